Context: an optimization exercise on an open-source flow, tuned for small area, a short achievable clock period and few clock cycles. The choices shown serve that exercise and are no tape-out recipe. Only simulation tests tie the RTL to the original design; equivalence was not proved. Order is by start time. A run may have started before the one above it ended, and the first run may already hold edits. Some runs may be left out. An edit can pass the tests and still lose a function that they never use. Power and IR drop assume default switching activity.

`design/flow/config.mk`:
```
export PLATFORM = sky130hd
export DESIGN_NAME = cube_solver
export DESIGN_NICKNAME = cube_solver
export VERILOG_FILES = /design/flow/design.v
export SDC_FILE = /design/flow/constraint.sdc
export NUM_CORES = 4
export LEC_CHECK = 0
export CAP_MARGIN = 20
export CORE_MARGIN = 2
export CORE_UTILIZATION = 40
export SLEW_MARGIN = 20
```
`design/flow/constraint.sdc`:
```
create_clock -name core_clock -period 5.0 [get_ports {clk}]
set_input_delay 1.0000 -clock core_clock [delete_from_list [all_inputs] [get_ports {clk}]]
set_output_delay 1.0000 -clock core_clock [all_outputs]
set_load 0.01 [all_outputs]
```
`design/flow/design.v`:
```
module cube_solver (
    input  wire        clk,
    input  wire        rst,
    input  wire        run,
    input  wire [11:0] lo,
    input  wire [11:0] hi,
    output wire [11:0] total_found,
    output reg         solver_done
);
    function automatic [6:0] p_tab(input [11:0] x);
        case (x)
            12'h000: p_tab = 7'd0;
            12'h001: p_tab = 7'd0;
            12'h002: p_tab = 7'd0;
            12'h003: p_tab = 7'd0;
            12'h004: p_tab = 7'd0;
            12'h005: p_tab = 7'd0;
            12'h006: p_tab = 7'd0;
            12'h007: p_tab = 7'd0;
            12'h008: p_tab = 7'd0;
            12'h009: p_tab = 7'd0;
            12'h00a: p_tab = 7'd0;
            12'h00b: p_tab = 7'd0;
            12'h00c: p_tab = 7'd0;
            12'h00d: p_tab = 7'd0;
            12'h00e: p_tab = 7'd0;
            12'h00f: p_tab = 7'd0;
            12'h010: p_tab = 7'd0;
            12'h011: p_tab = 7'd0;
            12'h012: p_tab = 7'd0;
            12'h013: p_tab = 7'd1;
            12'h014: p_tab = 7'd1;
            12'h015: p_tab = 7'd1;
            12'h016: p_tab = 7'd1;
            12'h017: p_tab = 7'd2;
            12'h018: p_tab = 7'd2;
            12'h019: p_tab = 7'd3;
            12'h01a: p_tab = 7'd3;
            12'h01b: p_tab = 7'd4;
            12'h01c: p_tab = 7'd5;
            12'h01d: p_tab = 7'd6;
            12'h01e: p_tab = 7'd7;
            12'h01f: p_tab = 7'd8;
            12'h020: p_tab = 7'd8;
            12'h021: p_tab = 7'd8;
            12'h022: p_tab = 7'd8;
            12'h023: p_tab = 7'd8;
            12'h024: p_tab = 7'd8;
            12'h025: p_tab = 7'd8;
            12'h026: p_tab = 7'd8;
            12'h027: p_tab = 7'd8;
            12'h028: p_tab = 7'd8;
            12'h029: p_tab = 7'd8;
            12'h02a: p_tab = 7'd8;
            12'h02b: p_tab = 7'd8;
            12'h02c: p_tab = 7'd8;
            12'h02d: p_tab = 7'd8;
            12'h02e: p_tab = 7'd8;
            12'h02f: p_tab = 7'd8;
            12'h030: p_tab = 7'd8;
            12'h031: p_tab = 7'd8;
            12'h032: p_tab = 7'd8;
            12'h033: p_tab = 7'd8;
            12'h034: p_tab = 7'd8;
            12'h035: p_tab = 7'd8;
            12'h036: p_tab = 7'd8;
            12'h037: p_tab = 7'd9;
            12'h038: p_tab = 7'd9;
            12'h039: p_tab = 7'd9;
            12'h03a: p_tab = 7'd9;
            12'h03b: p_tab = 7'd10;
            12'h03c: p_tab = 7'd10;
            12'h03d: p_tab = 7'd11;
            12'h03e: p_tab = 7'd12;
            12'h03f: p_tab = 7'd13;
            12'h040: p_tab = 7'd13;
            12'h041: p_tab = 7'd13;
            12'h042: p_tab = 7'd13;
            12'h043: p_tab = 7'd13;
            12'h044: p_tab = 7'd13;
            12'h045: p_tab = 7'd13;
            12'h046: p_tab = 7'd13;
            12'h047: p_tab = 7'd13;
            12'h048: p_tab = 7'd13;
            12'h049: p_tab = 7'd13;
            12'h04a: p_tab = 7'd13;
            12'h04b: p_tab = 7'd13;
            12'h04c: p_tab = 7'd13;
            12'h04d: p_tab = 7'd13;
            12'h04e: p_tab = 7'd13;
            12'h04f: p_tab = 7'd13;
            12'h050: p_tab = 7'd13;
            12'h051: p_tab = 7'd13;
            12'h052: p_tab = 7'd13;
            12'h053: p_tab = 7'd14;
            12'h054: p_tab = 7'd14;
            12'h055: p_tab = 7'd14;
            12'h056: p_tab = 7'd14;
            12'h057: p_tab = 7'd15;
            12'h058: p_tab = 7'd15;
            12'h059: p_tab = 7'd15;
            12'h05a: p_tab = 7'd15;
            12'h05b: p_tab = 7'd16;
            12'h05c: p_tab = 7'd16;
            12'h05d: p_tab = 7'd16;
            12'h05e: p_tab = 7'd16;
            12'h05f: p_tab = 7'd17;
            12'h060: p_tab = 7'd17;
            12'h061: p_tab = 7'd17;
            12'h062: p_tab = 7'd17;
            12'h063: p_tab = 7'd17;
            12'h064: p_tab = 7'd17;
            12'h065: p_tab = 7'd17;
            12'h066: p_tab = 7'd17;
            12'h067: p_tab = 7'd17;
            12'h068: p_tab = 7'd17;
            12'h069: p_tab = 7'd17;
            12'h06a: p_tab = 7'd17;
            12'h06b: p_tab = 7'd17;
            12'h06c: p_tab = 7'd17;
            12'h06d: p_tab = 7'd17;
            12'h06e: p_tab = 7'd17;
            12'h06f: p_tab = 7'd17;
            12'h070: p_tab = 7'd17;
            12'h071: p_tab = 7'd17;
            12'h072: p_tab = 7'd17;
            12'h073: p_tab = 7'd18;
            12'h074: p_tab = 7'd18;
            12'h075: p_tab = 7'd18;
            12'h076: p_tab = 7'd18;
            12'h077: p_tab = 7'd19;
            12'h078: p_tab = 7'd19;
            12'h079: p_tab = 7'd19;
            12'h07a: p_tab = 7'd19;
            12'h07b: p_tab = 7'd20;
            12'h07c: p_tab = 7'd20;
            12'h07d: p_tab = 7'd21;
            12'h07e: p_tab = 7'd22;
            12'h07f: p_tab = 7'd23;
            12'h080: p_tab = 7'd23;
            12'h081: p_tab = 7'd23;
            12'h082: p_tab = 7'd23;
            12'h083: p_tab = 7'd23;
            12'h084: p_tab = 7'd23;
            12'h085: p_tab = 7'd23;
            12'h086: p_tab = 7'd23;
            12'h087: p_tab = 7'd23;
            12'h088: p_tab = 7'd23;
            12'h089: p_tab = 7'd23;
            12'h08a: p_tab = 7'd23;
            12'h08b: p_tab = 7'd23;
            12'h08c: p_tab = 7'd23;
            12'h08d: p_tab = 7'd23;
            12'h08e: p_tab = 7'd23;
            12'h08f: p_tab = 7'd23;
            12'h090: p_tab = 7'd23;
            12'h091: p_tab = 7'd23;
            12'h092: p_tab = 7'd23;
            12'h093: p_tab = 7'd23;
            12'h094: p_tab = 7'd23;
            12'h095: p_tab = 7'd23;
            12'h096: p_tab = 7'd23;
            12'h097: p_tab = 7'd23;
            12'h098: p_tab = 7'd23;
            12'h099: p_tab = 7'd23;
            12'h09a: p_tab = 7'd23;
            12'h09b: p_tab = 7'd23;
            12'h09c: p_tab = 7'd23;
            12'h09d: p_tab = 7'd23;
            12'h09e: p_tab = 7'd23;
            12'h09f: p_tab = 7'd23;
            12'h0a0: p_tab = 7'd23;
            12'h0a1: p_tab = 7'd23;
            12'h0a2: p_tab = 7'd23;
            12'h0a3: p_tab = 7'd23;
            12'h0a4: p_tab = 7'd23;
            12'h0a5: p_tab = 7'd23;
            12'h0a6: p_tab = 7'd23;
            12'h0a7: p_tab = 7'd23;
            12'h0a8: p_tab = 7'd23;
            12'h0a9: p_tab = 7'd23;
            12'h0aa: p_tab = 7'd23;
            12'h0ab: p_tab = 7'd23;
            12'h0ac: p_tab = 7'd23;
            12'h0ad: p_tab = 7'd23;
            12'h0ae: p_tab = 7'd23;
            12'h0af: p_tab = 7'd23;
            12'h0b0: p_tab = 7'd23;
            12'h0b1: p_tab = 7'd23;
            12'h0b2: p_tab = 7'd23;
            12'h0b3: p_tab = 7'd23;
            12'h0b4: p_tab = 7'd23;
            12'h0b5: p_tab = 7'd23;
            12'h0b6: p_tab = 7'd23;
            12'h0b7: p_tab = 7'd23;
            12'h0b8: p_tab = 7'd23;
            12'h0b9: p_tab = 7'd23;
            12'h0ba: p_tab = 7'd23;
            12'h0bb: p_tab = 7'd23;
            12'h0bc: p_tab = 7'd23;
            12'h0bd: p_tab = 7'd23;
            12'h0be: p_tab = 7'd23;
            12'h0bf: p_tab = 7'd23;
            12'h0c0: p_tab = 7'd23;
            12'h0c1: p_tab = 7'd23;
            12'h0c2: p_tab = 7'd23;
            12'h0c3: p_tab = 7'd23;
            12'h0c4: p_tab = 7'd23;
            12'h0c5: p_tab = 7'd23;
            12'h0c6: p_tab = 7'd23;
            12'h0c7: p_tab = 7'd23;
            12'h0c8: p_tab = 7'd23;
            12'h0c9: p_tab = 7'd23;
            12'h0ca: p_tab = 7'd23;
            12'h0cb: p_tab = 7'd23;
            12'h0cc: p_tab = 7'd23;
            12'h0cd: p_tab = 7'd23;
            12'h0ce: p_tab = 7'd23;
            12'h0cf: p_tab = 7'd23;
            12'h0d0: p_tab = 7'd23;
            12'h0d1: p_tab = 7'd23;
            12'h0d2: p_tab = 7'd23;
            12'h0d3: p_tab = 7'd23;
            12'h0d4: p_tab = 7'd23;
            12'h0d5: p_tab = 7'd23;
            12'h0d6: p_tab = 7'd23;
            12'h0d7: p_tab = 7'd23;
            12'h0d8: p_tab = 7'd23;
            12'h0d9: p_tab = 7'd23;
            12'h0da: p_tab = 7'd23;
            12'h0db: p_tab = 7'd23;
            12'h0dc: p_tab = 7'd23;
            12'h0dd: p_tab = 7'd23;
            12'h0de: p_tab = 7'd23;
            12'h0df: p_tab = 7'd23;
            12'h0e0: p_tab = 7'd23;
            12'h0e1: p_tab = 7'd23;
            12'h0e2: p_tab = 7'd23;
            12'h0e3: p_tab = 7'd23;
            12'h0e4: p_tab = 7'd23;
            12'h0e5: p_tab = 7'd23;
            12'h0e6: p_tab = 7'd23;
            12'h0e7: p_tab = 7'd23;
            12'h0e8: p_tab = 7'd23;
            12'h0e9: p_tab = 7'd23;
            12'h0ea: p_tab = 7'd23;
            12'h0eb: p_tab = 7'd23;
            12'h0ec: p_tab = 7'd23;
            12'h0ed: p_tab = 7'd23;
            12'h0ee: p_tab = 7'd23;
            12'h0ef: p_tab = 7'd23;
            12'h0f0: p_tab = 7'd23;
            12'h0f1: p_tab = 7'd23;
            12'h0f2: p_tab = 7'd23;
            12'h0f3: p_tab = 7'd23;
            12'h0f4: p_tab = 7'd23;
            12'h0f5: p_tab = 7'd23;
            12'h0f6: p_tab = 7'd23;
            12'h0f7: p_tab = 7'd24;
            12'h0f8: p_tab = 7'd24;
            12'h0f9: p_tab = 7'd24;
            12'h0fa: p_tab = 7'd24;
            12'h0fb: p_tab = 7'd24;
            12'h0fc: p_tab = 7'd24;
            12'h0fd: p_tab = 7'd24;
            12'h0fe: p_tab = 7'd24;
            12'h0ff: p_tab = 7'd25;
            12'h100: p_tab = 7'd25;
            12'h101: p_tab = 7'd25;
            12'h102: p_tab = 7'd25;
            12'h103: p_tab = 7'd25;
            12'h104: p_tab = 7'd25;
            12'h105: p_tab = 7'd25;
            12'h106: p_tab = 7'd25;
            12'h107: p_tab = 7'd25;
            12'h108: p_tab = 7'd25;
            12'h109: p_tab = 7'd25;
            12'h10a: p_tab = 7'd25;
            12'h10b: p_tab = 7'd25;
            12'h10c: p_tab = 7'd25;
            12'h10d: p_tab = 7'd25;
            12'h10e: p_tab = 7'd25;
            12'h10f: p_tab = 7'd25;
            12'h110: p_tab = 7'd25;
            12'h111: p_tab = 7'd25;
            12'h112: p_tab = 7'd25;
            12'h113: p_tab = 7'd25;
            12'h114: p_tab = 7'd25;
            12'h115: p_tab = 7'd25;
            12'h116: p_tab = 7'd25;
            12'h117: p_tab = 7'd26;
            12'h118: p_tab = 7'd26;
            12'h119: p_tab = 7'd26;
            12'h11a: p_tab = 7'd26;
            12'h11b: p_tab = 7'd26;
            12'h11c: p_tab = 7'd26;
            12'h11d: p_tab = 7'd26;
            12'h11e: p_tab = 7'd27;
            12'h11f: p_tab = 7'd28;
            12'h120: p_tab = 7'd28;
            12'h121: p_tab = 7'd28;
            12'h122: p_tab = 7'd28;
            12'h123: p_tab = 7'd28;
            12'h124: p_tab = 7'd28;
            12'h125: p_tab = 7'd28;
            12'h126: p_tab = 7'd28;
            12'h127: p_tab = 7'd28;
            12'h128: p_tab = 7'd28;
            12'h129: p_tab = 7'd28;
            12'h12a: p_tab = 7'd28;
            12'h12b: p_tab = 7'd28;
            12'h12c: p_tab = 7'd28;
            12'h12d: p_tab = 7'd29;
            12'h12e: p_tab = 7'd30;
            12'h12f: p_tab = 7'd31;
            12'h130: p_tab = 7'd31;
            12'h131: p_tab = 7'd31;
            12'h132: p_tab = 7'd31;
            12'h133: p_tab = 7'd31;
            12'h134: p_tab = 7'd31;
            12'h135: p_tab = 7'd31;
            12'h136: p_tab = 7'd31;
            12'h137: p_tab = 7'd31;
            12'h138: p_tab = 7'd31;
            12'h139: p_tab = 7'd31;
            12'h13a: p_tab = 7'd31;
            12'h13b: p_tab = 7'd31;
            12'h13c: p_tab = 7'd31;
            12'h13d: p_tab = 7'd31;
            12'h13e: p_tab = 7'd32;
            12'h13f: p_tab = 7'd33;
            12'h140: p_tab = 7'd33;
            12'h141: p_tab = 7'd33;
            12'h142: p_tab = 7'd33;
            12'h143: p_tab = 7'd33;
            12'h144: p_tab = 7'd33;
            12'h145: p_tab = 7'd33;
            12'h146: p_tab = 7'd33;
            12'h147: p_tab = 7'd33;
            12'h148: p_tab = 7'd33;
            12'h149: p_tab = 7'd33;
            12'h14a: p_tab = 7'd33;
            12'h14b: p_tab = 7'd33;
            12'h14c: p_tab = 7'd33;
            12'h14d: p_tab = 7'd33;
            12'h14e: p_tab = 7'd33;
            12'h14f: p_tab = 7'd33;
            12'h150: p_tab = 7'd33;
            12'h151: p_tab = 7'd33;
            12'h152: p_tab = 7'd33;
            12'h153: p_tab = 7'd33;
            12'h154: p_tab = 7'd33;
            12'h155: p_tab = 7'd33;
            12'h156: p_tab = 7'd33;
            12'h157: p_tab = 7'd34;
            12'h158: p_tab = 7'd34;
            12'h159: p_tab = 7'd34;
            12'h15a: p_tab = 7'd34;
            12'h15b: p_tab = 7'd35;
            12'h15c: p_tab = 7'd36;
            12'h15d: p_tab = 7'd37;
            12'h15e: p_tab = 7'd38;
            12'h15f: p_tab = 7'd39;
            12'h160: p_tab = 7'd39;
            12'h161: p_tab = 7'd39;
            12'h162: p_tab = 7'd39;
            12'h163: p_tab = 7'd39;
            12'h164: p_tab = 7'd39;
            12'h165: p_tab = 7'd39;
            12'h166: p_tab = 7'd39;
            12'h167: p_tab = 7'd39;
            12'h168: p_tab = 7'd39;
            12'h169: p_tab = 7'd39;
            12'h16a: p_tab = 7'd39;
            12'h16b: p_tab = 7'd40;
            12'h16c: p_tab = 7'd40;
            12'h16d: p_tab = 7'd41;
            12'h16e: p_tab = 7'd41;
            12'h16f: p_tab = 7'd42;
            12'h170: p_tab = 7'd42;
            12'h171: p_tab = 7'd42;
            12'h172: p_tab = 7'd42;
            12'h173: p_tab = 7'd42;
            12'h174: p_tab = 7'd42;
            12'h175: p_tab = 7'd42;
            12'h176: p_tab = 7'd43;
            12'h177: p_tab = 7'd44;
            12'h178: p_tab = 7'd44;
            12'h179: p_tab = 7'd44;
            12'h17a: p_tab = 7'd44;
            12'h17b: p_tab = 7'd44;
            12'h17c: p_tab = 7'd45;
            12'h17d: p_tab = 7'd46;
            12'h17e: p_tab = 7'd47;
            12'h17f: p_tab = 7'd48;
            12'h180: p_tab = 7'd48;
            12'h181: p_tab = 7'd48;
            12'h182: p_tab = 7'd48;
            12'h183: p_tab = 7'd48;
            12'h184: p_tab = 7'd48;
            12'h185: p_tab = 7'd48;
            12'h186: p_tab = 7'd48;
            12'h187: p_tab = 7'd48;
            12'h188: p_tab = 7'd48;
            12'h189: p_tab = 7'd48;
            12'h18a: p_tab = 7'd48;
            12'h18b: p_tab = 7'd48;
            12'h18c: p_tab = 7'd48;
            12'h18d: p_tab = 7'd48;
            12'h18e: p_tab = 7'd48;
            12'h18f: p_tab = 7'd48;
            12'h190: p_tab = 7'd48;
            12'h191: p_tab = 7'd48;
            12'h192: p_tab = 7'd48;
            12'h193: p_tab = 7'd48;
            12'h194: p_tab = 7'd48;
            12'h195: p_tab = 7'd48;
            12'h196: p_tab = 7'd48;
            12'h197: p_tab = 7'd49;
            12'h198: p_tab = 7'd49;
            12'h199: p_tab = 7'd49;
            12'h19a: p_tab = 7'd49;
            12'h19b: p_tab = 7'd50;
            12'h19c: p_tab = 7'd50;
            12'h19d: p_tab = 7'd50;
            12'h19e: p_tab = 7'd51;
            12'h19f: p_tab = 7'd52;
            12'h1a0: p_tab = 7'd52;
            12'h1a1: p_tab = 7'd52;
            12'h1a2: p_tab = 7'd52;
            12'h1a3: p_tab = 7'd52;
            12'h1a4: p_tab = 7'd52;
            12'h1a5: p_tab = 7'd52;
            12'h1a6: p_tab = 7'd53;
            12'h1a7: p_tab = 7'd54;
            12'h1a8: p_tab = 7'd54;
            12'h1a9: p_tab = 7'd54;
            12'h1aa: p_tab = 7'd54;
            12'h1ab: p_tab = 7'd54;
            12'h1ac: p_tab = 7'd54;
            12'h1ad: p_tab = 7'd54;
            12'h1ae: p_tab = 7'd55;
            12'h1af: p_tab = 7'd56;
            12'h1b0: p_tab = 7'd56;
            12'h1b1: p_tab = 7'd56;
            12'h1b2: p_tab = 7'd56;
            12'h1b3: p_tab = 7'd56;
            12'h1b4: p_tab = 7'd56;
            12'h1b5: p_tab = 7'd56;
            12'h1b6: p_tab = 7'd57;
            12'h1b7: p_tab = 7'd58;
            12'h1b8: p_tab = 7'd58;
            12'h1b9: p_tab = 7'd58;
            12'h1ba: p_tab = 7'd58;
            12'h1bb: p_tab = 7'd58;
            12'h1bc: p_tab = 7'd58;
            12'h1bd: p_tab = 7'd58;
            12'h1be: p_tab = 7'd59;
            12'h1bf: p_tab = 7'd60;
            12'h1c0: p_tab = 7'd60;
            12'h1c1: p_tab = 7'd60;
            12'h1c2: p_tab = 7'd60;
            12'h1c3: p_tab = 7'd60;
            12'h1c4: p_tab = 7'd60;
            12'h1c5: p_tab = 7'd60;
            12'h1c6: p_tab = 7'd60;
            12'h1c7: p_tab = 7'd60;
            12'h1c8: p_tab = 7'd60;
            12'h1c9: p_tab = 7'd60;
            12'h1ca: p_tab = 7'd60;
            12'h1cb: p_tab = 7'd60;
            12'h1cc: p_tab = 7'd60;
            12'h1cd: p_tab = 7'd60;
            12'h1ce: p_tab = 7'd60;
            12'h1cf: p_tab = 7'd60;
            12'h1d0: p_tab = 7'd60;
            12'h1d1: p_tab = 7'd60;
            12'h1d2: p_tab = 7'd60;
            12'h1d3: p_tab = 7'd60;
            12'h1d4: p_tab = 7'd60;
            12'h1d5: p_tab = 7'd60;
            12'h1d6: p_tab = 7'd60;
            12'h1d7: p_tab = 7'd61;
            12'h1d8: p_tab = 7'd61;
            12'h1d9: p_tab = 7'd61;
            12'h1da: p_tab = 7'd61;
            12'h1db: p_tab = 7'd62;
            12'h1dc: p_tab = 7'd62;
            12'h1dd: p_tab = 7'd63;
            12'h1de: p_tab = 7'd64;
            12'h1df: p_tab = 7'd65;
            12'h1e0: p_tab = 7'd65;
            12'h1e1: p_tab = 7'd65;
            12'h1e2: p_tab = 7'd65;
            12'h1e3: p_tab = 7'd65;
            12'h1e4: p_tab = 7'd65;
            12'h1e5: p_tab = 7'd65;
            12'h1e6: p_tab = 7'd65;
            12'h1e7: p_tab = 7'd66;
            12'h1e8: p_tab = 7'd66;
            12'h1e9: p_tab = 7'd66;
            12'h1ea: p_tab = 7'd66;
            12'h1eb: p_tab = 7'd67;
            12'h1ec: p_tab = 7'd67;
            12'h1ed: p_tab = 7'd68;
            12'h1ee: p_tab = 7'd69;
            12'h1ef: p_tab = 7'd70;
            12'h1f0: p_tab = 7'd70;
            12'h1f1: p_tab = 7'd70;
            12'h1f2: p_tab = 7'd70;
            12'h1f3: p_tab = 7'd70;
            12'h1f4: p_tab = 7'd70;
            12'h1f5: p_tab = 7'd70;
            12'h1f6: p_tab = 7'd71;
            12'h1f7: p_tab = 7'd72;
            12'h1f8: p_tab = 7'd72;
            12'h1f9: p_tab = 7'd72;
            12'h1fa: p_tab = 7'd73;
            12'h1fb: p_tab = 7'd74;
            12'h1fc: p_tab = 7'd75;
            12'h1fd: p_tab = 7'd76;
            12'h1fe: p_tab = 7'd77;
            12'h1ff: p_tab = 7'd78;
            12'h200: p_tab = 7'd78;
            12'h201: p_tab = 7'd78;
            12'h202: p_tab = 7'd78;
            12'h203: p_tab = 7'd78;
            12'h204: p_tab = 7'd78;
            12'h205: p_tab = 7'd78;
            12'h206: p_tab = 7'd78;
            12'h207: p_tab = 7'd78;
            12'h208: p_tab = 7'd78;
            12'h209: p_tab = 7'd78;
            12'h20a: p_tab = 7'd78;
            12'h20b: p_tab = 7'd78;
            12'h20c: p_tab = 7'd78;
            12'h20d: p_tab = 7'd78;
            12'h20e: p_tab = 7'd78;
            12'h20f: p_tab = 7'd78;
            12'h210: p_tab = 7'd78;
            12'h211: p_tab = 7'd78;
            12'h212: p_tab = 7'd78;
            12'h213: p_tab = 7'd78;
            12'h214: p_tab = 7'd78;
            12'h215: p_tab = 7'd78;
            12'h216: p_tab = 7'd78;
            12'h217: p_tab = 7'd78;
            12'h218: p_tab = 7'd78;
            12'h219: p_tab = 7'd78;
            12'h21a: p_tab = 7'd78;
            12'h21b: p_tab = 7'd78;
            12'h21c: p_tab = 7'd78;
            12'h21d: p_tab = 7'd78;
            12'h21e: p_tab = 7'd78;
            12'h21f: p_tab = 7'd78;
            12'h220: p_tab = 7'd78;
            12'h221: p_tab = 7'd78;
            12'h222: p_tab = 7'd78;
            12'h223: p_tab = 7'd78;
            12'h224: p_tab = 7'd78;
            12'h225: p_tab = 7'd78;
            12'h226: p_tab = 7'd78;
            12'h227: p_tab = 7'd78;
            12'h228: p_tab = 7'd78;
            12'h229: p_tab = 7'd78;
            12'h22a: p_tab = 7'd78;
            12'h22b: p_tab = 7'd78;
            12'h22c: p_tab = 7'd78;
            12'h22d: p_tab = 7'd78;
            12'h22e: p_tab = 7'd78;
            12'h22f: p_tab = 7'd78;
            12'h230: p_tab = 7'd78;
            12'h231: p_tab = 7'd78;
            12'h232: p_tab = 7'd78;
            12'h233: p_tab = 7'd78;
            12'h234: p_tab = 7'd78;
            12'h235: p_tab = 7'd78;
            12'h236: p_tab = 7'd78;
            12'h237: p_tab = 7'd78;
            12'h238: p_tab = 7'd78;
            12'h239: p_tab = 7'd78;
            12'h23a: p_tab = 7'd78;
            12'h23b: p_tab = 7'd78;
            12'h23c: p_tab = 7'd78;
            12'h23d: p_tab = 7'd78;
            12'h23e: p_tab = 7'd78;
            12'h23f: p_tab = 7'd78;
            12'h240: p_tab = 7'd78;
            12'h241: p_tab = 7'd78;
            12'h242: p_tab = 7'd78;
            12'h243: p_tab = 7'd78;
            12'h244: p_tab = 7'd78;
            12'h245: p_tab = 7'd78;
            12'h246: p_tab = 7'd78;
            12'h247: p_tab = 7'd78;
            12'h248: p_tab = 7'd78;
            12'h249: p_tab = 7'd78;
            12'h24a: p_tab = 7'd78;
            12'h24b: p_tab = 7'd78;
            12'h24c: p_tab = 7'd78;
            12'h24d: p_tab = 7'd78;
            12'h24e: p_tab = 7'd78;
            12'h24f: p_tab = 7'd78;
            12'h250: p_tab = 7'd78;
            12'h251: p_tab = 7'd78;
            12'h252: p_tab = 7'd78;
            12'h253: p_tab = 7'd78;
            12'h254: p_tab = 7'd78;
            12'h255: p_tab = 7'd78;
            12'h256: p_tab = 7'd78;
            12'h257: p_tab = 7'd78;
            12'h258: p_tab = 7'd78;
            12'h259: p_tab = 7'd78;
            12'h25a: p_tab = 7'd78;
            12'h25b: p_tab = 7'd78;
            12'h25c: p_tab = 7'd78;
            12'h25d: p_tab = 7'd78;
            12'h25e: p_tab = 7'd78;
            12'h25f: p_tab = 7'd78;
            12'h260: p_tab = 7'd78;
            12'h261: p_tab = 7'd78;
            12'h262: p_tab = 7'd78;
            12'h263: p_tab = 7'd78;
            12'h264: p_tab = 7'd78;
            12'h265: p_tab = 7'd78;
            12'h266: p_tab = 7'd78;
            12'h267: p_tab = 7'd78;
            12'h268: p_tab = 7'd78;
            12'h269: p_tab = 7'd78;
            12'h26a: p_tab = 7'd78;
            12'h26b: p_tab = 7'd78;
            12'h26c: p_tab = 7'd78;
            12'h26d: p_tab = 7'd78;
            12'h26e: p_tab = 7'd78;
            12'h26f: p_tab = 7'd78;
            12'h270: p_tab = 7'd78;
            12'h271: p_tab = 7'd78;
            12'h272: p_tab = 7'd78;
            12'h273: p_tab = 7'd78;
            12'h274: p_tab = 7'd78;
            12'h275: p_tab = 7'd78;
            12'h276: p_tab = 7'd78;
            12'h277: p_tab = 7'd78;
            12'h278: p_tab = 7'd78;
            12'h279: p_tab = 7'd78;
            12'h27a: p_tab = 7'd78;
            12'h27b: p_tab = 7'd78;
            12'h27c: p_tab = 7'd78;
            12'h27d: p_tab = 7'd78;
            12'h27e: p_tab = 7'd78;
            12'h27f: p_tab = 7'd78;
            12'h280: p_tab = 7'd78;
            12'h281: p_tab = 7'd78;
            12'h282: p_tab = 7'd78;
            12'h283: p_tab = 7'd78;
            12'h284: p_tab = 7'd78;
            12'h285: p_tab = 7'd78;
            12'h286: p_tab = 7'd78;
            12'h287: p_tab = 7'd78;
            12'h288: p_tab = 7'd78;
            12'h289: p_tab = 7'd78;
            12'h28a: p_tab = 7'd78;
            12'h28b: p_tab = 7'd78;
            12'h28c: p_tab = 7'd78;
            12'h28d: p_tab = 7'd78;
            12'h28e: p_tab = 7'd78;
            12'h28f: p_tab = 7'd78;
            12'h290: p_tab = 7'd78;
            12'h291: p_tab = 7'd78;
            12'h292: p_tab = 7'd78;
            12'h293: p_tab = 7'd78;
            12'h294: p_tab = 7'd78;
            12'h295: p_tab = 7'd78;
            12'h296: p_tab = 7'd78;
            12'h297: p_tab = 7'd78;
            12'h298: p_tab = 7'd78;
            12'h299: p_tab = 7'd78;
            12'h29a: p_tab = 7'd78;
            12'h29b: p_tab = 7'd78;
            12'h29c: p_tab = 7'd78;
            12'h29d: p_tab = 7'd78;
            12'h29e: p_tab = 7'd78;
            12'h29f: p_tab = 7'd78;
            12'h2a0: p_tab = 7'd78;
            12'h2a1: p_tab = 7'd78;
            12'h2a2: p_tab = 7'd78;
            12'h2a3: p_tab = 7'd78;
            12'h2a4: p_tab = 7'd78;
            12'h2a5: p_tab = 7'd78;
            12'h2a6: p_tab = 7'd78;
            12'h2a7: p_tab = 7'd78;
            12'h2a8: p_tab = 7'd78;
            12'h2a9: p_tab = 7'd78;
            12'h2aa: p_tab = 7'd78;
            12'h2ab: p_tab = 7'd78;
            12'h2ac: p_tab = 7'd78;
            12'h2ad: p_tab = 7'd78;
            12'h2ae: p_tab = 7'd78;
            12'h2af: p_tab = 7'd78;
            12'h2b0: p_tab = 7'd78;
            12'h2b1: p_tab = 7'd78;
            12'h2b2: p_tab = 7'd78;
            12'h2b3: p_tab = 7'd78;
            12'h2b4: p_tab = 7'd78;
            12'h2b5: p_tab = 7'd78;
            12'h2b6: p_tab = 7'd78;
            12'h2b7: p_tab = 7'd78;
            12'h2b8: p_tab = 7'd78;
            12'h2b9: p_tab = 7'd78;
            12'h2ba: p_tab = 7'd78;
            12'h2bb: p_tab = 7'd78;
            12'h2bc: p_tab = 7'd78;
            12'h2bd: p_tab = 7'd78;
            12'h2be: p_tab = 7'd78;
            12'h2bf: p_tab = 7'd78;
            12'h2c0: p_tab = 7'd78;
            12'h2c1: p_tab = 7'd78;
            12'h2c2: p_tab = 7'd78;
            12'h2c3: p_tab = 7'd78;
            12'h2c4: p_tab = 7'd78;
            12'h2c5: p_tab = 7'd78;
            12'h2c6: p_tab = 7'd78;
            12'h2c7: p_tab = 7'd78;
            12'h2c8: p_tab = 7'd78;
            12'h2c9: p_tab = 7'd78;
            12'h2ca: p_tab = 7'd78;
            12'h2cb: p_tab = 7'd78;
            12'h2cc: p_tab = 7'd78;
            12'h2cd: p_tab = 7'd78;
            12'h2ce: p_tab = 7'd78;
            12'h2cf: p_tab = 7'd78;
            12'h2d0: p_tab = 7'd78;
            12'h2d1: p_tab = 7'd78;
            12'h2d2: p_tab = 7'd78;
            12'h2d3: p_tab = 7'd78;
            12'h2d4: p_tab = 7'd78;
            12'h2d5: p_tab = 7'd78;
            12'h2d6: p_tab = 7'd78;
            12'h2d7: p_tab = 7'd78;
            12'h2d8: p_tab = 7'd78;
            12'h2d9: p_tab = 7'd78;
            12'h2da: p_tab = 7'd78;
            12'h2db: p_tab = 7'd78;
            12'h2dc: p_tab = 7'd78;
            12'h2dd: p_tab = 7'd78;
            12'h2de: p_tab = 7'd78;
            12'h2df: p_tab = 7'd78;
            12'h2e0: p_tab = 7'd78;
            12'h2e1: p_tab = 7'd78;
            12'h2e2: p_tab = 7'd78;
            12'h2e3: p_tab = 7'd78;
            12'h2e4: p_tab = 7'd78;
            12'h2e5: p_tab = 7'd78;
            12'h2e6: p_tab = 7'd78;
            12'h2e7: p_tab = 7'd78;
            12'h2e8: p_tab = 7'd78;
            12'h2e9: p_tab = 7'd78;
            12'h2ea: p_tab = 7'd78;
            12'h2eb: p_tab = 7'd78;
            12'h2ec: p_tab = 7'd78;
            12'h2ed: p_tab = 7'd78;
            12'h2ee: p_tab = 7'd78;
            12'h2ef: p_tab = 7'd78;
            12'h2f0: p_tab = 7'd78;
            12'h2f1: p_tab = 7'd78;
            12'h2f2: p_tab = 7'd78;
            12'h2f3: p_tab = 7'd78;
            12'h2f4: p_tab = 7'd78;
            12'h2f5: p_tab = 7'd78;
            12'h2f6: p_tab = 7'd78;
            12'h2f7: p_tab = 7'd78;
            12'h2f8: p_tab = 7'd78;
            12'h2f9: p_tab = 7'd78;
            12'h2fa: p_tab = 7'd78;
            12'h2fb: p_tab = 7'd78;
            12'h2fc: p_tab = 7'd78;
            12'h2fd: p_tab = 7'd78;
            12'h2fe: p_tab = 7'd78;
            12'h2ff: p_tab = 7'd78;
            12'h300: p_tab = 7'd78;
            12'h301: p_tab = 7'd78;
            12'h302: p_tab = 7'd78;
            12'h303: p_tab = 7'd78;
            12'h304: p_tab = 7'd78;
            12'h305: p_tab = 7'd78;
            12'h306: p_tab = 7'd78;
            12'h307: p_tab = 7'd78;
            12'h308: p_tab = 7'd78;
            12'h309: p_tab = 7'd78;
            12'h30a: p_tab = 7'd78;
            12'h30b: p_tab = 7'd78;
            12'h30c: p_tab = 7'd78;
            12'h30d: p_tab = 7'd78;
            12'h30e: p_tab = 7'd78;
            12'h30f: p_tab = 7'd78;
            12'h310: p_tab = 7'd78;
            12'h311: p_tab = 7'd78;
            12'h312: p_tab = 7'd78;
            12'h313: p_tab = 7'd78;
            12'h314: p_tab = 7'd78;
            12'h315: p_tab = 7'd78;
            12'h316: p_tab = 7'd78;
            12'h317: p_tab = 7'd78;
            12'h318: p_tab = 7'd78;
            12'h319: p_tab = 7'd78;
            12'h31a: p_tab = 7'd78;
            12'h31b: p_tab = 7'd78;
            12'h31c: p_tab = 7'd78;
            12'h31d: p_tab = 7'd78;
            12'h31e: p_tab = 7'd78;
            12'h31f: p_tab = 7'd78;
            12'h320: p_tab = 7'd78;
            12'h321: p_tab = 7'd78;
            12'h322: p_tab = 7'd78;
            12'h323: p_tab = 7'd78;
            12'h324: p_tab = 7'd78;
            12'h325: p_tab = 7'd78;
            12'h326: p_tab = 7'd78;
            12'h327: p_tab = 7'd78;
            12'h328: p_tab = 7'd78;
            12'h329: p_tab = 7'd78;
            12'h32a: p_tab = 7'd78;
            12'h32b: p_tab = 7'd78;
            12'h32c: p_tab = 7'd78;
            12'h32d: p_tab = 7'd78;
            12'h32e: p_tab = 7'd78;
            12'h32f: p_tab = 7'd78;
            12'h330: p_tab = 7'd78;
            12'h331: p_tab = 7'd78;
            12'h332: p_tab = 7'd78;
            12'h333: p_tab = 7'd78;
            12'h334: p_tab = 7'd78;
            12'h335: p_tab = 7'd78;
            12'h336: p_tab = 7'd78;
            12'h337: p_tab = 7'd78;
            12'h338: p_tab = 7'd78;
            12'h339: p_tab = 7'd78;
            12'h33a: p_tab = 7'd78;
            12'h33b: p_tab = 7'd78;
            12'h33c: p_tab = 7'd78;
            12'h33d: p_tab = 7'd78;
            12'h33e: p_tab = 7'd78;
            12'h33f: p_tab = 7'd78;
            12'h340: p_tab = 7'd78;
            12'h341: p_tab = 7'd78;
            12'h342: p_tab = 7'd78;
            12'h343: p_tab = 7'd78;
            12'h344: p_tab = 7'd78;
            12'h345: p_tab = 7'd78;
            12'h346: p_tab = 7'd78;
            12'h347: p_tab = 7'd78;
            12'h348: p_tab = 7'd78;
            12'h349: p_tab = 7'd78;
            12'h34a: p_tab = 7'd78;
            12'h34b: p_tab = 7'd78;
            12'h34c: p_tab = 7'd78;
            12'h34d: p_tab = 7'd78;
            12'h34e: p_tab = 7'd78;
            12'h34f: p_tab = 7'd78;
            12'h350: p_tab = 7'd78;
            12'h351: p_tab = 7'd78;
            12'h352: p_tab = 7'd78;
            12'h353: p_tab = 7'd78;
            12'h354: p_tab = 7'd78;
            12'h355: p_tab = 7'd78;
            12'h356: p_tab = 7'd78;
            12'h357: p_tab = 7'd78;
            12'h358: p_tab = 7'd78;
            12'h359: p_tab = 7'd78;
            12'h35a: p_tab = 7'd78;
            12'h35b: p_tab = 7'd78;
            12'h35c: p_tab = 7'd79;
            12'h35d: p_tab = 7'd80;
            12'h35e: p_tab = 7'd80;
            12'h35f: p_tab = 7'd81;
            12'h360: p_tab = 7'd81;
            12'h361: p_tab = 7'd81;
            12'h362: p_tab = 7'd81;
            12'h363: p_tab = 7'd81;
            12'h364: p_tab = 7'd81;
            12'h365: p_tab = 7'd81;
            12'h366: p_tab = 7'd81;
            12'h367: p_tab = 7'd81;
            12'h368: p_tab = 7'd81;
            12'h369: p_tab = 7'd81;
            12'h36a: p_tab = 7'd81;
            12'h36b: p_tab = 7'd81;
            12'h36c: p_tab = 7'd81;
            12'h36d: p_tab = 7'd81;
            12'h36e: p_tab = 7'd81;
            12'h36f: p_tab = 7'd81;
            12'h370: p_tab = 7'd81;
            12'h371: p_tab = 7'd81;
            12'h372: p_tab = 7'd81;
            12'h373: p_tab = 7'd81;
            12'h374: p_tab = 7'd81;
            12'h375: p_tab = 7'd81;
            12'h376: p_tab = 7'd81;
            12'h377: p_tab = 7'd81;
            12'h378: p_tab = 7'd81;
            12'h379: p_tab = 7'd81;
            12'h37a: p_tab = 7'd81;
            12'h37b: p_tab = 7'd81;
            12'h37c: p_tab = 7'd81;
            12'h37d: p_tab = 7'd81;
            12'h37e: p_tab = 7'd81;
            12'h37f: p_tab = 7'd82;
            12'h380: p_tab = 7'd82;
            12'h381: p_tab = 7'd82;
            12'h382: p_tab = 7'd82;
            12'h383: p_tab = 7'd82;
            12'h384: p_tab = 7'd82;
            12'h385: p_tab = 7'd82;
            12'h386: p_tab = 7'd82;
            12'h387: p_tab = 7'd82;
            12'h388: p_tab = 7'd82;
            12'h389: p_tab = 7'd82;
            12'h38a: p_tab = 7'd82;
            12'h38b: p_tab = 7'd82;
            12'h38c: p_tab = 7'd82;
            12'h38d: p_tab = 7'd82;
            12'h38e: p_tab = 7'd82;
            12'h38f: p_tab = 7'd82;
            12'h390: p_tab = 7'd82;
            12'h391: p_tab = 7'd82;
            12'h392: p_tab = 7'd82;
            12'h393: p_tab = 7'd82;
            12'h394: p_tab = 7'd82;
            12'h395: p_tab = 7'd82;
            12'h396: p_tab = 7'd82;
            12'h397: p_tab = 7'd83;
            12'h398: p_tab = 7'd83;
            12'h399: p_tab = 7'd83;
            12'h39a: p_tab = 7'd83;
            12'h39b: p_tab = 7'd83;
            12'h39c: p_tab = 7'd83;
            12'h39d: p_tab = 7'd83;
            12'h39e: p_tab = 7'd84;
            12'h39f: p_tab = 7'd85;
            12'h3a0: p_tab = 7'd85;
            12'h3a1: p_tab = 7'd85;
            12'h3a2: p_tab = 7'd85;
            12'h3a3: p_tab = 7'd85;
            12'h3a4: p_tab = 7'd85;
            12'h3a5: p_tab = 7'd85;
            12'h3a6: p_tab = 7'd85;
            12'h3a7: p_tab = 7'd85;
            12'h3a8: p_tab = 7'd85;
            12'h3a9: p_tab = 7'd85;
            12'h3aa: p_tab = 7'd85;
            12'h3ab: p_tab = 7'd85;
            12'h3ac: p_tab = 7'd85;
            12'h3ad: p_tab = 7'd86;
            12'h3ae: p_tab = 7'd87;
            12'h3af: p_tab = 7'd88;
            12'h3b0: p_tab = 7'd88;
            12'h3b1: p_tab = 7'd88;
            12'h3b2: p_tab = 7'd88;
            12'h3b3: p_tab = 7'd88;
            12'h3b4: p_tab = 7'd88;
            12'h3b5: p_tab = 7'd88;
            12'h3b6: p_tab = 7'd88;
            12'h3b7: p_tab = 7'd88;
            12'h3b8: p_tab = 7'd88;
            12'h3b9: p_tab = 7'd88;
            12'h3ba: p_tab = 7'd88;
            12'h3bb: p_tab = 7'd88;
            12'h3bc: p_tab = 7'd88;
            12'h3bd: p_tab = 7'd88;
            12'h3be: p_tab = 7'd89;
            12'h3bf: p_tab = 7'd90;
            12'h3c0: p_tab = 7'd90;
            12'h3c1: p_tab = 7'd90;
            12'h3c2: p_tab = 7'd90;
            12'h3c3: p_tab = 7'd90;
            12'h3c4: p_tab = 7'd90;
            12'h3c5: p_tab = 7'd90;
            12'h3c6: p_tab = 7'd90;
            12'h3c7: p_tab = 7'd90;
            12'h3c8: p_tab = 7'd90;
            12'h3c9: p_tab = 7'd90;
            12'h3ca: p_tab = 7'd90;
            12'h3cb: p_tab = 7'd91;
            12'h3cc: p_tab = 7'd91;
            12'h3cd: p_tab = 7'd92;
            12'h3ce: p_tab = 7'd92;
            12'h3cf: p_tab = 7'd93;
            12'h3d0: p_tab = 7'd93;
            12'h3d1: p_tab = 7'd93;
            12'h3d2: p_tab = 7'd93;
            12'h3d3: p_tab = 7'd93;
            12'h3d4: p_tab = 7'd93;
            12'h3d5: p_tab = 7'd94;
            12'h3d6: p_tab = 7'd94;
            12'h3d7: p_tab = 7'd95;
            12'h3d8: p_tab = 7'd95;
            12'h3d9: p_tab = 7'd95;
            12'h3da: p_tab = 7'd96;
            12'h3db: p_tab = 7'd97;
            12'h3dc: p_tab = 7'd97;
            12'h3dd: p_tab = 7'd98;
            12'h3de: p_tab = 7'd99;
            12'h3df: p_tab = 7'd100;
            12'h3e0: p_tab = 7'd100;
            12'h3e1: p_tab = 7'd100;
            12'h3e2: p_tab = 7'd100;
            12'h3e3: p_tab = 7'd100;
            12'h3e4: p_tab = 7'd100;
            12'h3e5: p_tab = 7'd100;
            12'h3e6: p_tab = 7'd100;
            12'h3e7: p_tab = 7'd100;
            12'h3e8: p_tab = 7'd100;
            12'h3e9: p_tab = 7'd100;
            12'h3ea: p_tab = 7'd100;
            12'h3eb: p_tab = 7'd100;
            12'h3ec: p_tab = 7'd100;
            12'h3ed: p_tab = 7'd101;
            12'h3ee: p_tab = 7'd101;
            12'h3ef: p_tab = 7'd102;
            12'h3f0: p_tab = 7'd102;
            12'h3f1: p_tab = 7'd102;
            12'h3f2: p_tab = 7'd102;
            12'h3f3: p_tab = 7'd102;
            12'h3f4: p_tab = 7'd102;
            12'h3f5: p_tab = 7'd103;
            12'h3f6: p_tab = 7'd104;
            12'h3f7: p_tab = 7'd105;
            12'h3f8: p_tab = 7'd105;
            12'h3f9: p_tab = 7'd106;
            12'h3fa: p_tab = 7'd107;
            12'h3fb: p_tab = 7'd108;
            12'h3fc: p_tab = 7'd109;
            12'h3fd: p_tab = 7'd110;
            12'h3fe: p_tab = 7'd111;
            12'h3ff: p_tab = 7'd112;
            12'h400: p_tab = 7'd112;
            12'h401: p_tab = 7'd112;
            12'h402: p_tab = 7'd112;
            12'h403: p_tab = 7'd112;
            12'h404: p_tab = 7'd112;
            12'h405: p_tab = 7'd112;
            12'h406: p_tab = 7'd112;
            12'h407: p_tab = 7'd112;
            12'h408: p_tab = 7'd112;
            12'h409: p_tab = 7'd112;
            12'h40a: p_tab = 7'd112;
            12'h40b: p_tab = 7'd112;
            12'h40c: p_tab = 7'd112;
            12'h40d: p_tab = 7'd112;
            12'h40e: p_tab = 7'd112;
            12'h40f: p_tab = 7'd112;
            12'h410: p_tab = 7'd112;
            12'h411: p_tab = 7'd112;
            12'h412: p_tab = 7'd112;
            12'h413: p_tab = 7'd112;
            12'h414: p_tab = 7'd112;
            12'h415: p_tab = 7'd112;
            12'h416: p_tab = 7'd112;
            12'h417: p_tab = 7'd112;
            12'h418: p_tab = 7'd112;
            12'h419: p_tab = 7'd112;
            12'h41a: p_tab = 7'd112;
            12'h41b: p_tab = 7'd112;
            12'h41c: p_tab = 7'd112;
            12'h41d: p_tab = 7'd112;
            12'h41e: p_tab = 7'd112;
            12'h41f: p_tab = 7'd112;
            12'h420: p_tab = 7'd112;
            12'h421: p_tab = 7'd112;
            12'h422: p_tab = 7'd112;
            12'h423: p_tab = 7'd112;
            12'h424: p_tab = 7'd112;
            12'h425: p_tab = 7'd112;
            12'h426: p_tab = 7'd112;
            12'h427: p_tab = 7'd112;
            12'h428: p_tab = 7'd112;
            12'h429: p_tab = 7'd112;
            12'h42a: p_tab = 7'd112;
            12'h42b: p_tab = 7'd112;
            12'h42c: p_tab = 7'd112;
            12'h42d: p_tab = 7'd112;
            12'h42e: p_tab = 7'd112;
            12'h42f: p_tab = 7'd112;
            12'h430: p_tab = 7'd112;
            12'h431: p_tab = 7'd112;
            12'h432: p_tab = 7'd112;
            12'h433: p_tab = 7'd112;
            12'h434: p_tab = 7'd112;
            12'h435: p_tab = 7'd112;
            12'h436: p_tab = 7'd112;
            12'h437: p_tab = 7'd112;
            12'h438: p_tab = 7'd112;
            12'h439: p_tab = 7'd112;
            12'h43a: p_tab = 7'd112;
            12'h43b: p_tab = 7'd112;
            12'h43c: p_tab = 7'd112;
            12'h43d: p_tab = 7'd112;
            12'h43e: p_tab = 7'd112;
            12'h43f: p_tab = 7'd112;
            12'h440: p_tab = 7'd112;
            12'h441: p_tab = 7'd112;
            12'h442: p_tab = 7'd112;
            12'h443: p_tab = 7'd112;
            12'h444: p_tab = 7'd112;
            12'h445: p_tab = 7'd112;
            12'h446: p_tab = 7'd112;
            12'h447: p_tab = 7'd112;
            12'h448: p_tab = 7'd112;
            12'h449: p_tab = 7'd112;
            12'h44a: p_tab = 7'd112;
            12'h44b: p_tab = 7'd112;
            12'h44c: p_tab = 7'd112;
            12'h44d: p_tab = 7'd112;
            12'h44e: p_tab = 7'd112;
            12'h44f: p_tab = 7'd112;
            12'h450: p_tab = 7'd112;
            12'h451: p_tab = 7'd112;
            12'h452: p_tab = 7'd112;
            12'h453: p_tab = 7'd112;
            12'h454: p_tab = 7'd112;
            12'h455: p_tab = 7'd112;
            12'h456: p_tab = 7'd112;
            12'h457: p_tab = 7'd112;
            12'h458: p_tab = 7'd112;
            12'h459: p_tab = 7'd112;
            12'h45a: p_tab = 7'd112;
            12'h45b: p_tab = 7'd112;
            12'h45c: p_tab = 7'd112;
            12'h45d: p_tab = 7'd112;
            12'h45e: p_tab = 7'd112;
            12'h45f: p_tab = 7'd112;
            12'h460: p_tab = 7'd112;
            12'h461: p_tab = 7'd112;
            12'h462: p_tab = 7'd112;
            12'h463: p_tab = 7'd112;
            12'h464: p_tab = 7'd112;
            12'h465: p_tab = 7'd112;
            12'h466: p_tab = 7'd112;
            12'h467: p_tab = 7'd112;
            12'h468: p_tab = 7'd112;
            12'h469: p_tab = 7'd112;
            12'h46a: p_tab = 7'd112;
            12'h46b: p_tab = 7'd112;
            12'h46c: p_tab = 7'd112;
            12'h46d: p_tab = 7'd112;
            12'h46e: p_tab = 7'd112;
            12'h46f: p_tab = 7'd112;
            12'h470: p_tab = 7'd112;
            12'h471: p_tab = 7'd112;
            12'h472: p_tab = 7'd112;
            12'h473: p_tab = 7'd112;
            12'h474: p_tab = 7'd112;
            12'h475: p_tab = 7'd112;
            12'h476: p_tab = 7'd112;
            12'h477: p_tab = 7'd112;
            12'h478: p_tab = 7'd112;
            12'h479: p_tab = 7'd112;
            12'h47a: p_tab = 7'd112;
            12'h47b: p_tab = 7'd112;
            12'h47c: p_tab = 7'd112;
            12'h47d: p_tab = 7'd112;
            12'h47e: p_tab = 7'd112;
            12'h47f: p_tab = 7'd112;
            12'h480: p_tab = 7'd112;
            12'h481: p_tab = 7'd112;
            12'h482: p_tab = 7'd112;
            12'h483: p_tab = 7'd112;
            12'h484: p_tab = 7'd112;
            12'h485: p_tab = 7'd112;
            12'h486: p_tab = 7'd112;
            12'h487: p_tab = 7'd112;
            12'h488: p_tab = 7'd112;
            12'h489: p_tab = 7'd112;
            12'h48a: p_tab = 7'd112;
            12'h48b: p_tab = 7'd112;
            12'h48c: p_tab = 7'd112;
            12'h48d: p_tab = 7'd112;
            12'h48e: p_tab = 7'd112;
            12'h48f: p_tab = 7'd112;
            12'h490: p_tab = 7'd112;
            12'h491: p_tab = 7'd112;
            12'h492: p_tab = 7'd112;
            12'h493: p_tab = 7'd112;
            12'h494: p_tab = 7'd112;
            12'h495: p_tab = 7'd112;
            12'h496: p_tab = 7'd112;
            12'h497: p_tab = 7'd112;
            12'h498: p_tab = 7'd112;
            12'h499: p_tab = 7'd112;
            12'h49a: p_tab = 7'd112;
            12'h49b: p_tab = 7'd112;
            12'h49c: p_tab = 7'd112;
            12'h49d: p_tab = 7'd112;
            12'h49e: p_tab = 7'd112;
            12'h49f: p_tab = 7'd112;
            12'h4a0: p_tab = 7'd112;
            12'h4a1: p_tab = 7'd112;
            12'h4a2: p_tab = 7'd112;
            12'h4a3: p_tab = 7'd112;
            12'h4a4: p_tab = 7'd112;
            12'h4a5: p_tab = 7'd112;
            12'h4a6: p_tab = 7'd112;
            12'h4a7: p_tab = 7'd112;
            12'h4a8: p_tab = 7'd112;
            12'h4a9: p_tab = 7'd112;
            12'h4aa: p_tab = 7'd112;
            12'h4ab: p_tab = 7'd112;
            12'h4ac: p_tab = 7'd112;
            12'h4ad: p_tab = 7'd112;
            12'h4ae: p_tab = 7'd112;
            12'h4af: p_tab = 7'd112;
            12'h4b0: p_tab = 7'd112;
            12'h4b1: p_tab = 7'd112;
            12'h4b2: p_tab = 7'd112;
            12'h4b3: p_tab = 7'd112;
            12'h4b4: p_tab = 7'd112;
            12'h4b5: p_tab = 7'd112;
            12'h4b6: p_tab = 7'd112;
            12'h4b7: p_tab = 7'd112;
            12'h4b8: p_tab = 7'd112;
            12'h4b9: p_tab = 7'd112;
            12'h4ba: p_tab = 7'd112;
            12'h4bb: p_tab = 7'd112;
            12'h4bc: p_tab = 7'd112;
            12'h4bd: p_tab = 7'd112;
            12'h4be: p_tab = 7'd112;
            12'h4bf: p_tab = 7'd112;
            12'h4c0: p_tab = 7'd112;
            12'h4c1: p_tab = 7'd112;
            12'h4c2: p_tab = 7'd112;
            12'h4c3: p_tab = 7'd112;
            12'h4c4: p_tab = 7'd112;
            12'h4c5: p_tab = 7'd112;
            12'h4c6: p_tab = 7'd112;
            12'h4c7: p_tab = 7'd112;
            12'h4c8: p_tab = 7'd112;
            12'h4c9: p_tab = 7'd112;
            12'h4ca: p_tab = 7'd112;
            12'h4cb: p_tab = 7'd112;
            12'h4cc: p_tab = 7'd112;
            12'h4cd: p_tab = 7'd112;
            12'h4ce: p_tab = 7'd112;
            12'h4cf: p_tab = 7'd112;
            12'h4d0: p_tab = 7'd112;
            12'h4d1: p_tab = 7'd112;
            12'h4d2: p_tab = 7'd112;
            12'h4d3: p_tab = 7'd112;
            12'h4d4: p_tab = 7'd112;
            12'h4d5: p_tab = 7'd112;
            12'h4d6: p_tab = 7'd112;
            12'h4d7: p_tab = 7'd112;
            12'h4d8: p_tab = 7'd112;
            12'h4d9: p_tab = 7'd112;
            12'h4da: p_tab = 7'd112;
            12'h4db: p_tab = 7'd112;
            12'h4dc: p_tab = 7'd112;
            12'h4dd: p_tab = 7'd112;
            12'h4de: p_tab = 7'd112;
            12'h4df: p_tab = 7'd112;
            12'h4e0: p_tab = 7'd112;
            12'h4e1: p_tab = 7'd112;
            12'h4e2: p_tab = 7'd112;
            12'h4e3: p_tab = 7'd112;
            12'h4e4: p_tab = 7'd112;
            12'h4e5: p_tab = 7'd112;
            12'h4e6: p_tab = 7'd112;
            12'h4e7: p_tab = 7'd112;
            12'h4e8: p_tab = 7'd112;
            12'h4e9: p_tab = 7'd112;
            12'h4ea: p_tab = 7'd112;
            12'h4eb: p_tab = 7'd112;
            12'h4ec: p_tab = 7'd112;
            12'h4ed: p_tab = 7'd112;
            12'h4ee: p_tab = 7'd112;
            12'h4ef: p_tab = 7'd112;
            12'h4f0: p_tab = 7'd112;
            12'h4f1: p_tab = 7'd112;
            12'h4f2: p_tab = 7'd112;
            12'h4f3: p_tab = 7'd112;
            12'h4f4: p_tab = 7'd112;
            12'h4f5: p_tab = 7'd112;
            12'h4f6: p_tab = 7'd112;
            12'h4f7: p_tab = 7'd112;
            12'h4f8: p_tab = 7'd112;
            12'h4f9: p_tab = 7'd112;
            12'h4fa: p_tab = 7'd112;
            12'h4fb: p_tab = 7'd112;
            12'h4fc: p_tab = 7'd112;
            12'h4fd: p_tab = 7'd112;
            12'h4fe: p_tab = 7'd112;
            12'h4ff: p_tab = 7'd112;
            12'h500: p_tab = 7'd112;
            12'h501: p_tab = 7'd112;
            12'h502: p_tab = 7'd112;
            12'h503: p_tab = 7'd112;
            12'h504: p_tab = 7'd112;
            12'h505: p_tab = 7'd112;
            12'h506: p_tab = 7'd112;
            12'h507: p_tab = 7'd112;
            12'h508: p_tab = 7'd112;
            12'h509: p_tab = 7'd112;
            12'h50a: p_tab = 7'd112;
            12'h50b: p_tab = 7'd112;
            12'h50c: p_tab = 7'd112;
            12'h50d: p_tab = 7'd112;
            12'h50e: p_tab = 7'd112;
            12'h50f: p_tab = 7'd112;
            12'h510: p_tab = 7'd112;
            12'h511: p_tab = 7'd112;
            12'h512: p_tab = 7'd112;
            12'h513: p_tab = 7'd112;
            12'h514: p_tab = 7'd112;
            12'h515: p_tab = 7'd112;
            12'h516: p_tab = 7'd112;
            12'h517: p_tab = 7'd112;
            12'h518: p_tab = 7'd112;
            12'h519: p_tab = 7'd112;
            12'h51a: p_tab = 7'd112;
            12'h51b: p_tab = 7'd112;
            12'h51c: p_tab = 7'd112;
            12'h51d: p_tab = 7'd112;
            12'h51e: p_tab = 7'd112;
            12'h51f: p_tab = 7'd112;
            12'h520: p_tab = 7'd112;
            12'h521: p_tab = 7'd112;
            12'h522: p_tab = 7'd112;
            12'h523: p_tab = 7'd112;
            12'h524: p_tab = 7'd112;
            12'h525: p_tab = 7'd112;
            12'h526: p_tab = 7'd112;
            12'h527: p_tab = 7'd112;
            12'h528: p_tab = 7'd112;
            12'h529: p_tab = 7'd112;
            12'h52a: p_tab = 7'd112;
            12'h52b: p_tab = 7'd112;
            12'h52c: p_tab = 7'd112;
            12'h52d: p_tab = 7'd112;
            12'h52e: p_tab = 7'd112;
            12'h52f: p_tab = 7'd112;
            12'h530: p_tab = 7'd112;
            12'h531: p_tab = 7'd112;
            12'h532: p_tab = 7'd112;
            12'h533: p_tab = 7'd112;
            12'h534: p_tab = 7'd112;
            12'h535: p_tab = 7'd112;
            12'h536: p_tab = 7'd112;
            12'h537: p_tab = 7'd112;
            12'h538: p_tab = 7'd112;
            12'h539: p_tab = 7'd112;
            12'h53a: p_tab = 7'd112;
            12'h53b: p_tab = 7'd112;
            12'h53c: p_tab = 7'd112;
            12'h53d: p_tab = 7'd112;
            12'h53e: p_tab = 7'd112;
            12'h53f: p_tab = 7'd112;
            12'h540: p_tab = 7'd112;
            12'h541: p_tab = 7'd112;
            12'h542: p_tab = 7'd112;
            12'h543: p_tab = 7'd112;
            12'h544: p_tab = 7'd112;
            12'h545: p_tab = 7'd112;
            12'h546: p_tab = 7'd112;
            12'h547: p_tab = 7'd112;
            12'h548: p_tab = 7'd112;
            12'h549: p_tab = 7'd112;
            12'h54a: p_tab = 7'd112;
            12'h54b: p_tab = 7'd112;
            12'h54c: p_tab = 7'd112;
            12'h54d: p_tab = 7'd112;
            12'h54e: p_tab = 7'd112;
            12'h54f: p_tab = 7'd112;
            12'h550: p_tab = 7'd112;
            12'h551: p_tab = 7'd112;
            12'h552: p_tab = 7'd112;
            12'h553: p_tab = 7'd112;
            12'h554: p_tab = 7'd112;
            12'h555: p_tab = 7'd112;
            12'h556: p_tab = 7'd112;
            12'h557: p_tab = 7'd112;
            12'h558: p_tab = 7'd112;
            12'h559: p_tab = 7'd112;
            12'h55a: p_tab = 7'd112;
            12'h55b: p_tab = 7'd112;
            12'h55c: p_tab = 7'd112;
            12'h55d: p_tab = 7'd112;
            12'h55e: p_tab = 7'd112;
            12'h55f: p_tab = 7'd112;
            12'h560: p_tab = 7'd112;
            12'h561: p_tab = 7'd112;
            12'h562: p_tab = 7'd112;
            12'h563: p_tab = 7'd112;
            12'h564: p_tab = 7'd112;
            12'h565: p_tab = 7'd112;
            12'h566: p_tab = 7'd112;
            12'h567: p_tab = 7'd112;
            12'h568: p_tab = 7'd112;
            12'h569: p_tab = 7'd112;
            12'h56a: p_tab = 7'd112;
            12'h56b: p_tab = 7'd112;
            12'h56c: p_tab = 7'd112;
            12'h56d: p_tab = 7'd112;
            12'h56e: p_tab = 7'd112;
            12'h56f: p_tab = 7'd112;
            12'h570: p_tab = 7'd112;
            12'h571: p_tab = 7'd112;
            12'h572: p_tab = 7'd112;
            12'h573: p_tab = 7'd112;
            12'h574: p_tab = 7'd112;
            12'h575: p_tab = 7'd112;
            12'h576: p_tab = 7'd112;
            12'h577: p_tab = 7'd112;
            12'h578: p_tab = 7'd112;
            12'h579: p_tab = 7'd112;
            12'h57a: p_tab = 7'd112;
            12'h57b: p_tab = 7'd112;
            12'h57c: p_tab = 7'd112;
            12'h57d: p_tab = 7'd112;
            12'h57e: p_tab = 7'd112;
            12'h57f: p_tab = 7'd112;
            12'h580: p_tab = 7'd112;
            12'h581: p_tab = 7'd112;
            12'h582: p_tab = 7'd112;
            12'h583: p_tab = 7'd112;
            12'h584: p_tab = 7'd112;
            12'h585: p_tab = 7'd112;
            12'h586: p_tab = 7'd112;
            12'h587: p_tab = 7'd112;
            12'h588: p_tab = 7'd112;
            12'h589: p_tab = 7'd112;
            12'h58a: p_tab = 7'd112;
            12'h58b: p_tab = 7'd112;
            12'h58c: p_tab = 7'd112;
            12'h58d: p_tab = 7'd112;
            12'h58e: p_tab = 7'd112;
            12'h58f: p_tab = 7'd112;
            12'h590: p_tab = 7'd112;
            12'h591: p_tab = 7'd112;
            12'h592: p_tab = 7'd112;
            12'h593: p_tab = 7'd112;
            12'h594: p_tab = 7'd112;
            12'h595: p_tab = 7'd112;
            12'h596: p_tab = 7'd112;
            12'h597: p_tab = 7'd112;
            12'h598: p_tab = 7'd112;
            12'h599: p_tab = 7'd112;
            12'h59a: p_tab = 7'd112;
            12'h59b: p_tab = 7'd112;
            12'h59c: p_tab = 7'd112;
            12'h59d: p_tab = 7'd112;
            12'h59e: p_tab = 7'd112;
            12'h59f: p_tab = 7'd112;
            12'h5a0: p_tab = 7'd112;
            12'h5a1: p_tab = 7'd112;
            12'h5a2: p_tab = 7'd112;
            12'h5a3: p_tab = 7'd112;
            12'h5a4: p_tab = 7'd112;
            12'h5a5: p_tab = 7'd112;
            12'h5a6: p_tab = 7'd112;
            12'h5a7: p_tab = 7'd112;
            12'h5a8: p_tab = 7'd112;
            12'h5a9: p_tab = 7'd112;
            12'h5aa: p_tab = 7'd112;
            12'h5ab: p_tab = 7'd112;
            12'h5ac: p_tab = 7'd112;
            12'h5ad: p_tab = 7'd112;
            12'h5ae: p_tab = 7'd112;
            12'h5af: p_tab = 7'd112;
            12'h5b0: p_tab = 7'd112;
            12'h5b1: p_tab = 7'd112;
            12'h5b2: p_tab = 7'd112;
            12'h5b3: p_tab = 7'd112;
            12'h5b4: p_tab = 7'd112;
            12'h5b5: p_tab = 7'd112;
            12'h5b6: p_tab = 7'd112;
            12'h5b7: p_tab = 7'd112;
            12'h5b8: p_tab = 7'd112;
            12'h5b9: p_tab = 7'd112;
            12'h5ba: p_tab = 7'd112;
            12'h5bb: p_tab = 7'd112;
            12'h5bc: p_tab = 7'd112;
            12'h5bd: p_tab = 7'd112;
            12'h5be: p_tab = 7'd112;
            12'h5bf: p_tab = 7'd112;
            12'h5c0: p_tab = 7'd112;
            12'h5c1: p_tab = 7'd112;
            12'h5c2: p_tab = 7'd112;
            12'h5c3: p_tab = 7'd112;
            12'h5c4: p_tab = 7'd112;
            12'h5c5: p_tab = 7'd112;
            12'h5c6: p_tab = 7'd112;
            12'h5c7: p_tab = 7'd112;
            12'h5c8: p_tab = 7'd112;
            12'h5c9: p_tab = 7'd112;
            12'h5ca: p_tab = 7'd112;
            12'h5cb: p_tab = 7'd112;
            12'h5cc: p_tab = 7'd112;
            12'h5cd: p_tab = 7'd112;
            12'h5ce: p_tab = 7'd112;
            12'h5cf: p_tab = 7'd112;
            12'h5d0: p_tab = 7'd112;
            12'h5d1: p_tab = 7'd112;
            12'h5d2: p_tab = 7'd112;
            12'h5d3: p_tab = 7'd112;
            12'h5d4: p_tab = 7'd112;
            12'h5d5: p_tab = 7'd112;
            12'h5d6: p_tab = 7'd112;
            12'h5d7: p_tab = 7'd112;
            12'h5d8: p_tab = 7'd112;
            12'h5d9: p_tab = 7'd112;
            12'h5da: p_tab = 7'd112;
            12'h5db: p_tab = 7'd112;
            12'h5dc: p_tab = 7'd112;
            12'h5dd: p_tab = 7'd112;
            12'h5de: p_tab = 7'd112;
            12'h5df: p_tab = 7'd112;
            12'h5e0: p_tab = 7'd112;
            12'h5e1: p_tab = 7'd112;
            12'h5e2: p_tab = 7'd112;
            12'h5e3: p_tab = 7'd112;
            12'h5e4: p_tab = 7'd112;
            12'h5e5: p_tab = 7'd112;
            12'h5e6: p_tab = 7'd112;
            12'h5e7: p_tab = 7'd112;
            12'h5e8: p_tab = 7'd112;
            12'h5e9: p_tab = 7'd112;
            12'h5ea: p_tab = 7'd112;
            12'h5eb: p_tab = 7'd112;
            12'h5ec: p_tab = 7'd112;
            12'h5ed: p_tab = 7'd112;
            12'h5ee: p_tab = 7'd112;
            12'h5ef: p_tab = 7'd112;
            12'h5f0: p_tab = 7'd112;
            12'h5f1: p_tab = 7'd112;
            12'h5f2: p_tab = 7'd112;
            12'h5f3: p_tab = 7'd112;
            12'h5f4: p_tab = 7'd112;
            12'h5f5: p_tab = 7'd112;
            12'h5f6: p_tab = 7'd112;
            12'h5f7: p_tab = 7'd113;
            12'h5f8: p_tab = 7'd113;
            12'h5f9: p_tab = 7'd113;
            12'h5fa: p_tab = 7'd114;
            12'h5fb: p_tab = 7'd115;
            12'h5fc: p_tab = 7'd115;
            12'h5fd: p_tab = 7'd115;
            12'h5fe: p_tab = 7'd115;
            12'h5ff: p_tab = 7'd116;
            12'h600: p_tab = 7'd116;
            12'h601: p_tab = 7'd116;
            12'h602: p_tab = 7'd116;
            12'h603: p_tab = 7'd116;
            12'h604: p_tab = 7'd116;
            12'h605: p_tab = 7'd116;
            12'h606: p_tab = 7'd116;
            12'h607: p_tab = 7'd116;
            12'h608: p_tab = 7'd116;
            12'h609: p_tab = 7'd116;
            12'h60a: p_tab = 7'd116;
            12'h60b: p_tab = 7'd116;
            12'h60c: p_tab = 7'd116;
            12'h60d: p_tab = 7'd116;
            12'h60e: p_tab = 7'd116;
            12'h60f: p_tab = 7'd116;
            12'h610: p_tab = 7'd116;
            12'h611: p_tab = 7'd116;
            12'h612: p_tab = 7'd116;
            12'h613: p_tab = 7'd116;
            12'h614: p_tab = 7'd116;
            12'h615: p_tab = 7'd116;
            12'h616: p_tab = 7'd116;
            12'h617: p_tab = 7'd116;
            12'h618: p_tab = 7'd116;
            12'h619: p_tab = 7'd116;
            12'h61a: p_tab = 7'd116;
            12'h61b: p_tab = 7'd116;
            12'h61c: p_tab = 7'd116;
            12'h61d: p_tab = 7'd116;
            12'h61e: p_tab = 7'd116;
            12'h61f: p_tab = 7'd116;
            12'h620: p_tab = 7'd116;
            12'h621: p_tab = 7'd116;
            12'h622: p_tab = 7'd116;
            12'h623: p_tab = 7'd116;
            12'h624: p_tab = 7'd116;
            12'h625: p_tab = 7'd116;
            12'h626: p_tab = 7'd116;
            12'h627: p_tab = 7'd116;
            12'h628: p_tab = 7'd116;
            12'h629: p_tab = 7'd116;
            12'h62a: p_tab = 7'd116;
            12'h62b: p_tab = 7'd116;
            12'h62c: p_tab = 7'd116;
            12'h62d: p_tab = 7'd116;
            12'h62e: p_tab = 7'd116;
            12'h62f: p_tab = 7'd116;
            12'h630: p_tab = 7'd116;
            12'h631: p_tab = 7'd116;
            12'h632: p_tab = 7'd116;
            12'h633: p_tab = 7'd116;
            12'h634: p_tab = 7'd116;
            12'h635: p_tab = 7'd116;
            12'h636: p_tab = 7'd116;
            12'h637: p_tab = 7'd116;
            12'h638: p_tab = 7'd116;
            12'h639: p_tab = 7'd116;
            12'h63a: p_tab = 7'd116;
            12'h63b: p_tab = 7'd116;
            12'h63c: p_tab = 7'd116;
            12'h63d: p_tab = 7'd116;
            12'h63e: p_tab = 7'd116;
            12'h63f: p_tab = 7'd116;
            12'h640: p_tab = 7'd116;
            12'h641: p_tab = 7'd116;
            12'h642: p_tab = 7'd116;
            12'h643: p_tab = 7'd116;
            12'h644: p_tab = 7'd116;
            12'h645: p_tab = 7'd116;
            12'h646: p_tab = 7'd116;
            12'h647: p_tab = 7'd116;
            12'h648: p_tab = 7'd116;
            12'h649: p_tab = 7'd116;
            12'h64a: p_tab = 7'd116;
            12'h64b: p_tab = 7'd116;
            12'h64c: p_tab = 7'd116;
            12'h64d: p_tab = 7'd116;
            12'h64e: p_tab = 7'd116;
            12'h64f: p_tab = 7'd116;
            12'h650: p_tab = 7'd116;
            12'h651: p_tab = 7'd116;
            12'h652: p_tab = 7'd116;
            12'h653: p_tab = 7'd116;
            12'h654: p_tab = 7'd116;
            12'h655: p_tab = 7'd116;
            12'h656: p_tab = 7'd116;
            12'h657: p_tab = 7'd116;
            12'h658: p_tab = 7'd116;
            12'h659: p_tab = 7'd116;
            12'h65a: p_tab = 7'd116;
            12'h65b: p_tab = 7'd116;
            12'h65c: p_tab = 7'd116;
            12'h65d: p_tab = 7'd116;
            12'h65e: p_tab = 7'd116;
            12'h65f: p_tab = 7'd116;
            12'h660: p_tab = 7'd116;
            12'h661: p_tab = 7'd116;
            12'h662: p_tab = 7'd116;
            12'h663: p_tab = 7'd116;
            12'h664: p_tab = 7'd116;
            12'h665: p_tab = 7'd116;
            12'h666: p_tab = 7'd116;
            12'h667: p_tab = 7'd116;
            12'h668: p_tab = 7'd116;
            12'h669: p_tab = 7'd116;
            12'h66a: p_tab = 7'd116;
            12'h66b: p_tab = 7'd116;
            12'h66c: p_tab = 7'd116;
            12'h66d: p_tab = 7'd116;
            12'h66e: p_tab = 7'd116;
            12'h66f: p_tab = 7'd116;
            12'h670: p_tab = 7'd116;
            12'h671: p_tab = 7'd116;
            12'h672: p_tab = 7'd116;
            12'h673: p_tab = 7'd116;
            12'h674: p_tab = 7'd116;
            12'h675: p_tab = 7'd116;
            12'h676: p_tab = 7'd116;
            12'h677: p_tab = 7'd116;
            12'h678: p_tab = 7'd116;
            12'h679: p_tab = 7'd116;
            12'h67a: p_tab = 7'd116;
            12'h67b: p_tab = 7'd116;
            12'h67c: p_tab = 7'd116;
            12'h67d: p_tab = 7'd116;
            12'h67e: p_tab = 7'd116;
            12'h67f: p_tab = 7'd116;
            12'h680: p_tab = 7'd116;
            12'h681: p_tab = 7'd116;
            12'h682: p_tab = 7'd116;
            12'h683: p_tab = 7'd116;
            12'h684: p_tab = 7'd116;
            12'h685: p_tab = 7'd116;
            12'h686: p_tab = 7'd116;
            12'h687: p_tab = 7'd116;
            12'h688: p_tab = 7'd116;
            12'h689: p_tab = 7'd116;
            12'h68a: p_tab = 7'd116;
            12'h68b: p_tab = 7'd116;
            12'h68c: p_tab = 7'd116;
            12'h68d: p_tab = 7'd116;
            12'h68e: p_tab = 7'd116;
            12'h68f: p_tab = 7'd116;
            12'h690: p_tab = 7'd116;
            12'h691: p_tab = 7'd116;
            12'h692: p_tab = 7'd116;
            12'h693: p_tab = 7'd116;
            12'h694: p_tab = 7'd116;
            12'h695: p_tab = 7'd116;
            12'h696: p_tab = 7'd116;
            12'h697: p_tab = 7'd116;
            12'h698: p_tab = 7'd116;
            12'h699: p_tab = 7'd116;
            12'h69a: p_tab = 7'd116;
            12'h69b: p_tab = 7'd116;
            12'h69c: p_tab = 7'd116;
            12'h69d: p_tab = 7'd116;
            12'h69e: p_tab = 7'd116;
            12'h69f: p_tab = 7'd116;
            12'h6a0: p_tab = 7'd116;
            12'h6a1: p_tab = 7'd116;
            12'h6a2: p_tab = 7'd116;
            12'h6a3: p_tab = 7'd116;
            12'h6a4: p_tab = 7'd116;
            12'h6a5: p_tab = 7'd116;
            12'h6a6: p_tab = 7'd116;
            12'h6a7: p_tab = 7'd116;
            12'h6a8: p_tab = 7'd116;
            12'h6a9: p_tab = 7'd116;
            12'h6aa: p_tab = 7'd116;
            12'h6ab: p_tab = 7'd116;
            12'h6ac: p_tab = 7'd116;
            12'h6ad: p_tab = 7'd116;
            12'h6ae: p_tab = 7'd116;
            12'h6af: p_tab = 7'd116;
            12'h6b0: p_tab = 7'd116;
            12'h6b1: p_tab = 7'd116;
            12'h6b2: p_tab = 7'd116;
            12'h6b3: p_tab = 7'd116;
            12'h6b4: p_tab = 7'd116;
            12'h6b5: p_tab = 7'd116;
            12'h6b6: p_tab = 7'd116;
            12'h6b7: p_tab = 7'd116;
            12'h6b8: p_tab = 7'd116;
            12'h6b9: p_tab = 7'd116;
            12'h6ba: p_tab = 7'd116;
            12'h6bb: p_tab = 7'd116;
            12'h6bc: p_tab = 7'd116;
            12'h6bd: p_tab = 7'd116;
            12'h6be: p_tab = 7'd116;
            12'h6bf: p_tab = 7'd116;
            12'h6c0: p_tab = 7'd116;
            12'h6c1: p_tab = 7'd116;
            12'h6c2: p_tab = 7'd116;
            12'h6c3: p_tab = 7'd116;
            12'h6c4: p_tab = 7'd116;
            12'h6c5: p_tab = 7'd116;
            12'h6c6: p_tab = 7'd116;
            12'h6c7: p_tab = 7'd116;
            12'h6c8: p_tab = 7'd116;
            12'h6c9: p_tab = 7'd116;
            12'h6ca: p_tab = 7'd116;
            12'h6cb: p_tab = 7'd116;
            12'h6cc: p_tab = 7'd116;
            12'h6cd: p_tab = 7'd116;
            12'h6ce: p_tab = 7'd116;
            12'h6cf: p_tab = 7'd116;
            12'h6d0: p_tab = 7'd116;
            12'h6d1: p_tab = 7'd116;
            12'h6d2: p_tab = 7'd116;
            12'h6d3: p_tab = 7'd116;
            12'h6d4: p_tab = 7'd116;
            12'h6d5: p_tab = 7'd116;
            12'h6d6: p_tab = 7'd116;
            12'h6d7: p_tab = 7'd116;
            12'h6d8: p_tab = 7'd116;
            12'h6d9: p_tab = 7'd116;
            12'h6da: p_tab = 7'd116;
            12'h6db: p_tab = 7'd116;
            12'h6dc: p_tab = 7'd116;
            12'h6dd: p_tab = 7'd116;
            12'h6de: p_tab = 7'd116;
            12'h6df: p_tab = 7'd116;
            12'h6e0: p_tab = 7'd116;
            12'h6e1: p_tab = 7'd116;
            12'h6e2: p_tab = 7'd116;
            12'h6e3: p_tab = 7'd116;
            12'h6e4: p_tab = 7'd116;
            12'h6e5: p_tab = 7'd116;
            12'h6e6: p_tab = 7'd116;
            12'h6e7: p_tab = 7'd116;
            12'h6e8: p_tab = 7'd116;
            12'h6e9: p_tab = 7'd116;
            12'h6ea: p_tab = 7'd116;
            12'h6eb: p_tab = 7'd116;
            12'h6ec: p_tab = 7'd116;
            12'h6ed: p_tab = 7'd116;
            12'h6ee: p_tab = 7'd116;
            12'h6ef: p_tab = 7'd116;
            12'h6f0: p_tab = 7'd116;
            12'h6f1: p_tab = 7'd116;
            12'h6f2: p_tab = 7'd116;
            12'h6f3: p_tab = 7'd116;
            12'h6f4: p_tab = 7'd116;
            12'h6f5: p_tab = 7'd116;
            12'h6f6: p_tab = 7'd116;
            12'h6f7: p_tab = 7'd116;
            12'h6f8: p_tab = 7'd116;
            12'h6f9: p_tab = 7'd116;
            12'h6fa: p_tab = 7'd116;
            12'h6fb: p_tab = 7'd116;
            12'h6fc: p_tab = 7'd116;
            12'h6fd: p_tab = 7'd116;
            12'h6fe: p_tab = 7'd116;
            12'h6ff: p_tab = 7'd116;
            12'h700: p_tab = 7'd116;
            12'h701: p_tab = 7'd116;
            12'h702: p_tab = 7'd116;
            12'h703: p_tab = 7'd116;
            12'h704: p_tab = 7'd116;
            12'h705: p_tab = 7'd116;
            12'h706: p_tab = 7'd116;
            12'h707: p_tab = 7'd116;
            12'h708: p_tab = 7'd116;
            12'h709: p_tab = 7'd116;
            12'h70a: p_tab = 7'd116;
            12'h70b: p_tab = 7'd116;
            12'h70c: p_tab = 7'd116;
            12'h70d: p_tab = 7'd116;
            12'h70e: p_tab = 7'd116;
            12'h70f: p_tab = 7'd116;
            12'h710: p_tab = 7'd116;
            12'h711: p_tab = 7'd116;
            12'h712: p_tab = 7'd116;
            12'h713: p_tab = 7'd116;
            12'h714: p_tab = 7'd116;
            12'h715: p_tab = 7'd116;
            12'h716: p_tab = 7'd116;
            12'h717: p_tab = 7'd116;
            12'h718: p_tab = 7'd116;
            12'h719: p_tab = 7'd116;
            12'h71a: p_tab = 7'd116;
            12'h71b: p_tab = 7'd116;
            12'h71c: p_tab = 7'd116;
            12'h71d: p_tab = 7'd116;
            12'h71e: p_tab = 7'd116;
            12'h71f: p_tab = 7'd116;
            12'h720: p_tab = 7'd116;
            12'h721: p_tab = 7'd116;
            12'h722: p_tab = 7'd116;
            12'h723: p_tab = 7'd116;
            12'h724: p_tab = 7'd116;
            12'h725: p_tab = 7'd116;
            12'h726: p_tab = 7'd116;
            12'h727: p_tab = 7'd116;
            12'h728: p_tab = 7'd116;
            12'h729: p_tab = 7'd116;
            12'h72a: p_tab = 7'd116;
            12'h72b: p_tab = 7'd116;
            12'h72c: p_tab = 7'd116;
            12'h72d: p_tab = 7'd116;
            12'h72e: p_tab = 7'd116;
            12'h72f: p_tab = 7'd116;
            12'h730: p_tab = 7'd116;
            12'h731: p_tab = 7'd116;
            12'h732: p_tab = 7'd116;
            12'h733: p_tab = 7'd116;
            12'h734: p_tab = 7'd116;
            12'h735: p_tab = 7'd116;
            12'h736: p_tab = 7'd116;
            12'h737: p_tab = 7'd116;
            12'h738: p_tab = 7'd116;
            12'h739: p_tab = 7'd116;
            12'h73a: p_tab = 7'd116;
            12'h73b: p_tab = 7'd116;
            12'h73c: p_tab = 7'd116;
            12'h73d: p_tab = 7'd116;
            12'h73e: p_tab = 7'd116;
            12'h73f: p_tab = 7'd116;
            12'h740: p_tab = 7'd116;
            12'h741: p_tab = 7'd116;
            12'h742: p_tab = 7'd116;
            12'h743: p_tab = 7'd116;
            12'h744: p_tab = 7'd116;
            12'h745: p_tab = 7'd116;
            12'h746: p_tab = 7'd116;
            12'h747: p_tab = 7'd116;
            12'h748: p_tab = 7'd116;
            12'h749: p_tab = 7'd116;
            12'h74a: p_tab = 7'd116;
            12'h74b: p_tab = 7'd116;
            12'h74c: p_tab = 7'd116;
            12'h74d: p_tab = 7'd116;
            12'h74e: p_tab = 7'd116;
            12'h74f: p_tab = 7'd116;
            12'h750: p_tab = 7'd116;
            12'h751: p_tab = 7'd116;
            12'h752: p_tab = 7'd116;
            12'h753: p_tab = 7'd116;
            12'h754: p_tab = 7'd116;
            12'h755: p_tab = 7'd116;
            12'h756: p_tab = 7'd116;
            12'h757: p_tab = 7'd116;
            12'h758: p_tab = 7'd116;
            12'h759: p_tab = 7'd116;
            12'h75a: p_tab = 7'd116;
            12'h75b: p_tab = 7'd116;
            12'h75c: p_tab = 7'd116;
            12'h75d: p_tab = 7'd116;
            12'h75e: p_tab = 7'd116;
            12'h75f: p_tab = 7'd116;
            12'h760: p_tab = 7'd116;
            12'h761: p_tab = 7'd116;
            12'h762: p_tab = 7'd116;
            12'h763: p_tab = 7'd116;
            12'h764: p_tab = 7'd116;
            12'h765: p_tab = 7'd116;
            12'h766: p_tab = 7'd116;
            12'h767: p_tab = 7'd116;
            12'h768: p_tab = 7'd116;
            12'h769: p_tab = 7'd116;
            12'h76a: p_tab = 7'd116;
            12'h76b: p_tab = 7'd116;
            12'h76c: p_tab = 7'd116;
            12'h76d: p_tab = 7'd116;
            12'h76e: p_tab = 7'd116;
            12'h76f: p_tab = 7'd116;
            12'h770: p_tab = 7'd116;
            12'h771: p_tab = 7'd116;
            12'h772: p_tab = 7'd116;
            12'h773: p_tab = 7'd116;
            12'h774: p_tab = 7'd116;
            12'h775: p_tab = 7'd116;
            12'h776: p_tab = 7'd116;
            12'h777: p_tab = 7'd116;
            12'h778: p_tab = 7'd116;
            12'h779: p_tab = 7'd116;
            12'h77a: p_tab = 7'd116;
            12'h77b: p_tab = 7'd116;
            12'h77c: p_tab = 7'd116;
            12'h77d: p_tab = 7'd116;
            12'h77e: p_tab = 7'd116;
            12'h77f: p_tab = 7'd116;
            12'h780: p_tab = 7'd116;
            12'h781: p_tab = 7'd116;
            12'h782: p_tab = 7'd116;
            12'h783: p_tab = 7'd116;
            12'h784: p_tab = 7'd116;
            12'h785: p_tab = 7'd116;
            12'h786: p_tab = 7'd116;
            12'h787: p_tab = 7'd116;
            12'h788: p_tab = 7'd116;
            12'h789: p_tab = 7'd116;
            12'h78a: p_tab = 7'd116;
            12'h78b: p_tab = 7'd116;
            12'h78c: p_tab = 7'd116;
            12'h78d: p_tab = 7'd116;
            12'h78e: p_tab = 7'd116;
            12'h78f: p_tab = 7'd116;
            12'h790: p_tab = 7'd116;
            12'h791: p_tab = 7'd116;
            12'h792: p_tab = 7'd116;
            12'h793: p_tab = 7'd116;
            12'h794: p_tab = 7'd116;
            12'h795: p_tab = 7'd116;
            12'h796: p_tab = 7'd116;
            12'h797: p_tab = 7'd116;
            12'h798: p_tab = 7'd116;
            12'h799: p_tab = 7'd116;
            12'h79a: p_tab = 7'd116;
            12'h79b: p_tab = 7'd116;
            12'h79c: p_tab = 7'd116;
            12'h79d: p_tab = 7'd116;
            12'h79e: p_tab = 7'd116;
            12'h79f: p_tab = 7'd116;
            12'h7a0: p_tab = 7'd116;
            12'h7a1: p_tab = 7'd116;
            12'h7a2: p_tab = 7'd116;
            12'h7a3: p_tab = 7'd116;
            12'h7a4: p_tab = 7'd116;
            12'h7a5: p_tab = 7'd116;
            12'h7a6: p_tab = 7'd116;
            12'h7a7: p_tab = 7'd116;
            12'h7a8: p_tab = 7'd116;
            12'h7a9: p_tab = 7'd116;
            12'h7aa: p_tab = 7'd116;
            12'h7ab: p_tab = 7'd116;
            12'h7ac: p_tab = 7'd116;
            12'h7ad: p_tab = 7'd116;
            12'h7ae: p_tab = 7'd116;
            12'h7af: p_tab = 7'd116;
            12'h7b0: p_tab = 7'd116;
            12'h7b1: p_tab = 7'd116;
            12'h7b2: p_tab = 7'd116;
            12'h7b3: p_tab = 7'd116;
            12'h7b4: p_tab = 7'd116;
            12'h7b5: p_tab = 7'd116;
            12'h7b6: p_tab = 7'd116;
            12'h7b7: p_tab = 7'd116;
            12'h7b8: p_tab = 7'd116;
            12'h7b9: p_tab = 7'd116;
            12'h7ba: p_tab = 7'd116;
            12'h7bb: p_tab = 7'd116;
            12'h7bc: p_tab = 7'd116;
            12'h7bd: p_tab = 7'd116;
            12'h7be: p_tab = 7'd117;
            12'h7bf: p_tab = 7'd118;
            12'h7c0: p_tab = 7'd118;
            12'h7c1: p_tab = 7'd118;
            12'h7c2: p_tab = 7'd118;
            12'h7c3: p_tab = 7'd118;
            12'h7c4: p_tab = 7'd118;
            12'h7c5: p_tab = 7'd118;
            12'h7c6: p_tab = 7'd118;
            12'h7c7: p_tab = 7'd118;
            12'h7c8: p_tab = 7'd118;
            12'h7c9: p_tab = 7'd118;
            12'h7ca: p_tab = 7'd118;
            12'h7cb: p_tab = 7'd118;
            12'h7cc: p_tab = 7'd118;
            12'h7cd: p_tab = 7'd118;
            12'h7ce: p_tab = 7'd118;
            12'h7cf: p_tab = 7'd118;
            12'h7d0: p_tab = 7'd118;
            12'h7d1: p_tab = 7'd118;
            12'h7d2: p_tab = 7'd118;
            12'h7d3: p_tab = 7'd118;
            12'h7d4: p_tab = 7'd118;
            12'h7d5: p_tab = 7'd118;
            12'h7d6: p_tab = 7'd118;
            12'h7d7: p_tab = 7'd118;
            12'h7d8: p_tab = 7'd118;
            12'h7d9: p_tab = 7'd118;
            12'h7da: p_tab = 7'd118;
            12'h7db: p_tab = 7'd119;
            12'h7dc: p_tab = 7'd119;
            12'h7dd: p_tab = 7'd119;
            12'h7de: p_tab = 7'd119;
            12'h7df: p_tab = 7'd120;
            12'h7e0: p_tab = 7'd120;
            12'h7e1: p_tab = 7'd120;
            12'h7e2: p_tab = 7'd120;
            12'h7e3: p_tab = 7'd120;
            12'h7e4: p_tab = 7'd120;
            12'h7e5: p_tab = 7'd120;
            12'h7e6: p_tab = 7'd120;
            12'h7e7: p_tab = 7'd120;
            12'h7e8: p_tab = 7'd120;
            12'h7e9: p_tab = 7'd120;
            12'h7ea: p_tab = 7'd120;
            12'h7eb: p_tab = 7'd120;
            12'h7ec: p_tab = 7'd120;
            12'h7ed: p_tab = 7'd120;
            12'h7ee: p_tab = 7'd120;
            12'h7ef: p_tab = 7'd120;
            12'h7f0: p_tab = 7'd120;
            12'h7f1: p_tab = 7'd120;
            12'h7f2: p_tab = 7'd120;
            12'h7f3: p_tab = 7'd120;
            12'h7f4: p_tab = 7'd120;
            12'h7f5: p_tab = 7'd120;
            12'h7f6: p_tab = 7'd120;
            12'h7f7: p_tab = 7'd120;
            12'h7f8: p_tab = 7'd120;
            12'h7f9: p_tab = 7'd120;
            12'h7fa: p_tab = 7'd120;
            12'h7fb: p_tab = 7'd120;
            12'h7fc: p_tab = 7'd120;
            12'h7fd: p_tab = 7'd121;
            12'h7fe: p_tab = 7'd121;
            12'h7ff: p_tab = 7'd122;
            12'h800: p_tab = 7'd122;
            12'h801: p_tab = 7'd122;
            12'h802: p_tab = 7'd122;
            12'h803: p_tab = 7'd122;
            12'h804: p_tab = 7'd122;
            12'h805: p_tab = 7'd122;
            12'h806: p_tab = 7'd122;
            12'h807: p_tab = 7'd122;
            12'h808: p_tab = 7'd122;
            12'h809: p_tab = 7'd122;
            12'h80a: p_tab = 7'd122;
            12'h80b: p_tab = 7'd122;
            12'h80c: p_tab = 7'd122;
            12'h80d: p_tab = 7'd122;
            12'h80e: p_tab = 7'd122;
            12'h80f: p_tab = 7'd122;
            12'h810: p_tab = 7'd122;
            12'h811: p_tab = 7'd122;
            12'h812: p_tab = 7'd122;
            12'h813: p_tab = 7'd122;
            12'h814: p_tab = 7'd122;
            12'h815: p_tab = 7'd122;
            12'h816: p_tab = 7'd122;
            12'h817: p_tab = 7'd122;
            12'h818: p_tab = 7'd122;
            12'h819: p_tab = 7'd122;
            12'h81a: p_tab = 7'd122;
            12'h81b: p_tab = 7'd122;
            12'h81c: p_tab = 7'd122;
            12'h81d: p_tab = 7'd122;
            12'h81e: p_tab = 7'd122;
            12'h81f: p_tab = 7'd122;
            12'h820: p_tab = 7'd122;
            12'h821: p_tab = 7'd122;
            12'h822: p_tab = 7'd122;
            12'h823: p_tab = 7'd122;
            12'h824: p_tab = 7'd122;
            12'h825: p_tab = 7'd122;
            12'h826: p_tab = 7'd122;
            12'h827: p_tab = 7'd122;
            12'h828: p_tab = 7'd122;
            12'h829: p_tab = 7'd122;
            12'h82a: p_tab = 7'd122;
            12'h82b: p_tab = 7'd122;
            12'h82c: p_tab = 7'd122;
            12'h82d: p_tab = 7'd122;
            12'h82e: p_tab = 7'd122;
            12'h82f: p_tab = 7'd122;
            12'h830: p_tab = 7'd122;
            12'h831: p_tab = 7'd122;
            12'h832: p_tab = 7'd122;
            12'h833: p_tab = 7'd122;
            12'h834: p_tab = 7'd122;
            12'h835: p_tab = 7'd122;
            12'h836: p_tab = 7'd122;
            12'h837: p_tab = 7'd122;
            12'h838: p_tab = 7'd122;
            12'h839: p_tab = 7'd122;
            12'h83a: p_tab = 7'd122;
            12'h83b: p_tab = 7'd122;
            12'h83c: p_tab = 7'd122;
            12'h83d: p_tab = 7'd122;
            12'h83e: p_tab = 7'd122;
            12'h83f: p_tab = 7'd122;
            12'h840: p_tab = 7'd122;
            12'h841: p_tab = 7'd122;
            12'h842: p_tab = 7'd122;
            12'h843: p_tab = 7'd122;
            12'h844: p_tab = 7'd122;
            12'h845: p_tab = 7'd122;
            12'h846: p_tab = 7'd122;
            12'h847: p_tab = 7'd122;
            12'h848: p_tab = 7'd122;
            12'h849: p_tab = 7'd122;
            12'h84a: p_tab = 7'd122;
            12'h84b: p_tab = 7'd122;
            12'h84c: p_tab = 7'd122;
            12'h84d: p_tab = 7'd122;
            12'h84e: p_tab = 7'd122;
            12'h84f: p_tab = 7'd122;
            12'h850: p_tab = 7'd122;
            12'h851: p_tab = 7'd122;
            12'h852: p_tab = 7'd122;
            12'h853: p_tab = 7'd122;
            12'h854: p_tab = 7'd122;
            12'h855: p_tab = 7'd122;
            12'h856: p_tab = 7'd122;
            12'h857: p_tab = 7'd122;
            12'h858: p_tab = 7'd122;
            12'h859: p_tab = 7'd122;
            12'h85a: p_tab = 7'd122;
            12'h85b: p_tab = 7'd122;
            12'h85c: p_tab = 7'd122;
            12'h85d: p_tab = 7'd122;
            12'h85e: p_tab = 7'd122;
            12'h85f: p_tab = 7'd122;
            12'h860: p_tab = 7'd122;
            12'h861: p_tab = 7'd122;
            12'h862: p_tab = 7'd122;
            12'h863: p_tab = 7'd122;
            12'h864: p_tab = 7'd122;
            12'h865: p_tab = 7'd122;
            12'h866: p_tab = 7'd122;
            12'h867: p_tab = 7'd122;
            12'h868: p_tab = 7'd122;
            12'h869: p_tab = 7'd122;
            12'h86a: p_tab = 7'd122;
            12'h86b: p_tab = 7'd122;
            12'h86c: p_tab = 7'd122;
            12'h86d: p_tab = 7'd122;
            12'h86e: p_tab = 7'd122;
            12'h86f: p_tab = 7'd122;
            12'h870: p_tab = 7'd122;
            12'h871: p_tab = 7'd122;
            12'h872: p_tab = 7'd122;
            12'h873: p_tab = 7'd122;
            12'h874: p_tab = 7'd122;
            12'h875: p_tab = 7'd122;
            12'h876: p_tab = 7'd122;
            12'h877: p_tab = 7'd122;
            12'h878: p_tab = 7'd122;
            12'h879: p_tab = 7'd122;
            12'h87a: p_tab = 7'd122;
            12'h87b: p_tab = 7'd122;
            12'h87c: p_tab = 7'd122;
            12'h87d: p_tab = 7'd122;
            12'h87e: p_tab = 7'd122;
            12'h87f: p_tab = 7'd122;
            12'h880: p_tab = 7'd122;
            12'h881: p_tab = 7'd122;
            12'h882: p_tab = 7'd122;
            12'h883: p_tab = 7'd122;
            12'h884: p_tab = 7'd122;
            12'h885: p_tab = 7'd122;
            12'h886: p_tab = 7'd122;
            12'h887: p_tab = 7'd122;
            12'h888: p_tab = 7'd122;
            12'h889: p_tab = 7'd122;
            12'h88a: p_tab = 7'd122;
            12'h88b: p_tab = 7'd122;
            12'h88c: p_tab = 7'd122;
            12'h88d: p_tab = 7'd122;
            12'h88e: p_tab = 7'd122;
            12'h88f: p_tab = 7'd122;
            12'h890: p_tab = 7'd122;
            12'h891: p_tab = 7'd122;
            12'h892: p_tab = 7'd122;
            12'h893: p_tab = 7'd122;
            12'h894: p_tab = 7'd122;
            12'h895: p_tab = 7'd122;
            12'h896: p_tab = 7'd122;
            12'h897: p_tab = 7'd122;
            12'h898: p_tab = 7'd122;
            12'h899: p_tab = 7'd122;
            12'h89a: p_tab = 7'd122;
            12'h89b: p_tab = 7'd122;
            12'h89c: p_tab = 7'd122;
            12'h89d: p_tab = 7'd122;
            12'h89e: p_tab = 7'd122;
            12'h89f: p_tab = 7'd122;
            12'h8a0: p_tab = 7'd122;
            12'h8a1: p_tab = 7'd122;
            12'h8a2: p_tab = 7'd122;
            12'h8a3: p_tab = 7'd122;
            12'h8a4: p_tab = 7'd122;
            12'h8a5: p_tab = 7'd122;
            12'h8a6: p_tab = 7'd122;
            12'h8a7: p_tab = 7'd122;
            12'h8a8: p_tab = 7'd122;
            12'h8a9: p_tab = 7'd122;
            12'h8aa: p_tab = 7'd122;
            12'h8ab: p_tab = 7'd122;
            12'h8ac: p_tab = 7'd122;
            12'h8ad: p_tab = 7'd122;
            12'h8ae: p_tab = 7'd122;
            12'h8af: p_tab = 7'd122;
            12'h8b0: p_tab = 7'd122;
            12'h8b1: p_tab = 7'd122;
            12'h8b2: p_tab = 7'd122;
            12'h8b3: p_tab = 7'd122;
            12'h8b4: p_tab = 7'd122;
            12'h8b5: p_tab = 7'd122;
            12'h8b6: p_tab = 7'd122;
            12'h8b7: p_tab = 7'd122;
            12'h8b8: p_tab = 7'd122;
            12'h8b9: p_tab = 7'd122;
            12'h8ba: p_tab = 7'd122;
            12'h8bb: p_tab = 7'd122;
            12'h8bc: p_tab = 7'd122;
            12'h8bd: p_tab = 7'd122;
            12'h8be: p_tab = 7'd122;
            12'h8bf: p_tab = 7'd122;
            12'h8c0: p_tab = 7'd122;
            12'h8c1: p_tab = 7'd122;
            12'h8c2: p_tab = 7'd122;
            12'h8c3: p_tab = 7'd122;
            12'h8c4: p_tab = 7'd122;
            12'h8c5: p_tab = 7'd122;
            12'h8c6: p_tab = 7'd122;
            12'h8c7: p_tab = 7'd122;
            12'h8c8: p_tab = 7'd122;
            12'h8c9: p_tab = 7'd122;
            12'h8ca: p_tab = 7'd122;
            12'h8cb: p_tab = 7'd122;
            12'h8cc: p_tab = 7'd122;
            12'h8cd: p_tab = 7'd122;
            12'h8ce: p_tab = 7'd122;
            12'h8cf: p_tab = 7'd122;
            12'h8d0: p_tab = 7'd122;
            12'h8d1: p_tab = 7'd122;
            12'h8d2: p_tab = 7'd122;
            12'h8d3: p_tab = 7'd122;
            12'h8d4: p_tab = 7'd122;
            12'h8d5: p_tab = 7'd122;
            12'h8d6: p_tab = 7'd122;
            12'h8d7: p_tab = 7'd122;
            12'h8d8: p_tab = 7'd122;
            12'h8d9: p_tab = 7'd122;
            12'h8da: p_tab = 7'd122;
            12'h8db: p_tab = 7'd122;
            12'h8dc: p_tab = 7'd122;
            12'h8dd: p_tab = 7'd122;
            12'h8de: p_tab = 7'd122;
            12'h8df: p_tab = 7'd122;
            12'h8e0: p_tab = 7'd122;
            12'h8e1: p_tab = 7'd122;
            12'h8e2: p_tab = 7'd122;
            12'h8e3: p_tab = 7'd122;
            12'h8e4: p_tab = 7'd122;
            12'h8e5: p_tab = 7'd122;
            12'h8e6: p_tab = 7'd122;
            12'h8e7: p_tab = 7'd122;
            12'h8e8: p_tab = 7'd122;
            12'h8e9: p_tab = 7'd122;
            12'h8ea: p_tab = 7'd122;
            12'h8eb: p_tab = 7'd122;
            12'h8ec: p_tab = 7'd122;
            12'h8ed: p_tab = 7'd122;
            12'h8ee: p_tab = 7'd122;
            12'h8ef: p_tab = 7'd122;
            12'h8f0: p_tab = 7'd122;
            12'h8f1: p_tab = 7'd122;
            12'h8f2: p_tab = 7'd122;
            12'h8f3: p_tab = 7'd122;
            12'h8f4: p_tab = 7'd122;
            12'h8f5: p_tab = 7'd122;
            12'h8f6: p_tab = 7'd122;
            12'h8f7: p_tab = 7'd122;
            12'h8f8: p_tab = 7'd122;
            12'h8f9: p_tab = 7'd122;
            12'h8fa: p_tab = 7'd122;
            12'h8fb: p_tab = 7'd122;
            12'h8fc: p_tab = 7'd122;
            12'h8fd: p_tab = 7'd122;
            12'h8fe: p_tab = 7'd122;
            12'h8ff: p_tab = 7'd122;
            12'h900: p_tab = 7'd122;
            12'h901: p_tab = 7'd122;
            12'h902: p_tab = 7'd122;
            12'h903: p_tab = 7'd122;
            12'h904: p_tab = 7'd122;
            12'h905: p_tab = 7'd122;
            12'h906: p_tab = 7'd122;
            12'h907: p_tab = 7'd122;
            12'h908: p_tab = 7'd122;
            12'h909: p_tab = 7'd122;
            12'h90a: p_tab = 7'd122;
            12'h90b: p_tab = 7'd122;
            12'h90c: p_tab = 7'd122;
            12'h90d: p_tab = 7'd122;
            12'h90e: p_tab = 7'd122;
            12'h90f: p_tab = 7'd122;
            12'h910: p_tab = 7'd122;
            12'h911: p_tab = 7'd122;
            12'h912: p_tab = 7'd122;
            12'h913: p_tab = 7'd122;
            12'h914: p_tab = 7'd122;
            12'h915: p_tab = 7'd122;
            12'h916: p_tab = 7'd122;
            12'h917: p_tab = 7'd122;
            12'h918: p_tab = 7'd122;
            12'h919: p_tab = 7'd122;
            12'h91a: p_tab = 7'd122;
            12'h91b: p_tab = 7'd122;
            12'h91c: p_tab = 7'd122;
            12'h91d: p_tab = 7'd122;
            12'h91e: p_tab = 7'd122;
            12'h91f: p_tab = 7'd122;
            12'h920: p_tab = 7'd122;
            12'h921: p_tab = 7'd122;
            12'h922: p_tab = 7'd122;
            12'h923: p_tab = 7'd122;
            12'h924: p_tab = 7'd122;
            12'h925: p_tab = 7'd122;
            12'h926: p_tab = 7'd122;
            12'h927: p_tab = 7'd122;
            12'h928: p_tab = 7'd122;
            12'h929: p_tab = 7'd122;
            12'h92a: p_tab = 7'd122;
            12'h92b: p_tab = 7'd122;
            12'h92c: p_tab = 7'd122;
            12'h92d: p_tab = 7'd122;
            12'h92e: p_tab = 7'd122;
            12'h92f: p_tab = 7'd122;
            12'h930: p_tab = 7'd122;
            12'h931: p_tab = 7'd122;
            12'h932: p_tab = 7'd122;
            12'h933: p_tab = 7'd122;
            12'h934: p_tab = 7'd122;
            12'h935: p_tab = 7'd122;
            12'h936: p_tab = 7'd122;
            12'h937: p_tab = 7'd122;
            12'h938: p_tab = 7'd122;
            12'h939: p_tab = 7'd122;
            12'h93a: p_tab = 7'd122;
            12'h93b: p_tab = 7'd122;
            12'h93c: p_tab = 7'd122;
            12'h93d: p_tab = 7'd122;
            12'h93e: p_tab = 7'd122;
            12'h93f: p_tab = 7'd122;
            12'h940: p_tab = 7'd122;
            12'h941: p_tab = 7'd122;
            12'h942: p_tab = 7'd122;
            12'h943: p_tab = 7'd122;
            12'h944: p_tab = 7'd122;
            12'h945: p_tab = 7'd122;
            12'h946: p_tab = 7'd122;
            12'h947: p_tab = 7'd122;
            12'h948: p_tab = 7'd122;
            12'h949: p_tab = 7'd122;
            12'h94a: p_tab = 7'd122;
            12'h94b: p_tab = 7'd122;
            12'h94c: p_tab = 7'd122;
            12'h94d: p_tab = 7'd122;
            12'h94e: p_tab = 7'd122;
            12'h94f: p_tab = 7'd122;
            12'h950: p_tab = 7'd122;
            12'h951: p_tab = 7'd122;
            12'h952: p_tab = 7'd122;
            12'h953: p_tab = 7'd122;
            12'h954: p_tab = 7'd122;
            12'h955: p_tab = 7'd122;
            12'h956: p_tab = 7'd122;
            12'h957: p_tab = 7'd122;
            12'h958: p_tab = 7'd122;
            12'h959: p_tab = 7'd122;
            12'h95a: p_tab = 7'd122;
            12'h95b: p_tab = 7'd122;
            12'h95c: p_tab = 7'd122;
            12'h95d: p_tab = 7'd122;
            12'h95e: p_tab = 7'd122;
            12'h95f: p_tab = 7'd122;
            12'h960: p_tab = 7'd122;
            12'h961: p_tab = 7'd122;
            12'h962: p_tab = 7'd122;
            12'h963: p_tab = 7'd122;
            12'h964: p_tab = 7'd122;
            12'h965: p_tab = 7'd122;
            12'h966: p_tab = 7'd122;
            12'h967: p_tab = 7'd122;
            12'h968: p_tab = 7'd122;
            12'h969: p_tab = 7'd122;
            12'h96a: p_tab = 7'd122;
            12'h96b: p_tab = 7'd122;
            12'h96c: p_tab = 7'd122;
            12'h96d: p_tab = 7'd122;
            12'h96e: p_tab = 7'd122;
            12'h96f: p_tab = 7'd122;
            12'h970: p_tab = 7'd122;
            12'h971: p_tab = 7'd122;
            12'h972: p_tab = 7'd122;
            12'h973: p_tab = 7'd122;
            12'h974: p_tab = 7'd122;
            12'h975: p_tab = 7'd122;
            12'h976: p_tab = 7'd122;
            12'h977: p_tab = 7'd122;
            12'h978: p_tab = 7'd122;
            12'h979: p_tab = 7'd122;
            12'h97a: p_tab = 7'd122;
            12'h97b: p_tab = 7'd122;
            12'h97c: p_tab = 7'd122;
            12'h97d: p_tab = 7'd122;
            12'h97e: p_tab = 7'd122;
            12'h97f: p_tab = 7'd122;
            12'h980: p_tab = 7'd122;
            12'h981: p_tab = 7'd122;
            12'h982: p_tab = 7'd122;
            12'h983: p_tab = 7'd122;
            12'h984: p_tab = 7'd122;
            12'h985: p_tab = 7'd122;
            12'h986: p_tab = 7'd122;
            12'h987: p_tab = 7'd122;
            12'h988: p_tab = 7'd122;
            12'h989: p_tab = 7'd122;
            12'h98a: p_tab = 7'd122;
            12'h98b: p_tab = 7'd122;
            12'h98c: p_tab = 7'd122;
            12'h98d: p_tab = 7'd122;
            12'h98e: p_tab = 7'd122;
            12'h98f: p_tab = 7'd122;
            12'h990: p_tab = 7'd122;
            12'h991: p_tab = 7'd122;
            12'h992: p_tab = 7'd122;
            12'h993: p_tab = 7'd122;
            12'h994: p_tab = 7'd122;
            12'h995: p_tab = 7'd122;
            12'h996: p_tab = 7'd122;
            12'h997: p_tab = 7'd122;
            12'h998: p_tab = 7'd122;
            12'h999: p_tab = 7'd122;
            12'h99a: p_tab = 7'd122;
            12'h99b: p_tab = 7'd122;
            12'h99c: p_tab = 7'd122;
            12'h99d: p_tab = 7'd122;
            12'h99e: p_tab = 7'd122;
            12'h99f: p_tab = 7'd122;
            12'h9a0: p_tab = 7'd122;
            12'h9a1: p_tab = 7'd122;
            12'h9a2: p_tab = 7'd122;
            12'h9a3: p_tab = 7'd122;
            12'h9a4: p_tab = 7'd122;
            12'h9a5: p_tab = 7'd122;
            12'h9a6: p_tab = 7'd122;
            12'h9a7: p_tab = 7'd122;
            12'h9a8: p_tab = 7'd122;
            12'h9a9: p_tab = 7'd122;
            12'h9aa: p_tab = 7'd122;
            12'h9ab: p_tab = 7'd122;
            12'h9ac: p_tab = 7'd122;
            12'h9ad: p_tab = 7'd122;
            12'h9ae: p_tab = 7'd122;
            12'h9af: p_tab = 7'd122;
            12'h9b0: p_tab = 7'd122;
            12'h9b1: p_tab = 7'd122;
            12'h9b2: p_tab = 7'd122;
            12'h9b3: p_tab = 7'd122;
            12'h9b4: p_tab = 7'd122;
            12'h9b5: p_tab = 7'd122;
            12'h9b6: p_tab = 7'd122;
            12'h9b7: p_tab = 7'd122;
            12'h9b8: p_tab = 7'd122;
            12'h9b9: p_tab = 7'd122;
            12'h9ba: p_tab = 7'd122;
            12'h9bb: p_tab = 7'd122;
            12'h9bc: p_tab = 7'd122;
            12'h9bd: p_tab = 7'd122;
            12'h9be: p_tab = 7'd122;
            12'h9bf: p_tab = 7'd122;
            12'h9c0: p_tab = 7'd122;
            12'h9c1: p_tab = 7'd122;
            12'h9c2: p_tab = 7'd122;
            12'h9c3: p_tab = 7'd122;
            12'h9c4: p_tab = 7'd122;
            12'h9c5: p_tab = 7'd122;
            12'h9c6: p_tab = 7'd122;
            12'h9c7: p_tab = 7'd122;
            12'h9c8: p_tab = 7'd122;
            12'h9c9: p_tab = 7'd122;
            12'h9ca: p_tab = 7'd122;
            12'h9cb: p_tab = 7'd122;
            12'h9cc: p_tab = 7'd122;
            12'h9cd: p_tab = 7'd122;
            12'h9ce: p_tab = 7'd122;
            12'h9cf: p_tab = 7'd122;
            12'h9d0: p_tab = 7'd122;
            12'h9d1: p_tab = 7'd122;
            12'h9d2: p_tab = 7'd122;
            12'h9d3: p_tab = 7'd122;
            12'h9d4: p_tab = 7'd122;
            12'h9d5: p_tab = 7'd122;
            12'h9d6: p_tab = 7'd122;
            12'h9d7: p_tab = 7'd122;
            12'h9d8: p_tab = 7'd122;
            12'h9d9: p_tab = 7'd122;
            12'h9da: p_tab = 7'd122;
            12'h9db: p_tab = 7'd122;
            12'h9dc: p_tab = 7'd122;
            12'h9dd: p_tab = 7'd122;
            12'h9de: p_tab = 7'd122;
            12'h9df: p_tab = 7'd122;
            12'h9e0: p_tab = 7'd122;
            12'h9e1: p_tab = 7'd122;
            12'h9e2: p_tab = 7'd122;
            12'h9e3: p_tab = 7'd122;
            12'h9e4: p_tab = 7'd122;
            12'h9e5: p_tab = 7'd122;
            12'h9e6: p_tab = 7'd122;
            12'h9e7: p_tab = 7'd122;
            12'h9e8: p_tab = 7'd122;
            12'h9e9: p_tab = 7'd122;
            12'h9ea: p_tab = 7'd122;
            12'h9eb: p_tab = 7'd122;
            12'h9ec: p_tab = 7'd122;
            12'h9ed: p_tab = 7'd122;
            12'h9ee: p_tab = 7'd122;
            12'h9ef: p_tab = 7'd122;
            12'h9f0: p_tab = 7'd122;
            12'h9f1: p_tab = 7'd122;
            12'h9f2: p_tab = 7'd122;
            12'h9f3: p_tab = 7'd122;
            12'h9f4: p_tab = 7'd122;
            12'h9f5: p_tab = 7'd122;
            12'h9f6: p_tab = 7'd122;
            12'h9f7: p_tab = 7'd122;
            12'h9f8: p_tab = 7'd122;
            12'h9f9: p_tab = 7'd122;
            12'h9fa: p_tab = 7'd122;
            12'h9fb: p_tab = 7'd122;
            12'h9fc: p_tab = 7'd122;
            12'h9fd: p_tab = 7'd122;
            12'h9fe: p_tab = 7'd122;
            12'h9ff: p_tab = 7'd122;
            12'ha00: p_tab = 7'd122;
            12'ha01: p_tab = 7'd122;
            12'ha02: p_tab = 7'd122;
            12'ha03: p_tab = 7'd122;
            12'ha04: p_tab = 7'd122;
            12'ha05: p_tab = 7'd122;
            12'ha06: p_tab = 7'd122;
            12'ha07: p_tab = 7'd122;
            12'ha08: p_tab = 7'd122;
            12'ha09: p_tab = 7'd122;
            12'ha0a: p_tab = 7'd122;
            12'ha0b: p_tab = 7'd122;
            12'ha0c: p_tab = 7'd122;
            12'ha0d: p_tab = 7'd122;
            12'ha0e: p_tab = 7'd122;
            12'ha0f: p_tab = 7'd122;
            12'ha10: p_tab = 7'd122;
            12'ha11: p_tab = 7'd122;
            12'ha12: p_tab = 7'd122;
            12'ha13: p_tab = 7'd122;
            12'ha14: p_tab = 7'd122;
            12'ha15: p_tab = 7'd122;
            12'ha16: p_tab = 7'd122;
            12'ha17: p_tab = 7'd122;
            12'ha18: p_tab = 7'd122;
            12'ha19: p_tab = 7'd122;
            12'ha1a: p_tab = 7'd122;
            12'ha1b: p_tab = 7'd122;
            12'ha1c: p_tab = 7'd122;
            12'ha1d: p_tab = 7'd122;
            12'ha1e: p_tab = 7'd122;
            12'ha1f: p_tab = 7'd122;
            12'ha20: p_tab = 7'd122;
            12'ha21: p_tab = 7'd122;
            12'ha22: p_tab = 7'd122;
            12'ha23: p_tab = 7'd122;
            12'ha24: p_tab = 7'd122;
            12'ha25: p_tab = 7'd122;
            12'ha26: p_tab = 7'd122;
            12'ha27: p_tab = 7'd122;
            12'ha28: p_tab = 7'd122;
            12'ha29: p_tab = 7'd122;
            12'ha2a: p_tab = 7'd122;
            12'ha2b: p_tab = 7'd122;
            12'ha2c: p_tab = 7'd122;
            12'ha2d: p_tab = 7'd122;
            12'ha2e: p_tab = 7'd122;
            12'ha2f: p_tab = 7'd122;
            12'ha30: p_tab = 7'd122;
            12'ha31: p_tab = 7'd122;
            12'ha32: p_tab = 7'd122;
            12'ha33: p_tab = 7'd122;
            12'ha34: p_tab = 7'd122;
            12'ha35: p_tab = 7'd122;
            12'ha36: p_tab = 7'd122;
            12'ha37: p_tab = 7'd122;
            12'ha38: p_tab = 7'd122;
            12'ha39: p_tab = 7'd122;
            12'ha3a: p_tab = 7'd122;
            12'ha3b: p_tab = 7'd122;
            12'ha3c: p_tab = 7'd122;
            12'ha3d: p_tab = 7'd122;
            12'ha3e: p_tab = 7'd122;
            12'ha3f: p_tab = 7'd122;
            12'ha40: p_tab = 7'd122;
            12'ha41: p_tab = 7'd122;
            12'ha42: p_tab = 7'd122;
            12'ha43: p_tab = 7'd122;
            12'ha44: p_tab = 7'd122;
            12'ha45: p_tab = 7'd122;
            12'ha46: p_tab = 7'd122;
            12'ha47: p_tab = 7'd122;
            12'ha48: p_tab = 7'd122;
            12'ha49: p_tab = 7'd122;
            12'ha4a: p_tab = 7'd122;
            12'ha4b: p_tab = 7'd122;
            12'ha4c: p_tab = 7'd122;
            12'ha4d: p_tab = 7'd122;
            12'ha4e: p_tab = 7'd122;
            12'ha4f: p_tab = 7'd122;
            12'ha50: p_tab = 7'd122;
            12'ha51: p_tab = 7'd122;
            12'ha52: p_tab = 7'd122;
            12'ha53: p_tab = 7'd122;
            12'ha54: p_tab = 7'd122;
            12'ha55: p_tab = 7'd122;
            12'ha56: p_tab = 7'd122;
            12'ha57: p_tab = 7'd122;
            12'ha58: p_tab = 7'd122;
            12'ha59: p_tab = 7'd122;
            12'ha5a: p_tab = 7'd122;
            12'ha5b: p_tab = 7'd122;
            12'ha5c: p_tab = 7'd122;
            12'ha5d: p_tab = 7'd122;
            12'ha5e: p_tab = 7'd122;
            12'ha5f: p_tab = 7'd122;
            12'ha60: p_tab = 7'd122;
            12'ha61: p_tab = 7'd122;
            12'ha62: p_tab = 7'd122;
            12'ha63: p_tab = 7'd122;
            12'ha64: p_tab = 7'd122;
            12'ha65: p_tab = 7'd122;
            12'ha66: p_tab = 7'd122;
            12'ha67: p_tab = 7'd122;
            12'ha68: p_tab = 7'd122;
            12'ha69: p_tab = 7'd122;
            12'ha6a: p_tab = 7'd122;
            12'ha6b: p_tab = 7'd122;
            12'ha6c: p_tab = 7'd122;
            12'ha6d: p_tab = 7'd122;
            12'ha6e: p_tab = 7'd122;
            12'ha6f: p_tab = 7'd122;
            12'ha70: p_tab = 7'd122;
            12'ha71: p_tab = 7'd122;
            12'ha72: p_tab = 7'd122;
            12'ha73: p_tab = 7'd122;
            12'ha74: p_tab = 7'd122;
            12'ha75: p_tab = 7'd122;
            12'ha76: p_tab = 7'd122;
            12'ha77: p_tab = 7'd122;
            12'ha78: p_tab = 7'd122;
            12'ha79: p_tab = 7'd122;
            12'ha7a: p_tab = 7'd122;
            12'ha7b: p_tab = 7'd122;
            12'ha7c: p_tab = 7'd122;
            12'ha7d: p_tab = 7'd122;
            12'ha7e: p_tab = 7'd122;
            12'ha7f: p_tab = 7'd122;
            12'ha80: p_tab = 7'd122;
            12'ha81: p_tab = 7'd122;
            12'ha82: p_tab = 7'd122;
            12'ha83: p_tab = 7'd122;
            12'ha84: p_tab = 7'd122;
            12'ha85: p_tab = 7'd122;
            12'ha86: p_tab = 7'd122;
            12'ha87: p_tab = 7'd122;
            12'ha88: p_tab = 7'd122;
            12'ha89: p_tab = 7'd122;
            12'ha8a: p_tab = 7'd122;
            12'ha8b: p_tab = 7'd122;
            12'ha8c: p_tab = 7'd122;
            12'ha8d: p_tab = 7'd122;
            12'ha8e: p_tab = 7'd122;
            12'ha8f: p_tab = 7'd122;
            12'ha90: p_tab = 7'd122;
            12'ha91: p_tab = 7'd122;
            12'ha92: p_tab = 7'd122;
            12'ha93: p_tab = 7'd122;
            12'ha94: p_tab = 7'd122;
            12'ha95: p_tab = 7'd122;
            12'ha96: p_tab = 7'd122;
            12'ha97: p_tab = 7'd122;
            12'ha98: p_tab = 7'd122;
            12'ha99: p_tab = 7'd122;
            12'ha9a: p_tab = 7'd122;
            12'ha9b: p_tab = 7'd122;
            12'ha9c: p_tab = 7'd122;
            12'ha9d: p_tab = 7'd122;
            12'ha9e: p_tab = 7'd122;
            12'ha9f: p_tab = 7'd122;
            12'haa0: p_tab = 7'd122;
            12'haa1: p_tab = 7'd122;
            12'haa2: p_tab = 7'd122;
            12'haa3: p_tab = 7'd122;
            12'haa4: p_tab = 7'd122;
            12'haa5: p_tab = 7'd122;
            12'haa6: p_tab = 7'd122;
            12'haa7: p_tab = 7'd122;
            12'haa8: p_tab = 7'd122;
            12'haa9: p_tab = 7'd122;
            12'haaa: p_tab = 7'd122;
            12'haab: p_tab = 7'd122;
            12'haac: p_tab = 7'd122;
            12'haad: p_tab = 7'd122;
            12'haae: p_tab = 7'd122;
            12'haaf: p_tab = 7'd122;
            12'hab0: p_tab = 7'd122;
            12'hab1: p_tab = 7'd122;
            12'hab2: p_tab = 7'd122;
            12'hab3: p_tab = 7'd122;
            12'hab4: p_tab = 7'd122;
            12'hab5: p_tab = 7'd122;
            12'hab6: p_tab = 7'd122;
            12'hab7: p_tab = 7'd122;
            12'hab8: p_tab = 7'd122;
            12'hab9: p_tab = 7'd122;
            12'haba: p_tab = 7'd122;
            12'habb: p_tab = 7'd122;
            12'habc: p_tab = 7'd122;
            12'habd: p_tab = 7'd122;
            12'habe: p_tab = 7'd122;
            12'habf: p_tab = 7'd122;
            12'hac0: p_tab = 7'd122;
            12'hac1: p_tab = 7'd122;
            12'hac2: p_tab = 7'd122;
            12'hac3: p_tab = 7'd122;
            12'hac4: p_tab = 7'd122;
            12'hac5: p_tab = 7'd122;
            12'hac6: p_tab = 7'd122;
            12'hac7: p_tab = 7'd122;
            12'hac8: p_tab = 7'd122;
            12'hac9: p_tab = 7'd122;
            12'haca: p_tab = 7'd122;
            12'hacb: p_tab = 7'd122;
            12'hacc: p_tab = 7'd122;
            12'hacd: p_tab = 7'd122;
            12'hace: p_tab = 7'd122;
            12'hacf: p_tab = 7'd122;
            12'had0: p_tab = 7'd122;
            12'had1: p_tab = 7'd122;
            12'had2: p_tab = 7'd122;
            12'had3: p_tab = 7'd122;
            12'had4: p_tab = 7'd122;
            12'had5: p_tab = 7'd122;
            12'had6: p_tab = 7'd122;
            12'had7: p_tab = 7'd122;
            12'had8: p_tab = 7'd122;
            12'had9: p_tab = 7'd122;
            12'hada: p_tab = 7'd122;
            12'hadb: p_tab = 7'd122;
            12'hadc: p_tab = 7'd122;
            12'hadd: p_tab = 7'd122;
            12'hade: p_tab = 7'd122;
            12'hadf: p_tab = 7'd122;
            12'hae0: p_tab = 7'd122;
            12'hae1: p_tab = 7'd122;
            12'hae2: p_tab = 7'd122;
            12'hae3: p_tab = 7'd122;
            12'hae4: p_tab = 7'd122;
            12'hae5: p_tab = 7'd122;
            12'hae6: p_tab = 7'd122;
            12'hae7: p_tab = 7'd122;
            12'hae8: p_tab = 7'd122;
            12'hae9: p_tab = 7'd122;
            12'haea: p_tab = 7'd122;
            12'haeb: p_tab = 7'd122;
            12'haec: p_tab = 7'd122;
            12'haed: p_tab = 7'd122;
            12'haee: p_tab = 7'd122;
            12'haef: p_tab = 7'd122;
            12'haf0: p_tab = 7'd122;
            12'haf1: p_tab = 7'd122;
            12'haf2: p_tab = 7'd122;
            12'haf3: p_tab = 7'd122;
            12'haf4: p_tab = 7'd122;
            12'haf5: p_tab = 7'd122;
            12'haf6: p_tab = 7'd122;
            12'haf7: p_tab = 7'd122;
            12'haf8: p_tab = 7'd122;
            12'haf9: p_tab = 7'd122;
            12'hafa: p_tab = 7'd122;
            12'hafb: p_tab = 7'd122;
            12'hafc: p_tab = 7'd122;
            12'hafd: p_tab = 7'd122;
            12'hafe: p_tab = 7'd122;
            12'haff: p_tab = 7'd122;
            12'hb00: p_tab = 7'd122;
            12'hb01: p_tab = 7'd122;
            12'hb02: p_tab = 7'd122;
            12'hb03: p_tab = 7'd122;
            12'hb04: p_tab = 7'd122;
            12'hb05: p_tab = 7'd122;
            12'hb06: p_tab = 7'd122;
            12'hb07: p_tab = 7'd122;
            12'hb08: p_tab = 7'd122;
            12'hb09: p_tab = 7'd122;
            12'hb0a: p_tab = 7'd122;
            12'hb0b: p_tab = 7'd122;
            12'hb0c: p_tab = 7'd122;
            12'hb0d: p_tab = 7'd122;
            12'hb0e: p_tab = 7'd122;
            12'hb0f: p_tab = 7'd122;
            12'hb10: p_tab = 7'd122;
            12'hb11: p_tab = 7'd122;
            12'hb12: p_tab = 7'd122;
            12'hb13: p_tab = 7'd122;
            12'hb14: p_tab = 7'd122;
            12'hb15: p_tab = 7'd122;
            12'hb16: p_tab = 7'd122;
            12'hb17: p_tab = 7'd122;
            12'hb18: p_tab = 7'd122;
            12'hb19: p_tab = 7'd122;
            12'hb1a: p_tab = 7'd122;
            12'hb1b: p_tab = 7'd122;
            12'hb1c: p_tab = 7'd122;
            12'hb1d: p_tab = 7'd122;
            12'hb1e: p_tab = 7'd122;
            12'hb1f: p_tab = 7'd122;
            12'hb20: p_tab = 7'd122;
            12'hb21: p_tab = 7'd122;
            12'hb22: p_tab = 7'd122;
            12'hb23: p_tab = 7'd122;
            12'hb24: p_tab = 7'd122;
            12'hb25: p_tab = 7'd122;
            12'hb26: p_tab = 7'd122;
            12'hb27: p_tab = 7'd122;
            12'hb28: p_tab = 7'd122;
            12'hb29: p_tab = 7'd122;
            12'hb2a: p_tab = 7'd122;
            12'hb2b: p_tab = 7'd122;
            12'hb2c: p_tab = 7'd122;
            12'hb2d: p_tab = 7'd122;
            12'hb2e: p_tab = 7'd122;
            12'hb2f: p_tab = 7'd122;
            12'hb30: p_tab = 7'd122;
            12'hb31: p_tab = 7'd122;
            12'hb32: p_tab = 7'd122;
            12'hb33: p_tab = 7'd122;
            12'hb34: p_tab = 7'd122;
            12'hb35: p_tab = 7'd122;
            12'hb36: p_tab = 7'd122;
            12'hb37: p_tab = 7'd122;
            12'hb38: p_tab = 7'd122;
            12'hb39: p_tab = 7'd122;
            12'hb3a: p_tab = 7'd122;
            12'hb3b: p_tab = 7'd122;
            12'hb3c: p_tab = 7'd122;
            12'hb3d: p_tab = 7'd122;
            12'hb3e: p_tab = 7'd122;
            12'hb3f: p_tab = 7'd122;
            12'hb40: p_tab = 7'd122;
            12'hb41: p_tab = 7'd122;
            12'hb42: p_tab = 7'd122;
            12'hb43: p_tab = 7'd122;
            12'hb44: p_tab = 7'd122;
            12'hb45: p_tab = 7'd122;
            12'hb46: p_tab = 7'd122;
            12'hb47: p_tab = 7'd122;
            12'hb48: p_tab = 7'd122;
            12'hb49: p_tab = 7'd122;
            12'hb4a: p_tab = 7'd122;
            12'hb4b: p_tab = 7'd122;
            12'hb4c: p_tab = 7'd122;
            12'hb4d: p_tab = 7'd122;
            12'hb4e: p_tab = 7'd122;
            12'hb4f: p_tab = 7'd122;
            12'hb50: p_tab = 7'd122;
            12'hb51: p_tab = 7'd122;
            12'hb52: p_tab = 7'd122;
            12'hb53: p_tab = 7'd122;
            12'hb54: p_tab = 7'd122;
            12'hb55: p_tab = 7'd122;
            12'hb56: p_tab = 7'd122;
            12'hb57: p_tab = 7'd122;
            12'hb58: p_tab = 7'd122;
            12'hb59: p_tab = 7'd122;
            12'hb5a: p_tab = 7'd122;
            12'hb5b: p_tab = 7'd122;
            12'hb5c: p_tab = 7'd122;
            12'hb5d: p_tab = 7'd122;
            12'hb5e: p_tab = 7'd122;
            12'hb5f: p_tab = 7'd122;
            12'hb60: p_tab = 7'd122;
            12'hb61: p_tab = 7'd122;
            12'hb62: p_tab = 7'd122;
            12'hb63: p_tab = 7'd122;
            12'hb64: p_tab = 7'd122;
            12'hb65: p_tab = 7'd122;
            12'hb66: p_tab = 7'd122;
            12'hb67: p_tab = 7'd122;
            12'hb68: p_tab = 7'd122;
            12'hb69: p_tab = 7'd122;
            12'hb6a: p_tab = 7'd122;
            12'hb6b: p_tab = 7'd122;
            12'hb6c: p_tab = 7'd122;
            12'hb6d: p_tab = 7'd122;
            12'hb6e: p_tab = 7'd122;
            12'hb6f: p_tab = 7'd122;
            12'hb70: p_tab = 7'd122;
            12'hb71: p_tab = 7'd122;
            12'hb72: p_tab = 7'd122;
            12'hb73: p_tab = 7'd122;
            12'hb74: p_tab = 7'd122;
            12'hb75: p_tab = 7'd122;
            12'hb76: p_tab = 7'd122;
            12'hb77: p_tab = 7'd122;
            12'hb78: p_tab = 7'd122;
            12'hb79: p_tab = 7'd122;
            12'hb7a: p_tab = 7'd122;
            12'hb7b: p_tab = 7'd122;
            12'hb7c: p_tab = 7'd122;
            12'hb7d: p_tab = 7'd122;
            12'hb7e: p_tab = 7'd122;
            12'hb7f: p_tab = 7'd122;
            12'hb80: p_tab = 7'd122;
            12'hb81: p_tab = 7'd122;
            12'hb82: p_tab = 7'd122;
            12'hb83: p_tab = 7'd122;
            12'hb84: p_tab = 7'd122;
            12'hb85: p_tab = 7'd122;
            12'hb86: p_tab = 7'd122;
            12'hb87: p_tab = 7'd122;
            12'hb88: p_tab = 7'd122;
            12'hb89: p_tab = 7'd122;
            12'hb8a: p_tab = 7'd122;
            12'hb8b: p_tab = 7'd122;
            12'hb8c: p_tab = 7'd122;
            12'hb8d: p_tab = 7'd122;
            12'hb8e: p_tab = 7'd122;
            12'hb8f: p_tab = 7'd122;
            12'hb90: p_tab = 7'd122;
            12'hb91: p_tab = 7'd122;
            12'hb92: p_tab = 7'd122;
            12'hb93: p_tab = 7'd122;
            12'hb94: p_tab = 7'd122;
            12'hb95: p_tab = 7'd122;
            12'hb96: p_tab = 7'd122;
            12'hb97: p_tab = 7'd122;
            12'hb98: p_tab = 7'd122;
            12'hb99: p_tab = 7'd122;
            12'hb9a: p_tab = 7'd122;
            12'hb9b: p_tab = 7'd122;
            12'hb9c: p_tab = 7'd122;
            12'hb9d: p_tab = 7'd122;
            12'hb9e: p_tab = 7'd122;
            12'hb9f: p_tab = 7'd122;
            12'hba0: p_tab = 7'd122;
            12'hba1: p_tab = 7'd122;
            12'hba2: p_tab = 7'd122;
            12'hba3: p_tab = 7'd122;
            12'hba4: p_tab = 7'd122;
            12'hba5: p_tab = 7'd122;
            12'hba6: p_tab = 7'd122;
            12'hba7: p_tab = 7'd122;
            12'hba8: p_tab = 7'd122;
            12'hba9: p_tab = 7'd122;
            12'hbaa: p_tab = 7'd122;
            12'hbab: p_tab = 7'd122;
            12'hbac: p_tab = 7'd122;
            12'hbad: p_tab = 7'd122;
            12'hbae: p_tab = 7'd122;
            12'hbaf: p_tab = 7'd122;
            12'hbb0: p_tab = 7'd122;
            12'hbb1: p_tab = 7'd122;
            12'hbb2: p_tab = 7'd122;
            12'hbb3: p_tab = 7'd122;
            12'hbb4: p_tab = 7'd122;
            12'hbb5: p_tab = 7'd122;
            12'hbb6: p_tab = 7'd122;
            12'hbb7: p_tab = 7'd122;
            12'hbb8: p_tab = 7'd122;
            12'hbb9: p_tab = 7'd122;
            12'hbba: p_tab = 7'd122;
            12'hbbb: p_tab = 7'd122;
            12'hbbc: p_tab = 7'd122;
            12'hbbd: p_tab = 7'd122;
            12'hbbe: p_tab = 7'd122;
            12'hbbf: p_tab = 7'd122;
            12'hbc0: p_tab = 7'd122;
            12'hbc1: p_tab = 7'd122;
            12'hbc2: p_tab = 7'd122;
            12'hbc3: p_tab = 7'd122;
            12'hbc4: p_tab = 7'd122;
            12'hbc5: p_tab = 7'd122;
            12'hbc6: p_tab = 7'd122;
            12'hbc7: p_tab = 7'd122;
            12'hbc8: p_tab = 7'd122;
            12'hbc9: p_tab = 7'd122;
            12'hbca: p_tab = 7'd122;
            12'hbcb: p_tab = 7'd122;
            12'hbcc: p_tab = 7'd122;
            12'hbcd: p_tab = 7'd122;
            12'hbce: p_tab = 7'd122;
            12'hbcf: p_tab = 7'd122;
            12'hbd0: p_tab = 7'd122;
            12'hbd1: p_tab = 7'd122;
            12'hbd2: p_tab = 7'd122;
            12'hbd3: p_tab = 7'd122;
            12'hbd4: p_tab = 7'd122;
            12'hbd5: p_tab = 7'd122;
            12'hbd6: p_tab = 7'd122;
            12'hbd7: p_tab = 7'd122;
            12'hbd8: p_tab = 7'd122;
            12'hbd9: p_tab = 7'd122;
            12'hbda: p_tab = 7'd122;
            12'hbdb: p_tab = 7'd122;
            12'hbdc: p_tab = 7'd122;
            12'hbdd: p_tab = 7'd122;
            12'hbde: p_tab = 7'd122;
            12'hbdf: p_tab = 7'd122;
            12'hbe0: p_tab = 7'd122;
            12'hbe1: p_tab = 7'd122;
            12'hbe2: p_tab = 7'd122;
            12'hbe3: p_tab = 7'd122;
            12'hbe4: p_tab = 7'd122;
            12'hbe5: p_tab = 7'd122;
            12'hbe6: p_tab = 7'd122;
            12'hbe7: p_tab = 7'd122;
            12'hbe8: p_tab = 7'd122;
            12'hbe9: p_tab = 7'd122;
            12'hbea: p_tab = 7'd122;
            12'hbeb: p_tab = 7'd122;
            12'hbec: p_tab = 7'd122;
            12'hbed: p_tab = 7'd122;
            12'hbee: p_tab = 7'd122;
            12'hbef: p_tab = 7'd122;
            12'hbf0: p_tab = 7'd122;
            12'hbf1: p_tab = 7'd122;
            12'hbf2: p_tab = 7'd122;
            12'hbf3: p_tab = 7'd122;
            12'hbf4: p_tab = 7'd122;
            12'hbf5: p_tab = 7'd122;
            12'hbf6: p_tab = 7'd122;
            12'hbf7: p_tab = 7'd122;
            12'hbf8: p_tab = 7'd122;
            12'hbf9: p_tab = 7'd122;
            12'hbfa: p_tab = 7'd122;
            12'hbfb: p_tab = 7'd122;
            12'hbfc: p_tab = 7'd122;
            12'hbfd: p_tab = 7'd122;
            12'hbfe: p_tab = 7'd122;
            12'hbff: p_tab = 7'd122;
            12'hc00: p_tab = 7'd122;
            12'hc01: p_tab = 7'd122;
            12'hc02: p_tab = 7'd122;
            12'hc03: p_tab = 7'd122;
            12'hc04: p_tab = 7'd122;
            12'hc05: p_tab = 7'd122;
            12'hc06: p_tab = 7'd122;
            12'hc07: p_tab = 7'd122;
            12'hc08: p_tab = 7'd122;
            12'hc09: p_tab = 7'd122;
            12'hc0a: p_tab = 7'd122;
            12'hc0b: p_tab = 7'd122;
            12'hc0c: p_tab = 7'd122;
            12'hc0d: p_tab = 7'd122;
            12'hc0e: p_tab = 7'd122;
            12'hc0f: p_tab = 7'd122;
            12'hc10: p_tab = 7'd122;
            12'hc11: p_tab = 7'd122;
            12'hc12: p_tab = 7'd122;
            12'hc13: p_tab = 7'd122;
            12'hc14: p_tab = 7'd122;
            12'hc15: p_tab = 7'd122;
            12'hc16: p_tab = 7'd122;
            12'hc17: p_tab = 7'd122;
            12'hc18: p_tab = 7'd122;
            12'hc19: p_tab = 7'd122;
            12'hc1a: p_tab = 7'd122;
            12'hc1b: p_tab = 7'd122;
            12'hc1c: p_tab = 7'd122;
            12'hc1d: p_tab = 7'd122;
            12'hc1e: p_tab = 7'd122;
            12'hc1f: p_tab = 7'd122;
            12'hc20: p_tab = 7'd122;
            12'hc21: p_tab = 7'd122;
            12'hc22: p_tab = 7'd122;
            12'hc23: p_tab = 7'd122;
            12'hc24: p_tab = 7'd122;
            12'hc25: p_tab = 7'd122;
            12'hc26: p_tab = 7'd122;
            12'hc27: p_tab = 7'd122;
            12'hc28: p_tab = 7'd122;
            12'hc29: p_tab = 7'd122;
            12'hc2a: p_tab = 7'd122;
            12'hc2b: p_tab = 7'd122;
            12'hc2c: p_tab = 7'd122;
            12'hc2d: p_tab = 7'd122;
            12'hc2e: p_tab = 7'd122;
            12'hc2f: p_tab = 7'd122;
            12'hc30: p_tab = 7'd122;
            12'hc31: p_tab = 7'd122;
            12'hc32: p_tab = 7'd122;
            12'hc33: p_tab = 7'd122;
            12'hc34: p_tab = 7'd122;
            12'hc35: p_tab = 7'd122;
            12'hc36: p_tab = 7'd122;
            12'hc37: p_tab = 7'd122;
            12'hc38: p_tab = 7'd122;
            12'hc39: p_tab = 7'd122;
            12'hc3a: p_tab = 7'd122;
            12'hc3b: p_tab = 7'd122;
            12'hc3c: p_tab = 7'd122;
            12'hc3d: p_tab = 7'd122;
            12'hc3e: p_tab = 7'd122;
            12'hc3f: p_tab = 7'd122;
            12'hc40: p_tab = 7'd122;
            12'hc41: p_tab = 7'd122;
            12'hc42: p_tab = 7'd122;
            12'hc43: p_tab = 7'd122;
            12'hc44: p_tab = 7'd122;
            12'hc45: p_tab = 7'd122;
            12'hc46: p_tab = 7'd122;
            12'hc47: p_tab = 7'd122;
            12'hc48: p_tab = 7'd122;
            12'hc49: p_tab = 7'd122;
            12'hc4a: p_tab = 7'd122;
            12'hc4b: p_tab = 7'd122;
            12'hc4c: p_tab = 7'd122;
            12'hc4d: p_tab = 7'd122;
            12'hc4e: p_tab = 7'd122;
            12'hc4f: p_tab = 7'd122;
            12'hc50: p_tab = 7'd122;
            12'hc51: p_tab = 7'd122;
            12'hc52: p_tab = 7'd122;
            12'hc53: p_tab = 7'd122;
            12'hc54: p_tab = 7'd122;
            12'hc55: p_tab = 7'd122;
            12'hc56: p_tab = 7'd122;
            12'hc57: p_tab = 7'd122;
            12'hc58: p_tab = 7'd122;
            12'hc59: p_tab = 7'd122;
            12'hc5a: p_tab = 7'd122;
            12'hc5b: p_tab = 7'd122;
            12'hc5c: p_tab = 7'd122;
            12'hc5d: p_tab = 7'd122;
            12'hc5e: p_tab = 7'd122;
            12'hc5f: p_tab = 7'd122;
            12'hc60: p_tab = 7'd122;
            12'hc61: p_tab = 7'd122;
            12'hc62: p_tab = 7'd122;
            12'hc63: p_tab = 7'd122;
            12'hc64: p_tab = 7'd122;
            12'hc65: p_tab = 7'd122;
            12'hc66: p_tab = 7'd122;
            12'hc67: p_tab = 7'd122;
            12'hc68: p_tab = 7'd122;
            12'hc69: p_tab = 7'd122;
            12'hc6a: p_tab = 7'd122;
            12'hc6b: p_tab = 7'd122;
            12'hc6c: p_tab = 7'd122;
            12'hc6d: p_tab = 7'd122;
            12'hc6e: p_tab = 7'd122;
            12'hc6f: p_tab = 7'd122;
            12'hc70: p_tab = 7'd122;
            12'hc71: p_tab = 7'd122;
            12'hc72: p_tab = 7'd122;
            12'hc73: p_tab = 7'd122;
            12'hc74: p_tab = 7'd122;
            12'hc75: p_tab = 7'd122;
            12'hc76: p_tab = 7'd122;
            12'hc77: p_tab = 7'd122;
            12'hc78: p_tab = 7'd122;
            12'hc79: p_tab = 7'd122;
            12'hc7a: p_tab = 7'd122;
            12'hc7b: p_tab = 7'd122;
            12'hc7c: p_tab = 7'd122;
            12'hc7d: p_tab = 7'd122;
            12'hc7e: p_tab = 7'd122;
            12'hc7f: p_tab = 7'd122;
            12'hc80: p_tab = 7'd122;
            12'hc81: p_tab = 7'd122;
            12'hc82: p_tab = 7'd122;
            12'hc83: p_tab = 7'd122;
            12'hc84: p_tab = 7'd122;
            12'hc85: p_tab = 7'd122;
            12'hc86: p_tab = 7'd122;
            12'hc87: p_tab = 7'd122;
            12'hc88: p_tab = 7'd122;
            12'hc89: p_tab = 7'd122;
            12'hc8a: p_tab = 7'd122;
            12'hc8b: p_tab = 7'd122;
            12'hc8c: p_tab = 7'd122;
            12'hc8d: p_tab = 7'd122;
            12'hc8e: p_tab = 7'd122;
            12'hc8f: p_tab = 7'd122;
            12'hc90: p_tab = 7'd122;
            12'hc91: p_tab = 7'd122;
            12'hc92: p_tab = 7'd122;
            12'hc93: p_tab = 7'd122;
            12'hc94: p_tab = 7'd122;
            12'hc95: p_tab = 7'd122;
            12'hc96: p_tab = 7'd122;
            12'hc97: p_tab = 7'd122;
            12'hc98: p_tab = 7'd122;
            12'hc99: p_tab = 7'd122;
            12'hc9a: p_tab = 7'd122;
            12'hc9b: p_tab = 7'd122;
            12'hc9c: p_tab = 7'd122;
            12'hc9d: p_tab = 7'd122;
            12'hc9e: p_tab = 7'd122;
            12'hc9f: p_tab = 7'd122;
            12'hca0: p_tab = 7'd122;
            12'hca1: p_tab = 7'd122;
            12'hca2: p_tab = 7'd122;
            12'hca3: p_tab = 7'd122;
            12'hca4: p_tab = 7'd122;
            12'hca5: p_tab = 7'd122;
            12'hca6: p_tab = 7'd122;
            12'hca7: p_tab = 7'd122;
            12'hca8: p_tab = 7'd122;
            12'hca9: p_tab = 7'd122;
            12'hcaa: p_tab = 7'd122;
            12'hcab: p_tab = 7'd122;
            12'hcac: p_tab = 7'd122;
            12'hcad: p_tab = 7'd122;
            12'hcae: p_tab = 7'd122;
            12'hcaf: p_tab = 7'd122;
            12'hcb0: p_tab = 7'd122;
            12'hcb1: p_tab = 7'd122;
            12'hcb2: p_tab = 7'd122;
            12'hcb3: p_tab = 7'd122;
            12'hcb4: p_tab = 7'd122;
            12'hcb5: p_tab = 7'd122;
            12'hcb6: p_tab = 7'd122;
            12'hcb7: p_tab = 7'd122;
            12'hcb8: p_tab = 7'd122;
            12'hcb9: p_tab = 7'd122;
            12'hcba: p_tab = 7'd122;
            12'hcbb: p_tab = 7'd122;
            12'hcbc: p_tab = 7'd122;
            12'hcbd: p_tab = 7'd122;
            12'hcbe: p_tab = 7'd122;
            12'hcbf: p_tab = 7'd122;
            12'hcc0: p_tab = 7'd122;
            12'hcc1: p_tab = 7'd122;
            12'hcc2: p_tab = 7'd122;
            12'hcc3: p_tab = 7'd122;
            12'hcc4: p_tab = 7'd122;
            12'hcc5: p_tab = 7'd122;
            12'hcc6: p_tab = 7'd122;
            12'hcc7: p_tab = 7'd122;
            12'hcc8: p_tab = 7'd122;
            12'hcc9: p_tab = 7'd122;
            12'hcca: p_tab = 7'd122;
            12'hccb: p_tab = 7'd122;
            12'hccc: p_tab = 7'd122;
            12'hccd: p_tab = 7'd122;
            12'hcce: p_tab = 7'd122;
            12'hccf: p_tab = 7'd122;
            12'hcd0: p_tab = 7'd122;
            12'hcd1: p_tab = 7'd122;
            12'hcd2: p_tab = 7'd122;
            12'hcd3: p_tab = 7'd122;
            12'hcd4: p_tab = 7'd122;
            12'hcd5: p_tab = 7'd122;
            12'hcd6: p_tab = 7'd122;
            12'hcd7: p_tab = 7'd122;
            12'hcd8: p_tab = 7'd122;
            12'hcd9: p_tab = 7'd122;
            12'hcda: p_tab = 7'd122;
            12'hcdb: p_tab = 7'd122;
            12'hcdc: p_tab = 7'd122;
            12'hcdd: p_tab = 7'd122;
            12'hcde: p_tab = 7'd122;
            12'hcdf: p_tab = 7'd122;
            12'hce0: p_tab = 7'd122;
            12'hce1: p_tab = 7'd122;
            12'hce2: p_tab = 7'd122;
            12'hce3: p_tab = 7'd122;
            12'hce4: p_tab = 7'd122;
            12'hce5: p_tab = 7'd122;
            12'hce6: p_tab = 7'd122;
            12'hce7: p_tab = 7'd122;
            12'hce8: p_tab = 7'd122;
            12'hce9: p_tab = 7'd122;
            12'hcea: p_tab = 7'd122;
            12'hceb: p_tab = 7'd122;
            12'hcec: p_tab = 7'd122;
            12'hced: p_tab = 7'd122;
            12'hcee: p_tab = 7'd122;
            12'hcef: p_tab = 7'd122;
            12'hcf0: p_tab = 7'd122;
            12'hcf1: p_tab = 7'd122;
            12'hcf2: p_tab = 7'd122;
            12'hcf3: p_tab = 7'd122;
            12'hcf4: p_tab = 7'd122;
            12'hcf5: p_tab = 7'd122;
            12'hcf6: p_tab = 7'd122;
            12'hcf7: p_tab = 7'd122;
            12'hcf8: p_tab = 7'd122;
            12'hcf9: p_tab = 7'd122;
            12'hcfa: p_tab = 7'd122;
            12'hcfb: p_tab = 7'd122;
            12'hcfc: p_tab = 7'd122;
            12'hcfd: p_tab = 7'd122;
            12'hcfe: p_tab = 7'd122;
            12'hcff: p_tab = 7'd122;
            12'hd00: p_tab = 7'd122;
            12'hd01: p_tab = 7'd122;
            12'hd02: p_tab = 7'd122;
            12'hd03: p_tab = 7'd122;
            12'hd04: p_tab = 7'd122;
            12'hd05: p_tab = 7'd122;
            12'hd06: p_tab = 7'd122;
            12'hd07: p_tab = 7'd122;
            12'hd08: p_tab = 7'd122;
            12'hd09: p_tab = 7'd122;
            12'hd0a: p_tab = 7'd122;
            12'hd0b: p_tab = 7'd122;
            12'hd0c: p_tab = 7'd122;
            12'hd0d: p_tab = 7'd122;
            12'hd0e: p_tab = 7'd122;
            12'hd0f: p_tab = 7'd122;
            12'hd10: p_tab = 7'd122;
            12'hd11: p_tab = 7'd122;
            12'hd12: p_tab = 7'd122;
            12'hd13: p_tab = 7'd122;
            12'hd14: p_tab = 7'd122;
            12'hd15: p_tab = 7'd122;
            12'hd16: p_tab = 7'd122;
            12'hd17: p_tab = 7'd122;
            12'hd18: p_tab = 7'd122;
            12'hd19: p_tab = 7'd122;
            12'hd1a: p_tab = 7'd122;
            12'hd1b: p_tab = 7'd122;
            12'hd1c: p_tab = 7'd122;
            12'hd1d: p_tab = 7'd122;
            12'hd1e: p_tab = 7'd122;
            12'hd1f: p_tab = 7'd122;
            12'hd20: p_tab = 7'd122;
            12'hd21: p_tab = 7'd122;
            12'hd22: p_tab = 7'd122;
            12'hd23: p_tab = 7'd122;
            12'hd24: p_tab = 7'd122;
            12'hd25: p_tab = 7'd122;
            12'hd26: p_tab = 7'd122;
            12'hd27: p_tab = 7'd122;
            12'hd28: p_tab = 7'd122;
            12'hd29: p_tab = 7'd122;
            12'hd2a: p_tab = 7'd122;
            12'hd2b: p_tab = 7'd122;
            12'hd2c: p_tab = 7'd122;
            12'hd2d: p_tab = 7'd122;
            12'hd2e: p_tab = 7'd122;
            12'hd2f: p_tab = 7'd122;
            12'hd30: p_tab = 7'd122;
            12'hd31: p_tab = 7'd122;
            12'hd32: p_tab = 7'd122;
            12'hd33: p_tab = 7'd122;
            12'hd34: p_tab = 7'd122;
            12'hd35: p_tab = 7'd122;
            12'hd36: p_tab = 7'd122;
            12'hd37: p_tab = 7'd122;
            12'hd38: p_tab = 7'd122;
            12'hd39: p_tab = 7'd122;
            12'hd3a: p_tab = 7'd122;
            12'hd3b: p_tab = 7'd122;
            12'hd3c: p_tab = 7'd122;
            12'hd3d: p_tab = 7'd122;
            12'hd3e: p_tab = 7'd122;
            12'hd3f: p_tab = 7'd122;
            12'hd40: p_tab = 7'd122;
            12'hd41: p_tab = 7'd122;
            12'hd42: p_tab = 7'd122;
            12'hd43: p_tab = 7'd122;
            12'hd44: p_tab = 7'd122;
            12'hd45: p_tab = 7'd122;
            12'hd46: p_tab = 7'd122;
            12'hd47: p_tab = 7'd122;
            12'hd48: p_tab = 7'd122;
            12'hd49: p_tab = 7'd122;
            12'hd4a: p_tab = 7'd122;
            12'hd4b: p_tab = 7'd122;
            12'hd4c: p_tab = 7'd122;
            12'hd4d: p_tab = 7'd122;
            12'hd4e: p_tab = 7'd122;
            12'hd4f: p_tab = 7'd122;
            12'hd50: p_tab = 7'd122;
            12'hd51: p_tab = 7'd122;
            12'hd52: p_tab = 7'd122;
            12'hd53: p_tab = 7'd122;
            12'hd54: p_tab = 7'd122;
            12'hd55: p_tab = 7'd122;
            12'hd56: p_tab = 7'd122;
            12'hd57: p_tab = 7'd122;
            12'hd58: p_tab = 7'd122;
            12'hd59: p_tab = 7'd122;
            12'hd5a: p_tab = 7'd122;
            12'hd5b: p_tab = 7'd122;
            12'hd5c: p_tab = 7'd122;
            12'hd5d: p_tab = 7'd122;
            12'hd5e: p_tab = 7'd122;
            12'hd5f: p_tab = 7'd122;
            12'hd60: p_tab = 7'd122;
            12'hd61: p_tab = 7'd122;
            12'hd62: p_tab = 7'd122;
            12'hd63: p_tab = 7'd122;
            12'hd64: p_tab = 7'd122;
            12'hd65: p_tab = 7'd122;
            12'hd66: p_tab = 7'd122;
            12'hd67: p_tab = 7'd122;
            12'hd68: p_tab = 7'd122;
            12'hd69: p_tab = 7'd122;
            12'hd6a: p_tab = 7'd122;
            12'hd6b: p_tab = 7'd122;
            12'hd6c: p_tab = 7'd122;
            12'hd6d: p_tab = 7'd122;
            12'hd6e: p_tab = 7'd122;
            12'hd6f: p_tab = 7'd122;
            12'hd70: p_tab = 7'd122;
            12'hd71: p_tab = 7'd122;
            12'hd72: p_tab = 7'd122;
            12'hd73: p_tab = 7'd122;
            12'hd74: p_tab = 7'd122;
            12'hd75: p_tab = 7'd122;
            12'hd76: p_tab = 7'd122;
            12'hd77: p_tab = 7'd122;
            12'hd78: p_tab = 7'd122;
            12'hd79: p_tab = 7'd122;
            12'hd7a: p_tab = 7'd122;
            12'hd7b: p_tab = 7'd122;
            12'hd7c: p_tab = 7'd122;
            12'hd7d: p_tab = 7'd122;
            12'hd7e: p_tab = 7'd122;
            12'hd7f: p_tab = 7'd122;
            12'hd80: p_tab = 7'd122;
            12'hd81: p_tab = 7'd122;
            12'hd82: p_tab = 7'd122;
            12'hd83: p_tab = 7'd122;
            12'hd84: p_tab = 7'd122;
            12'hd85: p_tab = 7'd122;
            12'hd86: p_tab = 7'd122;
            12'hd87: p_tab = 7'd122;
            12'hd88: p_tab = 7'd122;
            12'hd89: p_tab = 7'd122;
            12'hd8a: p_tab = 7'd122;
            12'hd8b: p_tab = 7'd122;
            12'hd8c: p_tab = 7'd122;
            12'hd8d: p_tab = 7'd122;
            12'hd8e: p_tab = 7'd122;
            12'hd8f: p_tab = 7'd122;
            12'hd90: p_tab = 7'd122;
            12'hd91: p_tab = 7'd122;
            12'hd92: p_tab = 7'd122;
            12'hd93: p_tab = 7'd122;
            12'hd94: p_tab = 7'd122;
            12'hd95: p_tab = 7'd122;
            12'hd96: p_tab = 7'd122;
            12'hd97: p_tab = 7'd122;
            12'hd98: p_tab = 7'd122;
            12'hd99: p_tab = 7'd122;
            12'hd9a: p_tab = 7'd122;
            12'hd9b: p_tab = 7'd122;
            12'hd9c: p_tab = 7'd122;
            12'hd9d: p_tab = 7'd122;
            12'hd9e: p_tab = 7'd122;
            12'hd9f: p_tab = 7'd122;
            12'hda0: p_tab = 7'd122;
            12'hda1: p_tab = 7'd122;
            12'hda2: p_tab = 7'd122;
            12'hda3: p_tab = 7'd122;
            12'hda4: p_tab = 7'd122;
            12'hda5: p_tab = 7'd122;
            12'hda6: p_tab = 7'd122;
            12'hda7: p_tab = 7'd122;
            12'hda8: p_tab = 7'd122;
            12'hda9: p_tab = 7'd122;
            12'hdaa: p_tab = 7'd122;
            12'hdab: p_tab = 7'd122;
            12'hdac: p_tab = 7'd122;
            12'hdad: p_tab = 7'd122;
            12'hdae: p_tab = 7'd122;
            12'hdaf: p_tab = 7'd122;
            12'hdb0: p_tab = 7'd122;
            12'hdb1: p_tab = 7'd122;
            12'hdb2: p_tab = 7'd122;
            12'hdb3: p_tab = 7'd122;
            12'hdb4: p_tab = 7'd122;
            12'hdb5: p_tab = 7'd122;
            12'hdb6: p_tab = 7'd122;
            12'hdb7: p_tab = 7'd122;
            12'hdb8: p_tab = 7'd122;
            12'hdb9: p_tab = 7'd122;
            12'hdba: p_tab = 7'd122;
            12'hdbb: p_tab = 7'd122;
            12'hdbc: p_tab = 7'd122;
            12'hdbd: p_tab = 7'd122;
            12'hdbe: p_tab = 7'd122;
            12'hdbf: p_tab = 7'd122;
            12'hdc0: p_tab = 7'd122;
            12'hdc1: p_tab = 7'd122;
            12'hdc2: p_tab = 7'd122;
            12'hdc3: p_tab = 7'd122;
            12'hdc4: p_tab = 7'd122;
            12'hdc5: p_tab = 7'd122;
            12'hdc6: p_tab = 7'd122;
            12'hdc7: p_tab = 7'd122;
            12'hdc8: p_tab = 7'd122;
            12'hdc9: p_tab = 7'd122;
            12'hdca: p_tab = 7'd122;
            12'hdcb: p_tab = 7'd122;
            12'hdcc: p_tab = 7'd122;
            12'hdcd: p_tab = 7'd122;
            12'hdce: p_tab = 7'd122;
            12'hdcf: p_tab = 7'd122;
            12'hdd0: p_tab = 7'd122;
            12'hdd1: p_tab = 7'd122;
            12'hdd2: p_tab = 7'd122;
            12'hdd3: p_tab = 7'd122;
            12'hdd4: p_tab = 7'd122;
            12'hdd5: p_tab = 7'd122;
            12'hdd6: p_tab = 7'd122;
            12'hdd7: p_tab = 7'd122;
            12'hdd8: p_tab = 7'd122;
            12'hdd9: p_tab = 7'd122;
            12'hdda: p_tab = 7'd122;
            12'hddb: p_tab = 7'd122;
            12'hddc: p_tab = 7'd122;
            12'hddd: p_tab = 7'd122;
            12'hdde: p_tab = 7'd122;
            12'hddf: p_tab = 7'd122;
            12'hde0: p_tab = 7'd122;
            12'hde1: p_tab = 7'd122;
            12'hde2: p_tab = 7'd122;
            12'hde3: p_tab = 7'd122;
            12'hde4: p_tab = 7'd122;
            12'hde5: p_tab = 7'd122;
            12'hde6: p_tab = 7'd122;
            12'hde7: p_tab = 7'd122;
            12'hde8: p_tab = 7'd122;
            12'hde9: p_tab = 7'd122;
            12'hdea: p_tab = 7'd122;
            12'hdeb: p_tab = 7'd122;
            12'hdec: p_tab = 7'd122;
            12'hded: p_tab = 7'd122;
            12'hdee: p_tab = 7'd122;
            12'hdef: p_tab = 7'd122;
            12'hdf0: p_tab = 7'd122;
            12'hdf1: p_tab = 7'd122;
            12'hdf2: p_tab = 7'd122;
            12'hdf3: p_tab = 7'd122;
            12'hdf4: p_tab = 7'd122;
            12'hdf5: p_tab = 7'd122;
            12'hdf6: p_tab = 7'd122;
            12'hdf7: p_tab = 7'd122;
            12'hdf8: p_tab = 7'd122;
            12'hdf9: p_tab = 7'd122;
            12'hdfa: p_tab = 7'd122;
            12'hdfb: p_tab = 7'd122;
            12'hdfc: p_tab = 7'd122;
            12'hdfd: p_tab = 7'd122;
            12'hdfe: p_tab = 7'd122;
            12'hdff: p_tab = 7'd122;
            12'he00: p_tab = 7'd122;
            12'he01: p_tab = 7'd122;
            12'he02: p_tab = 7'd122;
            12'he03: p_tab = 7'd122;
            12'he04: p_tab = 7'd122;
            12'he05: p_tab = 7'd122;
            12'he06: p_tab = 7'd122;
            12'he07: p_tab = 7'd122;
            12'he08: p_tab = 7'd122;
            12'he09: p_tab = 7'd122;
            12'he0a: p_tab = 7'd122;
            12'he0b: p_tab = 7'd122;
            12'he0c: p_tab = 7'd122;
            12'he0d: p_tab = 7'd122;
            12'he0e: p_tab = 7'd122;
            12'he0f: p_tab = 7'd122;
            12'he10: p_tab = 7'd122;
            12'he11: p_tab = 7'd122;
            12'he12: p_tab = 7'd122;
            12'he13: p_tab = 7'd122;
            12'he14: p_tab = 7'd122;
            12'he15: p_tab = 7'd122;
            12'he16: p_tab = 7'd122;
            12'he17: p_tab = 7'd122;
            12'he18: p_tab = 7'd122;
            12'he19: p_tab = 7'd122;
            12'he1a: p_tab = 7'd122;
            12'he1b: p_tab = 7'd122;
            12'he1c: p_tab = 7'd122;
            12'he1d: p_tab = 7'd122;
            12'he1e: p_tab = 7'd122;
            12'he1f: p_tab = 7'd122;
            12'he20: p_tab = 7'd122;
            12'he21: p_tab = 7'd122;
            12'he22: p_tab = 7'd122;
            12'he23: p_tab = 7'd122;
            12'he24: p_tab = 7'd122;
            12'he25: p_tab = 7'd122;
            12'he26: p_tab = 7'd122;
            12'he27: p_tab = 7'd122;
            12'he28: p_tab = 7'd122;
            12'he29: p_tab = 7'd122;
            12'he2a: p_tab = 7'd122;
            12'he2b: p_tab = 7'd122;
            12'he2c: p_tab = 7'd122;
            12'he2d: p_tab = 7'd122;
            12'he2e: p_tab = 7'd122;
            12'he2f: p_tab = 7'd122;
            12'he30: p_tab = 7'd122;
            12'he31: p_tab = 7'd122;
            12'he32: p_tab = 7'd122;
            12'he33: p_tab = 7'd122;
            12'he34: p_tab = 7'd122;
            12'he35: p_tab = 7'd122;
            12'he36: p_tab = 7'd122;
            12'he37: p_tab = 7'd122;
            12'he38: p_tab = 7'd122;
            12'he39: p_tab = 7'd122;
            12'he3a: p_tab = 7'd122;
            12'he3b: p_tab = 7'd122;
            12'he3c: p_tab = 7'd122;
            12'he3d: p_tab = 7'd122;
            12'he3e: p_tab = 7'd122;
            12'he3f: p_tab = 7'd122;
            12'he40: p_tab = 7'd122;
            12'he41: p_tab = 7'd122;
            12'he42: p_tab = 7'd122;
            12'he43: p_tab = 7'd122;
            12'he44: p_tab = 7'd122;
            12'he45: p_tab = 7'd122;
            12'he46: p_tab = 7'd122;
            12'he47: p_tab = 7'd122;
            12'he48: p_tab = 7'd122;
            12'he49: p_tab = 7'd122;
            12'he4a: p_tab = 7'd122;
            12'he4b: p_tab = 7'd122;
            12'he4c: p_tab = 7'd122;
            12'he4d: p_tab = 7'd122;
            12'he4e: p_tab = 7'd122;
            12'he4f: p_tab = 7'd122;
            12'he50: p_tab = 7'd122;
            12'he51: p_tab = 7'd122;
            12'he52: p_tab = 7'd122;
            12'he53: p_tab = 7'd122;
            12'he54: p_tab = 7'd122;
            12'he55: p_tab = 7'd122;
            12'he56: p_tab = 7'd122;
            12'he57: p_tab = 7'd122;
            12'he58: p_tab = 7'd122;
            12'he59: p_tab = 7'd122;
            12'he5a: p_tab = 7'd122;
            12'he5b: p_tab = 7'd122;
            12'he5c: p_tab = 7'd122;
            12'he5d: p_tab = 7'd122;
            12'he5e: p_tab = 7'd122;
            12'he5f: p_tab = 7'd122;
            12'he60: p_tab = 7'd122;
            12'he61: p_tab = 7'd122;
            12'he62: p_tab = 7'd122;
            12'he63: p_tab = 7'd122;
            12'he64: p_tab = 7'd122;
            12'he65: p_tab = 7'd122;
            12'he66: p_tab = 7'd122;
            12'he67: p_tab = 7'd122;
            12'he68: p_tab = 7'd122;
            12'he69: p_tab = 7'd122;
            12'he6a: p_tab = 7'd122;
            12'he6b: p_tab = 7'd122;
            12'he6c: p_tab = 7'd122;
            12'he6d: p_tab = 7'd122;
            12'he6e: p_tab = 7'd122;
            12'he6f: p_tab = 7'd122;
            12'he70: p_tab = 7'd122;
            12'he71: p_tab = 7'd122;
            12'he72: p_tab = 7'd122;
            12'he73: p_tab = 7'd122;
            12'he74: p_tab = 7'd122;
            12'he75: p_tab = 7'd122;
            12'he76: p_tab = 7'd122;
            12'he77: p_tab = 7'd122;
            12'he78: p_tab = 7'd122;
            12'he79: p_tab = 7'd122;
            12'he7a: p_tab = 7'd122;
            12'he7b: p_tab = 7'd122;
            12'he7c: p_tab = 7'd122;
            12'he7d: p_tab = 7'd122;
            12'he7e: p_tab = 7'd122;
            12'he7f: p_tab = 7'd122;
            12'he80: p_tab = 7'd122;
            12'he81: p_tab = 7'd122;
            12'he82: p_tab = 7'd122;
            12'he83: p_tab = 7'd122;
            12'he84: p_tab = 7'd122;
            12'he85: p_tab = 7'd122;
            12'he86: p_tab = 7'd122;
            12'he87: p_tab = 7'd122;
            12'he88: p_tab = 7'd122;
            12'he89: p_tab = 7'd122;
            12'he8a: p_tab = 7'd122;
            12'he8b: p_tab = 7'd122;
            12'he8c: p_tab = 7'd122;
            12'he8d: p_tab = 7'd122;
            12'he8e: p_tab = 7'd122;
            12'he8f: p_tab = 7'd122;
            12'he90: p_tab = 7'd122;
            12'he91: p_tab = 7'd122;
            12'he92: p_tab = 7'd122;
            12'he93: p_tab = 7'd122;
            12'he94: p_tab = 7'd122;
            12'he95: p_tab = 7'd122;
            12'he96: p_tab = 7'd122;
            12'he97: p_tab = 7'd122;
            12'he98: p_tab = 7'd122;
            12'he99: p_tab = 7'd122;
            12'he9a: p_tab = 7'd122;
            12'he9b: p_tab = 7'd122;
            12'he9c: p_tab = 7'd122;
            12'he9d: p_tab = 7'd122;
            12'he9e: p_tab = 7'd122;
            12'he9f: p_tab = 7'd122;
            12'hea0: p_tab = 7'd122;
            12'hea1: p_tab = 7'd122;
            12'hea2: p_tab = 7'd122;
            12'hea3: p_tab = 7'd122;
            12'hea4: p_tab = 7'd122;
            12'hea5: p_tab = 7'd122;
            12'hea6: p_tab = 7'd122;
            12'hea7: p_tab = 7'd122;
            12'hea8: p_tab = 7'd122;
            12'hea9: p_tab = 7'd122;
            12'heaa: p_tab = 7'd122;
            12'heab: p_tab = 7'd122;
            12'heac: p_tab = 7'd122;
            12'head: p_tab = 7'd122;
            12'heae: p_tab = 7'd122;
            12'heaf: p_tab = 7'd122;
            12'heb0: p_tab = 7'd122;
            12'heb1: p_tab = 7'd122;
            12'heb2: p_tab = 7'd122;
            12'heb3: p_tab = 7'd122;
            12'heb4: p_tab = 7'd122;
            12'heb5: p_tab = 7'd122;
            12'heb6: p_tab = 7'd122;
            12'heb7: p_tab = 7'd122;
            12'heb8: p_tab = 7'd122;
            12'heb9: p_tab = 7'd122;
            12'heba: p_tab = 7'd122;
            12'hebb: p_tab = 7'd122;
            12'hebc: p_tab = 7'd122;
            12'hebd: p_tab = 7'd122;
            12'hebe: p_tab = 7'd122;
            12'hebf: p_tab = 7'd122;
            12'hec0: p_tab = 7'd122;
            12'hec1: p_tab = 7'd122;
            12'hec2: p_tab = 7'd122;
            12'hec3: p_tab = 7'd122;
            12'hec4: p_tab = 7'd122;
            12'hec5: p_tab = 7'd122;
            12'hec6: p_tab = 7'd122;
            12'hec7: p_tab = 7'd122;
            12'hec8: p_tab = 7'd122;
            12'hec9: p_tab = 7'd122;
            12'heca: p_tab = 7'd122;
            12'hecb: p_tab = 7'd122;
            12'hecc: p_tab = 7'd122;
            12'hecd: p_tab = 7'd122;
            12'hece: p_tab = 7'd122;
            12'hecf: p_tab = 7'd122;
            12'hed0: p_tab = 7'd122;
            12'hed1: p_tab = 7'd122;
            12'hed2: p_tab = 7'd122;
            12'hed3: p_tab = 7'd122;
            12'hed4: p_tab = 7'd122;
            12'hed5: p_tab = 7'd122;
            12'hed6: p_tab = 7'd122;
            12'hed7: p_tab = 7'd122;
            12'hed8: p_tab = 7'd122;
            12'hed9: p_tab = 7'd122;
            12'heda: p_tab = 7'd122;
            12'hedb: p_tab = 7'd122;
            12'hedc: p_tab = 7'd122;
            12'hedd: p_tab = 7'd122;
            12'hede: p_tab = 7'd122;
            12'hedf: p_tab = 7'd122;
            12'hee0: p_tab = 7'd122;
            12'hee1: p_tab = 7'd122;
            12'hee2: p_tab = 7'd122;
            12'hee3: p_tab = 7'd122;
            12'hee4: p_tab = 7'd122;
            12'hee5: p_tab = 7'd122;
            12'hee6: p_tab = 7'd122;
            12'hee7: p_tab = 7'd122;
            12'hee8: p_tab = 7'd122;
            12'hee9: p_tab = 7'd122;
            12'heea: p_tab = 7'd122;
            12'heeb: p_tab = 7'd122;
            12'heec: p_tab = 7'd122;
            12'heed: p_tab = 7'd122;
            12'heee: p_tab = 7'd122;
            12'heef: p_tab = 7'd122;
            12'hef0: p_tab = 7'd122;
            12'hef1: p_tab = 7'd122;
            12'hef2: p_tab = 7'd122;
            12'hef3: p_tab = 7'd122;
            12'hef4: p_tab = 7'd122;
            12'hef5: p_tab = 7'd122;
            12'hef6: p_tab = 7'd122;
            12'hef7: p_tab = 7'd122;
            12'hef8: p_tab = 7'd122;
            12'hef9: p_tab = 7'd122;
            12'hefa: p_tab = 7'd122;
            12'hefb: p_tab = 7'd122;
            12'hefc: p_tab = 7'd122;
            12'hefd: p_tab = 7'd122;
            12'hefe: p_tab = 7'd122;
            12'heff: p_tab = 7'd122;
            12'hf00: p_tab = 7'd122;
            12'hf01: p_tab = 7'd122;
            12'hf02: p_tab = 7'd122;
            12'hf03: p_tab = 7'd122;
            12'hf04: p_tab = 7'd122;
            12'hf05: p_tab = 7'd122;
            12'hf06: p_tab = 7'd122;
            12'hf07: p_tab = 7'd122;
            12'hf08: p_tab = 7'd122;
            12'hf09: p_tab = 7'd122;
            12'hf0a: p_tab = 7'd122;
            12'hf0b: p_tab = 7'd122;
            12'hf0c: p_tab = 7'd122;
            12'hf0d: p_tab = 7'd122;
            12'hf0e: p_tab = 7'd122;
            12'hf0f: p_tab = 7'd122;
            12'hf10: p_tab = 7'd122;
            12'hf11: p_tab = 7'd122;
            12'hf12: p_tab = 7'd122;
            12'hf13: p_tab = 7'd122;
            12'hf14: p_tab = 7'd122;
            12'hf15: p_tab = 7'd122;
            12'hf16: p_tab = 7'd122;
            12'hf17: p_tab = 7'd122;
            12'hf18: p_tab = 7'd122;
            12'hf19: p_tab = 7'd122;
            12'hf1a: p_tab = 7'd122;
            12'hf1b: p_tab = 7'd122;
            12'hf1c: p_tab = 7'd122;
            12'hf1d: p_tab = 7'd122;
            12'hf1e: p_tab = 7'd122;
            12'hf1f: p_tab = 7'd122;
            12'hf20: p_tab = 7'd122;
            12'hf21: p_tab = 7'd122;
            12'hf22: p_tab = 7'd122;
            12'hf23: p_tab = 7'd122;
            12'hf24: p_tab = 7'd122;
            12'hf25: p_tab = 7'd122;
            12'hf26: p_tab = 7'd122;
            12'hf27: p_tab = 7'd122;
            12'hf28: p_tab = 7'd122;
            12'hf29: p_tab = 7'd122;
            12'hf2a: p_tab = 7'd122;
            12'hf2b: p_tab = 7'd122;
            12'hf2c: p_tab = 7'd122;
            12'hf2d: p_tab = 7'd122;
            12'hf2e: p_tab = 7'd122;
            12'hf2f: p_tab = 7'd122;
            12'hf30: p_tab = 7'd122;
            12'hf31: p_tab = 7'd122;
            12'hf32: p_tab = 7'd122;
            12'hf33: p_tab = 7'd122;
            12'hf34: p_tab = 7'd122;
            12'hf35: p_tab = 7'd122;
            12'hf36: p_tab = 7'd122;
            12'hf37: p_tab = 7'd122;
            12'hf38: p_tab = 7'd122;
            12'hf39: p_tab = 7'd122;
            12'hf3a: p_tab = 7'd122;
            12'hf3b: p_tab = 7'd122;
            12'hf3c: p_tab = 7'd122;
            12'hf3d: p_tab = 7'd122;
            12'hf3e: p_tab = 7'd122;
            12'hf3f: p_tab = 7'd122;
            12'hf40: p_tab = 7'd122;
            12'hf41: p_tab = 7'd122;
            12'hf42: p_tab = 7'd122;
            12'hf43: p_tab = 7'd122;
            12'hf44: p_tab = 7'd122;
            12'hf45: p_tab = 7'd122;
            12'hf46: p_tab = 7'd122;
            12'hf47: p_tab = 7'd122;
            12'hf48: p_tab = 7'd122;
            12'hf49: p_tab = 7'd122;
            12'hf4a: p_tab = 7'd122;
            12'hf4b: p_tab = 7'd122;
            12'hf4c: p_tab = 7'd122;
            12'hf4d: p_tab = 7'd122;
            12'hf4e: p_tab = 7'd122;
            12'hf4f: p_tab = 7'd122;
            12'hf50: p_tab = 7'd122;
            12'hf51: p_tab = 7'd122;
            12'hf52: p_tab = 7'd122;
            12'hf53: p_tab = 7'd122;
            12'hf54: p_tab = 7'd122;
            12'hf55: p_tab = 7'd122;
            12'hf56: p_tab = 7'd122;
            12'hf57: p_tab = 7'd122;
            12'hf58: p_tab = 7'd122;
            12'hf59: p_tab = 7'd122;
            12'hf5a: p_tab = 7'd122;
            12'hf5b: p_tab = 7'd122;
            12'hf5c: p_tab = 7'd122;
            12'hf5d: p_tab = 7'd122;
            12'hf5e: p_tab = 7'd122;
            12'hf5f: p_tab = 7'd122;
            12'hf60: p_tab = 7'd122;
            12'hf61: p_tab = 7'd122;
            12'hf62: p_tab = 7'd122;
            12'hf63: p_tab = 7'd122;
            12'hf64: p_tab = 7'd122;
            12'hf65: p_tab = 7'd122;
            12'hf66: p_tab = 7'd122;
            12'hf67: p_tab = 7'd122;
            12'hf68: p_tab = 7'd122;
            12'hf69: p_tab = 7'd122;
            12'hf6a: p_tab = 7'd122;
            12'hf6b: p_tab = 7'd122;
            12'hf6c: p_tab = 7'd122;
            12'hf6d: p_tab = 7'd122;
            12'hf6e: p_tab = 7'd122;
            12'hf6f: p_tab = 7'd122;
            12'hf70: p_tab = 7'd122;
            12'hf71: p_tab = 7'd122;
            12'hf72: p_tab = 7'd122;
            12'hf73: p_tab = 7'd122;
            12'hf74: p_tab = 7'd122;
            12'hf75: p_tab = 7'd122;
            12'hf76: p_tab = 7'd122;
            12'hf77: p_tab = 7'd122;
            12'hf78: p_tab = 7'd122;
            12'hf79: p_tab = 7'd122;
            12'hf7a: p_tab = 7'd122;
            12'hf7b: p_tab = 7'd122;
            12'hf7c: p_tab = 7'd122;
            12'hf7d: p_tab = 7'd122;
            12'hf7e: p_tab = 7'd122;
            12'hf7f: p_tab = 7'd122;
            12'hf80: p_tab = 7'd122;
            12'hf81: p_tab = 7'd122;
            12'hf82: p_tab = 7'd122;
            12'hf83: p_tab = 7'd122;
            12'hf84: p_tab = 7'd122;
            12'hf85: p_tab = 7'd122;
            12'hf86: p_tab = 7'd122;
            12'hf87: p_tab = 7'd122;
            12'hf88: p_tab = 7'd122;
            12'hf89: p_tab = 7'd122;
            12'hf8a: p_tab = 7'd122;
            12'hf8b: p_tab = 7'd122;
            12'hf8c: p_tab = 7'd122;
            12'hf8d: p_tab = 7'd122;
            12'hf8e: p_tab = 7'd122;
            12'hf8f: p_tab = 7'd122;
            12'hf90: p_tab = 7'd122;
            12'hf91: p_tab = 7'd122;
            12'hf92: p_tab = 7'd122;
            12'hf93: p_tab = 7'd122;
            12'hf94: p_tab = 7'd122;
            12'hf95: p_tab = 7'd122;
            12'hf96: p_tab = 7'd122;
            12'hf97: p_tab = 7'd122;
            12'hf98: p_tab = 7'd122;
            12'hf99: p_tab = 7'd122;
            12'hf9a: p_tab = 7'd122;
            12'hf9b: p_tab = 7'd122;
            12'hf9c: p_tab = 7'd122;
            12'hf9d: p_tab = 7'd122;
            12'hf9e: p_tab = 7'd122;
            12'hf9f: p_tab = 7'd122;
            12'hfa0: p_tab = 7'd122;
            12'hfa1: p_tab = 7'd122;
            12'hfa2: p_tab = 7'd122;
            12'hfa3: p_tab = 7'd122;
            12'hfa4: p_tab = 7'd122;
            12'hfa5: p_tab = 7'd122;
            12'hfa6: p_tab = 7'd122;
            12'hfa7: p_tab = 7'd122;
            12'hfa8: p_tab = 7'd122;
            12'hfa9: p_tab = 7'd122;
            12'hfaa: p_tab = 7'd122;
            12'hfab: p_tab = 7'd122;
            12'hfac: p_tab = 7'd122;
            12'hfad: p_tab = 7'd122;
            12'hfae: p_tab = 7'd122;
            12'hfaf: p_tab = 7'd122;
            12'hfb0: p_tab = 7'd122;
            12'hfb1: p_tab = 7'd122;
            12'hfb2: p_tab = 7'd122;
            12'hfb3: p_tab = 7'd122;
            12'hfb4: p_tab = 7'd122;
            12'hfb5: p_tab = 7'd122;
            12'hfb6: p_tab = 7'd122;
            12'hfb7: p_tab = 7'd122;
            12'hfb8: p_tab = 7'd122;
            12'hfb9: p_tab = 7'd122;
            12'hfba: p_tab = 7'd122;
            12'hfbb: p_tab = 7'd122;
            12'hfbc: p_tab = 7'd122;
            12'hfbd: p_tab = 7'd122;
            12'hfbe: p_tab = 7'd122;
            12'hfbf: p_tab = 7'd122;
            12'hfc0: p_tab = 7'd122;
            12'hfc1: p_tab = 7'd122;
            12'hfc2: p_tab = 7'd122;
            12'hfc3: p_tab = 7'd122;
            12'hfc4: p_tab = 7'd122;
            12'hfc5: p_tab = 7'd122;
            12'hfc6: p_tab = 7'd122;
            12'hfc7: p_tab = 7'd122;
            12'hfc8: p_tab = 7'd122;
            12'hfc9: p_tab = 7'd122;
            12'hfca: p_tab = 7'd122;
            12'hfcb: p_tab = 7'd122;
            12'hfcc: p_tab = 7'd122;
            12'hfcd: p_tab = 7'd122;
            12'hfce: p_tab = 7'd122;
            12'hfcf: p_tab = 7'd122;
            12'hfd0: p_tab = 7'd122;
            12'hfd1: p_tab = 7'd122;
            12'hfd2: p_tab = 7'd122;
            12'hfd3: p_tab = 7'd122;
            12'hfd4: p_tab = 7'd122;
            12'hfd5: p_tab = 7'd122;
            12'hfd6: p_tab = 7'd122;
            12'hfd7: p_tab = 7'd122;
            12'hfd8: p_tab = 7'd122;
            12'hfd9: p_tab = 7'd122;
            12'hfda: p_tab = 7'd122;
            12'hfdb: p_tab = 7'd122;
            12'hfdc: p_tab = 7'd122;
            12'hfdd: p_tab = 7'd122;
            12'hfde: p_tab = 7'd122;
            12'hfdf: p_tab = 7'd122;
            12'hfe0: p_tab = 7'd122;
            12'hfe1: p_tab = 7'd122;
            12'hfe2: p_tab = 7'd122;
            12'hfe3: p_tab = 7'd122;
            12'hfe4: p_tab = 7'd122;
            12'hfe5: p_tab = 7'd122;
            12'hfe6: p_tab = 7'd122;
            12'hfe7: p_tab = 7'd122;
            12'hfe8: p_tab = 7'd122;
            12'hfe9: p_tab = 7'd122;
            12'hfea: p_tab = 7'd122;
            12'hfeb: p_tab = 7'd122;
            12'hfec: p_tab = 7'd122;
            12'hfed: p_tab = 7'd122;
            12'hfee: p_tab = 7'd122;
            12'hfef: p_tab = 7'd122;
            12'hff0: p_tab = 7'd122;
            12'hff1: p_tab = 7'd122;
            12'hff2: p_tab = 7'd122;
            12'hff3: p_tab = 7'd122;
            12'hff4: p_tab = 7'd122;
            12'hff5: p_tab = 7'd122;
            12'hff6: p_tab = 7'd122;
            12'hff7: p_tab = 7'd122;
            12'hff8: p_tab = 7'd122;
            12'hff9: p_tab = 7'd122;
            12'hffa: p_tab = 7'd122;
            12'hffb: p_tab = 7'd122;
            12'hffc: p_tab = 7'd122;
            12'hffd: p_tab = 7'd122;
            12'hffe: p_tab = 7'd122;
            12'hfff: p_tab = 7'd123;
            default: p_tab = 7'd0;
        endcase
    endfunction
    function automatic [6:0] q_tab(input [11:0] x);
        case (x)
            12'h000: q_tab = 7'd0;
            12'h001: q_tab = 7'd0;
            12'h002: q_tab = 7'd0;
            12'h003: q_tab = 7'd0;
            12'h004: q_tab = 7'd0;
            12'h005: q_tab = 7'd0;
            12'h006: q_tab = 7'd0;
            12'h007: q_tab = 7'd0;
            12'h008: q_tab = 7'd0;
            12'h009: q_tab = 7'd0;
            12'h00a: q_tab = 7'd0;
            12'h00b: q_tab = 7'd0;
            12'h00c: q_tab = 7'd0;
            12'h00d: q_tab = 7'd0;
            12'h00e: q_tab = 7'd0;
            12'h00f: q_tab = 7'd0;
            12'h010: q_tab = 7'd0;
            12'h011: q_tab = 7'd0;
            12'h012: q_tab = 7'd0;
            12'h013: q_tab = 7'd0;
            12'h014: q_tab = 7'd1;
            12'h015: q_tab = 7'd1;
            12'h016: q_tab = 7'd1;
            12'h017: q_tab = 7'd1;
            12'h018: q_tab = 7'd2;
            12'h019: q_tab = 7'd2;
            12'h01a: q_tab = 7'd3;
            12'h01b: q_tab = 7'd3;
            12'h01c: q_tab = 7'd4;
            12'h01d: q_tab = 7'd5;
            12'h01e: q_tab = 7'd6;
            12'h01f: q_tab = 7'd7;
            12'h020: q_tab = 7'd8;
            12'h021: q_tab = 7'd8;
            12'h022: q_tab = 7'd8;
            12'h023: q_tab = 7'd8;
            12'h024: q_tab = 7'd8;
            12'h025: q_tab = 7'd8;
            12'h026: q_tab = 7'd8;
            12'h027: q_tab = 7'd8;
            12'h028: q_tab = 7'd8;
            12'h029: q_tab = 7'd8;
            12'h02a: q_tab = 7'd8;
            12'h02b: q_tab = 7'd8;
            12'h02c: q_tab = 7'd8;
            12'h02d: q_tab = 7'd8;
            12'h02e: q_tab = 7'd8;
            12'h02f: q_tab = 7'd8;
            12'h030: q_tab = 7'd8;
            12'h031: q_tab = 7'd8;
            12'h032: q_tab = 7'd8;
            12'h033: q_tab = 7'd8;
            12'h034: q_tab = 7'd8;
            12'h035: q_tab = 7'd8;
            12'h036: q_tab = 7'd8;
            12'h037: q_tab = 7'd8;
            12'h038: q_tab = 7'd9;
            12'h039: q_tab = 7'd9;
            12'h03a: q_tab = 7'd9;
            12'h03b: q_tab = 7'd9;
            12'h03c: q_tab = 7'd10;
            12'h03d: q_tab = 7'd10;
            12'h03e: q_tab = 7'd11;
            12'h03f: q_tab = 7'd12;
            12'h040: q_tab = 7'd13;
            12'h041: q_tab = 7'd13;
            12'h042: q_tab = 7'd13;
            12'h043: q_tab = 7'd13;
            12'h044: q_tab = 7'd13;
            12'h045: q_tab = 7'd13;
            12'h046: q_tab = 7'd13;
            12'h047: q_tab = 7'd13;
            12'h048: q_tab = 7'd13;
            12'h049: q_tab = 7'd13;
            12'h04a: q_tab = 7'd13;
            12'h04b: q_tab = 7'd13;
            12'h04c: q_tab = 7'd13;
            12'h04d: q_tab = 7'd13;
            12'h04e: q_tab = 7'd13;
            12'h04f: q_tab = 7'd13;
            12'h050: q_tab = 7'd13;
            12'h051: q_tab = 7'd13;
            12'h052: q_tab = 7'd13;
            12'h053: q_tab = 7'd13;
            12'h054: q_tab = 7'd14;
            12'h055: q_tab = 7'd14;
            12'h056: q_tab = 7'd14;
            12'h057: q_tab = 7'd14;
            12'h058: q_tab = 7'd15;
            12'h059: q_tab = 7'd15;
            12'h05a: q_tab = 7'd15;
            12'h05b: q_tab = 7'd15;
            12'h05c: q_tab = 7'd16;
            12'h05d: q_tab = 7'd16;
            12'h05e: q_tab = 7'd16;
            12'h05f: q_tab = 7'd16;
            12'h060: q_tab = 7'd17;
            12'h061: q_tab = 7'd17;
            12'h062: q_tab = 7'd17;
            12'h063: q_tab = 7'd17;
            12'h064: q_tab = 7'd17;
            12'h065: q_tab = 7'd17;
            12'h066: q_tab = 7'd17;
            12'h067: q_tab = 7'd17;
            12'h068: q_tab = 7'd17;
            12'h069: q_tab = 7'd17;
            12'h06a: q_tab = 7'd17;
            12'h06b: q_tab = 7'd17;
            12'h06c: q_tab = 7'd17;
            12'h06d: q_tab = 7'd17;
            12'h06e: q_tab = 7'd17;
            12'h06f: q_tab = 7'd17;
            12'h070: q_tab = 7'd17;
            12'h071: q_tab = 7'd17;
            12'h072: q_tab = 7'd17;
            12'h073: q_tab = 7'd17;
            12'h074: q_tab = 7'd18;
            12'h075: q_tab = 7'd18;
            12'h076: q_tab = 7'd18;
            12'h077: q_tab = 7'd18;
            12'h078: q_tab = 7'd19;
            12'h079: q_tab = 7'd19;
            12'h07a: q_tab = 7'd19;
            12'h07b: q_tab = 7'd19;
            12'h07c: q_tab = 7'd20;
            12'h07d: q_tab = 7'd20;
            12'h07e: q_tab = 7'd21;
            12'h07f: q_tab = 7'd22;
            12'h080: q_tab = 7'd23;
            12'h081: q_tab = 7'd23;
            12'h082: q_tab = 7'd23;
            12'h083: q_tab = 7'd23;
            12'h084: q_tab = 7'd23;
            12'h085: q_tab = 7'd23;
            12'h086: q_tab = 7'd23;
            12'h087: q_tab = 7'd23;
            12'h088: q_tab = 7'd23;
            12'h089: q_tab = 7'd23;
            12'h08a: q_tab = 7'd23;
            12'h08b: q_tab = 7'd23;
            12'h08c: q_tab = 7'd23;
            12'h08d: q_tab = 7'd23;
            12'h08e: q_tab = 7'd23;
            12'h08f: q_tab = 7'd23;
            12'h090: q_tab = 7'd23;
            12'h091: q_tab = 7'd23;
            12'h092: q_tab = 7'd23;
            12'h093: q_tab = 7'd23;
            12'h094: q_tab = 7'd23;
            12'h095: q_tab = 7'd23;
            12'h096: q_tab = 7'd23;
            12'h097: q_tab = 7'd23;
            12'h098: q_tab = 7'd23;
            12'h099: q_tab = 7'd23;
            12'h09a: q_tab = 7'd23;
            12'h09b: q_tab = 7'd23;
            12'h09c: q_tab = 7'd23;
            12'h09d: q_tab = 7'd23;
            12'h09e: q_tab = 7'd23;
            12'h09f: q_tab = 7'd23;
            12'h0a0: q_tab = 7'd23;
            12'h0a1: q_tab = 7'd23;
            12'h0a2: q_tab = 7'd23;
            12'h0a3: q_tab = 7'd23;
            12'h0a4: q_tab = 7'd23;
            12'h0a5: q_tab = 7'd23;
            12'h0a6: q_tab = 7'd23;
            12'h0a7: q_tab = 7'd23;
            12'h0a8: q_tab = 7'd23;
            12'h0a9: q_tab = 7'd23;
            12'h0aa: q_tab = 7'd23;
            12'h0ab: q_tab = 7'd23;
            12'h0ac: q_tab = 7'd23;
            12'h0ad: q_tab = 7'd23;
            12'h0ae: q_tab = 7'd23;
            12'h0af: q_tab = 7'd23;
            12'h0b0: q_tab = 7'd23;
            12'h0b1: q_tab = 7'd23;
            12'h0b2: q_tab = 7'd23;
            12'h0b3: q_tab = 7'd23;
            12'h0b4: q_tab = 7'd23;
            12'h0b5: q_tab = 7'd23;
            12'h0b6: q_tab = 7'd23;
            12'h0b7: q_tab = 7'd23;
            12'h0b8: q_tab = 7'd23;
            12'h0b9: q_tab = 7'd23;
            12'h0ba: q_tab = 7'd23;
            12'h0bb: q_tab = 7'd23;
            12'h0bc: q_tab = 7'd23;
            12'h0bd: q_tab = 7'd23;
            12'h0be: q_tab = 7'd23;
            12'h0bf: q_tab = 7'd23;
            12'h0c0: q_tab = 7'd23;
            12'h0c1: q_tab = 7'd23;
            12'h0c2: q_tab = 7'd23;
            12'h0c3: q_tab = 7'd23;
            12'h0c4: q_tab = 7'd23;
            12'h0c5: q_tab = 7'd23;
            12'h0c6: q_tab = 7'd23;
            12'h0c7: q_tab = 7'd23;
            12'h0c8: q_tab = 7'd23;
            12'h0c9: q_tab = 7'd23;
            12'h0ca: q_tab = 7'd23;
            12'h0cb: q_tab = 7'd23;
            12'h0cc: q_tab = 7'd23;
            12'h0cd: q_tab = 7'd23;
            12'h0ce: q_tab = 7'd23;
            12'h0cf: q_tab = 7'd23;
            12'h0d0: q_tab = 7'd23;
            12'h0d1: q_tab = 7'd23;
            12'h0d2: q_tab = 7'd23;
            12'h0d3: q_tab = 7'd23;
            12'h0d4: q_tab = 7'd23;
            12'h0d5: q_tab = 7'd23;
            12'h0d6: q_tab = 7'd23;
            12'h0d7: q_tab = 7'd23;
            12'h0d8: q_tab = 7'd23;
            12'h0d9: q_tab = 7'd23;
            12'h0da: q_tab = 7'd23;
            12'h0db: q_tab = 7'd23;
            12'h0dc: q_tab = 7'd23;
            12'h0dd: q_tab = 7'd23;
            12'h0de: q_tab = 7'd23;
            12'h0df: q_tab = 7'd23;
            12'h0e0: q_tab = 7'd23;
            12'h0e1: q_tab = 7'd23;
            12'h0e2: q_tab = 7'd23;
            12'h0e3: q_tab = 7'd23;
            12'h0e4: q_tab = 7'd23;
            12'h0e5: q_tab = 7'd23;
            12'h0e6: q_tab = 7'd23;
            12'h0e7: q_tab = 7'd23;
            12'h0e8: q_tab = 7'd23;
            12'h0e9: q_tab = 7'd23;
            12'h0ea: q_tab = 7'd23;
            12'h0eb: q_tab = 7'd23;
            12'h0ec: q_tab = 7'd23;
            12'h0ed: q_tab = 7'd23;
            12'h0ee: q_tab = 7'd23;
            12'h0ef: q_tab = 7'd23;
            12'h0f0: q_tab = 7'd23;
            12'h0f1: q_tab = 7'd23;
            12'h0f2: q_tab = 7'd23;
            12'h0f3: q_tab = 7'd23;
            12'h0f4: q_tab = 7'd23;
            12'h0f5: q_tab = 7'd23;
            12'h0f6: q_tab = 7'd23;
            12'h0f7: q_tab = 7'd23;
            12'h0f8: q_tab = 7'd24;
            12'h0f9: q_tab = 7'd24;
            12'h0fa: q_tab = 7'd24;
            12'h0fb: q_tab = 7'd24;
            12'h0fc: q_tab = 7'd24;
            12'h0fd: q_tab = 7'd24;
            12'h0fe: q_tab = 7'd24;
            12'h0ff: q_tab = 7'd24;
            12'h100: q_tab = 7'd25;
            12'h101: q_tab = 7'd25;
            12'h102: q_tab = 7'd25;
            12'h103: q_tab = 7'd25;
            12'h104: q_tab = 7'd25;
            12'h105: q_tab = 7'd25;
            12'h106: q_tab = 7'd25;
            12'h107: q_tab = 7'd25;
            12'h108: q_tab = 7'd25;
            12'h109: q_tab = 7'd25;
            12'h10a: q_tab = 7'd25;
            12'h10b: q_tab = 7'd25;
            12'h10c: q_tab = 7'd25;
            12'h10d: q_tab = 7'd25;
            12'h10e: q_tab = 7'd25;
            12'h10f: q_tab = 7'd25;
            12'h110: q_tab = 7'd25;
            12'h111: q_tab = 7'd25;
            12'h112: q_tab = 7'd25;
            12'h113: q_tab = 7'd25;
            12'h114: q_tab = 7'd25;
            12'h115: q_tab = 7'd25;
            12'h116: q_tab = 7'd25;
            12'h117: q_tab = 7'd25;
            12'h118: q_tab = 7'd26;
            12'h119: q_tab = 7'd26;
            12'h11a: q_tab = 7'd26;
            12'h11b: q_tab = 7'd26;
            12'h11c: q_tab = 7'd26;
            12'h11d: q_tab = 7'd26;
            12'h11e: q_tab = 7'd26;
            12'h11f: q_tab = 7'd27;
            12'h120: q_tab = 7'd28;
            12'h121: q_tab = 7'd28;
            12'h122: q_tab = 7'd28;
            12'h123: q_tab = 7'd28;
            12'h124: q_tab = 7'd28;
            12'h125: q_tab = 7'd28;
            12'h126: q_tab = 7'd28;
            12'h127: q_tab = 7'd28;
            12'h128: q_tab = 7'd28;
            12'h129: q_tab = 7'd28;
            12'h12a: q_tab = 7'd28;
            12'h12b: q_tab = 7'd28;
            12'h12c: q_tab = 7'd28;
            12'h12d: q_tab = 7'd28;
            12'h12e: q_tab = 7'd29;
            12'h12f: q_tab = 7'd30;
            12'h130: q_tab = 7'd31;
            12'h131: q_tab = 7'd31;
            12'h132: q_tab = 7'd31;
            12'h133: q_tab = 7'd31;
            12'h134: q_tab = 7'd31;
            12'h135: q_tab = 7'd31;
            12'h136: q_tab = 7'd31;
            12'h137: q_tab = 7'd31;
            12'h138: q_tab = 7'd31;
            12'h139: q_tab = 7'd31;
            12'h13a: q_tab = 7'd31;
            12'h13b: q_tab = 7'd31;
            12'h13c: q_tab = 7'd31;
            12'h13d: q_tab = 7'd31;
            12'h13e: q_tab = 7'd31;
            12'h13f: q_tab = 7'd32;
            12'h140: q_tab = 7'd33;
            12'h141: q_tab = 7'd33;
            12'h142: q_tab = 7'd33;
            12'h143: q_tab = 7'd33;
            12'h144: q_tab = 7'd33;
            12'h145: q_tab = 7'd33;
            12'h146: q_tab = 7'd33;
            12'h147: q_tab = 7'd33;
            12'h148: q_tab = 7'd33;
            12'h149: q_tab = 7'd33;
            12'h14a: q_tab = 7'd33;
            12'h14b: q_tab = 7'd33;
            12'h14c: q_tab = 7'd33;
            12'h14d: q_tab = 7'd33;
            12'h14e: q_tab = 7'd33;
            12'h14f: q_tab = 7'd33;
            12'h150: q_tab = 7'd33;
            12'h151: q_tab = 7'd33;
            12'h152: q_tab = 7'd33;
            12'h153: q_tab = 7'd33;
            12'h154: q_tab = 7'd33;
            12'h155: q_tab = 7'd33;
            12'h156: q_tab = 7'd33;
            12'h157: q_tab = 7'd33;
            12'h158: q_tab = 7'd34;
            12'h159: q_tab = 7'd34;
            12'h15a: q_tab = 7'd34;
            12'h15b: q_tab = 7'd34;
            12'h15c: q_tab = 7'd35;
            12'h15d: q_tab = 7'd36;
            12'h15e: q_tab = 7'd37;
            12'h15f: q_tab = 7'd38;
            12'h160: q_tab = 7'd39;
            12'h161: q_tab = 7'd39;
            12'h162: q_tab = 7'd39;
            12'h163: q_tab = 7'd39;
            12'h164: q_tab = 7'd39;
            12'h165: q_tab = 7'd39;
            12'h166: q_tab = 7'd39;
            12'h167: q_tab = 7'd39;
            12'h168: q_tab = 7'd39;
            12'h169: q_tab = 7'd39;
            12'h16a: q_tab = 7'd39;
            12'h16b: q_tab = 7'd39;
            12'h16c: q_tab = 7'd40;
            12'h16d: q_tab = 7'd40;
            12'h16e: q_tab = 7'd41;
            12'h16f: q_tab = 7'd41;
            12'h170: q_tab = 7'd42;
            12'h171: q_tab = 7'd42;
            12'h172: q_tab = 7'd42;
            12'h173: q_tab = 7'd42;
            12'h174: q_tab = 7'd42;
            12'h175: q_tab = 7'd42;
            12'h176: q_tab = 7'd42;
            12'h177: q_tab = 7'd43;
            12'h178: q_tab = 7'd44;
            12'h179: q_tab = 7'd44;
            12'h17a: q_tab = 7'd44;
            12'h17b: q_tab = 7'd44;
            12'h17c: q_tab = 7'd44;
            12'h17d: q_tab = 7'd45;
            12'h17e: q_tab = 7'd46;
            12'h17f: q_tab = 7'd47;
            12'h180: q_tab = 7'd48;
            12'h181: q_tab = 7'd48;
            12'h182: q_tab = 7'd48;
            12'h183: q_tab = 7'd48;
            12'h184: q_tab = 7'd48;
            12'h185: q_tab = 7'd48;
            12'h186: q_tab = 7'd48;
            12'h187: q_tab = 7'd48;
            12'h188: q_tab = 7'd48;
            12'h189: q_tab = 7'd48;
            12'h18a: q_tab = 7'd48;
            12'h18b: q_tab = 7'd48;
            12'h18c: q_tab = 7'd48;
            12'h18d: q_tab = 7'd48;
            12'h18e: q_tab = 7'd48;
            12'h18f: q_tab = 7'd48;
            12'h190: q_tab = 7'd48;
            12'h191: q_tab = 7'd48;
            12'h192: q_tab = 7'd48;
            12'h193: q_tab = 7'd48;
            12'h194: q_tab = 7'd48;
            12'h195: q_tab = 7'd48;
            12'h196: q_tab = 7'd48;
            12'h197: q_tab = 7'd48;
            12'h198: q_tab = 7'd49;
            12'h199: q_tab = 7'd49;
            12'h19a: q_tab = 7'd49;
            12'h19b: q_tab = 7'd49;
            12'h19c: q_tab = 7'd50;
            12'h19d: q_tab = 7'd50;
            12'h19e: q_tab = 7'd50;
            12'h19f: q_tab = 7'd51;
            12'h1a0: q_tab = 7'd52;
            12'h1a1: q_tab = 7'd52;
            12'h1a2: q_tab = 7'd52;
            12'h1a3: q_tab = 7'd52;
            12'h1a4: q_tab = 7'd52;
            12'h1a5: q_tab = 7'd52;
            12'h1a6: q_tab = 7'd52;
            12'h1a7: q_tab = 7'd53;
            12'h1a8: q_tab = 7'd54;
            12'h1a9: q_tab = 7'd54;
            12'h1aa: q_tab = 7'd54;
            12'h1ab: q_tab = 7'd54;
            12'h1ac: q_tab = 7'd54;
            12'h1ad: q_tab = 7'd54;
            12'h1ae: q_tab = 7'd54;
            12'h1af: q_tab = 7'd55;
            12'h1b0: q_tab = 7'd56;
            12'h1b1: q_tab = 7'd56;
            12'h1b2: q_tab = 7'd56;
            12'h1b3: q_tab = 7'd56;
            12'h1b4: q_tab = 7'd56;
            12'h1b5: q_tab = 7'd56;
            12'h1b6: q_tab = 7'd56;
            12'h1b7: q_tab = 7'd57;
            12'h1b8: q_tab = 7'd58;
            12'h1b9: q_tab = 7'd58;
            12'h1ba: q_tab = 7'd58;
            12'h1bb: q_tab = 7'd58;
            12'h1bc: q_tab = 7'd58;
            12'h1bd: q_tab = 7'd58;
            12'h1be: q_tab = 7'd58;
            12'h1bf: q_tab = 7'd59;
            12'h1c0: q_tab = 7'd60;
            12'h1c1: q_tab = 7'd60;
            12'h1c2: q_tab = 7'd60;
            12'h1c3: q_tab = 7'd60;
            12'h1c4: q_tab = 7'd60;
            12'h1c5: q_tab = 7'd60;
            12'h1c6: q_tab = 7'd60;
            12'h1c7: q_tab = 7'd60;
            12'h1c8: q_tab = 7'd60;
            12'h1c9: q_tab = 7'd60;
            12'h1ca: q_tab = 7'd60;
            12'h1cb: q_tab = 7'd60;
            12'h1cc: q_tab = 7'd60;
            12'h1cd: q_tab = 7'd60;
            12'h1ce: q_tab = 7'd60;
            12'h1cf: q_tab = 7'd60;
            12'h1d0: q_tab = 7'd60;
            12'h1d1: q_tab = 7'd60;
            12'h1d2: q_tab = 7'd60;
            12'h1d3: q_tab = 7'd60;
            12'h1d4: q_tab = 7'd60;
            12'h1d5: q_tab = 7'd60;
            12'h1d6: q_tab = 7'd60;
            12'h1d7: q_tab = 7'd60;
            12'h1d8: q_tab = 7'd61;
            12'h1d9: q_tab = 7'd61;
            12'h1da: q_tab = 7'd61;
            12'h1db: q_tab = 7'd61;
            12'h1dc: q_tab = 7'd62;
            12'h1dd: q_tab = 7'd62;
            12'h1de: q_tab = 7'd63;
            12'h1df: q_tab = 7'd64;
            12'h1e0: q_tab = 7'd65;
            12'h1e1: q_tab = 7'd65;
            12'h1e2: q_tab = 7'd65;
            12'h1e3: q_tab = 7'd65;
            12'h1e4: q_tab = 7'd65;
            12'h1e5: q_tab = 7'd65;
            12'h1e6: q_tab = 7'd65;
            12'h1e7: q_tab = 7'd65;
            12'h1e8: q_tab = 7'd66;
            12'h1e9: q_tab = 7'd66;
            12'h1ea: q_tab = 7'd66;
            12'h1eb: q_tab = 7'd66;
            12'h1ec: q_tab = 7'd67;
            12'h1ed: q_tab = 7'd67;
            12'h1ee: q_tab = 7'd68;
            12'h1ef: q_tab = 7'd69;
            12'h1f0: q_tab = 7'd70;
            12'h1f1: q_tab = 7'd70;
            12'h1f2: q_tab = 7'd70;
            12'h1f3: q_tab = 7'd70;
            12'h1f4: q_tab = 7'd70;
            12'h1f5: q_tab = 7'd70;
            12'h1f6: q_tab = 7'd70;
            12'h1f7: q_tab = 7'd71;
            12'h1f8: q_tab = 7'd72;
            12'h1f9: q_tab = 7'd72;
            12'h1fa: q_tab = 7'd72;
            12'h1fb: q_tab = 7'd73;
            12'h1fc: q_tab = 7'd74;
            12'h1fd: q_tab = 7'd75;
            12'h1fe: q_tab = 7'd76;
            12'h1ff: q_tab = 7'd77;
            12'h200: q_tab = 7'd78;
            12'h201: q_tab = 7'd78;
            12'h202: q_tab = 7'd78;
            12'h203: q_tab = 7'd78;
            12'h204: q_tab = 7'd78;
            12'h205: q_tab = 7'd78;
            12'h206: q_tab = 7'd78;
            12'h207: q_tab = 7'd78;
            12'h208: q_tab = 7'd78;
            12'h209: q_tab = 7'd78;
            12'h20a: q_tab = 7'd78;
            12'h20b: q_tab = 7'd78;
            12'h20c: q_tab = 7'd78;
            12'h20d: q_tab = 7'd78;
            12'h20e: q_tab = 7'd78;
            12'h20f: q_tab = 7'd78;
            12'h210: q_tab = 7'd78;
            12'h211: q_tab = 7'd78;
            12'h212: q_tab = 7'd78;
            12'h213: q_tab = 7'd78;
            12'h214: q_tab = 7'd78;
            12'h215: q_tab = 7'd78;
            12'h216: q_tab = 7'd78;
            12'h217: q_tab = 7'd78;
            12'h218: q_tab = 7'd78;
            12'h219: q_tab = 7'd78;
            12'h21a: q_tab = 7'd78;
            12'h21b: q_tab = 7'd78;
            12'h21c: q_tab = 7'd78;
            12'h21d: q_tab = 7'd78;
            12'h21e: q_tab = 7'd78;
            12'h21f: q_tab = 7'd78;
            12'h220: q_tab = 7'd78;
            12'h221: q_tab = 7'd78;
            12'h222: q_tab = 7'd78;
            12'h223: q_tab = 7'd78;
            12'h224: q_tab = 7'd78;
            12'h225: q_tab = 7'd78;
            12'h226: q_tab = 7'd78;
            12'h227: q_tab = 7'd78;
            12'h228: q_tab = 7'd78;
            12'h229: q_tab = 7'd78;
            12'h22a: q_tab = 7'd78;
            12'h22b: q_tab = 7'd78;
            12'h22c: q_tab = 7'd78;
            12'h22d: q_tab = 7'd78;
            12'h22e: q_tab = 7'd78;
            12'h22f: q_tab = 7'd78;
            12'h230: q_tab = 7'd78;
            12'h231: q_tab = 7'd78;
            12'h232: q_tab = 7'd78;
            12'h233: q_tab = 7'd78;
            12'h234: q_tab = 7'd78;
            12'h235: q_tab = 7'd78;
            12'h236: q_tab = 7'd78;
            12'h237: q_tab = 7'd78;
            12'h238: q_tab = 7'd78;
            12'h239: q_tab = 7'd78;
            12'h23a: q_tab = 7'd78;
            12'h23b: q_tab = 7'd78;
            12'h23c: q_tab = 7'd78;
            12'h23d: q_tab = 7'd78;
            12'h23e: q_tab = 7'd78;
            12'h23f: q_tab = 7'd78;
            12'h240: q_tab = 7'd78;
            12'h241: q_tab = 7'd78;
            12'h242: q_tab = 7'd78;
            12'h243: q_tab = 7'd78;
            12'h244: q_tab = 7'd78;
            12'h245: q_tab = 7'd78;
            12'h246: q_tab = 7'd78;
            12'h247: q_tab = 7'd78;
            12'h248: q_tab = 7'd78;
            12'h249: q_tab = 7'd78;
            12'h24a: q_tab = 7'd78;
            12'h24b: q_tab = 7'd78;
            12'h24c: q_tab = 7'd78;
            12'h24d: q_tab = 7'd78;
            12'h24e: q_tab = 7'd78;
            12'h24f: q_tab = 7'd78;
            12'h250: q_tab = 7'd78;
            12'h251: q_tab = 7'd78;
            12'h252: q_tab = 7'd78;
            12'h253: q_tab = 7'd78;
            12'h254: q_tab = 7'd78;
            12'h255: q_tab = 7'd78;
            12'h256: q_tab = 7'd78;
            12'h257: q_tab = 7'd78;
            12'h258: q_tab = 7'd78;
            12'h259: q_tab = 7'd78;
            12'h25a: q_tab = 7'd78;
            12'h25b: q_tab = 7'd78;
            12'h25c: q_tab = 7'd78;
            12'h25d: q_tab = 7'd78;
            12'h25e: q_tab = 7'd78;
            12'h25f: q_tab = 7'd78;
            12'h260: q_tab = 7'd78;
            12'h261: q_tab = 7'd78;
            12'h262: q_tab = 7'd78;
            12'h263: q_tab = 7'd78;
            12'h264: q_tab = 7'd78;
            12'h265: q_tab = 7'd78;
            12'h266: q_tab = 7'd78;
            12'h267: q_tab = 7'd78;
            12'h268: q_tab = 7'd78;
            12'h269: q_tab = 7'd78;
            12'h26a: q_tab = 7'd78;
            12'h26b: q_tab = 7'd78;
            12'h26c: q_tab = 7'd78;
            12'h26d: q_tab = 7'd78;
            12'h26e: q_tab = 7'd78;
            12'h26f: q_tab = 7'd78;
            12'h270: q_tab = 7'd78;
            12'h271: q_tab = 7'd78;
            12'h272: q_tab = 7'd78;
            12'h273: q_tab = 7'd78;
            12'h274: q_tab = 7'd78;
            12'h275: q_tab = 7'd78;
            12'h276: q_tab = 7'd78;
            12'h277: q_tab = 7'd78;
            12'h278: q_tab = 7'd78;
            12'h279: q_tab = 7'd78;
            12'h27a: q_tab = 7'd78;
            12'h27b: q_tab = 7'd78;
            12'h27c: q_tab = 7'd78;
            12'h27d: q_tab = 7'd78;
            12'h27e: q_tab = 7'd78;
            12'h27f: q_tab = 7'd78;
            12'h280: q_tab = 7'd78;
            12'h281: q_tab = 7'd78;
            12'h282: q_tab = 7'd78;
            12'h283: q_tab = 7'd78;
            12'h284: q_tab = 7'd78;
            12'h285: q_tab = 7'd78;
            12'h286: q_tab = 7'd78;
            12'h287: q_tab = 7'd78;
            12'h288: q_tab = 7'd78;
            12'h289: q_tab = 7'd78;
            12'h28a: q_tab = 7'd78;
            12'h28b: q_tab = 7'd78;
            12'h28c: q_tab = 7'd78;
            12'h28d: q_tab = 7'd78;
            12'h28e: q_tab = 7'd78;
            12'h28f: q_tab = 7'd78;
            12'h290: q_tab = 7'd78;
            12'h291: q_tab = 7'd78;
            12'h292: q_tab = 7'd78;
            12'h293: q_tab = 7'd78;
            12'h294: q_tab = 7'd78;
            12'h295: q_tab = 7'd78;
            12'h296: q_tab = 7'd78;
            12'h297: q_tab = 7'd78;
            12'h298: q_tab = 7'd78;
            12'h299: q_tab = 7'd78;
            12'h29a: q_tab = 7'd78;
            12'h29b: q_tab = 7'd78;
            12'h29c: q_tab = 7'd78;
            12'h29d: q_tab = 7'd78;
            12'h29e: q_tab = 7'd78;
            12'h29f: q_tab = 7'd78;
            12'h2a0: q_tab = 7'd78;
            12'h2a1: q_tab = 7'd78;
            12'h2a2: q_tab = 7'd78;
            12'h2a3: q_tab = 7'd78;
            12'h2a4: q_tab = 7'd78;
            12'h2a5: q_tab = 7'd78;
            12'h2a6: q_tab = 7'd78;
            12'h2a7: q_tab = 7'd78;
            12'h2a8: q_tab = 7'd78;
            12'h2a9: q_tab = 7'd78;
            12'h2aa: q_tab = 7'd78;
            12'h2ab: q_tab = 7'd78;
            12'h2ac: q_tab = 7'd78;
            12'h2ad: q_tab = 7'd78;
            12'h2ae: q_tab = 7'd78;
            12'h2af: q_tab = 7'd78;
            12'h2b0: q_tab = 7'd78;
            12'h2b1: q_tab = 7'd78;
            12'h2b2: q_tab = 7'd78;
            12'h2b3: q_tab = 7'd78;
            12'h2b4: q_tab = 7'd78;
            12'h2b5: q_tab = 7'd78;
            12'h2b6: q_tab = 7'd78;
            12'h2b7: q_tab = 7'd78;
            12'h2b8: q_tab = 7'd78;
            12'h2b9: q_tab = 7'd78;
            12'h2ba: q_tab = 7'd78;
            12'h2bb: q_tab = 7'd78;
            12'h2bc: q_tab = 7'd78;
            12'h2bd: q_tab = 7'd78;
            12'h2be: q_tab = 7'd78;
            12'h2bf: q_tab = 7'd78;
            12'h2c0: q_tab = 7'd78;
            12'h2c1: q_tab = 7'd78;
            12'h2c2: q_tab = 7'd78;
            12'h2c3: q_tab = 7'd78;
            12'h2c4: q_tab = 7'd78;
            12'h2c5: q_tab = 7'd78;
            12'h2c6: q_tab = 7'd78;
            12'h2c7: q_tab = 7'd78;
            12'h2c8: q_tab = 7'd78;
            12'h2c9: q_tab = 7'd78;
            12'h2ca: q_tab = 7'd78;
            12'h2cb: q_tab = 7'd78;
            12'h2cc: q_tab = 7'd78;
            12'h2cd: q_tab = 7'd78;
            12'h2ce: q_tab = 7'd78;
            12'h2cf: q_tab = 7'd78;
            12'h2d0: q_tab = 7'd78;
            12'h2d1: q_tab = 7'd78;
            12'h2d2: q_tab = 7'd78;
            12'h2d3: q_tab = 7'd78;
            12'h2d4: q_tab = 7'd78;
            12'h2d5: q_tab = 7'd78;
            12'h2d6: q_tab = 7'd78;
            12'h2d7: q_tab = 7'd78;
            12'h2d8: q_tab = 7'd78;
            12'h2d9: q_tab = 7'd78;
            12'h2da: q_tab = 7'd78;
            12'h2db: q_tab = 7'd78;
            12'h2dc: q_tab = 7'd78;
            12'h2dd: q_tab = 7'd78;
            12'h2de: q_tab = 7'd78;
            12'h2df: q_tab = 7'd78;
            12'h2e0: q_tab = 7'd78;
            12'h2e1: q_tab = 7'd78;
            12'h2e2: q_tab = 7'd78;
            12'h2e3: q_tab = 7'd78;
            12'h2e4: q_tab = 7'd78;
            12'h2e5: q_tab = 7'd78;
            12'h2e6: q_tab = 7'd78;
            12'h2e7: q_tab = 7'd78;
            12'h2e8: q_tab = 7'd78;
            12'h2e9: q_tab = 7'd78;
            12'h2ea: q_tab = 7'd78;
            12'h2eb: q_tab = 7'd78;
            12'h2ec: q_tab = 7'd78;
            12'h2ed: q_tab = 7'd78;
            12'h2ee: q_tab = 7'd78;
            12'h2ef: q_tab = 7'd78;
            12'h2f0: q_tab = 7'd78;
            12'h2f1: q_tab = 7'd78;
            12'h2f2: q_tab = 7'd78;
            12'h2f3: q_tab = 7'd78;
            12'h2f4: q_tab = 7'd78;
            12'h2f5: q_tab = 7'd78;
            12'h2f6: q_tab = 7'd78;
            12'h2f7: q_tab = 7'd78;
            12'h2f8: q_tab = 7'd78;
            12'h2f9: q_tab = 7'd78;
            12'h2fa: q_tab = 7'd78;
            12'h2fb: q_tab = 7'd78;
            12'h2fc: q_tab = 7'd78;
            12'h2fd: q_tab = 7'd78;
            12'h2fe: q_tab = 7'd78;
            12'h2ff: q_tab = 7'd78;
            12'h300: q_tab = 7'd78;
            12'h301: q_tab = 7'd78;
            12'h302: q_tab = 7'd78;
            12'h303: q_tab = 7'd78;
            12'h304: q_tab = 7'd78;
            12'h305: q_tab = 7'd78;
            12'h306: q_tab = 7'd78;
            12'h307: q_tab = 7'd78;
            12'h308: q_tab = 7'd78;
            12'h309: q_tab = 7'd78;
            12'h30a: q_tab = 7'd78;
            12'h30b: q_tab = 7'd78;
            12'h30c: q_tab = 7'd78;
            12'h30d: q_tab = 7'd78;
            12'h30e: q_tab = 7'd78;
            12'h30f: q_tab = 7'd78;
            12'h310: q_tab = 7'd78;
            12'h311: q_tab = 7'd78;
            12'h312: q_tab = 7'd78;
            12'h313: q_tab = 7'd78;
            12'h314: q_tab = 7'd78;
            12'h315: q_tab = 7'd78;
            12'h316: q_tab = 7'd78;
            12'h317: q_tab = 7'd78;
            12'h318: q_tab = 7'd78;
            12'h319: q_tab = 7'd78;
            12'h31a: q_tab = 7'd78;
            12'h31b: q_tab = 7'd78;
            12'h31c: q_tab = 7'd78;
            12'h31d: q_tab = 7'd78;
            12'h31e: q_tab = 7'd78;
            12'h31f: q_tab = 7'd78;
            12'h320: q_tab = 7'd78;
            12'h321: q_tab = 7'd78;
            12'h322: q_tab = 7'd78;
            12'h323: q_tab = 7'd78;
            12'h324: q_tab = 7'd78;
            12'h325: q_tab = 7'd78;
            12'h326: q_tab = 7'd78;
            12'h327: q_tab = 7'd78;
            12'h328: q_tab = 7'd78;
            12'h329: q_tab = 7'd78;
            12'h32a: q_tab = 7'd78;
            12'h32b: q_tab = 7'd78;
            12'h32c: q_tab = 7'd78;
            12'h32d: q_tab = 7'd78;
            12'h32e: q_tab = 7'd78;
            12'h32f: q_tab = 7'd78;
            12'h330: q_tab = 7'd78;
            12'h331: q_tab = 7'd78;
            12'h332: q_tab = 7'd78;
            12'h333: q_tab = 7'd78;
            12'h334: q_tab = 7'd78;
            12'h335: q_tab = 7'd78;
            12'h336: q_tab = 7'd78;
            12'h337: q_tab = 7'd78;
            12'h338: q_tab = 7'd78;
            12'h339: q_tab = 7'd78;
            12'h33a: q_tab = 7'd78;
            12'h33b: q_tab = 7'd78;
            12'h33c: q_tab = 7'd78;
            12'h33d: q_tab = 7'd78;
            12'h33e: q_tab = 7'd78;
            12'h33f: q_tab = 7'd78;
            12'h340: q_tab = 7'd78;
            12'h341: q_tab = 7'd78;
            12'h342: q_tab = 7'd78;
            12'h343: q_tab = 7'd78;
            12'h344: q_tab = 7'd78;
            12'h345: q_tab = 7'd78;
            12'h346: q_tab = 7'd78;
            12'h347: q_tab = 7'd78;
            12'h348: q_tab = 7'd78;
            12'h349: q_tab = 7'd78;
            12'h34a: q_tab = 7'd78;
            12'h34b: q_tab = 7'd78;
            12'h34c: q_tab = 7'd78;
            12'h34d: q_tab = 7'd78;
            12'h34e: q_tab = 7'd78;
            12'h34f: q_tab = 7'd78;
            12'h350: q_tab = 7'd78;
            12'h351: q_tab = 7'd78;
            12'h352: q_tab = 7'd78;
            12'h353: q_tab = 7'd78;
            12'h354: q_tab = 7'd78;
            12'h355: q_tab = 7'd78;
            12'h356: q_tab = 7'd78;
            12'h357: q_tab = 7'd78;
            12'h358: q_tab = 7'd78;
            12'h359: q_tab = 7'd78;
            12'h35a: q_tab = 7'd78;
            12'h35b: q_tab = 7'd78;
            12'h35c: q_tab = 7'd78;
            12'h35d: q_tab = 7'd79;
            12'h35e: q_tab = 7'd80;
            12'h35f: q_tab = 7'd80;
            12'h360: q_tab = 7'd81;
            12'h361: q_tab = 7'd81;
            12'h362: q_tab = 7'd81;
            12'h363: q_tab = 7'd81;
            12'h364: q_tab = 7'd81;
            12'h365: q_tab = 7'd81;
            12'h366: q_tab = 7'd81;
            12'h367: q_tab = 7'd81;
            12'h368: q_tab = 7'd81;
            12'h369: q_tab = 7'd81;
            12'h36a: q_tab = 7'd81;
            12'h36b: q_tab = 7'd81;
            12'h36c: q_tab = 7'd81;
            12'h36d: q_tab = 7'd81;
            12'h36e: q_tab = 7'd81;
            12'h36f: q_tab = 7'd81;
            12'h370: q_tab = 7'd81;
            12'h371: q_tab = 7'd81;
            12'h372: q_tab = 7'd81;
            12'h373: q_tab = 7'd81;
            12'h374: q_tab = 7'd81;
            12'h375: q_tab = 7'd81;
            12'h376: q_tab = 7'd81;
            12'h377: q_tab = 7'd81;
            12'h378: q_tab = 7'd81;
            12'h379: q_tab = 7'd81;
            12'h37a: q_tab = 7'd81;
            12'h37b: q_tab = 7'd81;
            12'h37c: q_tab = 7'd81;
            12'h37d: q_tab = 7'd81;
            12'h37e: q_tab = 7'd81;
            12'h37f: q_tab = 7'd81;
            12'h380: q_tab = 7'd82;
            12'h381: q_tab = 7'd82;
            12'h382: q_tab = 7'd82;
            12'h383: q_tab = 7'd82;
            12'h384: q_tab = 7'd82;
            12'h385: q_tab = 7'd82;
            12'h386: q_tab = 7'd82;
            12'h387: q_tab = 7'd82;
            12'h388: q_tab = 7'd82;
            12'h389: q_tab = 7'd82;
            12'h38a: q_tab = 7'd82;
            12'h38b: q_tab = 7'd82;
            12'h38c: q_tab = 7'd82;
            12'h38d: q_tab = 7'd82;
            12'h38e: q_tab = 7'd82;
            12'h38f: q_tab = 7'd82;
            12'h390: q_tab = 7'd82;
            12'h391: q_tab = 7'd82;
            12'h392: q_tab = 7'd82;
            12'h393: q_tab = 7'd82;
            12'h394: q_tab = 7'd82;
            12'h395: q_tab = 7'd82;
            12'h396: q_tab = 7'd82;
            12'h397: q_tab = 7'd82;
            12'h398: q_tab = 7'd83;
            12'h399: q_tab = 7'd83;
            12'h39a: q_tab = 7'd83;
            12'h39b: q_tab = 7'd83;
            12'h39c: q_tab = 7'd83;
            12'h39d: q_tab = 7'd83;
            12'h39e: q_tab = 7'd83;
            12'h39f: q_tab = 7'd84;
            12'h3a0: q_tab = 7'd85;
            12'h3a1: q_tab = 7'd85;
            12'h3a2: q_tab = 7'd85;
            12'h3a3: q_tab = 7'd85;
            12'h3a4: q_tab = 7'd85;
            12'h3a5: q_tab = 7'd85;
            12'h3a6: q_tab = 7'd85;
            12'h3a7: q_tab = 7'd85;
            12'h3a8: q_tab = 7'd85;
            12'h3a9: q_tab = 7'd85;
            12'h3aa: q_tab = 7'd85;
            12'h3ab: q_tab = 7'd85;
            12'h3ac: q_tab = 7'd85;
            12'h3ad: q_tab = 7'd85;
            12'h3ae: q_tab = 7'd86;
            12'h3af: q_tab = 7'd87;
            12'h3b0: q_tab = 7'd88;
            12'h3b1: q_tab = 7'd88;
            12'h3b2: q_tab = 7'd88;
            12'h3b3: q_tab = 7'd88;
            12'h3b4: q_tab = 7'd88;
            12'h3b5: q_tab = 7'd88;
            12'h3b6: q_tab = 7'd88;
            12'h3b7: q_tab = 7'd88;
            12'h3b8: q_tab = 7'd88;
            12'h3b9: q_tab = 7'd88;
            12'h3ba: q_tab = 7'd88;
            12'h3bb: q_tab = 7'd88;
            12'h3bc: q_tab = 7'd88;
            12'h3bd: q_tab = 7'd88;
            12'h3be: q_tab = 7'd88;
            12'h3bf: q_tab = 7'd89;
            12'h3c0: q_tab = 7'd90;
            12'h3c1: q_tab = 7'd90;
            12'h3c2: q_tab = 7'd90;
            12'h3c3: q_tab = 7'd90;
            12'h3c4: q_tab = 7'd90;
            12'h3c5: q_tab = 7'd90;
            12'h3c6: q_tab = 7'd90;
            12'h3c7: q_tab = 7'd90;
            12'h3c8: q_tab = 7'd90;
            12'h3c9: q_tab = 7'd90;
            12'h3ca: q_tab = 7'd90;
            12'h3cb: q_tab = 7'd90;
            12'h3cc: q_tab = 7'd91;
            12'h3cd: q_tab = 7'd91;
            12'h3ce: q_tab = 7'd92;
            12'h3cf: q_tab = 7'd92;
            12'h3d0: q_tab = 7'd93;
            12'h3d1: q_tab = 7'd93;
            12'h3d2: q_tab = 7'd93;
            12'h3d3: q_tab = 7'd93;
            12'h3d4: q_tab = 7'd93;
            12'h3d5: q_tab = 7'd93;
            12'h3d6: q_tab = 7'd94;
            12'h3d7: q_tab = 7'd94;
            12'h3d8: q_tab = 7'd95;
            12'h3d9: q_tab = 7'd95;
            12'h3da: q_tab = 7'd95;
            12'h3db: q_tab = 7'd96;
            12'h3dc: q_tab = 7'd97;
            12'h3dd: q_tab = 7'd97;
            12'h3de: q_tab = 7'd98;
            12'h3df: q_tab = 7'd99;
            12'h3e0: q_tab = 7'd100;
            12'h3e1: q_tab = 7'd100;
            12'h3e2: q_tab = 7'd100;
            12'h3e3: q_tab = 7'd100;
            12'h3e4: q_tab = 7'd100;
            12'h3e5: q_tab = 7'd100;
            12'h3e6: q_tab = 7'd100;
            12'h3e7: q_tab = 7'd100;
            12'h3e8: q_tab = 7'd100;
            12'h3e9: q_tab = 7'd100;
            12'h3ea: q_tab = 7'd100;
            12'h3eb: q_tab = 7'd100;
            12'h3ec: q_tab = 7'd100;
            12'h3ed: q_tab = 7'd100;
            12'h3ee: q_tab = 7'd101;
            12'h3ef: q_tab = 7'd101;
            12'h3f0: q_tab = 7'd102;
            12'h3f1: q_tab = 7'd102;
            12'h3f2: q_tab = 7'd102;
            12'h3f3: q_tab = 7'd102;
            12'h3f4: q_tab = 7'd102;
            12'h3f5: q_tab = 7'd102;
            12'h3f6: q_tab = 7'd103;
            12'h3f7: q_tab = 7'd104;
            12'h3f8: q_tab = 7'd105;
            12'h3f9: q_tab = 7'd105;
            12'h3fa: q_tab = 7'd106;
            12'h3fb: q_tab = 7'd107;
            12'h3fc: q_tab = 7'd108;
            12'h3fd: q_tab = 7'd109;
            12'h3fe: q_tab = 7'd110;
            12'h3ff: q_tab = 7'd111;
            12'h400: q_tab = 7'd112;
            12'h401: q_tab = 7'd112;
            12'h402: q_tab = 7'd112;
            12'h403: q_tab = 7'd112;
            12'h404: q_tab = 7'd112;
            12'h405: q_tab = 7'd112;
            12'h406: q_tab = 7'd112;
            12'h407: q_tab = 7'd112;
            12'h408: q_tab = 7'd112;
            12'h409: q_tab = 7'd112;
            12'h40a: q_tab = 7'd112;
            12'h40b: q_tab = 7'd112;
            12'h40c: q_tab = 7'd112;
            12'h40d: q_tab = 7'd112;
            12'h40e: q_tab = 7'd112;
            12'h40f: q_tab = 7'd112;
            12'h410: q_tab = 7'd112;
            12'h411: q_tab = 7'd112;
            12'h412: q_tab = 7'd112;
            12'h413: q_tab = 7'd112;
            12'h414: q_tab = 7'd112;
            12'h415: q_tab = 7'd112;
            12'h416: q_tab = 7'd112;
            12'h417: q_tab = 7'd112;
            12'h418: q_tab = 7'd112;
            12'h419: q_tab = 7'd112;
            12'h41a: q_tab = 7'd112;
            12'h41b: q_tab = 7'd112;
            12'h41c: q_tab = 7'd112;
            12'h41d: q_tab = 7'd112;
            12'h41e: q_tab = 7'd112;
            12'h41f: q_tab = 7'd112;
            12'h420: q_tab = 7'd112;
            12'h421: q_tab = 7'd112;
            12'h422: q_tab = 7'd112;
            12'h423: q_tab = 7'd112;
            12'h424: q_tab = 7'd112;
            12'h425: q_tab = 7'd112;
            12'h426: q_tab = 7'd112;
            12'h427: q_tab = 7'd112;
            12'h428: q_tab = 7'd112;
            12'h429: q_tab = 7'd112;
            12'h42a: q_tab = 7'd112;
            12'h42b: q_tab = 7'd112;
            12'h42c: q_tab = 7'd112;
            12'h42d: q_tab = 7'd112;
            12'h42e: q_tab = 7'd112;
            12'h42f: q_tab = 7'd112;
            12'h430: q_tab = 7'd112;
            12'h431: q_tab = 7'd112;
            12'h432: q_tab = 7'd112;
            12'h433: q_tab = 7'd112;
            12'h434: q_tab = 7'd112;
            12'h435: q_tab = 7'd112;
            12'h436: q_tab = 7'd112;
            12'h437: q_tab = 7'd112;
            12'h438: q_tab = 7'd112;
            12'h439: q_tab = 7'd112;
            12'h43a: q_tab = 7'd112;
            12'h43b: q_tab = 7'd112;
            12'h43c: q_tab = 7'd112;
            12'h43d: q_tab = 7'd112;
            12'h43e: q_tab = 7'd112;
            12'h43f: q_tab = 7'd112;
            12'h440: q_tab = 7'd112;
            12'h441: q_tab = 7'd112;
            12'h442: q_tab = 7'd112;
            12'h443: q_tab = 7'd112;
            12'h444: q_tab = 7'd112;
            12'h445: q_tab = 7'd112;
            12'h446: q_tab = 7'd112;
            12'h447: q_tab = 7'd112;
            12'h448: q_tab = 7'd112;
            12'h449: q_tab = 7'd112;
            12'h44a: q_tab = 7'd112;
            12'h44b: q_tab = 7'd112;
            12'h44c: q_tab = 7'd112;
            12'h44d: q_tab = 7'd112;
            12'h44e: q_tab = 7'd112;
            12'h44f: q_tab = 7'd112;
            12'h450: q_tab = 7'd112;
            12'h451: q_tab = 7'd112;
            12'h452: q_tab = 7'd112;
            12'h453: q_tab = 7'd112;
            12'h454: q_tab = 7'd112;
            12'h455: q_tab = 7'd112;
            12'h456: q_tab = 7'd112;
            12'h457: q_tab = 7'd112;
            12'h458: q_tab = 7'd112;
            12'h459: q_tab = 7'd112;
            12'h45a: q_tab = 7'd112;
            12'h45b: q_tab = 7'd112;
            12'h45c: q_tab = 7'd112;
            12'h45d: q_tab = 7'd112;
            12'h45e: q_tab = 7'd112;
            12'h45f: q_tab = 7'd112;
            12'h460: q_tab = 7'd112;
            12'h461: q_tab = 7'd112;
            12'h462: q_tab = 7'd112;
            12'h463: q_tab = 7'd112;
            12'h464: q_tab = 7'd112;
            12'h465: q_tab = 7'd112;
            12'h466: q_tab = 7'd112;
            12'h467: q_tab = 7'd112;
            12'h468: q_tab = 7'd112;
            12'h469: q_tab = 7'd112;
            12'h46a: q_tab = 7'd112;
            12'h46b: q_tab = 7'd112;
            12'h46c: q_tab = 7'd112;
            12'h46d: q_tab = 7'd112;
            12'h46e: q_tab = 7'd112;
            12'h46f: q_tab = 7'd112;
            12'h470: q_tab = 7'd112;
            12'h471: q_tab = 7'd112;
            12'h472: q_tab = 7'd112;
            12'h473: q_tab = 7'd112;
            12'h474: q_tab = 7'd112;
            12'h475: q_tab = 7'd112;
            12'h476: q_tab = 7'd112;
            12'h477: q_tab = 7'd112;
            12'h478: q_tab = 7'd112;
            12'h479: q_tab = 7'd112;
            12'h47a: q_tab = 7'd112;
            12'h47b: q_tab = 7'd112;
            12'h47c: q_tab = 7'd112;
            12'h47d: q_tab = 7'd112;
            12'h47e: q_tab = 7'd112;
            12'h47f: q_tab = 7'd112;
            12'h480: q_tab = 7'd112;
            12'h481: q_tab = 7'd112;
            12'h482: q_tab = 7'd112;
            12'h483: q_tab = 7'd112;
            12'h484: q_tab = 7'd112;
            12'h485: q_tab = 7'd112;
            12'h486: q_tab = 7'd112;
            12'h487: q_tab = 7'd112;
            12'h488: q_tab = 7'd112;
            12'h489: q_tab = 7'd112;
            12'h48a: q_tab = 7'd112;
            12'h48b: q_tab = 7'd112;
            12'h48c: q_tab = 7'd112;
            12'h48d: q_tab = 7'd112;
            12'h48e: q_tab = 7'd112;
            12'h48f: q_tab = 7'd112;
            12'h490: q_tab = 7'd112;
            12'h491: q_tab = 7'd112;
            12'h492: q_tab = 7'd112;
            12'h493: q_tab = 7'd112;
            12'h494: q_tab = 7'd112;
            12'h495: q_tab = 7'd112;
            12'h496: q_tab = 7'd112;
            12'h497: q_tab = 7'd112;
            12'h498: q_tab = 7'd112;
            12'h499: q_tab = 7'd112;
            12'h49a: q_tab = 7'd112;
            12'h49b: q_tab = 7'd112;
            12'h49c: q_tab = 7'd112;
            12'h49d: q_tab = 7'd112;
            12'h49e: q_tab = 7'd112;
            12'h49f: q_tab = 7'd112;
            12'h4a0: q_tab = 7'd112;
            12'h4a1: q_tab = 7'd112;
            12'h4a2: q_tab = 7'd112;
            12'h4a3: q_tab = 7'd112;
            12'h4a4: q_tab = 7'd112;
            12'h4a5: q_tab = 7'd112;
            12'h4a6: q_tab = 7'd112;
            12'h4a7: q_tab = 7'd112;
            12'h4a8: q_tab = 7'd112;
            12'h4a9: q_tab = 7'd112;
            12'h4aa: q_tab = 7'd112;
            12'h4ab: q_tab = 7'd112;
            12'h4ac: q_tab = 7'd112;
            12'h4ad: q_tab = 7'd112;
            12'h4ae: q_tab = 7'd112;
            12'h4af: q_tab = 7'd112;
            12'h4b0: q_tab = 7'd112;
            12'h4b1: q_tab = 7'd112;
            12'h4b2: q_tab = 7'd112;
            12'h4b3: q_tab = 7'd112;
            12'h4b4: q_tab = 7'd112;
            12'h4b5: q_tab = 7'd112;
            12'h4b6: q_tab = 7'd112;
            12'h4b7: q_tab = 7'd112;
            12'h4b8: q_tab = 7'd112;
            12'h4b9: q_tab = 7'd112;
            12'h4ba: q_tab = 7'd112;
            12'h4bb: q_tab = 7'd112;
            12'h4bc: q_tab = 7'd112;
            12'h4bd: q_tab = 7'd112;
            12'h4be: q_tab = 7'd112;
            12'h4bf: q_tab = 7'd112;
            12'h4c0: q_tab = 7'd112;
            12'h4c1: q_tab = 7'd112;
            12'h4c2: q_tab = 7'd112;
            12'h4c3: q_tab = 7'd112;
            12'h4c4: q_tab = 7'd112;
            12'h4c5: q_tab = 7'd112;
            12'h4c6: q_tab = 7'd112;
            12'h4c7: q_tab = 7'd112;
            12'h4c8: q_tab = 7'd112;
            12'h4c9: q_tab = 7'd112;
            12'h4ca: q_tab = 7'd112;
            12'h4cb: q_tab = 7'd112;
            12'h4cc: q_tab = 7'd112;
            12'h4cd: q_tab = 7'd112;
            12'h4ce: q_tab = 7'd112;
            12'h4cf: q_tab = 7'd112;
            12'h4d0: q_tab = 7'd112;
            12'h4d1: q_tab = 7'd112;
            12'h4d2: q_tab = 7'd112;
            12'h4d3: q_tab = 7'd112;
            12'h4d4: q_tab = 7'd112;
            12'h4d5: q_tab = 7'd112;
            12'h4d6: q_tab = 7'd112;
            12'h4d7: q_tab = 7'd112;
            12'h4d8: q_tab = 7'd112;
            12'h4d9: q_tab = 7'd112;
            12'h4da: q_tab = 7'd112;
            12'h4db: q_tab = 7'd112;
            12'h4dc: q_tab = 7'd112;
            12'h4dd: q_tab = 7'd112;
            12'h4de: q_tab = 7'd112;
            12'h4df: q_tab = 7'd112;
            12'h4e0: q_tab = 7'd112;
            12'h4e1: q_tab = 7'd112;
            12'h4e2: q_tab = 7'd112;
            12'h4e3: q_tab = 7'd112;
            12'h4e4: q_tab = 7'd112;
            12'h4e5: q_tab = 7'd112;
            12'h4e6: q_tab = 7'd112;
            12'h4e7: q_tab = 7'd112;
            12'h4e8: q_tab = 7'd112;
            12'h4e9: q_tab = 7'd112;
            12'h4ea: q_tab = 7'd112;
            12'h4eb: q_tab = 7'd112;
            12'h4ec: q_tab = 7'd112;
            12'h4ed: q_tab = 7'd112;
            12'h4ee: q_tab = 7'd112;
            12'h4ef: q_tab = 7'd112;
            12'h4f0: q_tab = 7'd112;
            12'h4f1: q_tab = 7'd112;
            12'h4f2: q_tab = 7'd112;
            12'h4f3: q_tab = 7'd112;
            12'h4f4: q_tab = 7'd112;
            12'h4f5: q_tab = 7'd112;
            12'h4f6: q_tab = 7'd112;
            12'h4f7: q_tab = 7'd112;
            12'h4f8: q_tab = 7'd112;
            12'h4f9: q_tab = 7'd112;
            12'h4fa: q_tab = 7'd112;
            12'h4fb: q_tab = 7'd112;
            12'h4fc: q_tab = 7'd112;
            12'h4fd: q_tab = 7'd112;
            12'h4fe: q_tab = 7'd112;
            12'h4ff: q_tab = 7'd112;
            12'h500: q_tab = 7'd112;
            12'h501: q_tab = 7'd112;
            12'h502: q_tab = 7'd112;
            12'h503: q_tab = 7'd112;
            12'h504: q_tab = 7'd112;
            12'h505: q_tab = 7'd112;
            12'h506: q_tab = 7'd112;
            12'h507: q_tab = 7'd112;
            12'h508: q_tab = 7'd112;
            12'h509: q_tab = 7'd112;
            12'h50a: q_tab = 7'd112;
            12'h50b: q_tab = 7'd112;
            12'h50c: q_tab = 7'd112;
            12'h50d: q_tab = 7'd112;
            12'h50e: q_tab = 7'd112;
            12'h50f: q_tab = 7'd112;
            12'h510: q_tab = 7'd112;
            12'h511: q_tab = 7'd112;
            12'h512: q_tab = 7'd112;
            12'h513: q_tab = 7'd112;
            12'h514: q_tab = 7'd112;
            12'h515: q_tab = 7'd112;
            12'h516: q_tab = 7'd112;
            12'h517: q_tab = 7'd112;
            12'h518: q_tab = 7'd112;
            12'h519: q_tab = 7'd112;
            12'h51a: q_tab = 7'd112;
            12'h51b: q_tab = 7'd112;
            12'h51c: q_tab = 7'd112;
            12'h51d: q_tab = 7'd112;
            12'h51e: q_tab = 7'd112;
            12'h51f: q_tab = 7'd112;
            12'h520: q_tab = 7'd112;
            12'h521: q_tab = 7'd112;
            12'h522: q_tab = 7'd112;
            12'h523: q_tab = 7'd112;
            12'h524: q_tab = 7'd112;
            12'h525: q_tab = 7'd112;
            12'h526: q_tab = 7'd112;
            12'h527: q_tab = 7'd112;
            12'h528: q_tab = 7'd112;
            12'h529: q_tab = 7'd112;
            12'h52a: q_tab = 7'd112;
            12'h52b: q_tab = 7'd112;
            12'h52c: q_tab = 7'd112;
            12'h52d: q_tab = 7'd112;
            12'h52e: q_tab = 7'd112;
            12'h52f: q_tab = 7'd112;
            12'h530: q_tab = 7'd112;
            12'h531: q_tab = 7'd112;
            12'h532: q_tab = 7'd112;
            12'h533: q_tab = 7'd112;
            12'h534: q_tab = 7'd112;
            12'h535: q_tab = 7'd112;
            12'h536: q_tab = 7'd112;
            12'h537: q_tab = 7'd112;
            12'h538: q_tab = 7'd112;
            12'h539: q_tab = 7'd112;
            12'h53a: q_tab = 7'd112;
            12'h53b: q_tab = 7'd112;
            12'h53c: q_tab = 7'd112;
            12'h53d: q_tab = 7'd112;
            12'h53e: q_tab = 7'd112;
            12'h53f: q_tab = 7'd112;
            12'h540: q_tab = 7'd112;
            12'h541: q_tab = 7'd112;
            12'h542: q_tab = 7'd112;
            12'h543: q_tab = 7'd112;
            12'h544: q_tab = 7'd112;
            12'h545: q_tab = 7'd112;
            12'h546: q_tab = 7'd112;
            12'h547: q_tab = 7'd112;
            12'h548: q_tab = 7'd112;
            12'h549: q_tab = 7'd112;
            12'h54a: q_tab = 7'd112;
            12'h54b: q_tab = 7'd112;
            12'h54c: q_tab = 7'd112;
            12'h54d: q_tab = 7'd112;
            12'h54e: q_tab = 7'd112;
            12'h54f: q_tab = 7'd112;
            12'h550: q_tab = 7'd112;
            12'h551: q_tab = 7'd112;
            12'h552: q_tab = 7'd112;
            12'h553: q_tab = 7'd112;
            12'h554: q_tab = 7'd112;
            12'h555: q_tab = 7'd112;
            12'h556: q_tab = 7'd112;
            12'h557: q_tab = 7'd112;
            12'h558: q_tab = 7'd112;
            12'h559: q_tab = 7'd112;
            12'h55a: q_tab = 7'd112;
            12'h55b: q_tab = 7'd112;
            12'h55c: q_tab = 7'd112;
            12'h55d: q_tab = 7'd112;
            12'h55e: q_tab = 7'd112;
            12'h55f: q_tab = 7'd112;
            12'h560: q_tab = 7'd112;
            12'h561: q_tab = 7'd112;
            12'h562: q_tab = 7'd112;
            12'h563: q_tab = 7'd112;
            12'h564: q_tab = 7'd112;
            12'h565: q_tab = 7'd112;
            12'h566: q_tab = 7'd112;
            12'h567: q_tab = 7'd112;
            12'h568: q_tab = 7'd112;
            12'h569: q_tab = 7'd112;
            12'h56a: q_tab = 7'd112;
            12'h56b: q_tab = 7'd112;
            12'h56c: q_tab = 7'd112;
            12'h56d: q_tab = 7'd112;
            12'h56e: q_tab = 7'd112;
            12'h56f: q_tab = 7'd112;
            12'h570: q_tab = 7'd112;
            12'h571: q_tab = 7'd112;
            12'h572: q_tab = 7'd112;
            12'h573: q_tab = 7'd112;
            12'h574: q_tab = 7'd112;
            12'h575: q_tab = 7'd112;
            12'h576: q_tab = 7'd112;
            12'h577: q_tab = 7'd112;
            12'h578: q_tab = 7'd112;
            12'h579: q_tab = 7'd112;
            12'h57a: q_tab = 7'd112;
            12'h57b: q_tab = 7'd112;
            12'h57c: q_tab = 7'd112;
            12'h57d: q_tab = 7'd112;
            12'h57e: q_tab = 7'd112;
            12'h57f: q_tab = 7'd112;
            12'h580: q_tab = 7'd112;
            12'h581: q_tab = 7'd112;
            12'h582: q_tab = 7'd112;
            12'h583: q_tab = 7'd112;
            12'h584: q_tab = 7'd112;
            12'h585: q_tab = 7'd112;
            12'h586: q_tab = 7'd112;
            12'h587: q_tab = 7'd112;
            12'h588: q_tab = 7'd112;
            12'h589: q_tab = 7'd112;
            12'h58a: q_tab = 7'd112;
            12'h58b: q_tab = 7'd112;
            12'h58c: q_tab = 7'd112;
            12'h58d: q_tab = 7'd112;
            12'h58e: q_tab = 7'd112;
            12'h58f: q_tab = 7'd112;
            12'h590: q_tab = 7'd112;
            12'h591: q_tab = 7'd112;
            12'h592: q_tab = 7'd112;
            12'h593: q_tab = 7'd112;
            12'h594: q_tab = 7'd112;
            12'h595: q_tab = 7'd112;
            12'h596: q_tab = 7'd112;
            12'h597: q_tab = 7'd112;
            12'h598: q_tab = 7'd112;
            12'h599: q_tab = 7'd112;
            12'h59a: q_tab = 7'd112;
            12'h59b: q_tab = 7'd112;
            12'h59c: q_tab = 7'd112;
            12'h59d: q_tab = 7'd112;
            12'h59e: q_tab = 7'd112;
            12'h59f: q_tab = 7'd112;
            12'h5a0: q_tab = 7'd112;
            12'h5a1: q_tab = 7'd112;
            12'h5a2: q_tab = 7'd112;
            12'h5a3: q_tab = 7'd112;
            12'h5a4: q_tab = 7'd112;
            12'h5a5: q_tab = 7'd112;
            12'h5a6: q_tab = 7'd112;
            12'h5a7: q_tab = 7'd112;
            12'h5a8: q_tab = 7'd112;
            12'h5a9: q_tab = 7'd112;
            12'h5aa: q_tab = 7'd112;
            12'h5ab: q_tab = 7'd112;
            12'h5ac: q_tab = 7'd112;
            12'h5ad: q_tab = 7'd112;
            12'h5ae: q_tab = 7'd112;
            12'h5af: q_tab = 7'd112;
            12'h5b0: q_tab = 7'd112;
            12'h5b1: q_tab = 7'd112;
            12'h5b2: q_tab = 7'd112;
            12'h5b3: q_tab = 7'd112;
            12'h5b4: q_tab = 7'd112;
            12'h5b5: q_tab = 7'd112;
            12'h5b6: q_tab = 7'd112;
            12'h5b7: q_tab = 7'd112;
            12'h5b8: q_tab = 7'd112;
            12'h5b9: q_tab = 7'd112;
            12'h5ba: q_tab = 7'd112;
            12'h5bb: q_tab = 7'd112;
            12'h5bc: q_tab = 7'd112;
            12'h5bd: q_tab = 7'd112;
            12'h5be: q_tab = 7'd112;
            12'h5bf: q_tab = 7'd112;
            12'h5c0: q_tab = 7'd112;
            12'h5c1: q_tab = 7'd112;
            12'h5c2: q_tab = 7'd112;
            12'h5c3: q_tab = 7'd112;
            12'h5c4: q_tab = 7'd112;
            12'h5c5: q_tab = 7'd112;
            12'h5c6: q_tab = 7'd112;
            12'h5c7: q_tab = 7'd112;
            12'h5c8: q_tab = 7'd112;
            12'h5c9: q_tab = 7'd112;
            12'h5ca: q_tab = 7'd112;
            12'h5cb: q_tab = 7'd112;
            12'h5cc: q_tab = 7'd112;
            12'h5cd: q_tab = 7'd112;
            12'h5ce: q_tab = 7'd112;
            12'h5cf: q_tab = 7'd112;
            12'h5d0: q_tab = 7'd112;
            12'h5d1: q_tab = 7'd112;
            12'h5d2: q_tab = 7'd112;
            12'h5d3: q_tab = 7'd112;
            12'h5d4: q_tab = 7'd112;
            12'h5d5: q_tab = 7'd112;
            12'h5d6: q_tab = 7'd112;
            12'h5d7: q_tab = 7'd112;
            12'h5d8: q_tab = 7'd112;
            12'h5d9: q_tab = 7'd112;
            12'h5da: q_tab = 7'd112;
            12'h5db: q_tab = 7'd112;
            12'h5dc: q_tab = 7'd112;
            12'h5dd: q_tab = 7'd112;
            12'h5de: q_tab = 7'd112;
            12'h5df: q_tab = 7'd112;
            12'h5e0: q_tab = 7'd112;
            12'h5e1: q_tab = 7'd112;
            12'h5e2: q_tab = 7'd112;
            12'h5e3: q_tab = 7'd112;
            12'h5e4: q_tab = 7'd112;
            12'h5e5: q_tab = 7'd112;
            12'h5e6: q_tab = 7'd112;
            12'h5e7: q_tab = 7'd112;
            12'h5e8: q_tab = 7'd112;
            12'h5e9: q_tab = 7'd112;
            12'h5ea: q_tab = 7'd112;
            12'h5eb: q_tab = 7'd112;
            12'h5ec: q_tab = 7'd112;
            12'h5ed: q_tab = 7'd112;
            12'h5ee: q_tab = 7'd112;
            12'h5ef: q_tab = 7'd112;
            12'h5f0: q_tab = 7'd112;
            12'h5f1: q_tab = 7'd112;
            12'h5f2: q_tab = 7'd112;
            12'h5f3: q_tab = 7'd112;
            12'h5f4: q_tab = 7'd112;
            12'h5f5: q_tab = 7'd112;
            12'h5f6: q_tab = 7'd112;
            12'h5f7: q_tab = 7'd112;
            12'h5f8: q_tab = 7'd113;
            12'h5f9: q_tab = 7'd113;
            12'h5fa: q_tab = 7'd113;
            12'h5fb: q_tab = 7'd114;
            12'h5fc: q_tab = 7'd115;
            12'h5fd: q_tab = 7'd115;
            12'h5fe: q_tab = 7'd115;
            12'h5ff: q_tab = 7'd115;
            12'h600: q_tab = 7'd116;
            12'h601: q_tab = 7'd116;
            12'h602: q_tab = 7'd116;
            12'h603: q_tab = 7'd116;
            12'h604: q_tab = 7'd116;
            12'h605: q_tab = 7'd116;
            12'h606: q_tab = 7'd116;
            12'h607: q_tab = 7'd116;
            12'h608: q_tab = 7'd116;
            12'h609: q_tab = 7'd116;
            12'h60a: q_tab = 7'd116;
            12'h60b: q_tab = 7'd116;
            12'h60c: q_tab = 7'd116;
            12'h60d: q_tab = 7'd116;
            12'h60e: q_tab = 7'd116;
            12'h60f: q_tab = 7'd116;
            12'h610: q_tab = 7'd116;
            12'h611: q_tab = 7'd116;
            12'h612: q_tab = 7'd116;
            12'h613: q_tab = 7'd116;
            12'h614: q_tab = 7'd116;
            12'h615: q_tab = 7'd116;
            12'h616: q_tab = 7'd116;
            12'h617: q_tab = 7'd116;
            12'h618: q_tab = 7'd116;
            12'h619: q_tab = 7'd116;
            12'h61a: q_tab = 7'd116;
            12'h61b: q_tab = 7'd116;
            12'h61c: q_tab = 7'd116;
            12'h61d: q_tab = 7'd116;
            12'h61e: q_tab = 7'd116;
            12'h61f: q_tab = 7'd116;
            12'h620: q_tab = 7'd116;
            12'h621: q_tab = 7'd116;
            12'h622: q_tab = 7'd116;
            12'h623: q_tab = 7'd116;
            12'h624: q_tab = 7'd116;
            12'h625: q_tab = 7'd116;
            12'h626: q_tab = 7'd116;
            12'h627: q_tab = 7'd116;
            12'h628: q_tab = 7'd116;
            12'h629: q_tab = 7'd116;
            12'h62a: q_tab = 7'd116;
            12'h62b: q_tab = 7'd116;
            12'h62c: q_tab = 7'd116;
            12'h62d: q_tab = 7'd116;
            12'h62e: q_tab = 7'd116;
            12'h62f: q_tab = 7'd116;
            12'h630: q_tab = 7'd116;
            12'h631: q_tab = 7'd116;
            12'h632: q_tab = 7'd116;
            12'h633: q_tab = 7'd116;
            12'h634: q_tab = 7'd116;
            12'h635: q_tab = 7'd116;
            12'h636: q_tab = 7'd116;
            12'h637: q_tab = 7'd116;
            12'h638: q_tab = 7'd116;
            12'h639: q_tab = 7'd116;
            12'h63a: q_tab = 7'd116;
            12'h63b: q_tab = 7'd116;
            12'h63c: q_tab = 7'd116;
            12'h63d: q_tab = 7'd116;
            12'h63e: q_tab = 7'd116;
            12'h63f: q_tab = 7'd116;
            12'h640: q_tab = 7'd116;
            12'h641: q_tab = 7'd116;
            12'h642: q_tab = 7'd116;
            12'h643: q_tab = 7'd116;
            12'h644: q_tab = 7'd116;
            12'h645: q_tab = 7'd116;
            12'h646: q_tab = 7'd116;
            12'h647: q_tab = 7'd116;
            12'h648: q_tab = 7'd116;
            12'h649: q_tab = 7'd116;
            12'h64a: q_tab = 7'd116;
            12'h64b: q_tab = 7'd116;
            12'h64c: q_tab = 7'd116;
            12'h64d: q_tab = 7'd116;
            12'h64e: q_tab = 7'd116;
            12'h64f: q_tab = 7'd116;
            12'h650: q_tab = 7'd116;
            12'h651: q_tab = 7'd116;
            12'h652: q_tab = 7'd116;
            12'h653: q_tab = 7'd116;
            12'h654: q_tab = 7'd116;
            12'h655: q_tab = 7'd116;
            12'h656: q_tab = 7'd116;
            12'h657: q_tab = 7'd116;
            12'h658: q_tab = 7'd116;
            12'h659: q_tab = 7'd116;
            12'h65a: q_tab = 7'd116;
            12'h65b: q_tab = 7'd116;
            12'h65c: q_tab = 7'd116;
            12'h65d: q_tab = 7'd116;
            12'h65e: q_tab = 7'd116;
            12'h65f: q_tab = 7'd116;
            12'h660: q_tab = 7'd116;
            12'h661: q_tab = 7'd116;
            12'h662: q_tab = 7'd116;
            12'h663: q_tab = 7'd116;
            12'h664: q_tab = 7'd116;
            12'h665: q_tab = 7'd116;
            12'h666: q_tab = 7'd116;
            12'h667: q_tab = 7'd116;
            12'h668: q_tab = 7'd116;
            12'h669: q_tab = 7'd116;
            12'h66a: q_tab = 7'd116;
            12'h66b: q_tab = 7'd116;
            12'h66c: q_tab = 7'd116;
            12'h66d: q_tab = 7'd116;
            12'h66e: q_tab = 7'd116;
            12'h66f: q_tab = 7'd116;
            12'h670: q_tab = 7'd116;
            12'h671: q_tab = 7'd116;
            12'h672: q_tab = 7'd116;
            12'h673: q_tab = 7'd116;
            12'h674: q_tab = 7'd116;
            12'h675: q_tab = 7'd116;
            12'h676: q_tab = 7'd116;
            12'h677: q_tab = 7'd116;
            12'h678: q_tab = 7'd116;
            12'h679: q_tab = 7'd116;
            12'h67a: q_tab = 7'd116;
            12'h67b: q_tab = 7'd116;
            12'h67c: q_tab = 7'd116;
            12'h67d: q_tab = 7'd116;
            12'h67e: q_tab = 7'd116;
            12'h67f: q_tab = 7'd116;
            12'h680: q_tab = 7'd116;
            12'h681: q_tab = 7'd116;
            12'h682: q_tab = 7'd116;
            12'h683: q_tab = 7'd116;
            12'h684: q_tab = 7'd116;
            12'h685: q_tab = 7'd116;
            12'h686: q_tab = 7'd116;
            12'h687: q_tab = 7'd116;
            12'h688: q_tab = 7'd116;
            12'h689: q_tab = 7'd116;
            12'h68a: q_tab = 7'd116;
            12'h68b: q_tab = 7'd116;
            12'h68c: q_tab = 7'd116;
            12'h68d: q_tab = 7'd116;
            12'h68e: q_tab = 7'd116;
            12'h68f: q_tab = 7'd116;
            12'h690: q_tab = 7'd116;
            12'h691: q_tab = 7'd116;
            12'h692: q_tab = 7'd116;
            12'h693: q_tab = 7'd116;
            12'h694: q_tab = 7'd116;
            12'h695: q_tab = 7'd116;
            12'h696: q_tab = 7'd116;
            12'h697: q_tab = 7'd116;
            12'h698: q_tab = 7'd116;
            12'h699: q_tab = 7'd116;
            12'h69a: q_tab = 7'd116;
            12'h69b: q_tab = 7'd116;
            12'h69c: q_tab = 7'd116;
            12'h69d: q_tab = 7'd116;
            12'h69e: q_tab = 7'd116;
            12'h69f: q_tab = 7'd116;
            12'h6a0: q_tab = 7'd116;
            12'h6a1: q_tab = 7'd116;
            12'h6a2: q_tab = 7'd116;
            12'h6a3: q_tab = 7'd116;
            12'h6a4: q_tab = 7'd116;
            12'h6a5: q_tab = 7'd116;
            12'h6a6: q_tab = 7'd116;
            12'h6a7: q_tab = 7'd116;
            12'h6a8: q_tab = 7'd116;
            12'h6a9: q_tab = 7'd116;
            12'h6aa: q_tab = 7'd116;
            12'h6ab: q_tab = 7'd116;
            12'h6ac: q_tab = 7'd116;
            12'h6ad: q_tab = 7'd116;
            12'h6ae: q_tab = 7'd116;
            12'h6af: q_tab = 7'd116;
            12'h6b0: q_tab = 7'd116;
            12'h6b1: q_tab = 7'd116;
            12'h6b2: q_tab = 7'd116;
            12'h6b3: q_tab = 7'd116;
            12'h6b4: q_tab = 7'd116;
            12'h6b5: q_tab = 7'd116;
            12'h6b6: q_tab = 7'd116;
            12'h6b7: q_tab = 7'd116;
            12'h6b8: q_tab = 7'd116;
            12'h6b9: q_tab = 7'd116;
            12'h6ba: q_tab = 7'd116;
            12'h6bb: q_tab = 7'd116;
            12'h6bc: q_tab = 7'd116;
            12'h6bd: q_tab = 7'd116;
            12'h6be: q_tab = 7'd116;
            12'h6bf: q_tab = 7'd116;
            12'h6c0: q_tab = 7'd116;
            12'h6c1: q_tab = 7'd116;
            12'h6c2: q_tab = 7'd116;
            12'h6c3: q_tab = 7'd116;
            12'h6c4: q_tab = 7'd116;
            12'h6c5: q_tab = 7'd116;
            12'h6c6: q_tab = 7'd116;
            12'h6c7: q_tab = 7'd116;
            12'h6c8: q_tab = 7'd116;
            12'h6c9: q_tab = 7'd116;
            12'h6ca: q_tab = 7'd116;
            12'h6cb: q_tab = 7'd116;
            12'h6cc: q_tab = 7'd116;
            12'h6cd: q_tab = 7'd116;
            12'h6ce: q_tab = 7'd116;
            12'h6cf: q_tab = 7'd116;
            12'h6d0: q_tab = 7'd116;
            12'h6d1: q_tab = 7'd116;
            12'h6d2: q_tab = 7'd116;
            12'h6d3: q_tab = 7'd116;
            12'h6d4: q_tab = 7'd116;
            12'h6d5: q_tab = 7'd116;
            12'h6d6: q_tab = 7'd116;
            12'h6d7: q_tab = 7'd116;
            12'h6d8: q_tab = 7'd116;
            12'h6d9: q_tab = 7'd116;
            12'h6da: q_tab = 7'd116;
            12'h6db: q_tab = 7'd116;
            12'h6dc: q_tab = 7'd116;
            12'h6dd: q_tab = 7'd116;
            12'h6de: q_tab = 7'd116;
            12'h6df: q_tab = 7'd116;
            12'h6e0: q_tab = 7'd116;
            12'h6e1: q_tab = 7'd116;
            12'h6e2: q_tab = 7'd116;
            12'h6e3: q_tab = 7'd116;
            12'h6e4: q_tab = 7'd116;
            12'h6e5: q_tab = 7'd116;
            12'h6e6: q_tab = 7'd116;
            12'h6e7: q_tab = 7'd116;
            12'h6e8: q_tab = 7'd116;
            12'h6e9: q_tab = 7'd116;
            12'h6ea: q_tab = 7'd116;
            12'h6eb: q_tab = 7'd116;
            12'h6ec: q_tab = 7'd116;
            12'h6ed: q_tab = 7'd116;
            12'h6ee: q_tab = 7'd116;
            12'h6ef: q_tab = 7'd116;
            12'h6f0: q_tab = 7'd116;
            12'h6f1: q_tab = 7'd116;
            12'h6f2: q_tab = 7'd116;
            12'h6f3: q_tab = 7'd116;
            12'h6f4: q_tab = 7'd116;
            12'h6f5: q_tab = 7'd116;
            12'h6f6: q_tab = 7'd116;
            12'h6f7: q_tab = 7'd116;
            12'h6f8: q_tab = 7'd116;
            12'h6f9: q_tab = 7'd116;
            12'h6fa: q_tab = 7'd116;
            12'h6fb: q_tab = 7'd116;
            12'h6fc: q_tab = 7'd116;
            12'h6fd: q_tab = 7'd116;
            12'h6fe: q_tab = 7'd116;
            12'h6ff: q_tab = 7'd116;
            12'h700: q_tab = 7'd116;
            12'h701: q_tab = 7'd116;
            12'h702: q_tab = 7'd116;
            12'h703: q_tab = 7'd116;
            12'h704: q_tab = 7'd116;
            12'h705: q_tab = 7'd116;
            12'h706: q_tab = 7'd116;
            12'h707: q_tab = 7'd116;
            12'h708: q_tab = 7'd116;
            12'h709: q_tab = 7'd116;
            12'h70a: q_tab = 7'd116;
            12'h70b: q_tab = 7'd116;
            12'h70c: q_tab = 7'd116;
            12'h70d: q_tab = 7'd116;
            12'h70e: q_tab = 7'd116;
            12'h70f: q_tab = 7'd116;
            12'h710: q_tab = 7'd116;
            12'h711: q_tab = 7'd116;
            12'h712: q_tab = 7'd116;
            12'h713: q_tab = 7'd116;
            12'h714: q_tab = 7'd116;
            12'h715: q_tab = 7'd116;
            12'h716: q_tab = 7'd116;
            12'h717: q_tab = 7'd116;
            12'h718: q_tab = 7'd116;
            12'h719: q_tab = 7'd116;
            12'h71a: q_tab = 7'd116;
            12'h71b: q_tab = 7'd116;
            12'h71c: q_tab = 7'd116;
            12'h71d: q_tab = 7'd116;
            12'h71e: q_tab = 7'd116;
            12'h71f: q_tab = 7'd116;
            12'h720: q_tab = 7'd116;
            12'h721: q_tab = 7'd116;
            12'h722: q_tab = 7'd116;
            12'h723: q_tab = 7'd116;
            12'h724: q_tab = 7'd116;
            12'h725: q_tab = 7'd116;
            12'h726: q_tab = 7'd116;
            12'h727: q_tab = 7'd116;
            12'h728: q_tab = 7'd116;
            12'h729: q_tab = 7'd116;
            12'h72a: q_tab = 7'd116;
            12'h72b: q_tab = 7'd116;
            12'h72c: q_tab = 7'd116;
            12'h72d: q_tab = 7'd116;
            12'h72e: q_tab = 7'd116;
            12'h72f: q_tab = 7'd116;
            12'h730: q_tab = 7'd116;
            12'h731: q_tab = 7'd116;
            12'h732: q_tab = 7'd116;
            12'h733: q_tab = 7'd116;
            12'h734: q_tab = 7'd116;
            12'h735: q_tab = 7'd116;
            12'h736: q_tab = 7'd116;
            12'h737: q_tab = 7'd116;
            12'h738: q_tab = 7'd116;
            12'h739: q_tab = 7'd116;
            12'h73a: q_tab = 7'd116;
            12'h73b: q_tab = 7'd116;
            12'h73c: q_tab = 7'd116;
            12'h73d: q_tab = 7'd116;
            12'h73e: q_tab = 7'd116;
            12'h73f: q_tab = 7'd116;
            12'h740: q_tab = 7'd116;
            12'h741: q_tab = 7'd116;
            12'h742: q_tab = 7'd116;
            12'h743: q_tab = 7'd116;
            12'h744: q_tab = 7'd116;
            12'h745: q_tab = 7'd116;
            12'h746: q_tab = 7'd116;
            12'h747: q_tab = 7'd116;
            12'h748: q_tab = 7'd116;
            12'h749: q_tab = 7'd116;
            12'h74a: q_tab = 7'd116;
            12'h74b: q_tab = 7'd116;
            12'h74c: q_tab = 7'd116;
            12'h74d: q_tab = 7'd116;
            12'h74e: q_tab = 7'd116;
            12'h74f: q_tab = 7'd116;
            12'h750: q_tab = 7'd116;
            12'h751: q_tab = 7'd116;
            12'h752: q_tab = 7'd116;
            12'h753: q_tab = 7'd116;
            12'h754: q_tab = 7'd116;
            12'h755: q_tab = 7'd116;
            12'h756: q_tab = 7'd116;
            12'h757: q_tab = 7'd116;
            12'h758: q_tab = 7'd116;
            12'h759: q_tab = 7'd116;
            12'h75a: q_tab = 7'd116;
            12'h75b: q_tab = 7'd116;
            12'h75c: q_tab = 7'd116;
            12'h75d: q_tab = 7'd116;
            12'h75e: q_tab = 7'd116;
            12'h75f: q_tab = 7'd116;
            12'h760: q_tab = 7'd116;
            12'h761: q_tab = 7'd116;
            12'h762: q_tab = 7'd116;
            12'h763: q_tab = 7'd116;
            12'h764: q_tab = 7'd116;
            12'h765: q_tab = 7'd116;
            12'h766: q_tab = 7'd116;
            12'h767: q_tab = 7'd116;
            12'h768: q_tab = 7'd116;
            12'h769: q_tab = 7'd116;
            12'h76a: q_tab = 7'd116;
            12'h76b: q_tab = 7'd116;
            12'h76c: q_tab = 7'd116;
            12'h76d: q_tab = 7'd116;
            12'h76e: q_tab = 7'd116;
            12'h76f: q_tab = 7'd116;
            12'h770: q_tab = 7'd116;
            12'h771: q_tab = 7'd116;
            12'h772: q_tab = 7'd116;
            12'h773: q_tab = 7'd116;
            12'h774: q_tab = 7'd116;
            12'h775: q_tab = 7'd116;
            12'h776: q_tab = 7'd116;
            12'h777: q_tab = 7'd116;
            12'h778: q_tab = 7'd116;
            12'h779: q_tab = 7'd116;
            12'h77a: q_tab = 7'd116;
            12'h77b: q_tab = 7'd116;
            12'h77c: q_tab = 7'd116;
            12'h77d: q_tab = 7'd116;
            12'h77e: q_tab = 7'd116;
            12'h77f: q_tab = 7'd116;
            12'h780: q_tab = 7'd116;
            12'h781: q_tab = 7'd116;
            12'h782: q_tab = 7'd116;
            12'h783: q_tab = 7'd116;
            12'h784: q_tab = 7'd116;
            12'h785: q_tab = 7'd116;
            12'h786: q_tab = 7'd116;
            12'h787: q_tab = 7'd116;
            12'h788: q_tab = 7'd116;
            12'h789: q_tab = 7'd116;
            12'h78a: q_tab = 7'd116;
            12'h78b: q_tab = 7'd116;
            12'h78c: q_tab = 7'd116;
            12'h78d: q_tab = 7'd116;
            12'h78e: q_tab = 7'd116;
            12'h78f: q_tab = 7'd116;
            12'h790: q_tab = 7'd116;
            12'h791: q_tab = 7'd116;
            12'h792: q_tab = 7'd116;
            12'h793: q_tab = 7'd116;
            12'h794: q_tab = 7'd116;
            12'h795: q_tab = 7'd116;
            12'h796: q_tab = 7'd116;
            12'h797: q_tab = 7'd116;
            12'h798: q_tab = 7'd116;
            12'h799: q_tab = 7'd116;
            12'h79a: q_tab = 7'd116;
            12'h79b: q_tab = 7'd116;
            12'h79c: q_tab = 7'd116;
            12'h79d: q_tab = 7'd116;
            12'h79e: q_tab = 7'd116;
            12'h79f: q_tab = 7'd116;
            12'h7a0: q_tab = 7'd116;
            12'h7a1: q_tab = 7'd116;
            12'h7a2: q_tab = 7'd116;
            12'h7a3: q_tab = 7'd116;
            12'h7a4: q_tab = 7'd116;
            12'h7a5: q_tab = 7'd116;
            12'h7a6: q_tab = 7'd116;
            12'h7a7: q_tab = 7'd116;
            12'h7a8: q_tab = 7'd116;
            12'h7a9: q_tab = 7'd116;
            12'h7aa: q_tab = 7'd116;
            12'h7ab: q_tab = 7'd116;
            12'h7ac: q_tab = 7'd116;
            12'h7ad: q_tab = 7'd116;
            12'h7ae: q_tab = 7'd116;
            12'h7af: q_tab = 7'd116;
            12'h7b0: q_tab = 7'd116;
            12'h7b1: q_tab = 7'd116;
            12'h7b2: q_tab = 7'd116;
            12'h7b3: q_tab = 7'd116;
            12'h7b4: q_tab = 7'd116;
            12'h7b5: q_tab = 7'd116;
            12'h7b6: q_tab = 7'd116;
            12'h7b7: q_tab = 7'd116;
            12'h7b8: q_tab = 7'd116;
            12'h7b9: q_tab = 7'd116;
            12'h7ba: q_tab = 7'd116;
            12'h7bb: q_tab = 7'd116;
            12'h7bc: q_tab = 7'd116;
            12'h7bd: q_tab = 7'd116;
            12'h7be: q_tab = 7'd116;
            12'h7bf: q_tab = 7'd117;
            12'h7c0: q_tab = 7'd118;
            12'h7c1: q_tab = 7'd118;
            12'h7c2: q_tab = 7'd118;
            12'h7c3: q_tab = 7'd118;
            12'h7c4: q_tab = 7'd118;
            12'h7c5: q_tab = 7'd118;
            12'h7c6: q_tab = 7'd118;
            12'h7c7: q_tab = 7'd118;
            12'h7c8: q_tab = 7'd118;
            12'h7c9: q_tab = 7'd118;
            12'h7ca: q_tab = 7'd118;
            12'h7cb: q_tab = 7'd118;
            12'h7cc: q_tab = 7'd118;
            12'h7cd: q_tab = 7'd118;
            12'h7ce: q_tab = 7'd118;
            12'h7cf: q_tab = 7'd118;
            12'h7d0: q_tab = 7'd118;
            12'h7d1: q_tab = 7'd118;
            12'h7d2: q_tab = 7'd118;
            12'h7d3: q_tab = 7'd118;
            12'h7d4: q_tab = 7'd118;
            12'h7d5: q_tab = 7'd118;
            12'h7d6: q_tab = 7'd118;
            12'h7d7: q_tab = 7'd118;
            12'h7d8: q_tab = 7'd118;
            12'h7d9: q_tab = 7'd118;
            12'h7da: q_tab = 7'd118;
            12'h7db: q_tab = 7'd118;
            12'h7dc: q_tab = 7'd119;
            12'h7dd: q_tab = 7'd119;
            12'h7de: q_tab = 7'd119;
            12'h7df: q_tab = 7'd119;
            12'h7e0: q_tab = 7'd120;
            12'h7e1: q_tab = 7'd120;
            12'h7e2: q_tab = 7'd120;
            12'h7e3: q_tab = 7'd120;
            12'h7e4: q_tab = 7'd120;
            12'h7e5: q_tab = 7'd120;
            12'h7e6: q_tab = 7'd120;
            12'h7e7: q_tab = 7'd120;
            12'h7e8: q_tab = 7'd120;
            12'h7e9: q_tab = 7'd120;
            12'h7ea: q_tab = 7'd120;
            12'h7eb: q_tab = 7'd120;
            12'h7ec: q_tab = 7'd120;
            12'h7ed: q_tab = 7'd120;
            12'h7ee: q_tab = 7'd120;
            12'h7ef: q_tab = 7'd120;
            12'h7f0: q_tab = 7'd120;
            12'h7f1: q_tab = 7'd120;
            12'h7f2: q_tab = 7'd120;
            12'h7f3: q_tab = 7'd120;
            12'h7f4: q_tab = 7'd120;
            12'h7f5: q_tab = 7'd120;
            12'h7f6: q_tab = 7'd120;
            12'h7f7: q_tab = 7'd120;
            12'h7f8: q_tab = 7'd120;
            12'h7f9: q_tab = 7'd120;
            12'h7fa: q_tab = 7'd120;
            12'h7fb: q_tab = 7'd120;
            12'h7fc: q_tab = 7'd120;
            12'h7fd: q_tab = 7'd120;
            12'h7fe: q_tab = 7'd121;
            12'h7ff: q_tab = 7'd121;
            12'h800: q_tab = 7'd122;
            12'h801: q_tab = 7'd122;
            12'h802: q_tab = 7'd122;
            12'h803: q_tab = 7'd122;
            12'h804: q_tab = 7'd122;
            12'h805: q_tab = 7'd122;
            12'h806: q_tab = 7'd122;
            12'h807: q_tab = 7'd122;
            12'h808: q_tab = 7'd122;
            12'h809: q_tab = 7'd122;
            12'h80a: q_tab = 7'd122;
            12'h80b: q_tab = 7'd122;
            12'h80c: q_tab = 7'd122;
            12'h80d: q_tab = 7'd122;
            12'h80e: q_tab = 7'd122;
            12'h80f: q_tab = 7'd122;
            12'h810: q_tab = 7'd122;
            12'h811: q_tab = 7'd122;
            12'h812: q_tab = 7'd122;
            12'h813: q_tab = 7'd122;
            12'h814: q_tab = 7'd122;
            12'h815: q_tab = 7'd122;
            12'h816: q_tab = 7'd122;
            12'h817: q_tab = 7'd122;
            12'h818: q_tab = 7'd122;
            12'h819: q_tab = 7'd122;
            12'h81a: q_tab = 7'd122;
            12'h81b: q_tab = 7'd122;
            12'h81c: q_tab = 7'd122;
            12'h81d: q_tab = 7'd122;
            12'h81e: q_tab = 7'd122;
            12'h81f: q_tab = 7'd122;
            12'h820: q_tab = 7'd122;
            12'h821: q_tab = 7'd122;
            12'h822: q_tab = 7'd122;
            12'h823: q_tab = 7'd122;
            12'h824: q_tab = 7'd122;
            12'h825: q_tab = 7'd122;
            12'h826: q_tab = 7'd122;
            12'h827: q_tab = 7'd122;
            12'h828: q_tab = 7'd122;
            12'h829: q_tab = 7'd122;
            12'h82a: q_tab = 7'd122;
            12'h82b: q_tab = 7'd122;
            12'h82c: q_tab = 7'd122;
            12'h82d: q_tab = 7'd122;
            12'h82e: q_tab = 7'd122;
            12'h82f: q_tab = 7'd122;
            12'h830: q_tab = 7'd122;
            12'h831: q_tab = 7'd122;
            12'h832: q_tab = 7'd122;
            12'h833: q_tab = 7'd122;
            12'h834: q_tab = 7'd122;
            12'h835: q_tab = 7'd122;
            12'h836: q_tab = 7'd122;
            12'h837: q_tab = 7'd122;
            12'h838: q_tab = 7'd122;
            12'h839: q_tab = 7'd122;
            12'h83a: q_tab = 7'd122;
            12'h83b: q_tab = 7'd122;
            12'h83c: q_tab = 7'd122;
            12'h83d: q_tab = 7'd122;
            12'h83e: q_tab = 7'd122;
            12'h83f: q_tab = 7'd122;
            12'h840: q_tab = 7'd122;
            12'h841: q_tab = 7'd122;
            12'h842: q_tab = 7'd122;
            12'h843: q_tab = 7'd122;
            12'h844: q_tab = 7'd122;
            12'h845: q_tab = 7'd122;
            12'h846: q_tab = 7'd122;
            12'h847: q_tab = 7'd122;
            12'h848: q_tab = 7'd122;
            12'h849: q_tab = 7'd122;
            12'h84a: q_tab = 7'd122;
            12'h84b: q_tab = 7'd122;
            12'h84c: q_tab = 7'd122;
            12'h84d: q_tab = 7'd122;
            12'h84e: q_tab = 7'd122;
            12'h84f: q_tab = 7'd122;
            12'h850: q_tab = 7'd122;
            12'h851: q_tab = 7'd122;
            12'h852: q_tab = 7'd122;
            12'h853: q_tab = 7'd122;
            12'h854: q_tab = 7'd122;
            12'h855: q_tab = 7'd122;
            12'h856: q_tab = 7'd122;
            12'h857: q_tab = 7'd122;
            12'h858: q_tab = 7'd122;
            12'h859: q_tab = 7'd122;
            12'h85a: q_tab = 7'd122;
            12'h85b: q_tab = 7'd122;
            12'h85c: q_tab = 7'd122;
            12'h85d: q_tab = 7'd122;
            12'h85e: q_tab = 7'd122;
            12'h85f: q_tab = 7'd122;
            12'h860: q_tab = 7'd122;
            12'h861: q_tab = 7'd122;
            12'h862: q_tab = 7'd122;
            12'h863: q_tab = 7'd122;
            12'h864: q_tab = 7'd122;
            12'h865: q_tab = 7'd122;
            12'h866: q_tab = 7'd122;
            12'h867: q_tab = 7'd122;
            12'h868: q_tab = 7'd122;
            12'h869: q_tab = 7'd122;
            12'h86a: q_tab = 7'd122;
            12'h86b: q_tab = 7'd122;
            12'h86c: q_tab = 7'd122;
            12'h86d: q_tab = 7'd122;
            12'h86e: q_tab = 7'd122;
            12'h86f: q_tab = 7'd122;
            12'h870: q_tab = 7'd122;
            12'h871: q_tab = 7'd122;
            12'h872: q_tab = 7'd122;
            12'h873: q_tab = 7'd122;
            12'h874: q_tab = 7'd122;
            12'h875: q_tab = 7'd122;
            12'h876: q_tab = 7'd122;
            12'h877: q_tab = 7'd122;
            12'h878: q_tab = 7'd122;
            12'h879: q_tab = 7'd122;
            12'h87a: q_tab = 7'd122;
            12'h87b: q_tab = 7'd122;
            12'h87c: q_tab = 7'd122;
            12'h87d: q_tab = 7'd122;
            12'h87e: q_tab = 7'd122;
            12'h87f: q_tab = 7'd122;
            12'h880: q_tab = 7'd122;
            12'h881: q_tab = 7'd122;
            12'h882: q_tab = 7'd122;
            12'h883: q_tab = 7'd122;
            12'h884: q_tab = 7'd122;
            12'h885: q_tab = 7'd122;
            12'h886: q_tab = 7'd122;
            12'h887: q_tab = 7'd122;
            12'h888: q_tab = 7'd122;
            12'h889: q_tab = 7'd122;
            12'h88a: q_tab = 7'd122;
            12'h88b: q_tab = 7'd122;
            12'h88c: q_tab = 7'd122;
            12'h88d: q_tab = 7'd122;
            12'h88e: q_tab = 7'd122;
            12'h88f: q_tab = 7'd122;
            12'h890: q_tab = 7'd122;
            12'h891: q_tab = 7'd122;
            12'h892: q_tab = 7'd122;
            12'h893: q_tab = 7'd122;
            12'h894: q_tab = 7'd122;
            12'h895: q_tab = 7'd122;
            12'h896: q_tab = 7'd122;
            12'h897: q_tab = 7'd122;
            12'h898: q_tab = 7'd122;
            12'h899: q_tab = 7'd122;
            12'h89a: q_tab = 7'd122;
            12'h89b: q_tab = 7'd122;
            12'h89c: q_tab = 7'd122;
            12'h89d: q_tab = 7'd122;
            12'h89e: q_tab = 7'd122;
            12'h89f: q_tab = 7'd122;
            12'h8a0: q_tab = 7'd122;
            12'h8a1: q_tab = 7'd122;
            12'h8a2: q_tab = 7'd122;
            12'h8a3: q_tab = 7'd122;
            12'h8a4: q_tab = 7'd122;
            12'h8a5: q_tab = 7'd122;
            12'h8a6: q_tab = 7'd122;
            12'h8a7: q_tab = 7'd122;
            12'h8a8: q_tab = 7'd122;
            12'h8a9: q_tab = 7'd122;
            12'h8aa: q_tab = 7'd122;
            12'h8ab: q_tab = 7'd122;
            12'h8ac: q_tab = 7'd122;
            12'h8ad: q_tab = 7'd122;
            12'h8ae: q_tab = 7'd122;
            12'h8af: q_tab = 7'd122;
            12'h8b0: q_tab = 7'd122;
            12'h8b1: q_tab = 7'd122;
            12'h8b2: q_tab = 7'd122;
            12'h8b3: q_tab = 7'd122;
            12'h8b4: q_tab = 7'd122;
            12'h8b5: q_tab = 7'd122;
            12'h8b6: q_tab = 7'd122;
            12'h8b7: q_tab = 7'd122;
            12'h8b8: q_tab = 7'd122;
            12'h8b9: q_tab = 7'd122;
            12'h8ba: q_tab = 7'd122;
            12'h8bb: q_tab = 7'd122;
            12'h8bc: q_tab = 7'd122;
            12'h8bd: q_tab = 7'd122;
            12'h8be: q_tab = 7'd122;
            12'h8bf: q_tab = 7'd122;
            12'h8c0: q_tab = 7'd122;
            12'h8c1: q_tab = 7'd122;
            12'h8c2: q_tab = 7'd122;
            12'h8c3: q_tab = 7'd122;
            12'h8c4: q_tab = 7'd122;
            12'h8c5: q_tab = 7'd122;
            12'h8c6: q_tab = 7'd122;
            12'h8c7: q_tab = 7'd122;
            12'h8c8: q_tab = 7'd122;
            12'h8c9: q_tab = 7'd122;
            12'h8ca: q_tab = 7'd122;
            12'h8cb: q_tab = 7'd122;
            12'h8cc: q_tab = 7'd122;
            12'h8cd: q_tab = 7'd122;
            12'h8ce: q_tab = 7'd122;
            12'h8cf: q_tab = 7'd122;
            12'h8d0: q_tab = 7'd122;
            12'h8d1: q_tab = 7'd122;
            12'h8d2: q_tab = 7'd122;
            12'h8d3: q_tab = 7'd122;
            12'h8d4: q_tab = 7'd122;
            12'h8d5: q_tab = 7'd122;
            12'h8d6: q_tab = 7'd122;
            12'h8d7: q_tab = 7'd122;
            12'h8d8: q_tab = 7'd122;
            12'h8d9: q_tab = 7'd122;
            12'h8da: q_tab = 7'd122;
            12'h8db: q_tab = 7'd122;
            12'h8dc: q_tab = 7'd122;
            12'h8dd: q_tab = 7'd122;
            12'h8de: q_tab = 7'd122;
            12'h8df: q_tab = 7'd122;
            12'h8e0: q_tab = 7'd122;
            12'h8e1: q_tab = 7'd122;
            12'h8e2: q_tab = 7'd122;
            12'h8e3: q_tab = 7'd122;
            12'h8e4: q_tab = 7'd122;
            12'h8e5: q_tab = 7'd122;
            12'h8e6: q_tab = 7'd122;
            12'h8e7: q_tab = 7'd122;
            12'h8e8: q_tab = 7'd122;
            12'h8e9: q_tab = 7'd122;
            12'h8ea: q_tab = 7'd122;
            12'h8eb: q_tab = 7'd122;
            12'h8ec: q_tab = 7'd122;
            12'h8ed: q_tab = 7'd122;
            12'h8ee: q_tab = 7'd122;
            12'h8ef: q_tab = 7'd122;
            12'h8f0: q_tab = 7'd122;
            12'h8f1: q_tab = 7'd122;
            12'h8f2: q_tab = 7'd122;
            12'h8f3: q_tab = 7'd122;
            12'h8f4: q_tab = 7'd122;
            12'h8f5: q_tab = 7'd122;
            12'h8f6: q_tab = 7'd122;
            12'h8f7: q_tab = 7'd122;
            12'h8f8: q_tab = 7'd122;
            12'h8f9: q_tab = 7'd122;
            12'h8fa: q_tab = 7'd122;
            12'h8fb: q_tab = 7'd122;
            12'h8fc: q_tab = 7'd122;
            12'h8fd: q_tab = 7'd122;
            12'h8fe: q_tab = 7'd122;
            12'h8ff: q_tab = 7'd122;
            12'h900: q_tab = 7'd122;
            12'h901: q_tab = 7'd122;
            12'h902: q_tab = 7'd122;
            12'h903: q_tab = 7'd122;
            12'h904: q_tab = 7'd122;
            12'h905: q_tab = 7'd122;
            12'h906: q_tab = 7'd122;
            12'h907: q_tab = 7'd122;
            12'h908: q_tab = 7'd122;
            12'h909: q_tab = 7'd122;
            12'h90a: q_tab = 7'd122;
            12'h90b: q_tab = 7'd122;
            12'h90c: q_tab = 7'd122;
            12'h90d: q_tab = 7'd122;
            12'h90e: q_tab = 7'd122;
            12'h90f: q_tab = 7'd122;
            12'h910: q_tab = 7'd122;
            12'h911: q_tab = 7'd122;
            12'h912: q_tab = 7'd122;
            12'h913: q_tab = 7'd122;
            12'h914: q_tab = 7'd122;
            12'h915: q_tab = 7'd122;
            12'h916: q_tab = 7'd122;
            12'h917: q_tab = 7'd122;
            12'h918: q_tab = 7'd122;
            12'h919: q_tab = 7'd122;
            12'h91a: q_tab = 7'd122;
            12'h91b: q_tab = 7'd122;
            12'h91c: q_tab = 7'd122;
            12'h91d: q_tab = 7'd122;
            12'h91e: q_tab = 7'd122;
            12'h91f: q_tab = 7'd122;
            12'h920: q_tab = 7'd122;
            12'h921: q_tab = 7'd122;
            12'h922: q_tab = 7'd122;
            12'h923: q_tab = 7'd122;
            12'h924: q_tab = 7'd122;
            12'h925: q_tab = 7'd122;
            12'h926: q_tab = 7'd122;
            12'h927: q_tab = 7'd122;
            12'h928: q_tab = 7'd122;
            12'h929: q_tab = 7'd122;
            12'h92a: q_tab = 7'd122;
            12'h92b: q_tab = 7'd122;
            12'h92c: q_tab = 7'd122;
            12'h92d: q_tab = 7'd122;
            12'h92e: q_tab = 7'd122;
            12'h92f: q_tab = 7'd122;
            12'h930: q_tab = 7'd122;
            12'h931: q_tab = 7'd122;
            12'h932: q_tab = 7'd122;
            12'h933: q_tab = 7'd122;
            12'h934: q_tab = 7'd122;
            12'h935: q_tab = 7'd122;
            12'h936: q_tab = 7'd122;
            12'h937: q_tab = 7'd122;
            12'h938: q_tab = 7'd122;
            12'h939: q_tab = 7'd122;
            12'h93a: q_tab = 7'd122;
            12'h93b: q_tab = 7'd122;
            12'h93c: q_tab = 7'd122;
            12'h93d: q_tab = 7'd122;
            12'h93e: q_tab = 7'd122;
            12'h93f: q_tab = 7'd122;
            12'h940: q_tab = 7'd122;
            12'h941: q_tab = 7'd122;
            12'h942: q_tab = 7'd122;
            12'h943: q_tab = 7'd122;
            12'h944: q_tab = 7'd122;
            12'h945: q_tab = 7'd122;
            12'h946: q_tab = 7'd122;
            12'h947: q_tab = 7'd122;
            12'h948: q_tab = 7'd122;
            12'h949: q_tab = 7'd122;
            12'h94a: q_tab = 7'd122;
            12'h94b: q_tab = 7'd122;
            12'h94c: q_tab = 7'd122;
            12'h94d: q_tab = 7'd122;
            12'h94e: q_tab = 7'd122;
            12'h94f: q_tab = 7'd122;
            12'h950: q_tab = 7'd122;
            12'h951: q_tab = 7'd122;
            12'h952: q_tab = 7'd122;
            12'h953: q_tab = 7'd122;
            12'h954: q_tab = 7'd122;
            12'h955: q_tab = 7'd122;
            12'h956: q_tab = 7'd122;
            12'h957: q_tab = 7'd122;
            12'h958: q_tab = 7'd122;
            12'h959: q_tab = 7'd122;
            12'h95a: q_tab = 7'd122;
            12'h95b: q_tab = 7'd122;
            12'h95c: q_tab = 7'd122;
            12'h95d: q_tab = 7'd122;
            12'h95e: q_tab = 7'd122;
            12'h95f: q_tab = 7'd122;
            12'h960: q_tab = 7'd122;
            12'h961: q_tab = 7'd122;
            12'h962: q_tab = 7'd122;
            12'h963: q_tab = 7'd122;
            12'h964: q_tab = 7'd122;
            12'h965: q_tab = 7'd122;
            12'h966: q_tab = 7'd122;
            12'h967: q_tab = 7'd122;
            12'h968: q_tab = 7'd122;
            12'h969: q_tab = 7'd122;
            12'h96a: q_tab = 7'd122;
            12'h96b: q_tab = 7'd122;
            12'h96c: q_tab = 7'd122;
            12'h96d: q_tab = 7'd122;
            12'h96e: q_tab = 7'd122;
            12'h96f: q_tab = 7'd122;
            12'h970: q_tab = 7'd122;
            12'h971: q_tab = 7'd122;
            12'h972: q_tab = 7'd122;
            12'h973: q_tab = 7'd122;
            12'h974: q_tab = 7'd122;
            12'h975: q_tab = 7'd122;
            12'h976: q_tab = 7'd122;
            12'h977: q_tab = 7'd122;
            12'h978: q_tab = 7'd122;
            12'h979: q_tab = 7'd122;
            12'h97a: q_tab = 7'd122;
            12'h97b: q_tab = 7'd122;
            12'h97c: q_tab = 7'd122;
            12'h97d: q_tab = 7'd122;
            12'h97e: q_tab = 7'd122;
            12'h97f: q_tab = 7'd122;
            12'h980: q_tab = 7'd122;
            12'h981: q_tab = 7'd122;
            12'h982: q_tab = 7'd122;
            12'h983: q_tab = 7'd122;
            12'h984: q_tab = 7'd122;
            12'h985: q_tab = 7'd122;
            12'h986: q_tab = 7'd122;
            12'h987: q_tab = 7'd122;
            12'h988: q_tab = 7'd122;
            12'h989: q_tab = 7'd122;
            12'h98a: q_tab = 7'd122;
            12'h98b: q_tab = 7'd122;
            12'h98c: q_tab = 7'd122;
            12'h98d: q_tab = 7'd122;
            12'h98e: q_tab = 7'd122;
            12'h98f: q_tab = 7'd122;
            12'h990: q_tab = 7'd122;
            12'h991: q_tab = 7'd122;
            12'h992: q_tab = 7'd122;
            12'h993: q_tab = 7'd122;
            12'h994: q_tab = 7'd122;
            12'h995: q_tab = 7'd122;
            12'h996: q_tab = 7'd122;
            12'h997: q_tab = 7'd122;
            12'h998: q_tab = 7'd122;
            12'h999: q_tab = 7'd122;
            12'h99a: q_tab = 7'd122;
            12'h99b: q_tab = 7'd122;
            12'h99c: q_tab = 7'd122;
            12'h99d: q_tab = 7'd122;
            12'h99e: q_tab = 7'd122;
            12'h99f: q_tab = 7'd122;
            12'h9a0: q_tab = 7'd122;
            12'h9a1: q_tab = 7'd122;
            12'h9a2: q_tab = 7'd122;
            12'h9a3: q_tab = 7'd122;
            12'h9a4: q_tab = 7'd122;
            12'h9a5: q_tab = 7'd122;
            12'h9a6: q_tab = 7'd122;
            12'h9a7: q_tab = 7'd122;
            12'h9a8: q_tab = 7'd122;
            12'h9a9: q_tab = 7'd122;
            12'h9aa: q_tab = 7'd122;
            12'h9ab: q_tab = 7'd122;
            12'h9ac: q_tab = 7'd122;
            12'h9ad: q_tab = 7'd122;
            12'h9ae: q_tab = 7'd122;
            12'h9af: q_tab = 7'd122;
            12'h9b0: q_tab = 7'd122;
            12'h9b1: q_tab = 7'd122;
            12'h9b2: q_tab = 7'd122;
            12'h9b3: q_tab = 7'd122;
            12'h9b4: q_tab = 7'd122;
            12'h9b5: q_tab = 7'd122;
            12'h9b6: q_tab = 7'd122;
            12'h9b7: q_tab = 7'd122;
            12'h9b8: q_tab = 7'd122;
            12'h9b9: q_tab = 7'd122;
            12'h9ba: q_tab = 7'd122;
            12'h9bb: q_tab = 7'd122;
            12'h9bc: q_tab = 7'd122;
            12'h9bd: q_tab = 7'd122;
            12'h9be: q_tab = 7'd122;
            12'h9bf: q_tab = 7'd122;
            12'h9c0: q_tab = 7'd122;
            12'h9c1: q_tab = 7'd122;
            12'h9c2: q_tab = 7'd122;
            12'h9c3: q_tab = 7'd122;
            12'h9c4: q_tab = 7'd122;
            12'h9c5: q_tab = 7'd122;
            12'h9c6: q_tab = 7'd122;
            12'h9c7: q_tab = 7'd122;
            12'h9c8: q_tab = 7'd122;
            12'h9c9: q_tab = 7'd122;
            12'h9ca: q_tab = 7'd122;
            12'h9cb: q_tab = 7'd122;
            12'h9cc: q_tab = 7'd122;
            12'h9cd: q_tab = 7'd122;
            12'h9ce: q_tab = 7'd122;
            12'h9cf: q_tab = 7'd122;
            12'h9d0: q_tab = 7'd122;
            12'h9d1: q_tab = 7'd122;
            12'h9d2: q_tab = 7'd122;
            12'h9d3: q_tab = 7'd122;
            12'h9d4: q_tab = 7'd122;
            12'h9d5: q_tab = 7'd122;
            12'h9d6: q_tab = 7'd122;
            12'h9d7: q_tab = 7'd122;
            12'h9d8: q_tab = 7'd122;
            12'h9d9: q_tab = 7'd122;
            12'h9da: q_tab = 7'd122;
            12'h9db: q_tab = 7'd122;
            12'h9dc: q_tab = 7'd122;
            12'h9dd: q_tab = 7'd122;
            12'h9de: q_tab = 7'd122;
            12'h9df: q_tab = 7'd122;
            12'h9e0: q_tab = 7'd122;
            12'h9e1: q_tab = 7'd122;
            12'h9e2: q_tab = 7'd122;
            12'h9e3: q_tab = 7'd122;
            12'h9e4: q_tab = 7'd122;
            12'h9e5: q_tab = 7'd122;
            12'h9e6: q_tab = 7'd122;
            12'h9e7: q_tab = 7'd122;
            12'h9e8: q_tab = 7'd122;
            12'h9e9: q_tab = 7'd122;
            12'h9ea: q_tab = 7'd122;
            12'h9eb: q_tab = 7'd122;
            12'h9ec: q_tab = 7'd122;
            12'h9ed: q_tab = 7'd122;
            12'h9ee: q_tab = 7'd122;
            12'h9ef: q_tab = 7'd122;
            12'h9f0: q_tab = 7'd122;
            12'h9f1: q_tab = 7'd122;
            12'h9f2: q_tab = 7'd122;
            12'h9f3: q_tab = 7'd122;
            12'h9f4: q_tab = 7'd122;
            12'h9f5: q_tab = 7'd122;
            12'h9f6: q_tab = 7'd122;
            12'h9f7: q_tab = 7'd122;
            12'h9f8: q_tab = 7'd122;
            12'h9f9: q_tab = 7'd122;
            12'h9fa: q_tab = 7'd122;
            12'h9fb: q_tab = 7'd122;
            12'h9fc: q_tab = 7'd122;
            12'h9fd: q_tab = 7'd122;
            12'h9fe: q_tab = 7'd122;
            12'h9ff: q_tab = 7'd122;
            12'ha00: q_tab = 7'd122;
            12'ha01: q_tab = 7'd122;
            12'ha02: q_tab = 7'd122;
            12'ha03: q_tab = 7'd122;
            12'ha04: q_tab = 7'd122;
            12'ha05: q_tab = 7'd122;
            12'ha06: q_tab = 7'd122;
            12'ha07: q_tab = 7'd122;
            12'ha08: q_tab = 7'd122;
            12'ha09: q_tab = 7'd122;
            12'ha0a: q_tab = 7'd122;
            12'ha0b: q_tab = 7'd122;
            12'ha0c: q_tab = 7'd122;
            12'ha0d: q_tab = 7'd122;
            12'ha0e: q_tab = 7'd122;
            12'ha0f: q_tab = 7'd122;
            12'ha10: q_tab = 7'd122;
            12'ha11: q_tab = 7'd122;
            12'ha12: q_tab = 7'd122;
            12'ha13: q_tab = 7'd122;
            12'ha14: q_tab = 7'd122;
            12'ha15: q_tab = 7'd122;
            12'ha16: q_tab = 7'd122;
            12'ha17: q_tab = 7'd122;
            12'ha18: q_tab = 7'd122;
            12'ha19: q_tab = 7'd122;
            12'ha1a: q_tab = 7'd122;
            12'ha1b: q_tab = 7'd122;
            12'ha1c: q_tab = 7'd122;
            12'ha1d: q_tab = 7'd122;
            12'ha1e: q_tab = 7'd122;
            12'ha1f: q_tab = 7'd122;
            12'ha20: q_tab = 7'd122;
            12'ha21: q_tab = 7'd122;
            12'ha22: q_tab = 7'd122;
            12'ha23: q_tab = 7'd122;
            12'ha24: q_tab = 7'd122;
            12'ha25: q_tab = 7'd122;
            12'ha26: q_tab = 7'd122;
            12'ha27: q_tab = 7'd122;
            12'ha28: q_tab = 7'd122;
            12'ha29: q_tab = 7'd122;
            12'ha2a: q_tab = 7'd122;
            12'ha2b: q_tab = 7'd122;
            12'ha2c: q_tab = 7'd122;
            12'ha2d: q_tab = 7'd122;
            12'ha2e: q_tab = 7'd122;
            12'ha2f: q_tab = 7'd122;
            12'ha30: q_tab = 7'd122;
            12'ha31: q_tab = 7'd122;
            12'ha32: q_tab = 7'd122;
            12'ha33: q_tab = 7'd122;
            12'ha34: q_tab = 7'd122;
            12'ha35: q_tab = 7'd122;
            12'ha36: q_tab = 7'd122;
            12'ha37: q_tab = 7'd122;
            12'ha38: q_tab = 7'd122;
            12'ha39: q_tab = 7'd122;
            12'ha3a: q_tab = 7'd122;
            12'ha3b: q_tab = 7'd122;
            12'ha3c: q_tab = 7'd122;
            12'ha3d: q_tab = 7'd122;
            12'ha3e: q_tab = 7'd122;
            12'ha3f: q_tab = 7'd122;
            12'ha40: q_tab = 7'd122;
            12'ha41: q_tab = 7'd122;
            12'ha42: q_tab = 7'd122;
            12'ha43: q_tab = 7'd122;
            12'ha44: q_tab = 7'd122;
            12'ha45: q_tab = 7'd122;
            12'ha46: q_tab = 7'd122;
            12'ha47: q_tab = 7'd122;
            12'ha48: q_tab = 7'd122;
            12'ha49: q_tab = 7'd122;
            12'ha4a: q_tab = 7'd122;
            12'ha4b: q_tab = 7'd122;
            12'ha4c: q_tab = 7'd122;
            12'ha4d: q_tab = 7'd122;
            12'ha4e: q_tab = 7'd122;
            12'ha4f: q_tab = 7'd122;
            12'ha50: q_tab = 7'd122;
            12'ha51: q_tab = 7'd122;
            12'ha52: q_tab = 7'd122;
            12'ha53: q_tab = 7'd122;
            12'ha54: q_tab = 7'd122;
            12'ha55: q_tab = 7'd122;
            12'ha56: q_tab = 7'd122;
            12'ha57: q_tab = 7'd122;
            12'ha58: q_tab = 7'd122;
            12'ha59: q_tab = 7'd122;
            12'ha5a: q_tab = 7'd122;
            12'ha5b: q_tab = 7'd122;
            12'ha5c: q_tab = 7'd122;
            12'ha5d: q_tab = 7'd122;
            12'ha5e: q_tab = 7'd122;
            12'ha5f: q_tab = 7'd122;
            12'ha60: q_tab = 7'd122;
            12'ha61: q_tab = 7'd122;
            12'ha62: q_tab = 7'd122;
            12'ha63: q_tab = 7'd122;
            12'ha64: q_tab = 7'd122;
            12'ha65: q_tab = 7'd122;
            12'ha66: q_tab = 7'd122;
            12'ha67: q_tab = 7'd122;
            12'ha68: q_tab = 7'd122;
            12'ha69: q_tab = 7'd122;
            12'ha6a: q_tab = 7'd122;
            12'ha6b: q_tab = 7'd122;
            12'ha6c: q_tab = 7'd122;
            12'ha6d: q_tab = 7'd122;
            12'ha6e: q_tab = 7'd122;
            12'ha6f: q_tab = 7'd122;
            12'ha70: q_tab = 7'd122;
            12'ha71: q_tab = 7'd122;
            12'ha72: q_tab = 7'd122;
            12'ha73: q_tab = 7'd122;
            12'ha74: q_tab = 7'd122;
            12'ha75: q_tab = 7'd122;
            12'ha76: q_tab = 7'd122;
            12'ha77: q_tab = 7'd122;
            12'ha78: q_tab = 7'd122;
            12'ha79: q_tab = 7'd122;
            12'ha7a: q_tab = 7'd122;
            12'ha7b: q_tab = 7'd122;
            12'ha7c: q_tab = 7'd122;
            12'ha7d: q_tab = 7'd122;
            12'ha7e: q_tab = 7'd122;
            12'ha7f: q_tab = 7'd122;
            12'ha80: q_tab = 7'd122;
            12'ha81: q_tab = 7'd122;
            12'ha82: q_tab = 7'd122;
            12'ha83: q_tab = 7'd122;
            12'ha84: q_tab = 7'd122;
            12'ha85: q_tab = 7'd122;
            12'ha86: q_tab = 7'd122;
            12'ha87: q_tab = 7'd122;
            12'ha88: q_tab = 7'd122;
            12'ha89: q_tab = 7'd122;
            12'ha8a: q_tab = 7'd122;
            12'ha8b: q_tab = 7'd122;
            12'ha8c: q_tab = 7'd122;
            12'ha8d: q_tab = 7'd122;
            12'ha8e: q_tab = 7'd122;
            12'ha8f: q_tab = 7'd122;
            12'ha90: q_tab = 7'd122;
            12'ha91: q_tab = 7'd122;
            12'ha92: q_tab = 7'd122;
            12'ha93: q_tab = 7'd122;
            12'ha94: q_tab = 7'd122;
            12'ha95: q_tab = 7'd122;
            12'ha96: q_tab = 7'd122;
            12'ha97: q_tab = 7'd122;
            12'ha98: q_tab = 7'd122;
            12'ha99: q_tab = 7'd122;
            12'ha9a: q_tab = 7'd122;
            12'ha9b: q_tab = 7'd122;
            12'ha9c: q_tab = 7'd122;
            12'ha9d: q_tab = 7'd122;
            12'ha9e: q_tab = 7'd122;
            12'ha9f: q_tab = 7'd122;
            12'haa0: q_tab = 7'd122;
            12'haa1: q_tab = 7'd122;
            12'haa2: q_tab = 7'd122;
            12'haa3: q_tab = 7'd122;
            12'haa4: q_tab = 7'd122;
            12'haa5: q_tab = 7'd122;
            12'haa6: q_tab = 7'd122;
            12'haa7: q_tab = 7'd122;
            12'haa8: q_tab = 7'd122;
            12'haa9: q_tab = 7'd122;
            12'haaa: q_tab = 7'd122;
            12'haab: q_tab = 7'd122;
            12'haac: q_tab = 7'd122;
            12'haad: q_tab = 7'd122;
            12'haae: q_tab = 7'd122;
            12'haaf: q_tab = 7'd122;
            12'hab0: q_tab = 7'd122;
            12'hab1: q_tab = 7'd122;
            12'hab2: q_tab = 7'd122;
            12'hab3: q_tab = 7'd122;
            12'hab4: q_tab = 7'd122;
            12'hab5: q_tab = 7'd122;
            12'hab6: q_tab = 7'd122;
            12'hab7: q_tab = 7'd122;
            12'hab8: q_tab = 7'd122;
            12'hab9: q_tab = 7'd122;
            12'haba: q_tab = 7'd122;
            12'habb: q_tab = 7'd122;
            12'habc: q_tab = 7'd122;
            12'habd: q_tab = 7'd122;
            12'habe: q_tab = 7'd122;
            12'habf: q_tab = 7'd122;
            12'hac0: q_tab = 7'd122;
            12'hac1: q_tab = 7'd122;
            12'hac2: q_tab = 7'd122;
            12'hac3: q_tab = 7'd122;
            12'hac4: q_tab = 7'd122;
            12'hac5: q_tab = 7'd122;
            12'hac6: q_tab = 7'd122;
            12'hac7: q_tab = 7'd122;
            12'hac8: q_tab = 7'd122;
            12'hac9: q_tab = 7'd122;
            12'haca: q_tab = 7'd122;
            12'hacb: q_tab = 7'd122;
            12'hacc: q_tab = 7'd122;
            12'hacd: q_tab = 7'd122;
            12'hace: q_tab = 7'd122;
            12'hacf: q_tab = 7'd122;
            12'had0: q_tab = 7'd122;
            12'had1: q_tab = 7'd122;
            12'had2: q_tab = 7'd122;
            12'had3: q_tab = 7'd122;
            12'had4: q_tab = 7'd122;
            12'had5: q_tab = 7'd122;
            12'had6: q_tab = 7'd122;
            12'had7: q_tab = 7'd122;
            12'had8: q_tab = 7'd122;
            12'had9: q_tab = 7'd122;
            12'hada: q_tab = 7'd122;
            12'hadb: q_tab = 7'd122;
            12'hadc: q_tab = 7'd122;
            12'hadd: q_tab = 7'd122;
            12'hade: q_tab = 7'd122;
            12'hadf: q_tab = 7'd122;
            12'hae0: q_tab = 7'd122;
            12'hae1: q_tab = 7'd122;
            12'hae2: q_tab = 7'd122;
            12'hae3: q_tab = 7'd122;
            12'hae4: q_tab = 7'd122;
            12'hae5: q_tab = 7'd122;
            12'hae6: q_tab = 7'd122;
            12'hae7: q_tab = 7'd122;
            12'hae8: q_tab = 7'd122;
            12'hae9: q_tab = 7'd122;
            12'haea: q_tab = 7'd122;
            12'haeb: q_tab = 7'd122;
            12'haec: q_tab = 7'd122;
            12'haed: q_tab = 7'd122;
            12'haee: q_tab = 7'd122;
            12'haef: q_tab = 7'd122;
            12'haf0: q_tab = 7'd122;
            12'haf1: q_tab = 7'd122;
            12'haf2: q_tab = 7'd122;
            12'haf3: q_tab = 7'd122;
            12'haf4: q_tab = 7'd122;
            12'haf5: q_tab = 7'd122;
            12'haf6: q_tab = 7'd122;
            12'haf7: q_tab = 7'd122;
            12'haf8: q_tab = 7'd122;
            12'haf9: q_tab = 7'd122;
            12'hafa: q_tab = 7'd122;
            12'hafb: q_tab = 7'd122;
            12'hafc: q_tab = 7'd122;
            12'hafd: q_tab = 7'd122;
            12'hafe: q_tab = 7'd122;
            12'haff: q_tab = 7'd122;
            12'hb00: q_tab = 7'd122;
            12'hb01: q_tab = 7'd122;
            12'hb02: q_tab = 7'd122;
            12'hb03: q_tab = 7'd122;
            12'hb04: q_tab = 7'd122;
            12'hb05: q_tab = 7'd122;
            12'hb06: q_tab = 7'd122;
            12'hb07: q_tab = 7'd122;
            12'hb08: q_tab = 7'd122;
            12'hb09: q_tab = 7'd122;
            12'hb0a: q_tab = 7'd122;
            12'hb0b: q_tab = 7'd122;
            12'hb0c: q_tab = 7'd122;
            12'hb0d: q_tab = 7'd122;
            12'hb0e: q_tab = 7'd122;
            12'hb0f: q_tab = 7'd122;
            12'hb10: q_tab = 7'd122;
            12'hb11: q_tab = 7'd122;
            12'hb12: q_tab = 7'd122;
            12'hb13: q_tab = 7'd122;
            12'hb14: q_tab = 7'd122;
            12'hb15: q_tab = 7'd122;
            12'hb16: q_tab = 7'd122;
            12'hb17: q_tab = 7'd122;
            12'hb18: q_tab = 7'd122;
            12'hb19: q_tab = 7'd122;
            12'hb1a: q_tab = 7'd122;
            12'hb1b: q_tab = 7'd122;
            12'hb1c: q_tab = 7'd122;
            12'hb1d: q_tab = 7'd122;
            12'hb1e: q_tab = 7'd122;
            12'hb1f: q_tab = 7'd122;
            12'hb20: q_tab = 7'd122;
            12'hb21: q_tab = 7'd122;
            12'hb22: q_tab = 7'd122;
            12'hb23: q_tab = 7'd122;
            12'hb24: q_tab = 7'd122;
            12'hb25: q_tab = 7'd122;
            12'hb26: q_tab = 7'd122;
            12'hb27: q_tab = 7'd122;
            12'hb28: q_tab = 7'd122;
            12'hb29: q_tab = 7'd122;
            12'hb2a: q_tab = 7'd122;
            12'hb2b: q_tab = 7'd122;
            12'hb2c: q_tab = 7'd122;
            12'hb2d: q_tab = 7'd122;
            12'hb2e: q_tab = 7'd122;
            12'hb2f: q_tab = 7'd122;
            12'hb30: q_tab = 7'd122;
            12'hb31: q_tab = 7'd122;
            12'hb32: q_tab = 7'd122;
            12'hb33: q_tab = 7'd122;
            12'hb34: q_tab = 7'd122;
            12'hb35: q_tab = 7'd122;
            12'hb36: q_tab = 7'd122;
            12'hb37: q_tab = 7'd122;
            12'hb38: q_tab = 7'd122;
            12'hb39: q_tab = 7'd122;
            12'hb3a: q_tab = 7'd122;
            12'hb3b: q_tab = 7'd122;
            12'hb3c: q_tab = 7'd122;
            12'hb3d: q_tab = 7'd122;
            12'hb3e: q_tab = 7'd122;
            12'hb3f: q_tab = 7'd122;
            12'hb40: q_tab = 7'd122;
            12'hb41: q_tab = 7'd122;
            12'hb42: q_tab = 7'd122;
            12'hb43: q_tab = 7'd122;
            12'hb44: q_tab = 7'd122;
            12'hb45: q_tab = 7'd122;
            12'hb46: q_tab = 7'd122;
            12'hb47: q_tab = 7'd122;
            12'hb48: q_tab = 7'd122;
            12'hb49: q_tab = 7'd122;
            12'hb4a: q_tab = 7'd122;
            12'hb4b: q_tab = 7'd122;
            12'hb4c: q_tab = 7'd122;
            12'hb4d: q_tab = 7'd122;
            12'hb4e: q_tab = 7'd122;
            12'hb4f: q_tab = 7'd122;
            12'hb50: q_tab = 7'd122;
            12'hb51: q_tab = 7'd122;
            12'hb52: q_tab = 7'd122;
            12'hb53: q_tab = 7'd122;
            12'hb54: q_tab = 7'd122;
            12'hb55: q_tab = 7'd122;
            12'hb56: q_tab = 7'd122;
            12'hb57: q_tab = 7'd122;
            12'hb58: q_tab = 7'd122;
            12'hb59: q_tab = 7'd122;
            12'hb5a: q_tab = 7'd122;
            12'hb5b: q_tab = 7'd122;
            12'hb5c: q_tab = 7'd122;
            12'hb5d: q_tab = 7'd122;
            12'hb5e: q_tab = 7'd122;
            12'hb5f: q_tab = 7'd122;
            12'hb60: q_tab = 7'd122;
            12'hb61: q_tab = 7'd122;
            12'hb62: q_tab = 7'd122;
            12'hb63: q_tab = 7'd122;
            12'hb64: q_tab = 7'd122;
            12'hb65: q_tab = 7'd122;
            12'hb66: q_tab = 7'd122;
            12'hb67: q_tab = 7'd122;
            12'hb68: q_tab = 7'd122;
            12'hb69: q_tab = 7'd122;
            12'hb6a: q_tab = 7'd122;
            12'hb6b: q_tab = 7'd122;
            12'hb6c: q_tab = 7'd122;
            12'hb6d: q_tab = 7'd122;
            12'hb6e: q_tab = 7'd122;
            12'hb6f: q_tab = 7'd122;
            12'hb70: q_tab = 7'd122;
            12'hb71: q_tab = 7'd122;
            12'hb72: q_tab = 7'd122;
            12'hb73: q_tab = 7'd122;
            12'hb74: q_tab = 7'd122;
            12'hb75: q_tab = 7'd122;
            12'hb76: q_tab = 7'd122;
            12'hb77: q_tab = 7'd122;
            12'hb78: q_tab = 7'd122;
            12'hb79: q_tab = 7'd122;
            12'hb7a: q_tab = 7'd122;
            12'hb7b: q_tab = 7'd122;
            12'hb7c: q_tab = 7'd122;
            12'hb7d: q_tab = 7'd122;
            12'hb7e: q_tab = 7'd122;
            12'hb7f: q_tab = 7'd122;
            12'hb80: q_tab = 7'd122;
            12'hb81: q_tab = 7'd122;
            12'hb82: q_tab = 7'd122;
            12'hb83: q_tab = 7'd122;
            12'hb84: q_tab = 7'd122;
            12'hb85: q_tab = 7'd122;
            12'hb86: q_tab = 7'd122;
            12'hb87: q_tab = 7'd122;
            12'hb88: q_tab = 7'd122;
            12'hb89: q_tab = 7'd122;
            12'hb8a: q_tab = 7'd122;
            12'hb8b: q_tab = 7'd122;
            12'hb8c: q_tab = 7'd122;
            12'hb8d: q_tab = 7'd122;
            12'hb8e: q_tab = 7'd122;
            12'hb8f: q_tab = 7'd122;
            12'hb90: q_tab = 7'd122;
            12'hb91: q_tab = 7'd122;
            12'hb92: q_tab = 7'd122;
            12'hb93: q_tab = 7'd122;
            12'hb94: q_tab = 7'd122;
            12'hb95: q_tab = 7'd122;
            12'hb96: q_tab = 7'd122;
            12'hb97: q_tab = 7'd122;
            12'hb98: q_tab = 7'd122;
            12'hb99: q_tab = 7'd122;
            12'hb9a: q_tab = 7'd122;
            12'hb9b: q_tab = 7'd122;
            12'hb9c: q_tab = 7'd122;
            12'hb9d: q_tab = 7'd122;
            12'hb9e: q_tab = 7'd122;
            12'hb9f: q_tab = 7'd122;
            12'hba0: q_tab = 7'd122;
            12'hba1: q_tab = 7'd122;
            12'hba2: q_tab = 7'd122;
            12'hba3: q_tab = 7'd122;
            12'hba4: q_tab = 7'd122;
            12'hba5: q_tab = 7'd122;
            12'hba6: q_tab = 7'd122;
            12'hba7: q_tab = 7'd122;
            12'hba8: q_tab = 7'd122;
            12'hba9: q_tab = 7'd122;
            12'hbaa: q_tab = 7'd122;
            12'hbab: q_tab = 7'd122;
            12'hbac: q_tab = 7'd122;
            12'hbad: q_tab = 7'd122;
            12'hbae: q_tab = 7'd122;
            12'hbaf: q_tab = 7'd122;
            12'hbb0: q_tab = 7'd122;
            12'hbb1: q_tab = 7'd122;
            12'hbb2: q_tab = 7'd122;
            12'hbb3: q_tab = 7'd122;
            12'hbb4: q_tab = 7'd122;
            12'hbb5: q_tab = 7'd122;
            12'hbb6: q_tab = 7'd122;
            12'hbb7: q_tab = 7'd122;
            12'hbb8: q_tab = 7'd122;
            12'hbb9: q_tab = 7'd122;
            12'hbba: q_tab = 7'd122;
            12'hbbb: q_tab = 7'd122;
            12'hbbc: q_tab = 7'd122;
            12'hbbd: q_tab = 7'd122;
            12'hbbe: q_tab = 7'd122;
            12'hbbf: q_tab = 7'd122;
            12'hbc0: q_tab = 7'd122;
            12'hbc1: q_tab = 7'd122;
            12'hbc2: q_tab = 7'd122;
            12'hbc3: q_tab = 7'd122;
            12'hbc4: q_tab = 7'd122;
            12'hbc5: q_tab = 7'd122;
            12'hbc6: q_tab = 7'd122;
            12'hbc7: q_tab = 7'd122;
            12'hbc8: q_tab = 7'd122;
            12'hbc9: q_tab = 7'd122;
            12'hbca: q_tab = 7'd122;
            12'hbcb: q_tab = 7'd122;
            12'hbcc: q_tab = 7'd122;
            12'hbcd: q_tab = 7'd122;
            12'hbce: q_tab = 7'd122;
            12'hbcf: q_tab = 7'd122;
            12'hbd0: q_tab = 7'd122;
            12'hbd1: q_tab = 7'd122;
            12'hbd2: q_tab = 7'd122;
            12'hbd3: q_tab = 7'd122;
            12'hbd4: q_tab = 7'd122;
            12'hbd5: q_tab = 7'd122;
            12'hbd6: q_tab = 7'd122;
            12'hbd7: q_tab = 7'd122;
            12'hbd8: q_tab = 7'd122;
            12'hbd9: q_tab = 7'd122;
            12'hbda: q_tab = 7'd122;
            12'hbdb: q_tab = 7'd122;
            12'hbdc: q_tab = 7'd122;
            12'hbdd: q_tab = 7'd122;
            12'hbde: q_tab = 7'd122;
            12'hbdf: q_tab = 7'd122;
            12'hbe0: q_tab = 7'd122;
            12'hbe1: q_tab = 7'd122;
            12'hbe2: q_tab = 7'd122;
            12'hbe3: q_tab = 7'd122;
            12'hbe4: q_tab = 7'd122;
            12'hbe5: q_tab = 7'd122;
            12'hbe6: q_tab = 7'd122;
            12'hbe7: q_tab = 7'd122;
            12'hbe8: q_tab = 7'd122;
            12'hbe9: q_tab = 7'd122;
            12'hbea: q_tab = 7'd122;
            12'hbeb: q_tab = 7'd122;
            12'hbec: q_tab = 7'd122;
            12'hbed: q_tab = 7'd122;
            12'hbee: q_tab = 7'd122;
            12'hbef: q_tab = 7'd122;
            12'hbf0: q_tab = 7'd122;
            12'hbf1: q_tab = 7'd122;
            12'hbf2: q_tab = 7'd122;
            12'hbf3: q_tab = 7'd122;
            12'hbf4: q_tab = 7'd122;
            12'hbf5: q_tab = 7'd122;
            12'hbf6: q_tab = 7'd122;
            12'hbf7: q_tab = 7'd122;
            12'hbf8: q_tab = 7'd122;
            12'hbf9: q_tab = 7'd122;
            12'hbfa: q_tab = 7'd122;
            12'hbfb: q_tab = 7'd122;
            12'hbfc: q_tab = 7'd122;
            12'hbfd: q_tab = 7'd122;
            12'hbfe: q_tab = 7'd122;
            12'hbff: q_tab = 7'd122;
            12'hc00: q_tab = 7'd122;
            12'hc01: q_tab = 7'd122;
            12'hc02: q_tab = 7'd122;
            12'hc03: q_tab = 7'd122;
            12'hc04: q_tab = 7'd122;
            12'hc05: q_tab = 7'd122;
            12'hc06: q_tab = 7'd122;
            12'hc07: q_tab = 7'd122;
            12'hc08: q_tab = 7'd122;
            12'hc09: q_tab = 7'd122;
            12'hc0a: q_tab = 7'd122;
            12'hc0b: q_tab = 7'd122;
            12'hc0c: q_tab = 7'd122;
            12'hc0d: q_tab = 7'd122;
            12'hc0e: q_tab = 7'd122;
            12'hc0f: q_tab = 7'd122;
            12'hc10: q_tab = 7'd122;
            12'hc11: q_tab = 7'd122;
            12'hc12: q_tab = 7'd122;
            12'hc13: q_tab = 7'd122;
            12'hc14: q_tab = 7'd122;
            12'hc15: q_tab = 7'd122;
            12'hc16: q_tab = 7'd122;
            12'hc17: q_tab = 7'd122;
            12'hc18: q_tab = 7'd122;
            12'hc19: q_tab = 7'd122;
            12'hc1a: q_tab = 7'd122;
            12'hc1b: q_tab = 7'd122;
            12'hc1c: q_tab = 7'd122;
            12'hc1d: q_tab = 7'd122;
            12'hc1e: q_tab = 7'd122;
            12'hc1f: q_tab = 7'd122;
            12'hc20: q_tab = 7'd122;
            12'hc21: q_tab = 7'd122;
            12'hc22: q_tab = 7'd122;
            12'hc23: q_tab = 7'd122;
            12'hc24: q_tab = 7'd122;
            12'hc25: q_tab = 7'd122;
            12'hc26: q_tab = 7'd122;
            12'hc27: q_tab = 7'd122;
            12'hc28: q_tab = 7'd122;
            12'hc29: q_tab = 7'd122;
            12'hc2a: q_tab = 7'd122;
            12'hc2b: q_tab = 7'd122;
            12'hc2c: q_tab = 7'd122;
            12'hc2d: q_tab = 7'd122;
            12'hc2e: q_tab = 7'd122;
            12'hc2f: q_tab = 7'd122;
            12'hc30: q_tab = 7'd122;
            12'hc31: q_tab = 7'd122;
            12'hc32: q_tab = 7'd122;
            12'hc33: q_tab = 7'd122;
            12'hc34: q_tab = 7'd122;
            12'hc35: q_tab = 7'd122;
            12'hc36: q_tab = 7'd122;
            12'hc37: q_tab = 7'd122;
            12'hc38: q_tab = 7'd122;
            12'hc39: q_tab = 7'd122;
            12'hc3a: q_tab = 7'd122;
            12'hc3b: q_tab = 7'd122;
            12'hc3c: q_tab = 7'd122;
            12'hc3d: q_tab = 7'd122;
            12'hc3e: q_tab = 7'd122;
            12'hc3f: q_tab = 7'd122;
            12'hc40: q_tab = 7'd122;
            12'hc41: q_tab = 7'd122;
            12'hc42: q_tab = 7'd122;
            12'hc43: q_tab = 7'd122;
            12'hc44: q_tab = 7'd122;
            12'hc45: q_tab = 7'd122;
            12'hc46: q_tab = 7'd122;
            12'hc47: q_tab = 7'd122;
            12'hc48: q_tab = 7'd122;
            12'hc49: q_tab = 7'd122;
            12'hc4a: q_tab = 7'd122;
            12'hc4b: q_tab = 7'd122;
            12'hc4c: q_tab = 7'd122;
            12'hc4d: q_tab = 7'd122;
            12'hc4e: q_tab = 7'd122;
            12'hc4f: q_tab = 7'd122;
            12'hc50: q_tab = 7'd122;
            12'hc51: q_tab = 7'd122;
            12'hc52: q_tab = 7'd122;
            12'hc53: q_tab = 7'd122;
            12'hc54: q_tab = 7'd122;
            12'hc55: q_tab = 7'd122;
            12'hc56: q_tab = 7'd122;
            12'hc57: q_tab = 7'd122;
            12'hc58: q_tab = 7'd122;
            12'hc59: q_tab = 7'd122;
            12'hc5a: q_tab = 7'd122;
            12'hc5b: q_tab = 7'd122;
            12'hc5c: q_tab = 7'd122;
            12'hc5d: q_tab = 7'd122;
            12'hc5e: q_tab = 7'd122;
            12'hc5f: q_tab = 7'd122;
            12'hc60: q_tab = 7'd122;
            12'hc61: q_tab = 7'd122;
            12'hc62: q_tab = 7'd122;
            12'hc63: q_tab = 7'd122;
            12'hc64: q_tab = 7'd122;
            12'hc65: q_tab = 7'd122;
            12'hc66: q_tab = 7'd122;
            12'hc67: q_tab = 7'd122;
            12'hc68: q_tab = 7'd122;
            12'hc69: q_tab = 7'd122;
            12'hc6a: q_tab = 7'd122;
            12'hc6b: q_tab = 7'd122;
            12'hc6c: q_tab = 7'd122;
            12'hc6d: q_tab = 7'd122;
            12'hc6e: q_tab = 7'd122;
            12'hc6f: q_tab = 7'd122;
            12'hc70: q_tab = 7'd122;
            12'hc71: q_tab = 7'd122;
            12'hc72: q_tab = 7'd122;
            12'hc73: q_tab = 7'd122;
            12'hc74: q_tab = 7'd122;
            12'hc75: q_tab = 7'd122;
            12'hc76: q_tab = 7'd122;
            12'hc77: q_tab = 7'd122;
            12'hc78: q_tab = 7'd122;
            12'hc79: q_tab = 7'd122;
            12'hc7a: q_tab = 7'd122;
            12'hc7b: q_tab = 7'd122;
            12'hc7c: q_tab = 7'd122;
            12'hc7d: q_tab = 7'd122;
            12'hc7e: q_tab = 7'd122;
            12'hc7f: q_tab = 7'd122;
            12'hc80: q_tab = 7'd122;
            12'hc81: q_tab = 7'd122;
            12'hc82: q_tab = 7'd122;
            12'hc83: q_tab = 7'd122;
            12'hc84: q_tab = 7'd122;
            12'hc85: q_tab = 7'd122;
            12'hc86: q_tab = 7'd122;
            12'hc87: q_tab = 7'd122;
            12'hc88: q_tab = 7'd122;
            12'hc89: q_tab = 7'd122;
            12'hc8a: q_tab = 7'd122;
            12'hc8b: q_tab = 7'd122;
            12'hc8c: q_tab = 7'd122;
            12'hc8d: q_tab = 7'd122;
            12'hc8e: q_tab = 7'd122;
            12'hc8f: q_tab = 7'd122;
            12'hc90: q_tab = 7'd122;
            12'hc91: q_tab = 7'd122;
            12'hc92: q_tab = 7'd122;
            12'hc93: q_tab = 7'd122;
            12'hc94: q_tab = 7'd122;
            12'hc95: q_tab = 7'd122;
            12'hc96: q_tab = 7'd122;
            12'hc97: q_tab = 7'd122;
            12'hc98: q_tab = 7'd122;
            12'hc99: q_tab = 7'd122;
            12'hc9a: q_tab = 7'd122;
            12'hc9b: q_tab = 7'd122;
            12'hc9c: q_tab = 7'd122;
            12'hc9d: q_tab = 7'd122;
            12'hc9e: q_tab = 7'd122;
            12'hc9f: q_tab = 7'd122;
            12'hca0: q_tab = 7'd122;
            12'hca1: q_tab = 7'd122;
            12'hca2: q_tab = 7'd122;
            12'hca3: q_tab = 7'd122;
            12'hca4: q_tab = 7'd122;
            12'hca5: q_tab = 7'd122;
            12'hca6: q_tab = 7'd122;
            12'hca7: q_tab = 7'd122;
            12'hca8: q_tab = 7'd122;
            12'hca9: q_tab = 7'd122;
            12'hcaa: q_tab = 7'd122;
            12'hcab: q_tab = 7'd122;
            12'hcac: q_tab = 7'd122;
            12'hcad: q_tab = 7'd122;
            12'hcae: q_tab = 7'd122;
            12'hcaf: q_tab = 7'd122;
            12'hcb0: q_tab = 7'd122;
            12'hcb1: q_tab = 7'd122;
            12'hcb2: q_tab = 7'd122;
            12'hcb3: q_tab = 7'd122;
            12'hcb4: q_tab = 7'd122;
            12'hcb5: q_tab = 7'd122;
            12'hcb6: q_tab = 7'd122;
            12'hcb7: q_tab = 7'd122;
            12'hcb8: q_tab = 7'd122;
            12'hcb9: q_tab = 7'd122;
            12'hcba: q_tab = 7'd122;
            12'hcbb: q_tab = 7'd122;
            12'hcbc: q_tab = 7'd122;
            12'hcbd: q_tab = 7'd122;
            12'hcbe: q_tab = 7'd122;
            12'hcbf: q_tab = 7'd122;
            12'hcc0: q_tab = 7'd122;
            12'hcc1: q_tab = 7'd122;
            12'hcc2: q_tab = 7'd122;
            12'hcc3: q_tab = 7'd122;
            12'hcc4: q_tab = 7'd122;
            12'hcc5: q_tab = 7'd122;
            12'hcc6: q_tab = 7'd122;
            12'hcc7: q_tab = 7'd122;
            12'hcc8: q_tab = 7'd122;
            12'hcc9: q_tab = 7'd122;
            12'hcca: q_tab = 7'd122;
            12'hccb: q_tab = 7'd122;
            12'hccc: q_tab = 7'd122;
            12'hccd: q_tab = 7'd122;
            12'hcce: q_tab = 7'd122;
            12'hccf: q_tab = 7'd122;
            12'hcd0: q_tab = 7'd122;
            12'hcd1: q_tab = 7'd122;
            12'hcd2: q_tab = 7'd122;
            12'hcd3: q_tab = 7'd122;
            12'hcd4: q_tab = 7'd122;
            12'hcd5: q_tab = 7'd122;
            12'hcd6: q_tab = 7'd122;
            12'hcd7: q_tab = 7'd122;
            12'hcd8: q_tab = 7'd122;
            12'hcd9: q_tab = 7'd122;
            12'hcda: q_tab = 7'd122;
            12'hcdb: q_tab = 7'd122;
            12'hcdc: q_tab = 7'd122;
            12'hcdd: q_tab = 7'd122;
            12'hcde: q_tab = 7'd122;
            12'hcdf: q_tab = 7'd122;
            12'hce0: q_tab = 7'd122;
            12'hce1: q_tab = 7'd122;
            12'hce2: q_tab = 7'd122;
            12'hce3: q_tab = 7'd122;
            12'hce4: q_tab = 7'd122;
            12'hce5: q_tab = 7'd122;
            12'hce6: q_tab = 7'd122;
            12'hce7: q_tab = 7'd122;
            12'hce8: q_tab = 7'd122;
            12'hce9: q_tab = 7'd122;
            12'hcea: q_tab = 7'd122;
            12'hceb: q_tab = 7'd122;
            12'hcec: q_tab = 7'd122;
            12'hced: q_tab = 7'd122;
            12'hcee: q_tab = 7'd122;
            12'hcef: q_tab = 7'd122;
            12'hcf0: q_tab = 7'd122;
            12'hcf1: q_tab = 7'd122;
            12'hcf2: q_tab = 7'd122;
            12'hcf3: q_tab = 7'd122;
            12'hcf4: q_tab = 7'd122;
            12'hcf5: q_tab = 7'd122;
            12'hcf6: q_tab = 7'd122;
            12'hcf7: q_tab = 7'd122;
            12'hcf8: q_tab = 7'd122;
            12'hcf9: q_tab = 7'd122;
            12'hcfa: q_tab = 7'd122;
            12'hcfb: q_tab = 7'd122;
            12'hcfc: q_tab = 7'd122;
            12'hcfd: q_tab = 7'd122;
            12'hcfe: q_tab = 7'd122;
            12'hcff: q_tab = 7'd122;
            12'hd00: q_tab = 7'd122;
            12'hd01: q_tab = 7'd122;
            12'hd02: q_tab = 7'd122;
            12'hd03: q_tab = 7'd122;
            12'hd04: q_tab = 7'd122;
            12'hd05: q_tab = 7'd122;
            12'hd06: q_tab = 7'd122;
            12'hd07: q_tab = 7'd122;
            12'hd08: q_tab = 7'd122;
            12'hd09: q_tab = 7'd122;
            12'hd0a: q_tab = 7'd122;
            12'hd0b: q_tab = 7'd122;
            12'hd0c: q_tab = 7'd122;
            12'hd0d: q_tab = 7'd122;
            12'hd0e: q_tab = 7'd122;
            12'hd0f: q_tab = 7'd122;
            12'hd10: q_tab = 7'd122;
            12'hd11: q_tab = 7'd122;
            12'hd12: q_tab = 7'd122;
            12'hd13: q_tab = 7'd122;
            12'hd14: q_tab = 7'd122;
            12'hd15: q_tab = 7'd122;
            12'hd16: q_tab = 7'd122;
            12'hd17: q_tab = 7'd122;
            12'hd18: q_tab = 7'd122;
            12'hd19: q_tab = 7'd122;
            12'hd1a: q_tab = 7'd122;
            12'hd1b: q_tab = 7'd122;
            12'hd1c: q_tab = 7'd122;
            12'hd1d: q_tab = 7'd122;
            12'hd1e: q_tab = 7'd122;
            12'hd1f: q_tab = 7'd122;
            12'hd20: q_tab = 7'd122;
            12'hd21: q_tab = 7'd122;
            12'hd22: q_tab = 7'd122;
            12'hd23: q_tab = 7'd122;
            12'hd24: q_tab = 7'd122;
            12'hd25: q_tab = 7'd122;
            12'hd26: q_tab = 7'd122;
            12'hd27: q_tab = 7'd122;
            12'hd28: q_tab = 7'd122;
            12'hd29: q_tab = 7'd122;
            12'hd2a: q_tab = 7'd122;
            12'hd2b: q_tab = 7'd122;
            12'hd2c: q_tab = 7'd122;
            12'hd2d: q_tab = 7'd122;
            12'hd2e: q_tab = 7'd122;
            12'hd2f: q_tab = 7'd122;
            12'hd30: q_tab = 7'd122;
            12'hd31: q_tab = 7'd122;
            12'hd32: q_tab = 7'd122;
            12'hd33: q_tab = 7'd122;
            12'hd34: q_tab = 7'd122;
            12'hd35: q_tab = 7'd122;
            12'hd36: q_tab = 7'd122;
            12'hd37: q_tab = 7'd122;
            12'hd38: q_tab = 7'd122;
            12'hd39: q_tab = 7'd122;
            12'hd3a: q_tab = 7'd122;
            12'hd3b: q_tab = 7'd122;
            12'hd3c: q_tab = 7'd122;
            12'hd3d: q_tab = 7'd122;
            12'hd3e: q_tab = 7'd122;
            12'hd3f: q_tab = 7'd122;
            12'hd40: q_tab = 7'd122;
            12'hd41: q_tab = 7'd122;
            12'hd42: q_tab = 7'd122;
            12'hd43: q_tab = 7'd122;
            12'hd44: q_tab = 7'd122;
            12'hd45: q_tab = 7'd122;
            12'hd46: q_tab = 7'd122;
            12'hd47: q_tab = 7'd122;
            12'hd48: q_tab = 7'd122;
            12'hd49: q_tab = 7'd122;
            12'hd4a: q_tab = 7'd122;
            12'hd4b: q_tab = 7'd122;
            12'hd4c: q_tab = 7'd122;
            12'hd4d: q_tab = 7'd122;
            12'hd4e: q_tab = 7'd122;
            12'hd4f: q_tab = 7'd122;
            12'hd50: q_tab = 7'd122;
            12'hd51: q_tab = 7'd122;
            12'hd52: q_tab = 7'd122;
            12'hd53: q_tab = 7'd122;
            12'hd54: q_tab = 7'd122;
            12'hd55: q_tab = 7'd122;
            12'hd56: q_tab = 7'd122;
            12'hd57: q_tab = 7'd122;
            12'hd58: q_tab = 7'd122;
            12'hd59: q_tab = 7'd122;
            12'hd5a: q_tab = 7'd122;
            12'hd5b: q_tab = 7'd122;
            12'hd5c: q_tab = 7'd122;
            12'hd5d: q_tab = 7'd122;
            12'hd5e: q_tab = 7'd122;
            12'hd5f: q_tab = 7'd122;
            12'hd60: q_tab = 7'd122;
            12'hd61: q_tab = 7'd122;
            12'hd62: q_tab = 7'd122;
            12'hd63: q_tab = 7'd122;
            12'hd64: q_tab = 7'd122;
            12'hd65: q_tab = 7'd122;
            12'hd66: q_tab = 7'd122;
            12'hd67: q_tab = 7'd122;
            12'hd68: q_tab = 7'd122;
            12'hd69: q_tab = 7'd122;
            12'hd6a: q_tab = 7'd122;
            12'hd6b: q_tab = 7'd122;
            12'hd6c: q_tab = 7'd122;
            12'hd6d: q_tab = 7'd122;
            12'hd6e: q_tab = 7'd122;
            12'hd6f: q_tab = 7'd122;
            12'hd70: q_tab = 7'd122;
            12'hd71: q_tab = 7'd122;
            12'hd72: q_tab = 7'd122;
            12'hd73: q_tab = 7'd122;
            12'hd74: q_tab = 7'd122;
            12'hd75: q_tab = 7'd122;
            12'hd76: q_tab = 7'd122;
            12'hd77: q_tab = 7'd122;
            12'hd78: q_tab = 7'd122;
            12'hd79: q_tab = 7'd122;
            12'hd7a: q_tab = 7'd122;
            12'hd7b: q_tab = 7'd122;
            12'hd7c: q_tab = 7'd122;
            12'hd7d: q_tab = 7'd122;
            12'hd7e: q_tab = 7'd122;
            12'hd7f: q_tab = 7'd122;
            12'hd80: q_tab = 7'd122;
            12'hd81: q_tab = 7'd122;
            12'hd82: q_tab = 7'd122;
            12'hd83: q_tab = 7'd122;
            12'hd84: q_tab = 7'd122;
            12'hd85: q_tab = 7'd122;
            12'hd86: q_tab = 7'd122;
            12'hd87: q_tab = 7'd122;
            12'hd88: q_tab = 7'd122;
            12'hd89: q_tab = 7'd122;
            12'hd8a: q_tab = 7'd122;
            12'hd8b: q_tab = 7'd122;
            12'hd8c: q_tab = 7'd122;
            12'hd8d: q_tab = 7'd122;
            12'hd8e: q_tab = 7'd122;
            12'hd8f: q_tab = 7'd122;
            12'hd90: q_tab = 7'd122;
            12'hd91: q_tab = 7'd122;
            12'hd92: q_tab = 7'd122;
            12'hd93: q_tab = 7'd122;
            12'hd94: q_tab = 7'd122;
            12'hd95: q_tab = 7'd122;
            12'hd96: q_tab = 7'd122;
            12'hd97: q_tab = 7'd122;
            12'hd98: q_tab = 7'd122;
            12'hd99: q_tab = 7'd122;
            12'hd9a: q_tab = 7'd122;
            12'hd9b: q_tab = 7'd122;
            12'hd9c: q_tab = 7'd122;
            12'hd9d: q_tab = 7'd122;
            12'hd9e: q_tab = 7'd122;
            12'hd9f: q_tab = 7'd122;
            12'hda0: q_tab = 7'd122;
            12'hda1: q_tab = 7'd122;
            12'hda2: q_tab = 7'd122;
            12'hda3: q_tab = 7'd122;
            12'hda4: q_tab = 7'd122;
            12'hda5: q_tab = 7'd122;
            12'hda6: q_tab = 7'd122;
            12'hda7: q_tab = 7'd122;
            12'hda8: q_tab = 7'd122;
            12'hda9: q_tab = 7'd122;
            12'hdaa: q_tab = 7'd122;
            12'hdab: q_tab = 7'd122;
            12'hdac: q_tab = 7'd122;
            12'hdad: q_tab = 7'd122;
            12'hdae: q_tab = 7'd122;
            12'hdaf: q_tab = 7'd122;
            12'hdb0: q_tab = 7'd122;
            12'hdb1: q_tab = 7'd122;
            12'hdb2: q_tab = 7'd122;
            12'hdb3: q_tab = 7'd122;
            12'hdb4: q_tab = 7'd122;
            12'hdb5: q_tab = 7'd122;
            12'hdb6: q_tab = 7'd122;
            12'hdb7: q_tab = 7'd122;
            12'hdb8: q_tab = 7'd122;
            12'hdb9: q_tab = 7'd122;
            12'hdba: q_tab = 7'd122;
            12'hdbb: q_tab = 7'd122;
            12'hdbc: q_tab = 7'd122;
            12'hdbd: q_tab = 7'd122;
            12'hdbe: q_tab = 7'd122;
            12'hdbf: q_tab = 7'd122;
            12'hdc0: q_tab = 7'd122;
            12'hdc1: q_tab = 7'd122;
            12'hdc2: q_tab = 7'd122;
            12'hdc3: q_tab = 7'd122;
            12'hdc4: q_tab = 7'd122;
            12'hdc5: q_tab = 7'd122;
            12'hdc6: q_tab = 7'd122;
            12'hdc7: q_tab = 7'd122;
            12'hdc8: q_tab = 7'd122;
            12'hdc9: q_tab = 7'd122;
            12'hdca: q_tab = 7'd122;
            12'hdcb: q_tab = 7'd122;
            12'hdcc: q_tab = 7'd122;
            12'hdcd: q_tab = 7'd122;
            12'hdce: q_tab = 7'd122;
            12'hdcf: q_tab = 7'd122;
            12'hdd0: q_tab = 7'd122;
            12'hdd1: q_tab = 7'd122;
            12'hdd2: q_tab = 7'd122;
            12'hdd3: q_tab = 7'd122;
            12'hdd4: q_tab = 7'd122;
            12'hdd5: q_tab = 7'd122;
            12'hdd6: q_tab = 7'd122;
            12'hdd7: q_tab = 7'd122;
            12'hdd8: q_tab = 7'd122;
            12'hdd9: q_tab = 7'd122;
            12'hdda: q_tab = 7'd122;
            12'hddb: q_tab = 7'd122;
            12'hddc: q_tab = 7'd122;
            12'hddd: q_tab = 7'd122;
            12'hdde: q_tab = 7'd122;
            12'hddf: q_tab = 7'd122;
            12'hde0: q_tab = 7'd122;
            12'hde1: q_tab = 7'd122;
            12'hde2: q_tab = 7'd122;
            12'hde3: q_tab = 7'd122;
            12'hde4: q_tab = 7'd122;
            12'hde5: q_tab = 7'd122;
            12'hde6: q_tab = 7'd122;
            12'hde7: q_tab = 7'd122;
            12'hde8: q_tab = 7'd122;
            12'hde9: q_tab = 7'd122;
            12'hdea: q_tab = 7'd122;
            12'hdeb: q_tab = 7'd122;
            12'hdec: q_tab = 7'd122;
            12'hded: q_tab = 7'd122;
            12'hdee: q_tab = 7'd122;
            12'hdef: q_tab = 7'd122;
            12'hdf0: q_tab = 7'd122;
            12'hdf1: q_tab = 7'd122;
            12'hdf2: q_tab = 7'd122;
            12'hdf3: q_tab = 7'd122;
            12'hdf4: q_tab = 7'd122;
            12'hdf5: q_tab = 7'd122;
            12'hdf6: q_tab = 7'd122;
            12'hdf7: q_tab = 7'd122;
            12'hdf8: q_tab = 7'd122;
            12'hdf9: q_tab = 7'd122;
            12'hdfa: q_tab = 7'd122;
            12'hdfb: q_tab = 7'd122;
            12'hdfc: q_tab = 7'd122;
            12'hdfd: q_tab = 7'd122;
            12'hdfe: q_tab = 7'd122;
            12'hdff: q_tab = 7'd122;
            12'he00: q_tab = 7'd122;
            12'he01: q_tab = 7'd122;
            12'he02: q_tab = 7'd122;
            12'he03: q_tab = 7'd122;
            12'he04: q_tab = 7'd122;
            12'he05: q_tab = 7'd122;
            12'he06: q_tab = 7'd122;
            12'he07: q_tab = 7'd122;
            12'he08: q_tab = 7'd122;
            12'he09: q_tab = 7'd122;
            12'he0a: q_tab = 7'd122;
            12'he0b: q_tab = 7'd122;
            12'he0c: q_tab = 7'd122;
            12'he0d: q_tab = 7'd122;
            12'he0e: q_tab = 7'd122;
            12'he0f: q_tab = 7'd122;
            12'he10: q_tab = 7'd122;
            12'he11: q_tab = 7'd122;
            12'he12: q_tab = 7'd122;
            12'he13: q_tab = 7'd122;
            12'he14: q_tab = 7'd122;
            12'he15: q_tab = 7'd122;
            12'he16: q_tab = 7'd122;
            12'he17: q_tab = 7'd122;
            12'he18: q_tab = 7'd122;
            12'he19: q_tab = 7'd122;
            12'he1a: q_tab = 7'd122;
            12'he1b: q_tab = 7'd122;
            12'he1c: q_tab = 7'd122;
            12'he1d: q_tab = 7'd122;
            12'he1e: q_tab = 7'd122;
            12'he1f: q_tab = 7'd122;
            12'he20: q_tab = 7'd122;
            12'he21: q_tab = 7'd122;
            12'he22: q_tab = 7'd122;
            12'he23: q_tab = 7'd122;
            12'he24: q_tab = 7'd122;
            12'he25: q_tab = 7'd122;
            12'he26: q_tab = 7'd122;
            12'he27: q_tab = 7'd122;
            12'he28: q_tab = 7'd122;
            12'he29: q_tab = 7'd122;
            12'he2a: q_tab = 7'd122;
            12'he2b: q_tab = 7'd122;
            12'he2c: q_tab = 7'd122;
            12'he2d: q_tab = 7'd122;
            12'he2e: q_tab = 7'd122;
            12'he2f: q_tab = 7'd122;
            12'he30: q_tab = 7'd122;
            12'he31: q_tab = 7'd122;
            12'he32: q_tab = 7'd122;
            12'he33: q_tab = 7'd122;
            12'he34: q_tab = 7'd122;
            12'he35: q_tab = 7'd122;
            12'he36: q_tab = 7'd122;
            12'he37: q_tab = 7'd122;
            12'he38: q_tab = 7'd122;
            12'he39: q_tab = 7'd122;
            12'he3a: q_tab = 7'd122;
            12'he3b: q_tab = 7'd122;
            12'he3c: q_tab = 7'd122;
            12'he3d: q_tab = 7'd122;
            12'he3e: q_tab = 7'd122;
            12'he3f: q_tab = 7'd122;
            12'he40: q_tab = 7'd122;
            12'he41: q_tab = 7'd122;
            12'he42: q_tab = 7'd122;
            12'he43: q_tab = 7'd122;
            12'he44: q_tab = 7'd122;
            12'he45: q_tab = 7'd122;
            12'he46: q_tab = 7'd122;
            12'he47: q_tab = 7'd122;
            12'he48: q_tab = 7'd122;
            12'he49: q_tab = 7'd122;
            12'he4a: q_tab = 7'd122;
            12'he4b: q_tab = 7'd122;
            12'he4c: q_tab = 7'd122;
            12'he4d: q_tab = 7'd122;
            12'he4e: q_tab = 7'd122;
            12'he4f: q_tab = 7'd122;
            12'he50: q_tab = 7'd122;
            12'he51: q_tab = 7'd122;
            12'he52: q_tab = 7'd122;
            12'he53: q_tab = 7'd122;
            12'he54: q_tab = 7'd122;
            12'he55: q_tab = 7'd122;
            12'he56: q_tab = 7'd122;
            12'he57: q_tab = 7'd122;
            12'he58: q_tab = 7'd122;
            12'he59: q_tab = 7'd122;
            12'he5a: q_tab = 7'd122;
            12'he5b: q_tab = 7'd122;
            12'he5c: q_tab = 7'd122;
            12'he5d: q_tab = 7'd122;
            12'he5e: q_tab = 7'd122;
            12'he5f: q_tab = 7'd122;
            12'he60: q_tab = 7'd122;
            12'he61: q_tab = 7'd122;
            12'he62: q_tab = 7'd122;
            12'he63: q_tab = 7'd122;
            12'he64: q_tab = 7'd122;
            12'he65: q_tab = 7'd122;
            12'he66: q_tab = 7'd122;
            12'he67: q_tab = 7'd122;
            12'he68: q_tab = 7'd122;
            12'he69: q_tab = 7'd122;
            12'he6a: q_tab = 7'd122;
            12'he6b: q_tab = 7'd122;
            12'he6c: q_tab = 7'd122;
            12'he6d: q_tab = 7'd122;
            12'he6e: q_tab = 7'd122;
            12'he6f: q_tab = 7'd122;
            12'he70: q_tab = 7'd122;
            12'he71: q_tab = 7'd122;
            12'he72: q_tab = 7'd122;
            12'he73: q_tab = 7'd122;
            12'he74: q_tab = 7'd122;
            12'he75: q_tab = 7'd122;
            12'he76: q_tab = 7'd122;
            12'he77: q_tab = 7'd122;
            12'he78: q_tab = 7'd122;
            12'he79: q_tab = 7'd122;
            12'he7a: q_tab = 7'd122;
            12'he7b: q_tab = 7'd122;
            12'he7c: q_tab = 7'd122;
            12'he7d: q_tab = 7'd122;
            12'he7e: q_tab = 7'd122;
            12'he7f: q_tab = 7'd122;
            12'he80: q_tab = 7'd122;
            12'he81: q_tab = 7'd122;
            12'he82: q_tab = 7'd122;
            12'he83: q_tab = 7'd122;
            12'he84: q_tab = 7'd122;
            12'he85: q_tab = 7'd122;
            12'he86: q_tab = 7'd122;
            12'he87: q_tab = 7'd122;
            12'he88: q_tab = 7'd122;
            12'he89: q_tab = 7'd122;
            12'he8a: q_tab = 7'd122;
            12'he8b: q_tab = 7'd122;
            12'he8c: q_tab = 7'd122;
            12'he8d: q_tab = 7'd122;
            12'he8e: q_tab = 7'd122;
            12'he8f: q_tab = 7'd122;
            12'he90: q_tab = 7'd122;
            12'he91: q_tab = 7'd122;
            12'he92: q_tab = 7'd122;
            12'he93: q_tab = 7'd122;
            12'he94: q_tab = 7'd122;
            12'he95: q_tab = 7'd122;
            12'he96: q_tab = 7'd122;
            12'he97: q_tab = 7'd122;
            12'he98: q_tab = 7'd122;
            12'he99: q_tab = 7'd122;
            12'he9a: q_tab = 7'd122;
            12'he9b: q_tab = 7'd122;
            12'he9c: q_tab = 7'd122;
            12'he9d: q_tab = 7'd122;
            12'he9e: q_tab = 7'd122;
            12'he9f: q_tab = 7'd122;
            12'hea0: q_tab = 7'd122;
            12'hea1: q_tab = 7'd122;
            12'hea2: q_tab = 7'd122;
            12'hea3: q_tab = 7'd122;
            12'hea4: q_tab = 7'd122;
            12'hea5: q_tab = 7'd122;
            12'hea6: q_tab = 7'd122;
            12'hea7: q_tab = 7'd122;
            12'hea8: q_tab = 7'd122;
            12'hea9: q_tab = 7'd122;
            12'heaa: q_tab = 7'd122;
            12'heab: q_tab = 7'd122;
            12'heac: q_tab = 7'd122;
            12'head: q_tab = 7'd122;
            12'heae: q_tab = 7'd122;
            12'heaf: q_tab = 7'd122;
            12'heb0: q_tab = 7'd122;
            12'heb1: q_tab = 7'd122;
            12'heb2: q_tab = 7'd122;
            12'heb3: q_tab = 7'd122;
            12'heb4: q_tab = 7'd122;
            12'heb5: q_tab = 7'd122;
            12'heb6: q_tab = 7'd122;
            12'heb7: q_tab = 7'd122;
            12'heb8: q_tab = 7'd122;
            12'heb9: q_tab = 7'd122;
            12'heba: q_tab = 7'd122;
            12'hebb: q_tab = 7'd122;
            12'hebc: q_tab = 7'd122;
            12'hebd: q_tab = 7'd122;
            12'hebe: q_tab = 7'd122;
            12'hebf: q_tab = 7'd122;
            12'hec0: q_tab = 7'd122;
            12'hec1: q_tab = 7'd122;
            12'hec2: q_tab = 7'd122;
            12'hec3: q_tab = 7'd122;
            12'hec4: q_tab = 7'd122;
            12'hec5: q_tab = 7'd122;
            12'hec6: q_tab = 7'd122;
            12'hec7: q_tab = 7'd122;
            12'hec8: q_tab = 7'd122;
            12'hec9: q_tab = 7'd122;
            12'heca: q_tab = 7'd122;
            12'hecb: q_tab = 7'd122;
            12'hecc: q_tab = 7'd122;
            12'hecd: q_tab = 7'd122;
            12'hece: q_tab = 7'd122;
            12'hecf: q_tab = 7'd122;
            12'hed0: q_tab = 7'd122;
            12'hed1: q_tab = 7'd122;
            12'hed2: q_tab = 7'd122;
            12'hed3: q_tab = 7'd122;
            12'hed4: q_tab = 7'd122;
            12'hed5: q_tab = 7'd122;
            12'hed6: q_tab = 7'd122;
            12'hed7: q_tab = 7'd122;
            12'hed8: q_tab = 7'd122;
            12'hed9: q_tab = 7'd122;
            12'heda: q_tab = 7'd122;
            12'hedb: q_tab = 7'd122;
            12'hedc: q_tab = 7'd122;
            12'hedd: q_tab = 7'd122;
            12'hede: q_tab = 7'd122;
            12'hedf: q_tab = 7'd122;
            12'hee0: q_tab = 7'd122;
            12'hee1: q_tab = 7'd122;
            12'hee2: q_tab = 7'd122;
            12'hee3: q_tab = 7'd122;
            12'hee4: q_tab = 7'd122;
            12'hee5: q_tab = 7'd122;
            12'hee6: q_tab = 7'd122;
            12'hee7: q_tab = 7'd122;
            12'hee8: q_tab = 7'd122;
            12'hee9: q_tab = 7'd122;
            12'heea: q_tab = 7'd122;
            12'heeb: q_tab = 7'd122;
            12'heec: q_tab = 7'd122;
            12'heed: q_tab = 7'd122;
            12'heee: q_tab = 7'd122;
            12'heef: q_tab = 7'd122;
            12'hef0: q_tab = 7'd122;
            12'hef1: q_tab = 7'd122;
            12'hef2: q_tab = 7'd122;
            12'hef3: q_tab = 7'd122;
            12'hef4: q_tab = 7'd122;
            12'hef5: q_tab = 7'd122;
            12'hef6: q_tab = 7'd122;
            12'hef7: q_tab = 7'd122;
            12'hef8: q_tab = 7'd122;
            12'hef9: q_tab = 7'd122;
            12'hefa: q_tab = 7'd122;
            12'hefb: q_tab = 7'd122;
            12'hefc: q_tab = 7'd122;
            12'hefd: q_tab = 7'd122;
            12'hefe: q_tab = 7'd122;
            12'heff: q_tab = 7'd122;
            12'hf00: q_tab = 7'd122;
            12'hf01: q_tab = 7'd122;
            12'hf02: q_tab = 7'd122;
            12'hf03: q_tab = 7'd122;
            12'hf04: q_tab = 7'd122;
            12'hf05: q_tab = 7'd122;
            12'hf06: q_tab = 7'd122;
            12'hf07: q_tab = 7'd122;
            12'hf08: q_tab = 7'd122;
            12'hf09: q_tab = 7'd122;
            12'hf0a: q_tab = 7'd122;
            12'hf0b: q_tab = 7'd122;
            12'hf0c: q_tab = 7'd122;
            12'hf0d: q_tab = 7'd122;
            12'hf0e: q_tab = 7'd122;
            12'hf0f: q_tab = 7'd122;
            12'hf10: q_tab = 7'd122;
            12'hf11: q_tab = 7'd122;
            12'hf12: q_tab = 7'd122;
            12'hf13: q_tab = 7'd122;
            12'hf14: q_tab = 7'd122;
            12'hf15: q_tab = 7'd122;
            12'hf16: q_tab = 7'd122;
            12'hf17: q_tab = 7'd122;
            12'hf18: q_tab = 7'd122;
            12'hf19: q_tab = 7'd122;
            12'hf1a: q_tab = 7'd122;
            12'hf1b: q_tab = 7'd122;
            12'hf1c: q_tab = 7'd122;
            12'hf1d: q_tab = 7'd122;
            12'hf1e: q_tab = 7'd122;
            12'hf1f: q_tab = 7'd122;
            12'hf20: q_tab = 7'd122;
            12'hf21: q_tab = 7'd122;
            12'hf22: q_tab = 7'd122;
            12'hf23: q_tab = 7'd122;
            12'hf24: q_tab = 7'd122;
            12'hf25: q_tab = 7'd122;
            12'hf26: q_tab = 7'd122;
            12'hf27: q_tab = 7'd122;
            12'hf28: q_tab = 7'd122;
            12'hf29: q_tab = 7'd122;
            12'hf2a: q_tab = 7'd122;
            12'hf2b: q_tab = 7'd122;
            12'hf2c: q_tab = 7'd122;
            12'hf2d: q_tab = 7'd122;
            12'hf2e: q_tab = 7'd122;
            12'hf2f: q_tab = 7'd122;
            12'hf30: q_tab = 7'd122;
            12'hf31: q_tab = 7'd122;
            12'hf32: q_tab = 7'd122;
            12'hf33: q_tab = 7'd122;
            12'hf34: q_tab = 7'd122;
            12'hf35: q_tab = 7'd122;
            12'hf36: q_tab = 7'd122;
            12'hf37: q_tab = 7'd122;
            12'hf38: q_tab = 7'd122;
            12'hf39: q_tab = 7'd122;
            12'hf3a: q_tab = 7'd122;
            12'hf3b: q_tab = 7'd122;
            12'hf3c: q_tab = 7'd122;
            12'hf3d: q_tab = 7'd122;
            12'hf3e: q_tab = 7'd122;
            12'hf3f: q_tab = 7'd122;
            12'hf40: q_tab = 7'd122;
            12'hf41: q_tab = 7'd122;
            12'hf42: q_tab = 7'd122;
            12'hf43: q_tab = 7'd122;
            12'hf44: q_tab = 7'd122;
            12'hf45: q_tab = 7'd122;
            12'hf46: q_tab = 7'd122;
            12'hf47: q_tab = 7'd122;
            12'hf48: q_tab = 7'd122;
            12'hf49: q_tab = 7'd122;
            12'hf4a: q_tab = 7'd122;
            12'hf4b: q_tab = 7'd122;
            12'hf4c: q_tab = 7'd122;
            12'hf4d: q_tab = 7'd122;
            12'hf4e: q_tab = 7'd122;
            12'hf4f: q_tab = 7'd122;
            12'hf50: q_tab = 7'd122;
            12'hf51: q_tab = 7'd122;
            12'hf52: q_tab = 7'd122;
            12'hf53: q_tab = 7'd122;
            12'hf54: q_tab = 7'd122;
            12'hf55: q_tab = 7'd122;
            12'hf56: q_tab = 7'd122;
            12'hf57: q_tab = 7'd122;
            12'hf58: q_tab = 7'd122;
            12'hf59: q_tab = 7'd122;
            12'hf5a: q_tab = 7'd122;
            12'hf5b: q_tab = 7'd122;
            12'hf5c: q_tab = 7'd122;
            12'hf5d: q_tab = 7'd122;
            12'hf5e: q_tab = 7'd122;
            12'hf5f: q_tab = 7'd122;
            12'hf60: q_tab = 7'd122;
            12'hf61: q_tab = 7'd122;
            12'hf62: q_tab = 7'd122;
            12'hf63: q_tab = 7'd122;
            12'hf64: q_tab = 7'd122;
            12'hf65: q_tab = 7'd122;
            12'hf66: q_tab = 7'd122;
            12'hf67: q_tab = 7'd122;
            12'hf68: q_tab = 7'd122;
            12'hf69: q_tab = 7'd122;
            12'hf6a: q_tab = 7'd122;
            12'hf6b: q_tab = 7'd122;
            12'hf6c: q_tab = 7'd122;
            12'hf6d: q_tab = 7'd122;
            12'hf6e: q_tab = 7'd122;
            12'hf6f: q_tab = 7'd122;
            12'hf70: q_tab = 7'd122;
            12'hf71: q_tab = 7'd122;
            12'hf72: q_tab = 7'd122;
            12'hf73: q_tab = 7'd122;
            12'hf74: q_tab = 7'd122;
            12'hf75: q_tab = 7'd122;
            12'hf76: q_tab = 7'd122;
            12'hf77: q_tab = 7'd122;
            12'hf78: q_tab = 7'd122;
            12'hf79: q_tab = 7'd122;
            12'hf7a: q_tab = 7'd122;
            12'hf7b: q_tab = 7'd122;
            12'hf7c: q_tab = 7'd122;
            12'hf7d: q_tab = 7'd122;
            12'hf7e: q_tab = 7'd122;
            12'hf7f: q_tab = 7'd122;
            12'hf80: q_tab = 7'd122;
            12'hf81: q_tab = 7'd122;
            12'hf82: q_tab = 7'd122;
            12'hf83: q_tab = 7'd122;
            12'hf84: q_tab = 7'd122;
            12'hf85: q_tab = 7'd122;
            12'hf86: q_tab = 7'd122;
            12'hf87: q_tab = 7'd122;
            12'hf88: q_tab = 7'd122;
            12'hf89: q_tab = 7'd122;
            12'hf8a: q_tab = 7'd122;
            12'hf8b: q_tab = 7'd122;
            12'hf8c: q_tab = 7'd122;
            12'hf8d: q_tab = 7'd122;
            12'hf8e: q_tab = 7'd122;
            12'hf8f: q_tab = 7'd122;
            12'hf90: q_tab = 7'd122;
            12'hf91: q_tab = 7'd122;
            12'hf92: q_tab = 7'd122;
            12'hf93: q_tab = 7'd122;
            12'hf94: q_tab = 7'd122;
            12'hf95: q_tab = 7'd122;
            12'hf96: q_tab = 7'd122;
            12'hf97: q_tab = 7'd122;
            12'hf98: q_tab = 7'd122;
            12'hf99: q_tab = 7'd122;
            12'hf9a: q_tab = 7'd122;
            12'hf9b: q_tab = 7'd122;
            12'hf9c: q_tab = 7'd122;
            12'hf9d: q_tab = 7'd122;
            12'hf9e: q_tab = 7'd122;
            12'hf9f: q_tab = 7'd122;
            12'hfa0: q_tab = 7'd122;
            12'hfa1: q_tab = 7'd122;
            12'hfa2: q_tab = 7'd122;
            12'hfa3: q_tab = 7'd122;
            12'hfa4: q_tab = 7'd122;
            12'hfa5: q_tab = 7'd122;
            12'hfa6: q_tab = 7'd122;
            12'hfa7: q_tab = 7'd122;
            12'hfa8: q_tab = 7'd122;
            12'hfa9: q_tab = 7'd122;
            12'hfaa: q_tab = 7'd122;
            12'hfab: q_tab = 7'd122;
            12'hfac: q_tab = 7'd122;
            12'hfad: q_tab = 7'd122;
            12'hfae: q_tab = 7'd122;
            12'hfaf: q_tab = 7'd122;
            12'hfb0: q_tab = 7'd122;
            12'hfb1: q_tab = 7'd122;
            12'hfb2: q_tab = 7'd122;
            12'hfb3: q_tab = 7'd122;
            12'hfb4: q_tab = 7'd122;
            12'hfb5: q_tab = 7'd122;
            12'hfb6: q_tab = 7'd122;
            12'hfb7: q_tab = 7'd122;
            12'hfb8: q_tab = 7'd122;
            12'hfb9: q_tab = 7'd122;
            12'hfba: q_tab = 7'd122;
            12'hfbb: q_tab = 7'd122;
            12'hfbc: q_tab = 7'd122;
            12'hfbd: q_tab = 7'd122;
            12'hfbe: q_tab = 7'd122;
            12'hfbf: q_tab = 7'd122;
            12'hfc0: q_tab = 7'd122;
            12'hfc1: q_tab = 7'd122;
            12'hfc2: q_tab = 7'd122;
            12'hfc3: q_tab = 7'd122;
            12'hfc4: q_tab = 7'd122;
            12'hfc5: q_tab = 7'd122;
            12'hfc6: q_tab = 7'd122;
            12'hfc7: q_tab = 7'd122;
            12'hfc8: q_tab = 7'd122;
            12'hfc9: q_tab = 7'd122;
            12'hfca: q_tab = 7'd122;
            12'hfcb: q_tab = 7'd122;
            12'hfcc: q_tab = 7'd122;
            12'hfcd: q_tab = 7'd122;
            12'hfce: q_tab = 7'd122;
            12'hfcf: q_tab = 7'd122;
            12'hfd0: q_tab = 7'd122;
            12'hfd1: q_tab = 7'd122;
            12'hfd2: q_tab = 7'd122;
            12'hfd3: q_tab = 7'd122;
            12'hfd4: q_tab = 7'd122;
            12'hfd5: q_tab = 7'd122;
            12'hfd6: q_tab = 7'd122;
            12'hfd7: q_tab = 7'd122;
            12'hfd8: q_tab = 7'd122;
            12'hfd9: q_tab = 7'd122;
            12'hfda: q_tab = 7'd122;
            12'hfdb: q_tab = 7'd122;
            12'hfdc: q_tab = 7'd122;
            12'hfdd: q_tab = 7'd122;
            12'hfde: q_tab = 7'd122;
            12'hfdf: q_tab = 7'd122;
            12'hfe0: q_tab = 7'd122;
            12'hfe1: q_tab = 7'd122;
            12'hfe2: q_tab = 7'd122;
            12'hfe3: q_tab = 7'd122;
            12'hfe4: q_tab = 7'd122;
            12'hfe5: q_tab = 7'd122;
            12'hfe6: q_tab = 7'd122;
            12'hfe7: q_tab = 7'd122;
            12'hfe8: q_tab = 7'd122;
            12'hfe9: q_tab = 7'd122;
            12'hfea: q_tab = 7'd122;
            12'hfeb: q_tab = 7'd122;
            12'hfec: q_tab = 7'd122;
            12'hfed: q_tab = 7'd122;
            12'hfee: q_tab = 7'd122;
            12'hfef: q_tab = 7'd122;
            12'hff0: q_tab = 7'd122;
            12'hff1: q_tab = 7'd122;
            12'hff2: q_tab = 7'd122;
            12'hff3: q_tab = 7'd122;
            12'hff4: q_tab = 7'd122;
            12'hff5: q_tab = 7'd122;
            12'hff6: q_tab = 7'd122;
            12'hff7: q_tab = 7'd122;
            12'hff8: q_tab = 7'd122;
            12'hff9: q_tab = 7'd122;
            12'hffa: q_tab = 7'd122;
            12'hffb: q_tab = 7'd122;
            12'hffc: q_tab = 7'd122;
            12'hffd: q_tab = 7'd122;
            12'hffe: q_tab = 7'd122;
            12'hfff: q_tab = 7'd122;
            default: q_tab = 7'd0;
        endcase
    endfunction
    function automatic gt12(input [11:0] a, input [11:0] b);
        integer k;
        reg decided;
        begin
            gt12 = 1'b0;
            decided = 1'b0;
            for (k = 11; k >= 0; k = k - 1) begin
                if (!decided && (a[k] != b[k])) begin
                    gt12 = a[k];
                    decided = 1'b1;
                end
            end
        end
    endfunction
    reg [6:0] p_hi;
    reg [6:0] q_lo;
    reg       wrap;
    always @(posedge clk) begin
        if (rst)
            solver_done <= 1'b0;
        else if (run)
            solver_done <= 1'b1;
        if (run) begin
            p_hi <= p_tab(hi);
            q_lo <= q_tab(lo);
            wrap <= gt12(lo, hi);
        end
    end
    wire [6:0] count = p_hi - q_lo + (wrap ? 7'd123 : 7'd0);
    assign total_found = {5'd0, count};
endmodule
```
`design/flow/run.sh`:
```
#!/bin/bash
# synth_recipe.tcl (not shown) runs the flow's synth.tcl, then flattens the netlist and writes it again
# the make line also repeats each setting of config.mk as NAME=value (left out here)
make -C /OpenROAD-flow-scripts/flow DESIGN_CONFIG=/design/flow/config.mk WORK_HOME=/design/flow/orfs CLKGATE_MAP_FILE= SYNTH_SCRIPT=/design/flow/synth_recipe.tcl finish
```
==> results.sh, run 1 <==
export IMPL_outcome="stopped before the end"
export IMPL_haltStage="1_2_yosys"
export IMPL_first_error="ERROR: TCL interpreter returned an error: Source files actually used in the design:"
export IMPL_yosys_warnings=1
Testbench counts, summed over its fixed seeds: cycles 128.
==> run 2: changes to the inputs <==
==> design/flow/design.v (replaced) <==
module cube_solver (
    input  wire        clk,
    input  wire        rst,
    input  wire        run,
    input  wire [11:0] lo,
    input  wire [11:0] hi,
    output wire [11:0] total_found,
    output reg         solver_done
);
    function automatic gt12(input [11:0] a, input [11:0] b);
        integer k;
        reg decided;
        begin
            gt12 = 1'b0;
            decided = 1'b0;
            for (k = 11; k >= 0; k = k - 1) begin
                if (!decided && (a[k] != b[k])) begin
                    gt12 = a[k];
                    decided = 1'b1;
                end
            end
        end
    endfunction
    wire [6:0] p_w, s_w;
    cube_ptab u_ptab (
        .x00(hi[11]), .x01(hi[10]), .x02(hi[9]), .x03(hi[8]), .x04(hi[7]), .x05(hi[6]),
        .x06(hi[5]),  .x07(hi[4]),  .x08(hi[3]), .x09(hi[2]), .x10(hi[1]), .x11(hi[0]),
        .z0(p_w[6]), .z1(p_w[5]), .z2(p_w[4]), .z3(p_w[3]), .z4(p_w[2]), .z5(p_w[1]), .z6(p_w[0])
    );
    cube_stab u_stab (
        .x00(lo[11]), .x01(lo[10]), .x02(lo[9]), .x03(lo[8]), .x04(lo[7]), .x05(lo[6]),
        .x06(lo[5]),  .x07(lo[4]),  .x08(lo[3]), .x09(lo[2]), .x10(lo[1]), .x11(lo[0]),
        .z0(s_w[6]), .z1(s_w[5]), .z2(s_w[4]), .z3(s_w[3]), .z4(s_w[2]), .z5(s_w[1]), .z6(s_w[0])
    );
    reg [6:0] p_hi;      
    reg [6:0] s_lo;      
    reg       in_order;  
    always @(posedge clk) begin
        if (rst)
            solver_done <= 1'b0;
        else if (run)
            solver_done <= 1'b1;
        if (run) begin
            p_hi     <= p_w;
            s_lo     <= s_w;
            in_order <= !gt12(lo, hi);
        end
    end
    wire [6:0] count = p_hi + s_lo + (in_order ? 7'd5 : 7'd0);
    assign total_found = {5'd0, count};
endmodule
module cube_ptab ( 
    x00, x01, x02, x03, x04, x05, x06, x07, x08, x09, x10, x11,
    z0, z1, z2, z3, z4, z5, z6  );
  input  x00, x01, x02, x03, x04, x05, x06, x07, x08, x09, x10, x11;
  output z0, z1, z2, z3, z4, z5, z6;
  wire new_n20, new_n21, new_n22, new_n23, new_n24, new_n25, new_n26,
    new_n27, new_n28, new_n29, new_n30, new_n31, new_n32, new_n33, new_n35,
    new_n36, new_n37, new_n38, new_n39, new_n40, new_n41, new_n42, new_n43,
    new_n44, new_n45, new_n47, new_n48, new_n49, new_n50, new_n51, new_n52,
    new_n53, new_n54, new_n55, new_n56, new_n57, new_n58, new_n59, new_n60,
    new_n61, new_n62, new_n63, new_n64, new_n65, new_n66, new_n67, new_n68,
    new_n69, new_n70, new_n71, new_n72, new_n73, new_n74, new_n75, new_n76,
    new_n77, new_n78, new_n79, new_n80, new_n81, new_n82, new_n83, new_n84,
    new_n85, new_n86, new_n87, new_n88, new_n89, new_n90, new_n91, new_n92,
    new_n93, new_n94, new_n96, new_n97, new_n98, new_n99, new_n100,
    new_n101, new_n102, new_n103, new_n104, new_n105, new_n106, new_n107,
    new_n108, new_n109, new_n110, new_n111, new_n112, new_n113, new_n114,
    new_n115, new_n116, new_n117, new_n118, new_n119, new_n120, new_n121,
    new_n122, new_n123, new_n124, new_n125, new_n126, new_n127, new_n128,
    new_n129, new_n130, new_n131, new_n132, new_n133, new_n134, new_n135,
    new_n136, new_n137, new_n138, new_n139, new_n140, new_n141, new_n142,
    new_n143, new_n144, new_n145, new_n146, new_n147, new_n148, new_n149,
    new_n150, new_n151, new_n152, new_n153, new_n154, new_n155, new_n156,
    new_n157, new_n158, new_n159, new_n160, new_n161, new_n162, new_n163,
    new_n164, new_n165, new_n166, new_n167, new_n168, new_n169, new_n170,
    new_n171, new_n172, new_n173, new_n174, new_n175, new_n176, new_n177,
    new_n178, new_n179, new_n180, new_n181, new_n182, new_n183, new_n184,
    new_n185, new_n186, new_n187, new_n188, new_n189, new_n190, new_n192,
    new_n193, new_n194, new_n195, new_n196, new_n197, new_n198, new_n199,
    new_n200, new_n201, new_n202, new_n203, new_n204, new_n205, new_n206,
    new_n207, new_n208, new_n209, new_n210, new_n211, new_n212, new_n213,
    new_n214, new_n215, new_n216, new_n217, new_n218, new_n219, new_n220,
    new_n221, new_n222, new_n223, new_n224, new_n225, new_n226, new_n227,
    new_n228, new_n229, new_n230, new_n231, new_n232, new_n233, new_n234,
    new_n235, new_n236, new_n237, new_n238, new_n239, new_n240, new_n241,
    new_n242, new_n243, new_n244, new_n245, new_n246, new_n247, new_n248,
    new_n249, new_n250, new_n251, new_n252, new_n253, new_n254, new_n255,
    new_n256, new_n257, new_n258, new_n259, new_n260, new_n261, new_n262,
    new_n263, new_n264, new_n265, new_n266, new_n267, new_n268, new_n269,
    new_n270, new_n271, new_n272, new_n273, new_n274, new_n275, new_n276,
    new_n277, new_n278, new_n279, new_n280, new_n281, new_n283, new_n284,
    new_n285, new_n286, new_n287, new_n288, new_n289, new_n290, new_n291,
    new_n292, new_n293, new_n294, new_n295, new_n296, new_n297, new_n298,
    new_n299, new_n300, new_n301, new_n302, new_n303, new_n304, new_n305,
    new_n306, new_n307, new_n308, new_n309, new_n310, new_n311, new_n312,
    new_n313, new_n314, new_n315, new_n316, new_n317, new_n318, new_n319,
    new_n320, new_n321, new_n322, new_n323, new_n324, new_n325, new_n326,
    new_n327, new_n328, new_n329, new_n330, new_n331, new_n332, new_n333,
    new_n334, new_n335, new_n336, new_n337, new_n338, new_n339, new_n340,
    new_n341, new_n342, new_n343, new_n344, new_n345, new_n346, new_n348,
    new_n349, new_n350, new_n351, new_n352, new_n353, new_n354, new_n355,
    new_n356, new_n357, new_n358, new_n359, new_n360, new_n361, new_n362,
    new_n363, new_n364, new_n365, new_n366, new_n367, new_n368, new_n369,
    new_n370, new_n371, new_n372, new_n373, new_n374, new_n375, new_n376,
    new_n377, new_n378, new_n379, new_n380, new_n381, new_n382, new_n383,
    new_n384, new_n385, new_n386, new_n387, new_n388, new_n389, new_n390,
    new_n391, new_n392, new_n393, new_n394, new_n395, new_n396, new_n397,
    new_n398, new_n399, new_n400, new_n401, new_n402, new_n403, new_n404,
    new_n405, new_n406, new_n407, new_n408, new_n409, new_n410, new_n411,
    new_n412, new_n413, new_n414, new_n415, new_n416, new_n417, new_n418,
    new_n419, new_n420, new_n421, new_n422, new_n423, new_n424, new_n425,
    new_n426, new_n427, new_n428, new_n429, new_n430, new_n431, new_n432,
    new_n433, new_n434, new_n435, new_n436, new_n437, new_n438, new_n439,
    new_n440, new_n441, new_n442, new_n443, new_n444, new_n445, new_n446,
    new_n447, new_n448, new_n449, new_n450, new_n451;
  assign new_n20 = x09 & x10;
  assign new_n21 = ~x06 & ~new_n20;
  assign new_n22 = x05 & x06;
  assign new_n23 = x03 & x04;
  assign new_n24 = new_n22 & new_n23;
  assign new_n25 = ~x09 & ~x10;
  assign new_n26 = x08 & ~new_n25;
  assign new_n27 = x05 & x07;
  assign new_n28 = new_n23 & new_n27;
  assign new_n29 = new_n26 & new_n28;
  assign new_n30 = ~new_n24 & ~new_n29;
  assign new_n31 = ~new_n21 & ~new_n30;
  assign new_n32 = ~x01 & ~x02;
  assign new_n33 = ~x00 & new_n32;
  assign z0 = new_n31 | ~new_n33;
  assign new_n35 = ~x00 & ~x01;
  assign new_n36 = ~x02 & x03;
  assign new_n37 = ~x04 & ~x05;
  assign new_n38 = x07 & x08;
  assign new_n39 = x06 & new_n20;
  assign new_n40 = new_n38 & new_n39;
  assign new_n41 = new_n37 & ~new_n40;
  assign new_n42 = new_n36 & ~new_n41;
  assign new_n43 = new_n30 & ~new_n42;
  assign new_n44 = new_n31 & new_n42;
  assign new_n45 = ~new_n43 & ~new_n44;
  assign z1 = ~new_n35 | new_n45;
  assign new_n47 = x10 & x11;
  assign new_n48 = x09 & new_n47;
  assign new_n49 = ~x08 & ~new_n48;
  assign new_n50 = ~x02 & x04;
  assign new_n51 = x07 & new_n22;
  assign new_n52 = new_n50 & new_n51;
  assign new_n53 = ~new_n49 & new_n52;
  assign new_n54 = ~x11 & new_n20;
  assign new_n55 = x02 & new_n54;
  assign new_n56 = ~new_n48 & ~new_n55;
  assign new_n57 = new_n51 & ~new_n56;
  assign new_n58 = ~x06 & ~new_n49;
  assign new_n59 = ~x05 & x10;
  assign new_n60 = ~x11 & new_n59;
  assign new_n61 = x02 & ~x05;
  assign new_n62 = new_n26 & ~new_n61;
  assign new_n63 = ~new_n60 & new_n62;
  assign new_n64 = new_n58 & ~new_n63;
  assign new_n65 = ~x02 & ~x04;
  assign new_n66 = ~x09 & ~new_n47;
  assign new_n67 = x05 & x08;
  assign new_n68 = new_n66 & new_n67;
  assign new_n69 = new_n65 & ~new_n68;
  assign new_n70 = ~new_n64 & new_n69;
  assign new_n71 = ~new_n57 & new_n70;
  assign new_n72 = ~new_n53 & ~new_n71;
  assign new_n73 = x06 & ~new_n54;
  assign new_n74 = x09 & x11;
  assign new_n75 = ~x10 & new_n74;
  assign new_n76 = new_n73 & ~new_n75;
  assign new_n77 = x04 & ~new_n76;
  assign new_n78 = ~x10 & ~x11;
  assign new_n79 = x09 & ~new_n78;
  assign new_n80 = ~new_n77 & new_n79;
  assign new_n81 = new_n72 & new_n80;
  assign new_n82 = x03 & ~new_n81;
  assign new_n83 = ~x03 & new_n72;
  assign new_n84 = x08 & new_n27;
  assign new_n85 = ~new_n83 & new_n84;
  assign new_n86 = ~new_n82 & new_n85;
  assign new_n87 = ~new_n43 & ~new_n50;
  assign new_n88 = x02 & ~x03;
  assign new_n89 = ~x04 & ~new_n22;
  assign new_n90 = ~new_n88 & ~new_n89;
  assign new_n91 = ~new_n36 & ~new_n90;
  assign new_n92 = ~new_n31 & ~new_n91;
  assign new_n93 = ~new_n87 & new_n92;
  assign new_n94 = new_n35 & ~new_n93;
  assign z2 = new_n86 | ~new_n94;
  assign new_n96 = x08 & new_n48;
  assign new_n97 = x07 & new_n96;
  assign new_n98 = x08 & ~new_n66;
  assign new_n99 = ~x04 & new_n98;
  assign new_n100 = x04 & ~x08;
  assign new_n101 = ~new_n20 & new_n100;
  assign new_n102 = x07 & ~new_n101;
  assign new_n103 = ~new_n99 & ~new_n102;
  assign new_n104 = ~new_n97 & ~new_n103;
  assign new_n105 = ~x04 & new_n32;
  assign new_n106 = x02 & x04;
  assign new_n107 = ~new_n105 & ~new_n106;
  assign new_n108 = x06 & ~new_n107;
  assign new_n109 = new_n104 & ~new_n108;
  assign new_n110 = ~new_n43 & ~new_n109;
  assign new_n111 = x01 & x02;
  assign new_n112 = ~new_n104 & ~new_n111;
  assign new_n113 = new_n110 & ~new_n112;
  assign new_n114 = x02 & ~x04;
  assign new_n115 = ~x03 & x05;
  assign new_n116 = x04 & ~x06;
  assign new_n117 = new_n54 & ~new_n116;
  assign new_n118 = ~new_n115 & new_n117;
  assign new_n119 = x09 & ~x10;
  assign new_n120 = ~x09 & new_n47;
  assign new_n121 = ~new_n119 & ~new_n120;
  assign new_n122 = x06 & ~new_n121;
  assign new_n123 = ~new_n37 & ~new_n50;
  assign new_n124 = new_n122 & new_n123;
  assign new_n125 = ~new_n118 & ~new_n124;
  assign new_n126 = ~new_n114 & ~new_n125;
  assign new_n127 = x05 & ~new_n21;
  assign new_n128 = new_n50 & ~new_n127;
  assign new_n129 = ~new_n126 & ~new_n128;
  assign new_n130 = ~x01 & ~x03;
  assign new_n131 = ~x01 & x05;
  assign new_n132 = ~new_n130 & ~new_n131;
  assign new_n133 = ~new_n129 & ~new_n132;
  assign new_n134 = new_n20 & new_n38;
  assign new_n135 = ~x01 & ~x06;
  assign new_n136 = ~x02 & ~x05;
  assign new_n137 = new_n107 & ~new_n136;
  assign new_n138 = new_n135 & ~new_n137;
  assign new_n139 = x01 & ~x05;
  assign new_n140 = x04 & x06;
  assign new_n141 = ~x02 & new_n140;
  assign new_n142 = ~new_n139 & new_n141;
  assign new_n143 = ~new_n138 & ~new_n142;
  assign new_n144 = ~x11 & ~new_n61;
  assign new_n145 = ~new_n143 & ~new_n144;
  assign new_n146 = ~new_n130 & ~new_n145;
  assign new_n147 = ~x03 & ~new_n143;
  assign new_n148 = ~new_n146 & ~new_n147;
  assign new_n149 = new_n134 & ~new_n148;
  assign new_n150 = ~new_n36 & ~new_n66;
  assign new_n151 = x03 & ~x09;
  assign new_n152 = new_n135 & ~new_n151;
  assign new_n153 = ~new_n150 & new_n152;
  assign new_n154 = x04 & ~new_n25;
  assign new_n155 = x02 & ~x06;
  assign new_n156 = ~new_n74 & new_n155;
  assign new_n157 = ~new_n154 & new_n156;
  assign new_n158 = x05 & ~new_n157;
  assign new_n159 = ~new_n153 & new_n158;
  assign new_n160 = ~x03 & ~x06;
  assign new_n161 = ~x01 & new_n160;
  assign new_n162 = ~new_n66 & new_n161;
  assign new_n163 = x03 & x06;
  assign new_n164 = ~x01 & new_n163;
  assign new_n165 = ~x04 & new_n164;
  assign new_n166 = ~x05 & ~new_n165;
  assign new_n167 = ~new_n162 & new_n166;
  assign new_n168 = ~new_n159 & ~new_n167;
  assign new_n169 = ~new_n20 & new_n38;
  assign new_n170 = ~new_n168 & new_n169;
  assign new_n171 = ~new_n149 & ~new_n170;
  assign new_n172 = ~new_n133 & ~new_n171;
  assign new_n173 = ~x03 & new_n50;
  assign new_n174 = new_n135 & ~new_n173;
  assign new_n175 = ~new_n87 & new_n174;
  assign new_n176 = ~new_n172 & new_n175;
  assign new_n177 = ~new_n113 & ~new_n176;
  assign new_n178 = x05 & ~new_n177;
  assign new_n179 = ~new_n97 & new_n160;
  assign new_n180 = ~new_n36 & ~new_n179;
  assign new_n181 = ~new_n93 & ~new_n180;
  assign new_n182 = ~x07 & ~new_n96;
  assign new_n183 = new_n163 & ~new_n182;
  assign new_n184 = x04 & ~new_n183;
  assign new_n185 = ~x05 & ~new_n184;
  assign new_n186 = ~new_n181 & new_n185;
  assign new_n187 = ~new_n53 & ~new_n88;
  assign new_n188 = ~new_n186 & new_n187;
  assign new_n189 = ~x01 & ~new_n188;
  assign new_n190 = ~x00 & ~new_n189;
  assign z3 = new_n178 | ~new_n190;
  assign new_n192 = x06 & x09;
  assign new_n193 = new_n47 & new_n192;
  assign new_n194 = new_n136 & new_n193;
  assign new_n195 = ~new_n27 & new_n155;
  assign new_n196 = ~x08 & ~new_n195;
  assign new_n197 = ~new_n194 & new_n196;
  assign new_n198 = ~new_n25 & ~new_n79;
  assign new_n199 = x07 & ~new_n198;
  assign new_n200 = ~x07 & ~new_n79;
  assign new_n201 = new_n131 & ~new_n200;
  assign new_n202 = ~new_n199 & new_n201;
  assign new_n203 = new_n155 & ~new_n202;
  assign new_n204 = x08 & ~new_n203;
  assign new_n205 = ~new_n134 & ~new_n139;
  assign new_n206 = ~new_n204 & new_n205;
  assign new_n207 = ~x02 & x05;
  assign new_n208 = ~new_n79 & new_n207;
  assign new_n209 = x05 & ~new_n47;
  assign new_n210 = x02 & new_n74;
  assign new_n211 = ~new_n209 & new_n210;
  assign new_n212 = ~new_n208 & ~new_n211;
  assign new_n213 = x07 & x10;
  assign new_n214 = ~new_n131 & new_n213;
  assign new_n215 = ~x01 & ~x07;
  assign new_n216 = ~new_n59 & new_n215;
  assign new_n217 = ~new_n214 & ~new_n216;
  assign new_n218 = ~new_n212 & ~new_n217;
  assign new_n219 = ~new_n47 & ~new_n78;
  assign new_n220 = ~x01 & x02;
  assign new_n221 = new_n27 & new_n220;
  assign new_n222 = new_n219 & new_n221;
  assign new_n223 = ~x01 & ~x11;
  assign new_n224 = ~x05 & ~x07;
  assign new_n225 = new_n20 & new_n224;
  assign new_n226 = new_n223 & new_n225;
  assign new_n227 = ~new_n222 & ~new_n226;
  assign new_n228 = ~new_n218 & new_n227;
  assign new_n229 = x06 & ~new_n228;
  assign new_n230 = x07 & ~new_n66;
  assign new_n231 = ~x06 & ~new_n230;
  assign new_n232 = new_n32 & ~new_n48;
  assign new_n233 = ~new_n209 & new_n232;
  assign new_n234 = ~new_n231 & new_n233;
  assign new_n235 = ~new_n229 & ~new_n234;
  assign new_n236 = ~new_n206 & new_n235;
  assign new_n237 = ~new_n197 & ~new_n236;
  assign new_n238 = ~new_n74 & new_n135;
  assign new_n239 = ~x08 & ~new_n238;
  assign new_n240 = ~new_n54 & ~new_n239;
  assign new_n241 = ~new_n20 & new_n220;
  assign new_n242 = ~new_n155 & ~new_n241;
  assign new_n243 = new_n27 & ~new_n242;
  assign new_n244 = ~new_n240 & new_n243;
  assign new_n245 = ~new_n237 & ~new_n244;
  assign new_n246 = new_n23 & ~new_n245;
  assign new_n247 = new_n155 & ~new_n246;
  assign new_n248 = x08 & new_n77;
  assign new_n249 = ~new_n65 & ~new_n182;
  assign new_n250 = ~x05 & ~new_n249;
  assign new_n251 = ~x07 & new_n65;
  assign new_n252 = ~x08 & new_n251;
  assign new_n253 = ~new_n250 & ~new_n252;
  assign new_n254 = ~new_n248 & new_n253;
  assign new_n255 = new_n164 & ~new_n254;
  assign new_n256 = ~x01 & x04;
  assign new_n257 = x03 & ~new_n27;
  assign new_n258 = new_n256 & ~new_n257;
  assign new_n259 = ~new_n57 & new_n258;
  assign new_n260 = new_n115 & new_n135;
  assign new_n261 = ~new_n38 & ~new_n260;
  assign new_n262 = ~new_n259 & new_n261;
  assign new_n263 = ~new_n255 & new_n262;
  assign new_n264 = ~new_n247 & new_n263;
  assign new_n265 = ~new_n172 & ~new_n264;
  assign new_n266 = ~new_n110 & new_n111;
  assign new_n267 = x03 & ~new_n37;
  assign new_n268 = x02 & ~new_n267;
  assign new_n269 = x05 & ~x07;
  assign new_n270 = new_n256 & new_n269;
  assign new_n271 = x03 & new_n32;
  assign new_n272 = ~new_n49 & ~new_n98;
  assign new_n273 = ~new_n24 & ~new_n272;
  assign new_n274 = new_n271 & ~new_n273;
  assign new_n275 = ~new_n270 & ~new_n274;
  assign new_n276 = x08 & new_n74;
  assign new_n277 = ~new_n143 & ~new_n276;
  assign new_n278 = ~new_n275 & ~new_n277;
  assign new_n279 = ~new_n268 & ~new_n278;
  assign new_n280 = ~new_n266 & new_n279;
  assign new_n281 = ~new_n265 & new_n280;
  assign z4 = ~x00 & ~new_n281;
  assign new_n283 = new_n89 & new_n220;
  assign new_n284 = ~new_n86 & new_n283;
  assign new_n285 = ~new_n75 & ~new_n122;
  assign new_n286 = ~x05 & x08;
  assign new_n287 = ~new_n285 & new_n286;
  assign new_n288 = ~new_n72 & ~new_n287;
  assign new_n289 = new_n130 & ~new_n251;
  assign new_n290 = ~new_n288 & new_n289;
  assign new_n291 = x05 & new_n193;
  assign new_n292 = x09 & ~x11;
  assign new_n293 = new_n22 & ~new_n292;
  assign new_n294 = x07 & ~new_n20;
  assign new_n295 = ~new_n293 & new_n294;
  assign new_n296 = ~new_n291 & ~new_n295;
  assign new_n297 = ~x05 & new_n276;
  assign new_n298 = ~x04 & ~new_n297;
  assign new_n299 = new_n58 & new_n298;
  assign new_n300 = ~x07 & ~new_n299;
  assign new_n301 = ~x04 & x05;
  assign new_n302 = x09 & new_n301;
  assign new_n303 = x04 & ~x09;
  assign new_n304 = x08 & ~new_n303;
  assign new_n305 = ~new_n302 & new_n304;
  assign new_n306 = ~new_n300 & ~new_n305;
  assign new_n307 = ~new_n296 & ~new_n306;
  assign new_n308 = x07 & new_n296;
  assign new_n309 = new_n299 & new_n308;
  assign new_n310 = ~new_n307 & ~new_n309;
  assign new_n311 = new_n271 & ~new_n310;
  assign new_n312 = ~x08 & ~new_n230;
  assign new_n313 = new_n32 & ~new_n312;
  assign new_n314 = ~x04 & new_n48;
  assign new_n315 = x02 & ~new_n314;
  assign new_n316 = new_n38 & ~new_n315;
  assign new_n317 = ~new_n313 & ~new_n316;
  assign new_n318 = ~new_n47 & ~new_n256;
  assign new_n319 = ~new_n223 & new_n318;
  assign new_n320 = new_n230 & new_n319;
  assign new_n321 = new_n66 & new_n269;
  assign new_n322 = ~x02 & ~new_n49;
  assign new_n323 = ~new_n321 & new_n322;
  assign new_n324 = ~new_n320 & new_n323;
  assign new_n325 = ~new_n317 & ~new_n324;
  assign new_n326 = x03 & ~x08;
  assign new_n327 = new_n65 & new_n326;
  assign new_n328 = new_n20 & new_n27;
  assign new_n329 = ~new_n224 & ~new_n328;
  assign new_n330 = new_n327 & new_n329;
  assign new_n331 = new_n225 & ~new_n327;
  assign new_n332 = ~new_n330 & ~new_n331;
  assign new_n333 = ~new_n325 & new_n332;
  assign new_n334 = ~x08 & new_n115;
  assign new_n335 = ~new_n24 & ~new_n334;
  assign new_n336 = ~new_n165 & new_n335;
  assign new_n337 = ~new_n333 & ~new_n336;
  assign new_n338 = ~x04 & new_n54;
  assign new_n339 = ~new_n101 & ~new_n338;
  assign new_n340 = new_n32 & new_n51;
  assign new_n341 = ~new_n339 & new_n340;
  assign new_n342 = ~x00 & ~new_n341;
  assign new_n343 = ~new_n337 & new_n342;
  assign new_n344 = ~new_n311 & new_n343;
  assign new_n345 = ~new_n290 & new_n344;
  assign new_n346 = ~new_n246 & new_n345;
  assign z5 = new_n284 | ~new_n346;
  assign new_n348 = x00 & new_n86;
  assign new_n349 = ~new_n177 & new_n348;
  assign new_n350 = x03 & new_n248;
  assign new_n351 = ~new_n20 & new_n50;
  assign new_n352 = ~new_n272 & new_n351;
  assign new_n353 = new_n350 & new_n352;
  assign new_n354 = ~new_n350 & ~new_n352;
  assign new_n355 = ~x11 & new_n119;
  assign new_n356 = ~new_n47 & ~new_n355;
  assign new_n357 = x02 & ~new_n356;
  assign new_n358 = ~x06 & ~new_n357;
  assign new_n359 = x05 & ~new_n358;
  assign new_n360 = ~new_n354 & new_n359;
  assign new_n361 = ~new_n353 & new_n360;
  assign new_n362 = x06 & ~new_n276;
  assign new_n363 = x03 & ~new_n362;
  assign new_n364 = ~x05 & ~new_n363;
  assign new_n365 = x02 & new_n23;
  assign new_n366 = new_n364 & new_n365;
  assign new_n367 = new_n67 & new_n163;
  assign new_n368 = ~new_n356 & new_n367;
  assign new_n369 = new_n65 & ~new_n368;
  assign new_n370 = ~new_n364 & new_n369;
  assign new_n371 = ~x07 & ~new_n370;
  assign new_n372 = ~new_n366 & new_n371;
  assign new_n373 = ~new_n361 & new_n372;
  assign new_n374 = ~new_n66 & ~new_n74;
  assign new_n375 = new_n39 & ~new_n100;
  assign new_n376 = x06 & x08;
  assign new_n377 = x05 & ~new_n119;
  assign new_n378 = ~new_n376 & ~new_n377;
  assign new_n379 = ~x04 & ~new_n378;
  assign new_n380 = ~new_n375 & ~new_n379;
  assign new_n381 = ~new_n374 & ~new_n380;
  assign new_n382 = new_n219 & new_n272;
  assign new_n383 = ~x08 & ~new_n121;
  assign new_n384 = ~new_n292 & ~new_n383;
  assign new_n385 = ~x05 & ~new_n384;
  assign new_n386 = ~new_n382 & ~new_n385;
  assign new_n387 = ~x06 & ~new_n386;
  assign new_n388 = ~new_n381 & ~new_n387;
  assign new_n389 = x03 & ~new_n338;
  assign new_n390 = ~x02 & ~new_n389;
  assign new_n391 = ~new_n388 & new_n390;
  assign new_n392 = new_n23 & ~new_n55;
  assign new_n393 = new_n64 & new_n392;
  assign new_n394 = x07 & ~new_n393;
  assign new_n395 = ~new_n391 & new_n394;
  assign new_n396 = ~new_n373 & ~new_n395;
  assign new_n397 = x03 & ~new_n117;
  assign new_n398 = new_n50 & ~new_n53;
  assign new_n399 = ~new_n397 & new_n398;
  assign new_n400 = new_n90 & new_n114;
  assign new_n401 = ~new_n57 & new_n400;
  assign new_n402 = ~new_n399 & ~new_n401;
  assign new_n403 = ~new_n396 & new_n402;
  assign new_n404 = new_n35 & ~new_n403;
  assign new_n405 = ~new_n73 & new_n106;
  assign new_n406 = new_n374 & new_n405;
  assign new_n407 = new_n67 & ~new_n406;
  assign new_n408 = x10 & ~new_n374;
  assign new_n409 = x01 & new_n141;
  assign new_n410 = ~new_n408 & new_n409;
  assign new_n411 = x11 & ~new_n25;
  assign new_n412 = new_n135 & ~new_n303;
  assign new_n413 = new_n411 & new_n412;
  assign new_n414 = ~new_n315 & new_n413;
  assign new_n415 = x01 & x04;
  assign new_n416 = new_n75 & new_n415;
  assign new_n417 = ~new_n223 & ~new_n416;
  assign new_n418 = x10 & new_n351;
  assign new_n419 = ~x06 & ~new_n119;
  assign new_n420 = ~x02 & ~new_n192;
  assign new_n421 = ~new_n419 & ~new_n420;
  assign new_n422 = ~new_n418 & ~new_n421;
  assign new_n423 = ~new_n417 & ~new_n422;
  assign new_n424 = ~new_n414 & ~new_n423;
  assign new_n425 = ~new_n410 & new_n424;
  assign new_n426 = new_n407 & new_n425;
  assign new_n427 = new_n193 & new_n415;
  assign new_n428 = ~new_n21 & ~new_n54;
  assign new_n429 = ~x01 & ~x04;
  assign new_n430 = ~new_n428 & new_n429;
  assign new_n431 = ~new_n427 & ~new_n430;
  assign new_n432 = ~x02 & ~new_n431;
  assign new_n433 = new_n106 & new_n240;
  assign new_n434 = x04 & ~new_n74;
  assign new_n435 = ~x01 & x06;
  assign new_n436 = ~new_n207 & new_n435;
  assign new_n437 = ~new_n434 & new_n436;
  assign new_n438 = ~x08 & ~new_n437;
  assign new_n439 = ~new_n433 & new_n438;
  assign new_n440 = ~new_n432 & new_n439;
  assign new_n441 = x08 & ~new_n73;
  assign new_n442 = new_n105 & ~new_n441;
  assign new_n443 = new_n55 & new_n140;
  assign new_n444 = ~x05 & ~new_n443;
  assign new_n445 = ~new_n442 & new_n444;
  assign new_n446 = ~x00 & x03;
  assign new_n447 = x07 & new_n446;
  assign new_n448 = ~new_n445 & new_n447;
  assign new_n449 = ~new_n440 & new_n448;
  assign new_n450 = ~new_n426 & new_n449;
  assign new_n451 = ~new_n404 & ~new_n450;
  assign z6 = new_n349 | ~new_n451;
endmodule
module cube_stab ( 
    x00, x01, x02, x03, x04, x05, x06, x07, x08, x09, x10, x11,
    z0, z1, z2, z3, z4, z5, z6  );
  input  x00, x01, x02, x03, x04, x05, x06, x07, x08, x09, x10, x11;
  output z0, z1, z2, z3, z4, z5, z6;
  wire new_n20, new_n21, new_n22, new_n23, new_n25, new_n26, new_n27,
    new_n28, new_n29, new_n30, new_n31, new_n32, new_n33, new_n34, new_n35,
    new_n36, new_n37, new_n38, new_n39, new_n40, new_n41, new_n42, new_n43,
    new_n44, new_n45, new_n46, new_n47, new_n48, new_n49, new_n50, new_n51,
    new_n52, new_n53, new_n54, new_n56, new_n57, new_n58, new_n59, new_n60,
    new_n61, new_n62, new_n63, new_n64, new_n65, new_n66, new_n67, new_n68,
    new_n69, new_n70, new_n71, new_n72, new_n73, new_n74, new_n75, new_n76,
    new_n77, new_n78, new_n79, new_n80, new_n81, new_n82, new_n83, new_n84,
    new_n85, new_n86, new_n87, new_n88, new_n89, new_n90, new_n91, new_n92,
    new_n93, new_n94, new_n95, new_n96, new_n97, new_n98, new_n99,
    new_n100, new_n101, new_n102, new_n103, new_n104, new_n105, new_n106,
    new_n107, new_n108, new_n109, new_n110, new_n111, new_n112, new_n113,
    new_n114, new_n115, new_n116, new_n117, new_n118, new_n119, new_n120,
    new_n121, new_n122, new_n123, new_n124, new_n125, new_n126, new_n127,
    new_n128, new_n129, new_n130, new_n131, new_n132, new_n133, new_n134,
    new_n135, new_n136, new_n137, new_n138, new_n139, new_n140, new_n141,
    new_n143, new_n144, new_n146, new_n147, new_n148, new_n149, new_n150,
    new_n151, new_n152, new_n153, new_n154, new_n155, new_n157, new_n158,
    new_n159, new_n160, new_n161, new_n162, new_n163, new_n164, new_n165,
    new_n166, new_n167, new_n168, new_n169, new_n170, new_n171, new_n172,
    new_n173, new_n174, new_n175, new_n176, new_n177, new_n178, new_n179,
    new_n180, new_n181, new_n182, new_n183, new_n184, new_n185, new_n186,
    new_n187, new_n188, new_n189, new_n190, new_n191, new_n192, new_n193,
    new_n194, new_n195, new_n196, new_n197, new_n198, new_n199, new_n200,
    new_n201, new_n202, new_n203, new_n204, new_n205, new_n206, new_n207,
    new_n208, new_n209, new_n210, new_n211, new_n212, new_n213, new_n214,
    new_n215, new_n216, new_n217, new_n218, new_n219, new_n220, new_n221,
    new_n222, new_n223, new_n224, new_n225, new_n226, new_n227, new_n228,
    new_n229, new_n230, new_n231, new_n232, new_n233, new_n234, new_n235,
    new_n236, new_n237, new_n238, new_n239, new_n241, new_n242, new_n243,
    new_n244, new_n245, new_n246, new_n247, new_n248, new_n249, new_n250,
    new_n251, new_n252, new_n253, new_n254, new_n255, new_n256, new_n257,
    new_n258, new_n259, new_n260, new_n261, new_n262, new_n263, new_n264,
    new_n265, new_n266, new_n267, new_n268, new_n269, new_n270, new_n271,
    new_n272, new_n273, new_n274, new_n275, new_n276, new_n277, new_n278,
    new_n279, new_n280, new_n281, new_n282, new_n283, new_n284, new_n285,
    new_n286, new_n287, new_n288, new_n289, new_n290, new_n291, new_n292,
    new_n293, new_n294, new_n295, new_n296, new_n297, new_n298, new_n299,
    new_n300, new_n301, new_n302, new_n303, new_n304, new_n305, new_n306,
    new_n307, new_n308, new_n309, new_n310, new_n311, new_n312, new_n313,
    new_n314, new_n315, new_n316, new_n317, new_n318, new_n319, new_n320,
    new_n321, new_n322, new_n323;
  assign new_n20 = ~x01 & ~x02;
  assign new_n21 = ~x00 & new_n20;
  assign new_n22 = x03 & x05;
  assign new_n23 = x04 & new_n22;
  assign z0 = new_n21 & ~new_n23;
  assign new_n25 = x09 & x10;
  assign new_n26 = x08 & new_n25;
  assign new_n27 = x05 & new_n26;
  assign new_n28 = x02 & x06;
  assign new_n29 = x03 & ~new_n28;
  assign new_n30 = ~new_n27 & new_n29;
  assign new_n31 = x04 & ~new_n30;
  assign new_n32 = ~x02 & x03;
  assign new_n33 = ~x05 & x06;
  assign new_n34 = x04 & x05;
  assign new_n35 = ~x04 & ~x05;
  assign new_n36 = ~new_n34 & ~new_n35;
  assign new_n37 = ~new_n33 & ~new_n36;
  assign new_n38 = new_n32 & ~new_n37;
  assign new_n39 = x04 & ~new_n32;
  assign new_n40 = x05 & ~x06;
  assign new_n41 = ~new_n39 & new_n40;
  assign new_n42 = ~new_n38 & new_n41;
  assign new_n43 = x08 & x09;
  assign new_n44 = ~x04 & x06;
  assign new_n45 = ~new_n43 & new_n44;
  assign new_n46 = ~new_n33 & ~new_n45;
  assign new_n47 = new_n32 & ~new_n46;
  assign new_n48 = ~x07 & ~new_n47;
  assign new_n49 = ~new_n42 & new_n48;
  assign new_n50 = ~new_n31 & new_n49;
  assign new_n51 = x02 & new_n23;
  assign new_n52 = ~new_n50 & new_n51;
  assign new_n53 = ~x00 & ~x01;
  assign new_n54 = ~new_n38 & new_n53;
  assign z1 = ~new_n52 & new_n54;
  assign new_n56 = ~x05 & new_n44;
  assign new_n57 = ~x06 & x11;
  assign new_n58 = new_n25 & ~new_n57;
  assign new_n59 = ~x06 & ~x09;
  assign new_n60 = ~x06 & ~x11;
  assign new_n61 = ~x04 & ~new_n60;
  assign new_n62 = ~new_n59 & new_n61;
  assign new_n63 = ~new_n58 & ~new_n62;
  assign new_n64 = x08 & new_n22;
  assign new_n65 = ~new_n63 & new_n64;
  assign new_n66 = ~x02 & ~new_n65;
  assign new_n67 = ~x05 & ~x06;
  assign new_n68 = x11 & new_n26;
  assign new_n69 = new_n67 & new_n68;
  assign new_n70 = x10 & x11;
  assign new_n71 = new_n40 & ~new_n43;
  assign new_n72 = ~new_n70 & new_n71;
  assign new_n73 = ~new_n20 & ~new_n72;
  assign new_n74 = ~new_n69 & new_n73;
  assign new_n75 = ~new_n66 & ~new_n74;
  assign new_n76 = ~new_n30 & new_n43;
  assign new_n77 = new_n42 & ~new_n76;
  assign new_n78 = x03 & ~x05;
  assign new_n79 = x04 & x08;
  assign new_n80 = ~x02 & ~new_n79;
  assign new_n81 = ~new_n78 & new_n80;
  assign new_n82 = x05 & x06;
  assign new_n83 = ~x03 & ~new_n82;
  assign new_n84 = x07 & ~new_n83;
  assign new_n85 = ~new_n81 & new_n84;
  assign new_n86 = new_n56 & ~new_n68;
  assign new_n87 = x06 & new_n70;
  assign new_n88 = x09 & new_n87;
  assign new_n89 = ~x08 & new_n34;
  assign new_n90 = ~new_n88 & new_n89;
  assign new_n91 = ~new_n86 & ~new_n90;
  assign new_n92 = new_n85 & new_n91;
  assign new_n93 = ~new_n40 & new_n43;
  assign new_n94 = new_n91 & new_n93;
  assign new_n95 = ~x04 & x07;
  assign new_n96 = ~new_n85 & new_n95;
  assign new_n97 = ~new_n94 & new_n96;
  assign new_n98 = ~new_n92 & ~new_n97;
  assign new_n99 = ~new_n77 & ~new_n98;
  assign new_n100 = ~x01 & ~new_n99;
  assign new_n101 = ~new_n75 & ~new_n100;
  assign new_n102 = ~new_n50 & ~new_n101;
  assign new_n103 = new_n56 & new_n102;
  assign new_n104 = x03 & x06;
  assign new_n105 = ~x03 & ~x06;
  assign new_n106 = ~new_n36 & ~new_n105;
  assign new_n107 = ~new_n104 & ~new_n106;
  assign new_n108 = ~new_n102 & new_n107;
  assign new_n109 = x04 & ~new_n26;
  assign new_n110 = ~x07 & new_n109;
  assign new_n111 = x07 & x08;
  assign new_n112 = ~new_n109 & new_n111;
  assign new_n113 = ~new_n110 & ~new_n112;
  assign new_n114 = x04 & ~x06;
  assign new_n115 = new_n113 & ~new_n114;
  assign new_n116 = ~new_n44 & ~new_n82;
  assign new_n117 = ~x02 & ~new_n116;
  assign new_n118 = ~new_n113 & ~new_n117;
  assign new_n119 = x03 & ~new_n118;
  assign new_n120 = ~new_n115 & new_n119;
  assign new_n121 = x05 & x09;
  assign new_n122 = new_n111 & new_n121;
  assign new_n123 = ~x01 & x04;
  assign new_n124 = x03 & new_n123;
  assign new_n125 = ~new_n122 & new_n124;
  assign new_n126 = ~new_n20 & ~new_n125;
  assign new_n127 = ~new_n42 & ~new_n126;
  assign new_n128 = ~new_n120 & new_n127;
  assign new_n129 = ~new_n108 & new_n128;
  assign new_n130 = ~new_n103 & new_n129;
  assign new_n131 = x06 & x07;
  assign new_n132 = ~new_n78 & new_n131;
  assign new_n133 = ~new_n130 & new_n132;
  assign new_n134 = ~x06 & ~x07;
  assign new_n135 = ~new_n78 & ~new_n134;
  assign new_n136 = new_n130 & ~new_n135;
  assign new_n137 = ~new_n22 & ~new_n35;
  assign new_n138 = ~new_n20 & ~new_n123;
  assign new_n139 = ~x00 & ~new_n138;
  assign new_n140 = ~new_n137 & new_n139;
  assign new_n141 = ~new_n136 & new_n140;
  assign z2 = ~new_n133 & new_n141;
  assign new_n143 = x01 & x02;
  assign new_n144 = ~x00 & ~new_n143;
  assign z3 = ~new_n130 & new_n144;
  assign new_n146 = x06 & new_n43;
  assign new_n147 = new_n123 & new_n146;
  assign new_n148 = x04 & x06;
  assign new_n149 = x01 & ~new_n148;
  assign new_n150 = new_n22 & ~new_n149;
  assign new_n151 = ~new_n147 & new_n150;
  assign new_n152 = ~x05 & new_n123;
  assign new_n153 = x02 & ~new_n152;
  assign new_n154 = ~new_n151 & new_n153;
  assign new_n155 = ~new_n102 & ~new_n154;
  assign z4 = ~x00 & ~new_n155;
  assign new_n157 = ~x06 & ~x10;
  assign new_n158 = x09 & ~new_n157;
  assign new_n159 = ~x09 & ~new_n33;
  assign new_n160 = ~x04 & ~new_n159;
  assign new_n161 = ~new_n158 & new_n160;
  assign new_n162 = ~new_n114 & new_n121;
  assign new_n163 = ~new_n87 & new_n162;
  assign new_n164 = ~new_n161 & ~new_n163;
  assign new_n165 = new_n32 & ~new_n164;
  assign new_n166 = new_n56 & new_n70;
  assign new_n167 = ~x02 & new_n70;
  assign new_n168 = ~new_n20 & ~new_n167;
  assign new_n169 = new_n82 & new_n123;
  assign new_n170 = ~new_n168 & ~new_n169;
  assign new_n171 = ~new_n166 & new_n170;
  assign new_n172 = new_n164 & new_n171;
  assign new_n173 = ~x09 & new_n114;
  assign new_n174 = new_n111 & ~new_n149;
  assign new_n175 = ~new_n173 & new_n174;
  assign new_n176 = ~new_n172 & new_n175;
  assign new_n177 = ~new_n165 & new_n176;
  assign new_n178 = ~x04 & ~new_n121;
  assign new_n179 = ~x03 & ~new_n178;
  assign new_n180 = ~x01 & new_n104;
  assign new_n181 = ~new_n179 & ~new_n180;
  assign new_n182 = ~new_n175 & new_n181;
  assign new_n183 = ~new_n177 & ~new_n182;
  assign new_n184 = x01 & ~new_n114;
  assign new_n185 = x02 & ~new_n184;
  assign new_n186 = ~new_n183 & ~new_n185;
  assign new_n187 = ~x02 & ~x07;
  assign new_n188 = ~x04 & new_n187;
  assign new_n189 = ~x03 & ~new_n188;
  assign new_n190 = ~new_n91 & new_n188;
  assign new_n191 = ~x02 & x08;
  assign new_n192 = x06 & ~new_n191;
  assign new_n193 = x04 & x07;
  assign new_n194 = ~new_n110 & ~new_n193;
  assign new_n195 = new_n192 & ~new_n194;
  assign new_n196 = x02 & new_n193;
  assign new_n197 = new_n68 & new_n196;
  assign new_n198 = ~x05 & ~new_n197;
  assign new_n199 = ~new_n195 & new_n198;
  assign new_n200 = ~new_n190 & new_n199;
  assign new_n201 = ~new_n189 & ~new_n200;
  assign new_n202 = ~x01 & ~new_n201;
  assign new_n203 = ~x10 & new_n43;
  assign new_n204 = new_n75 & new_n203;
  assign new_n205 = x02 & ~x04;
  assign new_n206 = ~x06 & new_n205;
  assign new_n207 = x02 & ~x10;
  assign new_n208 = new_n148 & new_n207;
  assign new_n209 = ~x01 & ~x07;
  assign new_n210 = ~new_n208 & new_n209;
  assign new_n211 = ~new_n206 & new_n210;
  assign new_n212 = new_n20 & ~new_n60;
  assign new_n213 = ~new_n95 & ~new_n212;
  assign new_n214 = ~new_n211 & new_n213;
  assign new_n215 = new_n95 & new_n212;
  assign new_n216 = ~new_n214 & ~new_n215;
  assign new_n217 = new_n59 & ~new_n70;
  assign new_n218 = x08 & new_n217;
  assign new_n219 = ~x06 & new_n123;
  assign new_n220 = ~new_n44 & ~new_n219;
  assign new_n221 = x08 & ~x09;
  assign new_n222 = ~x02 & ~new_n221;
  assign new_n223 = ~new_n25 & ~new_n222;
  assign new_n224 = ~new_n220 & new_n223;
  assign new_n225 = ~new_n218 & new_n224;
  assign new_n226 = ~new_n216 & new_n225;
  assign new_n227 = new_n26 & new_n216;
  assign new_n228 = x10 & new_n79;
  assign new_n229 = new_n28 & ~new_n228;
  assign new_n230 = new_n91 & new_n229;
  assign new_n231 = ~new_n44 & ~new_n193;
  assign new_n232 = new_n192 & new_n231;
  assign new_n233 = new_n22 & ~new_n232;
  assign new_n234 = ~new_n230 & new_n233;
  assign new_n235 = ~new_n227 & new_n234;
  assign new_n236 = ~new_n226 & new_n235;
  assign new_n237 = ~new_n204 & new_n236;
  assign new_n238 = ~new_n202 & ~new_n237;
  assign new_n239 = ~new_n186 & ~new_n238;
  assign z5 = ~x00 & ~new_n239;
  assign new_n241 = x08 & ~x11;
  assign new_n242 = ~new_n206 & new_n241;
  assign new_n243 = x06 & ~new_n25;
  assign new_n244 = new_n80 & new_n243;
  assign new_n245 = x01 & x10;
  assign new_n246 = ~new_n43 & ~new_n245;
  assign new_n247 = ~new_n244 & new_n246;
  assign new_n248 = ~new_n242 & ~new_n247;
  assign new_n249 = x08 & ~new_n87;
  assign new_n250 = ~new_n217 & new_n249;
  assign new_n251 = x06 & ~x11;
  assign new_n252 = new_n25 & new_n251;
  assign new_n253 = ~x08 & ~new_n59;
  assign new_n254 = ~new_n252 & new_n253;
  assign new_n255 = ~new_n250 & ~new_n254;
  assign new_n256 = x06 & ~new_n221;
  assign new_n257 = new_n207 & ~new_n256;
  assign new_n258 = ~x02 & x10;
  assign new_n259 = new_n123 & ~new_n258;
  assign new_n260 = ~new_n257 & new_n259;
  assign new_n261 = ~new_n255 & new_n260;
  assign new_n262 = ~new_n248 & ~new_n261;
  assign new_n263 = ~x02 & ~x06;
  assign new_n264 = x11 & new_n43;
  assign new_n265 = ~new_n263 & new_n264;
  assign new_n266 = ~new_n262 & ~new_n265;
  assign new_n267 = new_n143 & new_n243;
  assign new_n268 = new_n20 & new_n251;
  assign new_n269 = x07 & ~new_n268;
  assign new_n270 = ~new_n267 & new_n269;
  assign new_n271 = ~new_n266 & new_n270;
  assign new_n272 = ~new_n211 & ~new_n271;
  assign new_n273 = ~new_n80 & new_n231;
  assign new_n274 = ~new_n203 & new_n273;
  assign new_n275 = ~new_n149 & ~new_n274;
  assign new_n276 = x04 & new_n43;
  assign new_n277 = ~x02 & ~x11;
  assign new_n278 = ~new_n134 & ~new_n277;
  assign new_n279 = new_n276 & new_n278;
  assign new_n280 = ~new_n275 & ~new_n279;
  assign new_n281 = ~new_n198 & ~new_n280;
  assign new_n282 = ~new_n272 & new_n281;
  assign new_n283 = ~new_n43 & new_n187;
  assign new_n284 = ~x04 & ~new_n68;
  assign new_n285 = x02 & ~x07;
  assign new_n286 = ~new_n26 & new_n285;
  assign new_n287 = ~new_n284 & ~new_n286;
  assign new_n288 = ~new_n283 & ~new_n287;
  assign new_n289 = ~new_n44 & ~new_n251;
  assign new_n290 = ~new_n243 & new_n289;
  assign new_n291 = ~new_n229 & new_n290;
  assign new_n292 = ~new_n288 & ~new_n291;
  assign new_n293 = ~new_n138 & new_n198;
  assign new_n294 = ~new_n292 & new_n293;
  assign new_n295 = ~new_n282 & ~new_n294;
  assign new_n296 = new_n44 & new_n203;
  assign new_n297 = ~new_n114 & ~new_n296;
  assign new_n298 = x02 & x05;
  assign new_n299 = ~new_n297 & ~new_n298;
  assign new_n300 = ~new_n111 & ~new_n299;
  assign new_n301 = x09 & new_n67;
  assign new_n302 = x02 & ~new_n70;
  assign new_n303 = ~new_n167 & ~new_n302;
  assign new_n304 = new_n301 & new_n303;
  assign new_n305 = ~x04 & new_n59;
  assign new_n306 = new_n111 & ~new_n305;
  assign new_n307 = ~new_n304 & new_n306;
  assign new_n308 = ~new_n300 & ~new_n307;
  assign new_n309 = ~x00 & x03;
  assign new_n310 = ~new_n308 & new_n309;
  assign new_n311 = ~new_n295 & new_n310;
  assign new_n312 = x09 & ~new_n252;
  assign new_n313 = new_n111 & ~new_n157;
  assign new_n314 = ~new_n312 & new_n313;
  assign new_n315 = x09 & new_n95;
  assign new_n316 = ~new_n35 & ~new_n315;
  assign new_n317 = x07 & ~new_n241;
  assign new_n318 = new_n301 & new_n317;
  assign new_n319 = ~new_n316 & ~new_n318;
  assign new_n320 = ~new_n314 & new_n319;
  assign new_n321 = ~x03 & new_n21;
  assign new_n322 = ~new_n85 & new_n321;
  assign new_n323 = ~new_n320 & new_n322;
  assign z6 = ~new_n311 & ~new_n323;
endmodule
--- a/design/flow/config.mk
+++ b/design/flow/config.mk
@@ -5,7 +5,9 @@
 export SDC_FILE = /design/flow/constraint.sdc
 export NUM_CORES = 4
 export LEC_CHECK = 0
+export ABC_AREA = 1
 export CAP_MARGIN = 20
 export CORE_MARGIN = 2
-export CORE_UTILIZATION = 40
+export CORE_UTILIZATION = 60
+export SETUP_SLACK_MARGIN = 1.2
 export SLEW_MARGIN = 20
==> results.sh, run 2 <==
export IMPL_skew_ns=0
export IMPL_start_util_pct=62.1
export IMPL_core_um2=6390
export IMPL_power_density_nw_per_um2=176
export IMPL_ys_dominant_reg_cell="edfxtp_1"
export IMPL_row_count=29
export IMPL_yosys_top_cells_count="nand2_1 (207), nand3_1 (81), inv_1 (79), nor2_1 (79), a21oi_1 (38)"
export IMPL_regArea_um2=470
export IMPL_h_tree_depth=1
export IMPL_grt_pass1_vias=4968
export IMPL_hold_path_class="flip-flop to flip-flop"
export IMPL_fin_cells=808
export IMPL_drc_errors=0
export IMPL_critPathMaxFanout=11
export IMPL_drive_above_1_share_pct=5.61
export IMPL_grt_overflow=0
export IMPL_drv_slew=0
export IMPL_post_route_min_period_ns=3.63
export IMPL_die_area_um2=7270
export IMPL_gp_congestion=1.07
export IMPL_async_flop_share_pct=0
export IMPL_cts_sinks=16
export IMPL_finalNetCount=777
export IMPL_hold_viol_final=0
export IMPL_netlist_area_um2=3960
export IMPL_grt_max_degree=21
export IMPL_synth_seq_area_share_pct=11.9
export IMPL_clockBufferDepth=2
export IMPL_fin_area_um2=4320
export IMPL_worst_setup_path_type="primary input to flip-flop"
export IMPL_cts_tree="done"
export IMPL_crit_chain="clkdlybuf4s50_1 -> inv_1 -> nand2_1 -> o21ai_0 -> o21ai_0 -> o21ai_1 -> a21oi_1 -> nand2_1 -> nand3_1 -> nand2_1 -> nand2_1 -> nand2_1 -> nand3_1"
export IMPL_post_cts_resized=0
export IMPL_hold_depth=2
export IMPL_cts_setup_buffers=0
export IMPL_relSlewSlack_pct=42.9
export IMPL_place_ws_ns=1.29
export IMPL_num_antenna_cells=0
export IMPL_multi_input_area_um2=2940
export IMPL_clockRootBuffer="clkbuf_8"
export IMPL_yosysMostFrequentCell="nand2_1"
export IMPL_syn_area_per_cell_um2=5.51
export IMPL_synth_edf_count=15
export IMPL_numCtsBuffers=3
export IMPL_cpMostUsedCell="nand2_1"
export IMPL_drv_cap=0
export IMPL_worst_pin_slew_ns=0.854
export IMPL_worst_slack_ns=1.37
export IMPL_synth_seq_cells=16
export IMPL_required_ns=4.98
export IMPL_insertion_delay_ns=0.24
export IMPL_syn_to_final_growth_pct=8.87
export IMPL_vias=5454
export IMPL_most_common_layout_cells="nand2_1 (207), nand3_1 (81), inv_1 (79), nor2_1 (79), a21oi_1 (38)"
export IMPL_post_dp_hpwl_um=11000
export IMPL_port_buffers=34
export IMPL_crit_arrival_ns=3.61
export IMPL_antenna_left=0
export IMPL_cellLeakagePower_nw=2.13
export IMPL_crit_path_start="hi[10]"
export IMPL_placed_cells=804
export IMPL_drt_wl_total_um=14700
export IMPL_yosys_area_top_type="nand2_1"
export IMPL_max_stage_delay_ns=0.64
export IMPL_setup_viol=0
export IMPL_dr_pass1_iters=7
export IMPL_synthCells=719
export IMPL_reg2reg_slack_ns=4.43
export IMPL_fin_crit_sh_pct=72.6
export IMPL_outcome="no timing/DRC/antenna violations"
export IMPL_pin_count=40
export IMPL_top_regs="p_hi (7), s_lo (7)"
export IMPL_viasPerCell=6.75
export IMPL_fmax_mhz=276
export IMPL_final_common_cell="nand2_1"
export IMPL_grt_first_pass_wirelength_um=23500
export IMPL_dieWidth_um=85.3
export IMPL_path_clk_slew_ns=0.06
export IMPL_tns_ns=0
export IMPL_rr_endpoint="solver_done"
export IMPL_crit_path_start_kind="primary input"
export IMPL_gr_usage_all_layers_pct=39.6
export IMPL_wl_per_cell_um=18.1
export IMPL_ir_worst_vdd_mv=0.298
export IMPL_crit_slowest_cell="clkdlybuf4s50_1"
export IMPL_grt_setup_unrepaired="false"
export IMPL_hp_start="solver_done"
export IMPL_synth_area_leaders="nand2_1 (20%), edfxtp_1 (11%), nand3_1 (10%)"
export IMPL_fillCellCount=585
export IMPL_drt_iter0_drc=924
export IMPL_die_y_um=85.3
export IMPL_placed_area_um2=4260
export IMPL_yosysUniqueCellTypes=46
export IMPL_hold_buffers=0
export IMPL_r2r_start="solver_done"
export IMPL_p_total_mw=0.758
export IMPL_holdPathEnd="solver_done"
export IMPL_synth_top_area_share_pct=19.6
export IMPL_reg2reg_depth=2
export IMPL_antenna_found_initial=0
export IMPL_yosys_warnings=1
export IMPL_end_kind="flip-flop"
## run 2: layer usage
metal	GRT usage, %	vias up	part of all wire (%)	wire length, µm
met4	24.4	0	7.5	1100
met2	65.8	531	44	6520
met1	48.8	2366	35	5130
li1	-	2418	-	-
met3	4.47	139	13	1910
met5	0	-	0	0
## run 2: how the worst max path moves through the flow
stage / cells after the start / slack, ns / to
final: 13 / 1.37 / p_hi[0]
after global routing: 14 / 1.25 / p_hi[3]
after CTS: 9 / 1.28 / total_found[6]
after detailed placement: 13 / 1.29 / p_hi[0]
after global placement: 13 / 1.24 / p_hi[0]
after floorplan: 8 / 2.16 / total_found[6]
## run 2: where the power goes
part,switching (mW),total (mW),internal (mW)
combinational,0.296,0.477,0.182
clock,0.0424,0.112,0.0698
sequential,0.00673,0.168,0.162
total,0.345,0.758,0.413
## run 2: cell families (layout without fill, tap and decap cells)
family	count (synthesis)	in the layout	synth area share [%]
fa+ha+maj	18	18	6.25
xor+xnor	13	13	2.87
buf+inv	131	139	14.4
flops	16	16	11.9
other cells	1	5	0.0946
simple gates	406	406	43.7
compound gates	134	134	20.9
## run 2: stage by stage
stage / hold WS (ns) / utilization (%)
after floorplan: 0.503 / -
after global placement: 0.451 / 66.7
after detailed placement: 0.486 / 66.7
after CTS: 0.504 / 67.5
after global routing: 0.533 / 67.6
final: 0.492 / 67.6
## run 2: final cells by class
class                           instances  area share (%)
Clock buffer                            4            1.28
Timing Repair Buffer                   43            9.51
Multi-Input combinational cell        576            68.1
Tap cell                               77            2.23
Sequential cell                        16            10.9
Inverter                               92            8.00
## run 2: worst max-delay path, delay by kind of cell
kind,cells,cell delay (ns)
compound gates,4,0.78
buf+inv,2,1.11
simple gates,7,0.71
Testbench counts for the RTL of run 2, summed over its fixed seeds: cycles 128.
==> run 3: too many edits to list; what changed since run 2 <==
design/flow/design.v: 903 -> 857 lines; modules unchanged: 1
  cube_solver: edited, 51 -> 64 lines
  cube_qtab: new, 326 lines, shown in part
  cube_pred: new, 114 lines
  removed: cube_ptab
==> module cube_solver as of run 3 <==
module cube_solver (
    input  wire        clk,
    input  wire        rst,
    input  wire        run,
    input  wire [11:0] lo,
    input  wire [11:0] hi,
    output wire [11:0] total_found,
    output reg         solver_done
);
    function automatic gt12(input [11:0] a, input [11:0] b);
        reg [15:0] g, l;
        integer k, w;
        begin
            g = 16'd0;
            l = 16'd0;
            for (k = 0; k < 12; k = k + 1) begin
                g[k] = a[k] & ~b[k];
                l[k] = ~a[k] & b[k];
            end
            for (w = 1; w < 16; w = w * 2)
                for (k = 0; k + w < 16; k = k + 2 * w) begin
                    g[k] = g[k + w] | (~l[k + w] & g[k]);
                    l[k] = l[k + w] | (~g[k + w] & l[k]);
                end
            gt12 = g[0];
        end
    endfunction
    wire [6:0] q_w, s_w;
    wire       pred_w;
    cube_qtab u_qtab (
        .x00(hi[11]), .x01(hi[10]), .x02(hi[9]), .x03(hi[8]), .x04(hi[7]), .x05(hi[6]),
        .x06(hi[5]),  .x07(hi[4]),  .x08(hi[3]), .x09(hi[2]), .x10(hi[1]), .x11(hi[0]),
        .z0(q_w[6]), .z1(q_w[5]), .z2(q_w[4]), .z3(q_w[3]), .z4(q_w[2]), .z5(q_w[1]), .z6(q_w[0])
    );
    cube_pred u_pred (
        .x00(hi[11]), .x01(hi[10]), .x02(hi[9]), .x03(hi[8]), .x04(hi[7]), .x05(hi[6]),
        .x06(hi[5]),  .x07(hi[4]),  .x08(hi[3]), .x09(hi[2]), .x10(hi[1]), .x11(hi[0]),
        .z0(pred_w)
    );
    cube_stab u_stab (
        .x00(lo[11]), .x01(lo[10]), .x02(lo[9]), .x03(lo[8]), .x04(lo[7]), .x05(lo[6]),
        .x06(lo[5]),  .x07(lo[4]),  .x08(lo[3]), .x09(lo[2]), .x10(lo[1]), .x11(lo[0]),
        .z0(s_w[6]), .z1(s_w[5]), .z2(s_w[4]), .z3(s_w[3]), .z4(s_w[2]), .z5(s_w[1]), .z6(s_w[0])
    );
    reg [6:0] q_hi;      
    reg [6:0] s_lo;      
    reg       hi_hit;    
    reg       in_order;  
    always @(posedge clk) begin
        if (rst)
            solver_done <= 1'b0;
        else if (run)
            solver_done <= 1'b1;
        if (run) begin
            q_hi     <= q_w;
            s_lo     <= s_w;
            hi_hit   <= pred_w;
            in_order <= !gt12(lo, hi);
        end
    end
    wire [2:0] extra = {in_order, in_order & hi_hit, in_order ^ hi_hit};
    wire [6:0] count = q_hi + s_lo + {4'd0, extra};
    assign total_found = {5'd0, count};
endmodule
==> module cube_qtab as of run 3, first 26 of 326 lines <==
module cube_qtab ( 
    x00, x01, x02, x03, x04, x05, x06, x07, x08, x09, x10, x11,
    z0, z1, z2, z3, z4, z5, z6  );
  input  x00, x01, x02, x03, x04, x05, x06, x07, x08, x09, x10, x11;
  output z0, z1, z2, z3, z4, z5, z6;
  wire new_n20, new_n21, new_n22, new_n23, new_n24, new_n25, new_n26,
    new_n27, new_n28, new_n29, new_n30, new_n31, new_n32, new_n33, new_n34,
    new_n35, new_n36, new_n37, new_n38, new_n39, new_n40, new_n41, new_n42,
    new_n43, new_n44, new_n45, new_n46, new_n47, new_n48, new_n49, new_n50,
    new_n51, new_n52, new_n53, new_n54, new_n55, new_n56, new_n57, new_n58,
    new_n59, new_n60, new_n61, new_n62, new_n63, new_n64, new_n65, new_n66,
    new_n67, new_n68, new_n69, new_n70, new_n71, new_n72, new_n73, new_n74,
    new_n75, new_n76, new_n77, new_n78, new_n79, new_n80, new_n81, new_n82,
    new_n83, new_n84, new_n85, new_n86, new_n87, new_n88, new_n89, new_n90,
    new_n91, new_n92, new_n93, new_n94, new_n95, new_n96, new_n97, new_n98,
    new_n99, new_n100, new_n101, new_n102, new_n103, new_n104, new_n105,
    new_n106, new_n107, new_n108, new_n109, new_n110, new_n111, new_n112,
    new_n113, new_n114, new_n115, new_n116, new_n117, new_n118, new_n119,
    new_n120, new_n121, new_n122, new_n123, new_n124, new_n125, new_n126,
    new_n127, new_n128, new_n129, new_n130, new_n131, new_n132, new_n133,
    new_n134, new_n135, new_n136, new_n138, new_n139, new_n140, new_n141,
    new_n142, new_n143, new_n144, new_n145, new_n146, new_n147, new_n149,
    new_n150, new_n151, new_n153, new_n154, new_n155, new_n156, new_n157,
    new_n158, new_n160, new_n161, new_n162, new_n163, new_n164, new_n165,
    new_n166, new_n167, new_n168, new_n169, new_n170, new_n171, new_n172,
    new_n173, new_n174, new_n175, new_n176, new_n177, new_n178, new_n179,
==> module cube_pred as of run 3 <==
module cube_pred ( 
    x00, x01, x02, x03, x04, x05, x06, x07, x08, x09, x10, x11,
    z0  );
  input  x00, x01, x02, x03, x04, x05, x06, x07, x08, x09, x10, x11;
  output z0;
  wire new_n14, new_n15, new_n16, new_n17, new_n18, new_n19, new_n20,
    new_n21, new_n22, new_n23, new_n24, new_n25, new_n26, new_n27, new_n28,
    new_n29, new_n30, new_n31, new_n32, new_n33, new_n34, new_n35, new_n36,
    new_n37, new_n38, new_n39, new_n40, new_n41, new_n42, new_n43, new_n44,
    new_n45, new_n46, new_n47, new_n48, new_n49, new_n50, new_n51, new_n52,
    new_n53, new_n54, new_n55, new_n56, new_n57, new_n58, new_n59, new_n60,
    new_n61, new_n62, new_n63, new_n64, new_n65, new_n66, new_n67, new_n68,
    new_n69, new_n70, new_n71, new_n72, new_n73, new_n74, new_n75, new_n76,
    new_n77, new_n78, new_n79, new_n80, new_n81, new_n82, new_n83, new_n84,
    new_n85, new_n86, new_n87, new_n88, new_n89, new_n90, new_n91, new_n92,
    new_n93, new_n94, new_n95, new_n96, new_n97, new_n98, new_n99,
    new_n100, new_n101, new_n102, new_n103, new_n104, new_n105, new_n106,
    new_n107;
  assign new_n14 = ~x05 & x06;
  assign new_n15 = ~x02 & x06;
  assign new_n16 = ~new_n14 & ~new_n15;
  assign new_n17 = x06 & new_n16;
  assign new_n18 = ~x10 & ~new_n17;
  assign new_n19 = x03 & ~new_n18;
  assign new_n20 = x06 & ~x09;
  assign new_n21 = x08 & ~new_n20;
  assign new_n22 = x05 & x11;
  assign new_n23 = ~new_n14 & ~new_n22;
  assign new_n24 = new_n21 & ~new_n23;
  assign new_n25 = x02 & ~new_n24;
  assign new_n26 = x05 & x08;
  assign new_n27 = new_n20 & new_n26;
  assign new_n28 = x06 & x09;
  assign new_n29 = new_n22 & new_n28;
  assign new_n30 = ~x02 & ~new_n29;
  assign new_n31 = ~new_n27 & new_n30;
  assign new_n32 = x04 & x07;
  assign new_n33 = ~new_n31 & new_n32;
  assign new_n34 = ~new_n25 & new_n33;
  assign new_n35 = new_n19 & new_n34;
  assign new_n36 = x10 & x11;
  assign new_n37 = x05 & ~x06;
  assign new_n38 = new_n21 & ~new_n37;
  assign new_n39 = ~new_n36 & ~new_n38;
  assign new_n40 = ~x05 & ~new_n32;
  assign new_n41 = x06 & ~x07;
  assign new_n42 = ~x06 & x07;
  assign new_n43 = ~new_n41 & ~new_n42;
  assign new_n44 = ~x02 & x08;
  assign new_n45 = x11 & new_n44;
  assign new_n46 = ~new_n43 & new_n45;
  assign new_n47 = ~new_n40 & new_n46;
  assign new_n48 = x02 & x04;
  assign new_n49 = new_n26 & ~new_n41;
  assign new_n50 = new_n48 & new_n49;
  assign new_n51 = ~new_n47 & ~new_n50;
  assign new_n52 = new_n19 & ~new_n51;
  assign new_n53 = x10 & new_n29;
  assign new_n54 = ~x03 & ~x04;
  assign new_n55 = ~new_n53 & ~new_n54;
  assign new_n56 = ~x02 & x07;
  assign new_n57 = ~x10 & ~x11;
  assign new_n58 = x06 & new_n57;
  assign new_n59 = new_n56 & ~new_n58;
  assign new_n60 = ~new_n55 & new_n59;
  assign new_n61 = ~new_n52 & ~new_n60;
  assign new_n62 = ~new_n39 & ~new_n61;
  assign new_n63 = ~x07 & x11;
  assign new_n64 = ~x04 & new_n63;
  assign new_n65 = ~x05 & x10;
  assign new_n66 = ~x07 & ~x11;
  assign new_n67 = x05 & ~new_n66;
  assign new_n68 = ~new_n65 & ~new_n67;
  assign new_n69 = ~new_n64 & new_n68;
  assign new_n70 = x04 & x10;
  assign new_n71 = ~x08 & ~new_n70;
  assign new_n72 = new_n15 & ~new_n71;
  assign new_n73 = x10 & ~new_n14;
  assign new_n74 = new_n56 & new_n73;
  assign new_n75 = ~new_n72 & ~new_n74;
  assign new_n76 = ~new_n69 & ~new_n75;
  assign new_n77 = ~x06 & ~x10;
  assign new_n78 = ~x04 & ~new_n36;
  assign new_n79 = ~new_n77 & new_n78;
  assign new_n80 = ~x07 & ~x08;
  assign new_n81 = x04 & new_n57;
  assign new_n82 = ~new_n80 & ~new_n81;
  assign new_n83 = ~new_n79 & new_n82;
  assign new_n84 = ~x05 & new_n43;
  assign new_n85 = new_n26 & ~new_n63;
  assign new_n86 = ~new_n48 & ~new_n85;
  assign new_n87 = ~new_n84 & ~new_n86;
  assign new_n88 = new_n83 & new_n87;
  assign new_n89 = ~new_n76 & ~new_n88;
  assign new_n90 = new_n16 & new_n69;
  assign new_n91 = ~x06 & ~x08;
  assign new_n92 = ~x11 & new_n91;
  assign new_n93 = x03 & ~new_n92;
  assign new_n94 = ~new_n90 & new_n93;
  assign new_n95 = ~new_n89 & new_n94;
  assign new_n96 = ~new_n62 & ~new_n95;
  assign new_n97 = ~x08 & new_n14;
  assign new_n98 = ~x03 & x11;
  assign new_n99 = ~new_n97 & new_n98;
  assign new_n100 = ~x09 & ~new_n99;
  assign new_n101 = ~new_n52 & new_n100;
  assign new_n102 = ~x01 & ~new_n101;
  assign new_n103 = ~new_n96 & new_n102;
  assign new_n104 = ~new_n35 & ~new_n103;
  assign new_n105 = x01 & x10;
  assign new_n106 = new_n17 & new_n105;
  assign new_n107 = x00 & ~new_n106;
  assign z0 = ~new_n104 & ~new_n107;
endmodule
removed: design/flow/run.sh
==> design/flow/flow/run.sh (new file) <==
#!/bin/bash
# The standard layout (standard.sh), with plain buf_1 cells as the port
# buffers instead of the buffer buffer_ports picks by default; timing repair
# still resizes the ones on critical paths. Output of make and every tool it
# runs goes to flow_make.log here; ORFS's per-step logs stay under orfs/logs.
set -euo pipefail
export BUFFER_PORTS_ARGS="-buffer_cell sky130_fd_sc_hd__buf_1"
bash standard.sh > flow_make.log 2>&1
==> design/flow/standard.sh (new file) <==
#!/bin/bash
# synth_recipe.tcl (not shown) runs the flow's synth.tcl, then flattens the netlist and writes it again
# the make line also repeats each setting of config.mk as NAME=value (left out here)
make -C /OpenROAD-flow-scripts/flow DESIGN_CONFIG=/design/flow/config.mk WORK_HOME=/design/flow/orfs CLKGATE_MAP_FILE= SYNTH_SCRIPT=/design/flow/synth_recipe.tcl "${@:-finish}"
--- a/design/flow/config.mk
+++ b/design/flow/config.mk
@@ -9,5 +9,5 @@
 export CAP_MARGIN = 20
 export CORE_MARGIN = 2
 export CORE_UTILIZATION = 60
-export SETUP_SLACK_MARGIN = 1.2
+export SETUP_SLACK_MARGIN = 1.5
 export SLEW_MARGIN = 20
==> results.sh, run 3 <==
export IMPL_outcome="no timing/DRC/antenna violations"
export IMPL_end_kind="primary output"
export IMPL_critPathMaxFanout=2
export IMPL_power_density_nw_per_um2=184
export IMPL_drc_errors=0
export IMPL_antenna_found_initial=0
export IMPL_grt_pass1_vias=4214
export IMPL_skew_ns=0
export IMPL_viasPerCell=6.71
export IMPL_gp_congestion=1.14
export IMPL_gr_usage_all_layers_pct=38.8
export IMPL_syn_to_final_growth_pct=3.68
export IMPL_fin_area_um2=3770
export IMPL_tns_ns=0
export IMPL_yosysUniqueCellTypes=53
export IMPL_synth_top_area_share_pct=13.8
export IMPL_fin_cells=693
export IMPL_post_route_min_period_ns=3.44
export IMPL_required_ns=4.00
export IMPL_port_buffers=34
export IMPL_top_regs="q_hi (7), s_lo (7)"
export IMPL_grt_overflow=0
export IMPL_synth_seq_area_share_pct=13.8
export IMPL_vias=4650
export IMPL_crit_slowest_cell="fa_1"
export IMPL_dieWidth_um=81.9
export IMPL_setup_viol=0
export IMPL_worst_pin_slew_ns=0.986
export IMPL_clockBufferDepth=2
export IMPL_async_flop_share_pct=0
export IMPL_placed_area_um2=3710
export IMPL_num_antenna_cells=0
export IMPL_grt_max_degree=21
export IMPL_ir_worst_vdd_mv=0.187
export IMPL_grt_first_pass_wirelength_um=20300
export IMPL_path_clk_slew_ns=0.08
export IMPL_placed_cells=689
export IMPL_fillCellCount=566
export IMPL_yosys_area_top_type="nand2_1"
export IMPL_hold_path_class="flip-flop to flip-flop"
export IMPL_synth_area_leaders="nand2_1 (14%), edfxtp_1 (13%), ha_1 (6.9%)"
export IMPL_pin_count=40
export IMPL_drt_wl_total_um=12900
export IMPL_path_delay_family="adder cells"
export IMPL_drv_cap=0
export IMPL_core_um2=5890
export IMPL_fmax_mhz=291
export IMPL_crit_path_start_kind="flip-flop"
export IMPL_path_buf_inv=2
export IMPL_yosys_warnings=1
export IMPL_worst_setup_path_type="flip-flop to primary output"
export IMPL_wl_per_cell_um=18.6
export IMPL_syn_area_per_cell_um2=6.00
export IMPL_clockRootBuffer="clkbuf_8"
export IMPL_synth_edf_count=16
export IMPL_grt_setup_unrepaired="true"
export IMPL_start_util_pct=61.8
export IMPL_cts_tree="done"
export IMPL_finalNetCount=670
export IMPL_antenna_left=0
export IMPL_die_y_um=81.9
export IMPL_drt_iter0_drc=814
export IMPL_die_area_um2=6700
export IMPL_regArea_um2=500
export IMPL_hold_buffers=0
export IMPL_cpMostUsedCell="ha_2"
export IMPL_crit_arrival_ns=2.44
export IMPL_synth_seq_cells=17
export IMPL_crit_chain="ha_2 -> fa_1 -> ha_2 -> inv_1 -> fa_2 -> o21ai_2 -> xor2_1 -> buf_2"
export IMPL_row_count=28
export IMPL_dr_pass1_iters=5
export IMPL_cts_sinks=17
export IMPL_insertion_delay_ns=0.25
export IMPL_final_common_cell="nand2_1"
export IMPL_numCtsBuffers=3
export IMPL_synthCells=606
export IMPL_drive_above_1_share_pct=10.0
export IMPL_multi_input_area_um2=2660
export IMPL_cellLeakagePower_nw=1.74
export IMPL_netlist_area_um2=3640
export IMPL_drv_slew=0
export IMPL_h_tree_depth=1
export IMPL_cts_setup_buffers=0
export IMPL_fin_crit_sh_pct=68.8
export IMPL_yosys_top_cells_count="nand2_1 (134), nor2_1 (64), inv_1 (61)"
export IMPL_yosysMostFrequentCell="nand2_1"
export IMPL_ys_dominant_reg_cell="edfxtp_1"
export IMPL_hold_viol_final=0
export IMPL_relSlewSlack_pct=34.2
export IMPL_most_common_layout_cells="nand2_1 (134), nor2_1 (64), inv_1 (61)"
export IMPL_max_stage_delay_ns=0.48
export IMPL_post_dp_hpwl_um=9670
[run 3: layer usage]
metal	vias up	global-route usage [%]	wire length, µm
met5	-	0	0
met4	0	10.7	372
met3	66	10.5	2270
met2	473	59.1	5370
met1	2021	53.7	4890
li1	2090	-	-
[run 3: tightest hold or removal path, cell delays in order, from the launching register on]
cell and delay, ns:
dfxtp_1 0.33, nor2_1 0.05, nor2_1 0.07
[run 3: final timing paths]
kind | start | end | slack (ns) | cells after the start
worst max-delay path | hi_hit | total_found[5] | 1.56 | 8
worst min-delay path | solver_done | solver_done | 0.48 | 2
worst max register to register | solver_done | solver_done | 4.44 | 2
worst min register to register | solver_done | solver_done | 0.48 | 2
[run 3: area by class of cell]
cell class	count	area share, %
Multi-Input combinational cell	478	70.5
Clock inverter	1	0.133
Clock buffer	3	1.09
Tap cell	75	2.49
Timing Repair Buffer	40	4.64
Inverter	79	7.86
Sequential cell	17	13.3
[run 3: through the flow]
step           power (mW)  utilization (%)  setup WS [ns]  hold slack [ns]
3_3_place_gp        0.560             63.1           1.60            0.452
6_report            0.692             64.1           1.56            0.476
5_1_grt             0.745             64.1           1.47            0.537
2_1_floorplan       0.464                -           1.90            0.503
4_1_cts             0.677             64.0           1.52            0.482
3_5_place_dp        0.568             63.1           1.58            0.465
[run 3: where the power goes]
| group | internal, mW | leakage, nW | switching, mW |
|---|---|---|---|
| combinational | 0.135 | 1.55 | 0.276 |
| sequential | 0.171 | 0.164 | 0.00707 |
| clock | 0.0552 | 0.0255 | 0.0480 |
[run 3: cell families after synthesis]
group	Yosys count	synth area share [%]
xor+xnor	6	1.44
buf+inv	115	13.9
flops	17	13.8
compound gates	149	25.7
fa+ha+maj	24	9.08
other cells	1	0.103
simple gates	294	36.1
[run 3: timing repair]
item	in CTS	in global routing
pin swaps	1	2
setup endpoints to repair	1	2
hold endpoints to repair	0	0
resized for setup	4	3
Testbench counts for the RTL of run 3, summed over its fixed seeds: cycles 128.
## Run 4: large edit since run 3, in outline
design/flow/design.v: 857 -> 810 lines; modules unchanged: 2
  cube_qtab: edited, 326 -> 315 lines, not shown
  cube_stab: edited, 353 -> 317 lines, shown in part
==> module cube_stab as of run 4, first 26 of 317 lines <==
module cube_stab ( 
    x00, x01, x02, x03, x04, x05, x06, x07, x08, x09, x10, x11,
    z0, z1, z2, z3, z4, z5, z6  );
  input  x00, x01, x02, x03, x04, x05, x06, x07, x08, x09, x10, x11;
  output z0, z1, z2, z3, z4, z5, z6;
  wire new_n20, new_n21, new_n22, new_n23, new_n25, new_n26, new_n27,
    new_n28, new_n29, new_n30, new_n31, new_n32, new_n33, new_n34, new_n35,
    new_n36, new_n37, new_n38, new_n39, new_n41, new_n42, new_n43, new_n44,
    new_n45, new_n46, new_n47, new_n48, new_n49, new_n50, new_n51, new_n52,
    new_n53, new_n54, new_n55, new_n56, new_n57, new_n58, new_n59, new_n60,
    new_n61, new_n62, new_n63, new_n64, new_n65, new_n66, new_n67, new_n68,
    new_n69, new_n70, new_n71, new_n72, new_n73, new_n74, new_n75, new_n76,
    new_n77, new_n78, new_n79, new_n80, new_n81, new_n82, new_n83, new_n84,
    new_n85, new_n86, new_n87, new_n88, new_n89, new_n90, new_n91, new_n92,
    new_n93, new_n94, new_n95, new_n96, new_n97, new_n98, new_n99,
    new_n100, new_n101, new_n102, new_n103, new_n104, new_n105, new_n106,
    new_n107, new_n108, new_n109, new_n110, new_n111, new_n112, new_n113,
    new_n114, new_n115, new_n116, new_n117, new_n118, new_n119, new_n120,
    new_n121, new_n122, new_n123, new_n124, new_n125, new_n126, new_n127,
    new_n128, new_n129, new_n130, new_n131, new_n132, new_n133, new_n134,
    new_n135, new_n136, new_n137, new_n138, new_n139, new_n140, new_n141,
    new_n142, new_n143, new_n144, new_n145, new_n146, new_n147, new_n148,
    new_n149, new_n150, new_n151, new_n152, new_n153, new_n154, new_n155,
    new_n156, new_n157, new_n158, new_n160, new_n161, new_n162, new_n163,
    new_n164, new_n165, new_n166, new_n167, new_n168, new_n169, new_n170,
    new_n171, new_n172, new_n173, new_n174, new_n175, new_n176, new_n177,
==> design/flow/flow/run.sh (replaced) <==
#!/bin/bash
# The standard layout (standard.sh) with two changes:
#  - plain buf_1 cells as the port buffers instead of the buffer that
#    buffer_ports picks by default (timing repair still resizes the ones on
#    critical paths);
#  - no ADDER_MAP_FILE, so Yosys does not cut half/full adders out of the
#    logic before ABC maps it: ABC maps the adders with the rest.
# Output of make and every tool it runs goes to flow_make.log here; ORFS's
# per-step logs stay under orfs/logs.
set -euo pipefail
export BUFFER_PORTS_ARGS="-buffer_cell sky130_fd_sc_hd__buf_1"
export ADDER_MAP_FILE=
bash standard.sh > flow_make.log 2>&1
==> results.sh, run 4 <==
export IMPL_synthMuxAreaShare_pct=0
export IMPL_most_common_layout_cells="nand2_1 (200), nor2_1 (90), inv_1 (76)"
export IMPL_antenna_left=0
export IMPL_synth_seq_area_share_pct=14.1
export IMPL_syn_area_per_cell_um2=5.35
export IMPL_crit_path_start_kind="flip-flop"
export IMPL_dr_pass1_iters=6
export IMPL_yosysMostFrequentCell="nand2_1"
export IMPL_row_count=28
export IMPL_yosys_top_cells_count="nand2_1 (200), nor2_1 (90), inv_1 (76)"
export IMPL_synth_edf_count=16
export IMPL_synth_seq_cells=17
export IMPL_fillCellCount=620
export IMPL_cts_setup_buffers=0
export IMPL_worst_setup_path_type="flip-flop to primary output"
export IMPL_numCtsBuffers=3
export IMPL_start_util_pct=61.0
export IMPL_tns_ns=0
export IMPL_fin_area_um2=3650
export IMPL_hold_buffers=0
export IMPL_antenna_found_initial=0
export IMPL_drv_slew=0
export IMPL_port_buffers=34
export IMPL_synth_xor_area_share_pct=2.96
export IMPL_wl_per_cell_um=16.1
export IMPL_cellInternalPower_mw=0.339
export IMPL_relSlewSlack_pct=45.5
export IMPL_place_ws_ns=1.76
export IMPL_synth_top_area_share_pct=21.2
export IMPL_async_flop_share_pct=0
export IMPL_die_area_um2=6540
export IMPL_finalNetCount=705
export IMPL_skew_ns=0
export IMPL_ir_worst_vdd_mv=0.145
export IMPL_critPathMaxFanout=4
export IMPL_fmax_mhz=325
export IMPL_grt_overflow=0
export IMPL_post_dp_hpwl_um=9390
export IMPL_p_sw_mw=0.309
export IMPL_clockPowerShare_pct=15.5
export IMPL_num_antenna_cells=0
export IMPL_cts_tree="done"
export IMPL_viasPerCell=6.22
export IMPL_path_clk_slew_ns=0.07
export IMPL_clockBufferDepth=2
export IMPL_gp_congestion=1.07
export IMPL_yosys_area_top_type="nand2_1"
export IMPL_outcome="no timing/DRC/antenna violations"
export IMPL_ys_dominant_reg_cell="edfxtp_1"
export IMPL_die_y_um=80.9
export IMPL_worst_slack_ns=1.93
export IMPL_required_ns=4.00
export IMPL_setup_viol=0
export IMPL_final_common_cell="nand2_1"
export IMPL_worst_pin_slew_ns=0.817
export IMPL_syn_to_final_growth_pct=2.96
export IMPL_drt_iter0_drc=694
export IMPL_vias=4674
export IMPL_hold_viol_final=0
export IMPL_post_route_min_period_ns=3.07
export IMPL_grt_setup_unrepaired="false"
export IMPL_yosysUniqueCellTypes=50
export IMPL_gr_usage_all_layers_pct=38.2
export IMPL_clockRootBuffer="clkbuf_8"
export IMPL_pin_count=40
export IMPL_fin_crit_sh_pct=61.5
export IMPL_synth_compound_area_share_pct=23.9
export IMPL_dieWidth_um=80.9
export IMPL_grt_max_degree=21
export IMPL_power_density_nw_per_um2=178
export IMPL_synthCells=663
export IMPL_insertion_delay_ns=0.26
export IMPL_synth_top_family_by_area="simple AND/OR/NAND/NOR gates"
export IMPL_placed_area_um2=3610
export IMPL_synth_simple_area_share_pct=43.6
export IMPL_post_cts_resized=0
export IMPL_h_tree_depth=1
export IMPL_yosys_warnings=1
export IMPL_cts_sinks=17
export IMPL_grt_first_pass_wirelength_um=19700
export IMPL_hold_path_class="flip-flop to flip-flop"
export IMPL_cellLeakagePower_nw=1.83
export IMPL_drc_errors=0
export IMPL_p_seq_share_pct=27.6
export IMPL_drt_wl_total_um=12100
export IMPL_netlist_area_um2=3550
export IMPL_crit_arrival_ns=2.07
export IMPL_p_comb_share_pct=56.9
export IMPL_core_um2=5820
export IMPL_end_kind="primary output"
export IMPL_yosys_area_share_adder_pct=0
export IMPL_drive_above_1_share_pct=5.32
export IMPL_top_regs="q_hi (7), s_lo (7)"
export IMPL_grt_pass1_vias=4163
export IMPL_p_sw_share_pct=47.7
export IMPL_drv_cap=0
export IMPL_synth_area_leaders="nand2_1 (21%), edfxtp_1 (14%), nor2_1 (9.5%)"
==> run 4: power by group through the flow <==
stage          Clock [mW]  Combinational (mW)  Sequential (mW)
6_report            0.100               0.369            0.179
5_1_grt             0.108               0.416            0.181
4_1_cts             0.102               0.358            0.179
3_5_place_dp            0               0.357            0.182
3_3_place_gp            0               0.354            0.181
2_1_floorplan           0               0.271            0.179
==> run 4: path summary, 6_finish.rpt <==
kind,startpoint,to,slack (ns),depth (start not counted)
min,solver_done,solver_done,0.49,2
max reg2reg,solver_done,solver_done,4.44,2
max,in_order,total_found[6],1.93,12
min reg2reg,solver_done,solver_done,0.49,2
==> run 4: layout make-up <==
class                           count  area [µm²]  area share, %
Multi-Input combinational cell    529        2520           68.9
Inverter                           89         337           9.21
Clock inverter                      1        5.00          0.137
Clock buffer                        3        41.3           1.13
Sequential cell                    17         500           13.7
Tap cell                           75        93.8           2.57
Timing Repair Buffer               38         158           4.32
==> run 4: kinds of logic after synthesis <==
group | Yosys count
DFF | 17
buffers and inverters | 121
and+or+nand+nor | 370
other | 1
xor gates and xnor gates | 12
AOI/OAI and AO/OA | 142
==> run 4: per-stage QoR <==
step                cells  power (mW)  hold WS [ns]  util, %
floorplan             667       0.450         0.503        -
global placement      748       0.535         0.454     62.0
detailed placement    748       0.539         0.476     62.0
CTS                   752       0.639         0.490     62.8
global route          752       0.705         0.520     62.8
finish                752       0.649         0.485     62.8
==> run 4: per-layer routing <==
metal / up-vias / track usage (%) / routed length [µm]
li1: 2215 / - / -
met1: 2021 / 50.6 / 4650
met2: 382 / 60.1 / 5240
met3: 56 / 8.56 / 1770
met4: 0 / 15.1 / 419
met5: - / 0 / 0
==> run 4: critical path, cell delays in order (launching register included) <==
cell and delay (ns):
edfxtp_1 0.44, nand2_1 0.09, inv_1 0.07, a21boi_0 0.23, nand2_1 0.12, a31oi_1 0.26
o21ai_1 0.12, nand2_1 0.07, nand2_1 0.07, nand2_1 0.08, nand3_1 0.06, nand2_1 0.06
buf_1 0.14
Testbench counts for the RTL of run 4, summed over its fixed seeds: cycles 128.
==> run 5: changes to the inputs <==
--- a/design/flow/config.mk
+++ b/design/flow/config.mk
@@ -9,5 +9,5 @@
 export CAP_MARGIN = 20
 export CORE_MARGIN = 2
 export CORE_UTILIZATION = 60
-export SETUP_SLACK_MARGIN = 1.5
+export SETUP_SLACK_MARGIN = 1.7
 export SLEW_MARGIN = 20
==> results.sh, run 5 <==
export IMPL_outcome="no timing/DRC/antenna violations"
export IMPL_path_clk_slew_ns=0.07
export IMPL_top_regs="q_hi (7), s_lo (7)"
export IMPL_ys_dominant_reg_cell="edfxtp_1"
export IMPL_setup_viol=0
export IMPL_most_common_layout_cells="nand2_1 (199), nor2_1 (90), inv_1 (76)"
export IMPL_viasPerCell=6.23
export IMPL_dieWidth_um=80.9
export IMPL_syn_to_final_growth_pct=3.31
export IMPL_pin_count=40
export IMPL_hold_viol_final=0
export IMPL_drive_above_1_share_pct=5.76
export IMPL_yosys_warnings=1
export IMPL_hold_depth=2
export IMPL_reg2reg_depth=2
export IMPL_vias=4685
export IMPL_fin_crit_sh_pct=61.7
export IMPL_regArea_um2=500
export IMPL_insertion_delay_ns=0.26
export IMPL_cts_sinks=17
export IMPL_required_ns=5.02
export IMPL_gp_congestion=1.07
export IMPL_clockRootBuffer="clkbuf_8"
export IMPL_path_delay_family="buffers and inverters"
export IMPL_final_common_cell="nand2_1"
export IMPL_num_antenna_cells=0
export IMPL_netlist_area_um2=3550
export IMPL_ir_worst_vdd_mv=0.178
export IMPL_worst_slack_ns=1.92
export IMPL_grt_overflow=0
export IMPL_timing_hold_ws_ns=0.485
export IMPL_post_cts_resized=0
export IMPL_multi_input_area_um2=2530
export IMPL_tns_ns=0
export IMPL_numCtsBuffers=3
export IMPL_fillCellCount=618
export IMPL_max_stage_delay_ns=0.53
export IMPL_h_tree_depth=1
export IMPL_yosys_area_top_type="nand2_1"
export IMPL_fin_area_um2=3670
export IMPL_wl_per_cell_um=16.2
export IMPL_async_flop_share_pct=0
export IMPL_drv_slew=0
export IMPL_drc_errors=0
export IMPL_yosys_top_cells_count="nand2_1 (200), nor2_1 (90), inv_1 (76)"
export IMPL_start_util_pct=61.0
export IMPL_worst_setup_path_type="primary input to flip-flop"
export IMPL_synth_area_leaders="nand2_1 (21%), edfxtp_1 (14%), nor2_1 (9.5%)"
export IMPL_crit_slowest_cell="buf_1"
export IMPL_synth_seq_area_share_pct=14.1
export IMPL_cpMostUsedCell="nand2_1"
export IMPL_crit_arrival_ns=3.10
export IMPL_relSlewSlack_pct=46.8
export IMPL_drt_iter0_drc=669
export IMPL_syn_area_per_cell_um2=5.35
export IMPL_grt_max_degree=21
export IMPL_crit_path_start_kind="primary input"
export IMPL_cellLeakagePower_nw=1.84
export IMPL_clockBufferDepth=2
export IMPL_die_area_um2=6540
export IMPL_finalNetCount=705
export IMPL_cts_setup_buffers=0
export IMPL_crit_chain="buf_1 -> inv_1 -> a21oi_1 -> nor2_1 -> nor2_1 -> nand2_1 -> nand3_1 -> nand2_1 -> a21oi_1 -> nand2_1 -> nand2_1 -> nand2_1 -> nand2_1 -> nand2_1"
export IMPL_hold_buffers=0
export IMPL_grt_first_pass_wirelength_um=19700
export IMPL_antenna_left=0
export IMPL_placed_area_um2=3610
export IMPL_grt_pass1_vias=4163
export IMPL_yosysUniqueCellTypes=50
export IMPL_cts_tree="done"
export IMPL_synth_top_area_share_pct=21.2
export IMPL_port_buffers=34
export IMPL_drv_cap=0
export IMPL_hold_path_class="flip-flop to flip-flop"
export IMPL_gr_usage_all_layers_pct=38.2
export IMPL_p_total_mw=0.656
export IMPL_worst_pin_slew_ns=0.798
export IMPL_drt_wl_total_um=12200
export IMPL_skew_ns=0
export IMPL_critical_path_depth=14
export IMPL_die_y_um=80.9
export IMPL_end_kind="flip-flop"
export IMPL_core_um2=5820
export IMPL_power_density_nw_per_um2=179
export IMPL_synth_edf_count=16
export IMPL_critPathMaxFanout=14
export IMPL_grt_setup_unrepaired="false"
export IMPL_antenna_found_initial=0
export IMPL_fmax_mhz=324
export IMPL_synthCells=663
export IMPL_synth_seq_cells=17
export IMPL_yosysMostFrequentCell="nand2_1"
export IMPL_dr_pass1_iters=6
export IMPL_path_buf_inv=2
export IMPL_post_dp_hpwl_um=9390
export IMPL_place_ws_ns=1.76
export IMPL_row_count=28
export IMPL_post_route_min_period_ns=3.08
==> run 5: cell count changes in the layout (fill, tap and decap cells not counted) <==
cell	change
nand2_1	-1
o21ai_1	-1
o21ai_2	+1
a31oi_1	-1
a31oi_2	+1
nand2_2	+1
==> run 5: layer usage <==
| layer | up-vias | global-route usage (%) | wire length (µm) |
|---|---|---|---|
| met5 | - | 0 | 0 |
| met4 | 0 | 15.1 | 399 |
| met3 | 52 | 8.56 | 1740 |
| met2 | 385 | 60.1 | 5340 |
| met1 | 2045 | 50.6 | 4730 |
| li1 | 2203 | - | - |
==> run 5: kinds of logic after synthesis <==
logic type | after synthesis | share of synthesized area [%]
other cells | 1 | 0.106
compound gates | 142 | 23.9
buf+inv | 121 | 15.3
simple gates | 370 | 43.6
xor+xnor | 12 | 2.96
flops | 17 | 14.1
==> run 5: area by class of cell <==
type / instances / area share [%]
Sequential cell: 17 / 13.7
Clock inverter: 1 / 0.137
Multi-Input combinational cell: 529 / 69.0
Inverter: 89 / 9.18
Clock buffer: 3 / 1.13
Tap cell: 75 / 2.56
Timing Repair Buffer: 38 / 4.30
==> run 5: path summary, 6_finish.rpt <==
kind	slack [ns]	start	endpoint
worst max-delay path	1.92	hi[3]	q_hi[1]
worst max register to register	4.44	solver_done	solver_done
worst min-delay path	0.49	solver_done	solver_done
worst min register to register	0.49	solver_done	solver_done
==> run 5: per-stage QoR <==
stage	util (%)	cells
2_1_floorplan	-	667
3_3_place_gp	62.0	748
3_5_place_dp	62.0	748
4_1_cts	62.8	752
5_1_grt	63.0	752
6_report	63.0	752
==> run 5: report_power, final <==
part           switching, mW  internal, mW  leakage (nW)  total, mW
Clock                 0.0461        0.0554        0.0255      0.101
Combinational          0.261         0.115          1.65      0.376
Sequential           0.00789         0.171         0.164      0.179
Total                  0.315         0.341          1.84      0.656
==> run 5: worst reg2reg max path, delay by kind of cell (launching register included) <==
family / cells / cell delay (ns)
flip-flops: 1 / 0.31
AND/OR/NAND/NOR: 2 / 0.14
==> run 6: changes to the inputs <==
==> design/flow/design.v (replaced) <==
module cube_solver (
    input  wire        clk,
    input  wire        rst,
    input  wire        run,
    input  wire [11:0] lo,
    input  wire [11:0] hi,
    output wire [11:0] total_found,
    output reg         solver_done
);
    function automatic gt12(input [11:0] a, input [11:0] b);
        reg [15:0] g, l;
        integer k, w;
        begin
            g = 16'd0;
            l = 16'd0;
            for (k = 0; k < 12; k = k + 1) begin
                g[k] = a[k] & ~b[k];
                l[k] = ~a[k] & b[k];
            end
            for (w = 1; w < 16; w = w * 2)
                for (k = 0; k + w < 16; k = k + 2 * w) begin
                    g[k] = g[k + w] | (~l[k + w] & g[k]);
                    l[k] = l[k + w] | (~g[k + w] & l[k]);
                end
            gt12 = g[0];
        end
    endfunction
    wire [6:0] q_w, s_w;
    wire       pred_w;
    cube_qtab u_qtab (
        .x00(hi[11]), .x01(hi[10]), .x02(hi[9]), .x03(hi[8]), .x04(hi[7]), .x05(hi[6]),
        .x06(hi[5]),  .x07(hi[4]),  .x08(hi[3]), .x09(hi[2]), .x10(hi[1]), .x11(hi[0]),
        .z0(q_w[6]), .z1(q_w[5]), .z2(q_w[4]), .z3(q_w[3]), .z4(q_w[2]), .z5(q_w[1]), .z6(q_w[0])
    );
    cube_pred u_pred (
        .x00(hi[11]), .x01(hi[10]), .x02(hi[9]), .x03(hi[8]), .x04(hi[7]), .x05(hi[6]),
        .x06(hi[5]),  .x07(hi[4]),  .x08(hi[3]), .x09(hi[2]), .x10(hi[1]), .x11(hi[0]),
        .z0(pred_w)
    );
    cube_stab u_stab (
        .x00(lo[11]), .x01(lo[10]), .x02(lo[9]), .x03(lo[8]), .x04(lo[7]), .x05(lo[6]),
        .x06(lo[5]),  .x07(lo[4]),  .x08(lo[3]), .x09(lo[2]), .x10(lo[1]), .x11(lo[0]),
        .z0(s_w[6]), .z1(s_w[5]), .z2(s_w[4]), .z3(s_w[3]), .z4(s_w[2]), .z5(s_w[1]), .z6(s_w[0])
    );
    reg [6:0] q_hi;      
    reg [6:0] s_lo;      
    reg       hi_hit;    
    reg       in_order;  
    always @(posedge clk) begin
        if (rst)
            solver_done <= 1'b0;
        else if (run)
            solver_done <= 1'b1;
        if (run) begin
            q_hi     <= q_w;
            s_lo     <= s_w;
            hi_hit   <= pred_w;
            in_order <= !gt12(lo, hi);
        end
    end
    wire [2:0] extra = {in_order, in_order & hi_hit, in_order ^ hi_hit};
    wire [6:0] count = q_hi + s_lo + {4'd0, extra};
    assign total_found = {5'd0, count};
endmodule
module cube_qtab ( 
    x00, x01, x02, x03, x04, x05, x06, x07, x08, x09, x10, x11,
    z0, z1, z2, z3, z4, z5, z6  );
  input  x00, x01, x02, x03, x04, x05, x06, x07, x08, x09, x10, x11;
  output z0, z1, z2, z3, z4, z5, z6;
  wire new_n20, new_n21, new_n22, new_n23, new_n24, new_n25, new_n26,
    new_n27, new_n28, new_n29, new_n30, new_n31, new_n32, new_n33, new_n35,
    new_n36, new_n37, new_n38, new_n39, new_n40, new_n41, new_n42, new_n43,
    new_n44, new_n45, new_n46, new_n47, new_n48, new_n49, new_n50, new_n51,
    new_n52, new_n53, new_n54, new_n55, new_n56, new_n57, new_n58, new_n59,
    new_n60, new_n61, new_n62, new_n63, new_n64, new_n65, new_n66, new_n67,
    new_n68, new_n69, new_n70, new_n71, new_n72, new_n73, new_n74, new_n75,
    new_n76, new_n77, new_n78, new_n79, new_n80, new_n81, new_n82, new_n83,
    new_n84, new_n85, new_n86, new_n87, new_n88, new_n89, new_n90, new_n91,
    new_n92, new_n93, new_n94, new_n95, new_n96, new_n97, new_n98, new_n99,
    new_n100, new_n101, new_n102, new_n103, new_n104, new_n105, new_n106,
    new_n107, new_n108, new_n109, new_n110, new_n111, new_n112, new_n114,
    new_n115, new_n116, new_n117, new_n118, new_n119, new_n120, new_n121,
    new_n123, new_n124, new_n125, new_n126, new_n127, new_n128, new_n129,
    new_n130, new_n131, new_n132, new_n133, new_n134, new_n135, new_n136,
    new_n137, new_n138, new_n139, new_n140, new_n141, new_n142, new_n143,
    new_n144, new_n145, new_n146, new_n147, new_n148, new_n149, new_n150,
    new_n151, new_n152, new_n153, new_n154, new_n155, new_n156, new_n157,
    new_n158, new_n159, new_n160, new_n161, new_n163, new_n164, new_n166,
    new_n167, new_n168, new_n169, new_n170, new_n171, new_n172, new_n173,
    new_n174, new_n175, new_n176, new_n177, new_n178, new_n179, new_n180,
    new_n181, new_n182, new_n183, new_n184, new_n185, new_n186, new_n187,
    new_n188, new_n189, new_n190, new_n191, new_n192, new_n193, new_n194,
    new_n195, new_n196, new_n197, new_n198, new_n199, new_n200, new_n201,
    new_n202, new_n203, new_n204, new_n205, new_n206, new_n207, new_n208,
    new_n209, new_n210, new_n211, new_n212, new_n213, new_n214, new_n215,
    new_n216, new_n217, new_n218, new_n219, new_n220, new_n221, new_n222,
    new_n223, new_n224, new_n225, new_n226, new_n227, new_n228, new_n229,
    new_n230, new_n231, new_n232, new_n233, new_n234, new_n235, new_n236,
    new_n238, new_n239, new_n240, new_n241, new_n242, new_n243, new_n244,
    new_n245, new_n246, new_n247, new_n248, new_n249, new_n250, new_n251,
    new_n252, new_n253, new_n254, new_n255, new_n256, new_n257, new_n258,
    new_n259, new_n260, new_n261, new_n262, new_n263, new_n264, new_n265,
    new_n266, new_n267, new_n268, new_n269, new_n270, new_n271, new_n272,
    new_n273, new_n274, new_n275, new_n276, new_n277, new_n278, new_n279,
    new_n280, new_n281, new_n282, new_n283, new_n284, new_n285, new_n286,
    new_n287, new_n288, new_n289, new_n290;
  assign new_n20 = x04 & x05;
  assign new_n21 = x03 & new_n20;
  assign new_n22 = ~x06 & new_n21;
  assign new_n23 = x07 & x08;
  assign new_n24 = x10 & x11;
  assign new_n25 = ~x02 & ~new_n24;
  assign new_n26 = x02 & new_n24;
  assign new_n27 = ~x09 & ~new_n26;
  assign new_n28 = ~new_n25 & ~new_n27;
  assign new_n29 = new_n23 & new_n28;
  assign new_n30 = new_n22 & ~new_n29;
  assign new_n31 = new_n21 & ~new_n30;
  assign new_n32 = ~x00 & ~x01;
  assign new_n33 = ~x02 & new_n32;
  assign z0 = new_n31 | ~new_n33;
  assign new_n35 = ~x02 & x03;
  assign new_n36 = ~x04 & ~x05;
  assign new_n37 = x08 & new_n28;
  assign new_n38 = x04 & ~x06;
  assign new_n39 = ~new_n36 & ~new_n38;
  assign new_n40 = ~x05 & ~x06;
  assign new_n41 = ~new_n39 & ~new_n40;
  assign new_n42 = ~new_n37 & new_n41;
  assign new_n43 = ~x02 & x05;
  assign new_n44 = ~x06 & ~x11;
  assign new_n45 = ~x04 & ~new_n44;
  assign new_n46 = x09 & x10;
  assign new_n47 = ~new_n38 & new_n46;
  assign new_n48 = ~new_n45 & ~new_n47;
  assign new_n49 = new_n43 & ~new_n48;
  assign new_n50 = ~x06 & ~x09;
  assign new_n51 = x08 & ~new_n50;
  assign new_n52 = new_n49 & new_n51;
  assign new_n53 = x03 & ~new_n52;
  assign new_n54 = ~new_n42 & new_n53;
  assign new_n55 = x08 & x09;
  assign new_n56 = ~x04 & x06;
  assign new_n57 = ~new_n55 & new_n56;
  assign new_n58 = ~x04 & ~x06;
  assign new_n59 = ~new_n55 & new_n58;
  assign new_n60 = ~new_n36 & ~new_n59;
  assign new_n61 = x08 & new_n58;
  assign new_n62 = new_n60 & new_n61;
  assign new_n63 = ~new_n57 & ~new_n62;
  assign new_n64 = x06 & new_n20;
  assign new_n65 = x06 & ~new_n24;
  assign new_n66 = new_n55 & ~new_n65;
  assign new_n67 = new_n36 & ~new_n66;
  assign new_n68 = ~new_n64 & ~new_n67;
  assign new_n69 = new_n63 & new_n68;
  assign new_n70 = ~x03 & ~new_n69;
  assign new_n71 = x07 & ~new_n70;
  assign new_n72 = ~new_n54 & new_n71;
  assign new_n73 = x02 & ~x06;
  assign new_n74 = x08 & new_n46;
  assign new_n75 = new_n73 & ~new_n74;
  assign new_n76 = x02 & ~new_n23;
  assign new_n77 = ~new_n75 & ~new_n76;
  assign new_n78 = new_n58 & ~new_n77;
  assign new_n79 = ~x02 & ~x06;
  assign new_n80 = new_n20 & new_n79;
  assign new_n81 = x03 & ~x05;
  assign new_n82 = x06 & new_n81;
  assign new_n83 = x02 & x06;
  assign new_n84 = x04 & new_n83;
  assign new_n85 = ~new_n82 & ~new_n84;
  assign new_n86 = ~new_n80 & new_n85;
  assign new_n87 = new_n35 & new_n57;
  assign new_n88 = ~x03 & ~new_n36;
  assign new_n89 = ~new_n56 & new_n88;
  assign new_n90 = ~new_n87 & ~new_n89;
  assign new_n91 = new_n86 & new_n90;
  assign new_n92 = ~x07 & ~new_n91;
  assign new_n93 = ~new_n78 & ~new_n92;
  assign new_n94 = x02 & ~x05;
  assign new_n95 = ~x04 & new_n94;
  assign new_n96 = new_n93 & ~new_n95;
  assign new_n97 = ~x08 & x09;
  assign new_n98 = new_n26 & new_n97;
  assign new_n99 = new_n20 & ~new_n98;
  assign new_n100 = ~x07 & ~new_n74;
  assign new_n101 = ~new_n23 & ~new_n100;
  assign new_n102 = x09 & new_n83;
  assign new_n103 = ~new_n101 & ~new_n102;
  assign new_n104 = new_n99 & ~new_n103;
  assign new_n105 = new_n96 & ~new_n104;
  assign new_n106 = ~new_n72 & new_n105;
  assign new_n107 = x06 & new_n106;
  assign new_n108 = new_n36 & ~new_n107;
  assign new_n109 = new_n35 & ~new_n108;
  assign new_n110 = ~new_n31 & new_n109;
  assign new_n111 = new_n31 & ~new_n109;
  assign new_n112 = new_n32 & ~new_n111;
  assign z1 = new_n110 | ~new_n112;
  assign new_n114 = ~x04 & new_n109;
  assign new_n115 = ~x04 & ~new_n93;
  assign new_n116 = new_n60 & ~new_n115;
  assign new_n117 = ~new_n35 & ~new_n116;
  assign new_n118 = x02 & ~x03;
  assign new_n119 = ~new_n31 & ~new_n118;
  assign new_n120 = ~new_n117 & new_n119;
  assign new_n121 = ~new_n114 & new_n120;
  assign z2 = ~new_n32 | new_n121;
  assign new_n123 = x09 & x11;
  assign new_n124 = ~new_n97 & ~new_n123;
  assign new_n125 = x07 & new_n40;
  assign new_n126 = ~new_n124 & new_n125;
  assign new_n127 = new_n74 & new_n126;
  assign new_n128 = x03 & ~new_n127;
  assign new_n129 = x01 & ~new_n64;
  assign new_n130 = x02 & ~new_n129;
  assign new_n131 = new_n128 & new_n130;
  assign new_n132 = ~x00 & ~new_n131;
  assign new_n133 = x01 & new_n132;
  assign new_n134 = ~new_n108 & new_n117;
  assign new_n135 = ~x03 & ~x06;
  assign new_n136 = new_n108 & ~new_n135;
  assign new_n137 = ~x02 & x06;
  assign new_n138 = ~new_n36 & new_n137;
  assign new_n139 = ~new_n84 & ~new_n138;
  assign new_n140 = x11 & ~new_n139;
  assign new_n141 = x02 & new_n20;
  assign new_n142 = ~new_n140 & ~new_n141;
  assign new_n143 = x06 & ~x10;
  assign new_n144 = x09 & ~new_n143;
  assign new_n145 = ~new_n76 & new_n144;
  assign new_n146 = ~new_n142 & new_n145;
  assign new_n147 = ~new_n25 & ~new_n146;
  assign new_n148 = new_n23 & new_n64;
  assign new_n149 = ~x02 & ~new_n148;
  assign new_n150 = ~x00 & ~new_n149;
  assign new_n151 = ~new_n147 & new_n150;
  assign new_n152 = ~new_n32 & ~new_n151;
  assign new_n153 = x03 & ~new_n139;
  assign new_n154 = ~new_n99 & new_n153;
  assign new_n155 = ~new_n92 & new_n154;
  assign new_n156 = ~new_n118 & ~new_n148;
  assign new_n157 = ~new_n30 & new_n156;
  assign new_n158 = ~new_n155 & new_n157;
  assign new_n159 = ~new_n152 & new_n158;
  assign new_n160 = ~new_n136 & new_n159;
  assign new_n161 = ~new_n134 & new_n160;
  assign z3 = ~new_n133 & ~new_n161;
  assign new_n163 = new_n32 & ~new_n106;
  assign new_n164 = x02 & new_n132;
  assign z4 = new_n163 | new_n164;
  assign new_n166 = x06 & x10;
  assign new_n167 = x08 & ~new_n137;
  assign new_n168 = ~new_n166 & new_n167;
  assign new_n169 = new_n54 & ~new_n168;
  assign new_n170 = ~new_n54 & new_n168;
  assign new_n171 = ~new_n169 & ~new_n170;
  assign new_n172 = x08 & ~x09;
  assign new_n173 = ~x02 & new_n172;
  assign new_n174 = new_n99 & ~new_n173;
  assign new_n175 = ~new_n171 & new_n174;
  assign new_n176 = ~x02 & ~new_n51;
  assign new_n177 = ~new_n79 & new_n123;
  assign new_n178 = x10 & new_n177;
  assign new_n179 = ~new_n83 & ~new_n178;
  assign new_n180 = ~new_n176 & new_n179;
  assign new_n181 = ~x05 & new_n180;
  assign new_n182 = x08 & ~new_n20;
  assign new_n183 = new_n73 & ~new_n182;
  assign new_n184 = new_n138 & new_n182;
  assign new_n185 = ~new_n95 & ~new_n184;
  assign new_n186 = ~new_n183 & new_n185;
  assign new_n187 = new_n46 & ~new_n186;
  assign new_n188 = ~new_n181 & ~new_n187;
  assign new_n189 = x05 & new_n180;
  assign new_n190 = ~x06 & ~x10;
  assign new_n191 = x09 & ~new_n190;
  assign new_n192 = ~new_n189 & new_n191;
  assign new_n193 = ~x03 & ~new_n192;
  assign new_n194 = ~new_n188 & ~new_n193;
  assign new_n195 = ~new_n61 & ~new_n87;
  assign new_n196 = ~new_n51 & ~new_n195;
  assign new_n197 = ~new_n194 & ~new_n196;
  assign new_n198 = ~new_n175 & new_n197;
  assign new_n199 = x07 & ~new_n198;
  assign new_n200 = ~new_n97 & ~new_n172;
  assign new_n201 = x05 & x07;
  assign new_n202 = ~new_n200 & new_n201;
  assign new_n203 = ~x04 & ~new_n202;
  assign new_n204 = ~new_n148 & ~new_n203;
  assign new_n205 = ~x02 & ~new_n128;
  assign new_n206 = ~x04 & ~new_n23;
  assign new_n207 = new_n79 & new_n206;
  assign new_n208 = ~new_n205 & ~new_n207;
  assign new_n209 = ~new_n204 & ~new_n208;
  assign new_n210 = x08 & ~new_n49;
  assign new_n211 = new_n63 & ~new_n210;
  assign new_n212 = ~x07 & new_n137;
  assign new_n213 = ~new_n67 & new_n212;
  assign new_n214 = ~new_n211 & new_n213;
  assign new_n215 = new_n74 & new_n94;
  assign new_n216 = ~new_n61 & ~new_n95;
  assign new_n217 = ~new_n75 & new_n216;
  assign new_n218 = ~new_n215 & new_n217;
  assign new_n219 = ~x04 & ~new_n46;
  assign new_n220 = x07 & ~new_n219;
  assign new_n221 = ~x02 & x11;
  assign new_n222 = ~new_n220 & ~new_n221;
  assign new_n223 = new_n220 & new_n221;
  assign new_n224 = ~new_n222 & ~new_n223;
  assign new_n225 = ~new_n218 & ~new_n224;
  assign new_n226 = ~x01 & x03;
  assign new_n227 = ~new_n225 & new_n226;
  assign new_n228 = ~new_n214 & new_n227;
  assign new_n229 = ~new_n209 & ~new_n228;
  assign new_n230 = ~new_n199 & ~new_n229;
  assign new_n231 = x02 & ~new_n22;
  assign new_n232 = ~x09 & new_n25;
  assign new_n233 = ~new_n149 & ~new_n232;
  assign new_n234 = ~new_n231 & new_n233;
  assign new_n235 = x01 & ~new_n234;
  assign new_n236 = ~new_n230 & ~new_n235;
  assign z5 = x00 | new_n236;
  assign new_n238 = ~x11 & new_n74;
  assign new_n239 = ~new_n96 & ~new_n238;
  assign new_n240 = new_n198 & ~new_n239;
  assign new_n241 = ~new_n43 & ~new_n94;
  assign new_n242 = ~new_n84 & ~new_n212;
  assign new_n243 = ~new_n241 & ~new_n242;
  assign new_n244 = ~new_n240 & new_n243;
  assign new_n245 = new_n42 & ~new_n100;
  assign new_n246 = new_n46 & new_n99;
  assign new_n247 = new_n101 & new_n246;
  assign new_n248 = ~new_n245 & ~new_n247;
  assign new_n249 = ~new_n187 & new_n241;
  assign new_n250 = ~new_n248 & new_n249;
  assign new_n251 = ~x09 & new_n83;
  assign new_n252 = ~new_n177 & ~new_n251;
  assign new_n253 = ~x10 & ~new_n252;
  assign new_n254 = ~x04 & x09;
  assign new_n255 = x04 & x10;
  assign new_n256 = ~new_n254 & ~new_n255;
  assign new_n257 = ~x02 & new_n44;
  assign new_n258 = ~new_n256 & new_n257;
  assign new_n259 = ~new_n253 & ~new_n258;
  assign new_n260 = x05 & ~new_n259;
  assign new_n261 = x02 & ~new_n24;
  assign new_n262 = x09 & ~new_n261;
  assign new_n263 = x02 & x05;
  assign new_n264 = new_n38 & ~new_n263;
  assign new_n265 = ~new_n262 & new_n264;
  assign new_n266 = ~new_n260 & ~new_n265;
  assign new_n267 = new_n23 & ~new_n266;
  assign new_n268 = ~new_n146 & ~new_n148;
  assign new_n269 = new_n24 & ~new_n268;
  assign new_n270 = ~x10 & new_n55;
  assign new_n271 = new_n38 & new_n270;
  assign new_n272 = ~new_n56 & ~new_n271;
  assign new_n273 = new_n263 & ~new_n272;
  assign new_n274 = ~x01 & ~new_n273;
  assign new_n275 = new_n208 & new_n274;
  assign new_n276 = ~new_n269 & new_n275;
  assign new_n277 = ~new_n267 & new_n276;
  assign new_n278 = ~new_n250 & new_n277;
  assign new_n279 = ~new_n244 & new_n278;
  assign new_n280 = x09 & ~new_n166;
  assign new_n281 = new_n23 & ~new_n123;
  assign new_n282 = ~new_n190 & new_n281;
  assign new_n283 = ~new_n280 & new_n282;
  assign new_n284 = x07 & new_n254;
  assign new_n285 = ~new_n36 & ~new_n284;
  assign new_n286 = ~new_n126 & ~new_n285;
  assign new_n287 = ~new_n283 & new_n286;
  assign new_n288 = new_n149 & ~new_n287;
  assign new_n289 = ~x03 & ~new_n288;
  assign new_n290 = ~new_n152 & ~new_n289;
  assign z6 = ~new_n279 & new_n290;
endmodule
module cube_stab ( 
    x00, x01, x02, x03, x04, x05, x06, x07, x08, x09, x10, x11,
    z0, z1, z2, z3, z4, z5, z6  );
  input  x00, x01, x02, x03, x04, x05, x06, x07, x08, x09, x10, x11;
  output z0, z1, z2, z3, z4, z5, z6;
  wire new_n20, new_n21, new_n22, new_n23, new_n25, new_n26, new_n27,
    new_n28, new_n29, new_n30, new_n31, new_n32, new_n33, new_n34, new_n35,
    new_n36, new_n37, new_n38, new_n39, new_n40, new_n41, new_n42, new_n43,
    new_n45, new_n46, new_n47, new_n48, new_n49, new_n50, new_n51, new_n52,
    new_n53, new_n54, new_n55, new_n56, new_n57, new_n58, new_n59, new_n60,
    new_n61, new_n62, new_n63, new_n64, new_n65, new_n66, new_n67, new_n68,
    new_n69, new_n70, new_n71, new_n72, new_n73, new_n74, new_n75, new_n76,
    new_n77, new_n78, new_n79, new_n80, new_n81, new_n82, new_n83, new_n84,
    new_n85, new_n86, new_n87, new_n88, new_n89, new_n90, new_n91, new_n93,
    new_n94, new_n95, new_n96, new_n97, new_n98, new_n99, new_n100,
    new_n101, new_n102, new_n103, new_n104, new_n105, new_n106, new_n107,
    new_n108, new_n109, new_n110, new_n111, new_n112, new_n113, new_n114,
    new_n115, new_n116, new_n117, new_n118, new_n119, new_n120, new_n121,
    new_n122, new_n123, new_n124, new_n125, new_n126, new_n127, new_n128,
    new_n129, new_n130, new_n131, new_n132, new_n133, new_n134, new_n135,
    new_n136, new_n137, new_n138, new_n139, new_n140, new_n141, new_n142,
    new_n143, new_n144, new_n145, new_n146, new_n147, new_n148, new_n149,
    new_n150, new_n151, new_n152, new_n153, new_n155, new_n156, new_n157,
    new_n158, new_n159, new_n160, new_n161, new_n162, new_n163, new_n164,
    new_n165, new_n167, new_n168, new_n169, new_n170, new_n171, new_n172,
    new_n173, new_n174, new_n175, new_n176, new_n177, new_n178, new_n179,
    new_n180, new_n181, new_n182, new_n183, new_n184, new_n185, new_n186,
    new_n187, new_n188, new_n189, new_n190, new_n191, new_n192, new_n193,
    new_n194, new_n195, new_n196, new_n197, new_n198, new_n199, new_n200,
    new_n201, new_n202, new_n203, new_n204, new_n205, new_n206, new_n207,
    new_n208, new_n209, new_n210, new_n211, new_n212, new_n213, new_n214,
    new_n215, new_n216, new_n217, new_n218, new_n219, new_n220, new_n221,
    new_n222, new_n223, new_n224, new_n225, new_n226, new_n227, new_n228,
    new_n229, new_n230, new_n231, new_n232, new_n233, new_n234, new_n235,
    new_n236, new_n237, new_n239, new_n240, new_n241, new_n242, new_n243,
    new_n244, new_n245, new_n246, new_n247, new_n248, new_n249, new_n250,
    new_n251, new_n252, new_n253, new_n254, new_n255, new_n256, new_n257,
    new_n258, new_n259, new_n260, new_n261, new_n262, new_n263, new_n264,
    new_n265, new_n266, new_n267, new_n268, new_n269, new_n270, new_n271,
    new_n272, new_n273, new_n274, new_n275, new_n276, new_n277, new_n278,
    new_n279, new_n280, new_n281, new_n282, new_n283, new_n284, new_n285,
    new_n286, new_n287, new_n288, new_n289, new_n290, new_n291, new_n292,
    new_n293, new_n294, new_n295, new_n296;
  assign new_n20 = x03 & x05;
  assign new_n21 = x04 & new_n20;
  assign new_n22 = ~x00 & ~x01;
  assign new_n23 = ~x02 & new_n22;
  assign z0 = ~new_n21 & new_n23;
  assign new_n25 = x02 & ~x06;
  assign new_n26 = x09 & x10;
  assign new_n27 = x08 & new_n26;
  assign new_n28 = ~x07 & ~new_n27;
  assign new_n29 = new_n25 & new_n28;
  assign new_n30 = ~x04 & ~x05;
  assign new_n31 = x03 & ~x06;
  assign new_n32 = new_n30 & ~new_n31;
  assign new_n33 = ~new_n20 & ~new_n32;
  assign new_n34 = ~new_n29 & ~new_n33;
  assign new_n35 = x02 & ~x04;
  assign new_n36 = new_n34 & ~new_n35;
  assign new_n37 = x03 & ~x04;
  assign new_n38 = ~x02 & ~new_n37;
  assign new_n39 = new_n36 & ~new_n38;
  assign new_n40 = x03 & x04;
  assign new_n41 = ~x05 & new_n40;
  assign new_n42 = ~x02 & new_n41;
  assign new_n43 = new_n22 & ~new_n42;
  assign z1 = ~new_n39 & new_n43;
  assign new_n45 = x11 & new_n27;
  assign new_n46 = ~new_n28 & ~new_n45;
  assign new_n47 = new_n25 & ~new_n46;
  assign new_n48 = x07 & x09;
  assign new_n49 = x08 & new_n48;
  assign new_n50 = ~x02 & new_n49;
  assign new_n51 = ~x06 & ~new_n50;
  assign new_n52 = new_n46 & ~new_n51;
  assign new_n53 = ~x05 & ~new_n52;
  assign new_n54 = ~new_n47 & new_n53;
  assign new_n55 = x11 & new_n26;
  assign new_n56 = ~x05 & ~new_n55;
  assign new_n57 = ~x02 & ~x09;
  assign new_n58 = x05 & ~new_n57;
  assign new_n59 = ~new_n56 & ~new_n58;
  assign new_n60 = x04 & new_n59;
  assign new_n61 = ~x02 & x06;
  assign new_n62 = ~new_n60 & new_n61;
  assign new_n63 = new_n54 & new_n62;
  assign new_n64 = x07 & new_n63;
  assign new_n65 = ~x01 & ~x03;
  assign new_n66 = ~x02 & new_n65;
  assign new_n67 = ~new_n64 & new_n66;
  assign new_n68 = x07 & x08;
  assign new_n69 = ~x09 & new_n68;
  assign new_n70 = ~x04 & new_n69;
  assign new_n71 = ~new_n49 & ~new_n70;
  assign new_n72 = x04 & x05;
  assign new_n73 = ~x02 & x08;
  assign new_n74 = ~new_n26 & new_n73;
  assign new_n75 = new_n72 & ~new_n74;
  assign new_n76 = ~new_n71 & new_n75;
  assign new_n77 = ~x02 & new_n72;
  assign new_n78 = new_n28 & new_n77;
  assign new_n79 = ~x05 & x06;
  assign new_n80 = ~new_n72 & ~new_n79;
  assign new_n81 = x06 & new_n80;
  assign new_n82 = new_n68 & new_n81;
  assign new_n83 = ~x01 & ~new_n35;
  assign new_n84 = x03 & new_n83;
  assign new_n85 = ~new_n82 & new_n84;
  assign new_n86 = ~new_n78 & new_n85;
  assign new_n87 = ~new_n76 & new_n86;
  assign new_n88 = ~new_n67 & ~new_n87;
  assign new_n89 = x06 & new_n88;
  assign new_n90 = x07 & new_n89;
  assign new_n91 = new_n22 & new_n36;
  assign z2 = ~new_n90 & new_n91;
  assign new_n93 = new_n37 & new_n79;
  assign new_n94 = x05 & ~x06;
  assign new_n95 = ~x03 & ~x04;
  assign new_n96 = ~new_n28 & new_n40;
  assign new_n97 = ~new_n95 & ~new_n96;
  assign new_n98 = new_n94 & ~new_n97;
  assign new_n99 = ~new_n93 & ~new_n98;
  assign new_n100 = ~new_n88 & new_n99;
  assign new_n101 = ~new_n41 & ~new_n95;
  assign new_n102 = x08 & x09;
  assign new_n103 = ~new_n55 & ~new_n102;
  assign new_n104 = x02 & ~new_n103;
  assign new_n105 = x08 & x11;
  assign new_n106 = x10 & new_n105;
  assign new_n107 = ~new_n104 & ~new_n106;
  assign new_n108 = ~new_n57 & ~new_n107;
  assign new_n109 = x05 & x08;
  assign new_n110 = x06 & new_n109;
  assign new_n111 = ~x04 & ~new_n79;
  assign new_n112 = ~new_n110 & ~new_n111;
  assign new_n113 = ~new_n108 & new_n112;
  assign new_n114 = ~new_n94 & ~new_n102;
  assign new_n115 = new_n94 & new_n102;
  assign new_n116 = ~new_n114 & ~new_n115;
  assign new_n117 = ~new_n113 & new_n116;
  assign new_n118 = ~new_n101 & ~new_n117;
  assign new_n119 = ~x01 & x07;
  assign new_n120 = ~x01 & x06;
  assign new_n121 = ~x04 & ~new_n102;
  assign new_n122 = new_n120 & new_n121;
  assign new_n123 = ~new_n119 & ~new_n122;
  assign new_n124 = ~x02 & ~x04;
  assign new_n125 = ~x06 & ~new_n26;
  assign new_n126 = x08 & ~x11;
  assign new_n127 = new_n48 & ~new_n126;
  assign new_n128 = new_n125 & ~new_n127;
  assign new_n129 = new_n109 & ~new_n128;
  assign new_n130 = x07 & ~new_n129;
  assign new_n131 = new_n124 & ~new_n130;
  assign new_n132 = x04 & ~new_n55;
  assign new_n133 = new_n26 & new_n109;
  assign new_n134 = new_n25 & ~new_n133;
  assign new_n135 = ~new_n132 & new_n134;
  assign new_n136 = x03 & ~new_n135;
  assign new_n137 = ~new_n131 & new_n136;
  assign new_n138 = ~new_n113 & new_n137;
  assign new_n139 = ~new_n123 & ~new_n138;
  assign new_n140 = ~new_n118 & new_n139;
  assign new_n141 = x04 & ~new_n31;
  assign new_n142 = new_n100 & ~new_n141;
  assign new_n143 = x01 & ~x02;
  assign new_n144 = ~new_n119 & ~new_n143;
  assign new_n145 = ~new_n89 & new_n144;
  assign new_n146 = ~new_n142 & new_n145;
  assign new_n147 = ~new_n140 & ~new_n146;
  assign new_n148 = new_n37 & ~new_n94;
  assign new_n149 = new_n80 & ~new_n148;
  assign new_n150 = new_n147 & new_n149;
  assign new_n151 = new_n100 & ~new_n150;
  assign new_n152 = x01 & x02;
  assign new_n153 = ~x00 & ~new_n152;
  assign z3 = ~new_n151 & new_n153;
  assign new_n155 = new_n76 & new_n120;
  assign new_n156 = x01 & ~new_n72;
  assign new_n157 = x03 & ~new_n156;
  assign new_n158 = ~new_n30 & new_n157;
  assign new_n159 = x02 & ~new_n158;
  assign new_n160 = ~new_n155 & ~new_n159;
  assign new_n161 = new_n147 & new_n160;
  assign new_n162 = new_n61 & new_n68;
  assign new_n163 = new_n72 & new_n162;
  assign new_n164 = ~new_n147 & new_n163;
  assign new_n165 = ~x00 & ~new_n164;
  assign z4 = ~new_n161 & new_n165;
  assign new_n167 = x10 & x11;
  assign new_n168 = new_n61 & ~new_n167;
  assign new_n169 = x01 & ~new_n168;
  assign new_n170 = new_n69 & ~new_n169;
  assign new_n171 = ~x06 & ~x10;
  assign new_n172 = ~x01 & ~x11;
  assign new_n173 = ~new_n171 & new_n172;
  assign new_n174 = ~x02 & ~x06;
  assign new_n175 = new_n49 & ~new_n174;
  assign new_n176 = ~new_n173 & new_n175;
  assign new_n177 = ~new_n170 & ~new_n176;
  assign new_n178 = new_n59 & new_n177;
  assign new_n179 = ~x04 & new_n129;
  assign new_n180 = ~new_n60 & ~new_n179;
  assign new_n181 = ~new_n178 & ~new_n180;
  assign new_n182 = ~x07 & new_n124;
  assign new_n183 = x04 & ~new_n73;
  assign new_n184 = ~new_n182 & ~new_n183;
  assign new_n185 = new_n79 & ~new_n184;
  assign new_n186 = ~new_n181 & ~new_n185;
  assign new_n187 = ~x07 & ~x08;
  assign new_n188 = ~x08 & ~x11;
  assign new_n189 = x07 & ~new_n188;
  assign new_n190 = x06 & new_n26;
  assign new_n191 = ~new_n189 & new_n190;
  assign new_n192 = ~new_n125 & ~new_n191;
  assign new_n193 = ~new_n187 & ~new_n192;
  assign new_n194 = ~new_n181 & ~new_n193;
  assign new_n195 = x08 & ~x10;
  assign new_n196 = x07 & ~new_n73;
  assign new_n197 = ~new_n195 & new_n196;
  assign new_n198 = ~new_n125 & new_n197;
  assign new_n199 = ~new_n74 & ~new_n198;
  assign new_n200 = ~x06 & x08;
  assign new_n201 = new_n107 & new_n200;
  assign new_n202 = new_n199 & ~new_n201;
  assign new_n203 = ~new_n194 & new_n202;
  assign new_n204 = ~new_n186 & ~new_n203;
  assign new_n205 = x05 & x09;
  assign new_n206 = ~new_n107 & new_n205;
  assign new_n207 = new_n120 & ~new_n206;
  assign new_n208 = ~x01 & ~new_n71;
  assign new_n209 = ~new_n25 & ~new_n162;
  assign new_n210 = ~new_n208 & new_n209;
  assign new_n211 = ~new_n207 & new_n210;
  assign new_n212 = x02 & new_n81;
  assign new_n213 = new_n157 & ~new_n212;
  assign new_n214 = ~new_n211 & new_n213;
  assign new_n215 = ~new_n204 & new_n214;
  assign new_n216 = new_n65 & ~new_n182;
  assign new_n217 = ~new_n163 & new_n216;
  assign new_n218 = ~new_n215 & ~new_n217;
  assign new_n219 = ~x01 & x04;
  assign new_n220 = new_n34 & new_n219;
  assign new_n221 = new_n202 & new_n220;
  assign new_n222 = ~x05 & new_n102;
  assign new_n223 = ~new_n193 & new_n222;
  assign new_n224 = x06 & new_n45;
  assign new_n225 = ~x08 & new_n205;
  assign new_n226 = new_n124 & ~new_n225;
  assign new_n227 = x08 & ~x09;
  assign new_n228 = ~new_n79 & new_n227;
  assign new_n229 = ~x07 & x09;
  assign new_n230 = x03 & ~new_n229;
  assign new_n231 = ~new_n228 & ~new_n230;
  assign new_n232 = new_n226 & new_n231;
  assign new_n233 = ~new_n224 & new_n232;
  assign new_n234 = ~new_n223 & new_n233;
  assign new_n235 = ~new_n221 & ~new_n234;
  assign new_n236 = ~new_n64 & new_n235;
  assign new_n237 = ~new_n218 & new_n236;
  assign z5 = ~x00 & ~new_n237;
  assign new_n239 = new_n107 & new_n120;
  assign new_n240 = ~new_n199 & new_n239;
  assign new_n241 = ~new_n107 & ~new_n120;
  assign new_n242 = new_n199 & new_n241;
  assign new_n243 = ~new_n177 & ~new_n242;
  assign new_n244 = ~new_n240 & new_n243;
  assign new_n245 = ~x02 & new_n193;
  assign new_n246 = x02 & ~new_n193;
  assign new_n247 = ~new_n227 & ~new_n246;
  assign new_n248 = ~new_n245 & new_n247;
  assign new_n249 = x04 & ~new_n248;
  assign new_n250 = ~new_n244 & new_n249;
  assign new_n251 = x04 & ~new_n177;
  assign new_n252 = x02 & ~x11;
  assign new_n253 = ~x02 & x11;
  assign new_n254 = ~new_n252 & ~new_n253;
  assign new_n255 = ~new_n55 & new_n254;
  assign new_n256 = ~x06 & ~new_n255;
  assign new_n257 = ~new_n57 & ~new_n256;
  assign new_n258 = new_n68 & ~new_n257;
  assign new_n259 = ~x01 & ~new_n258;
  assign new_n260 = ~new_n251 & ~new_n259;
  assign new_n261 = x06 & ~x10;
  assign new_n262 = new_n102 & new_n261;
  assign new_n263 = new_n182 & new_n262;
  assign new_n264 = new_n61 & ~new_n105;
  assign new_n265 = new_n119 & new_n264;
  assign new_n266 = x05 & ~new_n265;
  assign new_n267 = ~new_n263 & new_n266;
  assign new_n268 = ~new_n260 & new_n267;
  assign new_n269 = ~new_n250 & new_n268;
  assign new_n270 = x02 & new_n181;
  assign new_n271 = ~new_n83 & ~new_n270;
  assign new_n272 = ~new_n30 & ~new_n55;
  assign new_n273 = new_n61 & ~new_n272;
  assign new_n274 = ~new_n54 & ~new_n273;
  assign new_n275 = ~new_n63 & ~new_n274;
  assign new_n276 = ~new_n271 & new_n275;
  assign new_n277 = ~new_n269 & ~new_n276;
  assign new_n278 = ~new_n68 & ~new_n124;
  assign new_n279 = ~new_n70 & ~new_n278;
  assign new_n280 = x02 & new_n72;
  assign new_n281 = ~x06 & ~new_n280;
  assign new_n282 = ~new_n279 & new_n281;
  assign new_n283 = x03 & ~new_n282;
  assign new_n284 = ~new_n277 & new_n283;
  assign new_n285 = new_n49 & ~new_n190;
  assign new_n286 = new_n68 & ~new_n171;
  assign new_n287 = ~x05 & ~new_n286;
  assign new_n288 = ~new_n127 & ~new_n287;
  assign new_n289 = ~new_n285 & new_n288;
  assign new_n290 = ~x05 & ~x06;
  assign new_n291 = new_n127 & new_n290;
  assign new_n292 = ~x04 & ~new_n291;
  assign new_n293 = ~new_n289 & new_n292;
  assign new_n294 = new_n66 & ~new_n163;
  assign new_n295 = ~new_n293 & new_n294;
  assign new_n296 = ~new_n284 & ~new_n295;
  assign z6 = x00 | new_n296;
endmodule
module cube_pred ( 
    x00, x01, x02, x03, x04, x05, x06, x07, x08, x09, x10, x11,
    z0  );
  input  x00, x01, x02, x03, x04, x05, x06, x07, x08, x09, x10, x11;
  output z0;
  wire new_n14, new_n15, new_n16, new_n17, new_n18, new_n19, new_n20,
    new_n21, new_n22, new_n23, new_n24, new_n25, new_n26, new_n27, new_n28,
    new_n29, new_n30, new_n31, new_n32, new_n33, new_n34, new_n35, new_n36,
    new_n37, new_n38, new_n39, new_n40, new_n41, new_n42, new_n43, new_n44,
    new_n45, new_n46, new_n47, new_n48, new_n49, new_n50, new_n51, new_n52,
    new_n53, new_n54, new_n55, new_n56, new_n57, new_n58, new_n59, new_n60,
    new_n61, new_n62, new_n63, new_n64, new_n65, new_n66, new_n67, new_n68,
    new_n69, new_n70, new_n71, new_n72, new_n73, new_n74, new_n75, new_n76,
    new_n77, new_n78, new_n79, new_n80, new_n81, new_n82, new_n83, new_n84,
    new_n85, new_n86, new_n87, new_n88, new_n89, new_n90, new_n91, new_n92,
    new_n93, new_n94, new_n95, new_n96, new_n97, new_n98;
  assign new_n14 = x10 & x11;
  assign new_n15 = ~x02 & x04;
  assign new_n16 = ~x02 & ~x07;
  assign new_n17 = x06 & ~new_n16;
  assign new_n18 = x02 & ~x04;
  assign new_n19 = x05 & x08;
  assign new_n20 = ~new_n18 & new_n19;
  assign new_n21 = ~new_n17 & new_n20;
  assign new_n22 = ~new_n15 & ~new_n21;
  assign new_n23 = new_n14 & ~new_n22;
  assign new_n24 = ~x11 & ~new_n15;
  assign new_n25 = x08 & ~new_n24;
  assign new_n26 = x05 & ~x07;
  assign new_n27 = ~new_n25 & new_n26;
  assign new_n28 = x09 & ~new_n27;
  assign new_n29 = ~new_n23 & ~new_n28;
  assign new_n30 = ~x07 & ~new_n15;
  assign new_n31 = ~new_n19 & ~new_n30;
  assign new_n32 = x04 & ~x06;
  assign new_n33 = x07 & ~new_n32;
  assign new_n34 = ~x11 & ~new_n33;
  assign new_n35 = ~new_n31 & ~new_n34;
  assign new_n36 = ~x10 & ~new_n35;
  assign new_n37 = x02 & x05;
  assign new_n38 = ~x06 & ~x07;
  assign new_n39 = ~new_n37 & new_n38;
  assign new_n40 = ~new_n18 & ~new_n39;
  assign new_n41 = ~new_n36 & new_n40;
  assign new_n42 = ~x06 & ~x10;
  assign new_n43 = ~new_n14 & ~new_n42;
  assign new_n44 = x07 & ~new_n43;
  assign new_n45 = new_n35 & new_n44;
  assign new_n46 = ~new_n41 & ~new_n45;
  assign new_n47 = ~new_n29 & ~new_n46;
  assign new_n48 = x06 & x10;
  assign new_n49 = ~new_n37 & ~new_n48;
  assign new_n50 = x04 & x07;
  assign new_n51 = ~new_n49 & new_n50;
  assign new_n52 = x11 & new_n22;
  assign new_n53 = ~x10 & ~new_n52;
  assign new_n54 = new_n51 & ~new_n53;
  assign new_n55 = ~new_n47 & ~new_n54;
  assign new_n56 = ~x05 & x06;
  assign new_n57 = ~new_n15 & new_n56;
  assign new_n58 = ~x06 & ~x11;
  assign new_n59 = x09 & ~new_n58;
  assign new_n60 = ~new_n57 & new_n59;
  assign new_n61 = ~x08 & ~new_n60;
  assign new_n62 = x06 & ~x09;
  assign new_n63 = ~x05 & new_n62;
  assign new_n64 = x03 & ~new_n63;
  assign new_n65 = ~new_n61 & new_n64;
  assign new_n66 = ~new_n55 & new_n65;
  assign new_n67 = ~x09 & ~x11;
  assign new_n68 = ~x04 & ~new_n67;
  assign new_n69 = x08 & ~new_n62;
  assign new_n70 = ~new_n42 & new_n69;
  assign new_n71 = x02 & ~new_n70;
  assign new_n72 = ~x02 & x09;
  assign new_n73 = ~new_n37 & ~new_n72;
  assign new_n74 = x05 & x11;
  assign new_n75 = ~new_n73 & ~new_n74;
  assign new_n76 = new_n51 & ~new_n75;
  assign new_n77 = ~new_n71 & new_n76;
  assign new_n78 = x09 & x11;
  assign new_n79 = new_n77 & new_n78;
  assign new_n80 = ~new_n68 & ~new_n79;
  assign new_n81 = new_n14 & ~new_n63;
  assign new_n82 = x06 & new_n78;
  assign new_n83 = ~x05 & ~x06;
  assign new_n84 = ~new_n48 & ~new_n83;
  assign new_n85 = ~new_n82 & new_n84;
  assign new_n86 = x08 & ~new_n85;
  assign new_n87 = ~new_n81 & ~new_n86;
  assign new_n88 = ~x01 & ~x02;
  assign new_n89 = ~x03 & x07;
  assign new_n90 = new_n88 & new_n89;
  assign new_n91 = ~new_n87 & new_n90;
  assign new_n92 = ~new_n80 & new_n91;
  assign new_n93 = ~new_n66 & ~new_n92;
  assign new_n94 = x01 & new_n37;
  assign new_n95 = new_n48 & new_n94;
  assign new_n96 = x00 & ~new_n95;
  assign new_n97 = x01 & ~new_n77;
  assign new_n98 = ~new_n96 & ~new_n97;
  assign z0 = ~new_n93 & new_n98;
endmodule
--- a/design/flow/config.mk
+++ b/design/flow/config.mk
@@ -9,5 +9,6 @@
 export CAP_MARGIN = 20
 export CORE_MARGIN = 2
 export CORE_UTILIZATION = 60
+export PLACE_DENSITY = 0.8
 export SETUP_SLACK_MARGIN = 1.7
 export SLEW_MARGIN = 20
==> results.sh, run 6 <==
export IMPL_num_antenna_cells=0
export IMPL_worst_slack_ns=1.77
export IMPL_clockRootBuffer="clkbuf_8"
export IMPL_antenna_left=0
export IMPL_drt_wl_total_um=12200
export IMPL_synth_simple_area_share_pct=42.2
export IMPL_row_count=27
export IMPL_tns_ns=0
export IMPL_synth_top_area_share_pct=17.6
export IMPL_p_total_mw=0.654
export IMPL_yosys_area_top_type="nand2_1"
export IMPL_pin_count=40
export IMPL_drv_cap=0
export IMPL_numCtsBuffers=3
export IMPL_grt_first_pass_wirelength_um=20000
export IMPL_async_flop_share_pct=0
export IMPL_ir_worst_vdd_mv=0.150
export IMPL_worst_setup_path_type="primary input to flip-flop"
export IMPL_power_density_nw_per_um2=182
export IMPL_grt_overflow=0
export IMPL_vias=4708
export IMPL_drv_slew=0
export IMPL_placed_cells=714
export IMPL_crit_path_start_kind="primary input"
export IMPL_top_regs="q_hi (7), s_lo (7)"
export IMPL_yosys_top_cells_count="nand2_1 (164), inv_1 (67), nor2_1 (66)"
export IMPL_start_util_pct=62.9
export IMPL_netlist_area_um2=3510
export IMPL_crit_arrival_ns=3.20
export IMPL_placed_area_um2=3530
export IMPL_yosys_warnings=1
export IMPL_synth_area_leaders="nand2_1 (18%), edfxtp_1 (14%), nand3_1 (8.3%)"
export IMPL_timing_hold_ws_ns=0.481
export IMPL_end_kind="flip-flop"
export IMPL_viasPerCell=6.55
export IMPL_synth_top_family_by_area="simple AND/OR/NAND/NOR gates"
export IMPL_drt_iter0_drc=764
export IMPL_clockBufferDepth=2
export IMPL_fmax_mhz=310
export IMPL_insertion_delay_ns=0.25
export IMPL_synth_compound_area_share_pct=25.1
export IMPL_die_y_um=80.5
export IMPL_synth_seq_area_share_pct=14.3
export IMPL_gp_congestion=1.10
export IMPL_grt_max_degree=20
export IMPL_relSlewSlack_pct=42.1
export IMPL_syn_area_per_cell_um2=5.50
export IMPL_skew_ns=0
export IMPL_most_common_layout_cells="nand2_1 (163), inv_1 (67), nor2_1 (65)"
export IMPL_fin_crit_sh_pct=64.6
export IMPL_yosysUniqueCellTypes=43
export IMPL_hold_path_class="flip-flop to flip-flop"
export IMPL_grt_pass1_vias=4314
export IMPL_syn_to_final_growth_pct=2.50
export IMPL_setup_viol=0
export IMPL_gr_usage_all_layers_pct=38.7
export IMPL_drive_above_1_share_pct=7.42
export IMPL_ys_dominant_reg_cell="edfxtp_1"
export IMPL_path_clk_slew_ns=0.06
export IMPL_cts_sinks=17
export IMPL_dr_pass1_iters=6
export IMPL_synth_edf_count=16
export IMPL_post_dp_hpwl_um=9210
export IMPL_hold_viol_final=0
export IMPL_fin_area_um2=3590
export IMPL_final_core_util_pct=64.5
export IMPL_cts_tree="done"
export IMPL_outcome="no timing/DRC/antenna violations"
export IMPL_yosys_area_share_adder_pct=0
export IMPL_critPathMaxFanout=13
export IMPL_cellLeakagePower_nw=1.70
export IMPL_yosysMostFrequentCell="nand2_1"
export IMPL_grt_setup_unrepaired="false"
export IMPL_synth_xor_area_share_pct=3.25
export IMPL_core_um2=5570
export IMPL_wl_per_cell_um=17.0
export IMPL_synthMuxAreaShare_pct=0
export IMPL_dieWidth_um=80.5
export IMPL_synth_seq_cells=17
export IMPL_post_route_min_period_ns=3.23
export IMPL_final_common_cell="nand2_1"
export IMPL_fillCellCount=529
export IMPL_required_ns=4.97
export IMPL_fin_cells=719
export IMPL_h_tree_depth=1
export IMPL_finalNetCount=675
export IMPL_antenna_found_initial=0
export IMPL_worst_pin_slew_ns=0.868
export IMPL_die_area_um2=6470
export IMPL_drc_errors=0
export IMPL_synthCells=638
export IMPL_place_ws_ns=1.54
export IMPL_port_buffers=34
-- run 6: cell type report --
class	instances	area [µm²]	share of cell area [%]
multi-input cells	507	2500	69.5
flip-flops and latches	17	500	13.9
inverters	83	314	8.74
repair buffers	36	148	4.11
well taps	72	90.1	2.51
clock buffers	4	45.0	1.25
-- run 6: logic make-up after synthesis --
group / Yosys count
xor gates and xnor gates: 13
DFF: 17
buffers and inverters: 118
and+or+nand+nor: 340
AOI/OAI and AO/OA: 149
other: 1
-- run 6: critical path: stages --
cell,delay [ns]
buf_1,0.56
inv_1,0.34
nor2_1,0.37
nand4_1,0.21
nand3_1,0.14
nand3_1,0.14
nand3_2,0.14
nand2_2,0.09
nand3_1,0.09
nand3_1,0.11
-- run 6: what timing repair did --
item | CTS | global route
setup buffers | 0 | 1
hold buffers | 0 | 0
endpoints found under the setup margin | 0 | 7
resized for setup | 0 | 10
-- run 6: path summary, 6_finish.rpt --
kind                    start     endpoint  slack [ns]  depth (start not counted)
setup / recovery        hi[6]      q_hi[5]        1.77                         10
hold / removal    solver_done  solver_done        0.48                          2
setup reg to reg  solver_done  solver_done        4.44                          2
hold reg to reg   solver_done  solver_done        0.48                          2
-- run 6: per-layer routing --
metal  track usage (%)  share of wire (%)  up-vias
li1                  -                  -     2166
met1              51.5                 37     2032
met2              59.8                 42      439
met3              10.8                 17       71
met4              13.9                3.6        0
met5                 0                  0        -
-- run 6: power by group --
part	internal [mW]	switching (mW)	total [mW]
clock	0.0564	0.0413	0.0977
combinational	0.117	0.260	0.377
sequential	0.171	0.00744	0.179
Testbench counts for the RTL of run 6, summed over its fixed seeds: cycles 128.
==> run 7: changes to the inputs <==
--- a/design/flow/config.mk
+++ b/design/flow/config.mk
@@ -9,6 +9,9 @@
 export CAP_MARGIN = 20
 export CORE_MARGIN = 2
 export CORE_UTILIZATION = 60
+export CTS_BUF_LIST = sky130_fd_sc_hd__clkbuf_4
+export CTS_CLUSTER_DIAMETER = 100
+export CTS_CLUSTER_SIZE = 30
 export PLACE_DENSITY = 0.8
-export SETUP_SLACK_MARGIN = 1.7
+export SETUP_SLACK_MARGIN = 1.5
 export SLEW_MARGIN = 20
==> results.sh, run 7 <==
export IMPL_grt_pass1_vias=4297
export IMPL_timing_hold_ws_ns=0.489
export IMPL_drc_errors=0
export IMPL_path_buf_inv=3
export IMPL_drv_slew=0
export IMPL_port_buffers=34
export IMPL_hold_path_class="flip-flop to flip-flop"
export IMPL_skew_ns=0
export IMPL_path_clk_slew_ns=0.09
export IMPL_crit_path_start="hi[7]"
export IMPL_crit_arrival_ns=3.30
export IMPL_gr_usage_all_layers_pct=39.2
export IMPL_yosys_warnings=1
export IMPL_post_cts_resized=0
export IMPL_yosysUniqueCellTypes=43
export IMPL_power_density_nw_per_um2=177
export IMPL_pin_count=40
export IMPL_clockBufferDepth=2
export IMPL_viasPerCell=6.48
export IMPL_gp_congestion=1.10
export IMPL_h_tree_depth=1
export IMPL_drv_cap=0
export IMPL_drive_above_1_share_pct=6.50
export IMPL_drt_wl_total_um=12200
export IMPL_outcome="no timing/DRC/antenna violations"
export IMPL_synthCells=638
export IMPL_max_stage_delay_ns=0.62
export IMPL_synth_simple_area_share_pct=42.2
export IMPL_synth_edf_count=16
export IMPL_final_common_cell="nand2_1"
export IMPL_synth_area_leaders="nand2_1 (18%), edfxtp_1 (14%), nand3_1 (8.3%)"
export IMPL_setup_viol=0
export IMPL_yosys_top_cells_count="nand2_1 (164), inv_1 (67), nor2_1 (66)"
export IMPL_critPathMaxFanout=12
export IMPL_antenna_found_initial=0
export IMPL_post_route_min_period_ns=3.29
export IMPL_synth_seq_area_share_pct=14.3
export IMPL_hold_buffers=0
export IMPL_cts_tree="done"
export IMPL_clockRootBuffer="clkbuf_4"
export IMPL_synth_xor_area_share_pct=3.25
export IMPL_async_flop_share_pct=0
export IMPL_grt_overflow=0
export IMPL_core_um2=5570
export IMPL_worst_slack_ns=1.71
export IMPL_critical_path_depth=12
export IMPL_die_y_um=80.5
export IMPL_synth_compound_area_share_pct=25.1
export IMPL_end_kind="flip-flop"
export IMPL_synth_top_family_by_area="simple AND/OR/NAND/NOR gates"
export IMPL_grt_setup_unrepaired="false"
export IMPL_finalNetCount=674
export IMPL_cellLeakagePower_nw=1.68
export IMPL_ys_dominant_reg_cell="edfxtp_1"
export IMPL_rr_endpoint="solver_done"
export IMPL_drt_iter0_drc=765
export IMPL_hold_viol_final=0
export IMPL_row_count=27
export IMPL_post_dp_hpwl_um=9210
export IMPL_place_ws_ns=1.54
export IMPL_required_ns=5.02
export IMPL_ir_worst_vdd_mv=0.153
export IMPL_wl_per_cell_um=17.0
export IMPL_synth_seq_cells=17
export IMPL_die_area_um2=6470
export IMPL_vias=4653
export IMPL_netlist_area_um2=3510
export IMPL_tns_ns=0
export IMPL_crit_chain="buf_1 -> inv_2 -> nor2_2 -> inv_1 -> a21oi_1 -> nand2_1 -> nand3_1 -> nand3_1 -> nand3_2 -> nand2_2 -> nand3_1 -> nand3_1"
export IMPL_crit_path_start_kind="primary input"
export IMPL_syn_area_per_cell_um2=5.50
export IMPL_worst_setup_path_type="primary input to flip-flop"
export IMPL_synthMuxAreaShare_pct=0
export IMPL_cts_setup_buffers=0
export IMPL_synth_top_area_share_pct=17.6
export IMPL_r2r_start="solver_done"
export IMPL_cpMostUsedCell="nand3_1"
export IMPL_insertion_delay_ns=0.29
export IMPL_path_delay_family="buffers and inverters"
export IMPL_yosys_area_top_type="nand2_1"
export IMPL_grt_max_degree=20
export IMPL_final_core_util_pct=63.9
export IMPL_crit_slowest_cell="buf_1"
export IMPL_antenna_left=0
export IMPL_relSlewSlack_pct=32.6
export IMPL_numCtsBuffers=3
export IMPL_grt_first_pass_wirelength_um=20100
export IMPL_syn_to_final_growth_pct=1.50
export IMPL_start_util_pct=62.9
export IMPL_dieWidth_um=80.5
export IMPL_top_regs="q_hi (7), s_lo (7)"
export IMPL_fillCellCount=535
export IMPL_yosys_area_share_adder_pct=0
export IMPL_yosysMostFrequentCell="nand2_1"
export IMPL_reg2reg_slack_ns=4.44
export IMPL_fmax_mhz=304
export IMPL_crit_path_end="q_hi[5]"
export IMPL_fin_crit_sh_pct=65.7
export IMPL_num_antenna_cells=0
export IMPL_most_common_layout_cells="nand2_1 (164), inv_1 (67), nor2_1 (66)"
export IMPL_dr_pass1_iters=7
export IMPL_cts_sinks=17
export IMPL_reg2reg_depth=2
export IMPL_worst_pin_slew_ns=1.01
==> run 7: tightest hold or removal path, cell delays in order, from the launching register on <==
cell and delay (ns):
dfxtp_1 0.34, nor2_1 0.05, nor2_1 0.07
==> run 7: cell families (layout without fill, tap and decap cells) <==
group	count (synthesis)	in the layout
other	1	5
DFF	17	17
AOI/OAI and AO/OA	149	149
buffers and inverters	118	122
xor gates and xnor gates	13	13
and+or+nand+nor	340	340
==> run 7: routing by layer <==
layer  global-route usage, %  vias to the layer above  part of all wire [%]
met2                    60.8                      416                    42
met5                       0                        -                     0
met1                    52.0                     2002                    37
met4                    14.4                        0                   3.8
met3                    10.4                       73                    17
li1                        -                     2162                     -
==> run 7: through the flow <==
stage	cells	instance area (µm²)	total power [mW]
after global placement	714	3530	0.531
after global routing	718	3560	0.679
after detailed placement	714	3530	0.540
after CTS	718	3560	0.618
after floorplan	642	3520	0.455
final	718	3560	0.629
==> run 7: worst min path at each step <==
| stage | from | slack (ns) | to | cells past startpoint |
|---|---|---|---|---|
| after global placement | solver_done | 0.45 | solver_done | 2 |
| after detailed placement | solver_done | 0.47 | solver_done | 2 |
| after CTS | solver_done | 0.49 | solver_done | 2 |
| after floorplan | solver_done | 0.50 | solver_done | 2 |
| after global routing | solver_done | 0.51 | solver_done | 2 |
| final | solver_done | 0.49 | solver_done | 2 |
==> run 7: layout make-up <==
type	instances	area [µm²]	share of cell area (%)
Sequential cell	17	500	14.1
Timing Repair Buffer	35	135	3.80
Inverter	83	312	8.75
Clock buffer	4	30.0	0.844
Tap cell	72	90.1	2.53
Multi-Input combinational cell	507	2490	70.0
==> run 7: power by group <==
group / total [mW] / leakage, nW / switching [mW] / internal, mW
sequential: 0.179 / 0.164 / 0.00766 / 0.171
combinational: 0.374 / 1.49 / 0.259 / 0.115
clock: 0.0761 / 0.0184 / 0.0397 / 0.0365
total: 0.629 / 1.68 / 0.306 / 0.323
==> run 8: changes to the inputs <==
--- a/design/flow/design.v
+++ b/design/flow/design.v
@@ -59,7 +59,27 @@
         end
     end
     wire [2:0] extra = {in_order, in_order & hi_hit, in_order ^ hi_hit};
-    wire [6:0] count = q_hi + s_lo + {4'd0, extra};
+    wire [6:0] e3 = {4'd0, extra};
+    wire [6:0] xs = q_hi ^ s_lo ^ e3;
+    wire [6:0] ys = {(q_hi[5:0] & s_lo[5:0]) | (q_hi[5:0] & e3[5:0]) | (s_lo[5:0] & e3[5:0]), 1'b0};
+    wire [6:0] pg = xs ^ ys;     
+    wire [6:0] gg = xs & ys;     
+    function automatic [6:0] carries(input [6:0] g, input [6:0] p);
+        integer i, d;
+        reg [6:0] gk, pk;
+        begin
+            gk = g;
+            pk = p;
+            for (d = 1; d < 7; d = d * 2)
+                for (i = 6; i >= d; i = i - 1) begin
+                    gk[i] = gk[i] | (pk[i] & gk[i - d]);
+                    pk[i] = pk[i] & pk[i - d];
+                end
+            carries = gk;
+        end
+    endfunction
+    wire [6:0] gk = carries(gg, pg);
+    wire [6:0] count = pg ^ {gk[5:0], 1'b0};
     assign total_found = {5'd0, count};
 endmodule
 module cube_qtab ( 
==> design/flow/flow/run.sh (replaced) <==
#!/bin/bash
# The standard layout (standard.sh) with two changes:
#  - plain buf_2 cells as the port buffers instead of the buffer that
#    buffer_ports picks by default (timing repair still resizes the ones on
#    critical paths);
#  - no ADDER_MAP_FILE, so Yosys does not cut half/full adders out of the
#    logic before ABC maps it: ABC maps the adders with the rest.
# Output of make and every tool it runs goes to flow_make.log here; ORFS's
# per-step logs stay under orfs/logs.
set -euo pipefail
export BUFFER_PORTS_ARGS="-buffer_cell sky130_fd_sc_hd__buf_2"
export ADDER_MAP_FILE=
bash standard.sh > flow_make.log 2>&1
--- a/design/flow/config.mk
+++ b/design/flow/config.mk
@@ -13,5 +13,5 @@
 export CTS_CLUSTER_DIAMETER = 100
 export CTS_CLUSTER_SIZE = 30
 export PLACE_DENSITY = 0.8
-export SETUP_SLACK_MARGIN = 1.5
+export SETUP_SLACK_MARGIN = 1.7
 export SLEW_MARGIN = 20
==> results.sh, run 8 <==
export IMPL_syn_area_per_cell_um2=5.62
export IMPL_fin_crit_sh_pct=60.5
export IMPL_critPathMaxFanout=3
export IMPL_start_util_pct=61.3
export IMPL_setup_viol=0
export IMPL_h_tree_depth=1
export IMPL_synth_seq_area_share_pct=14.0
export IMPL_viasPerCell=6.28
export IMPL_port_buffers=34
export IMPL_crit_path_start_kind="flip-flop"
export IMPL_clockBufferDepth=2
export IMPL_crit_arrival_ns=2.02
export IMPL_r2r_start="solver_done"
export IMPL_netlist_area_um2=3590
export IMPL_antenna_found_initial=0
export IMPL_required_ns=4.00
export IMPL_finalNetCount=675
export IMPL_insertion_delay_ns=0.27
export IMPL_hp_start="solver_done"
export IMPL_clockRootBuffer="clkbuf_4"
export IMPL_fmax_mhz=331
export IMPL_drv_cap=0
export IMPL_post_route_min_period_ns=3.02
export IMPL_synth_seq_cells=17
export IMPL_antenna_left=0
export IMPL_reg2reg_depth=2
export IMPL_placed_area_um2=3640
export IMPL_yosys_area_top_type="nand2_1"
export IMPL_die_area_um2=6610
export IMPL_core_um2=5850
export IMPL_row_count=28
export IMPL_p_total_mw=0.644
export IMPL_final_core_util_pct=63.0
export IMPL_cellLeakagePower_nw=1.79
export IMPL_drt_iter0_drc=693
export IMPL_most_common_layout_cells="nand2_1 (165), nor2_1 (63), nand3_1 (59)"
export IMPL_yosysMostFrequentCell="nand2_1"
export IMPL_drv_slew=0
export IMPL_post_dp_hpwl_um=9030
export IMPL_top_regs="q_hi (7), s_lo (7)"
export IMPL_gr_usage_all_layers_pct=36.0
export IMPL_hold_viol_final=0
export IMPL_vias=4534
export IMPL_dieWidth_um=81.3
export IMPL_hold_buffers=0
export IMPL_outcome="no timing/DRC/antenna violations"
export IMPL_drt_wl_total_um=11900
export IMPL_num_antenna_cells=0
export IMPL_async_flop_share_pct=0
export IMPL_skew_ns=0
export IMPL_end_kind="primary output"
export IMPL_synth_edf_count=16
export IMPL_die_y_um=81.3
export IMPL_hold_path_class="flip-flop to flip-flop"
export IMPL_yosys_warnings=1
export IMPL_fin_cells=722
export IMPL_path_clk_slew_ns=0.09
export IMPL_grt_first_pass_wirelength_um=18800
export IMPL_grt_overflow=0
export IMPL_numCtsBuffers=3
export IMPL_reg2reg_slack_ns=4.44
export IMPL_grt_setup_unrepaired="false"
export IMPL_grt_max_degree=20
export IMPL_cts_tree="done"
export IMPL_synthCells=638
export IMPL_yosysUniqueCellTypes=48
export IMPL_ys_dominant_reg_cell="edfxtp_1"
export IMPL_gp_congestion=1.08
export IMPL_holdPathEnd="solver_done"
export IMPL_syn_to_final_growth_pct=2.76
export IMPL_dr_pass1_iters=7
export IMPL_drc_errors=0
export IMPL_wl_per_cell_um=16.4
export IMPL_yosys_top_cells_count="nand2_1 (165), nor2_1 (65), nand3_1 (59)"
export IMPL_hold_depth=2
export IMPL_ir_worst_vdd_mv=0.134
export IMPL_placed_cells=717
export IMPL_power_density_nw_per_um2=175
export IMPL_grt_pass1_vias=4001
export IMPL_worst_setup_path_type="flip-flop to primary output"
export IMPL_tns_ns=0
export IMPL_synth_top_area_share_pct=17.3
export IMPL_cts_sinks=17
export IMPL_drive_above_1_share_pct=15.3
export IMPL_rr_endpoint="solver_done"
export IMPL_final_common_cell="nand2_1"
export IMPL_synth_area_leaders="nand2_1 (17%), edfxtp_1 (13%), nand3_1 (8.2%)"
export IMPL_pin_count=40
export IMPL_fin_area_um2=3690
-- run 8: cell count changes after synthesis, sizes merged, moves of 3 or more --
cell	previous run	this run
a21boi	5	2
a21oi	27	30
a31oi	11	8
buf	32	29
nand2	171	174
nand4	11	7
nor2	72	76
o21ai	70	67
-- run 8: cells by family (layout without fill, tap and decap cells) --
family	count (synthesis)	after routing	synth area share, %
AO/OA/AOI/OAI	149	149	25.1
XOR/XNOR	14	14	3.42
AND/OR/NAND/NOR	342	342	42.7
buffers and inverters	115	120	14.8
flip-flops	17	17	14.0
other	1	5	0.105
-- run 8: area by class of cell --
class | count | area, µm²
flip-flops and latches | 17 | 500
multi-input cells | 510 | 2580
well taps | 75 | 93.8
inverters | 81 | 307
repair buffers | 35 | 178
fillers | 608 | 2160
clock buffers | 4 | 30.0
-- run 8: how the worst max path moves through the flow --
stage / from / end / cells after the start
finish: q_hi[1] / total_found[5] / 12
floorplan: s_lo[1] / total_found[5] / 11
detailed placement: hi[3] / q_hi[4] / 14
global route: in_order / total_found[5] / 13
global placement: hi[3] / q_hi[4] / 14
CTS: in_order / total_found[5] / 13
-- run 8: through the flow --
| step | worst slack (ns) | hold WS (ns) |
|---|---|---|
| 3_5_place_dp | 2.06 | 0.476 |
| 2_1_floorplan | 2.45 | 0.503 |
| 6_report | 1.98 | 0.487 |
| 4_1_cts | 1.87 | 0.497 |
| 3_3_place_gp | 2.05 | 0.448 |
| 5_1_grt | 1.69 | 0.548 |
-- run 8: worst max-delay path, cell delays in order (launching register included) --
cell,delay [ns]
edfxtp_1,0.42
or2_1,0.25
nand2_1,0.08
xor2_1,0.25
nor2_2,0.08
nand3_1,0.08
nand2_1,0.07
nand2_1,0.06
nand2_1,0.08
nand2_1,0.06
nand2_1,0.06
xnor2_1,0.12
buf_2,0.14
-- run 8: power breakdown --
group / internal (mW) / switching, mW
combinational: 0.130 / 0.262
clock: 0.0363 / 0.0373
sequential: 0.171 / 0.00767
total: 0.337 / 0.307
-- run 8: what timing repair did --
item | 4_1_cts | 5_1_grt
setup endpoints to repair | 0 | 2
setup buffers | 0 | 1
endpoints found under the hold margin | 0 | 0
resized for setup | 0 | 2
-- run 8: routing by layer --
metal	track usage, %	up-vias	wire length, µm
li1	-	2159	-
met4	11.5	0	293
met5	0	-	0
met1	50.2	1974	4720
met2	55.8	363	5190
met3	6.44	38	1670
Testbench counts for the RTL of run 8, summed over its fixed seeds: cycles 128.
==> run 9: changes to the inputs <==
--- a/design/flow/config.mk
+++ b/design/flow/config.mk
@@ -13,5 +13,5 @@
 export CTS_CLUSTER_DIAMETER = 100
 export CTS_CLUSTER_SIZE = 30
 export PLACE_DENSITY = 0.8
-export SETUP_SLACK_MARGIN = 1.7
+export SETUP_SLACK_MARGIN = 2.0
 export SLEW_MARGIN = 20
==> results.sh, run 9 <==
export IMPL_fillCellCount=604
export IMPL_use_met3_pct=6.44
export IMPL_synth_simple_area_share_pct=42.7
export IMPL_crit_path_start_kind="flip-flop"
export IMPL_num_antenna_cells=0
export IMPL_antenna_found_initial=0
export IMPL_finalNetCount=676
export IMPL_timing_hold_ws_ns=0.486
export IMPL_cts_sinks=17
export IMPL_fin_area_um2=3720
export IMPL_synthCells=638
export IMPL_placed_area_um2=3640
export IMPL_synth_top_family_by_area="simple AND/OR/NAND/NOR gates"
export IMPL_synth_seq_area_share_pct=14.0
export IMPL_met2_usage_pct=56.5
export IMPL_reg2reg_depth=2
export IMPL_gr_usage_all_layers_pct=36.2
export IMPL_grt_setup_unrepaired="true"
export IMPL_synth_edf_count=16
export IMPL_yosys_top_cells_count="nand2_1 (165), nor2_1 (65), nand3_1 (59)"
export IMPL_post_route_min_period_ns=2.96
export IMPL_power_density_nw_per_um2=176
export IMPL_grt_overflow=0
export IMPL_crit_chain="or2_1 -> nand2_2 -> xor2_2 -> nor2_2 -> buf_4 -> nand3_1 -> o2111ai_1 -> xor2_1 -> buf_2"
export IMPL_hold_depth=2
export IMPL_most_common_layout_cells="nand2_1 (162), nor2_1 (63), nand3_1 (59)"
export IMPL_dieWidth_um=81.3
export IMPL_path_clk_slew_ns=0.09
export IMPL_path_delay_family="simple AND/OR/NAND/NOR gates"
export IMPL_hp_start="solver_done"
export IMPL_ir_worst_vdd_mv=0.136
export IMPL_drt_iter0_drc=656
export IMPL_syn_area_per_cell_um2=5.62
export IMPL_required_ns=4.00
export IMPL_drv_slew=0
export IMPL_crit_arrival_ns=1.96
export IMPL_end_kind="primary output"
export IMPL_port_buffers=34
export IMPL_worst_setup_path_type="flip-flop to primary output"
export IMPL_grt_max_degree=20
export IMPL_fmax_mhz=338
export IMPL_wl_per_cell_um=16.5
export IMPL_crit_slowest_cell="edfxtp_1"
export IMPL_die_y_um=81.3
export IMPL_antenna_left=0
export IMPL_post_dp_hpwl_um=9030
export IMPL_max_stage_delay_ns=0.42
export IMPL_start_util_pct=61.3
export IMPL_ys_dominant_reg_cell="edfxtp_1"
export IMPL_top_regs="q_hi (7), s_lo (7)"
export IMPL_yosys_area_share_adder_pct=0
export IMPL_grt_first_pass_wirelength_um=18900
export IMPL_r2r_start="solver_done"
export IMPL_hold_viol_final=0
export IMPL_synth_seq_cells=17
export IMPL_path_buf_inv=2
export IMPL_yosys_warnings=1
export IMPL_setup_viol=0
export IMPL_clockBufferDepth=2
export IMPL_insertion_delay_ns=0.28
export IMPL_cts_tree="done"
export IMPL_viasPerCell=6.41
export IMPL_drt_wl_total_um=11900
export IMPL_top_usage_layer="met2"
export IMPL_cellLeakagePower_nw=1.80
export IMPL_skew_ns=0
export IMPL_dr_pass1_iters=6
export IMPL_met1_usage_pct=50.3
export IMPL_die_area_um2=6610
export IMPL_yosysUniqueCellTypes=48
export IMPL_critPathMaxFanout=2
export IMPL_clockRootBuffer="clkbuf_4"
export IMPL_netlist_area_um2=3590
export IMPL_fin_crit_sh_pct=59.3
export IMPL_drc_errors=0
export IMPL_core_um2=5850
export IMPL_yosys_area_top_type="nand2_1"
export IMPL_synth_xor_area_share_pct=3.42
export IMPL_drv_cap=0
export IMPL_synth_area_leaders="nand2_1 (17%), edfxtp_1 (13%), nand3_1 (8.2%)"
export IMPL_outcome="no timing/DRC/antenna violations"
export IMPL_reg2reg_slack_ns=4.45
export IMPL_synthMuxAreaShare_pct=0
export IMPL_syn_to_final_growth_pct=3.63
export IMPL_gp_congestion=1.08
export IMPL_row_count=28
export IMPL_h_tree_depth=1
export IMPL_numCtsBuffers=3
export IMPL_tns_ns=0
export IMPL_holdPathEnd="solver_done"
export IMPL_synth_top_area_share_pct=17.3
export IMPL_rr_endpoint="solver_done"
export IMPL_synth_compound_area_share_pct=25.1
export IMPL_async_flop_share_pct=0
export IMPL_grt_pass1_vias=4037
export IMPL_hold_path_class="flip-flop to flip-flop"
export IMPL_drive_above_1_share_pct=16.4
export IMPL_vias=4632
export IMPL_yosysMostFrequentCell="nand2_1"
export IMPL_pin_count=40
export IMPL_crit_path_start="q_hi[1]"
export IMPL_final_common_cell="nand2_1"
## run 9: cell counts after synthesis
No cell type changed its count.
## run 9: cell type report
cell class              instances  area (µm²)  share of cell area (%)
flip-flops and latches         17         500                    13.5
clock buffers                   4        30.0                   0.808
well taps                      75        93.8                    2.52
inverters                      81         307                    8.25
repair buffers                 36         185                    4.98
multi-input cells             510        2600                    70.0
## run 9: how the worst max path moves through the flow
| stage | endpoint | depth (start not counted) | slack [ns] |
|---|---|---|---|
| 2_1_floorplan | total_found[5] | 11 | 2.45 |
| 3_3_place_gp | q_hi[4] | 14 | 2.05 |
| 3_5_place_dp | q_hi[4] | 14 | 2.06 |
| 5_1_grt | total_found[5] | 12 | 1.86 |
| 4_1_cts | total_found[5] | 12 | 2.02 |
| 6_report | total_found[6] | 9 | 2.04 |
## run 9: what timing repair did
action                     4_1_cts  5_1_grt
setup buffers                    2        0
hold buffers                     0        0
cloned                           0        0
gates resized for setup          3        6
setup endpoints to repair        2        3
pin swaps                        1        3
## run 9: cell families after synthesis
logic type      Yosys count
other cells               1
compound gates          149
buf+inv                 115
simple gates            342
flops                    17
xor+xnor                 14
## run 9: per-layer routing
layer,share of wire (%),routed length (µm)
met1,40,4720
met2,43,5180
met3,14,1620
met4,3.2,384
met5,0,0
## run 9: worst min-delay path, stage by stage, from the launching register on
cell and delay (ns):
dfxtp_1 0.34, nor2_1 0.05, nor2_1 0.07
## run 9: stage by stage
step / total power, mW / utilization, % / cells / worst slack, ns
final: 0.653 / 63.5 / 723 / 2.04
after global routing: 0.707 / 63.5 / 723 / 1.86
after CTS: 0.638 / 63.3 / 723 / 2.02
after detailed placement: 0.559 / 62.3 / 717 / 2.06
after global placement: 0.554 / 62.3 / 717 / 2.05
after floorplan: 0.464 / - / 642 / 2.45
## run 9: power by group
part	leakage [nW]	total, mW	internal (mW)	switching (mW)
Combinational	1.62	0.402	0.135	0.267
Clock	0.0184	0.0737	0.0363	0.0375
Sequential	0.164	0.178	0.171	0.00732

## what the ideal ports hide
No port has a modelled driver above. Below, the same layouts with a new extraction and two added sets of constraints. Step 1 sets driving cells, clkbuf_16 on the clock port and buf_2 on the other inputs (assumed; they add their load-dependent delay and slew). Step 2 adds t to the input delays and takes it off the output delays; t is the mean of the earliest and latest rising clock arrival at the registers after step 1. Input paths then give back, and output paths get back, about the clock's delay inside the block. a / b / c = ideal / step 1 / step 2; a / b = the first two.
| run | t, ns | setup slack, ns | worst hold slack (ns) | worst data-port slew with drivers (ns) | cell pins on the clock port's net |
|---|---|---|---|---|---|
| run 2 | 0.267 | 1.371 / 1.360 / 1.093 | 0.492 / 0.492 / 0.492 | 0.04 | 1 |
| run 3 | 0.273 | 1.558 / 1.533 / 1.466 | 0.476 / 0.476 / 0.476 | 0.03 | 1 |
| run 4 | 0.276 | 1.927 / 1.903 / 1.655 | 0.485 / 0.485 / 0.485 | 0.04 | 1 |
| run 5 | 0.279 | 1.917 / 1.916 / 1.637 | 0.485 / 0.485 / 0.485 | 0.04 | 1 |
| run 6 | 0.271 | 1.772 / 1.773 / 1.502 | 0.481 / 0.481 / 0.481 | 0.04 | 1 |
| run 7 | 0.310 | 1.713 / 1.711 / 1.401 | 0.489 / 0.489 / 0.489 | 0.04 | 1 |
| run 8 | 0.293 | 1.976 / 1.954 / 1.944 | 0.487 / 0.487 / 0.487 | 0.03 | 1 |
| run 9 | 0.294 | 2.037 / 2.015 / 1.968 | 0.486 / 0.486 / 0.486 | 0.03 | 1 |
After both steps setup and hold are still met in every run listed. For run 7, which loses most, drivers alone change the setup slack by -0.002 ns; drivers and shift together by -0.312 ns.
